From an optimization exercise on the open Yosys and OpenROAD flow, aimed at small area; shortcuts taken in it are not production practice.
In this exercise RTL edits were held to simulation tests only and were not proved equivalent to the original.
The runs stand in the order in which they began. Some may have run side by side, so a run need not build on the results above it, and the first need not be the original design.
Not every run is shown, and edits may drop behaviour that the tests do not exercise.
Power figures rest on the tool's default switching activity, not on a simulated workload.

File: flow/design.v
module memory_apb2_slave #(
        parameter ADDR_BITS = 4,
        parameter DATA_BITS = 4,
        parameter RW_SIZE = 16,
        parameter RO_SIZE = 16,
        parameter RW_RESET_VAL = 0
    )
    (
        input wire clk,
        input wire rst,
        output reg [RW_SIZE * DATA_BITS - 1:0] mem_rw_values,
        input wire [RO_SIZE * DATA_BITS  - 1:0] mem_ro_values,
        input wire [ADDR_BITS - 1:0] PADDR,
        input wire PSEL,
        input wire PENABLE,
        input wire PWRITE,
        input wire [DATA_BITS - 1:0] PWDATA,
        output reg [DATA_BITS - 1:0] PRDATA
    );
    localparam TOTAL_SIZE = RW_SIZE + RO_SIZE;
    wire [(RW_SIZE + RO_SIZE) * DATA_BITS - 1:0] mem;
    assign mem = {mem_ro_values, mem_rw_values};
    always @(posedge clk) begin
        if (rst) begin
            mem_rw_values <= {RW_SIZE{RW_RESET_VAL[DATA_BITS - 1:0]}};
            PRDATA <= 0;
        end else if (PSEL) begin
            if (PWRITE) begin
                if (PENABLE && (PADDR < RW_SIZE)) begin
                    mem_rw_values[PADDR * DATA_BITS+:DATA_BITS] <= PWDATA;
                end
            end else begin
                PRDATA <= PADDR < TOTAL_SIZE ? mem[PADDR * DATA_BITS+:DATA_BITS] : 0;
            end
        end
    end
endmodule
module pin_mux #(
        parameter IO_PHYSICAL = 50,
        parameter IO_LOGICAL = 6
    )
    (
        input wire [IO_PHYSICAL - 1:0] physical_in,
        output reg [IO_PHYSICAL - 1:0] physical_val,
        output reg [IO_PHYSICAL - 1:0] physical_drive,
        input wire [IO_PHYSICAL * 8 - 1:0] physical_map,
        output reg [IO_LOGICAL - 1:0] logical_in,
        input wire [IO_LOGICAL - 1:0] logical_val,
        input wire [IO_LOGICAL - 1:0] logical_drive,
        input wire [IO_LOGICAL * 8 - 1:0] logical_map
    );
    integer i;
    integer j;
    integer logical_pin;
    integer physical_pin;
    always@(*)begin
        for(i = 0; i < IO_PHYSICAL; i = i + 1)begin
            logical_pin = physical_map[i * 8+:8];
            if(logical_pin >= IO_LOGICAL)begin
                physical_val[i] = 0;
                physical_drive[i] = 0;
            end else begin
                physical_val[i] = logical_val[logical_pin];
                physical_drive[i] = logical_drive[logical_pin];
            end
        end
        for(i = 0; i < IO_LOGICAL; i = i + 1)begin
            physical_pin = logical_map[i * 8 +: 8];
            if(physical_pin >= IO_PHYSICAL)begin
                logical_in[i] = 0;
            end else begin
                logical_in[i] = physical_in[physical_pin];
            end
        end
    end
endmodule
module io_multiplexer_apb2_slave#(
        parameter IO_PHYSICAL = 16,
        parameter IO_LOGICAL = 8
    )
    (
        input wire clk,
        input wire rst,
        input wire [IO_PHYSICAL - 1:0] physical_in,
        output wire [IO_PHYSICAL - 1:0] physical_val,
        output wire [IO_PHYSICAL - 1:0] physical_drive,
        output wire [IO_LOGICAL - 1:0] logical_in,
        input wire [IO_LOGICAL - 1:0] logical_val,
        input wire [IO_LOGICAL - 1:0] logical_drive,
        input wire [ADDR_BITS - 1:0] PADDR,
        input wire PSEL,
        input wire PENABLE,
        input wire PWRITE,
        input wire [DATA_BITS - 1:0] PWDATA,
        output wire [DATA_BITS - 1:0] PRDATA
   );
    localparam DATA_BITS = 8;
    localparam ADDR_BITS = 12;
    wire [(IO_PHYSICAL + IO_LOGICAL) * 8 - 1:0] phy_to_log_map;
    memory_apb2_slave #(.RW_SIZE(IO_PHYSICAL + IO_LOGICAL), .RO_SIZE(1), .ADDR_BITS(ADDR_BITS), .DATA_BITS(DATA_BITS), .RW_RESET_VAL(8'hFF)) memory_apb2_slave(
        .clk(clk),
        .rst(rst),
        .mem_rw_values(phy_to_log_map),
        .mem_ro_values(8'h0),
        .PADDR(PADDR),
        .PSEL(PSEL),
        .PENABLE(PENABLE),
        .PWRITE(PWRITE),
        .PWDATA(PWDATA),
        .PRDATA(PRDATA)
    );
    pin_mux #(.IO_PHYSICAL(IO_PHYSICAL), .IO_LOGICAL(IO_LOGICAL)) pin_mux(
        .physical_in(physical_in),
        .physical_val(physical_val),
        .physical_drive(physical_drive),
        .physical_map(phy_to_log_map[IO_PHYSICAL * 8 - 1:0]),
        .logical_in(logical_in),
        .logical_val(logical_val),
        .logical_drive(logical_drive),
        .logical_map(phy_to_log_map[(IO_PHYSICAL + IO_LOGICAL) * 8 - 1:IO_PHYSICAL * 8])
    );
endmodule
module slave_mux_apb2_slave #(
        parameter SELECTOR_BITS = 4,
        parameter DATA_BITS = 8,
        parameter SLAVES =  2**SELECTOR_BITS
    )
    (
        input wire [SELECTOR_BITS - 1:0] select,
        input wire [SLAVES * DATA_BITS - 1:0] PRDATAs,
        input wire PSEL,
        output wire [DATA_BITS - 1:0] PRDATA,
        output wire [SLAVES - 1:0] PSELs
    );
    assign PSELs = 0 + PSEL << select;
    assign PRDATA = (select < SLAVES) ? PRDATAs[select * DATA_BITS+:DATA_BITS] : 0;
endmodule
module spi_sequence_detector #(
        parameter KEY = 64'h929d9a9b2935a265,
        parameter KEY_SIZE = 64
    )
    (
        input wire clk,
        input wire rst,
        input wire sin,
        input wire sclk,
        output wire match
    );
    reg [KEY_SIZE - 1 - 1:0] bitstream;
    reg sclk_prev;
    reg match_reg;
    wire [KEY_SIZE - 1:0] key;
    wire posedge_sclk, negedge_sclk;
    assign key = {bitstream, sin};
    assign posedge_sclk = (sclk == 1) && (sclk_prev == 0);
    assign negedge_sclk =  (sclk == 0) && (sclk_prev == 1);
    assign match = negedge_sclk && match_reg;
    always @(posedge clk) begin
        if (rst) begin
            bitstream <= 0;
            sclk_prev <= 0;
            match_reg <= 0;
        end else begin
            sclk_prev <= sclk;
            if (posedge_sclk) begin
                bitstream <= (bitstream << 1) | sin;
                match_reg <= key == KEY;
            end else if (negedge_sclk) begin
                match_reg <= 0;
            end
        end
    end
endmodule
module pulse_selector #(
        parameter PULSE_COUNT = 4
    )
    (
        input wire clk,
        input wire rst,
        input wire [PULSE_COUNT - 1:0] pulses,
        output reg [7:0] index,
        output reg trigger
    );
    integer i;
    reg [7:0] msb;
    always @(*) begin
        msb = 0;
        for (i = 0; i < PULSE_COUNT; i = i + 1) begin
            if (pulses[i]) begin
                msb = i;
            end
        end
    end
    always @(posedge clk) begin
        if (rst) begin
            index <= ~0;
            trigger <= 0;
        end else begin
            if (pulses) begin
                index <= msb;
            end
            trigger <= 0 || pulses;
        end
    end
endmodule
module spi_cs_decoder #(
        parameter SELECT_SIZE = 8,
        parameter CYCLES_SIZE = 8
    )
    (
        input wire clk,
        input wire rst,
        input wire start,
        input wire sin,
        input wire sclk,
        output wire scs,
        output reg [SELECT_SIZE - 1:0] sindex
    );
    reg [CYCLES_SIZE + 3 - 1:0] scycles;
    reg [SELECT_SIZE + CYCLES_SIZE - 1 - 1:0] bitstream;
    reg sclk_prev;
    reg started;
    reg [7:0] cycles_until_start;
    reg scs_start_on_falling, scs_stop_on_falling;
    wire running;
    wire [SELECT_SIZE - 1:0] index;
    wire [CYCLES_SIZE - 1:0] cycles;
    wire posedge_sclk, negedge_sclk;
    assign index = bitstream[CYCLES_SIZE - 1 +:SELECT_SIZE];
    assign cycles = {bitstream[0 +:CYCLES_SIZE - 1], sin};  
    assign scs = (started && (!scs_start_on_falling || !sclk)) || (scs_stop_on_falling && sclk);
    assign posedge_sclk =  (sclk == 1) && (sclk_prev == 0);
    assign negedge_sclk =  (sclk == 0) && (sclk_prev == 1);
    assign running = start || started;
    always @(posedge clk) begin
        if (rst || start) begin
            sindex <= ~0;
            scycles <= 0;
            bitstream <= 0;
            sclk_prev <= 0;
            started <= 0;
            cycles_until_start <= rst ? 0 : SELECT_SIZE + CYCLES_SIZE;
            scs_start_on_falling <= 0;
            scs_stop_on_falling <= 0;
        end else begin
            sclk_prev <= sclk;
            if (posedge_sclk) begin
                bitstream <= (bitstream << 1) | sin;
                if (cycles_until_start > 0) begin
                    cycles_until_start <= cycles_until_start - 1;
                end
                if (cycles_until_start == 1) begin
                    sindex <= index;
                    scycles <= cycles << 3;
                    scs_start_on_falling <= 1;
                    started <= 1;
                end
                if (started) begin
                    scycles <= scycles - 1;
                    if (scycles == 1) begin
                        scs_stop_on_falling <= 1;
                        started <= 0;
                    end
                end
            end
            if (negedge_sclk) begin
                scs_start_on_falling <= 0;
                scs_stop_on_falling <= 0;
            end
        end
    end
endmodule
module spi_slave #(
        parameter DATA_BUS_WIDTH = 8
    )
    (
        input wire clk,
        input wire rst,
        output reg sout,
        input wire sin,
        input wire sclk,
        input wire scs,
        input wire [1:0] mode,
        input wire bit_order,
        input wire [5:0] sym_size,
        input wire [DATA_BUS_WIDTH - 1:0] dout,
        output reg [DATA_BUS_WIDTH - 1:0] din,
        output wire start,
        output reg next,
        output wire stop
    );
    localparam SPI_MODE_IDLE_LOW_SAMPLE_FIRST_EDGE   = 2'b00;
    localparam SPI_MODE_IDLE_LOW_SAMPLE_SECOND_EDGE  = 2'b01;
    localparam SPI_MODE_IDLE_HIGH_SAMPLE_FIRST_EDGE  = 2'b10;
    localparam SPI_MODE_IDLE_HIGH_SAMPLE_SECOND_EDGE = 2'b11;
    reg sclk_prev;
    reg scs_prev;
    reg [5:0] count;
    reg [DATA_BUS_WIDTH - 2:0] shift_in;
    reg [DATA_BUS_WIDTH - 1:0] shift_out;
    reg [1:0] mode_reg;
    reg [5:0] sym_size_reg;
    reg [5:0] sym_msb_idx;
    reg [DATA_BUS_WIDTH - 1:0] in_bit_mask;
    wire posedge_sclk;
    wire negedge_sclk;
    wire sample;
    assign start = (scs == 1'b1) && (scs_prev == 1'b0);
    assign stop = (scs == 1'b0) && (scs_prev == 1'b1);
    assign posedge_sclk = (sclk == 1'b1) && (sclk_prev == 1'b0);
    assign negedge_sclk = (sclk == 1'b0) && (sclk_prev == 1'b1);
    always @(posedge clk) begin
        sclk_prev <= sclk;
        scs_prev <= scs;
        if (rst == 1'b1) begin
            sout <= 0;
            din <= 0;
            next <= 0;
            if (mode == SPI_MODE_IDLE_LOW_SAMPLE_FIRST_EDGE ||
                mode == SPI_MODE_IDLE_LOW_SAMPLE_SECOND_EDGE) begin
                sclk_prev <= 0;
            end else
                sclk_prev <= 1;
            scs_prev <= 0;
            count <= 0;
            shift_out <= 0;
            shift_in <= 0;
            in_bit_mask <= 1;
            mode_reg <= mode;
            sym_msb_idx = sym_size - 1;
        end else if (scs == 1'b0) begin
            count <= 0;
            shift_in <= 0;
            next <= 0;
        end else begin
            if (start || next) begin
                shift_out <= dout;
            end
            if ((mode_reg == SPI_MODE_IDLE_LOW_SAMPLE_FIRST_EDGE && posedge_sclk) ||
                (mode_reg == SPI_MODE_IDLE_LOW_SAMPLE_SECOND_EDGE && negedge_sclk)  ||
                (mode_reg == SPI_MODE_IDLE_HIGH_SAMPLE_FIRST_EDGE && negedge_sclk) ||
                (mode_reg == SPI_MODE_IDLE_HIGH_SAMPLE_SECOND_EDGE && posedge_sclk)) begin
                if (count == sym_msb_idx) begin
                    count <= 0;
                    if (bit_order == 0)
                        din <= {shift_in, sin};
                    else begin
                        if (sin == 1)
                            din <= (shift_in | in_bit_mask);
                        else
                            din <= shift_in;
                    end
                    shift_in <= 0;
                    in_bit_mask <= 1;
                    next <= 1;
                end else begin
                    count <= count + 1;
                    if (bit_order == 0)
                        shift_in <= {shift_in, sin};
                    else begin
                        if (sin == 1)
                            shift_in <= (shift_in | in_bit_mask);
                        in_bit_mask <= in_bit_mask << 1;
                    end
                    next <= 0;
                end
            end else begin
                next <= 0;
            end
            if (start && (mode_reg == SPI_MODE_IDLE_LOW_SAMPLE_FIRST_EDGE ||
                          mode_reg == SPI_MODE_IDLE_HIGH_SAMPLE_FIRST_EDGE)) begin
                if (bit_order == 0) begin
                    sout <= dout[sym_msb_idx];
                    shift_out <= dout << 1;
                end else begin
                    sout <= dout[0];
                    shift_out <= dout >> 1;
                end
            end else if ((mode_reg == SPI_MODE_IDLE_LOW_SAMPLE_FIRST_EDGE && negedge_sclk) ||
                         (mode_reg == SPI_MODE_IDLE_LOW_SAMPLE_SECOND_EDGE && posedge_sclk) ||
                         (mode_reg == SPI_MODE_IDLE_HIGH_SAMPLE_FIRST_EDGE && posedge_sclk) ||
                         (mode_reg == SPI_MODE_IDLE_HIGH_SAMPLE_SECOND_EDGE && negedge_sclk)) begin
                if (bit_order == 0) begin
                    sout <= shift_out[sym_msb_idx];
                    shift_out <= shift_out << 1;
                end else begin
                    sout <= shift_out[0];
                    shift_out <= shift_out >> 1;
                end
            end
        end
    end
endmodule
module spi_slave_to_apb2_master #(
        parameter ADDR_BYTES = 1,
        parameter DATA_BUS_WIDTH = 8
    )
    (
        input wire clk,
        input wire rst,
        input wire spi_start,
        input wire spi_next,
        input wire spi_stop,
        input wire [DATA_BUS_WIDTH - 1:0] from_spi,
        output reg [DATA_BUS_WIDTH - 1:0] to_spi,
        output reg [ADDR_BYTES * 8 - 1:0] PADDR,
        output reg PSEL,
        output reg PENABLE,
        output reg PWRITE,
        output reg [7:0] PWDATA,
        input wire [7:0] PRDATA
    );
    reg [2:0] spi_state;
    reg [3:0] spi_addr_pos;
    reg [(ADDR_BYTES - 1) * 8 - 1:0] mem_addr_low;
    reg PWRITE_n_read;
    reg [1:0] mem_state;
    always @(posedge clk) begin
        if (rst) begin
            to_spi <= 0;
            PADDR <= 0;
            PSEL <= 0;
            PENABLE <= 0;
            PWRITE <= 0;
            PWDATA <= 0;
            spi_state <= 0;
            spi_addr_pos <= 0;
            mem_addr_low <= 0;
            mem_state <= 0;
        end else begin
            if (spi_start) begin
                spi_state <= 4;
                spi_addr_pos <= 0;
                to_spi <= 0;
                mem_addr_low <= 0;
            end else if (spi_next) begin
                case (spi_state)
                    4: begin
                        if (spi_addr_pos < ADDR_BYTES - 1) begin
                            mem_addr_low[spi_addr_pos * 8+:8] <= from_spi;
                            spi_addr_pos <= spi_addr_pos + 1;
                        end else begin
                            PADDR <= {from_spi, mem_addr_low};
                            PSEL <= 1;
                            PWRITE <= 0;
                            mem_state <= 2;
                            spi_state <= 3;
                        end
                    end
                    3: begin
                        PWDATA <= 0;
                        if (from_spi[0]) begin
                            PWRITE <= 1;
                            to_spi <= 0;
                        end else begin
                            PADDR <= PADDR + 1;
                            PSEL <= 1;
                            PWRITE <= 0;
                            mem_state <= 2;
                        end
                        spi_state <= 2;
                    end
                    2: begin
                        PADDR <= PWRITE ? PADDR : PADDR + 1;
                        PSEL <= 1;
                        PWDATA <= PWRITE ? from_spi : 0;
                        mem_state <= 2;
                        spi_state <= 1;
                    end
                    1: begin
                        PADDR <= PADDR + 1;
                        PSEL <= 1;
                        PWDATA <= PWRITE ? from_spi : 0;
                        mem_state <= 2;
                    end
                    default:;
                endcase
            end else if (spi_stop) begin
                spi_state <= 0;
            end
            if (mem_state == 2) begin
                mem_state <= 1;
                PENABLE <= 1;
            end else if (mem_state == 1) begin
                mem_state <= 0;
                PSEL <= 0;
                PENABLE <= 0;
                to_spi <= PWRITE ? 0 : PRDATA;
            end
        end
    end
endmodule
module control_manager #(
        parameter SPI_COUNT = 4,
        parameter SOUT_INDEX_WIDTH = 8,
        parameter ADDR_BYTES = 1
    )
    (
        input wire clk,
        input wire rst,
        input wire [SPI_COUNT - 1:0] sclks,
        input wire [SPI_COUNT - 1:0] sins,
        output reg [SOUT_INDEX_WIDTH - 1:0] sout_index,
        output reg sout_enable,
        output reg sout,
        output wire [ADDR_BYTES * 8 - 1:0] PADDR,
        output wire PSEL,
        output wire PENABLE,
        output wire PWRITE,
        output wire [7:0] PWDATA,
        input wire [7:0] PRDATA
    );
    wire [7:0] din;
    wire [7:0] dout;
    wire start, next, stop;
    wire [SPI_COUNT - 1:0] pulses;
    wire [7:0] spi_index;
    wire spi_trigger;
    wire scs;
    wire sin, sclk;
    wire [7:0] sout_index_internal;
    wire sout_internal;
    genvar i_gen;
    wire[1:0] ctrl_clk_mode;
    wire ctrl_bit_order;
    wire ctrl_duplex;
    wire[5:0] ctrl_sym_size;
    wire[7:0] ctrl_sym_cnt;
    assign ctrl_clk_mode = 2'd0;
    assign ctrl_bit_order = 1'b0;
    assign ctrl_duplex = 1'b0;
    assign ctrl_sym_size = 5'd8;
    assign ctrl_sym_cnt = 8'd0;
    assign sin = spi_index < SPI_COUNT ? sins[spi_index] : 0;
    assign sclk = spi_index < SPI_COUNT ? sclks[spi_index] : 0;
    pulse_selector #(.PULSE_COUNT(SPI_COUNT)) pulse_selector(
        .clk(clk),
        .rst(rst),
        .pulses(pulses),
        .index(spi_index),
        .trigger(spi_trigger)
    );
    spi_cs_decoder spi_cs_decoder(
        .clk(clk),
        .rst(rst),
        .start(spi_trigger),
        .sin(sin),
        .sclk(sclk),
        .scs(scs),
        .sindex(sout_index_internal)
    );
    spi_slave spi_slave(
        .clk(clk),
        .rst(rst),
        .sout(sout_internal),
        .sin(sin),
        .sclk(sclk),
        .scs(scs),
        .mode(ctrl_clk_mode),
        .bit_order(ctrl_bit_order),
        .sym_size(ctrl_sym_size),
        .dout(dout),
        .din(din),
        .start(start),
        .next(next),
        .stop(stop)
    );
    spi_slave_to_apb2_master #(.ADDR_BYTES(ADDR_BYTES)) spi_slave_to_apb2_master(
        .clk(clk),
        .rst(rst),
        .spi_start(start),
        .spi_next(next),
        .spi_stop(stop),
        .from_spi(din),
        .to_spi(dout),
        .PADDR(PADDR),
        .PSEL(PSEL),
        .PENABLE(PENABLE),
        .PWRITE(PWRITE),
        .PWDATA(PWDATA),
        .PRDATA(PRDATA)
    );
    for (i_gen = 0; i_gen < SPI_COUNT; i_gen = i_gen + 1) begin
        spi_sequence_detector spi_sequence_detector(
            .clk(clk),
            .rst(rst),
            .sin(sins[i_gen]),
            .sclk(sclks[i_gen]),
            .match(pulses[i_gen])
        );
    end
    always @(posedge clk) begin
        sout_index <= sout_index_internal;
        sout_enable <= scs;
        sout <= sout_internal;
    end
endmodule
module clock_divider
     (
        input wire clk,
        input wire rst,
        output wire clock_out,
        input wire [15:0] divisor,
        input wire clk_polarity,
        input wire sym_delay_request,
        input wire [15:0] sym_delay_ticks
    );
    reg [15:0] counter;
    reg [15:0] delay;
    reg [15:0] divisor_reg;
    reg start_reg;
    reg sym_delay_request_reg;
    assign clock_out = start_reg ? ((counter < (divisor_reg / 2)) ? (clk_polarity ? 1'b0 : 1'b1) : (clk_polarity ? 1'b1 : 1'b0)) : clk_polarity;
    always @(posedge clk) begin
        if (!rst) begin
            if (sym_delay_request) begin
                sym_delay_request_reg <= 1;
            end
            if (delay == 0) begin
                start_reg <= 1;
                if (start_reg) counter <= counter + 16'd1;
                if (counter >= (divisor_reg - 1)) begin
                    counter <= 16'd0;
                    if (sym_delay_request_reg) begin
                        delay <= sym_delay_ticks;  
                        sym_delay_request_reg <= 0;
                        start_reg <= 0;
                    end
                end
            end else begin
                delay <= delay - 1;
            end
        end else begin
            counter <= 0;
            divisor_reg <= divisor;
            delay <= ((divisor / 2) - 1);  
            start_reg <= 0;
            sym_delay_request_reg <= 0;
        end
    end
endmodule
module spi_master #(
        parameter DATA_BUS_WIDTH = 8
    )
    (
        input wire clk,
        input wire rst,
        output reg sout,
        input wire sin,
        output wire sclk,
        output reg scs,
        input wire [1:0] mode,
        input wire bit_order,
        input wire [5:0] sym_size,
        input wire [DATA_BUS_WIDTH - 1:0] dout,
        output reg [DATA_BUS_WIDTH - 1:0] din,
        input wire start,
        output reg next,
        input wire [15:0] divisor,
        input wire [7:0] delay_us,
        input wire [15:0] sym_delay_ticks,
        input wire [15:0] num_of_symbols,
        input wire hd_mode,
        output wire hd_tx_rx_proc
    );
    localparam SPI_MODE_IDLE_LOW_SAMPLE_FIRST_EDGE   = 2'b00;
    localparam SPI_MODE_IDLE_LOW_SAMPLE_SECOND_EDGE  = 2'b01;
    localparam SPI_MODE_IDLE_HIGH_SAMPLE_FIRST_EDGE  = 2'b10;
    localparam SPI_MODE_IDLE_HIGH_SAMPLE_SECOND_EDGE = 2'b11;
    reg sclk_prev;
    reg [5:0] count;
    reg [DATA_BUS_WIDTH - 2:0] shift_in;
    reg [DATA_BUS_WIDTH - 1:0] shift_out;
    reg [1:0] mode_reg;
    reg [5:0] sym_size_reg;
    reg [5:0] sym_msb_idx;
    reg [DATA_BUS_WIDTH - 1:0] in_bit_mask;
    reg [15:0] delay_us_reg;
    reg [15:0] sym_delay_ticks_reg;
    reg [15:0] num_of_symbols_reg;
    reg [15:0] num_of_symbols_hf_reg;
    reg [15:0] cs_deasert_delay;
    reg cs_deasert_request;
    wire posedge_sclk;
    wire negedge_sclk;
    wire clk_polarity;
    reg sclk_start;
    reg sym_delay_request;
    assign posedge_sclk = (sclk == 1'b1) && (sclk_prev == 1'b0);
    assign negedge_sclk = (sclk == 1'b0) && (sclk_prev == 1'b1);
    assign clk_polarity = (mode == SPI_MODE_IDLE_HIGH_SAMPLE_FIRST_EDGE || mode == SPI_MODE_IDLE_HIGH_SAMPLE_SECOND_EDGE);
    assign hd_tx_rx_proc = (hd_mode == 1'b1 && num_of_symbols_reg > num_of_symbols_hf_reg);  
    clock_divider clock_divider(clk, !(sclk_start & !cs_deasert_request), sclk, divisor, clk_polarity, sym_delay_request, sym_delay_ticks_reg);
    always @(posedge clk) begin
        sclk_prev <= sclk;
        if (rst == 1'b1) begin
            sout <= 0;
            din <= 0;
            scs <= 1'b0;
            next <= 0;
            if (mode == SPI_MODE_IDLE_LOW_SAMPLE_FIRST_EDGE ||
                mode == SPI_MODE_IDLE_LOW_SAMPLE_SECOND_EDGE) begin
                sclk_prev <= 0;
            end else
                sclk_prev <= 1;
            count <= 0;
            shift_out <= 0;
            shift_in <= 0;
            in_bit_mask <= 1;
            mode_reg <= mode;
            sym_msb_idx <= sym_size - 1;
            delay_us_reg <= delay_us * 100;
            sclk_start <= 0;
            num_of_symbols_reg <= num_of_symbols;
            num_of_symbols_hf_reg <= (num_of_symbols / 2);
            sym_delay_ticks_reg <= sym_delay_ticks;
            cs_deasert_delay <= divisor - 2;
            cs_deasert_request <= 1'b0;
        end else if (start == 0) begin
            sclk_start <= 0;
            scs <= 1'b0;
            shift_in <= 0;
            din <= 0;
        end else begin
            if (delay_us_reg == 8'd0) begin
                sclk_start <= 1;
                scs <= 1'b1;
                if (cs_deasert_request == 1'b1) begin
                    if (cs_deasert_delay == 0) begin
                        scs <= 1'b0;
                    end else cs_deasert_delay = cs_deasert_delay - 1;
                end
                if (num_of_symbols_reg == 8'd0) begin
                    if ((mode_reg == SPI_MODE_IDLE_LOW_SAMPLE_FIRST_EDGE ||
                        mode_reg == SPI_MODE_IDLE_LOW_SAMPLE_SECOND_EDGE) && sclk == 0) begin
                            cs_deasert_request <= 1'b1;
                    end
                    if ((mode_reg == SPI_MODE_IDLE_HIGH_SAMPLE_FIRST_EDGE ||
                        mode_reg == SPI_MODE_IDLE_HIGH_SAMPLE_SECOND_EDGE) && sclk == 1) begin
                            cs_deasert_request <= 1'b1;
                    end
                end
                if (next) begin
                    shift_out <= dout;
                    num_of_symbols_reg <= num_of_symbols_reg - 1;
                    if (sym_delay_ticks != 0) begin
                        sym_delay_request <= 1;
                    end
                end else begin
                    sym_delay_request <= 0;
                end
                if ((mode_reg == SPI_MODE_IDLE_LOW_SAMPLE_FIRST_EDGE && posedge_sclk) ||
                    (mode_reg == SPI_MODE_IDLE_LOW_SAMPLE_SECOND_EDGE && negedge_sclk)  ||
                    (mode_reg == SPI_MODE_IDLE_HIGH_SAMPLE_FIRST_EDGE && negedge_sclk) ||
                    (mode_reg == SPI_MODE_IDLE_HIGH_SAMPLE_SECOND_EDGE && posedge_sclk)) begin
                    if (count == sym_msb_idx) begin
                        count <= 0;
                        if (hd_mode == 0 || hd_tx_rx_proc == 0) begin
                            if (bit_order == 0)
                                din <= {shift_in, sin};
                            else begin
                                if (sin == 1)
                                    din <= (shift_in | in_bit_mask);
                                else
                                    din <= shift_in;
                            end
                        end
                        shift_in <= 0;
                        in_bit_mask <= 1;
                        next <= 1;
                    end else begin
                        count <= count + 1;
                        if (hd_mode == 0 || hd_tx_rx_proc == 0) begin
                            if (bit_order == 0)
                                shift_in <= {shift_in, sin};
                            else begin
                                if (sin == 1)
                                    shift_in <= (shift_in | in_bit_mask);
                                    in_bit_mask = in_bit_mask << 1;
                            end
                        end
                        next <= 0;
                    end
                end else begin
                    next <= 0;
                end
                if (hd_mode == 0 || hd_tx_rx_proc == 1) begin
                    if (!sclk_start && (mode_reg == SPI_MODE_IDLE_LOW_SAMPLE_FIRST_EDGE ||
                                        mode_reg == SPI_MODE_IDLE_HIGH_SAMPLE_FIRST_EDGE)) begin
                        if (bit_order == 0) begin
                            sout <= dout[sym_msb_idx];
                            shift_out <= dout << 1;
                        end else begin
                            sout <= dout[0];
                            shift_out <= dout >> 1;
                        end
                    end else if ((mode_reg == SPI_MODE_IDLE_LOW_SAMPLE_FIRST_EDGE && negedge_sclk) ||
                                (mode_reg == SPI_MODE_IDLE_LOW_SAMPLE_SECOND_EDGE && posedge_sclk) ||
                                (mode_reg == SPI_MODE_IDLE_HIGH_SAMPLE_FIRST_EDGE && posedge_sclk) ||
                                (mode_reg == SPI_MODE_IDLE_HIGH_SAMPLE_SECOND_EDGE && negedge_sclk)) begin
                        if (bit_order == 0) begin
                            sout <= shift_out[sym_msb_idx];
                            shift_out <= shift_out << 1;
                        end else begin
                            sout <= shift_out[0];
                            shift_out <= shift_out >> 1;
                        end
                     end
                end
            end else begin
                delay_us_reg <= delay_us_reg - 1;
                shift_out <= dout;
            end
        end
    end
endmodule
module spi_master_tester_apb2_slave #(
        parameter IO_LOGICAL = 8
    )
    (
        input wire clk,
        input wire rst,
        input wire [IO_LOGICAL - 1:0] logical_in,
        output wire [IO_LOGICAL - 1:0] logical_val,
        output wire [IO_LOGICAL - 1:0] logical_drive,
        input wire [ADDR_BITS - 1:0] PADDR,
        input wire PSEL,
        input wire PENABLE,
        input wire PWRITE,
        input wire [DATA_BITS - 1:0] PWDATA,
        output reg [DATA_BITS - 1:0] PRDATA,
        input wire sys_rst
    );
    localparam ADDR_BITS = 12;
    localparam DATA_BITS = 8;
    localparam FULL_DUPLEX = 0;
    localparam HALF_DUPLEX = 1;
    localparam HD_PROC_RX = 1;
    localparam HD_PROC_TX = 0;
    reg [7:0] starts;
    reg [7:0] stops;
    reg [15:0] transfers;
    reg start_sclk;  
    reg start_sin;   
    reg stop_sclk;   
    reg stop_sin;    
    reg [31:0] to_slave [0:3];
    reg [31:0] next_from_slave;
    reg [31:0] to_slave_checksum;
    reg [15:0] spi_slave_ctrl;
    reg [15:0] hd_tx_cnt;
    reg [15:0] hd_rx_cnt;
    reg [31:0] cs_to_first_sclk_cnt;
    reg [31:0] last_sclk_to_cs_cnt;
    reg cs_to_first_sclk_active;
    reg cs_to_first_sclk_done;
    reg sclk_prev;
    wire[1:0] ctrl_clk_mode;
    wire ctrl_bit_order;          
    wire ctrl_duplex;             
    wire[5:0] ctrl_sym_size;
    assign ctrl_clk_mode = spi_slave_ctrl[1:0];
    assign ctrl_bit_order = spi_slave_ctrl[2];
    assign ctrl_duplex = spi_slave_ctrl[3];
    assign ctrl_sym_size = spi_slave_ctrl[9:4];
    wire hd_proc_rx_tx = (ctrl_duplex == HALF_DUPLEX && hd_rx_cnt != 0);
    wire hd_prep_tx_buf = (ctrl_duplex == HALF_DUPLEX && hd_rx_cnt == 1);
    wire sin;
    wire sout;
    wire sclk;
    wire scs;
    wire [31:0] dout;
    wire [31:0] din;
    wire start;
    wire next;
    wire stop;
    wire sclk_edge;
    assign sin = (ctrl_duplex == HALF_DUPLEX ? (hd_rx_cnt ? logical_in[0] : 0) : logical_in[0]);
    assign logical_val[0] = (ctrl_duplex == HALF_DUPLEX ? (hd_rx_cnt ? 1'b0 : sout) : 1'b0);
    assign logical_drive[0] = (ctrl_duplex == HALF_DUPLEX ? (hd_rx_cnt ? 0 : 1) : 0);
    assign logical_val[1] = (ctrl_duplex == HALF_DUPLEX ? 1'b0 : sout) ;
    assign logical_drive[1] = scs;
    assign sclk = logical_in[2];
    assign scs = !logical_in[3];
    assign logical_val[IO_LOGICAL - 1:2] = 0;
    assign logical_drive[IO_LOGICAL - 1:2] = 0;
    assign dout = next_from_slave;
    assign sclk_edge = (sclk_prev != sclk);
    spi_slave #(.DATA_BUS_WIDTH(32)) spi_slave (clk, rst, sout, sin, sclk, scs, ctrl_clk_mode, ctrl_bit_order, ctrl_sym_size, dout, din, start, next, stop);
    always @(posedge clk) begin
        sclk_prev <= sclk;
        if (sclk_edge && scs == 1'b1) begin
                last_sclk_to_cs_cnt <= 32'd1;
        end else if (scs == 1'b1) begin
            last_sclk_to_cs_cnt <= last_sclk_to_cs_cnt + 1;
        end
        if (cs_to_first_sclk_done == 1'b0) begin
            if (cs_to_first_sclk_active == 1'b0 && scs == 1'b1) begin
                cs_to_first_sclk_active <= 1'b1;
            end
            if (cs_to_first_sclk_active == 1'b1 && scs == 1'b1) begin
                cs_to_first_sclk_cnt <= cs_to_first_sclk_cnt + 1;
            end
            if (cs_to_first_sclk_active == 1'b1 &&
                ((sclk == 1'b1 && (ctrl_clk_mode == 2'd0 || ctrl_clk_mode == 2'd1)) ||
                 (sclk == 1'b0 && (ctrl_clk_mode == 2'd2 || ctrl_clk_mode == 2'd3)))) begin
                cs_to_first_sclk_active <= 1'b0;
                cs_to_first_sclk_done <= 1'b1;
            end
        end
        if (rst) begin
            starts <= 0;
            stops <= 0;
            transfers <= 0;
            start_sclk <= 0;
            start_sin <= 0;
            stop_sclk <= 0;
            stop_sin <= 0;
            to_slave[0] <= 0;
            to_slave[1] <= 0;
            to_slave[2] <= 0;
            to_slave[3] <= 0;
            next_from_slave <= 0;
            to_slave_checksum <= 0;
            sclk_prev <= sclk;
            cs_to_first_sclk_active <= 1'b0;
            cs_to_first_sclk_done <= 1'b0;
            cs_to_first_sclk_cnt <= 32'd0;
            last_sclk_to_cs_cnt <= 32'd0;
        end else begin
            if (start) begin
                starts <= starts + 1;
                start_sclk <= sclk;
                start_sin <= sin;
                if (ctrl_duplex == FULL_DUPLEX) begin
                    next_from_slave <= next_from_slave + 1;
                end
            end
            if (next) begin
                transfers <= transfers + 1;
                if ((ctrl_duplex == FULL_DUPLEX) || (hd_proc_rx_tx == HD_PROC_TX) || hd_prep_tx_buf) begin
                    next_from_slave <= next_from_slave + 1;
                end
                if ((ctrl_duplex == FULL_DUPLEX) || (hd_proc_rx_tx == HD_PROC_RX)) begin
                    to_slave_checksum <= to_slave_checksum + din;
                    to_slave[0] <= to_slave[1];
                    to_slave[1] <= to_slave[2];
                    to_slave[2] <= to_slave[3];
                    to_slave[3] <= din;
                end
                if (ctrl_duplex == HALF_DUPLEX) begin
                    if (hd_proc_rx_tx == HD_PROC_RX) begin
                        hd_rx_cnt <= hd_rx_cnt - 1;
                    end
                    if (hd_tx_cnt && (hd_proc_rx_tx == HD_PROC_TX)) begin
                        hd_tx_cnt <= hd_tx_cnt - 1;
                    end
                end
            end
            if (stop) begin
                stops <= stops + 1;
                stop_sclk <= sclk;
                stop_sin <= sin;
                if (ctrl_duplex == FULL_DUPLEX) begin
                    next_from_slave <= next_from_slave - 1;
                end
            end
            if (PSEL) begin
                if (PWRITE && PENABLE) begin
                    case (PADDR)
                       17: next_from_slave     <= PWDATA;
                       22: spi_slave_ctrl[DATA_BITS * 0+:DATA_BITS]  <= PWDATA;
                       23: spi_slave_ctrl[DATA_BITS * 1+:DATA_BITS]  <= PWDATA;
                       24: hd_tx_cnt[DATA_BITS * 0+:DATA_BITS] <= PWDATA;
                       25: hd_tx_cnt[DATA_BITS * 1+:DATA_BITS] <= PWDATA;
                       26: hd_rx_cnt[DATA_BITS * 0+:DATA_BITS]  <= PWDATA;
                       27: hd_rx_cnt[DATA_BITS * 1+:DATA_BITS]  <= PWDATA;
                       28: cs_to_first_sclk_cnt[DATA_BITS * 0+:DATA_BITS]  <= PWDATA;
                       29: cs_to_first_sclk_cnt[DATA_BITS * 1+:DATA_BITS]  <= PWDATA;
                       30: cs_to_first_sclk_cnt[DATA_BITS * 2+:DATA_BITS]  <= PWDATA;
                       31: cs_to_first_sclk_cnt[DATA_BITS * 3+:DATA_BITS]  <= PWDATA;
                       32: last_sclk_to_cs_cnt[DATA_BITS * 0+:DATA_BITS]  <= PWDATA;
                       33: last_sclk_to_cs_cnt[DATA_BITS * 1+:DATA_BITS]  <= PWDATA;
                       34: last_sclk_to_cs_cnt[DATA_BITS * 2+:DATA_BITS]  <= PWDATA;
                       35: last_sclk_to_cs_cnt[DATA_BITS * 3+:DATA_BITS]  <= PWDATA;
                        default:;
                    endcase
                end
                if (!PWRITE) begin
                    case (PADDR)
                        8: PRDATA <= starts;
                        9: PRDATA <= stops;
                       10: PRDATA <= transfers[DATA_BITS * 0+:DATA_BITS];
                       11: PRDATA <= transfers[DATA_BITS * 1+:DATA_BITS];
                       12: PRDATA <= {4'h0, stop_sin, stop_sclk, start_sin, start_sclk};
                       13: PRDATA <= to_slave[0][7:0];
                       14: PRDATA <= to_slave[1][7:0];
                       15: PRDATA <= to_slave[2][7:0];
                       16: PRDATA <= to_slave[3][7:0];
                       17: PRDATA <= next_from_slave;
                       18: PRDATA <= to_slave_checksum[DATA_BITS * 0+:DATA_BITS];
                       19: PRDATA <= to_slave_checksum[DATA_BITS * 1+:DATA_BITS];
                       20: PRDATA <= to_slave_checksum[DATA_BITS * 2+:DATA_BITS];
                       21: PRDATA <= to_slave_checksum[DATA_BITS * 3+:DATA_BITS];
                       22: PRDATA <= spi_slave_ctrl[DATA_BITS * 0+:DATA_BITS];
                       23: PRDATA <= spi_slave_ctrl[DATA_BITS * 1+:DATA_BITS];
                       24: PRDATA <= hd_tx_cnt[DATA_BITS * 0+:DATA_BITS];
                       25: PRDATA <= hd_tx_cnt[DATA_BITS * 1+:DATA_BITS];
                       26: PRDATA <= hd_rx_cnt[DATA_BITS * 0+:DATA_BITS];
                       27: PRDATA <= hd_rx_cnt[DATA_BITS * 1+:DATA_BITS];
                       28: PRDATA <= cs_to_first_sclk_cnt[DATA_BITS * 0+:DATA_BITS];
                       29: PRDATA <= cs_to_first_sclk_cnt[DATA_BITS * 1+:DATA_BITS];
                       30: PRDATA <= cs_to_first_sclk_cnt[DATA_BITS * 2+:DATA_BITS];
                       31: PRDATA <= cs_to_first_sclk_cnt[DATA_BITS * 3+:DATA_BITS];
                       32: PRDATA <= last_sclk_to_cs_cnt[DATA_BITS * 0+:DATA_BITS];
                       33: PRDATA <= last_sclk_to_cs_cnt[DATA_BITS * 1+:DATA_BITS];
                       34: PRDATA <= last_sclk_to_cs_cnt[DATA_BITS * 2+:DATA_BITS];
                       35: PRDATA <= last_sclk_to_cs_cnt[DATA_BITS * 3+:DATA_BITS];
                       36: PRDATA <= to_slave[0][DATA_BITS * 0+:DATA_BITS];
                       37: PRDATA <= to_slave[0][DATA_BITS * 1+:DATA_BITS];
                       38: PRDATA <= to_slave[0][DATA_BITS * 2+:DATA_BITS];
                       39: PRDATA <= to_slave[0][DATA_BITS * 3+:DATA_BITS];
                       40: PRDATA <= to_slave[1][DATA_BITS * 0+:DATA_BITS];
                       41: PRDATA <= to_slave[1][DATA_BITS * 1+:DATA_BITS];
                       42: PRDATA <= to_slave[1][DATA_BITS * 2+:DATA_BITS];
                       43: PRDATA <= to_slave[1][DATA_BITS * 3+:DATA_BITS];
                       44: PRDATA <= to_slave[2][DATA_BITS * 0+:DATA_BITS];
                       45: PRDATA <= to_slave[2][DATA_BITS * 1+:DATA_BITS];
                       46: PRDATA <= to_slave[2][DATA_BITS * 2+:DATA_BITS];
                       47: PRDATA <= to_slave[2][DATA_BITS * 3+:DATA_BITS];
                       48: PRDATA <= to_slave[3][DATA_BITS * 0+:DATA_BITS];
                       49: PRDATA <= to_slave[3][DATA_BITS * 1+:DATA_BITS];
                       50: PRDATA <= to_slave[3][DATA_BITS * 2+:DATA_BITS];
                       51: PRDATA <= to_slave[3][DATA_BITS * 3+:DATA_BITS];
                        default: PRDATA <= 0;
                    endcase
                end
            end
        end
        if (sys_rst) begin
            spi_slave_ctrl <= 0;
            hd_tx_cnt <= 0;
            hd_rx_cnt <= 0;
        end
    end
endmodule
module spi_slave_tester_apb2_slave #(
        parameter IO_LOGICAL = 8
    )
    (
        input wire clk,
        input wire rst,
        input wire [IO_LOGICAL - 1:0] logical_in,
        output wire [IO_LOGICAL - 1:0] logical_val,
        output wire [IO_LOGICAL - 1:0] logical_drive,
        input wire [ADDR_BITS - 1:0] PADDR,
        input wire PSEL,
        input wire PENABLE,
        input wire PWRITE,
        input wire [DATA_BITS - 1:0] PWDATA,
        output reg [DATA_BITS - 1:0] PRDATA,
        input wire sys_rst
    );
    localparam ADDR_BITS = 12;
    localparam DATA_BITS = 8;
    localparam FULL_DUPLEX = 0;
    localparam HALF_DUPLEX = 1;
    localparam HD_PROC_RX = 0;
    localparam HD_PROC_TX = 1;
    reg [7:0] starts;
    reg [7:0] stops;
    reg [15:0] transfers;
    reg start_sclk;  
    reg start_sin;   
    reg stop_sclk;   
    reg stop_sin;    
    reg [31:0] to_master [0:3];
    reg [31:0] next_from_master;
    reg [31:0] to_master_checksum;
    reg [15:0] spi_slave_ctrl;
    reg [15:0] hd_tx_cnt;
    reg [15:0] hd_rx_cnt;
    reg [15:0] clk_divisor;
    reg [15:0] num_of_symbols;
    reg [7:0] start_delay_us;
    reg [15:0] sym_delay_ticks;
    reg scs_prev;
    wire[1:0] ctrl_clk_mode;
    wire ctrl_bit_order;          
    wire ctrl_duplex;             
    wire[5:0] ctrl_sym_size;
    wire[7:0] ctrl_start_delay_us;
    wire start_request;
    wire df_mode;
    wire hd_tx_rx;
    wire next;
    wire start;
    wire stop;
    wire sin;
    wire sout;
    wire sclk;
    wire scs;
    wire [31:0] dout;
    wire [31:0] din;
    assign ctrl_clk_mode = spi_slave_ctrl[1:0];
    assign ctrl_bit_order = spi_slave_ctrl[2];
    assign ctrl_duplex = spi_slave_ctrl[3];
    assign ctrl_sym_size = spi_slave_ctrl[9:4];
    assign start_request = spi_slave_ctrl[10];
    assign df_mode = spi_slave_ctrl[3];
    wire hd_proc_tx_rx = (ctrl_duplex == HALF_DUPLEX && hd_tx_rx);
    assign sin = (ctrl_duplex == HALF_DUPLEX ? (hd_tx_rx ? 1'b0 : logical_in[0]) : logical_in[1]);
    assign logical_val[0] = (ctrl_duplex == HALF_DUPLEX ? (hd_tx_rx ? sout : 1'b0) : sout);
    assign logical_drive[0] = (ctrl_duplex == HALF_DUPLEX ? (hd_tx_rx ? 1 : 0) : scs);
    assign logical_val[2] = sclk;
    assign logical_val[3] = !scs;
    assign logical_drive[1] = 0;
    assign logical_drive[2] = 1;
    assign logical_drive[3] = 1;
    assign logical_val[1] = 0;
    assign logical_val[IO_LOGICAL - 1:4] = 0;
    assign logical_drive[IO_LOGICAL - 1:4] = 0;
    assign dout = next_from_master;
    assign start = (scs == 1'b1) && (scs_prev == 1'b0);
    assign stop = (scs == 1'b0) && (scs_prev == 1'b1);
    spi_master #(
        .DATA_BUS_WIDTH(32)
    ) spi_master (
        clk,
        rst,
        sout,
        sin,
        sclk,
        scs,
        ctrl_clk_mode,
        ctrl_bit_order,
        ctrl_sym_size,
        dout,
        din,
        start_request,
        next,
        clk_divisor,
        start_delay_us,
        sym_delay_ticks,
        num_of_symbols,
        df_mode,
        hd_tx_rx
    );
    always @(posedge clk) begin
        scs_prev <= scs;
        if (rst) begin
            starts <= 0;
            stops <= 0;
            transfers <= 0;
            start_sclk <= 0;
            start_sin <= 0;
            stop_sclk <= 0;
            stop_sin <= 0;
            to_master[0] <= 0;
            to_master[1] <= 0;
            to_master[2] <= 0;
            to_master[3] <= 0;
            next_from_master <= 0;
            to_master_checksum <= 0;
        end else begin
            if (start) begin
                starts <= starts + 1;
                start_sclk <= sclk;
                start_sin <= sin;
                next_from_master <= next_from_master + 1;
            end
            if (next) begin
                transfers <= transfers + 1;
                if ((ctrl_duplex == FULL_DUPLEX) || (hd_proc_tx_rx == HD_PROC_TX)) begin
                    next_from_master <= next_from_master + 1;
                end
                if ((ctrl_duplex == FULL_DUPLEX) || (hd_proc_tx_rx == HD_PROC_RX)) begin
                    to_master_checksum <= to_master_checksum + din;
                    to_master[0] <= to_master[1];
                    to_master[1] <= to_master[2];
                    to_master[2] <= to_master[3];
                    to_master[3] <= din;
                end
                if (ctrl_duplex == HALF_DUPLEX) begin
                    if (hd_proc_tx_rx == HD_PROC_RX) begin
                        hd_rx_cnt <= hd_rx_cnt - 1;
                    end
                    if (hd_tx_cnt && (hd_proc_tx_rx == HD_PROC_TX)) begin
                        hd_tx_cnt <= hd_tx_cnt - 1;
                    end
                end
            end
            if (stop) begin
                stops <= stops + 1;
                stop_sclk <= sclk;
                stop_sin <= sin;
                spi_slave_ctrl[10] <= 0;
                if (ctrl_duplex == FULL_DUPLEX) begin
                    next_from_master <= next_from_master - 1;
                end
            end
            if (PSEL) begin
                if (PWRITE && PENABLE) begin
                    case (PADDR)
                       17: next_from_master[DATA_BITS * 0+:DATA_BITS]     <= PWDATA;
                       18: next_from_master[DATA_BITS * 1+:DATA_BITS]     <= PWDATA;
                       19: next_from_master[DATA_BITS * 2+:DATA_BITS]     <= PWDATA;
                       20: next_from_master[DATA_BITS * 3+:DATA_BITS]     <= PWDATA;
                       25: spi_slave_ctrl[DATA_BITS * 0+:DATA_BITS]  <= PWDATA;
                       26: spi_slave_ctrl[DATA_BITS * 1+:DATA_BITS]  <= PWDATA;
                       27: hd_tx_cnt[DATA_BITS * 0+:DATA_BITS] <= PWDATA;
                       28: hd_tx_cnt[DATA_BITS * 1+:DATA_BITS] <= PWDATA;
                       29: hd_rx_cnt[DATA_BITS * 0+:DATA_BITS] <= PWDATA;
                       30: hd_rx_cnt[DATA_BITS * 1+:DATA_BITS] <= PWDATA;
                       31: clk_divisor[DATA_BITS * 0+:DATA_BITS]  <= PWDATA;
                       32: clk_divisor[DATA_BITS * 1+:DATA_BITS]  <= PWDATA;
                       33: num_of_symbols[DATA_BITS * 0+:DATA_BITS]  <= PWDATA;
                       34: num_of_symbols[DATA_BITS * 1+:DATA_BITS]  <= PWDATA;
                       35: start_delay_us  <= PWDATA;
                       36: sym_delay_ticks[DATA_BITS * 0+:DATA_BITS]  <= PWDATA;
                       37: sym_delay_ticks[DATA_BITS * 1+:DATA_BITS]  <= PWDATA;
                        default:;
                    endcase
                end
                if (!PWRITE) begin
                    case (PADDR)
                        8: PRDATA <= starts;
                        9: PRDATA <= stops;
                       10: PRDATA <= transfers[DATA_BITS * 0+:DATA_BITS];
                       11: PRDATA <= transfers[DATA_BITS * 1+:DATA_BITS];
                       12: PRDATA <= {4'h0, stop_sin, stop_sclk, start_sin, start_sclk};
                       13: PRDATA <= to_master[0][7:0];
                       14: PRDATA <= to_master[1][7:0];
                       15: PRDATA <= to_master[2][7:0];
                       16: PRDATA <= to_master[3][7:0];
                       17: PRDATA <= next_from_master[DATA_BITS * 0+:DATA_BITS];
                       18: PRDATA <= next_from_master[DATA_BITS * 1+:DATA_BITS];
                       19: PRDATA <= next_from_master[DATA_BITS * 2+:DATA_BITS];
                       20: PRDATA <= next_from_master[DATA_BITS * 3+:DATA_BITS];
                       21: PRDATA <= to_master_checksum[DATA_BITS * 0+:DATA_BITS];
                       22: PRDATA <= to_master_checksum[DATA_BITS * 1+:DATA_BITS];
                       23: PRDATA <= to_master_checksum[DATA_BITS * 2+:DATA_BITS];
                       24: PRDATA <= to_master_checksum[DATA_BITS * 3+:DATA_BITS];
                       25: PRDATA <= spi_slave_ctrl[DATA_BITS * 0+:DATA_BITS];
                       26: PRDATA <= spi_slave_ctrl[DATA_BITS * 1+:DATA_BITS];
                       27: PRDATA <= hd_tx_cnt[DATA_BITS * 0+:DATA_BITS];
                       28: PRDATA <= hd_tx_cnt[DATA_BITS * 1+:DATA_BITS];
                       29: PRDATA <= hd_rx_cnt[DATA_BITS * 0+:DATA_BITS];
                       30: PRDATA <= hd_rx_cnt[DATA_BITS * 1+:DATA_BITS];
                       31: PRDATA <= clk_divisor[DATA_BITS * 0+:DATA_BITS];
                       32: PRDATA <= clk_divisor[DATA_BITS * 1+:DATA_BITS];
                       33: PRDATA <= num_of_symbols[DATA_BITS * 0+:DATA_BITS];
                       34: PRDATA <= num_of_symbols[DATA_BITS * 1+:DATA_BITS];
                       35: PRDATA <= start_delay_us;
                       36: PRDATA <= sym_delay_ticks[DATA_BITS * 0+:DATA_BITS];
                       37: PRDATA <= sym_delay_ticks[DATA_BITS * 1+:DATA_BITS];
                       40: PRDATA <= to_master[0][DATA_BITS * 0+:DATA_BITS];
                       41: PRDATA <= to_master[0][DATA_BITS * 1+:DATA_BITS];
                       42: PRDATA <= to_master[0][DATA_BITS * 2+:DATA_BITS];
                       43: PRDATA <= to_master[0][DATA_BITS * 3+:DATA_BITS];
                       44: PRDATA <= to_master[1][DATA_BITS * 0+:DATA_BITS];
                       45: PRDATA <= to_master[1][DATA_BITS * 1+:DATA_BITS];
                       46: PRDATA <= to_master[1][DATA_BITS * 2+:DATA_BITS];
                       47: PRDATA <= to_master[1][DATA_BITS * 3+:DATA_BITS];
                       48: PRDATA <= to_master[2][DATA_BITS * 0+:DATA_BITS];
                       49: PRDATA <= to_master[2][DATA_BITS * 1+:DATA_BITS];
                       50: PRDATA <= to_master[2][DATA_BITS * 2+:DATA_BITS];
                       51: PRDATA <= to_master[2][DATA_BITS * 3+:DATA_BITS];
                       52: PRDATA <= to_master[3][DATA_BITS * 0+:DATA_BITS];
                       53: PRDATA <= to_master[3][DATA_BITS * 1+:DATA_BITS];
                       54: PRDATA <= to_master[3][DATA_BITS * 2+:DATA_BITS];
                       55: PRDATA <= to_master[3][DATA_BITS * 3+:DATA_BITS];
                       default: PRDATA <= 0;
                    endcase
                end
            end
        end
        if (sys_rst) begin
            spi_slave_ctrl <= 0;
            hd_tx_cnt <= 0;
            hd_rx_cnt <= 0;
            clk_divisor <= 0;
            num_of_symbols <= 0;
            start_delay_us <= 0;
            sym_delay_ticks <= 0;
        end
    end
endmodule
module io_metrics_apb2_slave #(
        parameter IO_LOGICAL = 8
    )
    (
        input wire clk,
        input wire rst,
        input wire [IO_LOGICAL - 1:0] logical_in,
        output wire [IO_LOGICAL - 1:0] logical_val,
        output wire [IO_LOGICAL - 1:0] logical_drive,
        input wire [ADDR_BITS - 1:0] PADDR,
        input wire PSEL,
        input wire PENABLE,
        input wire PWRITE,
        input wire [DATA_BITS - 1:0] PWDATA,
        output reg [DATA_BITS - 1:0] PRDATA
    );
    localparam ADDR_BITS = 12;
    localparam DATA_BITS = 8;
    reg active;
    reg local_reset;
    reg [31:0] min_pulse_low[0:IO_LOGICAL - 1];
    reg [31:0] min_pulse_high[0:IO_LOGICAL - 1];
    reg [31:0] max_pulse_low[0:IO_LOGICAL - 1];
    reg [31:0] max_pulse_high[0:IO_LOGICAL - 1];
    reg [31:0] rising_edges[0:IO_LOGICAL - 1];
    reg [31:0] falling_edges[0:IO_LOGICAL - 1];
    reg [31:0] cur_pulse_low[0:IO_LOGICAL - 1];
    reg [31:0] cur_pulse_high[0:IO_LOGICAL - 1];
    reg rising_since_active[0:IO_LOGICAL - 1];
    reg falling_since_active[0:IO_LOGICAL - 1];
    reg [IO_LOGICAL - 1:0] prev_logical_in;
    integer i;
    wire [6:0] addr_bank;
    wire [4:0] addr_word;
    wire [2:0] addr_byte;
    assign addr_bank = PADDR[ADDR_BITS - 1:6];
    assign addr_word = PADDR[5:2];
    assign addr_byte = PADDR[1:0];
    assign logical_val = 0;
    assign logical_drive = 0;
    always @(posedge clk) begin
        if (rst || local_reset) begin
            active <= 0;
            local_reset <= 0;
            for (i = 0; i < IO_LOGICAL; i = i + 1) begin
                min_pulse_low[i] <= 32'hffffffff;
                min_pulse_high[i] <= 32'hffffffff;
                max_pulse_low[i] <= 0;
                max_pulse_high[i] <= 0;
                rising_edges[i] <= 0;
                falling_edges[i] <= 0;
                cur_pulse_low[i] <= 0;
                cur_pulse_high[i] <= 0;
                rising_since_active[i] <= 0;
                falling_since_active[i] <= 0;
            end
            prev_logical_in <= logical_in;
        end else begin
            if (active) begin
                for (i = 0; i < IO_LOGICAL; i = i + 1) begin
                    if ((prev_logical_in[i] == 0) && (logical_in[i] == 1)) begin
                        rising_edges[i] <= rising_edges[i] + 1;
                        rising_since_active[i] <= 1;
                        if (falling_since_active[i] && (cur_pulse_low[i] < min_pulse_low[i])) begin
                            min_pulse_low[i] <= cur_pulse_low[i];
                        end
                    end
                    if ((prev_logical_in[i] == 1) && (logical_in[i] == 0)) begin
                        falling_edges[i] <= falling_edges[i] + 1;
                        falling_since_active[i] <= 1;
                        if (rising_since_active[i] && (cur_pulse_high[i] < min_pulse_high[i])) begin
                            min_pulse_high[i] <= cur_pulse_high[i];
                        end
                    end
                    if (logical_in[i] == 0) begin
                        cur_pulse_low[i] <= cur_pulse_low[i] + 1;
                        cur_pulse_high[i] <= 0;
                    end
                    if (cur_pulse_low[i] > max_pulse_low[i]) begin
                        max_pulse_low[i] <= cur_pulse_low[i];
                    end
                    if (logical_in[i] == 1) begin
                        cur_pulse_low[i] <= 0;
                        cur_pulse_high[i] <= cur_pulse_high[i] + 1;
                    end
                    if (cur_pulse_high[i] > max_pulse_high[i]) begin
                        max_pulse_high[i] <= cur_pulse_high[i];
                    end
                end
            end else begin
                for (i = 0; i < IO_LOGICAL; i = i + 1) begin
                    rising_since_active[i] <= 0;
                    falling_since_active[i] <= 0;
                end
            end
            prev_logical_in <= logical_in;
            if (PSEL) begin
                if (PWRITE && PENABLE) begin
                    case (PADDR)
                        0: {local_reset, active} <= PWDATA[1:0];
                        default:;
                    endcase
                end
                if (!PWRITE) begin
                    if (addr_bank == 0) begin
                        PRDATA <= (PADDR == 0) ? active : 0;
                    end else if (addr_bank < IO_LOGICAL + 1) begin
                        case ({addr_word, 2'b00})
                             0: PRDATA <= min_pulse_low[addr_bank - 1][addr_byte * DATA_BITS+:DATA_BITS];
                             4: PRDATA <= min_pulse_high[addr_bank - 1][addr_byte * DATA_BITS+:DATA_BITS];
                             8: PRDATA <= max_pulse_low[addr_bank - 1][addr_byte * DATA_BITS+:DATA_BITS];
                            12: PRDATA <= max_pulse_high[addr_bank - 1][addr_byte * DATA_BITS+:DATA_BITS];
                            16: PRDATA <= rising_edges[addr_bank - 1][addr_byte * DATA_BITS+:DATA_BITS];
                            20: PRDATA <= falling_edges[addr_bank - 1][addr_byte * DATA_BITS+:DATA_BITS];
                            default: PRDATA <= 0;
                        endcase
                    end else begin
                        PRDATA <= 0;
                    end
                end
            end
        end
    end
endmodule
module uart_tx(
        input wire clk,
        input wire rst,
        input wire[15:0] div,
        input wire parity_enable,
        input wire parity_odd_n_even,
        input wire [3:0] bit_count,
        input wire [3:0] stop_count,
        input wire[15:0] data,
        input wire send,
        output wire tx,
        output wire ready,
        output wire strobe_started
    );
    reg [15:0] reg_div;
    reg [15:0] reg_div_count;
    reg reg_parity_enable;
    reg reg_parity_odd_n_even;
    reg [3:0] reg_bit_count;
    reg [3:0] reg_stop_count;
    reg [15:0] reg_data_shift;
    reg reg_tx;
    reg reg_ready;
    reg reg_strobe_started;
    reg [2:0] reg_state;
    assign tx = reg_tx;
    assign ready = reg_ready;
    assign strobe_started = reg_strobe_started;
    always @(posedge clk) begin
        if (rst) begin
            reg_div <= 'hFFFF;
            reg_div_count <= 'hFFFE;
            reg_parity_enable <= 0;
            reg_parity_odd_n_even <= 0;
            reg_bit_count <= 8;
            reg_stop_count <= 1;
            reg_data_shift <= 0;
            reg_tx <= 1;
            reg_ready <= 1;
            reg_strobe_started <= 0;
            reg_state <= 0;
        end else begin
            reg_strobe_started <= 0;
            if (reg_state != 0) begin
                if (reg_div_count > 0) begin
                    reg_div_count <= reg_div_count - 1;
                end else begin
                    reg_div_count <= reg_div - 1;
                end
            end
            if ((reg_state == 0) && send) begin
                reg_state <= 1;
                reg_ready <= 0;
                reg_div <= div;
                reg_div_count <= div - 1;
                reg_parity_enable <= parity_enable;
                reg_parity_odd_n_even <= parity_odd_n_even;
                reg_bit_count <= bit_count - 1;
                reg_stop_count <= stop_count - 1;
                reg_data_shift <= data;
                reg_strobe_started <= 1;
                reg_tx <= 0;
            end
            if (reg_div_count == 0) begin
                if (reg_state == 1) begin
                    reg_state <= 2;
                    reg_data_shift <= reg_data_shift >> 1;
                    reg_parity_odd_n_even <= reg_parity_odd_n_even ^ reg_data_shift[0];
                    reg_tx <= reg_data_shift[0];
                end else if (reg_state == 2) begin
                    if (reg_bit_count > 0) begin
                        reg_bit_count <= reg_bit_count - 1;
                        reg_data_shift <= reg_data_shift >> 1;
                        reg_parity_odd_n_even <= reg_parity_odd_n_even ^ reg_data_shift[0];
                        reg_tx <= reg_data_shift[0];
                    end else begin
                        if (reg_parity_enable) begin
                            reg_state <= 3;
                            reg_tx <= reg_parity_odd_n_even;
                        end else begin
                            reg_state <= 4;
                            reg_tx <= 1;
                        end
                    end
                end else if (reg_state == 3) begin
                    reg_state <= 4;
                    reg_tx <= 1;
                end else if (reg_state == 4) begin
                    if (reg_stop_count > 0) begin
                        reg_stop_count <= reg_stop_count - 1;
                        reg_tx <= 1;
                    end else begin
                        if (send) begin
                            reg_state <= 1;
                            reg_div <= div;
                            reg_div_count <= div - 1;
                            reg_parity_enable <= parity_enable;
                            reg_parity_odd_n_even <= parity_odd_n_even;
                            reg_bit_count <= bit_count - 1;
                            reg_stop_count <= stop_count - 1;
                            reg_data_shift <= data;
                            reg_strobe_started <= 1;
                            reg_tx <= 0;
                        end else begin
                            reg_state <= 0;
                            reg_ready <= 1;
                            reg_tx <= 1;
                        end
                    end
                end
            end
        end
    end
endmodule
module uart_rx(
        input wire clk,
        input wire rst,
        input wire enable,
        input wire[15:0] div,
        input wire parity_enable,
        input wire parity_odd_n_even,
        input wire [3:0] bit_count,
        input wire [3:0] stop_count,
        input wire rx,
        output wire strobe_done,
        output wire[15:0] data,
        output wire parity_error,
        output wire stop_error,
        output wire other_error
    );
    wire strobe_start;
    wire strobe_sample;
    wire strobe_transition;
    reg rx_prev;
    reg [15:0] div_count;
    reg [3:0] bit_count_reg;
    reg [3:0] stop_count_reg;
    reg strobe_done_reg;
    reg [15:0] data_reg;
    reg data_parity;
    reg parity_error_reg;
    reg stop_error_reg;
    reg other_error_reg;
    reg [2:0] state;
    integer i;
    assign strobe_start = enable && (state == 0) && (rx_prev == 1'b1) && (rx == 1'b0);
    assign strobe_sample = (state != 0) && (div_count == div[15:1]);
    assign strobe_transition = (state != 0) && (div_count == 0);
    assign strobe_done = strobe_done_reg;
    assign data = data_reg;
    assign parity_error = parity_error_reg;
    assign stop_error = stop_error_reg;
    assign other_error = other_error_reg;
    always @(posedge clk) begin
        rx_prev <= rx;
        strobe_done_reg <= 0;
        if ((rst == 1'b1) || (enable == 0)) begin
            div_count <= 0;
            bit_count_reg <= 0;
            stop_count_reg <= 0;
            strobe_done_reg <= 0;
            data_reg <= 0;
            data_parity <= 0;
            parity_error_reg <= 0;
            stop_error_reg <= 0;
            other_error_reg <= 0;
            state <= 0;
        end else begin
            if (strobe_start) begin
                div_count <= 1;
                bit_count_reg <= 0;
                stop_count_reg <= 0;
                data_reg <= 0;
                data_parity <= 0;
                parity_error_reg <= 0;
                stop_error_reg <= 0;
                other_error_reg <= 0;
                state <= 1;
            end
            if (state != 0) begin
                if (div_count + 1 >= div) begin
                    div_count <= 0;
                end else begin
                    div_count <= div_count + 1;
                end
            end
            if (strobe_sample) begin
                if (state == 1) begin
                    if (rx == 0) begin
                        state <= 2;
                    end else begin
                        data_reg <= 0;
                        other_error_reg <= 1;
                        strobe_done_reg <= 1;
                        state <= 0;
                    end
                end else if (state == 2) begin
                    data_reg[bit_count_reg] <= rx;
                    data_parity <= data_parity ^ rx;
                    if (bit_count_reg + 1 >= bit_count) begin
                        bit_count_reg <= 0;
                        state <= parity_enable ? 3 : 4;
                    end else begin
                        bit_count_reg <= bit_count_reg + 1;
                    end
                end else if (state == 3) begin
                    parity_error_reg <= (rx ^ data_parity) == parity_odd_n_even ? 0 : 1;
                    state <= 4;
                end else if (state == 4) begin
                    if (rx == 1) begin
                        if (stop_count_reg + 1 >= stop_count) begin
                            stop_count_reg <= 0;
                            strobe_done_reg <= 1;
                            state <= 0;
                        end else begin
                            stop_count_reg <= stop_count_reg + 1;
                        end
                    end else begin
                        stop_error_reg <= 1;
                        strobe_done_reg <= 1;
                        state <= 0;
                    end
                end
            end
        end
    end
endmodule
module uart_tester_apb2_slave #(
        parameter IO_LOGICAL = 8
    )
    (
        input wire clk,
        input wire rst,
        input wire [IO_LOGICAL - 1:0] logical_in,
        output wire [IO_LOGICAL - 1:0] logical_val,
        output wire [IO_LOGICAL - 1:0] logical_drive,
        input wire [ADDR_BITS - 1:0] PADDR,
        input wire PSEL,
        input wire PENABLE,
        input wire PWRITE,
        input wire [DATA_BITS - 1:0] PWDATA,
        output reg [DATA_BITS - 1:0] PRDATA
    );
    localparam ADDR_BITS = 12;
    localparam DATA_BITS = 8;
    wire tx;
    wire rx;
    wire cts;
    wire cts_delayed;
    wire [15:0] rx_data;
    wire rx_done;
    wire rx_parity_error;
    wire rx_stop_error;
    wire rx_framing_error;
    wire tx_strobe_started;
    wire tx_send;
    reg [15:0] baud_divisor;
    reg [3:0] bit_count;
    reg [3:0] stop_count;
    reg parity_enable;
    reg parity_odd_n_even;
    reg rx_enable;
    reg rx_reset;
    reg [31:0] rx_checksum;
    reg [31:0] rx_count;
    reg [31:0] rx_parity_errors;
    reg [31:0] rx_stop_errors;
    reg [31:0] rx_framing_errors;
    reg [15:0] rx_prev[0:4];
    reg tx_enable;
    reg tx_reset;
    reg cts_enable;
    reg [31:0] tx_count;
    reg [15:0] tx_next;
    reg [31:0] cts_deactivate_delay;
    reg [31:0] cts_deactivate_delay_cur;
    reg [31:0] tx_delay;
    reg [31:0] tx_delay_cur;
    assign logical_val[0] = tx;
    assign logical_drive[0] = 1;
    assign rx = logical_in[1];
    assign logical_val[1] = 0;
    assign logical_drive[1] = 0;
    assign cts = logical_in[2];
    assign logical_val[2] = 0;
    assign logical_drive[2] = 0;
    assign logical_val[3] = 0;
    assign logical_drive[3] = 1;
    assign logical_val[IO_LOGICAL - 1:4] = 0;
    assign logical_drive[IO_LOGICAL - 1:4] = 0;
    assign cts_delayed = cts_deactivate_delay_cur == 0 ? cts : 0;
    assign tx_send = (tx_count > 0) && tx_enable && (tx_delay_cur == 0) && (!cts_enable || !cts_delayed);
    uart_rx uart_rx(
        .clk(clk),
        .rst(rst),
        .enable(rx_enable),
        .div(baud_divisor),
        .parity_enable(parity_enable),
        .parity_odd_n_even(parity_odd_n_even),
        .bit_count(bit_count),
        .stop_count(stop_count),
        .rx(rx),
        .strobe_done(rx_done),
        .data(rx_data),
        .parity_error(rx_parity_error),
        .stop_error(rx_stop_error),
        .other_error(rx_framing_error)
    );
    uart_tx uart_tx(
        .clk(clk),
        .rst(rst),
        .div(baud_divisor),
        .parity_enable(parity_enable),
        .parity_odd_n_even(parity_odd_n_even),
        .bit_count(bit_count),
        .stop_count(stop_count),
        .data(tx_next),
        .send(tx_send),
        .tx(tx),
        .ready(),
        .strobe_started(tx_strobe_started)
    );
    always @(posedge clk) begin
        if (rst) begin
            baud_divisor <= 16'hFFFF;
            bit_count <= 8;
            stop_count <= 1;
            parity_enable <= 0;
            parity_odd_n_even <= 0;
            rx_enable <= 0;
            rx_reset <= 0;
            rx_checksum <= 0;
            rx_count <= 0;
            rx_parity_errors <= 0;
            rx_stop_errors <= 0;
            rx_framing_errors <= 0;
            rx_prev[0] <= 0;
            rx_prev[1] <= 0;
            rx_prev[2] <= 0;
            rx_prev[3] <= 0;
            tx_enable <= 0;
            tx_reset <= 0;
            cts_enable <= 0;
            tx_count <= 0;
            tx_next <= 0;
            cts_deactivate_delay <= 0;
            cts_deactivate_delay_cur <= 0;
            tx_delay <= 0;
            tx_delay_cur <= 0;
        end else begin
            if (rx_done) begin
                rx_checksum <= rx_checksum + rx_data;
                rx_count <= rx_count + 1;
                rx_prev[0] <= rx_prev[1];
                rx_prev[1] <= rx_prev[2];
                rx_prev[2] <= rx_prev[3];
                rx_prev[3] <= rx_data;
                if (rx_parity_error) begin
                    rx_parity_errors <= rx_parity_errors + 1;
                end
                if (rx_stop_error) begin
                    rx_stop_errors <= rx_stop_errors + 1;
                end
                if (rx_framing_error) begin
                    rx_framing_errors <= rx_framing_errors + 1;
                end
            end
            if (tx_strobe_started) begin
                if (tx_count > 0) begin
                    tx_count <= tx_count - 1;
                end
                tx_next <= tx_next + 1;
            end
            if (tx_enable) begin
                if (tx_delay_cur > 0) begin
                    tx_delay_cur <= tx_delay_cur - 1;
                end
            end else begin
                tx_delay_cur <= tx_delay;
            end
            if (cts_enable) begin
                if (cts) begin
                    if (cts_deactivate_delay_cur > 0) begin
                        cts_deactivate_delay_cur <= cts_deactivate_delay_cur - 1;
                    end
                end else begin
                    cts_deactivate_delay_cur <= cts_deactivate_delay;
                end
            end else begin
                cts_deactivate_delay_cur <= 0;
            end
            if (rx_reset) begin
                rx_enable <= 0;
                rx_reset <= 0;
                rx_checksum <= 0;
                rx_count <= 0;
                rx_parity_errors <= 0;
                rx_stop_errors <= 0;
                rx_framing_errors <= 0;
                rx_prev[0] <= 0;
                rx_prev[1] <= 0;
                rx_prev[2] <= 0;
                rx_prev[3] <= 0;
            end
            if (tx_reset) begin
                tx_enable <= 0;
                tx_reset <= 0;
                cts_enable <= 0;
                tx_count <= 0;
                tx_next <= 0;
                cts_deactivate_delay <= 0;
                cts_deactivate_delay_cur <= 0;
                tx_delay <= 0;
                tx_delay_cur <= 0;
            end
            if (PSEL) begin
                if (PWRITE && PENABLE) begin
                    case (PADDR)
                        'h004: baud_divisor[DATA_BITS * 0+:DATA_BITS] <= PWDATA;
                        'h005: baud_divisor[DATA_BITS * 1+:DATA_BITS] <= PWDATA;
                        'h010: bit_count <= PWDATA[3:0] > 0 ? PWDATA[3:0] : 1;
                        'h011: stop_count <= PWDATA[3:0] > 0 ? PWDATA[3:0] : 1;
                        'h012: {parity_odd_n_even, parity_enable} <= PWDATA[1:0];
                        'h100: {rx_reset, rx_enable} <= PWDATA[1:0];
                        'h200: {cts_enable, tx_reset, tx_enable} <= PWDATA[2:0];
                        'h204: tx_count[DATA_BITS * 0+:DATA_BITS] <= PWDATA;
                        'h205: tx_count[DATA_BITS * 1+:DATA_BITS] <= PWDATA;
                        'h206: tx_count[DATA_BITS * 2+:DATA_BITS] <= PWDATA;
                        'h207: tx_count[DATA_BITS * 3+:DATA_BITS] <= PWDATA;
                        'h208: tx_next[DATA_BITS * 0+:DATA_BITS] <= PWDATA;
                        'h209: tx_next[DATA_BITS * 1+:DATA_BITS] <= PWDATA;
                        'h210: cts_deactivate_delay[DATA_BITS * 0+:DATA_BITS] <= PWDATA;
                        'h211: cts_deactivate_delay[DATA_BITS * 1+:DATA_BITS] <= PWDATA;
                        'h212: cts_deactivate_delay[DATA_BITS * 2+:DATA_BITS] <= PWDATA;
                        'h213: cts_deactivate_delay[DATA_BITS * 3+:DATA_BITS] <= PWDATA;
                        'h214: tx_delay[DATA_BITS * 0+:DATA_BITS] <= PWDATA;
                        'h215: tx_delay[DATA_BITS * 1+:DATA_BITS] <= PWDATA;
                        'h216: tx_delay[DATA_BITS * 2+:DATA_BITS] <= PWDATA;
                        'h217: tx_delay[DATA_BITS * 3+:DATA_BITS] <= PWDATA;
                        default:;
                    endcase
                end
                if (!PWRITE) begin
                    case (PADDR)
                        'h004: PRDATA <= baud_divisor[DATA_BITS * 0+:DATA_BITS];
                        'h005: PRDATA <= baud_divisor[DATA_BITS * 1+:DATA_BITS];
                        'h010: PRDATA <= bit_count;
                        'h011: PRDATA <= stop_count;
                        'h012: PRDATA <= {6'h0, parity_odd_n_even, parity_enable};
                        'h100: PRDATA <= {7'h0, rx_enable};
                        'h104: PRDATA <= rx_checksum[DATA_BITS * 0+:DATA_BITS];
                        'h105: PRDATA <= rx_checksum[DATA_BITS * 1+:DATA_BITS];
                        'h106: PRDATA <= rx_checksum[DATA_BITS * 2+:DATA_BITS];
                        'h107: PRDATA <= rx_checksum[DATA_BITS * 3+:DATA_BITS];
                        'h108: PRDATA <= rx_count[DATA_BITS * 0+:DATA_BITS];
                        'h109: PRDATA <= rx_count[DATA_BITS * 1+:DATA_BITS];
                        'h10A: PRDATA <= rx_count[DATA_BITS * 2+:DATA_BITS];
                        'h10B: PRDATA <= rx_count[DATA_BITS * 3+:DATA_BITS];
                        'h10C: PRDATA <= rx_parity_errors[DATA_BITS * 0+:DATA_BITS];
                        'h10D: PRDATA <= rx_parity_errors[DATA_BITS * 1+:DATA_BITS];
                        'h10E: PRDATA <= rx_parity_errors[DATA_BITS * 2+:DATA_BITS];
                        'h10F: PRDATA <= rx_parity_errors[DATA_BITS * 3+:DATA_BITS];
                        'h110: PRDATA <= rx_stop_errors[DATA_BITS * 0+:DATA_BITS];
                        'h111: PRDATA <= rx_stop_errors[DATA_BITS * 1+:DATA_BITS];
                        'h112: PRDATA <= rx_stop_errors[DATA_BITS * 2+:DATA_BITS];
                        'h113: PRDATA <= rx_stop_errors[DATA_BITS * 3+:DATA_BITS];
                        'h114: PRDATA <= rx_framing_errors[DATA_BITS * 0+:DATA_BITS];
                        'h115: PRDATA <= rx_framing_errors[DATA_BITS * 1+:DATA_BITS];
                        'h116: PRDATA <= rx_framing_errors[DATA_BITS * 2+:DATA_BITS];
                        'h117: PRDATA <= rx_framing_errors[DATA_BITS * 3+:DATA_BITS];
                        'h118: PRDATA <= rx_prev[0][DATA_BITS * 0+:DATA_BITS];
                        'h119: PRDATA <= rx_prev[0][DATA_BITS * 1+:DATA_BITS];
                        'h11A: PRDATA <= rx_prev[1][DATA_BITS * 0+:DATA_BITS];
                        'h11B: PRDATA <= rx_prev[1][DATA_BITS * 1+:DATA_BITS];
                        'h11C: PRDATA <= rx_prev[2][DATA_BITS * 0+:DATA_BITS];
                        'h11D: PRDATA <= rx_prev[2][DATA_BITS * 1+:DATA_BITS];
                        'h11E: PRDATA <= rx_prev[3][DATA_BITS * 0+:DATA_BITS];
                        'h11F: PRDATA <= rx_prev[3][DATA_BITS * 1+:DATA_BITS];
                        'h200: PRDATA <= {7'h0, tx_enable};
                        'h204: PRDATA <= tx_count[DATA_BITS * 0+:DATA_BITS];
                        'h205: PRDATA <= tx_count[DATA_BITS * 1+:DATA_BITS];
                        'h206: PRDATA <= tx_count[DATA_BITS * 2+:DATA_BITS];
                        'h207: PRDATA <= tx_count[DATA_BITS * 3+:DATA_BITS];
                        'h208: PRDATA <= tx_next[DATA_BITS * 0+:DATA_BITS];
                        'h209: PRDATA <= tx_next[DATA_BITS * 1+:DATA_BITS];
                        'h210: PRDATA <= cts_deactivate_delay[DATA_BITS * 0+:DATA_BITS];
                        'h211: PRDATA <= cts_deactivate_delay[DATA_BITS * 1+:DATA_BITS];
                        'h212: PRDATA <= cts_deactivate_delay[DATA_BITS * 2+:DATA_BITS];
                        'h213: PRDATA <= cts_deactivate_delay[DATA_BITS * 3+:DATA_BITS];
                        'h214: PRDATA <= tx_delay[DATA_BITS * 0+:DATA_BITS];
                        'h215: PRDATA <= tx_delay[DATA_BITS * 1+:DATA_BITS];
                        'h216: PRDATA <= tx_delay[DATA_BITS * 2+:DATA_BITS];
                        'h217: PRDATA <= tx_delay[DATA_BITS * 3+:DATA_BITS];
                        default: PRDATA <= 0;
                    endcase
                end
            end
        end
    end
endmodule
module i2c_slave(
    input wire clk,
    input wire rst,
    input wire sda_in,
    output reg sda_out,
    output reg sda_drive,
    input wire scl,
    output reg ack,
    output reg nack,
    input wire [15:0] dev_addr,
    output reg transfer_complete,
    output reg dev_addr_match,
    output reg dev_addr_mismatch,
    output reg [3 - 1:0] state,
    output reg read,
    output reg write,
    output reg [7:0] din,
    output reg [7:0] dout,
    output reg start_cond,
    output reg stop_cond,
    input wire [7:0] send_data
    );
    reg [3 - 1:0] state_w;
    reg read_w;
    reg write_w;
    reg [7:0] din_w;
    reg [7:0] dout_w;
    reg [3 - 1:0] next_state;
    reg [3 - 1:0] next_state_w;
    reg [3:0] data_counter;
    reg [3:0] data_counter_w;
    reg [7:0] dev_addr_in;
    reg [7:0] dev_addr_in_w;
    reg [7:0] data_in;
    reg [7:0] data_in_w;
    reg [2:0] ack_edges;
    reg [2:0] ack_edges_w;
    reg sda_rising_edge;
    reg sda_falling_edge;
    reg scl_rising_edge;
    reg scl_falling_edge;
    reg [3:0] sda_stream;
    reg [3:0] scl_stream;
    always @(*) begin
        sda_out = 0;
        sda_drive = 0;
        ack = 0;
        nack = 0;
        transfer_complete = 0;
        dev_addr_match = 0;
        dev_addr_mismatch = 0;
        state_w = state;
        read_w = read;
        write_w = write;
        din_w = din;
        dout_w = dout;
        next_state_w = next_state;
        data_counter_w = data_counter;
        dev_addr_in_w = dev_addr_in;
        data_in_w = data_in;
        ack_edges_w = ack_edges;
        if (rst == 0) begin
            if (state == 0) begin
                transfer_complete = 0;
                ack = 0;
                nack = 0;
                if (start_cond == 1) begin
                    data_counter_w = 0;
                    state_w = 1;
                end
                else begin
                    state_w = 0;
                end
            end
            else if (state == 1) begin
                read_w = 0;
                write_w = 0;
                if (data_counter == 8) begin
                    if ((dev_addr_in & 16'hfffe) != dev_addr) begin
                        state_w = 5;
                        dev_addr_mismatch = 1;
                    end
                    else if (dev_addr_in[0] == 1) begin
                        state_w = 4;
                        next_state_w = 3;
                        dev_addr_match = 1;
                        din_w = dev_addr_in;
                    end
                    else begin
                        state_w = 4;
                        next_state_w = 2;
                        dev_addr_match = 1;
                        din_w = dev_addr_in;
                    end
                    data_counter_w = 0;
                end
                else if (scl_rising_edge == 1) begin
                    dev_addr_in_w[7-data_counter] = sda_in;
                    data_counter_w = data_counter + 1;
                end
            end
            else if (state == 2) begin
                ack = 0;
                nack = 0;
                transfer_complete = 0;
                read_w = 0;
                write_w = 1;
                if (start_cond == 1) begin
                    data_counter_w = 0;
                    state_w = 1;
                end
                else if (stop_cond == 1) begin
                    data_counter_w = 0;
                    state_w = 0;
                end
                else if (data_counter == 8) begin
                    state_w = 4;
                    next_state_w = 2;
                    data_counter_w = 0;
                    din_w = data_in;
                end
                else if (scl_rising_edge == 1) begin
                    data_in_w[7-data_counter] = sda_in;
                    data_counter_w = data_counter + 1;
                end
            end
            else if (state == 3) begin
                ack = 0;
                nack = 0;
                transfer_complete = 0;
                write_w = 0;
                read_w = 1;
                sda_drive = ~send_data[7-data_counter];
                if (scl_falling_edge == 1) begin
                    if (data_counter == 7) begin
                        state_w = 6;
                        data_counter_w = 0;
                        dout_w = send_data;
                    end
                    else begin
                        data_counter_w = data_counter + 1;
                    end
                end
            end
            else if (state == 4) begin
                dev_addr_match = 0;
                if (ack_edges >= 1) begin
                    sda_drive = 1;
                end
                if ((scl_rising_edge == 1) || (scl_falling_edge == 1)) begin
                    ack_edges_w = ack_edges + 1;
                    if (ack_edges == 2) begin
                        ack_edges_w = 0;
                        state_w = next_state;
                        ack = 1;
                        transfer_complete = 1;
                    end
                    else begin
                        ack = 0;
                        transfer_complete = 0;
                    end
                end
            end
            else if (state == 5) begin
                if ((scl_rising_edge == 1) || (scl_falling_edge == 1)) begin
                    ack_edges_w = ack_edges + 1;
                    if (ack_edges == 2) begin
                        ack_edges_w = 0;
                        state_w = 0;
                        nack = 1;
                        transfer_complete = 1;
                    end
                    else begin
                        nack = 0;
                        transfer_complete = 0;
                    end
                end
            end
            else if (state == 6) begin
                if (scl_rising_edge == 1) begin
                    if (sda_in == 1) begin 
                        next_state_w = 0;
                        transfer_complete = 1;
                        nack = 1;
                    end
                    else if (sda_in == 0) begin 
                        next_state_w = 3;
                        transfer_complete = 1;
                        data_counter_w = 0;
                        ack = 1;
                    end
                end
                else if (scl_falling_edge == 1) begin
                    state_w = next_state;
                end
            end
        end
        else begin
            state_w = 0;
            next_state_w = 0;
            ack_edges_w = 0;
            data_counter_w = 0;
            dev_addr_in_w = 0;
            data_in_w = 0;
            sda_out = 0;
            sda_drive = 0;
            ack = 0;
            nack = 0;
            transfer_complete = 0;
            dev_addr_match = 0;
            dev_addr_mismatch = 0;
            read_w = 0;
            write_w = 0;
            din_w = 0 ;
            dout_w = 0;
        end
    end
    always @(*) begin
        if (rst == 0) begin
            if ((sda_falling_edge == 1) && (scl_stream == 4'b1111)) begin
                start_cond = 1;
            end
            else begin
                start_cond = 0;
            end
            if ((sda_rising_edge == 1) && (scl_stream == 4'b1111)) begin
                stop_cond = 1;
            end
            else begin
                stop_cond = 0;
            end
        end
        else begin
            start_cond = 0;
            stop_cond = 0;
        end
    end
    always @(*) begin
        if (rst == 0) begin
            if (sda_stream == 4'b0011) begin
                sda_rising_edge = 1;
            end
            else begin
                sda_rising_edge = 0;
            end
            if (sda_stream == 4'b1100) begin
                sda_falling_edge = 1;
            end
            else begin
                sda_falling_edge = 0;
            end
            if (scl_stream == 4'b0011) begin
                scl_rising_edge = 1;
            end
            else begin
                scl_rising_edge = 0;
            end
            if (scl_stream == 4'b1100) begin
                scl_falling_edge = 1;
            end
            else begin
                scl_falling_edge = 0;
            end
        end
        else begin
            sda_rising_edge = 0;
            sda_falling_edge = 0;
            scl_rising_edge = 0;
            scl_falling_edge = 0;
        end
    end
    always @(posedge clk) begin
        state <= state_w;
        next_state <= next_state_w;
        sda_stream <= {sda_stream[2:0],sda_in};
        scl_stream <= {scl_stream[2:0],scl};
        ack_edges <= ack_edges_w;
        data_counter <= data_counter_w;
        dev_addr_in <= dev_addr_in_w;
        data_in <= data_in_w;
        read <= read_w;
        write <= write_w;
        din <= din_w;
        dout <= dout_w;
    end
endmodule
module i2c_master_tester_apb2_slave #(
        parameter IO_LOGICAL = 8
    )
    (
        input wire clk,
        input wire rst,
        input wire [IO_LOGICAL - 1:0] logical_in,
        output wire [IO_LOGICAL - 1:0] logical_val,
        output wire [IO_LOGICAL - 1:0] logical_drive,
        input wire [ADDR_BITS - 1:0] PADDR,
        input wire PSEL,
        input wire PENABLE,
        input wire PWRITE,
        input wire [DATA_BITS - 1:0] PWDATA,
        output reg [DATA_BITS - 1:0] PRDATA
    );
    localparam ADDR_BITS = 12;
    localparam DATA_BITS = 8;
    reg [7:0] starts;
    reg [7:0] starts_w;
    reg [7:0] stops;
    reg [7:0] stops_w;
    reg [15:0] acks;
    reg [15:0] acks_w;
    reg [15:0] nacks;
    reg [15:0] nacks_w;
    reg [15:0] transfers;
    reg [15:0] transfers_w;
    reg [31:0] checksum_to_slave;
    reg [31:0] checksum_to_slave_w;
    reg [2:0] state_num;
    wire [2:0] state_num_w;
    reg [7:0] dev_addr_matches;
    reg [7:0] dev_addr_matches_w;
    reg [15:0] dev_addr;
    wire [15:0] dev_addr_w;
    assign dev_addr_w = dev_addr;
    reg test_mode; 
    reg [7:0] prev_to_slave_4;
    reg [7:0] prev_to_slave_4_w;
    reg [7:0] prev_to_slave_3;
    reg [7:0] prev_to_slave_3_w;
    reg [7:0] prev_to_slave_2;
    reg [7:0] prev_to_slave_2_w;
    reg [7:0] prev_to_slave_1;
    reg [7:0] prev_to_slave_1_w;
    reg [7:0] next_from_slave;
    wire [7:0] next_from_slave_w;
    assign next_from_slave_w = next_from_slave;
    reg [15:0] num_writes;
    reg [15:0] num_writes_w;
    reg [15:0] num_reads;
    reg [15:0] num_reads_w;
    reg [31:0] checksum_from_slave;
    reg [31:0] checksum_from_slave_w;
    reg [7:0] dev_addr_mismatches;
    reg [7:0] dev_addr_mismatches_w;
    assign logical_val[IO_LOGICAL - 1:1] = 0;
    assign logical_drive[IO_LOGICAL - 1:1] = 0;
    wire logical_drive_sda;
    wire logical_val_sda;
    assign logical_drive[0] = logical_drive_sda | ~test_mode;
    assign logical_val[0] = test_mode ? logical_val_sda : 0;
    wire [3:0] sda_stream, scl_stream;
    reg ack;
    wire ack_w;
    reg nack;
    wire nack_w;
    reg transfer_complete;
    wire transfer_complete_w;
    reg dev_addr_match;
    wire dev_addr_match_w;
    reg dev_addr_mismatch;
    wire dev_addr_mismatch_w;
    wire read_w;
    wire write_w;
    wire [7:0] din_w;
    wire [7:0] dout_w;
    reg start;
    wire start_w;
    reg stop;
    wire stop_w;
    reg incrmt_send_data;
    i2c_slave i2c_slave(
        .clk(clk),
        .rst(rst),
        .sda_in(logical_in[0]),
        .sda_out(logical_val_sda),
        .sda_drive(logical_drive_sda),
        .scl(logical_in[1]),
        .ack(ack_w),
        .nack(nack_w),
        .dev_addr(dev_addr_w),
        .transfer_complete(transfer_complete_w),
        .dev_addr_match(dev_addr_match_w),
        .dev_addr_mismatch(dev_addr_mismatch_w),
        .state(state_num_w),
        .read(read_w),
        .write(write_w),
        .din(din_w),
        .dout(dout_w),
        .start_cond(start_w),
        .stop_cond(stop_w),
        .send_data(next_from_slave_w)
    );
    always @(*) begin
        starts_w = starts;
        stops_w = stops;
        acks_w = acks;
        nacks_w = nacks;
        transfers_w = transfers;
        dev_addr_matches_w = dev_addr_matches;
        dev_addr_mismatches_w = dev_addr_mismatches;
        prev_to_slave_4_w = prev_to_slave_4;
        prev_to_slave_3_w = prev_to_slave_3;
        prev_to_slave_2_w = prev_to_slave_2;
        prev_to_slave_1_w = prev_to_slave_1;
        num_writes_w = num_writes;
        num_reads_w = num_reads;
        checksum_to_slave_w = checksum_to_slave;
        checksum_from_slave_w = checksum_from_slave;
        incrmt_send_data = 0;
        if (rst == 0) begin
            if (start == 1) begin
                starts_w = starts + 1;
            end
            if (stop == 1) begin
                stops_w = stops + 1;
            end
            if (ack == 1) begin
                acks_w = acks + 1;
            end
            if (nack == 1) begin
                nacks_w = nacks + 1;
            end
            if (transfer_complete == 1) begin
                transfers_w = transfers + 1;
                if (read_w == 1) begin
                    num_reads_w = num_reads + 1;
                    checksum_from_slave_w = checksum_from_slave + dout_w;
                    incrmt_send_data = 1;
                end
                if (write_w == 1) begin
                    num_writes_w = num_writes + 1;
                    checksum_to_slave_w = checksum_to_slave + din_w;
                    prev_to_slave_1_w = din_w;
                    prev_to_slave_2_w = prev_to_slave_1;
                    prev_to_slave_3_w = prev_to_slave_2;
                    prev_to_slave_4_w = prev_to_slave_3;
                end
            end
            if (dev_addr_match == 1) begin
                dev_addr_matches_w = dev_addr_matches + 1;
            end
            if (dev_addr_mismatch == 1) begin
                dev_addr_mismatches_w = dev_addr_mismatches + 1;
            end
        end
        else begin
            starts_w = 0;
            stops_w = 0;
            acks_w = 0;
            nacks_w = 0;
            transfers_w = 0;
            dev_addr_matches_w = 0;
            dev_addr_mismatches_w = 0;
            prev_to_slave_4_w = 0;
            prev_to_slave_3_w = 0;
            prev_to_slave_2_w = 0;
            prev_to_slave_1_w = 0;
            num_writes_w = 0;
            num_reads_w = 0;
            checksum_to_slave_w = 0;
            checksum_from_slave_w = 0;
            incrmt_send_data = 0;
        end
    end
    always @(posedge clk) begin
        starts <= starts_w;
        stops <= stops_w;
        acks <= acks_w;
        nacks <= nacks_w;
        transfers <= transfers_w;
        checksum_to_slave <= checksum_to_slave_w;
        checksum_from_slave <= checksum_from_slave_w;
        state_num <= state_num_w;
        dev_addr_matches <= dev_addr_matches_w;
        dev_addr_mismatches <= dev_addr_mismatches_w;
        ack <= ack_w;
        nack <= nack_w;
        transfer_complete <= transfer_complete_w;
        dev_addr_match <= dev_addr_match_w;
        dev_addr_mismatch <= dev_addr_mismatch_w;
        prev_to_slave_4 <= prev_to_slave_4_w;
        prev_to_slave_3 <= prev_to_slave_3_w;
        prev_to_slave_2 <= prev_to_slave_2_w;
        prev_to_slave_1 <= prev_to_slave_1_w;
        num_writes <= num_writes_w;
        num_reads <= num_reads_w;
        start <= start_w;
        stop <= stop_w;
        if (rst == 1) begin
            dev_addr <= 16'h0098;
            test_mode <= 1;
            next_from_slave <= 1;
        end
        if (incrmt_send_data == 1) begin
            next_from_slave <= (next_from_slave + 1) & 8'hff;
        end
        if (PSEL) begin
            if (PWRITE && PENABLE) begin
                case (PADDR)
                    14: dev_addr[DATA_BITS * 0+:DATA_BITS] <= PWDATA;
                    15: dev_addr[DATA_BITS * 1+:DATA_BITS] <= PWDATA;
                    16: test_mode <= PWDATA;
                    21: next_from_slave <= PWDATA;
                    default:;
                endcase
            end
            if (!PWRITE) begin
                case (PADDR)
                    0:  PRDATA <= starts;
                    1:  PRDATA <= stops;
                    2:  PRDATA <= acks[DATA_BITS * 0+:DATA_BITS];
                    3:  PRDATA <= acks[DATA_BITS * 1+:DATA_BITS];
                    4:  PRDATA <= nacks[DATA_BITS * 0+:DATA_BITS];
                    5:  PRDATA <= nacks[DATA_BITS * 1+:DATA_BITS];
                    6:  PRDATA <= transfers[DATA_BITS * 0+:DATA_BITS];
                    7:  PRDATA <= transfers[DATA_BITS * 1+:DATA_BITS];
                    8:  PRDATA <= checksum_to_slave[DATA_BITS * 0+:DATA_BITS];
                    9:  PRDATA <= checksum_to_slave[DATA_BITS * 1+:DATA_BITS];
                    10: PRDATA <= checksum_to_slave[DATA_BITS * 2+:DATA_BITS];
                    11: PRDATA <= checksum_to_slave[DATA_BITS * 3+:DATA_BITS];
                    12: PRDATA <= {5'h0, state_num};
                    13: PRDATA <= dev_addr_matches;
                    14: PRDATA <= dev_addr[DATA_BITS * 0+:DATA_BITS];
                    15: PRDATA <= dev_addr[DATA_BITS * 1+:DATA_BITS];
                    17: PRDATA <= prev_to_slave_4;
                    18: PRDATA <= prev_to_slave_3;
                    19: PRDATA <= prev_to_slave_2;
                    20: PRDATA <= prev_to_slave_1;
                    21: PRDATA <= next_from_slave;
                    22: PRDATA <= num_writes[DATA_BITS * 0+:DATA_BITS];
                    23: PRDATA <= num_writes[DATA_BITS * 1+:DATA_BITS];
                    24: PRDATA <= num_reads[DATA_BITS * 0+:DATA_BITS];
                    25: PRDATA <= num_reads[DATA_BITS * 1+:DATA_BITS];
                    26: PRDATA <= checksum_from_slave[DATA_BITS * 0+:DATA_BITS];
                    27: PRDATA <= checksum_from_slave[DATA_BITS * 1+:DATA_BITS];
                    28: PRDATA <= checksum_from_slave[DATA_BITS * 2+:DATA_BITS];
                    29: PRDATA <= checksum_from_slave[DATA_BITS * 3+:DATA_BITS];
                    30: PRDATA <= dev_addr_mismatches;
                    default: PRDATA <= 0;
                endcase
            end
        end
    end
endmodule
module timer
    (
        input wire clk,
        input wire rst,
        input wire enable,
        input wire mode,
        input wire count_once,
        input wire[63:0] count_down_value,
        output reg[63:0] counter,
        output wire delay_pending
    );
    localparam MODE_TIMER              = 2'b00;   
    localparam MODE_COUNT_DOWN_TIMER   = 2'b01;   
    reg counting_enabled;
    reg enable_prev;
    wire negedge_enable;
    assign delay_pending = (mode == MODE_TIMER ? 0 : (counter == 0 ? 0 : 1));
    assign negedge_enable = (enable == 1'b0) && (enable_prev == 1'b1);
    always @(posedge clk) begin
        enable_prev <= enable;
        if (rst == 1'b1) begin
            if (mode == MODE_TIMER) begin
                counter <= 0;
                counting_enabled <= 1;
            end else begin
                counter <= count_down_value;
            end
        end else begin
            if (mode == MODE_TIMER) begin
                if (enable == 1'b1 && counting_enabled == 1'b1) begin
                    counter <= counter + 1;
                end
                if (count_once == 1'b1 && negedge_enable == 1'b1) begin
                    counting_enabled <= 1'b0;
                end
            end else begin
                if (enable == 1'b1 && counter > 0) begin
                    counter <= counter - 1;
                end
            end
        end
    end
endmodule
module timer_apb2_slave #(
        parameter IO_LOGICAL = 8
    )
    (
        input wire clk,
        input wire rst,
        input wire [IO_LOGICAL - 1:0] logical_in,
        output wire [IO_LOGICAL - 1:0] logical_val,
        output wire [IO_LOGICAL - 1:0] logical_drive,
        input wire [ADDR_BITS - 1:0] PADDR,
        input wire PSEL,
        input wire PENABLE,
        input wire PWRITE,
        input wire [DATA_BITS - 1:0] PWDATA,
        output reg [DATA_BITS - 1:0] PRDATA,
        input wire sys_rst
    );
    localparam ADDR_BITS = 12;
    localparam DATA_BITS = 8;
    wire [63:0] counter;
    reg [63:0] count_down_value;
    reg [7:0] ctrl;
    reg [7:0] reset_request;
    reg [63:0] counter_reg;
    wire enable;
    wire delay_pending;
    wire reset;
    assign enable = logical_in[0];
    assign logical_val[0] = 1'b0;
    assign logical_drive[0] = 0;
    assign logical_val[1] = delay_pending;
    assign logical_drive[1] = 1;
    assign logical_val[IO_LOGICAL - 1:2] = 0;
    assign logical_drive[IO_LOGICAL - 1:2] = 0;
    assign reset = ((rst == 1'b1) || (reset_request[0] == 1'b1));
    timer timer (
        clk,
        reset,
        enable,
        ctrl[0],
        ctrl[1],
        count_down_value,
        counter,
        delay_pending
    );
    wire negedge_enable;
    reg enable_prev;
    assign negedge_enable = (enable == 1'b0) && (enable_prev == 1'b1);
    always @(posedge clk) begin
        enable_prev <= enable;
        if (reset) begin
            counter_reg <= 0;
            reset_request <= 0;
        end else if (negedge_enable) begin
            counter_reg <= counter;
        end
        if (PSEL) begin
            if (PWRITE && PENABLE) begin
                case (PADDR)
                    0: counter_reg[DATA_BITS * 0+:DATA_BITS] <= PWDATA;
                    1: counter_reg[DATA_BITS * 1+:DATA_BITS] <= PWDATA;
                    2: counter_reg[DATA_BITS * 2+:DATA_BITS] <= PWDATA;
                    3: counter_reg[DATA_BITS * 3+:DATA_BITS] <= PWDATA;
                    4: counter_reg[DATA_BITS * 4+:DATA_BITS] <= PWDATA;
                    5: counter_reg[DATA_BITS * 5+:DATA_BITS] <= PWDATA;
                    6: counter_reg[DATA_BITS * 6+:DATA_BITS] <= PWDATA;
                    7: counter_reg[DATA_BITS * 7+:DATA_BITS] <= PWDATA;
                    8: count_down_value[DATA_BITS * 0+:DATA_BITS] <= PWDATA;
                    9: count_down_value[DATA_BITS * 1+:DATA_BITS] <= PWDATA;
                    10: count_down_value[DATA_BITS * 2+:DATA_BITS] <= PWDATA;
                    11: count_down_value[DATA_BITS * 3+:DATA_BITS] <= PWDATA;
                    12: count_down_value[DATA_BITS * 4+:DATA_BITS] <= PWDATA;
                    13: count_down_value[DATA_BITS * 5+:DATA_BITS] <= PWDATA;
                    14: count_down_value[DATA_BITS * 6+:DATA_BITS] <= PWDATA;
                    15: count_down_value[DATA_BITS * 7+:DATA_BITS] <= PWDATA;
                    16: ctrl <= PWDATA;
                    17: reset_request <= PWDATA;
                    default:;
                endcase
            end
            if (!PWRITE) begin
                case (PADDR)
                    0: PRDATA <= counter_reg[DATA_BITS * 0+:DATA_BITS];
                    1: PRDATA <= counter_reg[DATA_BITS * 1+:DATA_BITS];
                    2: PRDATA <= counter_reg[DATA_BITS * 2+:DATA_BITS];
                    3: PRDATA <= counter_reg[DATA_BITS * 3+:DATA_BITS];
                    4: PRDATA <= counter_reg[DATA_BITS * 4+:DATA_BITS];
                    5: PRDATA <= counter_reg[DATA_BITS * 5+:DATA_BITS];
                    6: PRDATA <= counter_reg[DATA_BITS * 6+:DATA_BITS];
                    7: PRDATA <= counter_reg[DATA_BITS * 7+:DATA_BITS];
                    8: PRDATA <= count_down_value[DATA_BITS * 0+:DATA_BITS];
                    9: PRDATA <= count_down_value[DATA_BITS * 1+:DATA_BITS];
                    10: PRDATA <= count_down_value[DATA_BITS * 2+:DATA_BITS];
                    11: PRDATA <= count_down_value[DATA_BITS * 3+:DATA_BITS];
                    12: PRDATA <= count_down_value[DATA_BITS * 4+:DATA_BITS];
                    13: PRDATA <= count_down_value[DATA_BITS * 5+:DATA_BITS];
                    14: PRDATA <= count_down_value[DATA_BITS * 6+:DATA_BITS];
                    15: PRDATA <= count_down_value[DATA_BITS * 7+:DATA_BITS];
                    default: PRDATA <= 0;
                endcase
            end
        end
        if (sys_rst) begin
            ctrl <= 0;
            count_down_value <= 0;
        end
    end
endmodule
module mbed_tester_peripherals_apb2_slave #(
        parameter IO_LOGICAL = 8
    )
    (
        input wire clk,
        input wire rst,
        input wire [IO_LOGICAL - 1:0] logical_in,
        output wire [IO_LOGICAL - 1:0] logical_val,
        output wire [IO_LOGICAL - 1:0] logical_drive,
        input wire [ADDR_BITS - 1:0] PADDR,
        input wire PSEL,
        input wire PENABLE,
        input wire PWRITE,
        input wire [DATA_BITS - 1:0] PWDATA,
        output wire [DATA_BITS - 1:0] PRDATA,
        input wire sys_rst
    );
    localparam DATA_BITS = 8;
    localparam ADDR_BITS = 20;
    localparam ADDR_LOW_BITS = 12;
    localparam ADDR_HIGH_BITS = ADDR_BITS - ADDR_LOW_BITS;
    localparam PERIPHERALS = 8;
    wire [PERIPHERALS * DATA_BITS - 1:0] PRDATAs;
    wire [PERIPHERALS - 1:0] PSELs;
    wire [ADDR_LOW_BITS - 1:0] paddr_low;
    wire [ADDR_HIGH_BITS - 1:0] paddr_high;
    wire [IO_LOGICAL - 1:0] logical_val_peripherals [0:PERIPHERALS - 1];
    wire [IO_LOGICAL - 1:0] logical_drive_peripherals [0:PERIPHERALS - 1];
    wire config_psel;
    reg [DATA_BITS - 1:0] config_prdata;
    reg [8 - 1:0] current_peripheral;
    wire gpio_psel;
    reg [DATA_BITS - 1:0] gpio_prdata;
    reg [IO_LOGICAL - 1:0] gpio_val;
    reg [IO_LOGICAL - 1:0] gpio_drive;
    wire spi_master_psel;
    wire [DATA_BITS - 1:0] spi_master_prdata;
    wire [IO_LOGICAL - 1:0] spi_master_val;
    wire [IO_LOGICAL - 1:0] spi_master_drive;
    wire io_metrics_psel;
    wire [DATA_BITS - 1:0] io_metrics_prdata;
    wire [IO_LOGICAL - 1:0] io_metrics_val;
    wire [IO_LOGICAL - 1:0] io_metrics_drive;
    wire uart_psel;
    wire [DATA_BITS - 1:0] uart_prdata;
    wire [IO_LOGICAL - 1:0] uart_val;
    wire [IO_LOGICAL - 1:0] uart_drive;
    wire i2c_master_psel;
    wire [DATA_BITS - 1:0] i2c_master_prdata;
    wire [IO_LOGICAL - 1:0] i2c_master_val;
    wire [IO_LOGICAL - 1:0] i2c_master_drive;
    wire spi_slave_psel;
    wire [DATA_BITS - 1:0] spi_slave_prdata;
    wire [IO_LOGICAL - 1:0] spi_slave_val;
    wire [IO_LOGICAL - 1:0] spi_slave_drive;
    wire timer_psel;
    wire [DATA_BITS - 1:0] timer_prdata;
    wire [IO_LOGICAL - 1:0] timer_val;
    wire [IO_LOGICAL - 1:0] timer_drive;
    genvar i_gen;
    assign paddr_low = PADDR[ADDR_LOW_BITS - 1:0];
    assign paddr_high = PADDR[ADDR_LOW_BITS + ADDR_HIGH_BITS - 1:ADDR_LOW_BITS];
    assign config_psel = PSELs[0];       
    assign gpio_psel = PSELs[1];         
    assign spi_master_psel = PSELs[2];   
    assign io_metrics_psel = PSELs[3];   
    assign uart_psel = PSELs[4];         
    assign i2c_master_psel = PSELs[5];   
    assign spi_slave_psel = PSELs[6];    
    assign timer_psel = PSELs[7];        
    assign PRDATAs[0 * DATA_BITS+:DATA_BITS] = config_prdata;
    assign PRDATAs[1 * DATA_BITS+:DATA_BITS] = gpio_prdata;
    assign PRDATAs[2 * DATA_BITS+:DATA_BITS] = spi_master_prdata;
    assign PRDATAs[3 * DATA_BITS+:DATA_BITS] = io_metrics_prdata;
    assign PRDATAs[4 * DATA_BITS+:DATA_BITS] = uart_prdata;
    assign PRDATAs[5 * DATA_BITS+:DATA_BITS] = i2c_master_prdata;
    assign PRDATAs[6 * DATA_BITS+:DATA_BITS] = spi_slave_prdata;
    assign PRDATAs[7 * DATA_BITS+:DATA_BITS] = timer_prdata;
    assign logical_val_peripherals[0] = 0;
    assign logical_val_peripherals[1] = gpio_val;
    assign logical_val_peripherals[2] = spi_master_val;
    assign logical_val_peripherals[3] = io_metrics_val;
    assign logical_val_peripherals[4] = uart_val;
    assign logical_val_peripherals[5] = i2c_master_val;
    assign logical_val_peripherals[6] = spi_slave_val;
    assign logical_val_peripherals[7] = timer_val;
    assign logical_drive_peripherals[0] = 0;
    assign logical_drive_peripherals[1] = gpio_drive;
    assign logical_drive_peripherals[2] = spi_master_drive;
    assign logical_drive_peripherals[3] = io_metrics_drive;
    assign logical_drive_peripherals[4] = uart_drive;
    assign logical_drive_peripherals[5] = i2c_master_drive;
    assign logical_drive_peripherals[6] = spi_slave_drive;
    assign logical_drive_peripherals[7] = timer_drive;
    slave_mux_apb2_slave #(.SELECTOR_BITS(ADDR_HIGH_BITS), .DATA_BITS(DATA_BITS), .SLAVES(PERIPHERALS)) slave_mux_apb2_slave(
        .select(paddr_high),
        .PSEL(PSEL),
        .PRDATA(PRDATA),
        .PSELs(PSELs),
        .PRDATAs(PRDATAs)
    );
    assign logical_val = current_peripheral < PERIPHERALS ? logical_val_peripherals[current_peripheral] : 0;
    assign logical_drive = current_peripheral < PERIPHERALS ? logical_drive_peripherals[current_peripheral] : 0;
    always @(posedge clk) begin
        if (rst) begin
            current_peripheral <= 0;
            config_prdata <= 0;
        end begin
            if (config_psel) begin
                if (PWRITE && PENABLE) begin
                    case (paddr_low)
                        0: current_peripheral <= PWDATA;
                        default:;
                    endcase
                end
                if (!PWRITE) begin
                    case (paddr_low)
                        0:  config_prdata <= current_peripheral;
                        default: config_prdata <= 0;
                    endcase
                end
            end
        end
    end
    always @(posedge clk) begin
        if (rst) begin
            gpio_val <= 0;
            gpio_drive <= 0;
            gpio_prdata <= 0;
        end begin
            if (gpio_psel) begin
                if (PWRITE && PENABLE) begin
                    if (paddr_low < IO_LOGICAL) begin
                        gpio_val[paddr_low] <= PWDATA[0];
                        gpio_drive[paddr_low] <= PWDATA[1];
                    end
                end
                if (!PWRITE) begin
                    if (paddr_low < IO_LOGICAL) begin
                        gpio_prdata <= logical_in[paddr_low];
                    end else begin
                        gpio_prdata <= 0;
                    end
                end
            end
        end
    end
    spi_master_tester_apb2_slave #(.IO_LOGICAL(IO_LOGICAL)) spi_master_tester_apb2_slave (
        clk,
        rst,
        logical_in,
        spi_master_val,
        spi_master_drive,
        paddr_low,
        spi_master_psel,
        PENABLE,
        PWRITE,
        PWDATA,
        spi_master_prdata,
        sys_rst
        );
    io_metrics_apb2_slave #(.IO_LOGICAL(IO_LOGICAL)) io_metrics_apb2_slave (
        clk,
        rst,
        logical_in,
        io_metrics_val,
        io_metrics_drive,
        paddr_low,
        io_metrics_psel,
        PENABLE,
        PWRITE,
        PWDATA,
        io_metrics_prdata
    );
    uart_tester_apb2_slave #(.IO_LOGICAL(IO_LOGICAL)) uart_tester_apb2_slave (
        clk,
        rst,
        logical_in,
        uart_val,
        uart_drive,
        paddr_low,
        uart_psel,
        PENABLE,
        PWRITE,
        PWDATA,
        uart_prdata
    );
    i2c_master_tester_apb2_slave #(.IO_LOGICAL(IO_LOGICAL)) i2c_master_tester_apb2_slave (
        clk,
        rst,
        logical_in,
        i2c_master_val,
        i2c_master_drive,
        paddr_low,
        i2c_master_psel,
        PENABLE,
        PWRITE,
        PWDATA,
        i2c_master_prdata
    );
    spi_slave_tester_apb2_slave #(.IO_LOGICAL(IO_LOGICAL)) spi_slave_tester_apb2_slave (
        clk,
        rst,
        logical_in,
        spi_slave_val,
        spi_slave_drive,
        paddr_low,
        spi_slave_psel,
        PENABLE,
        PWRITE,
        PWDATA,
        spi_slave_prdata,
        sys_rst
        );
    timer_apb2_slave #(.IO_LOGICAL(IO_LOGICAL)) timer_apb2_slave (
        clk,
        rst,
        logical_in,
        timer_val,
        timer_drive,
        paddr_low,
        timer_psel,
        PENABLE,
        PWRITE,
        PWDATA,
        timer_prdata,
        sys_rst
        );
endmodule
module mbed_tester #(
        parameter IO_PHYSICAL = 16,
        parameter IO_LOGICAL_PER_BANK = 8,
        parameter IO_BANKS = 2,
        parameter DIGITAL_ID_COUNT = 3,
        parameter LED_COUNT = 4,
        parameter I2C_COUNT = 3,
        parameter AN_MUX_WIDTH = 8,
        parameter ANALOG_COUNT = 4
    )
    (
        input wire clk,
        input wire rst,
        output wire reset_req,
        output wire reprogram_req,
        input wire [IO_PHYSICAL - 1:0] io_in,
        output wire [IO_PHYSICAL - 1:0] io_val,
        output wire [IO_PHYSICAL - 1:0] io_drive,
        input wire reset_btn_in,
        output wire reset_btn_val,
        output wire reset_btn_drive,
        input wire reprogram_in,
        output wire reprogram_val,
        output wire reprogram_drive,
        input wire [DIGITAL_ID_COUNT - 1:0] digital_id_in,
        output wire [DIGITAL_ID_COUNT - 1:0] digital_id_val,
        output wire [DIGITAL_ID_COUNT - 1:0] digital_id_drive,
        input wire [LED_COUNT - 1:0] leds_in,
        output wire [LED_COUNT - 1:0] leds_val,
        output wire [LED_COUNT - 1:0] leds_drive,
        input wire [3:0] spi_io_in,
        output reg [3:0] spi_io_val,
        output reg [3:0] spi_io_drive,
        input wire spi_clk_in,
        output reg spi_clk_val,
        output reg spi_clk_drive,
        input wire spi_cs_in,
        output reg spi_cs_val,
        output reg spi_cs_drive,
        input wire i2c_reset_in,
        output wire i2c_reset_val,
        output wire i2c_reset_drive,
        input wire [I2C_COUNT - 1:0] i2c_sda_in,
        output reg [I2C_COUNT - 1:0] i2c_sda_val,
        output reg [I2C_COUNT - 1:0] i2c_sda_drive,
        input wire [I2C_COUNT - 1:0] i2c_scl_in,
        output reg [I2C_COUNT - 1:0] i2c_scl_val,
        output reg [I2C_COUNT - 1:0] i2c_scl_drive,
        input wire an_mux_enable_in,
        output wire an_mux_enable_val,
        output wire an_mux_enable_drive,
        input wire an_mux_pwmout_in,
        output reg an_mux_pwmout_val,
        output reg an_mux_pwmout_drive,
        input wire an_mux_analogin_in,
        output wire an_mux_analogin_val,
        output wire an_mux_analogin_drive,
        input wire [AN_MUX_WIDTH - 1:0] an_mux_addr_in,
        output wire [AN_MUX_WIDTH - 1:0] an_mux_addr_val,
        output wire [AN_MUX_WIDTH - 1:0] an_mux_addr_drive,
        input wire [ANALOG_COUNT - 1:0] aninp_in,
        output wire [ANALOG_COUNT - 1:0] aninp_val,
        output wire [ANALOG_COUNT - 1:0] aninp_drive,
        input wire [ANALOG_COUNT - 1:0] aninn_in,
        output wire [ANALOG_COUNT - 1:0] aninn_val,
        output wire [ANALOG_COUNT - 1:0] aninn_drive,
        input wire [11:0] an_mux_analogin_measurement_in,
        input wire [(ANALOG_COUNT * 12) - 1:0] anin_measurements_in,
        input wire an_mux_analogin_updated,
        input wire [ANALOG_COUNT - 1:0] anin_updated,
        output reg sample_adc
    );
    localparam IO_LOGICAL_TOTAL = IO_LOGICAL_PER_BANK * (IO_BANKS + 1);
    localparam ADDR_BYTES = 4;
    localparam ADDR_BITS = ADDR_BYTES * 8;
    localparam ADDR_LOW_BITS = 20;
    localparam ADDR_HIGH_BITS = ADDR_BITS - ADDR_LOW_BITS;
    localparam CONTROL_LINES = IO_PHYSICAL / 2;
    localparam APB_SLAVE_COUNT = 3;
    localparam DATA_BITS = 8;
    localparam MBED_TESTER_VERSION = 'h00000001;
    reg reset_all;
    wire [IO_PHYSICAL - 1:0] physical_in;
    wire [IO_PHYSICAL - 1:0] physical_val;
    wire [IO_PHYSICAL - 1:0] physical_drive;
    wire [IO_PHYSICAL - 1:0] physical_override;
    wire [IO_PHYSICAL - 1:0] physical_mux_val;
    wire [IO_PHYSICAL - 1:0] physical_mux_drive;
    wire [IO_LOGICAL_TOTAL - 1:0] logical_in;
    wire [IO_LOGICAL_TOTAL - 1:0] logical_val;
    wire [IO_LOGICAL_TOTAL - 1:0] logical_drive;
    wire [CONTROL_LINES - 1:0] control_sclks;
    wire [CONTROL_LINES - 1:0] control_sins;
    wire [7:0] control_sout_index;
    wire control_sout_enable;
    wire control_sout;
    wire spi_start, spi_next, spi_stop;
    wire [7:0] from_spi;
    wire [7:0] to_spi;
    wire [ADDR_BITS - 1:0] PADDR;
    wire PSEL;
    wire PENABLE;
    wire PWRITE;
    wire [DATA_BITS - 1:0] PWDATA;
    wire [DATA_BITS - 1:0] PRDATA;
    wire [ADDR_LOW_BITS - 1:0] paddr_low;
    wire [ADDR_HIGH_BITS - 1:0] paddr_high;
    wire [APB_SLAVE_COUNT * DATA_BITS - 1:0] PRDATAs;
    wire [APB_SLAVE_COUNT - 1:0] PSELs;
    wire mbed_tester_control_psel;
    wire [DATA_BITS - 1:0] mbed_tester_control_prdata;
    wire mbed_tester_peripherals_a_psel;
    wire [DATA_BITS - 1:0] mbed_tester_peripherals_a_prdata;
    wire mbed_tester_peripherals_b_psel;
    wire [DATA_BITS - 1:0] mbed_tester_peripherals_b_prdata;
    genvar i_gen;
    assign physical_in = io_in;
    assign io_val = physical_val;
    assign io_drive = physical_drive;
    assign paddr_low = PADDR[ADDR_LOW_BITS - 1:0];
    assign paddr_high = PADDR[ADDR_HIGH_BITS + ADDR_LOW_BITS - 1:ADDR_LOW_BITS];
    assign mbed_tester_control_psel = PSELs[0];          
    assign mbed_tester_peripherals_a_psel = PSELs[1];    
    assign mbed_tester_peripherals_b_psel = PSELs[2];    
    assign PRDATAs[0 * DATA_BITS+:DATA_BITS] = mbed_tester_control_prdata;
    assign PRDATAs[1 * DATA_BITS+:DATA_BITS] = mbed_tester_peripherals_a_prdata;
    assign PRDATAs[2 * DATA_BITS+:DATA_BITS] = mbed_tester_peripherals_b_prdata;
    for (i_gen = 0; i_gen < IO_PHYSICAL; i_gen = i_gen + 1) begin
        assign physical_override[i_gen] = control_sout_enable && (i_gen == control_sout_index);
        assign physical_val[i_gen] = physical_override[i_gen] ? control_sout : physical_mux_val[i_gen];
        assign physical_drive[i_gen] = physical_override[i_gen] ? 1 : physical_mux_drive[i_gen];
    end
    for (i_gen = 0; i_gen < CONTROL_LINES; i_gen = i_gen + 1) begin
        assign control_sclks[i_gen] = physical_in[i_gen * 2];
        assign control_sins[i_gen] = physical_in[i_gen * 2 + 1];
    end
    control_manager #(.SPI_COUNT(CONTROL_LINES), .ADDR_BYTES(ADDR_BYTES)) control_manager(
        .clk(clk),
        .rst(rst),
        .sclks(control_sclks),
        .sins(control_sins),
        .sout_index(control_sout_index),
        .sout_enable(control_sout_enable),
        .sout(control_sout),
        .PADDR(PADDR),
        .PSEL(PSEL),
        .PENABLE(PENABLE),
        .PWRITE(PWRITE),
        .PWDATA(PWDATA),
        .PRDATA(PRDATA)
    );
    slave_mux_apb2_slave #(.SELECTOR_BITS(ADDR_HIGH_BITS), .DATA_BITS(DATA_BITS), .SLAVES(APB_SLAVE_COUNT)) slave_mux_apb2_slave (
        .select(paddr_high),
        .PSEL(PSEL),
        .PRDATA(PRDATA),
        .PSELs(PSELs),
        .PRDATAs(PRDATAs)
    );
    mbed_tester_peripherals_apb2_slave #(.IO_LOGICAL(IO_LOGICAL_PER_BANK)) mbed_tester_peripherals_apb2_slave_a(
        .clk(clk),
        .rst(rst || reset_all),
        .logical_in(logical_in[0 * IO_LOGICAL_PER_BANK+: IO_LOGICAL_PER_BANK]),
        .logical_val(logical_val[0 * IO_LOGICAL_PER_BANK+: IO_LOGICAL_PER_BANK]),
        .logical_drive(logical_drive[0 * IO_LOGICAL_PER_BANK+: IO_LOGICAL_PER_BANK]),
        .PADDR(paddr_low),
        .PSEL(mbed_tester_peripherals_a_psel),
        .PENABLE(PENABLE),
        .PWRITE(PWRITE),
        .PWDATA(PWDATA),
        .PRDATA(mbed_tester_peripherals_a_prdata),
        .sys_rst(rst)
    );
    mbed_tester_peripherals_apb2_slave #(.IO_LOGICAL(IO_LOGICAL_PER_BANK)) mbed_tester_peripherals_apb2_slave_b(
        .clk(clk),
        .rst(rst || reset_all),
        .logical_in(logical_in[1 * IO_LOGICAL_PER_BANK+: IO_LOGICAL_PER_BANK]),
        .logical_val(logical_val[1 * IO_LOGICAL_PER_BANK+: IO_LOGICAL_PER_BANK]),
        .logical_drive(logical_drive[1 * IO_LOGICAL_PER_BANK+: IO_LOGICAL_PER_BANK]),
        .PADDR(paddr_low),
        .PSEL(mbed_tester_peripherals_b_psel),
        .PENABLE(PENABLE),
        .PWRITE(PWRITE),
        .PWDATA(PWDATA),
        .PRDATA(mbed_tester_peripherals_b_prdata),
        .sys_rst(rst)
    );
    localparam LOCAL_SLAVE_COUNT = 3;
    wire control_psel;
    wire multiplexer_psel;
    wire sys_io_psel;
    assign control_psel = LOCAL_PSELs[0];        
    assign multiplexer_psel = LOCAL_PSELs[1];    
    assign sys_io_psel = LOCAL_PSELs[2];         
    reg [DATA_BITS - 1:0] control_prdata;
    wire [DATA_BITS - 1:0] multiplexer_prdata;
    reg [DATA_BITS - 1:0] sys_io_prdata;
    assign LOCAL_PRDATAs[0 * DATA_BITS+:DATA_BITS] = control_prdata;
    assign LOCAL_PRDATAs[1 * DATA_BITS+:DATA_BITS] = multiplexer_prdata;
    assign LOCAL_PRDATAs[2 * DATA_BITS+:DATA_BITS] = sys_io_prdata;
    localparam ADDR_LOW_BOTTOM_BITS = 12;
    localparam ADDR_LOW_TOP_BITS = ADDR_LOW_BITS - ADDR_LOW_BOTTOM_BITS;
    wire [ADDR_LOW_TOP_BITS - 1:0] paddr_low_top;
    wire [ADDR_LOW_BOTTOM_BITS - 1:0] paddr_low_bottom;
    assign paddr_low_top = paddr_low[ADDR_LOW_TOP_BITS + ADDR_LOW_BOTTOM_BITS - 1:ADDR_LOW_BOTTOM_BITS];
    assign paddr_low_bottom = paddr_low[ADDR_LOW_BOTTOM_BITS - 1:0];
    wire [LOCAL_SLAVE_COUNT * DATA_BITS - 1:0] LOCAL_PRDATAs;
    wire [LOCAL_SLAVE_COUNT - 1:0] LOCAL_PSELs;
    slave_mux_apb2_slave #(.SELECTOR_BITS(ADDR_LOW_TOP_BITS), .DATA_BITS(DATA_BITS), .SLAVES(LOCAL_SLAVE_COUNT)) slave_mux_apb2_slave_low (
        .select(paddr_low_top),
        .PSEL(mbed_tester_control_psel),
        .PRDATA(mbed_tester_control_prdata),
        .PSELs(LOCAL_PSELs),
        .PRDATAs(LOCAL_PRDATAs)
    );
    reg reset_req_reg;
    reg reprogram_req_reg;
    assign reset_req = reset_req_reg || !reset_btn_in;
    assign reprogram_req = reprogram_req_reg;
    always @(posedge clk) begin
        if (rst) begin
            control_prdata <= 0;
            reset_req_reg <= 0;
            reprogram_req_reg <= 0;
            reset_all <= 0;
        end else begin
            reset_all <= 0;
            if (control_psel) begin
                if (PWRITE && PENABLE) begin
                    case (paddr_low_bottom)
                        0: {reprogram_req_reg, reset_req_reg, reset_all} <= PWDATA[2:0];
                        default:;
                    endcase
                end
                if (!PWRITE) begin
                    case (paddr_low_bottom)
                        12'h000: control_prdata <= "m";
                        12'h001: control_prdata <= "b";
                        12'h002: control_prdata <= "e";
                        12'h003: control_prdata <= "d";
                        12'h010: control_prdata <= MBED_TESTER_VERSION[0 * DATA_BITS+:DATA_BITS];
                        12'h011: control_prdata <= MBED_TESTER_VERSION[1 * DATA_BITS+:DATA_BITS];
                        12'h012: control_prdata <= MBED_TESTER_VERSION[2 * DATA_BITS+:DATA_BITS];
                        12'h013: control_prdata <= MBED_TESTER_VERSION[3 * DATA_BITS+:DATA_BITS];
                        12'h014: control_prdata <= digital_id_in;
                        12'h020: control_prdata <= IO_PHYSICAL;
                        12'h021: control_prdata <= IO_LOGICAL_PER_BANK;
                        12'h022: control_prdata <= IO_BANKS;
                        12'h030: control_prdata <= DIGITAL_ID_COUNT;
                        12'h031: control_prdata <= LED_COUNT;
                        12'h032: control_prdata <= I2C_COUNT;
                        12'h033: control_prdata <= AN_MUX_WIDTH;
                        12'h034: control_prdata <= ANALOG_COUNT;
                        default: control_prdata <= 0;
                    endcase
                end
            end
        end
    end
    io_multiplexer_apb2_slave #(.IO_PHYSICAL(IO_PHYSICAL), .IO_LOGICAL(IO_LOGICAL_TOTAL)) io_multiplexer_apb2_slave(
        .clk(clk),
        .rst(rst),
        .physical_in(physical_in),
        .physical_val(physical_mux_val),
        .physical_drive(physical_mux_drive),
        .logical_in(logical_in),
        .logical_val(logical_val),
        .logical_drive(logical_drive),
        .PADDR(paddr_low_bottom),
        .PSEL(multiplexer_psel),
        .PENABLE(PENABLE),
        .PWRITE(PWRITE),
        .PWDATA(PWDATA),
        .PRDATA(multiplexer_prdata)
    );
    localparam SYS_IO_COUNT = 12 + ANALOG_COUNT * 2 + AN_MUX_WIDTH + I2C_COUNT * 2 + LED_COUNT + DIGITAL_ID_COUNT;
    localparam SYS_IO_MODE_DISABLED = 0;
    localparam SYS_IO_MODE_SPI_SERIAL_FLASH = 1;
    localparam SYS_IO_MODE_I2C_IO_EXPANDER = 2;
    wire [SYS_IO_COUNT - 1:0] sys_io_in;
    reg [SYS_IO_COUNT - 1:0] sys_io_val;
    reg [SYS_IO_COUNT - 1:0] sys_io_drive;
    reg [7:0] sys_io_mode;
    wire [IO_LOGICAL_PER_BANK - 1:0] sys_logical_in;
    reg [IO_LOGICAL_PER_BANK - 1:0] sys_logical_val;
    reg [IO_LOGICAL_PER_BANK - 1:0] sys_logical_drive;
    assign sys_logical_in = logical_in[2 * IO_LOGICAL_PER_BANK+: IO_LOGICAL_PER_BANK];
    assign logical_val[2 * IO_LOGICAL_PER_BANK+: IO_LOGICAL_PER_BANK] = sys_logical_val;
    assign logical_drive[2 * IO_LOGICAL_PER_BANK+: IO_LOGICAL_PER_BANK] = sys_logical_drive;
    wire [3:0] sys_io_spi_io_val;
    wire [3:0] sys_io_spi_io_drive;
    wire sys_io_spi_clk_val;
    wire sys_io_spi_clk_drive;
    wire sys_io_spi_cs_val;
    wire sys_io_spi_cs_drive;
    wire [I2C_COUNT - 1:0] sys_io_i2c_sda_val;
    wire [I2C_COUNT - 1:0] sys_io_i2c_sda_drive;
    wire [I2C_COUNT - 1:0] sys_io_i2c_scl_val;
    wire [I2C_COUNT - 1:0] sys_io_i2c_scl_drive;
    wire sys_io_an_mux_pwmout_val;
    wire sys_io_an_mux_pwmout_drive;
    always @(*) begin: io_modes
        integer i;
        for (i = 0; i < IO_LOGICAL_PER_BANK; i = i + 1) begin
            sys_logical_val[i] = 0;
            sys_logical_drive[i] = 0;
        end
        spi_io_val = sys_io_spi_io_val;
        spi_io_drive = sys_io_spi_io_drive;
        spi_clk_val = sys_io_spi_clk_val;
        spi_clk_drive = sys_io_spi_clk_drive;
        spi_cs_val = sys_io_spi_cs_val;
        spi_cs_drive = sys_io_spi_cs_drive;
        i2c_scl_val = sys_io_i2c_scl_val;
        i2c_scl_drive = sys_io_i2c_scl_drive;
        i2c_sda_val = sys_io_i2c_sda_val;
        i2c_sda_drive = sys_io_i2c_sda_drive;
        if (sys_io_mode == SYS_IO_MODE_SPI_SERIAL_FLASH) begin
            sys_logical_val[0] = 0;
            sys_logical_drive[0] = 0;
            spi_io_val[0] = sys_logical_in[0];
            spi_io_drive[0] = 1;
            sys_logical_val[1] = spi_io_in[1];
            sys_logical_drive[1] = 1;
            spi_io_val[1] = 0;
            spi_io_drive[1] = 0;
            sys_logical_val[2] = 0;
            sys_logical_drive[2] = 0;
            spi_clk_val = sys_logical_in[2];
            spi_clk_drive = 1;
            sys_logical_val[3] = 0;
            sys_logical_drive[3] = 0;
            spi_cs_val = sys_logical_in[3];
            spi_cs_drive = 1;
            spi_io_val[2] = 1;
            spi_io_drive[2] = 1;
            spi_io_val[3] = 1;
            spi_io_drive[3] = 1;
        end
        if ((sys_io_mode >= SYS_IO_MODE_I2C_IO_EXPANDER) && (sys_io_mode < SYS_IO_MODE_I2C_IO_EXPANDER + I2C_COUNT)) begin
            i = sys_io_mode - SYS_IO_MODE_I2C_IO_EXPANDER;
            sys_logical_val[0] = i2c_sda_in[i];
            sys_logical_drive[0] = 1;
            sys_logical_val[1] = 0;
            sys_logical_drive[1] = 0;
            i2c_sda_val[i] = 0;
            i2c_sda_drive[i] = !sys_logical_in[1];
            sys_logical_val[2] = i2c_scl_in[i];
            sys_logical_drive[2] = 1;
            sys_logical_val[3] = 0;
            sys_logical_drive[3] = 0;
            i2c_scl_val[i] = 0;
            i2c_scl_drive[i] = !sys_logical_in[3];
        end
    end
    reg pwm_enable;
    reg [31:0] pwm_period;
    reg [31:0] pwm_cycles_high;
    reg [31:0] pwm_count;
    reg [31:0] pwm_count_reg;
    always @(*) begin
        pwm_count = pwm_count_reg;
        an_mux_pwmout_val = sys_io_an_mux_pwmout_val;
        an_mux_pwmout_drive = sys_io_an_mux_pwmout_drive;
        if (rst == 0) begin
            if (pwm_enable) begin
                an_mux_pwmout_drive = 1;
                if (pwm_count < pwm_cycles_high) begin
                    an_mux_pwmout_val = 1;
                end else begin
                    an_mux_pwmout_val = 0;
                end
                if (pwm_count < pwm_period) begin
                    pwm_count = pwm_count_reg + 1;
                end else begin
                    pwm_count = 0;
                end
            end else begin
                pwm_count = 0;
            end
        end else begin  
            pwm_count = 0;
        end
    end
    always @(posedge clk) begin
        pwm_count_reg <= pwm_count;
    end
    reg [15:0] an_mux_analogin_measurement_snapshot;
    reg [31:0] num_power_samples_snapshot;
    reg [63:0] num_power_cycles_snapshot;
    reg [15:0] anin_measurement_snapshot [3:0];
    reg [63:0] anin_measurements_sum_snapshot [3:0];
    reg adc_snapshot;
    reg [15:0] an_mux_analogin_measurement_reg;
    reg [31:0] num_power_samples_reg;
    reg [63:0] num_power_cycles_reg;
    reg [15:0] anin_measurement_reg [3:0];
    reg [63:0] anin_measurements_sum_reg [3:0];
    reg [7:0] num_conversions_reg;
    reg [15:0] an_mux_analogin_measurement;
    reg [31:0] num_power_samples;
    reg [63:0] num_power_cycles;
    reg [15:0] anin_measurement [3:0];
    reg [63:0] anin_measurements_sum [3:0];
    reg [7:0] num_conversions;
    reg [15:0] an_mux_analogin_measurement_sync;
    reg [15:0] an_mux_analogin_measurement_sync_reg;
    reg [15:0] anin_measurement_sync [3:0];
    reg [15:0] anin_measurement_sync_reg [3:0];
    always @(*) begin: adc_combinational
        integer i;
        if (rst == 0) begin
            an_mux_analogin_measurement = an_mux_analogin_measurement_reg;
            num_power_samples = num_power_samples_reg;
            num_power_cycles  = num_power_cycles_reg;
            for (i = 0; i < ANALOG_COUNT; i = i + 1) begin
                anin_measurement[i] = anin_measurement_reg[i];
            end
            for (i = 0; i < ANALOG_COUNT; i = i + 1) begin
                anin_measurements_sum[i] = anin_measurements_sum_reg[i];
            end
            num_conversions = num_conversions_reg;
            an_mux_analogin_measurement_sync = an_mux_analogin_measurement_sync_reg;
            for (i = 0; i < ANALOG_COUNT; i = i + 1) begin
                anin_measurement_sync[i] = anin_measurement_sync_reg[i];
            end
            if (sample_adc) begin
                num_power_cycles = num_power_cycles_reg + 1;
                if (an_mux_analogin_updated) begin
                    an_mux_analogin_measurement = {4'b0000,an_mux_analogin_measurement_in[11:0]};
                    num_conversions = num_conversions_reg + 1;
                end
                for (i = 0; i < ANALOG_COUNT; i = i + 1) begin
                    if (anin_updated[i]) begin 
                        anin_measurement[i] = {4'b0000,anin_measurements_in[(i * 12)+:12]};
                        anin_measurements_sum[i] = anin_measurements_sum_reg[i] + anin_measurements_in[(i * 12)+:12];
                        num_conversions = num_conversions_reg + 1;
                    end
                end
                if (num_conversions == (ANALOG_COUNT + 1)) begin
                    num_power_samples = num_power_samples_reg + 1;
                    an_mux_analogin_measurement_sync = an_mux_analogin_measurement_reg;
                    for (i = 0; i < ANALOG_COUNT; i = i + 1) begin
                        anin_measurement_sync[i] = anin_measurement_reg[i];
                    end
                    num_conversions = 0;
                end
            end
        end else begin 
            an_mux_analogin_measurement = 0;
            num_power_samples = 0;
            num_power_cycles = 0;
            for (i = 0; i < ANALOG_COUNT; i = i + 1) begin
                anin_measurement[i] = 0;
            end
            for (i = 0; i < ANALOG_COUNT; i = i + 1) begin
                anin_measurements_sum[i] = 0;
            end
            num_conversions = 0;
            an_mux_analogin_measurement_sync = 0;
            for (i = 0; i < ANALOG_COUNT; i = i + 1) begin
                anin_measurement_sync[i] = 0;
            end
        end
    end
    always @(posedge clk) begin: adc_sequential
        integer i;
        an_mux_analogin_measurement_reg <= an_mux_analogin_measurement;
        num_power_samples_reg <= num_power_samples;
        num_power_cycles_reg <= num_power_cycles;
        for (i = 0; i < ANALOG_COUNT; i = i + 1) begin
            anin_measurement_reg[i] <= anin_measurement[i];
        end
        for (i = 0; i < ANALOG_COUNT; i = i + 1) begin
            anin_measurements_sum_reg[i] <= anin_measurements_sum[i];
        end
        num_conversions_reg <= num_conversions;
        an_mux_analogin_measurement_sync_reg <= an_mux_analogin_measurement_sync;
        for (i = 0; i < ANALOG_COUNT; i = i + 1) begin
            anin_measurement_sync_reg[i] <= anin_measurement_sync[i];
        end
    end
    assign sys_io_in = {
        aninn_in,                
        aninp_in,                
        an_mux_addr_in,          
        an_mux_analogin_in,      
        an_mux_pwmout_in,        
        an_mux_enable_in,        
        i2c_scl_in,              
        i2c_sda_in,              
        i2c_reset_in,            
        spi_cs_in,               
        spi_clk_in,              
        spi_io_in,               
        leds_in,                 
        digital_id_in,           
        reprogram_in,            
        reset_btn_in             
    };
    assign {
        aninn_val,
        aninp_val,
        an_mux_addr_val,
        an_mux_analogin_val,
        sys_io_an_mux_pwmout_val,
        an_mux_enable_val,
        sys_io_i2c_scl_val,
        sys_io_i2c_sda_val,
        i2c_reset_val,
        sys_io_spi_cs_val,
        sys_io_spi_clk_val,
        sys_io_spi_io_val,
        leds_val,
        digital_id_val,
        reprogram_val,
        reset_btn_val
    } = sys_io_val;
    assign {
        aninn_drive,
        aninp_drive,
        an_mux_addr_drive,
        an_mux_analogin_drive,
        sys_io_an_mux_pwmout_drive,
        an_mux_enable_drive,
        sys_io_i2c_scl_drive,
        sys_io_i2c_sda_drive,
        i2c_reset_drive,
        sys_io_spi_cs_drive,
        sys_io_spi_clk_drive,
        sys_io_spi_io_drive,
        leds_drive,
        digital_id_drive,
        reprogram_drive,
        reset_btn_drive
    } = sys_io_drive;
    always @(posedge clk) begin: mbed_tester_registers
        integer i;
        integer j;
        if (rst) begin
            sys_io_val <= 0;
            sys_io_drive <= 0;
            sys_io_prdata <= 0;
            sys_io_mode <= SYS_IO_MODE_DISABLED;
            pwm_enable <= 0;
            pwm_period <= 0;
            pwm_cycles_high <= 0;
            an_mux_analogin_measurement_snapshot <= 0;
            for (i = 0; i < ANALOG_COUNT; i = i + 1) begin
                anin_measurement_snapshot[i] <= 0;
            end
            num_power_samples_snapshot <= 0;
            num_power_cycles_snapshot <= 0;
            for (i = 0; i < ANALOG_COUNT; i = i + 1) begin
                anin_measurements_sum_snapshot[i] <= 0;
            end
            adc_snapshot <= 0;
            sample_adc <= 0;
        end else begin
            if (adc_snapshot) begin
                an_mux_analogin_measurement_snapshot <= an_mux_analogin_measurement_sync;
                num_power_samples_snapshot <= num_power_samples;
                num_power_cycles_snapshot <= num_power_cycles;
                for (i = 0; i < ANALOG_COUNT; i = i + 1) begin
                    anin_measurement_snapshot[i] <= anin_measurement_sync[i];
                end
                for (i = 0; i < ANALOG_COUNT; i = i + 1) begin
                    anin_measurements_sum_snapshot[i] <= anin_measurements_sum[i];
                end
                adc_snapshot <= 0;
            end
            if (sys_io_psel) begin
                if (PWRITE && PENABLE) begin
                    if (paddr_low_bottom < SYS_IO_COUNT) begin
                        sys_io_val[paddr_low_bottom] <= PWDATA[0];
                        sys_io_drive[paddr_low_bottom] <= PWDATA[1];
                    end
                    if (paddr_low_bottom == 12'hC00) begin
                        sys_io_mode <=  PWDATA;
                    end
                    if (paddr_low_bottom == 12'hC01) begin
                        pwm_enable <= PWDATA[0];
                    end
                    if (paddr_low_bottom == 12'hC02) begin
                        pwm_period[DATA_BITS * 0+:DATA_BITS] <= PWDATA;
                    end
                    if (paddr_low_bottom == 12'hC03) begin
                        pwm_period[DATA_BITS * 1+:DATA_BITS] <= PWDATA;
                    end
                    if (paddr_low_bottom == 12'hC04) begin
                        pwm_period[DATA_BITS * 2+:DATA_BITS] <= PWDATA;
                    end
                    if (paddr_low_bottom == 12'hC05) begin
                        pwm_period[DATA_BITS * 3+:DATA_BITS] <= PWDATA;
                    end
                    if (paddr_low_bottom == 12'hC06) begin
                        pwm_cycles_high[DATA_BITS * 0+:DATA_BITS] <= PWDATA;
                    end
                    if (paddr_low_bottom == 12'hC07) begin
                        pwm_cycles_high[DATA_BITS * 1+:DATA_BITS] <= PWDATA;
                    end
                    if (paddr_low_bottom == 12'hC08) begin
                        pwm_cycles_high[DATA_BITS * 2+:DATA_BITS] <= PWDATA;
                    end
                    if (paddr_low_bottom == 12'hC09) begin
                        pwm_cycles_high[DATA_BITS * 3+:DATA_BITS] <= PWDATA;
                    end
                    if (paddr_low_bottom == 12'hC18) begin
                        adc_snapshot <= PWDATA[0];
                    end
                    if (paddr_low_bottom == 12'hC19) begin
                        sample_adc <= PWDATA[0];
                    end
                end
                if (!PWRITE) begin
                    if (paddr_low_bottom < SYS_IO_COUNT) begin
                        sys_io_prdata <= sys_io_in[paddr_low_bottom];
                    end else begin
                        sys_io_prdata <= 0;
                    end
                    if (paddr_low_bottom == 12'hC00) begin
                        sys_io_prdata <= sys_io_mode;
                    end
                    if (paddr_low_bottom == 12'hC01) begin
                        sys_io_prdata <= {7'h00, pwm_enable};
                    end
                    if (paddr_low_bottom == 12'hC02) begin
                        sys_io_prdata <= pwm_period[DATA_BITS * 0+:DATA_BITS];
                    end
                    if (paddr_low_bottom == 12'hC03) begin
                        sys_io_prdata <= pwm_period[DATA_BITS * 1+:DATA_BITS];
                    end
                    if (paddr_low_bottom == 12'hC04) begin
                        sys_io_prdata <= pwm_period[DATA_BITS * 2+:DATA_BITS];
                    end
                    if (paddr_low_bottom == 12'hC05) begin
                        sys_io_prdata <= pwm_period[DATA_BITS * 3+:DATA_BITS];
                    end
                    if (paddr_low_bottom == 12'hC06) begin
                        sys_io_prdata <= pwm_cycles_high[DATA_BITS * 0+:DATA_BITS];
                    end
                    if (paddr_low_bottom == 12'hC07) begin
                        sys_io_prdata <= pwm_cycles_high[DATA_BITS * 1+:DATA_BITS];
                    end
                    if (paddr_low_bottom == 12'hC08) begin
                        sys_io_prdata <= pwm_cycles_high[DATA_BITS * 2+:DATA_BITS];
                    end
                    if (paddr_low_bottom == 12'hC09) begin
                        sys_io_prdata <= pwm_cycles_high[DATA_BITS * 3+:DATA_BITS];
                    end
                    if (paddr_low_bottom == 12'hC0A) begin
                        sys_io_prdata <= an_mux_analogin_measurement_snapshot[DATA_BITS * 0+:DATA_BITS];
                    end
                    if (paddr_low_bottom == 12'hC0B) begin
                        sys_io_prdata <= an_mux_analogin_measurement_snapshot[DATA_BITS * 1+:DATA_BITS];
                    end
                    if (paddr_low_bottom == 12'hC0C) begin
                        sys_io_prdata <= num_power_samples_snapshot[DATA_BITS * 0+:DATA_BITS];
                    end
                    if (paddr_low_bottom == 12'hC0D) begin
                        sys_io_prdata <= num_power_samples_snapshot[DATA_BITS * 1+:DATA_BITS];
                    end
                    if (paddr_low_bottom == 12'hC0E) begin
                        sys_io_prdata <= num_power_samples_snapshot[DATA_BITS * 2+:DATA_BITS];
                    end
                    if (paddr_low_bottom == 12'hC0F) begin
                        sys_io_prdata <= num_power_samples_snapshot[DATA_BITS * 3+:DATA_BITS];
                    end
                    if (paddr_low_bottom == 12'hC10) begin
                        sys_io_prdata <= num_power_cycles_snapshot[DATA_BITS * 0+:DATA_BITS];
                    end
                    if (paddr_low_bottom == 12'hC11) begin
                        sys_io_prdata <= num_power_cycles_snapshot[DATA_BITS * 1+:DATA_BITS];
                    end
                    if (paddr_low_bottom == 12'hC12) begin
                        sys_io_prdata <= num_power_cycles_snapshot[DATA_BITS * 2+:DATA_BITS];
                    end
                    if (paddr_low_bottom == 12'hC13) begin
                        sys_io_prdata <= num_power_cycles_snapshot[DATA_BITS * 3+:DATA_BITS];
                    end
                    if (paddr_low_bottom == 12'hC14) begin
                        sys_io_prdata <= num_power_cycles_snapshot[DATA_BITS * 4+:DATA_BITS];
                    end
                    if (paddr_low_bottom == 12'hC15) begin
                        sys_io_prdata <= num_power_cycles_snapshot[DATA_BITS * 5+:DATA_BITS];
                    end
                    if (paddr_low_bottom == 12'hC16) begin
                        sys_io_prdata <= num_power_cycles_snapshot[DATA_BITS * 6+:DATA_BITS];
                    end
                    if (paddr_low_bottom == 12'hC17) begin
                        sys_io_prdata <= num_power_cycles_snapshot[DATA_BITS * 7+:DATA_BITS];
                    end
                    for (i = 0; i < ANALOG_COUNT; i = i + 1) begin
                        for (j = 0; j < 2; j = j + 1) begin
                            if (paddr_low_bottom == (12'hC30 + ((i * (2 + 8)) + j))) begin
                                sys_io_prdata <= anin_measurement_snapshot[i][DATA_BITS * j+:DATA_BITS];
                            end
                        end
                        for (j = 0; j < 8; j = j + 1) begin
                            if (paddr_low_bottom == (12'hC30 + ((i * (2 + 8)) + 2 + j))) begin
                                sys_io_prdata <= anin_measurements_sum_snapshot[i][DATA_BITS * j+:DATA_BITS];
                            end
                        end
                    end
                end
            end
        end
    end
endmodule
File: flow/run.sh
#!/bin/bash
# synth_recipe.tcl (not shown) runs the flow's synth.tcl, then flattens the netlist and writes it again
# the make line also repeats each setting of config.mk as NAME=value (left out here)
make -C /OpenROAD-flow-scripts/flow DESIGN_CONFIG=/design/flow/config.mk WORK_HOME=/design/flow/orfs CLKGATE_MAP_FILE= SYNTH_SCRIPT=/design/flow/synth_recipe.tcl finish
File: flow/constraint.sdc
create_clock -name core_clock -period 12.0 [get_ports {clk}]
set_input_delay 2.4000 -clock core_clock [delete_from_list [all_inputs] [get_ports {clk}]]
set_output_delay 2.4000 -clock core_clock [all_outputs]
set_load 0.01 [all_outputs]
File: flow/config.mk
export PLATFORM = sky130hd
export DESIGN_NAME = mbed_tester
export DESIGN_NICKNAME = mbed_tester
export VERILOG_FILES = /design/flow/design.v
export SDC_FILE = /design/flow/constraint.sdc
export NUM_CORES = 8
export LEC_CHECK = 0
export CAP_MARGIN = 20
export CORE_MARGIN = 2
export CORE_UTILIZATION = 40
export SLEW_MARGIN = 20
==> results of run 1 <==
## worst reg2reg max path, delay by kind of cell (launching register included)
kind / cells / cell delay (ns)
flops: 1 / 0.83
buf+inv: 6 / 2.65
compound gates: 5 / 2.26
fa+ha+maj: 1 / 0.56
simple gates: 5 / 1.24
## metrics by stage
stage,power [mW],util
6_report,77.0,0.446
3_3_place_gp,38.2,0.416
4_1_cts,77.4,0.446
3_5_place_dp,38.2,0.416
2_1_floorplan,37.8,-
5_1_grt,78.9,0.446
## cells by family (layout without fill, tap and decap cells)
logic type | count (synthesis) | in the layout | synth area share
and+or+nand+nor | 25296 | 25296 | 0.201
AOI/OAI and AO/OA | 14214 | 14214 | 0.164
buffers and inverters | 7181 | 6449 | 0.0482
other | 0 | 150 | 0
muxes | 3604 | 3604 | 0.0734
adders and majority gates | 2913 | 2913 | 0.0648
DFF | 10748 | 10748 | 0.390
xor gates and xnor gates | 3756 | 3756 | 0.0582
## worst max path at each step
stage / from / cells past startpoint / endpoint
2_1_floorplan: io_in[6] / 7 / flop
3_3_place_gp: io_in[13] / 14 / io_drive[9]
3_5_place_dp: io_in[13] / 14 / io_drive[9]
4_1_cts: io_in[13] / 14 / io_drive[9]
5_1_grt: io_in[13] / 14 / io_drive[9]
6_report: io_in[13] / 14 / io_drive[9]
## cells in the mapped netlist (79+ instances only)
master / count
nand3_1: 2610
o211ai_1: 948
nand2b_1: 371
nand4_1: 1293
or2_2: 109
a222oi_1: 376
a22oi_1: 1160
a221o_1: 130
o31ai_1: 151
or4_1: 140
ha_1: 2891
nor2b_1: 433
nand2_1: 8275
and4_1: 230
nor4_1: 390
o21a_1: 321
mux4_2: 393
a211oi_1: 869
a21oi_1: 3767
a221oi_1: 595
and3_1: 870
a2111oi_0: 79
nor2_1: 8546
or3_1: 548
clkbuf_1: 3656
a22o_1: 397
o2111ai_1: 82
nor3_1: 827
xnor2_1: 1305
a31oi_1: 521
o22ai_1: 364
o221ai_1: 116
xor2_1: 2451
buf_2: 114
o21ai_0: 2808
and2_1: 232
a21o_1: 890
buf_1: 416
dfxtp_1: 10262
mux2i_1: 3121
inv_1: 2939
edfxtp_1: 486
## metal layers
metal  up-vias  share of wire
li1     236489              -
met1    241870           0.41
met5         -        0.00040
met4       128          0.071
met2     22543           0.42
met3      5284          0.098
## area by class of cell
class                           count  share of cell area
Antenna cell                      150            0.000598
Multi-Input combinational cell  49783               0.510
Clock inverter                    361             0.00645
Timing Repair Buffer             1281              0.0172
Clock buffer                     1847              0.0599
Sequential cell                 10748               0.350
Inverter                         2960              0.0178
Tap cell                        18834              0.0375
## report_power, final
| part | total, mW | switching [mW] | internal, mW |
|---|---|---|---|
| combinational | 1.37 | 1.02 | 0.346 |
| clock | 39.5 | 16.2 | 23.3 |
| sequential | 36.1 | 0.109 | 36.0 |
==> flow_metrics.py, run 1 <==
metrics = {
    "die": {
        "initial_core_util": 0.401,
        "boundaryPins": 241,
        "die_h_mm": 1.19,
        "fp.coreArea_sq_mm": 1.41,
        "rows": 436,
        "die-area_sq_mm": 1.42,
        "die_x_mm": 1.19,
    },
    "placed_design": {
        "place_inst": 83598,
        "dp_hpwl_mm": 1550,
        "pre_cts_ws_ns": 1.68,
        "gp_congestion": 0.983,
        "place_area_sq_mm": 0.586,
        "io_buffer_count": 240,
    },
    "timing": {
        "finalMaxSlewViolations": 0,
        "worstMarginPinSlew_ns": 1.32,
        "skew_ns": 0.140,
        "setup_tns_ns": 0,
        "fmax_mhz": 95.7,
        "fin_crit_sh": 0.870,
        "finalSetupViolations": 0,
        "min_period_ns": 10.44,
        "slew-limit-headroom": 0.114,
        "setup_ws_ns": 1.56,
        "rsz0062_at_grt": "false",
        "whs_ns": 0.342,
        "hold_viol": 0,
    },
    "finish": {
        "design_area_sq_mm": 0.628,
        "drive_gt1_frac": 0.0627,
        "fin_cells": 85964,
        "fill_cells": 138973,
        "regArea_sq_mm": 0.220,
        "syn_to_final_growth_pct": 11.2,
        "mostFrequentLayoutCell": "dfxtp_1",
        "multi_input_area_sq_mm": 0.320,
        "nets": 69096,
        "final_cell_mix": "dfxtp_1, nor2_1, nand2_1",
    },
    "yosys": {
        "ys_seq_elements": 10748,
        "yosys_warnings": 44,
        "synth-async-reset-ratio": 0,
        "synth-edff-count": 486,
        "synth_area_per_cell_sq_um": 8.34,
        "synth_area_leaders": "dfxtp_1, ha_1, nor2_1",
        "ys_types": 118,
        "synth_top_cell_area_share": 0.364,
        "synth_area_leader_cell": "dfxtp_1",
        "syn_area_sq_mm": 0.565,
        "synth_nets": 70749,
        "ys.flop_type": "dfxtp_1",
        "synth_seq_area_share": 0.390,
        "netlist_instances": 67712,
    },
    "cts": {
        "cts_hold_buf": 0,
        "clock_path_buffers": 6,
        "clock_latency_ns": 1.38,
        "cts-root-buf": "clkbuf_16",
        "cts_made_buffers": 1285,
        "path_clk_slew_ns": 0.06,
        "cts.sinks": 10748,
        "post_cts_buffers": 0,
        "cts_tree": "yes",
        "h-tree-depth": 7,
        "ctsResizeCount": 0,
    },
    "global_route": {
        "busiest_layer": "met2",
        "grt_pass1_wl_mm": 3140,
        "grtUsageMet2": 0.429,
        "met3_usage": 0.0649,
        "first_global_vias": 457270,
        "met1_usage": 0.385,
        "grt_max_degree": 233,
        "antenna_found_initial": 204,
        "grt_overflow_total": 0,
        "track_usage": 0.290,
    },
    "routing": {
        "drt-wirelength-per-cell_um": 25.2,
        "post-route-drc-count": 0,
        "routed_wl_mm": 2170,
        "viasPerCell": 5.89,
        "vias": 506314,
        "final_antenna_net_count": 0,
        "drt_iter0_markers": 60015,
        "drt_first_pass_iters": 13,
    },
    "critical_path": {
        "start_kind": "primary input",
        "cp-end-kind": "primary output",
        "crit_type": "primary input to primary output",
        "cp.buffers_inverters": 3,
        "critical_path.max_stage_delay_ns": 0.97,
        "worstPathCellList": "clkdlybuf4s50_1, mux4_1, mux4_2, nand2_2, a221oi_1, a21oi_1, nand2_1, o211ai_1, o2111ai_1, o211ai_1, nand4_1, nand2_1, buf_4, clkdlybuf4s50_1",
        "r2r_setup_slack_ns": 4.08,
        "rr_worst_depth": 17,
        "cp.arrival_ns": 8.04,
        "cp_max_fo": 7,
        "cp_top_family": "buffers and inverters",
        "crit_slowest_cell": "clkdlybuf4s50_1",
        "cp.required_ns": 9.60,
    },
    "pwr": {
        "ir_drop_v": 0.000124,
        "leakagePower_nw": 244,
        "p_per_area_mw_per_mm2": 123,
    },
    "min_path": {
        "hp-class": "flop to flop",
        "worstHoldPathCells": 0,
    },
    "status": {
        "status": "timing/DRC/antenna clean",
    },
    "run": {
        "drv_cap": 0,
    },
}
==> run 2, diff against run 1 <==
--- a/flow/design.v
+++ b/flow/design.v
@@ -286,3 +286,3 @@
         input wire [DATA_BUS_WIDTH - 1:0] dout,
-        output reg [DATA_BUS_WIDTH - 1:0] din,
+        output wire [DATA_BUS_WIDTH - 1:0] din,
         output wire start,
@@ -295,2 +295,3 @@
     localparam SPI_MODE_IDLE_HIGH_SAMPLE_SECOND_EDGE = 2'b11;
+    localparam IDX_BITS = (DATA_BUS_WIDTH <= 8) ? 4 : ((DATA_BUS_WIDTH <= 16) ? 5 : ((DATA_BUS_WIDTH <= 32) ? 6 : 7));
     reg sclk_prev;
@@ -298,8 +299,16 @@
     reg [5:0] count;
-    reg [DATA_BUS_WIDTH - 2:0] shift_in;
     reg [DATA_BUS_WIDTH - 1:0] shift_out;
     reg [1:0] mode_reg;
-    reg [5:0] sym_size_reg;
     reg [5:0] sym_msb_idx;
+    reg [DATA_BUS_WIDTH - 1:0] rx_shift;
+    wire [DATA_BUS_WIDTH - 2:0] shift_in = rx_shift[DATA_BUS_WIDTH - 2:0];
+    assign din = rx_shift;
+    reg [IDX_BITS - 1:0] in_bit_idx;
     reg [DATA_BUS_WIDTH - 1:0] in_bit_mask;
+    always @(*) begin: mask_decode
+        integer k;
+        for (k = 0; k < DATA_BUS_WIDTH; k = k + 1) begin
+            in_bit_mask[k] = (in_bit_idx == k);
+        end
+    end
     wire posedge_sclk;
@@ -316,3 +325,2 @@
             sout <= 0;
-            din <= 0;
             next <= 0;
@@ -326,4 +334,4 @@
             shift_out <= 0;
-            shift_in <= 0;
-            in_bit_mask <= 1;
+            rx_shift <= 0;
+            in_bit_idx <= 0;
             mode_reg <= mode;
@@ -332,3 +340,3 @@
             count <= 0;
-            shift_in <= 0;
+            rx_shift <= 0;
             next <= 0;
@@ -345,11 +353,10 @@
                     if (bit_order == 0)
-                        din <= {shift_in, sin};
+                        rx_shift <= {shift_in, sin};
                     else begin
                         if (sin == 1)
-                            din <= (shift_in | in_bit_mask);
+                            rx_shift <= (shift_in | in_bit_mask);
                         else
-                            din <= shift_in;
+                            rx_shift <= shift_in;
                     end
-                    shift_in <= 0;
-                    in_bit_mask <= 1;
+                    in_bit_idx <= 0;
                     next <= 1;
@@ -358,7 +365,8 @@
                     if (bit_order == 0)
-                        shift_in <= {shift_in, sin};
+                        rx_shift <= {shift_in, sin};
                     else begin
                         if (sin == 1)
-                            shift_in <= (shift_in | in_bit_mask);
-                        in_bit_mask <= in_bit_mask << 1;
+                            rx_shift <= (shift_in | in_bit_mask);
+                        if (in_bit_idx != DATA_BUS_WIDTH)
+                            in_bit_idx <= in_bit_idx + 1;
                     end
@@ -367,2 +375,4 @@
             end else begin
+                if (next)
+                    rx_shift <= 0;
                 next <= 0;
@@ -676,3 +686,11 @@
     reg [5:0] sym_msb_idx;
+    localparam IDX_BITS = (DATA_BUS_WIDTH <= 8) ? 4 : ((DATA_BUS_WIDTH <= 16) ? 5 : ((DATA_BUS_WIDTH <= 32) ? 6 : 7));
+    reg [IDX_BITS - 1:0] in_bit_idx;
     reg [DATA_BUS_WIDTH - 1:0] in_bit_mask;
+    always @(*) begin: mask_decode
+        integer k;
+        for (k = 0; k < DATA_BUS_WIDTH; k = k + 1) begin
+            in_bit_mask[k] = (in_bit_idx == k);
+        end
+    end
     reg [15:0] delay_us_reg;
@@ -708,3 +726,3 @@
             shift_in <= 0;
-            in_bit_mask <= 1;
+            in_bit_idx <= 0;
             mode_reg <= mode;
@@ -768,3 +786,3 @@
                         shift_in <= 0;
-                        in_bit_mask <= 1;
+                        in_bit_idx <= 0;
                         next <= 1;
@@ -778,3 +796,4 @@
                                     shift_in <= (shift_in | in_bit_mask);
-                                    in_bit_mask = in_bit_mask << 1;
+                                if (in_bit_idx != DATA_BUS_WIDTH)
+                                    in_bit_idx <= in_bit_idx + 1;
                             end
@@ -889,2 +908,103 @@
     spi_slave #(.DATA_BUS_WIDTH(32)) spi_slave (clk, rst, sout, sin, sclk, scs, ctrl_clk_mode, ctrl_bit_order, ctrl_sym_size, dout, din, start, next, stop);
+    function [31:0] inc32(input [31:0] a, input c0);
+        integer k;
+        reg c;
+        begin
+            c = c0;
+            for (k = 0; k < 32; k = k + 1) begin
+                inc32[k] = a[k] ^ c;
+                c = a[k] & c;
+            end
+        end
+    endfunction
+    function [31:0] step32(input [31:0] a, input en, input down);
+        integer k;
+        reg c, p, h;
+        begin
+            c = en;
+            for (k = 0; k < 32; k = k + 1) begin
+                p = a[k] ^ down;
+                h = p ^ c;
+                c = p & c;
+                step32[k] = h ^ down;
+            end
+        end
+    endfunction
+    function [15:0] dec16(input [15:0] a, input b0);
+        integer k;
+        reg b, p, h;
+        begin
+            b = b0;
+            for (k = 0; k < 16; k = k + 1) begin
+                p = ~a[k];
+                h = p ^ b;
+                b = p & b;
+                dec16[k] = ~h;
+            end
+        end
+    endfunction
+    function [31:0] add32(input [31:0] a, input [31:0] b);
+        integer k;
+        reg c, c0, c1;
+        reg [15:0] s0, s1;
+        begin
+            c = 1'b0;
+            for (k = 0; k < 16; k = k + 1) begin
+                add32[k] = a[k] ^ b[k] ^ c;
+                c = (a[k] & b[k]) | (a[k] & c) | (b[k] & c);
+            end
+            c0 = 1'b0;
+            c1 = 1'b1;
+            for (k = 16; k < 32; k = k + 1) begin
+                s0[k - 16] = a[k] ^ b[k] ^ c0;
+                c0 = (a[k] & b[k]) | (a[k] & c0) | (b[k] & c0);
+                s1[k - 16] = a[k] ^ b[k] ^ c1;
+                c1 = (a[k] & b[k]) | (a[k] & c1) | (b[k] & c1);
+            end
+            add32[31:16] = c ? s1 : s0;
+        end
+    endfunction
+    wire full_duplex = (ctrl_duplex == FULL_DUPLEX);
+    wire apb_write = PSEL && PWRITE && PENABLE;
+    wire rx_symbol = next && (full_duplex || (hd_proc_rx_tx == HD_PROC_RX));
+    wire nfs_down = stop && full_duplex;
+    wire nfs_up = (next && ((full_duplex) || (hd_proc_rx_tx == HD_PROC_TX) || hd_prep_tx_buf)) ||
+                  (start && full_duplex);
+    wire [31:0] next_from_slave_step = step32(next_from_slave, nfs_down || nfs_up, nfs_down);
+    wire [31:0] to_slave_checksum_next = add32(to_slave_checksum, din & {32{rx_symbol}});
+    wire hd_next = next && (ctrl_duplex == HALF_DUPLEX);
+    wire [15:0] hd_rx_cnt_dec = dec16(hd_rx_cnt, hd_next && (hd_proc_rx_tx == HD_PROC_RX));
+    wire [15:0] hd_tx_cnt_dec = dec16(hd_tx_cnt, hd_next && (hd_tx_cnt != 0) && (hd_proc_rx_tx == HD_PROC_TX));
+    wire cs_to_first_sclk_count = !cs_to_first_sclk_done && cs_to_first_sclk_active && scs;
+    wire [31:0] cs_to_first_sclk_cnt_inc = inc32(cs_to_first_sclk_cnt, cs_to_first_sclk_count);
+    wire [31:0] last_sclk_to_cs_cnt_inc = inc32(last_sclk_to_cs_cnt, 1'b1);
+    reg [DATA_BITS - 1:0] rd_byte;
+    always @(*) begin: rd_mux
+        integer k;
+        rd_byte = 0;
+        rd_byte = rd_byte
+            | (starts & {8{PADDR == 8}})
+            | (stops & {8{PADDR == 9}})
+            | (transfers[7:0] & {8{PADDR == 10}})
+            | (transfers[15:8] & {8{PADDR == 11}})
+            | ({4'h0, stop_sin, stop_sclk, start_sin, start_sclk} & {8{PADDR == 12}})
+            | (next_from_slave[7:0] & {8{PADDR == 17}});
+        for (k = 0; k < 4; k = k + 1) begin
+            rd_byte = rd_byte
+                | (to_slave[k][7:0] & {8{PADDR == 13 + k}})
+                | (to_slave_checksum[k * 8+:8] & {8{PADDR == 18 + k}})
+                | (cs_to_first_sclk_cnt[k * 8+:8] & {8{PADDR == 28 + k}})
+                | (last_sclk_to_cs_cnt[k * 8+:8] & {8{PADDR == 32 + k}})
+                | (to_slave[0][k * 8+:8] & {8{PADDR == 36 + k}})
+                | (to_slave[1][k * 8+:8] & {8{PADDR == 40 + k}})
+                | (to_slave[2][k * 8+:8] & {8{PADDR == 44 + k}})
+                | (to_slave[3][k * 8+:8] & {8{PADDR == 48 + k}});
+        end
+        for (k = 0; k < 2; k = k + 1) begin
+            rd_byte = rd_byte
+                | (spi_slave_ctrl[k * 8+:8] & {8{PADDR == 22 + k}})
+                | (hd_tx_cnt[k * 8+:8] & {8{PADDR == 24 + k}})
+                | (hd_rx_cnt[k * 8+:8] & {8{PADDR == 26 + k}});
+        end
+    end
     always @(posedge clk) begin
@@ -894,3 +1014,3 @@
         end else if (scs == 1'b1) begin
-            last_sclk_to_cs_cnt <= last_sclk_to_cs_cnt + 1;
+            last_sclk_to_cs_cnt <= last_sclk_to_cs_cnt_inc;
         end
@@ -900,5 +1020,2 @@
             end
-            if (cs_to_first_sclk_active == 1'b1 && scs == 1'b1) begin
-                cs_to_first_sclk_cnt <= cs_to_first_sclk_cnt + 1;
-            end
             if (cs_to_first_sclk_active == 1'b1 &&
@@ -910,2 +1027,3 @@
         end
+        cs_to_first_sclk_cnt <= cs_to_first_sclk_cnt_inc;
         if (rst) begin
@@ -934,5 +1052,2 @@
                 start_sin <= sin;
-                if (ctrl_duplex == FULL_DUPLEX) begin
-                    next_from_slave <= next_from_slave + 1;
-                end
             end
@@ -940,21 +1055,13 @@
                 transfers <= transfers + 1;
-                if ((ctrl_duplex == FULL_DUPLEX) || (hd_proc_rx_tx == HD_PROC_TX) || hd_prep_tx_buf) begin
-                    next_from_slave <= next_from_slave + 1;
-                end
-                if ((ctrl_duplex == FULL_DUPLEX) || (hd_proc_rx_tx == HD_PROC_RX)) begin
-                    to_slave_checksum <= to_slave_checksum + din;
-                    to_slave[0] <= to_slave[1];
-                    to_slave[1] <= to_slave[2];
-                    to_slave[2] <= to_slave[3];
-                    to_slave[3] <= din;
-                end
-                if (ctrl_duplex == HALF_DUPLEX) begin
-                    if (hd_proc_rx_tx == HD_PROC_RX) begin
-                        hd_rx_cnt <= hd_rx_cnt - 1;
-                    end
-                    if (hd_tx_cnt && (hd_proc_rx_tx == HD_PROC_TX)) begin
-                        hd_tx_cnt <= hd_tx_cnt - 1;
-                    end
-                end
             end
+            next_from_slave <= next_from_slave_step;
+            to_slave_checksum <= to_slave_checksum_next;
+            if (rx_symbol) begin
+                to_slave[0] <= to_slave[1];
+                to_slave[1] <= to_slave[2];
+                to_slave[2] <= to_slave[3];
+                to_slave[3] <= din;
+            end
+            hd_rx_cnt <= hd_rx_cnt_dec;
+            hd_tx_cnt <= hd_tx_cnt_dec;
             if (stop) begin
@@ -963,76 +1070,25 @@
                 stop_sin <= sin;
-                if (ctrl_duplex == FULL_DUPLEX) begin
-                    next_from_slave <= next_from_slave - 1;
-                end
             end
-            if (PSEL) begin
-                if (PWRITE && PENABLE) begin
-                    case (PADDR)
-                       17: next_from_slave     <= PWDATA;
-                       22: spi_slave_ctrl[DATA_BITS * 0+:DATA_BITS]  <= PWDATA;
-                       23: spi_slave_ctrl[DATA_BITS * 1+:DATA_BITS]  <= PWDATA;
-                       24: hd_tx_cnt[DATA_BITS * 0+:DATA_BITS] <= PWDATA;
-                       25: hd_tx_cnt[DATA_BITS * 1+:DATA_BITS] <= PWDATA;
-                       26: hd_rx_cnt[DATA_BITS * 0+:DATA_BITS]  <= PWDATA;
-                       27: hd_rx_cnt[DATA_BITS * 1+:DATA_BITS]  <= PWDATA;
-                       28: cs_to_first_sclk_cnt[DATA_BITS * 0+:DATA_BITS]  <= PWDATA;
-                       29: cs_to_first_sclk_cnt[DATA_BITS * 1+:DATA_BITS]  <= PWDATA;
-                       30: cs_to_first_sclk_cnt[DATA_BITS * 2+:DATA_BITS]  <= PWDATA;
-                       31: cs_to_first_sclk_cnt[DATA_BITS * 3+:DATA_BITS]  <= PWDATA;
-                       32: last_sclk_to_cs_cnt[DATA_BITS * 0+:DATA_BITS]  <= PWDATA;
-                       33: last_sclk_to_cs_cnt[DATA_BITS * 1+:DATA_BITS]  <= PWDATA;
-                       34: last_sclk_to_cs_cnt[DATA_BITS * 2+:DATA_BITS]  <= PWDATA;
-                       35: last_sclk_to_cs_cnt[DATA_BITS * 3+:DATA_BITS]  <= PWDATA;
-                        default:;
-                    endcase
-                end
-                if (!PWRITE) begin
-                    case (PADDR)
-                        8: PRDATA <= starts;
-                        9: PRDATA <= stops;
-                       10: PRDATA <= transfers[DATA_BITS * 0+:DATA_BITS];
-                       11: PRDATA <= transfers[DATA_BITS * 1+:DATA_BITS];
-                       12: PRDATA <= {4'h0, stop_sin, stop_sclk, start_sin, start_sclk};
-                       13: PRDATA <= to_slave[0][7:0];
-                       14: PRDATA <= to_slave[1][7:0];
-                       15: PRDATA <= to_slave[2][7:0];
-                       16: PRDATA <= to_slave[3][7:0];
-                       17: PRDATA <= next_from_slave;
-                       18: PRDATA <= to_slave_checksum[DATA_BITS * 0+:DATA_BITS];
-                       19: PRDATA <= to_slave_checksum[DATA_BITS * 1+:DATA_BITS];
-                       20: PRDATA <= to_slave_checksum[DATA_BITS * 2+:DATA_BITS];
-                       21: PRDATA <= to_slave_checksum[DATA_BITS * 3+:DATA_BITS];
-                       22: PRDATA <= spi_slave_ctrl[DATA_BITS * 0+:DATA_BITS];
-                       23: PRDATA <= spi_slave_ctrl[DATA_BITS * 1+:DATA_BITS];
-                       24: PRDATA <= hd_tx_cnt[DATA_BITS * 0+:DATA_BITS];
-                       25: PRDATA <= hd_tx_cnt[DATA_BITS * 1+:DATA_BITS];
-                       26: PRDATA <= hd_rx_cnt[DATA_BITS * 0+:DATA_BITS];
-                       27: PRDATA <= hd_rx_cnt[DATA_BITS * 1+:DATA_BITS];
-                       28: PRDATA <= cs_to_first_sclk_cnt[DATA_BITS * 0+:DATA_BITS];
-                       29: PRDATA <= cs_to_first_sclk_cnt[DATA_BITS * 1+:DATA_BITS];
-                       30: PRDATA <= cs_to_first_sclk_cnt[DATA_BITS * 2+:DATA_BITS];
-                       31: PRDATA <= cs_to_first_sclk_cnt[DATA_BITS * 3+:DATA_BITS];
-                       32: PRDATA <= last_sclk_to_cs_cnt[DATA_BITS * 0+:DATA_BITS];
-                       33: PRDATA <= last_sclk_to_cs_cnt[DATA_BITS * 1+:DATA_BITS];
-                       34: PRDATA <= last_sclk_to_cs_cnt[DATA_BITS * 2+:DATA_BITS];
-                       35: PRDATA <= last_sclk_to_cs_cnt[DATA_BITS * 3+:DATA_BITS];
-                       36: PRDATA <= to_slave[0][DATA_BITS * 0+:DATA_BITS];
-                       37: PRDATA <= to_slave[0][DATA_BITS * 1+:DATA_BITS];
-                       38: PRDATA <= to_slave[0][DATA_BITS * 2+:DATA_BITS];
-                       39: PRDATA <= to_slave[0][DATA_BITS * 3+:DATA_BITS];
-                       40: PRDATA <= to_slave[1][DATA_BITS * 0+:DATA_BITS];
-                       41: PRDATA <= to_slave[1][DATA_BITS * 1+:DATA_BITS];
-                       42: PRDATA <= to_slave[1][DATA_BITS * 2+:DATA_BITS];
-                       43: PRDATA <= to_slave[1][DATA_BITS * 3+:DATA_BITS];
-                       44: PRDATA <= to_slave[2][DATA_BITS * 0+:DATA_BITS];
-                       45: PRDATA <= to_slave[2][DATA_BITS * 1+:DATA_BITS];
-                       46: PRDATA <= to_slave[2][DATA_BITS * 2+:DATA_BITS];
-                       47: PRDATA <= to_slave[2][DATA_BITS * 3+:DATA_BITS];
-                       48: PRDATA <= to_slave[3][DATA_BITS * 0+:DATA_BITS];
-                       49: PRDATA <= to_slave[3][DATA_BITS * 1+:DATA_BITS];
-                       50: PRDATA <= to_slave[3][DATA_BITS * 2+:DATA_BITS];
-                       51: PRDATA <= to_slave[3][DATA_BITS * 3+:DATA_BITS];
-                        default: PRDATA <= 0;
-                    endcase
-                end
+            if (apb_write) begin
+                case (PADDR)
+                   17: next_from_slave     <= PWDATA;
+                   22: spi_slave_ctrl[DATA_BITS * 0+:DATA_BITS]  <= PWDATA;
+                   23: spi_slave_ctrl[DATA_BITS * 1+:DATA_BITS]  <= PWDATA;
+                   24: hd_tx_cnt[DATA_BITS * 0+:DATA_BITS] <= PWDATA;
+                   25: hd_tx_cnt[DATA_BITS * 1+:DATA_BITS] <= PWDATA;
+                   26: hd_rx_cnt[DATA_BITS * 0+:DATA_BITS]  <= PWDATA;
+                   27: hd_rx_cnt[DATA_BITS * 1+:DATA_BITS]  <= PWDATA;
+                   28: cs_to_first_sclk_cnt[DATA_BITS * 0+:DATA_BITS]  <= PWDATA;
+                   29: cs_to_first_sclk_cnt[DATA_BITS * 1+:DATA_BITS]  <= PWDATA;
+                   30: cs_to_first_sclk_cnt[DATA_BITS * 2+:DATA_BITS]  <= PWDATA;
+                   31: cs_to_first_sclk_cnt[DATA_BITS * 3+:DATA_BITS]  <= PWDATA;
+                   32: last_sclk_to_cs_cnt[DATA_BITS * 0+:DATA_BITS]  <= PWDATA;
+                   33: last_sclk_to_cs_cnt[DATA_BITS * 1+:DATA_BITS]  <= PWDATA;
+                   34: last_sclk_to_cs_cnt[DATA_BITS * 2+:DATA_BITS]  <= PWDATA;
+                   35: last_sclk_to_cs_cnt[DATA_BITS * 3+:DATA_BITS]  <= PWDATA;
+                    default:;
+                endcase
+            end
+            if (PSEL && !PWRITE) begin
+                PRDATA <= rd_byte;
             end
@@ -1148,2 +1204,90 @@
     );
+    function [31:0] step32(input [31:0] a, input en, input down);
+        integer k;
+        reg c, p, h;
+        begin
+            c = en;
+            for (k = 0; k < 32; k = k + 1) begin
+                p = a[k] ^ down;
+                h = p ^ c;
+                c = p & c;
+                step32[k] = h ^ down;
+            end
+        end
+    endfunction
+    function [15:0] dec16(input [15:0] a, input b0);
+        integer k;
+        reg b, p, h;
+        begin
+            b = b0;
+            for (k = 0; k < 16; k = k + 1) begin
+                p = ~a[k];
+                h = p ^ b;
+                b = p & b;
+                dec16[k] = ~h;
+            end
+        end
+    endfunction
+    function [31:0] add32(input [31:0] a, input [31:0] b);
+        integer k;
+        reg c, c0, c1;
+        reg [15:0] s0, s1;
+        begin
+            c = 1'b0;
+            for (k = 0; k < 16; k = k + 1) begin
+                add32[k] = a[k] ^ b[k] ^ c;
+                c = (a[k] & b[k]) | (a[k] & c) | (b[k] & c);
+            end
+            c0 = 1'b0;
+            c1 = 1'b1;
+            for (k = 16; k < 32; k = k + 1) begin
+                s0[k - 16] = a[k] ^ b[k] ^ c0;
+                c0 = (a[k] & b[k]) | (a[k] & c0) | (b[k] & c0);
+                s1[k - 16] = a[k] ^ b[k] ^ c1;
+                c1 = (a[k] & b[k]) | (a[k] & c1) | (b[k] & c1);
+            end
+            add32[31:16] = c ? s1 : s0;
+        end
+    endfunction
+    wire full_duplex = (ctrl_duplex == FULL_DUPLEX);
+    wire apb_write = PSEL && PWRITE && PENABLE;
+    wire rx_symbol = next && (full_duplex || (hd_proc_tx_rx == HD_PROC_RX));
+    wire nfm_down = stop && full_duplex;
+    wire nfm_up = (next && (full_duplex || (hd_proc_tx_rx == HD_PROC_TX))) || start;
+    wire [31:0] next_from_master_step = step32(next_from_master, nfm_down || nfm_up, nfm_down);
+    wire [31:0] to_master_checksum_next = add32(to_master_checksum, din & {32{rx_symbol}});
+    wire hd_next = next && (ctrl_duplex == HALF_DUPLEX);
+    wire [15:0] hd_rx_cnt_dec = dec16(hd_rx_cnt, hd_next && (hd_proc_tx_rx == HD_PROC_RX));
+    wire [15:0] hd_tx_cnt_dec = dec16(hd_tx_cnt, hd_next && (hd_tx_cnt != 0) && (hd_proc_tx_rx == HD_PROC_TX));
+    reg [DATA_BITS - 1:0] rd_byte;
+    always @(*) begin: rd_mux
+        integer k;
+        rd_byte = 0;
+        rd_byte = rd_byte
+            | (starts & {8{PADDR == 8}})
+            | (stops & {8{PADDR == 9}})
+            | (transfers[7:0] & {8{PADDR == 10}})
+            | (transfers[15:8] & {8{PADDR == 11}})
+            | ({4'h0, stop_sin, stop_sclk, start_sin, start_sclk} & {8{PADDR == 12}})
+            | (start_delay_us & {8{PADDR == 35}});
+        for (k = 0; k < 4; k = k + 1) begin
+            rd_byte = rd_byte
+                | (to_master[k][7:0] & {8{PADDR == 13 + k}})
+                | (next_from_master[k * 8+:8] & {8{PADDR == 17 + k}})
+                | (to_master_checksum[k * 8+:8] & {8{PADDR == 21 + k}})
+                | (to_master[0][k * 8+:8] & {8{PADDR == 40 + k}})
+                | (to_master[1][k * 8+:8] & {8{PADDR == 44 + k}})
+                | (to_master[2][k * 8+:8] & {8{PADDR == 48 + k}})
+                | (to_master[3][k * 8+:8] & {8{PADDR == 52 + k}});
+        end
+        for (k = 0; k < 2; k = k + 1) begin
+            rd_byte = rd_byte
+                | (spi_slave_ctrl[k * 8+:8] & {8{PADDR == 25 + k}})
+                | (hd_tx_cnt[k * 8+:8] & {8{PADDR == 27 + k}})
+                | (hd_rx_cnt[k * 8+:8] & {8{PADDR == 29 + k}})
+                | (clk_divisor[k * 8+:8] & {8{PADDR == 31 + k}})
+                | (num_of_symbols[k * 8+:8] & {8{PADDR == 33 + k}})
+                | (sym_delay_ticks[k * 8+:8] & {8{PADDR == 36 + k}});
+        end
+    end
     always @(posedge clk) begin
@@ -1169,3 +1313,2 @@
                 start_sin <= sin;
-                next_from_master <= next_from_master + 1;
             end
@@ -1173,21 +1316,13 @@
                 transfers <= transfers + 1;
-                if ((ctrl_duplex == FULL_DUPLEX) || (hd_proc_tx_rx == HD_PROC_TX)) begin
-                    next_from_master <= next_from_master + 1;
-                end
-                if ((ctrl_duplex == FULL_DUPLEX) || (hd_proc_tx_rx == HD_PROC_RX)) begin
-                    to_master_checksum <= to_master_checksum + din;
-                    to_master[0] <= to_master[1];
-                    to_master[1] <= to_master[2];
-                    to_master[2] <= to_master[3];
-                    to_master[3] <= din;
-                end
-                if (ctrl_duplex == HALF_DUPLEX) begin
-                    if (hd_proc_tx_rx == HD_PROC_RX) begin
-                        hd_rx_cnt <= hd_rx_cnt - 1;
-                    end
-                    if (hd_tx_cnt && (hd_proc_tx_rx == HD_PROC_TX)) begin
-                        hd_tx_cnt <= hd_tx_cnt - 1;
-                    end
-                end
             end
+            next_from_master <= next_from_master_step;
+            to_master_checksum <= to_master_checksum_next;
+            if (rx_symbol) begin
+                to_master[0] <= to_master[1];
+                to_master[1] <= to_master[2];
+                to_master[2] <= to_master[3];
+                to_master[3] <= din;
+            end
+            hd_rx_cnt <= hd_rx_cnt_dec;
+            hd_tx_cnt <= hd_tx_cnt_dec;
             if (stop) begin
@@ -1197,80 +1332,27 @@
                 spi_slave_ctrl[10] <= 0;
-                if (ctrl_duplex == FULL_DUPLEX) begin
-                    next_from_master <= next_from_master - 1;
-                end
             end
-            if (PSEL) begin
-                if (PWRITE && PENABLE) begin
-                    case (PADDR)
-                       17: next_from_master[DATA_BITS * 0+:DATA_BITS]     <= PWDATA;
-                       18: next_from_master[DATA_BITS * 1+:DATA_BITS]     <= PWDATA;
-                       19: next_from_master[DATA_BITS * 2+:DATA_BITS]     <= PWDATA;
-                       20: next_from_master[DATA_BITS * 3+:DATA_BITS]     <= PWDATA;
-                       25: spi_slave_ctrl[DATA_BITS * 0+:DATA_BITS]  <= PWDATA;
-                       26: spi_slave_ctrl[DATA_BITS * 1+:DATA_BITS]  <= PWDATA;
-                       27: hd_tx_cnt[DATA_BITS * 0+:DATA_BITS] <= PWDATA;
-                       28: hd_tx_cnt[DATA_BITS * 1+:DATA_BITS] <= PWDATA;
-                       29: hd_rx_cnt[DATA_BITS * 0+:DATA_BITS] <= PWDATA;
-                       30: hd_rx_cnt[DATA_BITS * 1+:DATA_BITS] <= PWDATA;
-                       31: clk_divisor[DATA_BITS * 0+:DATA_BITS]  <= PWDATA;
-                       32: clk_divisor[DATA_BITS * 1+:DATA_BITS]  <= PWDATA;
-                       33: num_of_symbols[DATA_BITS * 0+:DATA_BITS]  <= PWDATA;
-                       34: num_of_symbols[DATA_BITS * 1+:DATA_BITS]  <= PWDATA;
-                       35: start_delay_us  <= PWDATA;
-                       36: sym_delay_ticks[DATA_BITS * 0+:DATA_BITS]  <= PWDATA;
-                       37: sym_delay_ticks[DATA_BITS * 1+:DATA_BITS]  <= PWDATA;
-                        default:;
-                    endcase
-                end
-                if (!PWRITE) begin
-                    case (PADDR)
-                        8: PRDATA <= starts;
-                        9: PRDATA <= stops;
-                       10: PRDATA <= transfers[DATA_BITS * 0+:DATA_BITS];
-                       11: PRDATA <= transfers[DATA_BITS * 1+:DATA_BITS];
-                       12: PRDATA <= {4'h0, stop_sin, stop_sclk, start_sin, start_sclk};
-                       13: PRDATA <= to_master[0][7:0];
-                       14: PRDATA <= to_master[1][7:0];
-                       15: PRDATA <= to_master[2][7:0];
-                       16: PRDATA <= to_master[3][7:0];
-                       17: PRDATA <= next_from_master[DATA_BITS * 0+:DATA_BITS];
-                       18: PRDATA <= next_from_master[DATA_BITS * 1+:DATA_BITS];
-                       19: PRDATA <= next_from_master[DATA_BITS * 2+:DATA_BITS];
-                       20: PRDATA <= next_from_master[DATA_BITS * 3+:DATA_BITS];
-                       21: PRDATA <= to_master_checksum[DATA_BITS * 0+:DATA_BITS];
-                       22: PRDATA <= to_master_checksum[DATA_BITS * 1+:DATA_BITS];
-                       23: PRDATA <= to_master_checksum[DATA_BITS * 2+:DATA_BITS];
-                       24: PRDATA <= to_master_checksum[DATA_BITS * 3+:DATA_BITS];
-                       25: PRDATA <= spi_slave_ctrl[DATA_BITS * 0+:DATA_BITS];
-                       26: PRDATA <= spi_slave_ctrl[DATA_BITS * 1+:DATA_BITS];
-                       27: PRDATA <= hd_tx_cnt[DATA_BITS * 0+:DATA_BITS];
-                       28: PRDATA <= hd_tx_cnt[DATA_BITS * 1+:DATA_BITS];
-                       29: PRDATA <= hd_rx_cnt[DATA_BITS * 0+:DATA_BITS];
-                       30: PRDATA <= hd_rx_cnt[DATA_BITS * 1+:DATA_BITS];
-                       31: PRDATA <= clk_divisor[DATA_BITS * 0+:DATA_BITS];
-                       32: PRDATA <= clk_divisor[DATA_BITS * 1+:DATA_BITS];
-                       33: PRDATA <= num_of_symbols[DATA_BITS * 0+:DATA_BITS];
-                       34: PRDATA <= num_of_symbols[DATA_BITS * 1+:DATA_BITS];
-                       35: PRDATA <= start_delay_us;
-                       36: PRDATA <= sym_delay_ticks[DATA_BITS * 0+:DATA_BITS];
-                       37: PRDATA <= sym_delay_ticks[DATA_BITS * 1+:DATA_BITS];
-                       40: PRDATA <= to_master[0][DATA_BITS * 0+:DATA_BITS];
-                       41: PRDATA <= to_master[0][DATA_BITS * 1+:DATA_BITS];
-                       42: PRDATA <= to_master[0][DATA_BITS * 2+:DATA_BITS];
-                       43: PRDATA <= to_master[0][DATA_BITS * 3+:DATA_BITS];
-                       44: PRDATA <= to_master[1][DATA_BITS * 0+:DATA_BITS];
-                       45: PRDATA <= to_master[1][DATA_BITS * 1+:DATA_BITS];
-                       46: PRDATA <= to_master[1][DATA_BITS * 2+:DATA_BITS];
-                       47: PRDATA <= to_master[1][DATA_BITS * 3+:DATA_BITS];
-                       48: PRDATA <= to_master[2][DATA_BITS * 0+:DATA_BITS];
-                       49: PRDATA <= to_master[2][DATA_BITS * 1+:DATA_BITS];
-                       50: PRDATA <= to_master[2][DATA_BITS * 2+:DATA_BITS];
-                       51: PRDATA <= to_master[2][DATA_BITS * 3+:DATA_BITS];
-                       52: PRDATA <= to_master[3][DATA_BITS * 0+:DATA_BITS];
-                       53: PRDATA <= to_master[3][DATA_BITS * 1+:DATA_BITS];
-                       54: PRDATA <= to_master[3][DATA_BITS * 2+:DATA_BITS];
-                       55: PRDATA <= to_master[3][DATA_BITS * 3+:DATA_BITS];
-                       default: PRDATA <= 0;
-                    endcase
-                end
+            if (apb_write) begin
+                case (PADDR)
+                   17: next_from_master[DATA_BITS * 0+:DATA_BITS]     <= PWDATA;
+                   18: next_from_master[DATA_BITS * 1+:DATA_BITS]     <= PWDATA;
+                   19: next_from_master[DATA_BITS * 2+:DATA_BITS]     <= PWDATA;
+                   20: next_from_master[DATA_BITS * 3+:DATA_BITS]     <= PWDATA;
+                   25: spi_slave_ctrl[DATA_BITS * 0+:DATA_BITS]  <= PWDATA;
+                   26: spi_slave_ctrl[DATA_BITS * 1+:DATA_BITS]  <= PWDATA;
+                   27: hd_tx_cnt[DATA_BITS * 0+:DATA_BITS] <= PWDATA;
+                   28: hd_tx_cnt[DATA_BITS * 1+:DATA_BITS] <= PWDATA;
+                   29: hd_rx_cnt[DATA_BITS * 0+:DATA_BITS] <= PWDATA;
+                   30: hd_rx_cnt[DATA_BITS * 1+:DATA_BITS] <= PWDATA;
+                   31: clk_divisor[DATA_BITS * 0+:DATA_BITS]  <= PWDATA;
+                   32: clk_divisor[DATA_BITS * 1+:DATA_BITS]  <= PWDATA;
+                   33: num_of_symbols[DATA_BITS * 0+:DATA_BITS]  <= PWDATA;
+                   34: num_of_symbols[DATA_BITS * 1+:DATA_BITS]  <= PWDATA;
+                   35: start_delay_us  <= PWDATA;
+                   36: sym_delay_ticks[DATA_BITS * 0+:DATA_BITS]  <= PWDATA;
+                   37: sym_delay_ticks[DATA_BITS * 1+:DATA_BITS]  <= PWDATA;
+                    default:;
+                endcase
+            end
+            if (PSEL && !PWRITE) begin
+                PRDATA <= rd_byte;
             end
@@ -1314,71 +1396,121 @@
     reg [31:0] falling_edges[0:IO_LOGICAL - 1];
-    reg [31:0] cur_pulse_low[0:IO_LOGICAL - 1];
-    reg [31:0] cur_pulse_high[0:IO_LOGICAL - 1];
-    reg rising_since_active[0:IO_LOGICAL - 1];
-    reg falling_since_active[0:IO_LOGICAL - 1];
+    reg [31:0] cur_pulse[0:IO_LOGICAL - 1];
+    reg [IO_LOGICAL - 1:0] cur_level;
+    reg [IO_LOGICAL - 1:0] rising_since_active;
+    reg [IO_LOGICAL - 1:0] falling_since_active;
     reg [IO_LOGICAL - 1:0] prev_logical_in;
-    integer i;
-    wire [6:0] addr_bank;
-    wire [4:0] addr_word;
-    wire [2:0] addr_byte;
-    assign addr_bank = PADDR[ADDR_BITS - 1:6];
-    assign addr_word = PADDR[5:2];
-    assign addr_byte = PADDR[1:0];
+    wire clear = rst || local_reset;
+    function [31:0] inc32(input [31:0] a, input c0);
+        integer k;
+        reg c;
+        begin
+            c = c0;
+            for (k = 0; k < 32; k = k + 1) begin
+                inc32[k] = a[k] ^ c;
+                c = c & a[k];
+            end
+        end
+    endfunction
+    function lt32(input [31:0] a, input [31:0] b);
+        integer k;
+        reg l;
+        begin
+            l = 1'b0;
+            for (k = 0; k < 32; k = k + 1) begin
+                l = (a[k] ^ b[k]) ? b[k] : l;
+            end
+            lt32 = l;
+        end
+    endfunction
     assign logical_val = 0;
     assign logical_drive = 0;
-    always @(posedge clk) begin
-        if (rst || local_reset) begin
-            active <= 0;
-            local_reset <= 0;
-            for (i = 0; i < IO_LOGICAL; i = i + 1) begin
-                min_pulse_low[i] <= 32'hffffffff;
-                min_pulse_high[i] <= 32'hffffffff;
-                max_pulse_low[i] <= 0;
-                max_pulse_high[i] <= 0;
-                rising_edges[i] <= 0;
-                falling_edges[i] <= 0;
-                cur_pulse_low[i] <= 0;
-                cur_pulse_high[i] <= 0;
-                rising_since_active[i] <= 0;
-                falling_since_active[i] <= 0;
-            end
-            prev_logical_in <= logical_in;
-        end else begin
-            if (active) begin
-                for (i = 0; i < IO_LOGICAL; i = i + 1) begin
-                    if ((prev_logical_in[i] == 0) && (logical_in[i] == 1)) begin
-                        rising_edges[i] <= rising_edges[i] + 1;
-                        rising_since_active[i] <= 1;
-                        if (falling_since_active[i] && (cur_pulse_low[i] < min_pulse_low[i])) begin
-                            min_pulse_low[i] <= cur_pulse_low[i];
+    genvar g;
+    generate
+        for (g = 0; g < IO_LOGICAL; g = g + 1) begin : pin
+            wire in = logical_in[g];
+            wire prev = prev_logical_in[g];
+            wire lvl = cur_level[g];
+            wire [31:0] cnt = cur_pulse[g];
+            wire rise = !prev && in;
+            wire fall = prev && !in;
+            wire [31:0] rising_next = inc32(rising_edges[g], active && rise);
+            wire [31:0] falling_next = inc32(falling_edges[g], active && fall);
+            wire [31:0] closed = (lvl == prev) ? cnt : 32'd0;
+            wire [31:0] min_sel = prev ? min_pulse_high[g] : min_pulse_low[g];
+            wire min_lt = lt32(closed, min_sel);
+            wire [31:0] max_sel = lvl ? max_pulse_high[g] : max_pulse_low[g];
+            wire max_gt = lt32(max_sel, cnt);
+            wire [31:0] cnt_next = inc32((!active || lvl == in) ? cnt : 32'd0, active);
+            always @(posedge clk) begin
+                if (clear) begin
+                    min_pulse_low[g] <= 32'hffffffff;
+                    min_pulse_high[g] <= 32'hffffffff;
+                    max_pulse_low[g] <= 0;
+                    max_pulse_high[g] <= 0;
+                    rising_edges[g] <= 0;
+                    falling_edges[g] <= 0;
+                    cur_pulse[g] <= 0;
+                    cur_level[g] <= 0;
+                    rising_since_active[g] <= 0;
+                    falling_since_active[g] <= 0;
+                end else begin
+                    rising_edges[g] <= rising_next;
+                    falling_edges[g] <= falling_next;
+                    cur_pulse[g] <= cnt_next;
+                end
+                if (!clear && active) begin
+                    if (rise) begin
+                        rising_since_active[g] <= 1;
+                        if (falling_since_active[g] && min_lt) begin
+                            min_pulse_low[g] <= closed;
                         end
                     end
-                    if ((prev_logical_in[i] == 1) && (logical_in[i] == 0)) begin
-                        falling_edges[i] <= falling_edges[i] + 1;
-                        falling_since_active[i] <= 1;
-                        if (rising_since_active[i] && (cur_pulse_high[i] < min_pulse_high[i])) begin
-                            min_pulse_high[i] <= cur_pulse_high[i];
+                    if (fall) begin
+                        falling_since_active[g] <= 1;
+                        if (rising_since_active[g] && min_lt) begin
+                            min_pulse_high[g] <= closed;
                         end
                     end
-                    if (logical_in[i] == 0) begin
-                        cur_pulse_low[i] <= cur_pulse_low[i] + 1;
-                        cur_pulse_high[i] <= 0;
-                    end
-                    if (cur_pulse_low[i] > max_pulse_low[i]) begin
-                        max_pulse_low[i] <= cur_pulse_low[i];
-                    end
-                    if (logical_in[i] == 1) begin
-                        cur_pulse_low[i] <= 0;
-                        cur_pulse_high[i] <= cur_pulse_high[i] + 1;
-                    end
-                    if (cur_pulse_high[i] > max_pulse_high[i]) begin
-                        max_pulse_high[i] <= cur_pulse_high[i];
+                    if (max_gt) begin
+                        if (lvl) begin
+                            max_pulse_high[g] <= cnt;
+                        end else begin
+                            max_pulse_low[g] <= cnt;
+                        end
                     end
+                    cur_level[g] <= in;
+                end else if (!clear) begin
+                    rising_since_active[g] <= 0;
+                    falling_since_active[g] <= 0;
                 end
-            end else begin
-                for (i = 0; i < IO_LOGICAL; i = i + 1) begin
-                    rising_since_active[i] <= 0;
-                    falling_since_active[i] <= 0;
+            end
+        end
+    endgenerate
+    wire [6:0] addr_bank = PADDR[ADDR_BITS - 1:6];
+    wire [3:0] addr_word = PADDR[5:2];
+    wire [1:0] addr_byte = PADDR[1:0];
+    reg [DATA_BITS - 1:0] rd_byte;
+    always @(*) begin: rd_mux
+        integer p, b;
+        rd_byte = 0;
+        for (p = 0; p < IO_LOGICAL; p = p + 1) begin
+            for (b = 0; b < 4; b = b + 1) begin
+                if (addr_bank == p + 1 && addr_byte == b) begin
+                    rd_byte = rd_byte
+                        | (min_pulse_low[p][b * 8+:8] & {8{addr_word == 0}})
+                        | (min_pulse_high[p][b * 8+:8] & {8{addr_word == 1}})
+                        | (max_pulse_low[p][b * 8+:8] & {8{addr_word == 2}})
+                        | (max_pulse_high[p][b * 8+:8] & {8{addr_word == 3}})
+                        | (rising_edges[p][b * 8+:8] & {8{addr_word == 4}})
+                        | (falling_edges[p][b * 8+:8] & {8{addr_word == 5}});
                 end
             end
+        end
+    end
+    always @(posedge clk) begin
+        if (clear) begin
+            active <= 0;
+            local_reset <= 0;
+            prev_logical_in <= logical_in;
+        end else begin
             prev_logical_in <= logical_in;
@@ -1386,23 +1518,8 @@
                 if (PWRITE && PENABLE) begin
-                    case (PADDR)
-                        0: {local_reset, active} <= PWDATA[1:0];
-                        default:;
-                    endcase
+                    if (PADDR == 0) begin
+                        {local_reset, active} <= PWDATA[1:0];
+                    end
                 end
                 if (!PWRITE) begin
-                    if (addr_bank == 0) begin
-                        PRDATA <= (PADDR == 0) ? active : 0;
-                    end else if (addr_bank < IO_LOGICAL + 1) begin
-                        case ({addr_word, 2'b00})
-                             0: PRDATA <= min_pulse_low[addr_bank - 1][addr_byte * DATA_BITS+:DATA_BITS];
-                             4: PRDATA <= min_pulse_high[addr_bank - 1][addr_byte * DATA_BITS+:DATA_BITS];
-                             8: PRDATA <= max_pulse_low[addr_bank - 1][addr_byte * DATA_BITS+:DATA_BITS];
-                            12: PRDATA <= max_pulse_high[addr_bank - 1][addr_byte * DATA_BITS+:DATA_BITS];
-                            16: PRDATA <= rising_edges[addr_bank - 1][addr_byte * DATA_BITS+:DATA_BITS];
-                            20: PRDATA <= falling_edges[addr_bank - 1][addr_byte * DATA_BITS+:DATA_BITS];
-                            default: PRDATA <= 0;
-                        endcase
-                    end else begin
-                        PRDATA <= 0;
-                    end
+                    PRDATA <= rd_byte | ((PADDR == 0) ? active : 0);
                 end
@@ -1426,3 +1543,3 @@
     );
-    reg [15:0] reg_div;
+    reg [15:0] reg_div_m1;    
     reg [15:0] reg_div_count;
@@ -1437,2 +1554,3 @@
     reg [2:0] reg_state;
+    wire [15:0] div_m1 = div - 1;
     assign tx = reg_tx;
@@ -1442,3 +1560,3 @@
         if (rst) begin
-            reg_div <= 'hFFFF;
+            reg_div_m1 <= 'hFFFE;
             reg_div_count <= 'hFFFE;
@@ -1459,3 +1577,3 @@
                 end else begin
-                    reg_div_count <= reg_div - 1;
+                    reg_div_count <= reg_div_m1;
                 end
@@ -1465,4 +1583,4 @@
                 reg_ready <= 0;
-                reg_div <= div;
-                reg_div_count <= div - 1;
+                reg_div_m1 <= div_m1;
+                reg_div_count <= div_m1;
                 reg_parity_enable <= parity_enable;
@@ -1506,4 +1624,4 @@
                             reg_state <= 1;
-                            reg_div <= div;
-                            reg_div_count <= div - 1;
+                            reg_div_m1 <= div_m1;
+                            reg_div_count <= div_m1;
                             reg_parity_enable <= parity_enable;
@@ -1687,5 +1805,3 @@
     reg [31:0] cts_deactivate_delay;
-    reg [31:0] cts_deactivate_delay_cur;
     reg [31:0] tx_delay;
-    reg [31:0] tx_delay_cur;
     assign logical_val[0] = tx;
@@ -1702,4 +1818,10 @@
     assign logical_drive[IO_LOGICAL - 1:4] = 0;
-    assign cts_delayed = cts_deactivate_delay_cur == 0 ? cts : 0;
-    assign tx_send = (tx_count > 0) && tx_enable && (tx_delay_cur == 0) && (!cts_enable || !cts_delayed);
+    wire apb_write = PSEL && PWRITE && PENABLE;
+    wire tx_count_nz = |tx_count;
+    reg [31:0] tx_delay_cur_n;
+    reg [31:0] cts_deactivate_delay_cur_n;
+    wire tx_delay_cur_zero = &tx_delay_cur_n;
+    wire cts_deactivate_delay_cur_zero = &cts_deactivate_delay_cur_n;
+    assign cts_delayed = cts_deactivate_delay_cur_zero ? cts : 0;
+    assign tx_send = tx_count_nz && tx_enable && tx_delay_cur_zero && (!cts_enable || !cts_delayed);
     uart_rx uart_rx(
@@ -1734,3 +1856,88 @@
     );
-    always @(posedge clk) begin
+    function [31:0] inc32(input [31:0] a, input c0);
+        integer k;
+        reg c;
+        begin
+            c = c0;
+            for (k = 0; k < 32; k = k + 1) begin
+                inc32[k] = a[k] ^ c;
+                c = a[k] & c;
+            end
+        end
+    endfunction
+    function [15:0] inc16(input [15:0] a, input c0);
+        integer k;
+        reg c;
+        begin
+            c = c0;
+            for (k = 0; k < 16; k = k + 1) begin
+                inc16[k] = a[k] ^ c;
+                c = a[k] & c;
+            end
+        end
+    endfunction
+    function [31:0] add32_16(input [31:0] a, input [15:0] b);
+        integer k;
+        reg c;
+        begin
+            c = 1'b0;
+            for (k = 0; k < 16; k = k + 1) begin
+                add32_16[k] = a[k] ^ b[k] ^ c;
+                c = (a[k] & b[k]) | (a[k] & c) | (b[k] & c);
+            end
+            for (k = 16; k < 32; k = k + 1) begin
+                add32_16[k] = a[k] ^ c;
+                c = a[k] & c;
+            end
+        end
+    endfunction
+    reg [31:0] tx_count_dec;
+    always @(*) begin: tx_count_down
+        integer k;
+        reg b;
+        b = tx_strobe_started && tx_count_nz;
+        for (k = 0; k < 32; k = k + 1) begin
+            tx_count_dec[k] = tx_count[k] ^ b;
+            b = ~tx_count[k] & b;
+        end
+    end
+    wire [31:0] rx_checksum_next = add32_16(rx_checksum, rx_data & {16{rx_done}});
+    wire [31:0] rx_count_next = inc32(rx_count, rx_done);
+    wire [31:0] rx_parity_errors_next = inc32(rx_parity_errors, rx_done && rx_parity_error);
+    wire [31:0] rx_stop_errors_next = inc32(rx_stop_errors, rx_done && rx_stop_error);
+    wire [31:0] rx_framing_errors_next = inc32(rx_framing_errors, rx_done && rx_framing_error);
+    wire [15:0] tx_next_inc = inc16(tx_next, tx_strobe_started);
+    wire [31:0] tx_delay_cur_n_inc = inc32(tx_delay_cur_n, !tx_delay_cur_zero);
+    wire [31:0] cts_deactivate_delay_cur_n_inc = inc32(cts_deactivate_delay_cur_n, !cts_deactivate_delay_cur_zero);
+    reg [DATA_BITS - 1:0] rd_byte;
+    always @(*) begin: rd_mux
+        integer k;
+        rd_byte = 0;
+        for (k = 0; k < 2; k = k + 1) begin
+            rd_byte = rd_byte
+                | (baud_divisor[k * 8+:8] & {8{PADDR == 'h004 + k}})
+                | (tx_next[k * 8+:8] & {8{PADDR == 'h208 + k}});
+        end
+        rd_byte = rd_byte
+            | ({4'h0, bit_count} & {8{PADDR == 'h010}})
+            | ({4'h0, stop_count} & {8{PADDR == 'h011}})
+            | ({6'h0, parity_odd_n_even, parity_enable} & {8{PADDR == 'h012}})
+            | ({7'h0, rx_enable} & {8{PADDR == 'h100}})
+            | ({7'h0, tx_enable} & {8{PADDR == 'h200}});
+        for (k = 0; k < 4; k = k + 1) begin
+            rd_byte = rd_byte
+                | (rx_checksum[k * 8+:8] & {8{PADDR == 'h104 + k}})
+                | (rx_count[k * 8+:8] & {8{PADDR == 'h108 + k}})
+                | (rx_parity_errors[k * 8+:8] & {8{PADDR == 'h10C + k}})
+                | (rx_stop_errors[k * 8+:8] & {8{PADDR == 'h110 + k}})
+                | (rx_framing_errors[k * 8+:8] & {8{PADDR == 'h114 + k}})
+                | (rx_prev[k][7:0] & {8{PADDR == 'h118 + 2 * k}})
+                | (rx_prev[k][15:8] & {8{PADDR == 'h119 + 2 * k}})
+                | (tx_count[k * 8+:8] & {8{PADDR == 'h204 + k}})
+                | (cts_deactivate_delay[k * 8+:8] & {8{PADDR == 'h210 + k}})
+                | (tx_delay[k * 8+:8] & {8{PADDR == 'h214 + k}});
+        end
+    end
+    always @(posedge clk) begin: regs
+        integer k;
         if (rst) begin
@@ -1758,47 +1965,6 @@
             cts_deactivate_delay <= 0;
-            cts_deactivate_delay_cur <= 0;
+            cts_deactivate_delay_cur_n <= 32'hFFFFFFFF;
             tx_delay <= 0;
-            tx_delay_cur <= 0;
+            tx_delay_cur_n <= 32'hFFFFFFFF;
         end else begin
-            if (rx_done) begin
-                rx_checksum <= rx_checksum + rx_data;
-                rx_count <= rx_count + 1;
-                rx_prev[0] <= rx_prev[1];
-                rx_prev[1] <= rx_prev[2];
-                rx_prev[2] <= rx_prev[3];
-                rx_prev[3] <= rx_data;
-                if (rx_parity_error) begin
-                    rx_parity_errors <= rx_parity_errors + 1;
-                end
-                if (rx_stop_error) begin
-                    rx_stop_errors <= rx_stop_errors + 1;
-                end
-                if (rx_framing_error) begin
-                    rx_framing_errors <= rx_framing_errors + 1;
-                end
-            end
-            if (tx_strobe_started) begin
-                if (tx_count > 0) begin
-                    tx_count <= tx_count - 1;
-                end
-                tx_next <= tx_next + 1;
-            end
-            if (tx_enable) begin
-                if (tx_delay_cur > 0) begin
-                    tx_delay_cur <= tx_delay_cur - 1;
-                end
-            end else begin
-                tx_delay_cur <= tx_delay;
-            end
-            if (cts_enable) begin
-                if (cts) begin
-                    if (cts_deactivate_delay_cur > 0) begin
-                        cts_deactivate_delay_cur <= cts_deactivate_delay_cur - 1;
-                    end
-                end else begin
-                    cts_deactivate_delay_cur <= cts_deactivate_delay;
-                end
-            end else begin
-                cts_deactivate_delay_cur <= 0;
-            end
             if (rx_reset) begin
@@ -1815,2 +1981,14 @@
                 rx_prev[3] <= 0;
+            end else begin
+                rx_checksum <= rx_checksum_next;
+                rx_count <= rx_count_next;
+                rx_parity_errors <= rx_parity_errors_next;
+                rx_stop_errors <= rx_stop_errors_next;
+                rx_framing_errors <= rx_framing_errors_next;
+                if (rx_done) begin
+                    rx_prev[0] <= rx_prev[1];
+                    rx_prev[1] <= rx_prev[2];
+                    rx_prev[2] <= rx_prev[3];
+                    rx_prev[3] <= rx_data;
+                end
             end
@@ -1823,88 +2001,52 @@
                 cts_deactivate_delay <= 0;
-                cts_deactivate_delay_cur <= 0;
+                cts_deactivate_delay_cur_n <= 32'hFFFFFFFF;
                 tx_delay <= 0;
-                tx_delay_cur <= 0;
-            end
-            if (PSEL) begin
-                if (PWRITE && PENABLE) begin
-                    case (PADDR)
-                        'h004: baud_divisor[DATA_BITS * 0+:DATA_BITS] <= PWDATA;
-                        'h005: baud_divisor[DATA_BITS * 1+:DATA_BITS] <= PWDATA;
-                        'h010: bit_count <= PWDATA[3:0] > 0 ? PWDATA[3:0] : 1;
-                        'h011: stop_count <= PWDATA[3:0] > 0 ? PWDATA[3:0] : 1;
-                        'h012: {parity_odd_n_even, parity_enable} <= PWDATA[1:0];
-                        'h100: {rx_reset, rx_enable} <= PWDATA[1:0];
-                        'h200: {cts_enable, tx_reset, tx_enable} <= PWDATA[2:0];
-                        'h204: tx_count[DATA_BITS * 0+:DATA_BITS] <= PWDATA;
-                        'h205: tx_count[DATA_BITS * 1+:DATA_BITS] <= PWDATA;
-                        'h206: tx_count[DATA_BITS * 2+:DATA_BITS] <= PWDATA;
-                        'h207: tx_count[DATA_BITS * 3+:DATA_BITS] <= PWDATA;
-                        'h208: tx_next[DATA_BITS * 0+:DATA_BITS] <= PWDATA;
-                        'h209: tx_next[DATA_BITS * 1+:DATA_BITS] <= PWDATA;
-                        'h210: cts_deactivate_delay[DATA_BITS * 0+:DATA_BITS] <= PWDATA;
-                        'h211: cts_deactivate_delay[DATA_BITS * 1+:DATA_BITS] <= PWDATA;
-                        'h212: cts_deactivate_delay[DATA_BITS * 2+:DATA_BITS] <= PWDATA;
-                        'h213: cts_deactivate_delay[DATA_BITS * 3+:DATA_BITS] <= PWDATA;
-                        'h214: tx_delay[DATA_BITS * 0+:DATA_BITS] <= PWDATA;
-                        'h215: tx_delay[DATA_BITS * 1+:DATA_BITS] <= PWDATA;
-                        'h216: tx_delay[DATA_BITS * 2+:DATA_BITS] <= PWDATA;
-                        'h217: tx_delay[DATA_BITS * 3+:DATA_BITS] <= PWDATA;
-                        default:;
-                    endcase
+                tx_delay_cur_n <= 32'hFFFFFFFF;
+            end else begin
+                tx_count <= tx_count_dec;
+                tx_next <= tx_next_inc;
+                if (tx_enable) begin
+                    tx_delay_cur_n <= tx_delay_cur_n_inc;
+                end else begin
+                    tx_delay_cur_n <= ~tx_delay;
                 end
-                if (!PWRITE) begin
-                    case (PADDR)
-                        'h004: PRDATA <= baud_divisor[DATA_BITS * 0+:DATA_BITS];
-                        'h005: PRDATA <= baud_divisor[DATA_BITS * 1+:DATA_BITS];
-                        'h010: PRDATA <= bit_count;
-                        'h011: PRDATA <= stop_count;
-                        'h012: PRDATA <= {6'h0, parity_odd_n_even, parity_enable};
-                        'h100: PRDATA <= {7'h0, rx_enable};
-                        'h104: PRDATA <= rx_checksum[DATA_BITS * 0+:DATA_BITS];
-                        'h105: PRDATA <= rx_checksum[DATA_BITS * 1+:DATA_BITS];
-                        'h106: PRDATA <= rx_checksum[DATA_BITS * 2+:DATA_BITS];
-                        'h107: PRDATA <= rx_checksum[DATA_BITS * 3+:DATA_BITS];
-                        'h108: PRDATA <= rx_count[DATA_BITS * 0+:DATA_BITS];
-                        'h109: PRDATA <= rx_count[DATA_BITS * 1+:DATA_BITS];
-                        'h10A: PRDATA <= rx_count[DATA_BITS * 2+:DATA_BITS];
-                        'h10B: PRDATA <= rx_count[DATA_BITS * 3+:DATA_BITS];
-                        'h10C: PRDATA <= rx_parity_errors[DATA_BITS * 0+:DATA_BITS];
-                        'h10D: PRDATA <= rx_parity_errors[DATA_BITS * 1+:DATA_BITS];
-                        'h10E: PRDATA <= rx_parity_errors[DATA_BITS * 2+:DATA_BITS];
-                        'h10F: PRDATA <= rx_parity_errors[DATA_BITS * 3+:DATA_BITS];
-                        'h110: PRDATA <= rx_stop_errors[DATA_BITS * 0+:DATA_BITS];
-                        'h111: PRDATA <= rx_stop_errors[DATA_BITS * 1+:DATA_BITS];
-                        'h112: PRDATA <= rx_stop_errors[DATA_BITS * 2+:DATA_BITS];
-                        'h113: PRDATA <= rx_stop_errors[DATA_BITS * 3+:DATA_BITS];
-                        'h114: PRDATA <= rx_framing_errors[DATA_BITS * 0+:DATA_BITS];
-                        'h115: PRDATA <= rx_framing_errors[DATA_BITS * 1+:DATA_BITS];
-                        'h116: PRDATA <= rx_framing_errors[DATA_BITS * 2+:DATA_BITS];
-                        'h117: PRDATA <= rx_framing_errors[DATA_BITS * 3+:DATA_BITS];
-                        'h118: PRDATA <= rx_prev[0][DATA_BITS * 0+:DATA_BITS];
-                        'h119: PRDATA <= rx_prev[0][DATA_BITS * 1+:DATA_BITS];
-                        'h11A: PRDATA <= rx_prev[1][DATA_BITS * 0+:DATA_BITS];
-                        'h11B: PRDATA <= rx_prev[1][DATA_BITS * 1+:DATA_BITS];
-                        'h11C: PRDATA <= rx_prev[2][DATA_BITS * 0+:DATA_BITS];
-                        'h11D: PRDATA <= rx_prev[2][DATA_BITS * 1+:DATA_BITS];
-                        'h11E: PRDATA <= rx_prev[3][DATA_BITS * 0+:DATA_BITS];
-                        'h11F: PRDATA <= rx_prev[3][DATA_BITS * 1+:DATA_BITS];
-                        'h200: PRDATA <= {7'h0, tx_enable};
-                        'h204: PRDATA <= tx_count[DATA_BITS * 0+:DATA_BITS];
-                        'h205: PRDATA <= tx_count[DATA_BITS * 1+:DATA_BITS];
-                        'h206: PRDATA <= tx_count[DATA_BITS * 2+:DATA_BITS];
-                        'h207: PRDATA <= tx_count[DATA_BITS * 3+:DATA_BITS];
-                        'h208: PRDATA <= tx_next[DATA_BITS * 0+:DATA_BITS];
-                        'h209: PRDATA <= tx_next[DATA_BITS * 1+:DATA_BITS];
-                        'h210: PRDATA <= cts_deactivate_delay[DATA_BITS * 0+:DATA_BITS];
-                        'h211: PRDATA <= cts_deactivate_delay[DATA_BITS * 1+:DATA_BITS];
-                        'h212: PRDATA <= cts_deactivate_delay[DATA_BITS * 2+:DATA_BITS];
-                        'h213: PRDATA <= cts_deactivate_delay[DATA_BITS * 3+:DATA_BITS];
-                        'h214: PRDATA <= tx_delay[DATA_BITS * 0+:DATA_BITS];
-                        'h215: PRDATA <= tx_delay[DATA_BITS * 1+:DATA_BITS];
-                        'h216: PRDATA <= tx_delay[DATA_BITS * 2+:DATA_BITS];
-                        'h217: PRDATA <= tx_delay[DATA_BITS * 3+:DATA_BITS];
-                        default: PRDATA <= 0;
-                    endcase
+                if (cts_enable) begin
+                    if (cts) begin
+                        cts_deactivate_delay_cur_n <= cts_deactivate_delay_cur_n_inc;
+                    end else begin
+                        cts_deactivate_delay_cur_n <= ~cts_deactivate_delay;
+                    end
+                end else begin
+                    cts_deactivate_delay_cur_n <= 32'hFFFFFFFF;
                 end
             end
+            if (apb_write) begin
+                case (PADDR)
+                    'h004: baud_divisor[DATA_BITS * 0+:DATA_BITS] <= PWDATA;
+                    'h005: baud_divisor[DATA_BITS * 1+:DATA_BITS] <= PWDATA;
+                    'h010: bit_count <= PWDATA[3:0] > 0 ? PWDATA[3:0] : 1;
+                    'h011: stop_count <= PWDATA[3:0] > 0 ? PWDATA[3:0] : 1;
+                    'h012: {parity_odd_n_even, parity_enable} <= PWDATA[1:0];
+                    'h100: {rx_reset, rx_enable} <= PWDATA[1:0];
+                    'h200: {cts_enable, tx_reset, tx_enable} <= PWDATA[2:0];
+                    'h204: tx_count[DATA_BITS * 0+:DATA_BITS] <= PWDATA;
+                    'h205: tx_count[DATA_BITS * 1+:DATA_BITS] <= PWDATA;
+                    'h206: tx_count[DATA_BITS * 2+:DATA_BITS] <= PWDATA;
+                    'h207: tx_count[DATA_BITS * 3+:DATA_BITS] <= PWDATA;
+                    'h208: tx_next[DATA_BITS * 0+:DATA_BITS] <= PWDATA;
+                    'h209: tx_next[DATA_BITS * 1+:DATA_BITS] <= PWDATA;
+                    'h210: cts_deactivate_delay[DATA_BITS * 0+:DATA_BITS] <= PWDATA;
+                    'h211: cts_deactivate_delay[DATA_BITS * 1+:DATA_BITS] <= PWDATA;
+                    'h212: cts_deactivate_delay[DATA_BITS * 2+:DATA_BITS] <= PWDATA;
+                    'h213: cts_deactivate_delay[DATA_BITS * 3+:DATA_BITS] <= PWDATA;
+                    'h214: tx_delay[DATA_BITS * 0+:DATA_BITS] <= PWDATA;
+                    'h215: tx_delay[DATA_BITS * 1+:DATA_BITS] <= PWDATA;
+                    'h216: tx_delay[DATA_BITS * 2+:DATA_BITS] <= PWDATA;
+                    'h217: tx_delay[DATA_BITS * 3+:DATA_BITS] <= PWDATA;
+                    default:;
+                endcase
+            end
+            if (PSEL && !PWRITE) begin
+                PRDATA <= rd_byte;
+            end
         end
@@ -2303,10 +2445,53 @@
     );
+    function [15:0] inc16(input [15:0] a, input c0);
+        integer k;
+        reg c;
+        begin
+            c = c0;
+            for (k = 0; k < 16; k = k + 1) begin
+                inc16[k] = a[k] ^ c;
+                c = a[k] & c;
+            end
+        end
+    endfunction
+    function [7:0] inc8(input [7:0] a, input c0);
+        integer k;
+        reg c;
+        begin
+            c = c0;
+            for (k = 0; k < 8; k = k + 1) begin
+                inc8[k] = a[k] ^ c;
+                c = a[k] & c;
+            end
+        end
+    endfunction
+    function [31:0] add32_8(input [31:0] a, input [7:0] b);
+        integer k;
+        reg c;
+        begin
+            c = 1'b0;
+            for (k = 0; k < 8; k = k + 1) begin
+                add32_8[k] = a[k] ^ b[k] ^ c;
+                c = (a[k] & b[k]) | (a[k] & c) | (b[k] & c);
+            end
+            for (k = 8; k < 32; k = k + 1) begin
+                add32_8[k] = a[k] ^ c;
+                c = a[k] & c;
+            end
+        end
+    endfunction
+    wire do_read = transfer_complete && read_w;
+    wire do_write = transfer_complete && write_w;
     always @(*) begin
-        starts_w = starts;
-        stops_w = stops;
-        acks_w = acks;
-        nacks_w = nacks;
-        transfers_w = transfers;
-        dev_addr_matches_w = dev_addr_matches;
-        dev_addr_mismatches_w = dev_addr_mismatches;
+        starts_w = inc8(starts, start);
+        stops_w = inc8(stops, stop);
+        acks_w = inc16(acks, ack);
+        nacks_w = inc16(nacks, nack);
+        transfers_w = inc16(transfers, transfer_complete);
+        dev_addr_matches_w = inc8(dev_addr_matches, dev_addr_match);
+        dev_addr_mismatches_w = inc8(dev_addr_mismatches, dev_addr_mismatch);
+        num_reads_w = inc16(num_reads, do_read);
+        num_writes_w = inc16(num_writes, do_write);
+        checksum_from_slave_w = add32_8(checksum_from_slave, dout_w & {8{do_read}});
+        checksum_to_slave_w = add32_8(checksum_to_slave, din_w & {8{do_write}});
         prev_to_slave_4_w = prev_to_slave_4;
@@ -2315,44 +2500,10 @@
         prev_to_slave_1_w = prev_to_slave_1;
-        num_writes_w = num_writes;
-        num_reads_w = num_reads;
-        checksum_to_slave_w = checksum_to_slave;
-        checksum_from_slave_w = checksum_from_slave;
-        incrmt_send_data = 0;
-        if (rst == 0) begin
-            if (start == 1) begin
-                starts_w = starts + 1;
-            end
-            if (stop == 1) begin
-                stops_w = stops + 1;
-            end
-            if (ack == 1) begin
-                acks_w = acks + 1;
-            end
-            if (nack == 1) begin
-                nacks_w = nacks + 1;
-            end
-            if (transfer_complete == 1) begin
-                transfers_w = transfers + 1;
-                if (read_w == 1) begin
-                    num_reads_w = num_reads + 1;
-                    checksum_from_slave_w = checksum_from_slave + dout_w;
-                    incrmt_send_data = 1;
-                end
-                if (write_w == 1) begin
-                    num_writes_w = num_writes + 1;
-                    checksum_to_slave_w = checksum_to_slave + din_w;
-                    prev_to_slave_1_w = din_w;
-                    prev_to_slave_2_w = prev_to_slave_1;
-                    prev_to_slave_3_w = prev_to_slave_2;
-                    prev_to_slave_4_w = prev_to_slave_3;
-                end
-            end
-            if (dev_addr_match == 1) begin
-                dev_addr_matches_w = dev_addr_matches + 1;
-            end
-            if (dev_addr_mismatch == 1) begin
-                dev_addr_mismatches_w = dev_addr_mismatches + 1;
-            end
+        if (do_write) begin
+            prev_to_slave_1_w = din_w;
+            prev_to_slave_2_w = prev_to_slave_1;
+            prev_to_slave_3_w = prev_to_slave_2;
+            prev_to_slave_4_w = prev_to_slave_3;
         end
-        else begin
+        incrmt_send_data = do_read && !rst;
+        if (rst) begin
             starts_w = 0;
@@ -2372,3 +2523,32 @@
             checksum_from_slave_w = 0;
-            incrmt_send_data = 0;
+        end
+    end
+    reg [DATA_BITS - 1:0] rd_byte;
+    always @(*) begin: rd_mux
+        integer k;
+        rd_byte = 0;
+        rd_byte = rd_byte
+            | (starts & {8{PADDR == 0}})
+            | (stops & {8{PADDR == 1}})
+            | ({5'h0, state_num} & {8{PADDR == 12}})
+            | (dev_addr_matches & {8{PADDR == 13}})
+            | (prev_to_slave_4 & {8{PADDR == 17}})
+            | (prev_to_slave_3 & {8{PADDR == 18}})
+            | (prev_to_slave_2 & {8{PADDR == 19}})
+            | (prev_to_slave_1 & {8{PADDR == 20}})
+            | (next_from_slave & {8{PADDR == 21}})
+            | (dev_addr_mismatches & {8{PADDR == 30}});
+        for (k = 0; k < 2; k = k + 1) begin
+            rd_byte = rd_byte
+                | (acks[k * 8+:8] & {8{PADDR == 2 + k}})
+                | (nacks[k * 8+:8] & {8{PADDR == 4 + k}})
+                | (transfers[k * 8+:8] & {8{PADDR == 6 + k}})
+                | (dev_addr[k * 8+:8] & {8{PADDR == 14 + k}})
+                | (num_writes[k * 8+:8] & {8{PADDR == 22 + k}})
+                | (num_reads[k * 8+:8] & {8{PADDR == 24 + k}});
+        end
+        for (k = 0; k < 4; k = k + 1) begin
+            rd_byte = rd_byte
+                | (checksum_to_slave[k * 8+:8] & {8{PADDR == 8 + k}})
+                | (checksum_from_slave[k * 8+:8] & {8{PADDR == 26 + k}});
         end
@@ -2405,3 +2585,3 @@
         if (incrmt_send_data == 1) begin
-            next_from_slave <= (next_from_slave + 1) & 8'hff;
+            next_from_slave <= inc8(next_from_slave, 1'b1);
         end
@@ -2418,35 +2598,3 @@
             if (!PWRITE) begin
-                case (PADDR)
-                    0:  PRDATA <= starts;
-                    1:  PRDATA <= stops;
-                    2:  PRDATA <= acks[DATA_BITS * 0+:DATA_BITS];
-                    3:  PRDATA <= acks[DATA_BITS * 1+:DATA_BITS];
-                    4:  PRDATA <= nacks[DATA_BITS * 0+:DATA_BITS];
-                    5:  PRDATA <= nacks[DATA_BITS * 1+:DATA_BITS];
-                    6:  PRDATA <= transfers[DATA_BITS * 0+:DATA_BITS];
-                    7:  PRDATA <= transfers[DATA_BITS * 1+:DATA_BITS];
-                    8:  PRDATA <= checksum_to_slave[DATA_BITS * 0+:DATA_BITS];
-                    9:  PRDATA <= checksum_to_slave[DATA_BITS * 1+:DATA_BITS];
-                    10: PRDATA <= checksum_to_slave[DATA_BITS * 2+:DATA_BITS];
-                    11: PRDATA <= checksum_to_slave[DATA_BITS * 3+:DATA_BITS];
-                    12: PRDATA <= {5'h0, state_num};
-                    13: PRDATA <= dev_addr_matches;
-                    14: PRDATA <= dev_addr[DATA_BITS * 0+:DATA_BITS];
-                    15: PRDATA <= dev_addr[DATA_BITS * 1+:DATA_BITS];
-                    17: PRDATA <= prev_to_slave_4;
-                    18: PRDATA <= prev_to_slave_3;
-                    19: PRDATA <= prev_to_slave_2;
-                    20: PRDATA <= prev_to_slave_1;
-                    21: PRDATA <= next_from_slave;
-                    22: PRDATA <= num_writes[DATA_BITS * 0+:DATA_BITS];
-                    23: PRDATA <= num_writes[DATA_BITS * 1+:DATA_BITS];
-                    24: PRDATA <= num_reads[DATA_BITS * 0+:DATA_BITS];
-                    25: PRDATA <= num_reads[DATA_BITS * 1+:DATA_BITS];
-                    26: PRDATA <= checksum_from_slave[DATA_BITS * 0+:DATA_BITS];
-                    27: PRDATA <= checksum_from_slave[DATA_BITS * 1+:DATA_BITS];
-                    28: PRDATA <= checksum_from_slave[DATA_BITS * 2+:DATA_BITS];
-                    29: PRDATA <= checksum_from_slave[DATA_BITS * 3+:DATA_BITS];
-                    30: PRDATA <= dev_addr_mismatches;
-                    default: PRDATA <= 0;
-                endcase
+                PRDATA <= rd_byte;
             end
@@ -2471,4 +2619,23 @@
     wire negedge_enable;
-    assign delay_pending = (mode == MODE_TIMER ? 0 : (counter == 0 ? 0 : 1));
+    wire counter_nz = |counter;
+    assign delay_pending = (mode == MODE_TIMER ? 0 : counter_nz);
     assign negedge_enable = (enable == 1'b0) && (enable_prev == 1'b1);
+    wire step = enable && (mode == MODE_TIMER ? counting_enabled : counter_nz);
+    reg [63:0] counter_next;
+    always @(*) begin: updown
+        integer k;
+        reg c, p, h, blk;
+        c = step;
+        blk = step;
+        for (k = 0; k < 64; k = k + 1) begin
+            if (k % 16 == 0) begin
+                c = blk;
+                blk = blk & (&(counter[k+:16] ^ {16{mode}}));
+            end
+            p = counter[k] ^ mode;
+            h = p ^ c;
+            c = p & c;
+            counter_next[k] = h ^ mode;
+        end
+    end
     always @(posedge clk) begin
@@ -2483,6 +2650,4 @@
         end else begin
+            counter <= counter_next;
             if (mode == MODE_TIMER) begin
-                if (enable == 1'b1 && counting_enabled == 1'b1) begin
-                    counter <= counter + 1;
-                end
                 if (count_once == 1'b1 && negedge_enable == 1'b1) begin
@@ -2490,6 +2655,2 @@
                 end
-            end else begin
-                if (enable == 1'b1 && counter > 0) begin
-                    counter <= counter - 1;
-                end
             end
@@ -2546,2 +2707,12 @@
     assign negedge_enable = (enable == 1'b0) && (enable_prev == 1'b1);
+    reg [DATA_BITS - 1:0] rd_byte;
+    always @(*) begin: rd_mux
+        integer k;
+        rd_byte = 0;
+        for (k = 0; k < 8; k = k + 1) begin
+            rd_byte = rd_byte
+                | (counter_reg[k * 8+:8] & {8{PADDR == k}})
+                | (count_down_value[k * 8+:8] & {8{PADDR == k + 8}});
+        end
+    end
     always @(posedge clk) begin
@@ -2579,21 +2750,3 @@
             if (!PWRITE) begin
-                case (PADDR)
-                    0: PRDATA <= counter_reg[DATA_BITS * 0+:DATA_BITS];
-                    1: PRDATA <= counter_reg[DATA_BITS * 1+:DATA_BITS];
-                    2: PRDATA <= counter_reg[DATA_BITS * 2+:DATA_BITS];
-                    3: PRDATA <= counter_reg[DATA_BITS * 3+:DATA_BITS];
-                    4: PRDATA <= counter_reg[DATA_BITS * 4+:DATA_BITS];
-                    5: PRDATA <= counter_reg[DATA_BITS * 5+:DATA_BITS];
-                    6: PRDATA <= counter_reg[DATA_BITS * 6+:DATA_BITS];
-                    7: PRDATA <= counter_reg[DATA_BITS * 7+:DATA_BITS];
-                    8: PRDATA <= count_down_value[DATA_BITS * 0+:DATA_BITS];
-                    9: PRDATA <= count_down_value[DATA_BITS * 1+:DATA_BITS];
-                    10: PRDATA <= count_down_value[DATA_BITS * 2+:DATA_BITS];
-                    11: PRDATA <= count_down_value[DATA_BITS * 3+:DATA_BITS];
-                    12: PRDATA <= count_down_value[DATA_BITS * 4+:DATA_BITS];
-                    13: PRDATA <= count_down_value[DATA_BITS * 5+:DATA_BITS];
-                    14: PRDATA <= count_down_value[DATA_BITS * 6+:DATA_BITS];
-                    15: PRDATA <= count_down_value[DATA_BITS * 7+:DATA_BITS];
-                    default: PRDATA <= 0;
-                endcase
+                PRDATA <= rd_byte;
             end
@@ -3189,2 +3342,41 @@
     end
+    function [63:0] inc64(input [63:0] a, input c0);
+        integer k;
+        reg c, blk;
+        begin
+            blk = c0;
+            c = c0;
+            for (k = 0; k < 64; k = k + 1) begin
+                if (k % 16 == 0) begin
+                    c = blk;
+                    blk = blk & (&a[k+:16]);
+                end
+                inc64[k] = a[k] ^ c;
+                c = a[k] & c;
+            end
+        end
+    endfunction
+    function [63:0] add64_12(input [63:0] a, input [11:0] b);
+        integer k;
+        reg c;
+        begin
+            c = 1'b0;
+            for (k = 0; k < 12; k = k + 1) begin
+                add64_12[k] = a[k] ^ b[k] ^ c;
+                c = (a[k] & b[k]) | (a[k] & c) | (b[k] & c);
+            end
+            add64_12[63:12] = inc64({12'd0, a[63:12]}, c);
+        end
+    endfunction
+    function lt32(input [31:0] a, input [31:0] b);
+        integer k;
+        reg l;
+        begin
+            l = 1'b0;
+            for (k = 0; k < 32; k = k + 1) begin
+                l = (a[k] ^ b[k]) ? b[k] : l;
+            end
+            lt32 = l;
+        end
+    endfunction
     reg pwm_enable;
@@ -3192,26 +3384,12 @@
     reg [31:0] pwm_cycles_high;
-    reg [31:0] pwm_count;
     reg [31:0] pwm_count_reg;
+    wire pwm_run = (rst == 0) && pwm_enable;
+    wire pwm_count_go = pwm_run && lt32(pwm_count_reg, pwm_period);
+    wire [31:0] pwm_count = inc64({32'd0, pwm_count_reg}, 1'b1) & {32{pwm_count_go}};
     always @(*) begin
-        pwm_count = pwm_count_reg;
         an_mux_pwmout_val = sys_io_an_mux_pwmout_val;
         an_mux_pwmout_drive = sys_io_an_mux_pwmout_drive;
-        if (rst == 0) begin
-            if (pwm_enable) begin
-                an_mux_pwmout_drive = 1;
-                if (pwm_count < pwm_cycles_high) begin
-                    an_mux_pwmout_val = 1;
-                end else begin
-                    an_mux_pwmout_val = 0;
-                end
-                if (pwm_count < pwm_period) begin
-                    pwm_count = pwm_count_reg + 1;
-                end else begin
-                    pwm_count = 0;
-                end
-            end else begin
-                pwm_count = 0;
-            end
-        end else begin  
-            pwm_count = 0;
+        if (pwm_run) begin
+            an_mux_pwmout_drive = 1;
+            an_mux_pwmout_val = lt32(pwm_count_reg, pwm_cycles_high);
         end
@@ -3221,78 +3399,43 @@
     end
-    reg [15:0] an_mux_analogin_measurement_snapshot;
+    reg [11:0] an_mux_analogin_measurement_snapshot;
     reg [31:0] num_power_samples_snapshot;
     reg [63:0] num_power_cycles_snapshot;
-    reg [15:0] anin_measurement_snapshot [3:0];
+    reg [11:0] anin_measurement_snapshot [3:0];
     reg [63:0] anin_measurements_sum_snapshot [3:0];
     reg adc_snapshot;
-    reg [15:0] an_mux_analogin_measurement_reg;
+    reg [11:0] an_mux_analogin_measurement_reg;
     reg [31:0] num_power_samples_reg;
     reg [63:0] num_power_cycles_reg;
-    reg [15:0] anin_measurement_reg [3:0];
+    reg [11:0] anin_measurement_reg [3:0];
     reg [63:0] anin_measurements_sum_reg [3:0];
     reg [7:0] num_conversions_reg;
-    reg [15:0] an_mux_analogin_measurement;
+    reg [11:0] an_mux_analogin_measurement;
     reg [31:0] num_power_samples;
     reg [63:0] num_power_cycles;
-    reg [15:0] anin_measurement [3:0];
+    reg [11:0] anin_measurement [3:0];
     reg [63:0] anin_measurements_sum [3:0];
     reg [7:0] num_conversions;
-    reg [15:0] an_mux_analogin_measurement_sync;
-    reg [15:0] an_mux_analogin_measurement_sync_reg;
-    reg [15:0] anin_measurement_sync [3:0];
-    reg [15:0] anin_measurement_sync_reg [3:0];
+    reg [11:0] an_mux_analogin_measurement_sync;
+    reg [11:0] an_mux_analogin_measurement_sync_reg;
+    reg [11:0] anin_measurement_sync [3:0];
+    reg [11:0] anin_measurement_sync_reg [3:0];
+    wire adc_any_update = an_mux_analogin_updated || (|anin_updated);
+    wire [7:0] num_conversions_inc = inc64({56'd0, num_conversions_reg}, sample_adc && adc_any_update);
+    wire adc_sequence_done = sample_adc && (num_conversions_inc == (ANALOG_COUNT + 1));
     always @(*) begin: adc_combinational
         integer i;
-        if (rst == 0) begin
-            an_mux_analogin_measurement = an_mux_analogin_measurement_reg;
-            num_power_samples = num_power_samples_reg;
-            num_power_cycles  = num_power_cycles_reg;
-            for (i = 0; i < ANALOG_COUNT; i = i + 1) begin
-                anin_measurement[i] = anin_measurement_reg[i];
-            end
-            for (i = 0; i < ANALOG_COUNT; i = i + 1) begin
-                anin_measurements_sum[i] = anin_measurements_sum_reg[i];
-            end
-            num_conversions = num_conversions_reg;
-            an_mux_analogin_measurement_sync = an_mux_analogin_measurement_sync_reg;
-            for (i = 0; i < ANALOG_COUNT; i = i + 1) begin
-                anin_measurement_sync[i] = anin_measurement_sync_reg[i];
-            end
-            if (sample_adc) begin
-                num_power_cycles = num_power_cycles_reg + 1;
-                if (an_mux_analogin_updated) begin
-                    an_mux_analogin_measurement = {4'b0000,an_mux_analogin_measurement_in[11:0]};
-                    num_conversions = num_conversions_reg + 1;
-                end
-                for (i = 0; i < ANALOG_COUNT; i = i + 1) begin
-                    if (anin_updated[i]) begin 
-                        anin_measurement[i] = {4'b0000,anin_measurements_in[(i * 12)+:12]};
-                        anin_measurements_sum[i] = anin_measurements_sum_reg[i] + anin_measurements_in[(i * 12)+:12];
-                        num_conversions = num_conversions_reg + 1;
-                    end
-                end
-                if (num_conversions == (ANALOG_COUNT + 1)) begin
-                    num_power_samples = num_power_samples_reg + 1;
-                    an_mux_analogin_measurement_sync = an_mux_analogin_measurement_reg;
-                    for (i = 0; i < ANALOG_COUNT; i = i + 1) begin
-                        anin_measurement_sync[i] = anin_measurement_reg[i];
-                    end
-                    num_conversions = 0;
-                end
-            end
-        end else begin 
-            an_mux_analogin_measurement = 0;
-            num_power_samples = 0;
-            num_power_cycles = 0;
-            for (i = 0; i < ANALOG_COUNT; i = i + 1) begin
-                anin_measurement[i] = 0;
-            end
-            for (i = 0; i < ANALOG_COUNT; i = i + 1) begin
-                anin_measurements_sum[i] = 0;
-            end
-            num_conversions = 0;
-            an_mux_analogin_measurement_sync = 0;
-            for (i = 0; i < ANALOG_COUNT; i = i + 1) begin
-                anin_measurement_sync[i] = 0;
-            end
+        an_mux_analogin_measurement = (sample_adc && an_mux_analogin_updated) ?
+            an_mux_analogin_measurement_in[11:0] : an_mux_analogin_measurement_reg;
+        num_power_samples = inc64({32'd0, num_power_samples_reg}, adc_sequence_done);
+        num_power_cycles = inc64(num_power_cycles_reg, sample_adc);
+        num_conversions = adc_sequence_done ? 8'd0 : num_conversions_inc;
+        an_mux_analogin_measurement_sync = adc_sequence_done ?
+            an_mux_analogin_measurement_reg : an_mux_analogin_measurement_sync_reg;
+        for (i = 0; i < ANALOG_COUNT; i = i + 1) begin
+            anin_measurement[i] = (sample_adc && anin_updated[i]) ?
+                anin_measurements_in[(i * 12)+:12] : anin_measurement_reg[i];
+            anin_measurements_sum[i] = add64_12(anin_measurements_sum_reg[i],
+                anin_measurements_in[(i * 12)+:12] & {12{sample_adc && anin_updated[i]}});
+            anin_measurement_sync[i] = adc_sequence_done ?
+                anin_measurement_reg[i] : anin_measurement_sync_reg[i];
         end
@@ -3301,15 +3444,24 @@
         integer i;
-        an_mux_analogin_measurement_reg <= an_mux_analogin_measurement;
-        num_power_samples_reg <= num_power_samples;
-        num_power_cycles_reg <= num_power_cycles;
-        for (i = 0; i < ANALOG_COUNT; i = i + 1) begin
-            anin_measurement_reg[i] <= anin_measurement[i];
-        end
-        for (i = 0; i < ANALOG_COUNT; i = i + 1) begin
-            anin_measurements_sum_reg[i] <= anin_measurements_sum[i];
-        end
-        num_conversions_reg <= num_conversions;
-        an_mux_analogin_measurement_sync_reg <= an_mux_analogin_measurement_sync;
-        for (i = 0; i < ANALOG_COUNT; i = i + 1) begin
-            anin_measurement_sync_reg[i] <= anin_measurement_sync[i];
+        if (rst) begin
+            an_mux_analogin_measurement_reg <= 0;
+            num_power_samples_reg <= 0;
+            num_power_cycles_reg <= 0;
+            for (i = 0; i < ANALOG_COUNT; i = i + 1) begin
+                anin_measurement_reg[i] <= 0;
+                anin_measurements_sum_reg[i] <= 0;
+                anin_measurement_sync_reg[i] <= 0;
+            end
+            num_conversions_reg <= 0;
+            an_mux_analogin_measurement_sync_reg <= 0;
+        end else begin
+            an_mux_analogin_measurement_reg <= an_mux_analogin_measurement;
+            num_power_samples_reg <= num_power_samples;
+            num_power_cycles_reg <= num_power_cycles;
+            for (i = 0; i < ANALOG_COUNT; i = i + 1) begin
+                anin_measurement_reg[i] <= anin_measurement[i];
+                anin_measurements_sum_reg[i] <= anin_measurements_sum[i];
+                anin_measurement_sync_reg[i] <= anin_measurement_sync[i];
+            end
+            num_conversions_reg <= num_conversions;
+            an_mux_analogin_measurement_sync_reg <= an_mux_analogin_measurement_sync;
         end
@@ -3370,5 +3522,39 @@
     } = sys_io_drive;
+    reg [DATA_BITS - 1:0] sys_io_rd_byte;
+    always @(*) begin: sys_io_rd_mux
+        integer i, j;
+        sys_io_rd_byte = 0;
+        for (i = 0; i < SYS_IO_COUNT; i = i + 1) begin
+            sys_io_rd_byte[0] = sys_io_rd_byte[0] | (sys_io_in[i] & (paddr_low_bottom == i));
+        end
+        sys_io_rd_byte = sys_io_rd_byte
+            | (sys_io_mode & {8{paddr_low_bottom == 12'hC00}})
+            | ({7'h00, pwm_enable} & {8{paddr_low_bottom == 12'hC01}})
+            | (an_mux_analogin_measurement_snapshot[7:0] & {8{paddr_low_bottom == 12'hC0A}})
+            | ({4'h0, an_mux_analogin_measurement_snapshot[11:8]} & {8{paddr_low_bottom == 12'hC0B}});
+        for (j = 0; j < 4; j = j + 1) begin
+            sys_io_rd_byte = sys_io_rd_byte
+                | (pwm_period[DATA_BITS * j+:DATA_BITS] & {8{paddr_low_bottom == 12'hC02 + j}})
+                | (pwm_cycles_high[DATA_BITS * j+:DATA_BITS] & {8{paddr_low_bottom == 12'hC06 + j}})
+                | (num_power_samples_snapshot[DATA_BITS * j+:DATA_BITS] & {8{paddr_low_bottom == 12'hC0C + j}});
+        end
+        for (j = 0; j < 8; j = j + 1) begin
+            sys_io_rd_byte = sys_io_rd_byte
+                | (num_power_cycles_snapshot[DATA_BITS * j+:DATA_BITS] & {8{paddr_low_bottom == 12'hC10 + j}});
+        end
+        for (i = 0; i < ANALOG_COUNT; i = i + 1) begin
+            sys_io_rd_byte = sys_io_rd_byte
+                | (anin_measurement_snapshot[i][7:0] &
+                   {8{paddr_low_bottom == (12'hC30 + (i * (2 + 8)))}})
+                | ({4'h0, anin_measurement_snapshot[i][11:8]} &
+                   {8{paddr_low_bottom == (12'hC30 + (i * (2 + 8)) + 1)}});
+            for (j = 0; j < 8; j = j + 1) begin
+                sys_io_rd_byte = sys_io_rd_byte
+                    | (anin_measurements_sum_snapshot[i][DATA_BITS * j+:DATA_BITS] &
+                       {8{paddr_low_bottom == (12'hC30 + ((i * (2 + 8)) + 2 + j))}});
+            end
+        end
+    end
     always @(posedge clk) begin: mbed_tester_registers
         integer i;
-        integer j;
         if (rst) begin
@@ -3407,5 +3593,7 @@
                 if (PWRITE && PENABLE) begin
-                    if (paddr_low_bottom < SYS_IO_COUNT) begin
-                        sys_io_val[paddr_low_bottom] <= PWDATA[0];
-                        sys_io_drive[paddr_low_bottom] <= PWDATA[1];
+                    for (i = 0; i < SYS_IO_COUNT; i = i + 1) begin
+                        if (paddr_low_bottom == i) begin
+                            sys_io_val[i] <= PWDATA[0];
+                            sys_io_drive[i] <= PWDATA[1];
+                        end
                     end
@@ -3417,25 +3605,9 @@
                     end
-                    if (paddr_low_bottom == 12'hC02) begin
-                        pwm_period[DATA_BITS * 0+:DATA_BITS] <= PWDATA;
-                    end
-                    if (paddr_low_bottom == 12'hC03) begin
-                        pwm_period[DATA_BITS * 1+:DATA_BITS] <= PWDATA;
-                    end
-                    if (paddr_low_bottom == 12'hC04) begin
-                        pwm_period[DATA_BITS * 2+:DATA_BITS] <= PWDATA;
-                    end
-                    if (paddr_low_bottom == 12'hC05) begin
-                        pwm_period[DATA_BITS * 3+:DATA_BITS] <= PWDATA;
-                    end
-                    if (paddr_low_bottom == 12'hC06) begin
-                        pwm_cycles_high[DATA_BITS * 0+:DATA_BITS] <= PWDATA;
-                    end
-                    if (paddr_low_bottom == 12'hC07) begin
-                        pwm_cycles_high[DATA_BITS * 1+:DATA_BITS] <= PWDATA;
-                    end
-                    if (paddr_low_bottom == 12'hC08) begin
-                        pwm_cycles_high[DATA_BITS * 2+:DATA_BITS] <= PWDATA;
-                    end
-                    if (paddr_low_bottom == 12'hC09) begin
-                        pwm_cycles_high[DATA_BITS * 3+:DATA_BITS] <= PWDATA;
+                    for (i = 0; i < 4; i = i + 1) begin
+                        if (paddr_low_bottom == 12'hC02 + i) begin
+                            pwm_period[DATA_BITS * i+:DATA_BITS] <= PWDATA;
+                        end
+                        if (paddr_low_bottom == 12'hC06 + i) begin
+                            pwm_cycles_high[DATA_BITS * i+:DATA_BITS] <= PWDATA;
+                        end
                     end
@@ -3449,91 +3621,3 @@
                 if (!PWRITE) begin
-                    if (paddr_low_bottom < SYS_IO_COUNT) begin
-                        sys_io_prdata <= sys_io_in[paddr_low_bottom];
-                    end else begin
-                        sys_io_prdata <= 0;
-                    end
-                    if (paddr_low_bottom == 12'hC00) begin
-                        sys_io_prdata <= sys_io_mode;
-                    end
-                    if (paddr_low_bottom == 12'hC01) begin
-                        sys_io_prdata <= {7'h00, pwm_enable};
-                    end
-                    if (paddr_low_bottom == 12'hC02) begin
-                        sys_io_prdata <= pwm_period[DATA_BITS * 0+:DATA_BITS];
-                    end
-                    if (paddr_low_bottom == 12'hC03) begin
-                        sys_io_prdata <= pwm_period[DATA_BITS * 1+:DATA_BITS];
-                    end
-                    if (paddr_low_bottom == 12'hC04) begin
-                        sys_io_prdata <= pwm_period[DATA_BITS * 2+:DATA_BITS];
-                    end
-                    if (paddr_low_bottom == 12'hC05) begin
-                        sys_io_prdata <= pwm_period[DATA_BITS * 3+:DATA_BITS];
-                    end
-                    if (paddr_low_bottom == 12'hC06) begin
-                        sys_io_prdata <= pwm_cycles_high[DATA_BITS * 0+:DATA_BITS];
-                    end
-                    if (paddr_low_bottom == 12'hC07) begin
-                        sys_io_prdata <= pwm_cycles_high[DATA_BITS * 1+:DATA_BITS];
-                    end
-                    if (paddr_low_bottom == 12'hC08) begin
-                        sys_io_prdata <= pwm_cycles_high[DATA_BITS * 2+:DATA_BITS];
-                    end
-                    if (paddr_low_bottom == 12'hC09) begin
-                        sys_io_prdata <= pwm_cycles_high[DATA_BITS * 3+:DATA_BITS];
-                    end
-                    if (paddr_low_bottom == 12'hC0A) begin
-                        sys_io_prdata <= an_mux_analogin_measurement_snapshot[DATA_BITS * 0+:DATA_BITS];
-                    end
-                    if (paddr_low_bottom == 12'hC0B) begin
-                        sys_io_prdata <= an_mux_analogin_measurement_snapshot[DATA_BITS * 1+:DATA_BITS];
-                    end
-                    if (paddr_low_bottom == 12'hC0C) begin
-                        sys_io_prdata <= num_power_samples_snapshot[DATA_BITS * 0+:DATA_BITS];
-                    end
-                    if (paddr_low_bottom == 12'hC0D) begin
-                        sys_io_prdata <= num_power_samples_snapshot[DATA_BITS * 1+:DATA_BITS];
-                    end
-                    if (paddr_low_bottom == 12'hC0E) begin
-                        sys_io_prdata <= num_power_samples_snapshot[DATA_BITS * 2+:DATA_BITS];
-                    end
-                    if (paddr_low_bottom == 12'hC0F) begin
-                        sys_io_prdata <= num_power_samples_snapshot[DATA_BITS * 3+:DATA_BITS];
-                    end
-                    if (paddr_low_bottom == 12'hC10) begin
-                        sys_io_prdata <= num_power_cycles_snapshot[DATA_BITS * 0+:DATA_BITS];
-                    end
-                    if (paddr_low_bottom == 12'hC11) begin
-                        sys_io_prdata <= num_power_cycles_snapshot[DATA_BITS * 1+:DATA_BITS];
-                    end
-                    if (paddr_low_bottom == 12'hC12) begin
-                        sys_io_prdata <= num_power_cycles_snapshot[DATA_BITS * 2+:DATA_BITS];
-                    end
-                    if (paddr_low_bottom == 12'hC13) begin
-                        sys_io_prdata <= num_power_cycles_snapshot[DATA_BITS * 3+:DATA_BITS];
-                    end
-                    if (paddr_low_bottom == 12'hC14) begin
-                        sys_io_prdata <= num_power_cycles_snapshot[DATA_BITS * 4+:DATA_BITS];
-                    end
-                    if (paddr_low_bottom == 12'hC15) begin
-                        sys_io_prdata <= num_power_cycles_snapshot[DATA_BITS * 5+:DATA_BITS];
-                    end
-                    if (paddr_low_bottom == 12'hC16) begin
-                        sys_io_prdata <= num_power_cycles_snapshot[DATA_BITS * 6+:DATA_BITS];
-                    end
-                    if (paddr_low_bottom == 12'hC17) begin
-                        sys_io_prdata <= num_power_cycles_snapshot[DATA_BITS * 7+:DATA_BITS];
-                    end
-                    for (i = 0; i < ANALOG_COUNT; i = i + 1) begin
-                        for (j = 0; j < 2; j = j + 1) begin
-                            if (paddr_low_bottom == (12'hC30 + ((i * (2 + 8)) + j))) begin
-                                sys_io_prdata <= anin_measurement_snapshot[i][DATA_BITS * j+:DATA_BITS];
-                            end
-                        end
-                        for (j = 0; j < 8; j = j + 1) begin
-                            if (paddr_low_bottom == (12'hC30 + ((i * (2 + 8)) + 2 + j))) begin
-                                sys_io_prdata <= anin_measurements_sum_snapshot[i][DATA_BITS * j+:DATA_BITS];
-                            end
-                        end
-                    end
+                    sys_io_prdata <= sys_io_rd_byte;
                 end
--- a/flow/config.mk
+++ b/flow/config.mk
@@ -10,2 +10,3 @@
 export CORE_UTILIZATION = 40
+export CTS_BUF_LIST = sky130_fd_sc_hd__clkbuf_4
 export SLEW_MARGIN = 20
==> run 2 against run 1 <==
  * Still clean
  * Clock skew rose by 0.25 ns
  * Total power fell by 13%
  * Utilization fell by 0.18 points
  * Highest routed layer unchanged
==> flow_metrics.py, run 2 <==
metrics = {
    "cts": {
        "cts_tree": "yes",
        "h-tree-depth": 8,
        "post_cts_buffers": 0,
        "cts.sinks": 10039,
        "cts-root-buf": "clkbuf_4",
        "clock_latency_ns": 2.14,
        "cts_made_buffers": 2814,
        "clock_path_buffers": 6,
        "path_clk_slew_ns": 0.07,
        "cts_hold_buf": 0,
        "ctsResizeCount": 0,
    },
    "pwr": {
        "power_frac_comb": 0.020,
        "internal-power_mw": 50.4,
        "power_frac_clock": 0.478,
        "swShare": 0.247,
        "leakagePower_nw": 222,
        "total_power_mw": 66.9,
        "p_per_area_mw_per_mm2": 120,
        "ir_drop_v": 0.0000943,
        "power_switching_mw": 16.5,
        "seqPwrFrac": 0.503,
    },
    "yosys": {
        "yosys_warnings": 41,
        "synth-edff-count": 374,
        "ys_top_cells_by_count": "dfxtp_1, nand2_1, nor2_1",
        "synth_area_per_cell_sq_um": 8.92,
        "ys_seq_elements": 10039,
        "netlist_instances": 56347,
        "syn_area_sq_mm": 0.503,
        "synth_area_leaders": "dfxtp_1, ha_1, mux2i_1",
        "synth_nets": 60150,
        "ys_types": 110,
        "ys.flop_type": "dfxtp_1",
        "synth-async-reset-ratio": 0,
        "synth_seq_area_share": 0.407,
        "synth_area_leader_cell": "dfxtp_1",
        "synth_most_common_cell": "dfxtp_1",
        "synth_top_cell_area_share": 0.385,
    },
    "die": {
        "die-area_sq_mm": 1.27,
        "initial_core_util": 0.401,
        "fp.coreArea_sq_mm": 1.25,
        "rows": 411,
        "die_h_mm": 1.13,
        "boundaryPins": 241,
        "die_x_mm": 1.13,
    },
    "placed_design": {
        "io_buffer_count": 240,
        "pre_cts_ws_ns": 0.301,
        "dp_hpwl_mm": 1400,
        "place_inst": 70022,
        "place_area_sq_mm": 0.521,
        "gp_congestion": 0.998,
    },
    "global_route": {
        "first_global_vias": 413234,
        "grt_pass1_wl_mm": 2880,
        "antenna_found_initial": 205,
        "grt_overflow_total": 0,
        "grt_max_degree": 221,
        "track_usage": 0.300,
    },
    "finish": {
        "multi_input_area_sq_mm": 0.279,
        "regArea_sq_mm": 0.205,
        "final_cell_mix": "dfxtp_1, nand2_1, nor2_1",
        "nets": 59921,
        "drive_gt1_frac": 0.115,
        "fill_cells": 124060,
        "design_area_sq_mm": 0.556,
        "fin_util": 0.444,
        "fin_cells": 75012,
        "syn_to_final_growth_pct": 10.7,
        "mostFrequentLayoutCell": "dfxtp_1",
    },
    "timing": {
        "fin_crit_sh": 0.935,
        "finalMaxSlewViolations": 0,
        "rsz0062_at_grt": "false",
        "finalSetupViolations": 0,
        "setup_tns_ns": 0,
        "slew-limit-headroom": 0.0854,
        "whs_ns": 0.283,
        "min_period_ns": 11.22,
        "setup_ws_ns": 0.781,
        "skew_ns": 0.386,
        "worstMarginPinSlew_ns": 1.37,
        "fmax_mhz": 89.1,
        "hold_viol": 0,
    },
    "critical_path": {
        "cp.required_ns": 13.99,
        "cp.buffers_inverters": 2,
        "cp.arrival_ns": 13.21,
        "cp_top_family": "adder cells",
        "crit_slowest_cell": "a2111oi_2",
        "cpMostUsedCell": "fa_1",
        "r2r_setup_slack_ns": 0.78,
        "critical_path.max_stage_delay_ns": 0.64,
        "start_kind": "flop",
        "cp_max_fo": 44,
        "crit_type": "flop to flop",
        "cp-end-kind": "flop",
    },
    "min_path": {
        "hp-class": "flop to flop",
    },
    "status": {
        "status": "timing/DRC/antenna clean",
    },
    "routing": {
        "vias": 447133,
        "viasPerCell": 5.96,
        "drt_first_pass_iters": 10,
        "routed_wl_mm": 2000,
        "final_antenna_net_count": 0,
        "drt-wirelength-per-cell_um": 26.7,
        "post-route-drc-count": 0,
        "drt_iter0_markers": 54072,
    },
    "run": {
        "drv_cap": 0,
    },
}
## run 2: logic make-up after synthesis
kind of cell    share of synthesized area
fa+ha+maj                          0.0973
flops                               0.407
compound gates                      0.174
buf+inv                            0.0424
mux                                0.0796
xor+xnor                           0.0199
simple gates                        0.180
## run 2: final timing paths
| check | from | end | cells past startpoint |
|---|---|---|---|
| max | flop | flop | 33 |
| min | flop | flop | 2 |
| min reg2reg | flop | flop | 2 |
| max reg2reg | flop | flop | 33 |
## run 2: per-layer routing
layer | track usage | wire length [um]
met1 | 0.398 | 821000
met2 | 0.432 | 825000
met3 | 0.0876 | 225000
met4 | 0.179 | 132000
met5 | 0 | 1060
## run 2: worst reg2reg max path: cells and delay by family, from the launching register on
| kind | cells | cell delay, ns |
|---|---|---|
| buf+inv | 2 | 0.31 |
| compound gates | 7 | 2.22 |
| fa+ha+maj | 16 | 6.76 |
| xor+xnor | 1 | 0.16 |
| flops | 1 | 0.33 |
| simple gates | 7 | 1.34 |
## run 2: power groups by stage
stage | sequential [mW] | combinational, mW | clock (mW)
after floorplan | 34.3 | 0.896 | 0
after global placement | 34.4 | 1.30 | 0
after detailed placement | 34.4 | 1.30 | 0
after CTS | 33.6 | 1.31 | 32.5
after global routing | 33.6 | 1.40 | 34.3
final | 33.6 | 1.33 | 32.0
## run 2: cell type report
cell class	count	share of cell area
clock inverters	655	0.00659
repair buffers	1383	0.0215
flip-flops and latches	10039	0.368
clock buffers	4169	0.0563
well taps	16726	0.0376
diodes	160	0.000720
inverters	1025	0.00695
multi-input cells	40855	0.502
==> run 3, diff against run 2 <==
--- a/flow/design.v
+++ b/flow/design.v
@@ -17,3 +17,3 @@
         input wire [DATA_BITS - 1:0] PWDATA,
-        output reg [DATA_BITS - 1:0] PRDATA
+        output wire [DATA_BITS - 1:0] PRDATA
     );
@@ -22,2 +22,3 @@
     assign mem = {mem_ro_values, mem_rw_values};
+    assign PRDATA = PADDR < TOTAL_SIZE ? mem[PADDR * DATA_BITS+:DATA_BITS] : 0;
     always @(posedge clk) begin
@@ -25,3 +26,2 @@
             mem_rw_values <= {RW_SIZE{RW_RESET_VAL[DATA_BITS - 1:0]}};
-            PRDATA <= 0;
         end else if (PSEL) begin
@@ -31,4 +31,2 @@
                 end
-            end else begin
-                PRDATA <= PADDR < TOTAL_SIZE ? mem[PADDR * DATA_BITS+:DATA_BITS] : 0;
             end
@@ -148,8 +146,97 @@
     );
-    reg [KEY_SIZE - 1 - 1:0] bitstream;
+    localparam STATE_BITS = 7;
+    function key_bit(input integer p);
+        begin
+            key_bit = KEY[KEY_SIZE - 1 - p];
+        end
+    endfunction
+    function [STATE_BITS * (KEY_SIZE + 1) - 1:0] transitions(input integer which);
+        reg [STATE_BITS * KEY_SIZE - 1:0] pi;     
+        reg [STATE_BITS * (KEY_SIZE + 1) - 1:0] d0, d1;
+        integer i, j, n, k;
+        reg done;
+        begin
+            pi = 0;
+            for (i = 1; i < KEY_SIZE; i = i + 1) begin
+                j = pi[STATE_BITS * (i - 1)+:STATE_BITS];
+                done = 1'b0;
+                for (n = 0; n < KEY_SIZE; n = n + 1) begin
+                    if (!done) begin
+                        if (j > 0 && key_bit(i) != key_bit(j)) begin
+                            j = pi[STATE_BITS * (j - 1)+:STATE_BITS];
+                        end else begin
+                            done = 1'b1;
+                        end
+                    end
+                end
+                if (key_bit(i) == key_bit(j)) j = j + 1;
+                pi[STATE_BITS * i+:STATE_BITS] = j;
+            end
+            d0 = 0;
+            d1 = 0;
+            for (k = 0; k <= KEY_SIZE; k = k + 1) begin
+                if (k == 0) begin
+                    d0[0+:STATE_BITS] = (key_bit(0) == 0) ? 1 : 0;
+                    d1[0+:STATE_BITS] = (key_bit(0) == 1) ? 1 : 0;
+                end else begin
+                    j = pi[STATE_BITS * (k - 1)+:STATE_BITS];
+                    d0[STATE_BITS * k+:STATE_BITS] = d0[STATE_BITS * j+:STATE_BITS];
+                    d1[STATE_BITS * k+:STATE_BITS] = d1[STATE_BITS * j+:STATE_BITS];
+                    if (k < KEY_SIZE) begin
+                        if (key_bit(k) == 0) d0[STATE_BITS * k+:STATE_BITS] = k + 1;
+                        else d1[STATE_BITS * k+:STATE_BITS] = k + 1;
+                    end
+                end
+            end
+            transitions = 0;
+            if (which == 0) begin
+                for (k = 0; k < KEY_SIZE; k = k + 1) begin
+                    transitions[STATE_BITS * k+:STATE_BITS] = key_bit(k) ?
+                        d0[STATE_BITS * k+:STATE_BITS] : d1[STATE_BITS * k+:STATE_BITS];
+                end
+            end else begin
+                transitions[0+:STATE_BITS] = d0[STATE_BITS * KEY_SIZE+:STATE_BITS];
+                transitions[STATE_BITS+:STATE_BITS] = d1[STATE_BITS * KEY_SIZE+:STATE_BITS];
+            end
+        end
+    endfunction
+    function [KEY_SIZE - 1:0] key_order(input integer dummy);
+        integer p;
+        begin
+            for (p = 0; p < KEY_SIZE; p = p + 1) key_order[p] = key_bit(p);
+        end
+    endfunction
+    localparam [KEY_SIZE - 1:0] KEY_BITS = key_order(0);
+    localparam [STATE_BITS * (KEY_SIZE + 1) - 1:0] MISMATCH = transitions(0);
+    localparam [STATE_BITS * (KEY_SIZE + 1) - 1:0] FULL = transitions(1);
+    function [STATE_BITS - 1:0] reset_state(input integer dummy);
+        integer i;
+        begin
+            reset_state = 0;
+            for (i = 0; i < KEY_SIZE - 1; i = i + 1) begin
+                if (reset_state == KEY_SIZE)
+                    reset_state = FULL[0+:STATE_BITS];
+                else if (KEY_BITS[reset_state] == 0)
+                    reset_state = reset_state + 1;
+                else
+                    reset_state = MISMATCH[STATE_BITS * reset_state+:STATE_BITS];
+            end
+        end
+    endfunction
+    localparam [STATE_BITS - 1:0] RESET_STATE = reset_state(0);
+    reg [STATE_BITS - 1:0] state;
     reg sclk_prev;
     reg match_reg;
-    wire [KEY_SIZE - 1:0] key;
     wire posedge_sclk, negedge_sclk;
-    assign key = {bitstream, sin};
+    wire full = (state == KEY_SIZE);
+    wire expected = KEY_BITS[state[STATE_BITS - 2:0]];
+    reg [STATE_BITS - 1:0] state_next;
+    always @(*) begin
+        if (full)
+            state_next = sin ? FULL[STATE_BITS+:STATE_BITS] : FULL[0+:STATE_BITS];
+        else if (sin == expected)
+            state_next = state + 1;
+        else
+            state_next = MISMATCH[STATE_BITS * state+:STATE_BITS];
+    end
     assign posedge_sclk = (sclk == 1) && (sclk_prev == 0);
@@ -159,3 +246,3 @@
         if (rst) begin
-            bitstream <= 0;
+            state <= RESET_STATE;
             sclk_prev <= 0;
@@ -165,4 +252,4 @@
             if (posedge_sclk) begin
-                bitstream <= (bitstream << 1) | sin;
-                match_reg <= key == KEY;
+                state <= state_next;
+                match_reg <= state_next == KEY_SIZE;
             end else if (negedge_sclk) begin
@@ -427,2 +514,8 @@
     reg [1:0] mem_state;
+    reg [7:0] prdata_q;
+    always @(posedge clk) begin
+        if (mem_state == 2) begin
+            prdata_q <= PRDATA;
+        end
+    end
     always @(posedge clk) begin
@@ -497,3 +590,3 @@
                 PENABLE <= 0;
-                to_spi <= PWRITE ? 0 : PRDATA;
+                to_spi <= PWRITE ? 0 : prdata_q;
             end
@@ -849,3 +942,3 @@
         input wire [DATA_BITS - 1:0] PWDATA,
-        output reg [DATA_BITS - 1:0] PRDATA,
+        output wire [DATA_BITS - 1:0] PRDATA,
         input wire sys_rst
@@ -980,2 +1073,3 @@
     wire [31:0] last_sclk_to_cs_cnt_inc = inc32(last_sclk_to_cs_cnt, 1'b1);
+    assign PRDATA = rd_byte;
     reg [DATA_BITS - 1:0] rd_byte;
@@ -1091,5 +1185,2 @@
             end
-            if (PSEL && !PWRITE) begin
-                PRDATA <= rd_byte;
-            end
         end
@@ -1116,3 +1207,3 @@
         input wire [DATA_BITS - 1:0] PWDATA,
-        output reg [DATA_BITS - 1:0] PRDATA,
+        output wire [DATA_BITS - 1:0] PRDATA,
         input wire sys_rst
@@ -1261,2 +1352,3 @@
     wire [15:0] hd_tx_cnt_dec = dec16(hd_tx_cnt, hd_next && (hd_tx_cnt != 0) && (hd_proc_tx_rx == HD_PROC_TX));
+    assign PRDATA = rd_byte;
     reg [DATA_BITS - 1:0] rd_byte;
@@ -1355,5 +1447,2 @@
             end
-            if (PSEL && !PWRITE) begin
-                PRDATA <= rd_byte;
-            end
         end
@@ -1384,3 +1473,3 @@
         input wire [DATA_BITS - 1:0] PWDATA,
-        output reg [DATA_BITS - 1:0] PRDATA
+        output wire [DATA_BITS - 1:0] PRDATA
     );
@@ -1509,2 +1598,3 @@
     end
+    assign PRDATA = rd_byte | ((PADDR == 0) ? active : 0);
     always @(posedge clk) begin
@@ -1522,5 +1612,2 @@
                 end
-                if (!PWRITE) begin
-                    PRDATA <= rd_byte | ((PADDR == 0) ? active : 0);
-                end
             end
@@ -1771,3 +1858,3 @@
         input wire [DATA_BITS - 1:0] PWDATA,
-        output reg [DATA_BITS - 1:0] PRDATA
+        output wire [DATA_BITS - 1:0] PRDATA
     );
@@ -1911,2 +1998,3 @@
     wire [31:0] cts_deactivate_delay_cur_n_inc = inc32(cts_deactivate_delay_cur_n, !cts_deactivate_delay_cur_zero);
+    assign PRDATA = rd_byte;
     reg [DATA_BITS - 1:0] rd_byte;
@@ -2048,5 +2136,2 @@
             end
-            if (PSEL && !PWRITE) begin
-                PRDATA <= rd_byte;
-            end
         end
@@ -2354,3 +2439,3 @@
         input wire [DATA_BITS - 1:0] PWDATA,
-        output reg [DATA_BITS - 1:0] PRDATA
+        output wire [DATA_BITS - 1:0] PRDATA
     );
@@ -2525,2 +2610,3 @@
     end
+    assign PRDATA = rd_byte;
     reg [DATA_BITS - 1:0] rd_byte;
@@ -2597,5 +2683,2 @@
             end
-            if (!PWRITE) begin
-                PRDATA <= rd_byte;
-            end
         end
@@ -2673,3 +2756,3 @@
         input wire [DATA_BITS - 1:0] PWDATA,
-        output reg [DATA_BITS - 1:0] PRDATA,
+        output wire [DATA_BITS - 1:0] PRDATA,
         input wire sys_rst
@@ -2707,2 +2790,3 @@
     assign negedge_enable = (enable == 1'b0) && (enable_prev == 1'b1);
+    assign PRDATA = rd_byte;
     reg [DATA_BITS - 1:0] rd_byte;
@@ -2749,5 +2833,2 @@
             end
-            if (!PWRITE) begin
-                PRDATA <= rd_byte;
-            end
         end
@@ -2788,6 +2869,6 @@
     wire config_psel;
-    reg [DATA_BITS - 1:0] config_prdata;
+    wire [DATA_BITS - 1:0] config_prdata;
     reg [8 - 1:0] current_peripheral;
     wire gpio_psel;
-    reg [DATA_BITS - 1:0] gpio_prdata;
+    wire [DATA_BITS - 1:0] gpio_prdata;
     reg [IO_LOGICAL - 1:0] gpio_val;
@@ -2862,2 +2943,4 @@
     assign logical_drive = current_peripheral < PERIPHERALS ? logical_drive_peripherals[current_peripheral] : 0;
+    assign config_prdata = (paddr_low == 0) ? current_peripheral : 0;
+    assign gpio_prdata = (paddr_low < IO_LOGICAL) ? logical_in[paddr_low] : 0;
     always @(posedge clk) begin
@@ -2865,3 +2948,2 @@
             current_peripheral <= 0;
-            config_prdata <= 0;
         end begin
@@ -2874,8 +2956,2 @@
                 end
-                if (!PWRITE) begin
-                    case (paddr_low)
-                        0:  config_prdata <= current_peripheral;
-                        default: config_prdata <= 0;
-                    endcase
-                end
             end
@@ -2887,3 +2963,2 @@
             gpio_drive <= 0;
-            gpio_prdata <= 0;
         end begin
@@ -2896,9 +2971,2 @@
                 end
-                if (!PWRITE) begin
-                    if (paddr_low < IO_LOGICAL) begin
-                        gpio_prdata <= logical_in[paddr_low];
-                    end else begin
-                        gpio_prdata <= 0;
-                    end
-                end
             end
@@ -3181,5 +3249,5 @@
     assign sys_io_psel = LOCAL_PSELs[2];         
-    reg [DATA_BITS - 1:0] control_prdata;
+    reg [DATA_BITS - 1:0] control_prdata;   
     wire [DATA_BITS - 1:0] multiplexer_prdata;
-    reg [DATA_BITS - 1:0] sys_io_prdata;
+    wire [DATA_BITS - 1:0] sys_io_prdata;   
     assign LOCAL_PRDATAs[0 * DATA_BITS+:DATA_BITS] = control_prdata;
@@ -3206,5 +3274,26 @@
     assign reprogram_req = reprogram_req_reg;
+    always @(*) begin
+        case (paddr_low_bottom)
+            12'h000: control_prdata = "m";
+            12'h001: control_prdata = "b";
+            12'h002: control_prdata = "e";
+            12'h003: control_prdata = "d";
+            12'h010: control_prdata = MBED_TESTER_VERSION[0 * DATA_BITS+:DATA_BITS];
+            12'h011: control_prdata = MBED_TESTER_VERSION[1 * DATA_BITS+:DATA_BITS];
+            12'h012: control_prdata = MBED_TESTER_VERSION[2 * DATA_BITS+:DATA_BITS];
+            12'h013: control_prdata = MBED_TESTER_VERSION[3 * DATA_BITS+:DATA_BITS];
+            12'h014: control_prdata = digital_id_in;
+            12'h020: control_prdata = IO_PHYSICAL;
+            12'h021: control_prdata = IO_LOGICAL_PER_BANK;
+            12'h022: control_prdata = IO_BANKS;
+            12'h030: control_prdata = DIGITAL_ID_COUNT;
+            12'h031: control_prdata = LED_COUNT;
+            12'h032: control_prdata = I2C_COUNT;
+            12'h033: control_prdata = AN_MUX_WIDTH;
+            12'h034: control_prdata = ANALOG_COUNT;
+            default: control_prdata = 0;
+        endcase
+    end
     always @(posedge clk) begin
         if (rst) begin
-            control_prdata <= 0;
             reset_req_reg <= 0;
@@ -3221,24 +3310,2 @@
                 end
-                if (!PWRITE) begin
-                    case (paddr_low_bottom)
-                        12'h000: control_prdata <= "m";
-                        12'h001: control_prdata <= "b";
-                        12'h002: control_prdata <= "e";
-                        12'h003: control_prdata <= "d";
-                        12'h010: control_prdata <= MBED_TESTER_VERSION[0 * DATA_BITS+:DATA_BITS];
-                        12'h011: control_prdata <= MBED_TESTER_VERSION[1 * DATA_BITS+:DATA_BITS];
-                        12'h012: control_prdata <= MBED_TESTER_VERSION[2 * DATA_BITS+:DATA_BITS];
-                        12'h013: control_prdata <= MBED_TESTER_VERSION[3 * DATA_BITS+:DATA_BITS];
-                        12'h014: control_prdata <= digital_id_in;
-                        12'h020: control_prdata <= IO_PHYSICAL;
-                        12'h021: control_prdata <= IO_LOGICAL_PER_BANK;
-                        12'h022: control_prdata <= IO_BANKS;
-                        12'h030: control_prdata <= DIGITAL_ID_COUNT;
-                        12'h031: control_prdata <= LED_COUNT;
-                        12'h032: control_prdata <= I2C_COUNT;
-                        12'h033: control_prdata <= AN_MUX_WIDTH;
-                        12'h034: control_prdata <= ANALOG_COUNT;
-                        default: control_prdata <= 0;
-                    endcase
-                end
             end
@@ -3410,3 +3477,3 @@
     reg [63:0] anin_measurements_sum_reg [3:0];
-    reg [7:0] num_conversions_reg;
+    reg [2:0] num_conversions_reg;     
     reg [11:0] an_mux_analogin_measurement;
@@ -3416,3 +3483,3 @@
     reg [63:0] anin_measurements_sum [3:0];
-    reg [7:0] num_conversions;
+    reg [2:0] num_conversions;
     reg [11:0] an_mux_analogin_measurement_sync;
@@ -3422,3 +3489,3 @@
     wire adc_any_update = an_mux_analogin_updated || (|anin_updated);
-    wire [7:0] num_conversions_inc = inc64({56'd0, num_conversions_reg}, sample_adc && adc_any_update);
+    wire [2:0] num_conversions_inc = inc64({61'd0, num_conversions_reg}, sample_adc && adc_any_update);
     wire adc_sequence_done = sample_adc && (num_conversions_inc == (ANALOG_COUNT + 1));
@@ -3430,3 +3497,3 @@
         num_power_cycles = inc64(num_power_cycles_reg, sample_adc);
-        num_conversions = adc_sequence_done ? 8'd0 : num_conversions_inc;
+        num_conversions = adc_sequence_done ? 3'd0 : num_conversions_inc;
         an_mux_analogin_measurement_sync = adc_sequence_done ?
@@ -3557,2 +3624,3 @@
     end
+    assign sys_io_prdata = sys_io_rd_byte;
     always @(posedge clk) begin: mbed_tester_registers
@@ -3562,3 +3630,2 @@
             sys_io_drive <= 0;
-            sys_io_prdata <= 0;
             sys_io_mode <= SYS_IO_MODE_DISABLED;
@@ -3620,5 +3687,2 @@
                 end
-                if (!PWRITE) begin
-                    sys_io_prdata <= sys_io_rd_byte;
-                end
             end
==> flow/flow/run.sh (new file) <==
#!/bin/bash
# Layout flow: the standard flow (standard.sh: ORFS with the standard flow's synthesis,
# floorplan, power grid, placement and routing) with one change at clock tree
# synthesis: the tree is built from clkbuf_4 buffers and without the dummy
# loads TritonCTS adds to balance it. Everything else, synthesis included, is
# the standard flow.
set -euo pipefail
cd "$(dirname "$0")/.."
CTS="-sink_clustering_enable -repair_clock_nets -dont_use_dummy_load -buf_list sky130_fd_sc_hd__clkbuf_4"
bash standard.sh "CTS_ARGS=$CTS" finish > flow_make.log 2>&1
==> flow/standard.sh (new file) <==
#!/bin/bash
# synth_recipe.tcl (not shown) runs the flow's synth.tcl, then flattens the netlist and writes it again
# the make line also repeats each setting of config.mk as NAME=value (left out here)
make -C /OpenROAD-flow-scripts/flow DESIGN_CONFIG=/design/flow/config.mk WORK_HOME=/design/flow/orfs CLKGATE_MAP_FILE= SYNTH_SCRIPT=/design/flow/synth_recipe.tcl "${@:-finish}"
--- a/flow/config.mk
+++ b/flow/config.mk
@@ -10,3 +10,2 @@
 export CORE_UTILIZATION = 40
-export CTS_BUF_LIST = sky130_fd_sc_hd__clkbuf_4
 export SLEW_MARGIN = 20
removed: flow/run.sh
==> run 3 against run 2 <==
  * Critical path depth is the same
  * Via count down 1.1%
  * Total power shrank 16%
  * Synthesized area shrank 3.3%
  * Flip-flop and latch count decreased by 595
  * Non-clock buffer count rose by 121
  * Fmax down 0.94%
  * Sequential power decreased by 6%
  * Utilization decreased by 1.1 points
  * Critical path type unchanged
  * Largest power group unchanged
  * Highest routed layer unchanged
==> flow_metrics.py, run 3 <==
metrics = {
    "yosys": {
        "synth_area_per_cell_sq_um": 8.91,
        "ys_types": 119,
        "synth-edff-count": 286,
        "synth_seq_area_share": 0.395,
        "yosys_warnings": 41,
        "synth_top_cell_area_share": 0.377,
        "ys_seq_elements": 9444,
        "synth_nets": 58461,
        "ys.flop_type": "dfxtp_1",
        "netlist_instances": 54581,
        "synth_area_leader_cell": "dfxtp_1",
        "synth_area_leaders": "dfxtp_1, ha_1, mux2i_1",
        "syn_area_sq_mm": 0.486,
        "synth-async-reset-ratio": 0,
        "synth_most_common_cell": "dfxtp_1",
        "ys_top_cells_by_count": "dfxtp_1, nand2_1, nor2_1",
    },
    "timing": {
        "rsz0062_at_grt": "false",
        "worstMarginPinSlew_ns": 1.37,
        "min_period_ns": 11.33,
        "fmax_mhz": 88.3,
        "setup_tns_ns": 0,
        "hold_viol": 0,
        "skew_ns": 0.274,
        "finalMaxSlewViolations": 0,
        "slew-limit-headroom": 0.0813,
        "fin_crit_sh": 0.944,
        "finalSetupViolations": 0,
        "whs_ns": 0.335,
    },
    "die": {
        "boundaryPins": 241,
        "die-area_sq_mm": 1.22,
        "rows": 405,
        "fp.coreArea_sq_mm": 1.21,
        "die_x_mm": 1.11,
        "die_h_mm": 1.11,
        "initial_core_util": 0.401,
    },
    "min_path": {
        "worstHoldPathCells": 0,
        "hp-class": "flop to flop",
        "worst_hold_path.endpoint": "control_manager.sout_index[5]",
        "worstHoldStart": "control_manager.spi_cs_decoder.sindex[5]",
    },
    "finish": {
        "final_cell_mix": "dfxtp_1, nand2_1, nor2_1",
        "nets": 58372,
        "syn_to_final_growth_pct": 8.05,
        "drive_gt1_frac": 0.0950,
        "design_area_sq_mm": 0.526,
        "mostFrequentLayoutCell": "dfxtp_1",
    },
    "critical_path": {
        "cp_max_fo": 4,
        "start_kind": "flop",
        "cp.required_ns": 13.95,
        "cpMostUsedCell": "fa_1",
        "cp.arrival_ns": 13.27,
        "critical_path.max_stage_delay_ns": 0.53,
        "crit_type": "flop to flop",
        "cp-end-kind": "flop",
        "r2r_setup_slack_ns": 0.67,
        "rr_worst_depth": 33,
        "crit_slowest_cell": "or4_1",
    },
    "cts": {
        "cts.sinks": 9444,
        "cts-root-buf": "clkbuf_4",
        "ctsResizeCount": 0,
        "cts_tree": "yes",
        "clock_latency_ns": 2.15,
        "path_clk_slew_ns": 0.06,
        "clock_path_buffers": 6,
        "post_cts_buffers": 0,
        "cts_made_buffers": 2678,
        "cts_hold_buf": 0,
        "h-tree-depth": 8,
    },
    "global_route": {
        "first_global_vias": 405681,
        "grt_pass1_wl_mm": 2960,
        "antenna_found_initial": 221,
        "grt_max_degree": 231,
        "track_usage": 0.325,
        "grt_overflow_total": 0,
    },
    "run": {
        "drv_cap": 0,
    },
    "routing": {
        "post-route-drc-count": 0,
        "drt_first_pass_iters": 14,
        "vias": 442398,
        "viasPerCell": 6.26,
        "routed_wl_mm": 2090,
        "drt_iter0_markers": 61110,
        "final_antenna_net_count": 0,
        "drt-wirelength-per-cell_um": 29.6,
    },
    "placed_design": {
        "dp_hpwl_mm": 1470,
        "io_buffer_count": 240,
        "gp_congestion": 1.02,
        "place_area_sq_mm": 0.505,
    },
    "status": {
        "status": "timing/DRC/antenna clean",
    },
    "pwr": {
        "ir_drop_v": 0.0000774,
        "p_per_area_mw_per_mm2": 107,
        "total_power_mw": 56.4,
        "leakagePower_nw": 210,
    },
}
run 3: worst max-delay path, delay by kind of cell (launching register included):
family	cells	cell delay, ns
compound gates	8	2.11
mux	1	0.38
fa+ha+maj	16	6.63
flops	1	0.35
buf+inv	1	0.05
simple gates	7	1.65
run 3: worst max-delay path by stage:
stage                   start  depth (start not counted)   end
floorplan           io_in[12]                         44  flop
global placement    io_in[14]                         40  flop
detailed placement   io_in[4]                         41  flop
CTS                      flop                         33  flop
global route             flop                         33  flop
finish                   flop                         33  flop
run 3: final cells by class:
| class | instances | area [sq um] |
|---|---|---|
| diodes | 142 | 355 |
| clock buffers | 2678 | 20100 |
| fillers | 120332 | 689000 |
| inverters | 1036 | 3920 |
| multi-input cells | 39828 | 276000 |
| flip-flops and latches | 9444 | 192000 |
| well taps | 16076 | 20100 |
| repair buffers | 1504 | 12800 |
run 3: power by group:
part / switching, mW / total, mW / internal, mW
Clock: 13.1 / 23.2 / 10.1
Combinational: 1.08 / 1.47 / 0.397
Sequential: 0.103 / 31.7 / 31.6
run 3: through the flow:
| step | setup WS, ns | util | instances |
|---|---|---|---|
| 4_1_cts | 0.750 | 0.432 | 70560 |
| 2_1_floorplan | 0.754 | - | 54581 |
| 5_1_grt | 0.223 | 0.433 | 70592 |
| 3_3_place_gp | 0.175 | 0.416 | 67879 |
| 6_report | 0.675 | 0.433 | 70708 |
| 3_5_place_dp | 0.202 | 0.416 | 67882 |
run 3: metal layers:
metal	GRT usage	vias to the layer above	share of wire
li1	-	196526	-
met4	0.182	132	0.065
met5	0	-	0.00044
met1	0.434	212974	0.40
met2	0.463	26902	0.41
met3	0.101	5864	0.13
run 3: kinds of logic after synthesis:
| group | share of synthesized area |
|---|---|
| and+or+nand+nor | 0.173 |
| AOI/OAI and AO/OA | 0.184 |
| DFF | 0.395 |
| buffers and inverters | 0.0431 |
| adders and majority gates | 0.103 |
| muxes | 0.0815 |
| xor gates and xnor gates | 0.0209 |
==> run 4, diff against run 3 <==
==> flow/flow/run.sh (replaced) <==
#!/bin/bash
# Layout flow: the standard flow (standard.sh: ORFS with the standard flow's synthesis,
# floorplan, power grid, placement and routing) with one change at clock tree
# synthesis: the tree is built from clkbuf_4 buffers, with sinks clustered
# at most 7 to a leaf buffer within 40 um, and without the dummy
# loads TritonCTS adds to balance it. Everything else, synthesis included, is
# the standard flow.
set -euo pipefail
cd "$(dirname "$0")/.."
CTS="-sink_clustering_enable -repair_clock_nets -dont_use_dummy_load -buf_list sky130_fd_sc_hd__clkbuf_4 -sink_clustering_size 7 -sink_clustering_max_diameter 40"
bash standard.sh "CTS_ARGS=$CTS" finish > flow_make.log 2>&1
==> run 4 against run 3 <==
  * Fmax fell by 0.76%
  * Routed wire length decreased by 0.38%
  * Via count shrank 1.1%
  * Sequential power is essentially flat
  * Non-clock buffer count grew 1
  * Synthesized area stayed put
  * Largest cell class unchanged
  * Combinational power about the same
  * Critical path type unchanged
  * Utilization shrank 0.54 points
  * Count of clock-buffer cells in the layout decreased by 876
  * Worst setup slack got worse by 0.086 ns
  * Clock skew is 0.067 ns higher
==> flow_metrics.py, run 4 <==
metrics = {
    "critical_path": {
        "rr_worst_depth": 33,
        "r2r_setup_slack_ns": 0.59,
        "cp.arrival_ns": 13.33,
        "crit_type": "flop to flop",
        "crit_slowest_cell": "a211oi_1",
        "cp.required_ns": 13.92,
        "cp-end-kind": "flop",
        "critical_path.max_stage_delay_ns": 0.57,
        "start_kind": "flop",
        "cp_max_fo": 4,
        "cpMostUsedCell": "fa_1",
    },
    "timing": {
        "slew-limit-headroom": 0.0677,
        "setup_tns_ns": 0,
        "rsz0062_at_grt": "false",
        "min_period_ns": 11.41,
        "finalSetupViolations": 0,
        "finalMaxSlewViolations": 0,
        "hold_viol": 0,
        "fmax_mhz": 87.6,
        "worstMarginPinSlew_ns": 1.39,
        "setup_ws_ns": 0.589,
        "fin_crit_sh": 0.951,
        "whs_ns": 0.322,
        "skew_ns": 0.341,
    },
    "pwr": {
        "ir_drop_v": 0.0000794,
        "leakagePower_nw": 206,
        "p_per_area_mw_per_mm2": 100,
        "total_power_mw": 52.1,
    },
    "run": {
        "drv_cap": 0,
    },
    "min_path": {
        "worstHoldPathCells": 0,
        "worst_hold_path.endpoint": "control_manager.sout_index[5]",
        "worstHoldStart": "control_manager.spi_cs_decoder.sindex[5]",
        "hp-class": "flop to flop",
    },
    "die": {
        "initial_core_util": 0.401,
        "rows": 405,
        "die_x_mm": 1.11,
        "die_h_mm": 1.11,
        "die-area_sq_mm": 1.22,
        "boundaryPins": 241,
        "fp.coreArea_sq_mm": 1.21,
    },
    "global_route": {
        "grt_pass1_wl_mm": 2950,
        "track_usage": 0.324,
        "antenna_found_initial": 239,
        "grt_max_degree": 231,
        "grt_overflow_total": 0,
        "first_global_vias": 399883,
    },
    "finish": {
        "fill_cells": 120515,
        "syn_to_final_growth_pct": 6.71,
        "nets": 57497,
        "fin_util": 0.428,
        "final_cell_mix": "dfxtp_1, nand2_1, nor2_1",
        "design_area_sq_mm": 0.519,
        "mostFrequentLayoutCell": "dfxtp_1",
        "drive_gt1_frac": 0.0802,
        "fin_cells": 69865,
    },
    "placed_design": {
        "pre_cts_ws_ns": 0.202,
        "gp_congestion": 1.02,
        "io_buffer_count": 240,
        "place_area_sq_mm": 0.505,
        "dp_hpwl_mm": 1470,
        "place_inst": 67882,
    },
    "yosys": {
        "syn_area_sq_mm": 0.486,
        "synth_nets": 58461,
        "synth_area_per_cell_sq_um": 8.91,
        "synth_seq_area_share": 0.395,
        "synth_top_family_by_area": "compound AO/OA/AOI/OAI gates",
        "synth-async-reset-ratio": 0,
        "synth_area_leader_cell": "dfxtp_1",
        "synth_top_cell_area_share": 0.377,
        "synthMuxAreaShare": 0.0815,
        "synth_area_leaders": "dfxtp_1, ha_1, mux2i_1",
        "synthAdderAreaFrac": 0.103,
        "yosys_warnings": 41,
        "synth-edff-count": 286,
        "synth-simple-area-share": 0.173,
        "netlist_instances": 54581,
        "synthXorXnorAreaFrac": 0.0209,
        "synth_most_common_cell": "dfxtp_1",
        "ys_seq_elements": 9444,
        "ys_types": 119,
        "ys.flop_type": "dfxtp_1",
        "synth_compound_area_frac": 0.184,
        "ys_top_cells_by_count": "dfxtp_1, nand2_1, nor2_1",
    },
    "cts": {
        "clock_path_buffers": 6,
        "cts.sinks": 9444,
        "cts-root-buf": "clkbuf_4",
        "clock_latency_ns": 2.22,
        "path_clk_slew_ns": 0.08,
        "h-tree-depth": 7,
        "cts_made_buffers": 1802,
        "post_cts_buffers": 0,
        "cts_hold_buf": 0,
        "ctsResizeCount": 0,
        "cts_tree": "yes",
    },
    "routing": {
        "drt-wirelength-per-cell_um": 29.9,
        "drt_iter0_markers": 60762,
        "viasPerCell": 6.26,
        "post-route-drc-count": 0,
        "routed_wl_mm": 2090,
        "vias": 437398,
        "final_antenna_net_count": 0,
        "drt_first_pass_iters": 10,
    },
    "status": {
        "status": "timing/DRC/antenna clean",
    },
}
==> run 4: cell counts after synthesis <==
Identical to the previous run, type by type.
==> run 4: cell families (layout without fill, tap and decap cells) <==
logic type	Yosys count	in the layout
fa+ha+maj	3916	3916
other cells	0	174
compound gates	13333	13333
mux	3467	3467
simple gates	17950	17950
xor+xnor	1162	1162
buf+inv	5309	4343
flops	9444	9444
==> run 4: critical path, delay by kind of cell (launching register included) <==
| kind | cells | cell delay (ns) |
|---|---|---|
| AOI/OAI and AO/OA | 8 | 2.16 |
| adders and majority gates | 16 | 6.63 |
| buffers and inverters | 1 | 0.05 |
| DFF | 1 | 0.35 |
| muxes | 1 | 0.39 |
| and+or+nand+nor | 7 | 1.64 |
==> run 4: cell type report <==
class                           instances  area (sq um)  area share
Antenna cell                          174           435    0.000839
Clock buffer                         1802         13500      0.0261
Inverter                             1036          3920     0.00755
Multi-Input combinational cell      39828        276000       0.532
Sequential cell                      9444        192000       0.370
Tap cell                            16076         20100      0.0387
Timing Repair Buffer                 1505         12800      0.0246
==> run 4: how the worst max path moves through the flow <==
stage,endpoint,slack [ns],cells past startpoint
3_5_place_dp,flop,0.20,41
6_report,flop,0.59,33
5_1_grt,flop,0.25,33
3_3_place_gp,flop,0.17,40
2_1_floorplan,flop,0.75,44
4_1_cts,flop,0.78,33
==> run 4: power breakdown <==
group | internal [mW] | switching, mW
clock network | 6.81 | 12.2
logic | 0.397 | 1.08
registers | 31.5 | 0.103
==> run 4: layer usage <==
layer / GRT usage / vias to the layer above / part of all wire
met3: 0.103 / 5921 / 0.13
met2: 0.455 / 26214 / 0.40
li1: - / 194549 / -
met4: 0.191 / 142 / 0.068
met1: 0.432 / 210572 / 0.40
met5: 0.00112 / - / 0.00061
==> run 5, diff against run 4 <==
--- a/flow/design.v
+++ b/flow/design.v
@@ -1526,3 +1526,3 @@
             wire [31:0] falling_next = inc32(falling_edges[g], active && fall);
-            wire [31:0] closed = (lvl == prev) ? cnt : 32'd0;
+            wire [31:0] closed = cnt;
             wire [31:0] min_sel = prev ? min_pulse_high[g] : min_pulse_low[g];
==> run 5 against run 4 <==
  * Sequential power is essentially flat
  * Cell count shrank 2.6%
  * Clock power is essentially flat
  * Sequential share of layout area grew 0.64 points
  * Clock skew shrank 0.023 ns
  * Worst hold slack gained 0.027 ns
  * Largest cell class unchanged
  * Count of clock-buffer cells in the layout shrank 15
  * Largest power group unchanged
  * Worst setup slack gained 0.035 ns
  * Synthesized cell count shrank 3.0%
  * Combinational power is essentially flat
  * Highest routed layer unchanged
  * Routed wire length shrank 3.5%
==> flow_metrics.py, run 5 <==
metrics = {
    "die": {
        "die-area_sq_mm": 1.20,
        "boundaryPins": 241,
        "rows": 401,
        "die_h_mm": 1.10,
        "initial_core_util": 0.401,
        "fp.coreArea_sq_mm": 1.19,
        "die_x_mm": 1.10,
    },
    "yosys": {
        "syn_area_sq_mm": 0.478,
        "synth_nets": 56843,
        "ys_types": 111,
        "synthAdderAreaFrac": 0.104,
        "synth_area_leader_cell": "dfxtp_1",
        "synth_top_family_by_area": "compound AO/OA/AOI/OAI gates",
        "ys_top_cells_by_count": "dfxtp_1, nand2_1, nor2_1",
        "synthMuxAreaShare": 0.0763,
        "synth_compound_area_frac": 0.183,
        "yosys_warnings": 41,
        "ys_seq_elements": 9444,
        "synth-async-reset-ratio": 0,
        "synth_top_cell_area_share": 0.384,
        "synth_most_common_cell": "dfxtp_1",
        "netlist_instances": 52966,
        "synth_area_per_cell_sq_um": 9.02,
        "synth_seq_area_share": 0.402,
        "ys.flop_type": "dfxtp_1",
        "synthXorXnorAreaFrac": 0.0207,
        "synth-simple-area-share": 0.170,
        "synth_area_leaders": "dfxtp_1, ha_1, mux2i_1",
        "synth-edff-count": 286,
    },
    "routing": {
        "viasPerCell": 6.20,
        "vias": 422130,
        "drt-wirelength-per-cell_um": 29.6,
        "post-route-drc-count": 0,
        "drt_iter0_markers": 55080,
        "drt_first_pass_iters": 14,
        "routed_wl_mm": 2010,
        "final_antenna_net_count": 0,
    },
    "critical_path": {
        "crit_type": "flop to flop",
        "cp.required_ns": 13.96,
        "rr_worst_depth": 33,
        "start_kind": "flop",
        "cp-end-kind": "flop",
        "cp_max_fo": 5,
        "crit_slowest_cell": "a211oi_1",
        "cp.arrival_ns": 13.34,
        "cp_top_family": "adder cells",
        "critical_path.max_stage_delay_ns": 0.57,
        "cpMostUsedCell": "fa_1",
        "cp.buffers_inverters": 2,
        "r2r_setup_slack_ns": 0.62,
        "cp_num_cells": 33,
    },
    "timing": {
        "rsz0062_at_grt": "false",
        "fmax_mhz": 87.9,
        "worstMarginPinSlew_ns": 1.38,
        "finalMaxSlewViolations": 0,
        "fin_crit_sh": 0.948,
        "slew-limit-headroom": 0.0786,
        "setup_ws_ns": 0.624,
        "whs_ns": 0.349,
        "finalSetupViolations": 0,
        "setup_tns_ns": 0,
        "skew_ns": 0.318,
        "hold_viol": 0,
        "min_period_ns": 11.38,
    },
    "placed_design": {
        "place_inst": 66091,
        "gp_congestion": 1.03,
        "io_buffer_count": 240,
        "pre_cts_ws_ns": 0.270,
        "place_area_sq_mm": 0.496,
        "dp_hpwl_mm": 1430,
    },
    "cts": {
        "cts_tree": "yes",
        "path_clk_slew_ns": 0.08,
        "clock_latency_ns": 2.14,
        "cts-root-buf": "clkbuf_4",
        "cts_hold_buf": 0,
        "h-tree-depth": 7,
        "cts_made_buffers": 1787,
        "cts.sinks": 9444,
        "clock_path_buffers": 6,
    },
    "global_route": {
        "grt_max_degree": 191,
        "grt_pass1_wl_mm": 2850,
        "track_usage": 0.319,
        "first_global_vias": 386316,
        "grt_overflow_total": 0,
        "antenna_found_initial": 209,
    },
    "finish": {
        "final_cell_mix": "dfxtp_1, nand2_1, nor2_1",
        "nets": 55845,
        "fin_util": 0.428,
        "syn_to_final_growth_pct": 6.79,
        "drive_gt1_frac": 0.0812,
        "mostFrequentLayoutCell": "dfxtp_1",
        "design_area_sq_mm": 0.510,
        "fin_cells": 68053,
    },
    "pwr": {
        "internal-power_mw": 38.7,
        "seqPwrFrac": 0.610,
        "total_power_mw": 51.8,
        "ir_drop_v": 0.0000775,
        "swShare": 0.254,
        "power_frac_clock": 0.361,
        "p_per_area_mw_per_mm2": 102,
        "leakagePower_nw": 201,
        "power_switching_mw": 13.2,
        "power_frac_comb": 0.028,
    },
    "min_path": {
        "hp-class": "flop to flop",
        "worstHoldPathCells": 0,
    },
    "status": {
        "status": "timing/DRC/antenna clean",
    },
    "run": {
        "drv_cap": 0,
    },
}
[run 5: worst max path at each step]
stage | from | endpoint | slack, ns
after detailed placement | io_in[4] | flop | 0.27
after CTS | flop | flop | 0.39
after global routing | flop | flop | 0.1
after global placement | io_in[13] | flop | 0.24
after floorplan | io_in[15] | flop | 0.73
final | flop | flop | 0.62
[run 5: power by group through the flow]
| stage | Combinational [mW] | Clock (mW) | Sequential, mW |
|---|---|---|---|
| 4_1_cts | 1.42 | 19.0 | 31.6 |
| 2_1_floorplan | 0.984 | 0 | 32.3 |
| 6_report | 1.46 | 18.7 | 31.6 |
| 3_5_place_dp | 1.42 | 0 | 32.4 |
| 3_3_place_gp | 1.42 | 0 | 32.4 |
| 5_1_grt | 1.55 | 20.2 | 31.6 |
[run 5: worst reg2reg max path: cells and delay by family (launching register included)]
kind / cells / cell delay [ns]
adders and majority gates: 17 / 7.06
AOI/OAI and AO/OA: 6 / 1.99
and+or+nand+nor: 7 / 1.20
DFF: 1 / 0.46
muxes: 1 / 0.34
buffers and inverters: 2 / 0.24
[run 5: cell type report]
class	instances	area [sq um]
fill	118074	681000
multi-input combinational	38185	268000
sequential	9444	192000
tap	15918	19900
clock buffer	1787	13400
timing repair buffer	1476	12500
inverter	1074	4050
antenna	169	423
[run 5: cells by family (layout without fill, tap and decap cells)]
group	count (synthesis)	after routing
AO/OA/AOI/OAI	12909	12909
XOR/XNOR	1131	1131
adder cells (fa/ha/maj)	3910	3910
buffers and inverters	5337	4337
flip-flops	9444	9444
multiplexers	3133	3133
other	0	169
AND/OR/NAND/NOR	17102	17102
[run 5: repair_timing]
item,4_1_cts,5_1_grt
buffers inserted,0,0
gates resized for setup,0,2
endpoints found under the hold margin,0,0
endpoints found under the setup margin,0,8
[run 5: metal layers]
layer	track usage	vias up	routed length, um	share of wire
met5	0	-	1450	0.00072
met1	0.415	203128	797000	0.40
met4	0.211	118	159000	0.079
li1	-	189204	-	-
met3	0.0787	5848	220000	0.11
met2	0.470	23832	836000	0.42
==> run 6, diff against run 5 <==
--- a/flow/design.v
+++ b/flow/design.v
@@ -1066,3 +1066,3 @@
     wire [31:0] next_from_slave_step = step32(next_from_slave, nfs_down || nfs_up, nfs_down);
-    wire [31:0] to_slave_checksum_next = add32(to_slave_checksum, din & {32{rx_symbol}});
+    wire [31:0] to_slave_checksum_next = add32(to_slave_checksum, din);
     wire hd_next = next && (ctrl_duplex == HALF_DUPLEX);
@@ -1151,4 +1151,4 @@
             next_from_slave <= next_from_slave_step;
-            to_slave_checksum <= to_slave_checksum_next;
             if (rx_symbol) begin
+                to_slave_checksum <= to_slave_checksum_next;
                 to_slave[0] <= to_slave[1];
@@ -1348,3 +1348,3 @@
     wire [31:0] next_from_master_step = step32(next_from_master, nfm_down || nfm_up, nfm_down);
-    wire [31:0] to_master_checksum_next = add32(to_master_checksum, din & {32{rx_symbol}});
+    wire [31:0] to_master_checksum_next = add32(to_master_checksum, din);
     wire hd_next = next && (ctrl_duplex == HALF_DUPLEX);
@@ -1410,4 +1410,4 @@
             next_from_master <= next_from_master_step;
-            to_master_checksum <= to_master_checksum_next;
             if (rx_symbol) begin
+                to_master_checksum <= to_master_checksum_next;
                 to_master[0] <= to_master[1];
@@ -3439,9 +3439,11 @@
         integer k;
-        reg l;
+        reg l_lo, l_hi;
         begin
-            l = 1'b0;
-            for (k = 0; k < 32; k = k + 1) begin
-                l = (a[k] ^ b[k]) ? b[k] : l;
+            l_lo = 1'b0;
+            l_hi = 1'b0;
+            for (k = 0; k < 16; k = k + 1) begin
+                l_lo = (a[k] ^ b[k]) ? b[k] : l_lo;
+                l_hi = (a[k + 16] ^ b[k + 16]) ? b[k + 16] : l_hi;
             end
-            lt32 = l;
+            lt32 = l_hi | ((a[31:16] == b[31:16]) & l_lo);
         end
==> flow/flow/run.sh (replaced) <==
#!/bin/bash
# Layout flow: the standard flow (standard.sh) with two changes.
# 1. Synthesis maps the logic with flow/abc.script, an area-oriented ABC
#    script (flow/synth.tcl; otherwise the standard flow's synthesis unchanged).
# 2. Clock tree synthesis builds the tree from clkbuf_4 buffers, with sinks
#    clustered at most 7 to a leaf buffer within 40 um, and without the dummy
#    loads TritonCTS adds to balance the tree.
# Floorplan, power grid, placement, timing repair and routing are the
# standard flow's. make's output goes to flow_make.log; each ORFS step logs
# to orfs/logs/.
set -euo pipefail
cd "$(dirname "$0")/.."
WORK=$(pwd)
export FLOW_FLOW_ABC_SCRIPT="$WORK/flow/abc.script"
CTS="-sink_clustering_enable -repair_clock_nets -dont_use_dummy_load -buf_list sky130_fd_sc_hd__clkbuf_4 -sink_clustering_size 7 -sink_clustering_max_diameter 40"
bash standard.sh "SYNTH_SCRIPT=$WORK/flow/synth.tcl" "CTS_ARGS=$CTS" finish > flow_make.log 2>&1
==> flow/flow/abc.script (new file) <==
&get -n
&st
&dch
&nf -R 1000
&st
&syn2
&dch
&nf -R 1000
&put
topo
stime -c
buffer -c
upsize -c
dnsize -c
==> flow/flow/synth.tcl (new file) <==
proc synth {args} { yosys synth -nofsm -noshare {*}$args }
proc abc {args} {
  set i [lsearch -exact $args -script]
  if { $i >= 0 } {
    lset args [expr { $i + 1 }] $::env(FLOW_FLOW_ABC_SCRIPT)
  }
  yosys abc {*}$args
}
source $::env(SCRIPTS_DIR)/synth.tcl
# left out here: clear keep_hierarchy, flatten, clean up, hide names made inside functions, write 1_2_yosys.v
==> run 6 against run 5 <==
  * Clock power hardly changed
  * Non-clock buffer count is 94 lower
  * Register-to-register slack better by 0.19 ns
  * Final area is 3.3% lower
  * Cell count is 2.6% lower
  * Sequential share of layout area is 1.3 points higher
  * Clock skew is 0.13 ns higher
  * Count of clock-buffer cells in the layout is 19 lower
  * Synthesized cell count is 2.1% lower
  * Critical path type is now flop to primary output
==> flow_metrics.py, run 6 <==
metrics = {
    "finish": {
        "mostFrequentLayoutCell": "dfxtp_1",
        "design_area_sq_mm": 0.493,
        "regArea_sq_mm": 0.192,
        "multi_input_area_sq_mm": 0.254,
        "drive_gt1_frac": 0.0746,
        "fin_cells": 66256,
        "nets": 54752,
        "syn_to_final_growth_pct": 6.76,
        "final_cell_mix": "dfxtp_1, nor2_1, ha_1",
        "fill_cells": 114599,
    },
    "critical_path": {
        "cp-end-kind": "primary output",
        "cp.arrival_ns": 8.83,
        "critical_path.max_stage_delay_ns": 0.90,
        "r2r_setup_slack_ns": 0.81,
        "cp_max_fo": 8,
        "start_kind": "flop",
        "worstPathCellList": "ha_1, nand3_1, nor2_1, o311ai_0, a21oi_1, a211o_1, a21oi_1, a21oi_1, nand2b_2, nand3_1, a41oi_1, o21a_1, o211ai_1, a31oi_1, a22oi_1, nor3_1, a21oi_1, o31ai_1, clkdlybuf4s50_1",
        "crit_type": "flop to primary output",
        "cpMostUsedCell": "a21oi_1",
        "cp_top_family": "compound AO/OA/AOI/OAI gates",
        "cp.buffers_inverters": 1,
        "crit_slowest_cell": "clkdlybuf4s50_1",
        "cp.required_ns": 9.60,
    },
    "yosys": {
        "ys.flop_type": "dfxtp_1",
        "syn_area_sq_mm": 0.462,
        "synth_most_common_cell": "dfxtp_1",
        "synth_area_per_cell_sq_um": 8.92,
        "yosys_warnings": 41,
        "ys_top_cells_by_count": "dfxtp_1, nor2_1, ha_1",
        "synth_nets": 55724,
        "synth_seq_area_share": 0.415,
        "synth_area_leader_cell": "dfxtp_1",
        "ys_types": 95,
        "synth-async-reset-ratio": 0,
        "synth_top_cell_area_share": 0.397,
        "synth_area_leaders": "dfxtp_1, ha_1, nor2_1",
        "synth-edff-count": 286,
        "netlist_instances": 51842,
        "ys_seq_elements": 9444,
    },
    "run": {
        "drv_cap": 0,
    },
    "cts": {
        "cts.sinks": 9444,
        "h-tree-depth": 7,
        "cts-root-buf": "clkbuf_4",
        "path_clk_slew_ns": 0.08,
        "clock_path_buffers": 6,
        "cts_tree": "yes",
        "cts_made_buffers": 1768,
        "clock_latency_ns": 2.23,
    },
    "routing": {
        "routed.top_layer": "met5",
        "wl_met3_mm": 208,
        "drt_iter0_markers": 56586,
        "viasPerCell": 6.19,
        "final_antenna_net_count": 0,
        "drt-wirelength-per-cell_um": 28.5,
        "drt_first_pass_iters": 13,
        "wl_met2_mm": 780,
        "routed_wl_mm": 1890,
        "wl_met1_mm": 768,
        "post-route-drc-count": 0,
        "vias": 410081,
    },
    "global_route": {
        "grt_pass1_wl_mm": 2700,
        "antenna_found_initial": 176,
        "grt_max_degree": 236,
        "track_usage": 0.308,
        "first_global_vias": 375488,
        "grt_overflow_total": 0,
    },
    "die": {
        "boundaryPins": 241,
        "fp.coreArea_sq_mm": 1.15,
        "die_x_mm": 1.08,
        "die-area_sq_mm": 1.16,
        "die_h_mm": 1.08,
        "initial_core_util": 0.401,
        "rows": 394,
    },
    "pwr": {
        "leakagePower_nw": 201,
        "ir_drop_v": 0.0000667,
        "p_per_area_mw_per_mm2": 105,
        "total_power_mw": 51.6,
    },
    "timing": {
        "finalMaxSlewViolations": 0,
        "setup_ws_ns": 0.769,
        "slew-limit-headroom": 0.0360,
        "worstMarginPinSlew_ns": 1.45,
        "finalSetupViolations": 0,
        "fin_crit_sh": 0.936,
        "whs_ns": 0.215,
        "fmax_mhz": 89.0,
        "hold_viol": 0,
        "min_period_ns": 11.23,
        "skew_ns": 0.445,
    },
    "placed_design": {
        "pre_cts_ws_ns": 0.0917,
        "place_area_sq_mm": 0.480,
        "io_buffer_count": 240,
        "gp_congestion": 1.02,
        "place_inst": 64339,
        "dp_hpwl_mm": 1330,
    },
    "min_path": {
        "hp-class": "flop to flop",
    },
    "status": {
        "status": "timing/DRC/antenna clean",
    },
}
## run 6: cell types whose count changed after synthesis, moves of 299 or more
cell / delta
nor2_1: +1891
o21ai_0: +1767
buf_2: -404
a222oi_1: +941
o21ai_1: +299
nand2_1: -1865
and2_1: -315
o22a_1: -306
a22oi_1: -891
nand3_1: -653
mux2i_1: -641
## run 6: area by class of cell
type / instances / area share
repair buffers: 1382 / 0.0243
well taps: 15246 / 0.0387
flip-flops and latches: 9444 / 0.389
clock buffers: 1768 / 0.0269
multi-input cells: 37483 / 0.514
inverters: 791 / 0.00614
diodes: 142 / 0.000720
## run 6: logic make-up after synthesis
| family | share of synthesized area |
|---|---|
| compound gates | 0.202 |
| xor+xnor | 0.0187 |
| fa+ha+maj | 0.105 |
| buf+inv | 0.0403 |
| flops | 0.415 |
| mux | 0.0532 |
| simple gates | 0.165 |
## run 6: path summary, 6_finish.rpt
check	end	from	cells past startpoint
setup / recovery	io_val[12]	flop	19
hold / removal	control_manager.sout_index[2]	control_manager.spi_cs_decoder.sindex[2]	0
setup reg to reg	flop	flop	48
hold reg to reg	control_manager.sout_index[2]	control_manager.spi_cs_decoder.sindex[2]	0
## run 6: repair_timing
action / CTS / global route
setup buffers: 0 / 0
hold buffers: 0 / 0
resized for setup: 0 / 11
endpoints found under the setup margin: 0 / 4
## run 6: worst reg2reg max path, delay by kind of cell, from the launching register on
kind                     cells  cell delay (ns)
AND/OR/NAND/NOR             26             2.68
AO/OA/AOI/OAI                5             0.60
XOR/XNOR                     1             0.14
flip-flops                   1             0.33
adder cells (fa/ha/maj)     16             7.23
## run 6: report_power, final
group	leakage [nW]	switching [mW]	internal, mW
clock network	8.13	11.8	6.69
registers	76.6	0.117	31.5
logic	116	1.06	0.393
## run 6: layer usage
layer | global-route usage | vias to the layer above
li1 | - | 186109
met4 | 0.179 | 118
met2 | 0.451 | 22433
met5 | 0 | -
met1 | 0.413 | 196531
met3 | 0.0731 | 4890
## run 6: stage by stage
step / utilization / setup TNS, ns
detailed placement: 0.416 / 0
finish: 0.428 / 0
floorplan: - / 0
CTS: 0.428 / 0
global placement: 0.416 / 0
global route: 0.428 / -0.0142
==> run 7, diff against run 6 <==
--- a/flow/config.mk
+++ b/flow/config.mk
@@ -7,5 +7,5 @@
 export LEC_CHECK = 0
-export CAP_MARGIN = 20
+export CAP_MARGIN = 35
 export CORE_MARGIN = 2
 export CORE_UTILIZATION = 40
-export SLEW_MARGIN = 20
+export SLEW_MARGIN = 35
==> run 7 against run 6 <==
  * First-iteration DRC count is 0.79% lower
  * Critical path depth is 29 higher
  * Non-clock buffer count is 38 higher
  * Utilization is 0.14 points higher
  * Clock skew is 0.059 ns lower
  * Sequential power hardly changed
  * Via count hardly changed
  * Critical path type is now flop to flop
==> flow_metrics.py, run 7 <==
metrics = {
    "yosys": {
        "synth_area_leader_cell": "dfxtp_1",
        "ys_top_cells_by_count": "dfxtp_1, nor2_1, ha_1",
        "ys_types": 95,
        "ys_seq_elements": 9444,
        "synth_area_per_cell_sq_um": 8.92,
        "synth_seq_area_share": 0.415,
        "synth-edff-count": 286,
        "synth-async-reset-ratio": 0,
        "synth_area_leaders": "dfxtp_1, ha_1, nor2_1",
        "synth_top_cell_area_share": 0.397,
        "synth_nets": 55724,
        "netlist_instances": 51842,
        "yosys_warnings": 41,
        "syn_area_sq_mm": 0.462,
        "synth_most_common_cell": "dfxtp_1",
        "ys.flop_type": "dfxtp_1",
    },
    "timing": {
        "min_period_ns": 11.22,
        "slew-limit-headroom": 0.178,
        "setup_tns_ns": 0,
        "rsz0062_at_grt": "false",
        "whs_ns": 0.269,
        "setup_ws_ns": 0.783,
        "fmax_mhz": 89.1,
        "hold_viol": 0,
        "finalMaxSlewViolations": 0,
        "finalSetupViolations": 0,
        "worstMarginPinSlew_ns": 1.23,
        "skew_ns": 0.387,
        "fin_crit_sh": 0.935,
    },
    "global_route": {
        "first_global_vias": 375540,
        "grt_overflow_total": 0,
        "grt_max_degree": 236,
        "antenna_found_initial": 153,
        "grt_pass1_wl_mm": 2700,
        "track_usage": 0.308,
    },
    "critical_path": {
        "cp.arrival_ns": 13.13,
        "r2r_setup_slack_ns": 0.78,
        "cp.required_ns": 13.92,
        "cpMostUsedCell": "nor2_1",
        "cp-end-kind": "flop",
        "start_kind": "flop",
        "crit_type": "flop to flop",
        "cp_max_fo": 4,
        "crit_slowest_cell": "fa_1",
        "rr_worst_depth": 48,
        "critical_path.max_stage_delay_ns": 0.49,
    },
    "pwr": {
        "p_per_area_mw_per_mm2": 104,
        "leakagePower_nw": 201,
        "ir_drop_v": 0.0000779,
    },
    "die": {
        "die_x_mm": 1.08,
        "initial_core_util": 0.401,
        "fp.coreArea_sq_mm": 1.15,
        "die-area_sq_mm": 1.16,
        "rows": 394,
        "die_h_mm": 1.08,
        "boundaryPins": 241,
    },
    "finish": {
        "nets": 54793,
        "drive_gt1_frac": 0.0783,
        "final_cell_mix": "dfxtp_1, nor2_1, ha_1",
        "syn_to_final_growth_pct": 7.11,
        "mostFrequentLayoutCell": "dfxtp_1",
    },
    "cts": {
        "clock_path_buffers": 6,
        "cts_tree": "yes",
        "h-tree-depth": 7,
        "cts-root-buf": "clkbuf_4",
        "cts_made_buffers": 1771,
        "clock_latency_ns": 2.06,
        "path_clk_slew_ns": 0.08,
        "cts.sinks": 9444,
    },
    "routing": {
        "drt-wirelength-per-cell_um": 28.4,
        "vias": 410121,
        "drt_first_pass_iters": 14,
        "post-route-drc-count": 0,
        "routed_wl_mm": 1890,
        "final_antenna_net_count": 0,
        "viasPerCell": 6.19,
        "drt_iter0_markers": 56138,
    },
    "min_path": {
        "worstHoldPathCells": 2,
        "hp-class": "flop to flop",
    },
    "placed_design": {
        "pre_cts_ws_ns": 0.0683,
        "io_buffer_count": 240,
        "gp_congestion": 1.02,
        "dp_hpwl_mm": 1330,
    },
    "run": {
        "drv_cap": 0,
    },
    "status": {
        "status": "timing/DRC/antenna clean",
    },
}
## run 7: logic make-up after synthesis
family / share of synthesized area
simple gates: 0.165
compound gates: 0.202
flops: 0.415
buf+inv: 0.0403
fa+ha+maj: 0.105
mux: 0.0532
xor+xnor: 0.0187
## run 7: per-layer routing
metal,vias to the layer above,global-route usage,share of wire
met5,-,0.000893,0.00030
li1,186148,-,-
met1,196773,0.412,0.41
met4,84,0.178,0.068
met2,22363,0.451,0.41
met3,4753,0.0747,0.11
## run 7: stage by stage
step | power, mW | instances | cell area [sq um] | util
2_1_floorplan | 33.3 | 51842 | 462000 | -
3_3_place_gp | 33.8 | 64330 | 479000 | 0.416
3_5_place_dp | 33.8 | 64369 | 481000 | 0.417
4_1_cts | 51.9 | 66140 | 494000 | 0.429
5_1_grt | 53.3 | 66204 | 495000 | 0.430
6_report | 51.6 | 66288 | 495000 | 0.430
## run 7: worst max-delay path, delay by kind of cell (launching register included)
kind | cells | cell delay (ns)
compound gates | 7 | 0.85
simple gates | 25 | 2.67
fa+ha+maj | 16 | 7.19
flops | 1 | 0.34
## run 7: area by class of cell
cell class / instances / area, sq um
Fill cell: 114339 / 657000
Multi-Input combinational cell: 37483 / 255000
Sequential cell: 9444 / 192000
Tap cell: 15246 / 19100
Clock buffer: 1771 / 13300
Timing Repair Buffer: 1420 / 12700
Inverter: 791 / 3030
Antenna cell: 133 / 333
## run 7: report_power, final
part           total, mW  internal, mW  switching, mW
clock network       18.5          6.70           11.8
registers           31.6          31.5          0.117
logic               1.47         0.408           1.06
## run 7: worst max-delay path by stage
| stage | slack, ns | start | depth (start not counted) | endpoint |
|---|---|---|---|---|
| after floorplan | 1.07 | io_in[13] | 46 | flop |
| after global placement | 0.11 | io_in[3] | 43 | flop |
| after detailed placement | 0.07 | io_in[3] | 43 | flop |
| after CTS | 0.65 | flop | 48 | flop |
| after global routing | 0.008 | flop | 48 | flop |
| final | 0.78 | flop | 48 | flop |
## run 7: timing repair
| item | in CTS | in global routing |
|---|---|---|
| hold buffers | 0 | 0 |
| buffers inserted | 0 | 0 |
| endpoints found under the setup margin | 0 | 3 |
| resized for setup | 0 | 10 |

==> static timing again, ports no longer ideal <==
The flow's constraints put no driver on any port. The routed layouts listed below were extracted and timed again, unchanged, in two steps.
Step 1 (the two cells are an assumption about what drives the block):
set clk [get_ports {clk}]
set_driving_cell -lib_cell sky130_fd_sc_hd__clkbuf_16 $clk
set_driving_cell -lib_cell sky130_fd_sc_hd__buf_2 [delete_from_list [all_inputs] $clk]
Step 2 moves the port delays by t, midway between the first and last clock arrival at a register: inputs arrive t later, outputs are due t later. That takes back most of the time a late clock gives input paths.
a / b / c = no drivers / after step 1 / after step 2; a / b = the first two.
run | t, ns | setup WS [ns] | worst setup path after step 2 | slew at the worst register clock pin (ns) | worst slew at a driven data input, ns
run 1 | 1.492 | 1.555 / 1.526 / 1.526 | input to output | 0.07 / 0.07 | 0.31
run 2 | 2.163 | 0.781 / 0.781 / 0.033 | input to register | 0.09 / 0.09 | 0.32
run 3 | 2.212 | 0.675 / 0.675 / 0.067 | input to register | 0.08 / 0.08 | 0.13
run 4 | 2.272 | 0.589 / 0.589 / 0.034 | input to register | 0.11 / 0.11 | 0.12
run 5 | 2.178 | 0.624 / 0.624 / 0.144 | input to register | 0.10 / 0.10 | 0.19
run 6 | 2.101 | 0.769 / 0.643 / 0.142 | input to register | 0.10 / 0.10 | 0.14
run 7 | 2.102 | 0.783 / 0.760 / 0.053 | input to register | 0.10 / 0.10 | 0.15
After both steps every run listed still meets setup and hold. The setup slack of run 2, which loses most, moves by 0.000 ns with the drivers and by -0.748 ns with both steps.
